From an optimization exercise on the open Yosys and OpenROAD flow, aimed at small area; shortcuts taken in it are not production practice.
At most, simulation tests tie the RTL to the original design; equivalence was not proved.
Runs are listed by start time; runs that overlapped did not see each other's results, and the first one shown may already differ from the original design.
Some runs may be left out. An edit can pass the tests and still lose a function that they never use.
The RTL of runs 2, 3, 6, 9 and 10 was laid out without a check of its function.
Power figures rest on the tool's default switching activity, not on a simulated workload.

===== config.mk =====
export PLATFORM = sky130hd
export DESIGN_NAME = sparse_matrix_mul
export DESIGN_NICKNAME = sparse_matrix_mul
export VERILOG_FILES = /design/flow/design.v
export SDC_FILE = /design/flow/constraint.sdc
export NUM_CORES = 4
export LEC_CHECK = 0
export CAP_MARGIN = 20
export CORE_MARGIN = 2
export CORE_UTILIZATION = 40
export SLEW_MARGIN = 20

===== constraint.sdc =====
create_clock -name core_clock -period 5.0 [get_ports {clk}]
set_input_delay 1.0000 -clock core_clock [delete_from_list [all_inputs] [get_ports {clk}]]
set_output_delay 1.0000 -clock core_clock [all_outputs]
set_load 0.01 [all_outputs]

===== design.v =====
`timescale 1ns / 1ps
module computation_unit(clk,m1x,m2x,c1,co1,f);
input clk;
input [7:0] m1x, m2x;
input [8:0] c1;
input f;
output reg [8:0] co1;
reg [7:0] pm1am2;
reg [7:0] sout, fnew, en;
always @(posedge clk)
begin
    fnew = {f,f,f,f,f,f,f,f};
    en = (fnew & m2x);
    sout = m2x && 1'b1;
    sout = {sout[0],sout[0], sout[0], sout[0], sout[0], sout[0], sout[0], sout[0]};
    pm1am2 = m1x * en;
    co1 <= (sout & pm1am2) + c1;
end
endmodule
`timescale 1ns / 1ps
module sparse_matrix_mul(clk,m1i1,m1i2,m1i3,m1i4,m2c1,m2c2,m2c3,m2c4,m2c5, m2c6, m2c7, m2c8, m2c9, m2c10, m2c11, m2c12, m2c13, m2c14, m2c15, m2c16, f11, f12, f13, f14, f21, f22, f23, f24, f31, f32, f33, f34, f41, f42, f43, f44, o1,o2,o3,o4);
input clk;
input [7:0] m1i1,m1i2,m1i3,m1i4;
input [7:0] m2c1,m2c2,m2c3,m2c4;
input [7:0] m2c5,m2c6,m2c7,m2c8;
input [7:0] m2c9,m2c10,m2c11,m2c12;
input [7:0] m2c13,m2c14,m2c15,m2c16;
input f11, f12, f13, f14, f21, f22, f23, f24, f31, f32, f33, f34, f41, f42, f43, f44;
output [8:0] o1,o2,o3,o4;
wire [8:0] cu1oc1,cu2oc1,cu3oc1,cu4oc1;
wire [8:0] cu5oc1,cu6oc1,cu7oc1,cu8oc1;
wire [8:0] cu9oc1,cu10oc1,cu11oc1,cu12oc1;
wire [8:0] cu13oc1,cu14oc1,cu15oc1,cu16oc1;
computation_unit cu1c2(clk,m1i1,m2c1,0,cu1oc1,f11);
computation_unit cu2c2(clk,m1i1,m2c2,0,cu2oc1,f12);
computation_unit cu3c2(clk,m1i1,m2c3,0,cu3oc1,f13);
computation_unit cu4c2(clk,m1i1,m2c4,0,cu4oc1,f14);
computation_unit cu5c2(clk,m1i2,m2c5,cu1oc1,cu5oc1,f21);
computation_unit cu6c2(clk,m1i2,m2c6,cu2oc1,cu6oc1,f22);
computation_unit cu7c2(clk,m1i2,m2c7,cu3oc1,cu7oc1,f23);
computation_unit cu8c2(clk,m1i2,m2c8,cu4oc1,cu8oc1,f24);
computation_unit cu09c2(clk,m1i3,m2c9,cu5oc1,cu9oc1,f31);
computation_unit cu10c2(clk,m1i3,m2c10,cu6oc1,cu10oc1,f32);
computation_unit cu11c2(clk,m1i3,m2c11,cu7oc1,cu11oc1,f33);
computation_unit cu12c2(clk,m1i3,m2c12,cu8oc1,cu12oc1,f34);
computation_unit cu15c2(clk,m1i4,m2c13,cu9oc1,cu13oc1,f41);
computation_unit cu16c2(clk,m1i4,m2c14,cu10oc1,cu14oc1,f42);
computation_unit cu17c2(clk,m1i4,m2c15,cu11oc1,cu15oc1,f43);
computation_unit cu18c2(clk,m1i4,m2c16,cu12oc1,cu16oc1,f44);
assign {o1,o2,o3,o4} = {cu13oc1,cu14oc1,cu15oc1,cu16oc1};
endmodule

===== run.sh =====
#!/bin/bash
# synth_recipe.tcl (not shown) runs the flow's synth.tcl, then flattens the netlist and writes it again
# the make line also repeats each setting of config.mk as NAME=value (left out here)
make -C /OpenROAD-flow-scripts/flow DESIGN_CONFIG=/design/flow/config.mk WORK_HOME=/design/flow/orfs CLKGATE_MAP_FILE= SYNTH_SCRIPT=/design/flow/synth_recipe.tcl finish

==> results of run 1 <==
worst min path at each step:
stage,to,slack [ns],cells past startpoint
floorplan,cu09c2.co1[8]$_DFF_P_,0.41,1
global placement,cu17c2.co1[8]$_DFF_P_,0.42,1
detailed placement,cu17c2.co1[8]$_DFF_P_,0.42,1
CTS,cu17c2.co1[8]$_DFF_P_,0.44,1
global route,cu17c2.co1[8]$_DFF_P_,0.45,1
finish,cu17c2.co1[8]$_DFF_P_,0.43,1
critical path: stages:
cell	delay (ns)
dlygate4sd2_1	0.28
buf_12	0.16
and3_1	0.16
fa_1	0.41
inv_1	0.07
fa_1	0.43
fa_1	0.48
fa_2	0.37
xnor2_2	0.14
xnor2_1	0.13
xnor2_1	0.25
xnor3_1	0.40
xor2_2	0.18
nor2_2	0.06
ha_1	0.32
a21oi_2	0.15
a21oi_1	0.06
xor2_1	0.15
sequential cells by signal, indices dropped and copies added, names as in the netlist:
name	flops
cu15c2.co1	9
cu12c2.co1	9
cu11c2.co1	9
cu18c2.co1	9
cu5c2.co1	9
cu10c2.co1	9
cu09c2.co1	9
cu4c2.co1	8
cu1c2.co1	8
cu16c2.co1	9
cu17c2.co1	9
cu3c2.co1	8
cu2c2.co1	8
cu6c2.co1	9
cu8c2.co1	9
cu7c2.co1	9
where the power goes:
group	internal, W	switching [W]
logic	0.00321	0.00273
clock network	0.000809	0.000497
registers	0.00164	0.000217
final cells by class:
| cell class | count | area share [%] |
|---|---|---|
| Antenna cell | 4 | 0.0345 |
| Sequential cell | 140 | 9.65 |
| Tap cell | 704 | 3.03 |
| Multi-Input combinational cell | 1915 | 61.8 |
| Inverter | 404 | 5.22 |
| Timing Repair Buffer | 588 | 18.1 |
| Clock inverter | 10 | 0.483 |
| Clock buffer | 22 | 1.60 |
cells in the mapped netlist, drive strengths merged:
cell type	number
a21boi	16
a21o	49
a21oi	97
and2	58
and3	372
buf	11
clkbuf	89
dfxtp	140
fa	204
ha	352
inv	404
nand2	171
nand2b	12
nand3	97
nor2	55
nor2b	24
nor3	12
nor4	32
o211ai	8
o21a	4
o21ai	24
o41ai	4
or2	8
or3	16
xnor2	212
xnor3	27
xor2	61
stage by stage:
| step | utilization, % | cell area [um2] |
|---|---|---|
| after floorplan | - | 22400 |
| after global placement | 50.3 | 27600 |
| after detailed placement | 50.3 | 27600 |
| after CTS | 52.0 | 28500 |
| after global routing | 52.9 | 29000 |
| final | 52.9 | 29000 |
routing by layer:
| layer | wire length, um | share of wire [%] |
|---|---|---|
| met1 | 27600 | 45 |
| met2 | 28100 | 46 |
| met5 | 118 | 0.19 |
| met4 | 1300 | 2.1 |
| met3 | 3970 | 6.5 |
timing repair:
item,4_1_cts,5_1_grt
setup endpoints to repair,15,25
resized for setup,50,145
hold buffers,0,0
setup buffers,12,6
pin swaps,25,75
gates cloned,5,5
endpoints found under the hold margin,0,0
kinds of logic after synthesis:
group | count (synthesis) | share of synthesized area [%]
buf+inv | 504 | 8.67
compound gates | 202 | 5.52
fa+ha+maj | 556 | 38.4
simple gates | 857 | 21.1
xor+xnor | 300 | 13.6
flops | 140 | 12.7
==> metrics.cfg, run 1 <==
[timing]
layout_min_cycle_time_ns=4.89
fin_ws_ns=0.107
slew_headroom_pct=47.9
fin_skew_ns=0.00572
fmax_mhz=204
min_period_over_period_pct=97.9
finalHoldViolCount=0
tightest_slew_ns=0.774
slew_violations=0
setup_viol=0
tns_ns=0
rsz0062_at_grt=true
whs_ns=0.427

[yosys]
synth_top_area_share_pct=19.9
synth_cell_types=30
yosysSeqAreaShare_pct=12.7
netlist_area_um2=22100
yosys.area.top_type=ha_1
synth.area.top_cells=ha_1 20%, fa_1 18%, dfxtp_1 13%
post_synth.cell_area_avg_um2=8.63
ys_warn_count=5
syn_inst=2559
syn_nets=3292
synth-seq-cells=140

[drt]
wl_per_cell_um=16.1
drt_iter0_drc=1001
drc=0
vias_per_cell=5.06
dr.pass1.iters=5
routed_wl_um=61100
vias=19100
ant_nets=0

[worst_setup_path]
timing.rr.end=cu09c2.co1[6]$_DFF_P_
start_kind=input pin
crit_type=in -> reg
regToRegStartpoint=cu5c2.co1[0]$_DFF_P_
crit_end=cu18c2.co1[8]$_DFF_P_
endpoint_kind=flip-flop
ff2ff_path_depth=9
crit_fanout=12
crit_required_ns=5.34
r2r_slack_ns=2.85
cp.arrival_ns=5.23
startpoint=m1i4[1]

[clock_tree]
htree_levels=4
clk_pin_slew_ns=0.06
cts_root_buf=clkbuf_16
cts.sinks=140
cts_tree=yes
clock_latency_ns=0.46
numCtsBuffers=17
cts_max_path_buffers=2

[placed_design]
gp_congestion=0.925
post-dp-hpwl_um=49700
placed_cells=3724
dp_slack_ns=-0.737
portBuffers=212

[floorplan]
die-area_um2=57100
initial_utilization_pct=40.2
io-pin-count=213
rows=86
die_h_um=239
die-width_um=239
core_um2=54900

[power_and_ir_drop]
power_density_nw_per_um2=313
p_leak_nw=15.8
p_total_w=0.00910
ir_drop_v=0.000250

[final_layout]
nFillCells=5042
layout.nets=3799
seq_area_um2=2800
areaGrowthSynthToFinish_pct=31.4
final_common_cell=inv_1
multi_input_area_um2=17900
layout-drive-gt1-share_pct=17.5
mostFrequentLayoutCells=392 x inv_1, 363 x and3_1, 337 x buf_4
fin_cells=3787

[global_routing]
antenna_found_initial=14
gr-usage-met1_pct=29.1
use_met3_pct=4.18
grt_pass1_vias=20000
grt.overflow.total=0
track_usage_pct=21.8
grt_start_max_net_pins=31
busiest_layer=met2
grt_pass1_wl_um=100000
use_met2_pct=35.8

[run]
maxCapViolCount=0

[outcome]
status=no timing/DRC/antenna violations

[hold_path]
hp-start=cu11c2.co1[8]$_DFF_P_
hold_class=reg -> reg

## Run 2: large edit since run 1, in outline
design.v: 51 -> 3007 lines; modules unchanged: 0
  fa_cell: new, 6 lines
  ha_cell: new, 6 lines
  sparse_matrix_mul: edited, 31 -> 2995 lines, shown in part
  removed: computation_unit
  code outside the modules changed too, not shown
==> module fa_cell as of run 2 <==
module fa_cell(a, b, c, s, co);
  input a, b, c;
  output s, co;
  assign s = a ^ b ^ c;
  assign co = (a & b) | (a & c) | (b & c);
endmodule
==> module ha_cell as of run 2 <==
module ha_cell(a, b, s, co);
  input a, b;
  output s, co;
  assign s = a ^ b;
  assign co = a & b;
endmodule
==> module sparse_matrix_mul as of run 2, first 107 of 2995 lines <==
module sparse_matrix_mul(clk,m1i1,m1i2,m1i3,m1i4,m2c1,m2c2,m2c3,m2c4,m2c5, m2c6, m2c7, m2c8, m2c9, m2c10, m2c11, m2c12, m2c13, m2c14, m2c15, m2c16, f11, f12, f13, f14, f21, f22, f23, f24, f31, f32, f33, f34, f41, f42, f43, f44, o1,o2,o3,o4);
input clk;
input [7:0] m1i1,m1i2,m1i3,m1i4;
input [7:0] m2c1,m2c2,m2c3,m2c4,m2c5,m2c6,m2c7,m2c8,m2c9,m2c10,m2c11,m2c12,m2c13,m2c14,m2c15,m2c16;
input f11, f12, f13, f14, f21, f22, f23, f24, f31, f32, f33, f34, f41, f42, f43, f44;
output [8:0] o1,o2,o3,o4;
wire p11_1;
wire p11_2;
wire p11_3;
wire p11_4;
wire p11_5;
wire p11_6;
wire p11_7;
wire p11_8;
wire p11_9;
wire p11_10;
wire p11_11;
wire p11_12;
wire p11_13;
wire p11_14;
wire p11_15;
wire p11_16;
wire p11_17;
wire p11_18;
wire p11_19;
wire p11_20;
wire p11_21;
wire p11_22;
wire p11_23;
wire p11_24;
wire p11_25;
wire p11_26;
wire p11_27;
wire p11_28;
wire p11_29;
wire p11_30;
wire p11_31;
wire p11_32;
wire p11_33;
wire p11_34;
wire p11_35;
wire p11_36;
wire p11_37;
wire p11_38;
wire p11_39;
wire p11_40;
wire p11_41;
wire p11_42;
wire p11_43;
wire p11_44;
wire p11_45;
wire p11_46;
wire p11_47;
wire p11_48;
wire p11_49;
wire p11_50;
wire p11_51;
wire p11_52;
wire p11_53;
wire p11_54;
wire p11_55;
wire p11_56;
wire p11_57;
wire p11_58;
wire p11_59;
wire p11_60;
wire p11_61;
wire p11_62;
wire p11_63;
wire p11_64;
wire p11_65;
wire p11_66;
wire p11_67;
wire p11_68;
wire p11_69;
wire p11_70;
wire p11_71;
wire p11_72;
wire p11_73;
wire p11_74;
wire p11_75;
wire p11_76;
wire p11_77;
wire p11_78;
wire p11_79;
wire p11_80;
wire p11_81;
wire p11_82;
wire p11_83;
wire p11_84;
wire p11_85;
wire p11_86;
wire p11_87;
wire p11_88;
wire p11_89;
wire p11_90;
wire p11_91;
wire p11_92;
wire p11_93;
wire p12_1;
wire p12_2;
wire p12_3;
wire p12_4;
wire p12_5;
wire p12_6;
wire p12_7;
wire p12_8;
--- a/config.mk
+++ b/config.mk
@@ -9,3 +9,4 @@
 export CORE_MARGIN = 2
 export CORE_UTILIZATION = 40
 export SLEW_MARGIN = 20
+export SYNTH_HIERARCHICAL = 1
==> run 2 against run 1 <==
Net effect:
- still clean on timing, DRC and antenna
- critical path depth decreased by 6
- setup slack worse by 0.037 ns
- wire length decreased by 27%
- combinational power decreased by 52%
- clock power is 9.9% lower
- largest cell class unchanged
- highest routed layer unchanged
==> metrics.cfg, run 2 <==
[final_layout]
final_common_cell=and3_1
multi_input_area_um2=13600  ; -24%
layout.nets=2397  ; -37%
design_area_um2=21700  ; -25%
seq_area_um2=2800  ; unchanged
areaGrowthSynthToFinish_pct=31.7
mostFrequentLayoutCells=433 x and3_1, 270 x fa_1, 178 x clkdlybuf4s50_1
nFillCells=3576  ; -29%
layout-drive-gt1-share_pct=18.7  ; +1.2 points

[clock_tree]
cts.sinks=140  ; unchanged
cts_root_buf=clkbuf_16
clock_latency_ns=0.43  ; -0.03 ns
cts_setup_buffers=0  ; -12
numCtsBuffers=17  ; unchanged
clk_pin_slew_ns=0.06  ; about the same
cts_tree=yes
holdBufCountCts=0  ; unchanged
htree_levels=4  ; unchanged
cts_max_path_buffers=2  ; unchanged

[yosys]
synth-xor-area-share_pct=12.4  ; -1.1 points
synthMuxAreaShare_pct=0  ; unchanged
syn_nets=2053  ; -38%
synth.most_common_cell=and3_1
synth_edf_count=0  ; unchanged
yosys.area.top_type=fa_1
synth.area.top_cells=fa_1 39%, dfxtp_1 17%, and3_1 17%
netlist_area_um2=16500  ; -25%
post_synth.cell_area_avg_um2=11.4  ; +32%
synth-seq-cells=140  ; unchanged
ys_top_cells_by_count=438 x and3_1, 324 x fa_1, 140 x dfxtp_1, 116 x nand2_1, 112 x xnor2_1
yosysSeqAreaShare_pct=17.0  ; +4.3 points
synth_top_family_by_area=adder cells
syn_inst=1444  ; -44%
ys_warn_count=7  ; +2
synth_cell_types=13  ; -57%
synth_compound_area_share_pct=0  ; -5.5 points
async_flop_share_pct=0  ; unchanged
synth_top_area_share_pct=39.3  ; +19 points
synth_ff_type=dfxtp_1
synthSimpleGateAreaFrac_pct=20.7  ; -0.45 points
synth_adder_area_share_pct=47.5  ; +9.1 points

[timing]
finalHoldViolCount=0  ; unchanged
fmax_mhz=203  ; -0.76%
tightest_slew_ns=0.539  ; -0.235 ns
fin_skew_ns=0.0110  ; +0.00528 ns
slew_headroom_pct=63.9  ; +16 points
rsz0062_at_grt=true
setup_viol=0  ; unchanged
fin_ws_ns=0.0696  ; -0.0374 ns
layout_min_cycle_time_ns=4.93  ; +0.0374 ns
min_period_over_period_pct=98.6  ; +0.75 points
slew_violations=0  ; unchanged

[global_routing]
track_usage_pct=20.9  ; -0.86 points
grt_pass1_vias=13000  ; -35%
grt_pass1_wl_um=70700  ; -29%
grt.overflow.total=0  ; unchanged
antenna_found_initial=7  ; -7
grt_start_max_net_pins=25  ; -19%

[drt]
dr.pass1.iters=7  ; +2
wl_per_cell_um=19.0  ; +18%
drt_iter0_drc=779  ; -22%
drc=0  ; unchanged
vias_per_cell=5.16  ; +2.1%
ant_nets=0  ; unchanged
routed_wl_um=44400  ; -27%
vias=12100  ; -37%

[placed_design]
dp_slack_ns=-0.624  ; +0.113 ns
portBuffers=212  ; unchanged
dpl_cell_area_um2=20800  ; -25%
gp_congestion=0.870  ; -6.0%
post-dp-hpwl_um=35500  ; -28%

[worst_setup_path]
cp_slowest_stage_delay_ns=0.52  ; +0.04 ns
r2r_slack_ns=1.46  ; -1.39 ns
worst-path-buf-inv=2  ; -1
critPathTopFamily=adder cells
timing.rr.end=s34[8]$_DFF_P_
endpoint_kind=flip-flop
crit_path_frequent_cell=fa_1
ff2ff_path_depth=9  ; unchanged
crit_slowest_cell=fa_1
crit_fanout=12  ; unchanged
regToRegStartpoint=s24[0]$_DFF_P_
start_kind=input pin
crit_required_ns=5.31  ; -0.03 ns
crit_type=in -> reg
crit_chain=clkdlybuf4s50_1 -> buf_4 -> and3_1 -> ha_1 -> fa_1 -> fa_1 -> fa_2 -> fa_1 -> fa_1 -> fa_1 -> fa_2 -> xor2_1
cp.arrival_ns=5.24  ; about the same

[power_and_ir_drop]
seqPwrFrac_pct=32.3  ; +12 points
netSwitchingFraction_pct=34.8  ; -3.1 points
power_density_nw_per_um2=275  ; -12%
p_switching_w=0.00208  ; -40%
p_leak_nw=11.7  ; -26%
clock_power_share_pct=19.8  ; +5.4 points
power_frac_comb_pct=47.9  ; -17 points
ir_drop_v=0.000208  ; -17%
p_int_w=0.00390  ; -31%

[floorplan]
io-pin-count=213  ; unchanged
initial_utilization_pct=40.5  ; +0.23 points
core_um2=40700  ; -26%
die-width_um=207  ; -13%
die-area_um2=42900  ; -25%
die_h_um=207  ; -13%
rows=74  ; -14%

[hold_path]
hold_class=reg -> reg
hp-start=s31[8]$_DFF_P_
min_delay_worst_endpoint=s41[8]$_DFF_P_
min_path_cells=1  ; unchanged

[outcome]
status=no timing/DRC/antenna violations

[run]
maxCapViolCount=0  ; unchanged

==> run 2: logic make-up after synthesis <==
logic type | count (synthesis)
buffers and inverters | 96
flip-flops | 140
AND/OR/NAND/NOR | 592
XOR/XNOR | 184
adder cells (fa/ha/maj) | 432
==> run 2: worst max path at each step <==
stage / from / to / slack [ns] / depth (start not counted)
2_1_floorplan: f42 / s42[8]$_DFF_P_ / -0.01 / 15
3_3_place_gp: f44 / s44[7]$_DFF_P_ / -0.51 / 13
3_5_place_dp: f42 / s42[8]$_DFF_P_ / -0.62 / 15
4_1_cts: f41 / s41[7]$_DFF_P_ / 0.01 / 14
5_1_grt: m1i3[2] / s34[7]$_DFF_P_ / -0.02 / 14
6_report: f32 / s32[8]$_DFF_P_ / 0.07 / 12
==> run 2: per-stage QoR <==
stage          TNS, ns  hold slack (ns)  power [W]  cells  utilization [%]
2_1_floorplan  -0.0133            0.406    0.00357   1444                -
3_3_place_gp    -10.78            0.412    0.00473   2291             51.1
3_5_place_dp    -12.79            0.412    0.00482   2291             51.1
4_1_cts              0            0.420    0.00607   2328             52.9
5_1_grt        -0.0211            0.434    0.00650   2333             53.3
6_report             0            0.420    0.00597   2335             53.3
==> run 2: area by class of cell <==
class	instances	area share, %
Antenna cell	3	0.0346
Timing Repair Buffer	421	19.1
Sequential cell	140	12.9
Tap cell	532	3.06
Clock buffer	21	2.07
Multi-Input combinational cell	1208	62.4
Clock inverter	10	0.432
==> run 2: power by group through the flow <==
| stage | sequential [W] | combinational [W] | clock (W) |
|---|---|---|---|
| 2_1_floorplan | 0.00192 | 0.00165 | 0 |
| 3_3_place_gp | 0.00196 | 0.00278 | 0 |
| 3_5_place_dp | 0.00196 | 0.00286 | 0 |
| 4_1_cts | 0.00194 | 0.00291 | 0.00122 |
| 5_1_grt | 0.00198 | 0.00327 | 0.00126 |
| 6_report | 0.00193 | 0.00286 | 0.00118 |
==> run 2: what timing repair did <==
item,CTS,global route
setup endpoints to repair,21,23
cloned,6,4
pin swaps,30,65
gates resized for setup,19,51
==> run 2: worst reg2reg max path, delay by kind of cell (launching register included) <==
kind | cells | cell delay (ns)
adders and majority gates | 8 | 2.93
DFF | 1 | 0.34
xor gates and xnor gates | 1 | 0.17
==> run 2: per-module statistics from Yosys (local to each module, per instance) <==
module | area (um2) | cells | times used
sparse_matrix_mul | 8650 | 1012 | 1
ha_cell | 12.5 | 1 | 108
fa_cell | 20.0 | 1 | 324
==> run 2: metal layers <==
metal  up-vias  part of all wire (%)  track usage (%)  wire (um)
li1       5554                     -                -          -
met1      6035                    45             29.1      19900
met2       391                    47             33.3      20800
met3        60                   6.1             4.20       2690
met4        10                   2.0             5.86        895
met5         -                  0.17                0         75
--- run 3: outline of the changes from run 2 ---
design.v: 3007 -> 2068 lines; modules unchanged: 2
  dsel_cell: new, 7 lines
  nand3_cell: new, 5 lines
  or2_cell: new, 5 lines
  sel2_cell: new, 5 lines
  sel3_cell: new, 5 lines
  xnor2_cell: new, 5 lines
  xor2_cell: new, 5 lines
  sparse_matrix_mul: edited, 2995 -> 2019 lines, shown in part
==> module dsel_cell as of run 3 <==
module dsel_cell(lo, hi, f, s1, s2, s3);
  input lo, hi, f;
  output s1, s2, s3;
  assign s1 = f & lo & ~hi;
  assign s2 = f & ~lo & hi;
  assign s3 = f & lo & hi;
endmodule
==> module nand3_cell as of run 3 <==
module nand3_cell(a, b, c, y);
  input a, b, c;
  output y;
  assign y = ~(a & b & c);
endmodule
==> module or2_cell as of run 3 <==
module or2_cell(a, b, y);
  input a, b;
  output y;
  assign y = a | b;
endmodule
==> module sel2_cell as of run 3 <==
module sel2_cell(s1, s2, x, y);
  input s1, s2, x;
  output y;
  assign y = ~((s1 | s2) & x);
endmodule
==> module sel3_cell as of run 3 <==
module sel3_cell(s1, x1, s2, x2, s3, x3, y);
  input s1, x1, s2, x2, s3, x3;
  output y;
  assign y = ~((s1 & x1) | (s2 & x2) | (s3 & x3));
endmodule
==> module xnor2_cell as of run 3 <==
module xnor2_cell(a, b, y);
  input a, b;
  output y;
  assign y = ~(a ^ b);
endmodule
==> module xor2_cell as of run 3 <==
module xor2_cell(a, b, y);
  input a, b;
  output y;
  assign y = a ^ b;
endmodule
==> module sparse_matrix_mul, changes in run 3, first 122 of 2941 lines <==
@@ -4,6 +4,62 @@
 input [7:0] m2c1,m2c2,m2c3,m2c4,m2c5,m2c6,m2c7,m2c8,m2c9,m2c10,m2c11,m2c12,m2c13,m2c14,m2c15,m2c16;
 input f11, f12, f13, f14, f21, f22, f23, f24, f31, f32, f33, f34, f41, f42, f43, f44;
 output [8:0] o1,o2,o3,o4;
+wire t1_1;
+wire t1_2;
+wire t1_3;
+wire t1_4;
+wire t1_5;
+wire t1_6;
+wire t1_7;
+wire t1_8;
+wire t1_9;
+wire t1_10;
+wire t1_11;
+wire t1_12;
+wire t1_13;
+wire t1_14;
+wire t2_1;
+wire t2_2;
+wire t2_3;
+wire t2_4;
+wire t2_5;
+wire t2_6;
+wire t2_7;
+wire t2_8;
+wire t2_9;
+wire t2_10;
+wire t2_11;
+wire t2_12;
+wire t2_13;
+wire t2_14;
+wire t3_1;
+wire t3_2;
+wire t3_3;
+wire t3_4;
+wire t3_5;
+wire t3_6;
+wire t3_7;
+wire t3_8;
+wire t3_9;
+wire t3_10;
+wire t3_11;
+wire t3_12;
+wire t3_13;
+wire t3_14;
+wire t4_1;
+wire t4_2;
+wire t4_3;
+wire t4_4;
+wire t4_5;
+wire t4_6;
+wire t4_7;
+wire t4_8;
+wire t4_9;
+wire t4_10;
+wire t4_11;
+wire t4_12;
+wire t4_13;
+wire t4_14;
 wire p11_1;
 wire p11_2;
 wire p11_3;
@@ -59,44 +115,6 @@
 wire p11_53;
 wire p11_54;
 wire p11_55;
-wire p11_56;
-wire p11_57;
-wire p11_58;
-wire p11_59;
-wire p11_60;
-wire p11_61;
-wire p11_62;
-wire p11_63;
-wire p11_64;
-wire p11_65;
-wire p11_66;
-wire p11_67;
-wire p11_68;
-wire p11_69;
-wire p11_70;
-wire p11_71;
-wire p11_72;
-wire p11_73;
-wire p11_74;
-wire p11_75;
-wire p11_76;
-wire p11_77;
-wire p11_78;
-wire p11_79;
-wire p11_80;
-wire p11_81;
-wire p11_82;
-wire p11_83;
-wire p11_84;
-wire p11_85;
-wire p11_86;
-wire p11_87;
-wire p11_88;
-wire p11_89;
-wire p11_90;
-wire p11_91;
-wire p11_92;
-wire p11_93;
 wire p12_1;
 wire p12_2;
 wire p12_3;
@@ -152,44 +170,6 @@
 wire p12_53;
 wire p12_54;
 wire p12_55;
-wire p12_56;
-wire p12_57;
-wire p12_58;
-wire p12_59;
-wire p12_60;
-wire p12_61;
-wire p12_62;
-wire p12_63;
-wire p12_64;
-wire p12_65;
==> run 3 against run 2 <==
Net effect:
- now fails the layout checks on setup timing
- largest power group unchanged
- synthesized area down 21%
- non-clock buffer count is 22 higher
- register-to-register slack about the same
- clock power grew 12%
- worst hold slack got worse by 0.0055 ns
- first-iteration DRC count is 140% higher
- highest routed layer unchanged
- die area is 20% lower
- sequential power decreased by 2%
==> metrics.cfg, run 3 <==
[worst_setup_path]
crit_required_ns=5.30  ; about the same
crit_slowest_cell=fa_2
crit_fanout=5  ; -7
crit_path_frequent_cell=fa_2
endpoint_kind=flip-flop
cp_slowest_stage_delay_ns=0.51  ; about the same
start_kind=input pin
crit_chain=buf_8 -> ha_4 -> fa_2 -> fa_2 -> fa_2 -> fa_2 -> buf_6 -> a222oi_1 -> fa_1 -> fa_1 -> fa_2 -> fa_2 -> fa_2 -> xnor2_1
cp.arrival_ns=5.48  ; +0.24 ns
crit_type=in -> reg

[timing]
slew_violations=0  ; unchanged
layout_min_cycle_time_ns=5.18  ; +0.245 ns
fin_ws_ns=-0.175  ; -0.245 ns
finalHoldViolCount=0  ; unchanged
min_period_over_period_pct=104  ; +4.9 points
slew_headroom_pct=45.6  ; -18 points
whs_ns=0.414  ; -0.00550 ns
fmax_mhz=193  ; -4.7%
setup_viol=20  ; +20
rsz0062_at_grt=true
tns_ns=-2.04  ; -2.04 ns
tightest_slew_ns=0.815  ; +0.276 ns
fin_skew_ns=0.0117  ; +0.000682 ns

[drt]
wl_met1_um=16700  ; -16%
wl_met3_um=3260  ; +21%
vias_per_cell=5.98  ; +16%
vias=12100  ; +0.46%
wl_per_cell_um=19.9  ; +4.9%
dr.pass1.iters=13  ; +6
wl_met2_um=19000  ; -8.7%
routed_wl_um=40400  ; -9.0%
top_layer=met5
ant_nets=0  ; unchanged
drt_iter0_drc=1899  ; +140%
drc=0  ; unchanged

[yosys]
syn_nets=1489  ; -27%
synth.most_common_cell=a222oi_1
ys_warn_count=7  ; unchanged
yosys.area.top_type=fa_1
async_flop_share_pct=0  ; unchanged
netlist_area_um2=13100  ; -21%
ys_top_cells_by_count=240 x a222oi_1, 200 x fa_1, 140 x dfxtp_1, 104 x xor2_1, 96 x and3b_1
yosysSeqAreaShare_pct=21.4  ; +4.4 points
synth_top_area_share_pct=30.6  ; -8.8 points
synth-seq-cells=140  ; unchanged
synth.area.top_cells=fa_1 31%, dfxtp_1 21%, a222oi_1 18%
syn_inst=1108  ; -23%
synth_edf_count=0  ; unchanged
synth_cell_types=12  ; -1
synth_ff_type=dfxtp_1
post_synth.cell_area_avg_um2=11.8  ; +3.5%

[final_layout]
areaGrowthSynthToFinish_pct=39.9
layout.nets=1951  ; -19%
design_area_um2=18300  ; -16%
final_common_cell=a222oi_1
mostFrequentLayoutCells=240 x a222oi_1, 225 x buf_4, 203 x clkdlybuf4s50_1
layout-drive-gt1-share_pct=23.5  ; +4.8 points

[run]
maxCapViolCount=0  ; unchanged

[clock_tree]
clk_pin_slew_ns=0.06  ; about the same
cts.sinks=140  ; unchanged
holdBufCountCts=0  ; unchanged
htree_levels=4  ; unchanged
cts_tree=yes
cts_root_buf=clkbuf_16
cts_max_path_buffers=2  ; unchanged
clock_latency_ns=0.42  ; about the same
numCtsBuffers=17  ; unchanged

[power_and_ir_drop]
seqPwrFrac_pct=30.5  ; -1.8 points
clock_power_share_pct=21.4  ; +1.6 points
p_switching_w=0.00218  ; +5.0%
p_int_w=0.00401  ; +3.0%
power_density_nw_per_um2=338  ; +23%
power_frac_comb_pct=48.2  ; +0.3 points
netSwitchingFraction_pct=35.2  ; +0.43 points
ir_drop_v=0.000185  ; -11%
p_leak_nw=6.64  ; -43%

[placed_design]
portBuffers=212  ; unchanged
dpl_cell_area_um2=17600  ; -15%
post-dp-hpwl_um=32100  ; -9.8%
dp_slack_ns=-1.04  ; -0.417 ns
gp_congestion=0.949  ; +9.1%

[global_routing]
grt_pass1_vias=11900  ; -8.9%
antenna_found_initial=5  ; -2
grt_start_max_net_pins=33  ; +32%
grt.overflow.total=0  ; unchanged
grt_pass1_wl_um=62500  ; -12%
track_usage_pct=23.4  ; +2.4 points

[floorplan]
die_h_um=185  ; -11%
die-width_um=185  ; -11%
rows=66  ; -11%
die-area_um2=34200  ; -20%
core_um2=32400  ; -21%
initial_utilization_pct=40.5  ; about the same
io-pin-count=213  ; unchanged

[outcome]
failed_checks=setup timing
status=complete, but fails checks

[hold_path]
hold_class=reg -> reg

## run 3: routing by layer
metal / global-route usage [%] / vias to the layer above
met2: 38.7 / 675
met4: 9.46 / 6
met5: 0 / -
met3: 3.76 / 76
met1: 30.6 / 5894
li1: - / 5455
## run 3: cell type report
type                       count  area [um2]
multi-input combinational    932       10300
antenna                        2        5.00
timing repair buffer         443        3890
sequential                   140        2800
clock inverter                13         190
fill                        2824       14000
tap                          442         553
clock buffer                  17         425
inverter                      36         135
## run 3: worst paths after layout
check / to / start / slack [ns] / cells past startpoint
max: s44[8]$_DFF_P_ / m1i4[1] / -0.18 / 14
max reg2reg: s22[7]$_DFF_P_ / s12[0]$_DFF_P_ / 1.45 / 8
min reg2reg: s32[8]$_DFF_P_ / s22[8]$_DFF_P_ / 0.41 / 1
min: s32[8]$_DFF_P_ / s22[8]$_DFF_P_ / 0.41 / 1
## run 3: modules after synthesis, one instance, submodules excluded
module / area, um2 / flip-flops and latches / cells
dsel_cell: 25.0 / 0 / 3
fa_cell: 20.0 / 0 / 1
ha_cell: 12.5 / 0 / 1
nand3_cell: 5.00 / 0 / 1
or2_cell: 6.26 / 0 / 1
sel2_cell: 5.00 / 0 / 1
sel3_cell: 10.0 / 0 / 1
sparse_matrix_mul: 2940 / 140 / 176
xnor2_cell: 8.76 / 0 / 1
xor2_cell: 8.76 / 0 / 1
## run 3: cells by family (layout without fill, tap and decap cells)
| family | Yosys count | count (layout) | share of synthesized area (%) |
|---|---|---|---|
| AOI/OAI and AO/OA | 288 | 288 | 20.2 |
| buffers and inverters | 36 | 509 | 1.03 |
| adders and majority gates | 204 | 204 | 31.0 |
| and+or+nand+nor | 252 | 252 | 13.9 |
| DFF | 140 | 140 | 21.4 |
| other | 0 | 2 | 0 |
| xor gates and xnor gates | 188 | 188 | 12.6 |
## run 3: power groups by stage
stage / clock network, W / registers (W) / logic [W]
3_3_place_gp: 0 / 0.00193 / 0.00285
5_1_grt: 0.00140 / 0.00194 / 0.00330
3_5_place_dp: 0 / 0.00192 / 0.00295
4_1_cts: 0.00135 / 0.00190 / 0.00299
2_1_floorplan: 0 / 0.00183 / 0.00160
6_report: 0.00132 / 0.00189 / 0.00298
## run 3: per-stage QoR
stage / std cells / total power (W) / util (%)
after floorplan: 1108 / 0.00343 / -
final: 2025 / 0.00619 / 56.6
after global routing: 2024 / 0.00663 / 56.6
after global placement: 1985 / 0.00478 / 54.4
after detailed placement: 1985 / 0.00488 / 54.4
after CTS: 2019 / 0.00625 / 56.4
## run 3: critical path: cells and delay by family
family / cells / cell delay [ns]
buffers and inverters: 2 / 0.26
XOR/XNOR: 1 / 0.13
adder cells (fa/ha/maj): 10 / 3.70
AO/OA/AOI/OAI: 1 / 0.36
## run 3: what timing repair did
| item | CTS | global route |
|---|---|---|
| pin swaps | 31 | 25 |
| resized for setup | 55 | 5 |
| buffers inserted | 4 | 4 |
| endpoints found under the setup margin | 36 | 27 |
==> inputs of run 4 (changes only) <==
--- a/design.v
+++ b/design.v
@@ -11,12 +11,6 @@
   assign s = a ^ b ^ c;
   assign co = (a & b) | (a & c) | (b & c);
 endmodule
-module ha_cell(a, b, s, co);
-  input a, b;
-  output s, co;
-  assign s = a ^ b;
-  assign co = a & b;
-endmodule
 module nand3_cell(a, b, c, y);
   input a, b, c;
   output y;
@@ -37,6 +31,11 @@
   output y;
   assign y = ~((s1 & x1) | (s2 & x2) | (s3 & x3));
 endmodule
+module threea_cell(a, t);
+  input [7:0] a;
+  output [7:0] t;
+  assign t = a + {a[6:0], 1'b0};
+endmodule
 module xnor2_cell(a, b, y);
   input a, b;
   output y;
@@ -53,62 +52,6 @@
 input [7:0] m2c1,m2c2,m2c3,m2c4,m2c5,m2c6,m2c7,m2c8,m2c9,m2c10,m2c11,m2c12,m2c13,m2c14,m2c15,m2c16;
 input f11, f12, f13, f14, f21, f22, f23, f24, f31, f32, f33, f34, f41, f42, f43, f44;
 output [8:0] o1,o2,o3,o4;
-wire t1_1;
-wire t1_2;
-wire t1_3;
-wire t1_4;
-wire t1_5;
-wire t1_6;
-wire t1_7;
-wire t1_8;
-wire t1_9;
-wire t1_10;
-wire t1_11;
-wire t1_12;
-wire t1_13;
-wire t1_14;
-wire t2_1;
-wire t2_2;
-wire t2_3;
-wire t2_4;
-wire t2_5;
-wire t2_6;
-wire t2_7;
-wire t2_8;
-wire t2_9;
-wire t2_10;
-wire t2_11;
-wire t2_12;
-wire t2_13;
-wire t2_14;
-wire t3_1;
-wire t3_2;
-wire t3_3;
-wire t3_4;
-wire t3_5;
-wire t3_6;
-wire t3_7;
-wire t3_8;
-wire t3_9;
-wire t3_10;
-wire t3_11;
-wire t3_12;
-wire t3_13;
-wire t3_14;
-wire t4_1;
-wire t4_2;
-wire t4_3;
-wire t4_4;
-wire t4_5;
-wire t4_6;
-wire t4_7;
-wire t4_8;
-wire t4_9;
-wire t4_10;
-wire t4_11;
-wire t4_12;
-wire t4_13;
-wire t4_14;
 wire p11_1;
 wire p11_2;
 wire p11_3;
@@ -1189,42 +1132,14 @@
 wire p44_70;
 wire p44_71;
 wire p44_72;
-wire [7:0] t1 = {t1_14, t1_11, t1_9, t1_7, t1_5, t1_3, t1_1, m1i1[0]};   
-wire [7:0] t2 = {t2_14, t2_11, t2_9, t2_7, t2_5, t2_3, t2_1, m1i2[0]};   
-wire [7:0] t3 = {t3_14, t3_11, t3_9, t3_7, t3_5, t3_3, t3_1, m1i3[0]};   
-wire [7:0] t4 = {t4_14, t4_11, t4_9, t4_7, t4_5, t4_3, t4_1, m1i4[0]};   
-  ha_cell u_t1_1(m1i1[1], m1i1[0], t1_1, t1_2);
-  fa_cell u_t1_3(m1i1[2], m1i1[1], t1_2, t1_3, t1_4);
-  fa_cell u_t1_5(m1i1[3], m1i1[2], t1_4, t1_5, t1_6);
-  fa_cell u_t1_7(m1i1[4], m1i1[3], t1_6, t1_7, t1_8);
-  fa_cell u_t1_9(m1i1[5], m1i1[4], t1_8, t1_9, t1_10);
-  fa_cell u_t1_11(m1i1[6], m1i1[5], t1_10, t1_11, t1_12);
-  xor2_cell u_t1_13(m1i1[7], m1i1[6], t1_13);
-  xor2_cell u_t1_14(t1_13, t1_12, t1_14);
-  ha_cell u_t2_1(m1i2[1], m1i2[0], t2_1, t2_2);
-  fa_cell u_t2_3(m1i2[2], m1i2[1], t2_2, t2_3, t2_4);
-  fa_cell u_t2_5(m1i2[3], m1i2[2], t2_4, t2_5, t2_6);
-  fa_cell u_t2_7(m1i2[4], m1i2[3], t2_6, t2_7, t2_8);
-  fa_cell u_t2_9(m1i2[5], m1i2[4], t2_8, t2_9, t2_10);
-  fa_cell u_t2_11(m1i2[6], m1i2[5], t2_10, t2_11, t2_12);
-  xor2_cell u_t2_13(m1i2[7], m1i2[6], t2_13);
-  xor2_cell u_t2_14(t2_13, t2_12, t2_14);
-  ha_cell u_t3_1(m1i3[1], m1i3[0], t3_1, t3_2);
-  fa_cell u_t3_3(m1i3[2], m1i3[1], t3_2, t3_3, t3_4);
-  fa_cell u_t3_5(m1i3[3], m1i3[2], t3_4, t3_5, t3_6);
-  fa_cell u_t3_7(m1i3[4], m1i3[3], t3_6, t3_7, t3_8);
-  fa_cell u_t3_9(m1i3[5], m1i3[4], t3_8, t3_9, t3_10);
-  fa_cell u_t3_11(m1i3[6], m1i3[5], t3_10, t3_11, t3_12);
-  xor2_cell u_t3_13(m1i3[7], m1i3[6], t3_13);
-  xor2_cell u_t3_14(t3_13, t3_12, t3_14);
-  ha_cell u_t4_1(m1i4[1], m1i4[0], t4_1, t4_2);
-  fa_cell u_t4_3(m1i4[2], m1i4[1], t4_2, t4_3, t4_4);
-  fa_cell u_t4_5(m1i4[3], m1i4[2], t4_4, t4_5, t4_6);
-  fa_cell u_t4_7(m1i4[4], m1i4[3], t4_6, t4_7, t4_8);
-  fa_cell u_t4_9(m1i4[5], m1i4[4], t4_8, t4_9, t4_10);
-  fa_cell u_t4_11(m1i4[6], m1i4[5], t4_10, t4_11, t4_12);
-  xor2_cell u_t4_13(m1i4[7], m1i4[6], t4_13);
-  xor2_cell u_t4_14(t4_13, t4_12, t4_14);
+wire [7:0] t1;
+threea_cell u_t1(m1i1, t1);   
+wire [7:0] t2;
+threea_cell u_t2(m1i2, t2);   
+wire [7:0] t3;
+threea_cell u_t3(m1i3, t3);   
+wire [7:0] t4;
+threea_cell u_t4(m1i4, t4);   
   dsel_cell u_p11_1(m2c1[0], m2c1[1], f11, p11_1, p11_2, p11_3);
   sel2_cell u_p11_4(p11_1, p11_3, m1i1[0], p11_4);
   sel3_cell u_p11_5(p11_1, m1i1[1], p11_2, m1i1[0], p11_3, t1[1], p11_5);
@@ -1251,21 +1166,21 @@
   nand3_cell u_p11_30(m1i1[0], m2c1[7], f11, p11_30);
   xnor2_cell u_p11_31(p11_15, p11_6, p11_31);
   or2_cell u_p11_32(p11_15, p11_6, p11_32);
-  fa_cell u_p11_33(p11_16, p11_32, p11_7, p11_33, p11_34);
+  fa_cell u_p11_33(p11_16, p11_7, p11_32, p11_33, p11_34);
   fa_cell u_p11_35(p11_24, p11_17, p11_8, p11_35, p11_36);
   xnor2_cell u_p11_37(p11_34, p11_35, p11_37);
   or2_cell u_p11_38(p11_34, p11_35, p11_38);
   fa_cell u_p11_39(p11_25, p11_18, p11_9, p11_39, p11_40);
-  fa_cell u_p11_41(p11_36, p11_38, p11_39, p11_41, p11_42);
+  fa_cell u_p11_41(p11_36, p11_39, p11_38, p11_41, p11_42);
   fa_cell u_p11_43(p11_28, p11_26, p11_19, p11_43, p11_44);
-  fa_cell u_p11_45(p11_43, p11_10, p11_40, p11_45, p11_46);
-  xnor2_cell u_p11_47(p11_42, p11_45, p11_47);
-  or2_cell u_p11_48(p11_42, p11_45, p11_48);
+  fa_cell u_p11_45(p11_10, p11_43, p11_40, p11_45, p11_46);
+  xnor2_cell u_p11_47(p11_45, p11_42, p11_47);
+  or2_cell u_p11_48(p11_45, p11_42, p11_48);
   xor2_cell u_p11_49(p11_29, p11_30, p11_49);
   xor2_cell u_p11_50(p11_49, p11_27, p11_50);
   xor2_cell u_p11_51(p11_50, p11_20, p11_51);
-  xor2_cell u_p11_52(p11_44, p11_51, p11_52);
-  xor2_cell u_p11_53(p11_52, p11_11, p11_53);
+  xor2_cell u_p11_52(p11_51, p11_11, p11_52);
+  xor2_cell u_p11_53(p11_44, p11_52, p11_53);
   xor2_cell u_p11_54(p11_53, p11_46, p11_54);
   xnor2_cell u_p11_55(p11_54, p11_48, p11_55);
   dsel_cell u_p12_1(m2c2[0], m2c2[1], f12, p12_1, p12_2, p12_3);
@@ -1294,21 +1209,21 @@
   nand3_cell u_p12_30(m1i1[0], m2c2[7], f12, p12_30);
   xnor2_cell u_p12_31(p12_15, p12_6, p12_31);
   or2_cell u_p12_32(p12_15, p12_6, p12_32);
-  fa_cell u_p12_33(p12_16, p12_32, p12_7, p12_33, p12_34);
+  fa_cell u_p12_33(p12_16, p12_7, p12_32, p12_33, p12_34);
   fa_cell u_p12_35(p12_24, p12_17, p12_8, p12_35, p12_36);
   xnor2_cell u_p12_37(p12_34, p12_35, p12_37);
   or2_cell u_p12_38(p12_34, p12_35, p12_38);
   fa_cell u_p12_39(p12_25, p12_18, p12_9, p12_39, p12_40);
-  fa_cell u_p12_41(p12_36, p12_38, p12_39, p12_41, p12_42);
+  fa_cell u_p12_41(p12_36, p12_39, p12_38, p12_41, p12_42);
   fa_cell u_p12_43(p12_28, p12_26, p12_19, p12_43, p12_44);
-  fa_cell u_p12_45(p12_43, p12_10, p12_40, p12_45, p12_46);
-  xnor2_cell u_p12_47(p12_42, p12_45, p12_47);
-  or2_cell u_p12_48(p12_42, p12_45, p12_48);
+  fa_cell u_p12_45(p12_10, p12_43, p12_40, p12_45, p12_46);
+  xnor2_cell u_p12_47(p12_45, p12_42, p12_47);
+  or2_cell u_p12_48(p12_45, p12_42, p12_48);
   xor2_cell u_p12_49(p12_29, p12_30, p12_49);
   xor2_cell u_p12_50(p12_49, p12_27, p12_50);
   xor2_cell u_p12_51(p12_50, p12_20, p12_51);
-  xor2_cell u_p12_52(p12_44, p12_51, p12_52);
-  xor2_cell u_p12_53(p12_52, p12_11, p12_53);
+  xor2_cell u_p12_52(p12_51, p12_11, p12_52);
+  xor2_cell u_p12_53(p12_44, p12_52, p12_53);
   xor2_cell u_p12_54(p12_53, p12_46, p12_54);
   xnor2_cell u_p12_55(p12_54, p12_48, p12_55);
   dsel_cell u_p13_1(m2c3[0], m2c3[1], f13, p13_1, p13_2, p13_3);
@@ -1337,21 +1252,21 @@
   nand3_cell u_p13_30(m1i1[0], m2c3[7], f13, p13_30);
   xnor2_cell u_p13_31(p13_15, p13_6, p13_31);
   or2_cell u_p13_32(p13_15, p13_6, p13_32);
-  fa_cell u_p13_33(p13_16, p13_32, p13_7, p13_33, p13_34);
+  fa_cell u_p13_33(p13_16, p13_7, p13_32, p13_33, p13_34);
   fa_cell u_p13_35(p13_24, p13_17, p13_8, p13_35, p13_36);
   xnor2_cell u_p13_37(p13_34, p13_35, p13_37);
   or2_cell u_p13_38(p13_34, p13_35, p13_38);
   fa_cell u_p13_39(p13_25, p13_18, p13_9, p13_39, p13_40);
-  fa_cell u_p13_41(p13_36, p13_38, p13_39, p13_41, p13_42);
+  fa_cell u_p13_41(p13_36, p13_39, p13_38, p13_41, p13_42);
   fa_cell u_p13_43(p13_28, p13_26, p13_19, p13_43, p13_44);
-  fa_cell u_p13_45(p13_43, p13_10, p13_40, p13_45, p13_46);
-  xnor2_cell u_p13_47(p13_42, p13_45, p13_47);
-  or2_cell u_p13_48(p13_42, p13_45, p13_48);
+  fa_cell u_p13_45(p13_10, p13_43, p13_40, p13_45, p13_46);
+  xnor2_cell u_p13_47(p13_45, p13_42, p13_47);
+  or2_cell u_p13_48(p13_45, p13_42, p13_48);
   xor2_cell u_p13_49(p13_29, p13_30, p13_49);
   xor2_cell u_p13_50(p13_49, p13_27, p13_50);
   xor2_cell u_p13_51(p13_50, p13_20, p13_51);
-  xor2_cell u_p13_52(p13_44, p13_51, p13_52);
-  xor2_cell u_p13_53(p13_52, p13_11, p13_53);
+  xor2_cell u_p13_52(p13_51, p13_11, p13_52);
+  xor2_cell u_p13_53(p13_44, p13_52, p13_53);
   xor2_cell u_p13_54(p13_53, p13_46, p13_54);
   xnor2_cell u_p13_55(p13_54, p13_48, p13_55);
   dsel_cell u_p14_1(m2c4[0], m2c4[1], f14, p14_1, p14_2, p14_3);
@@ -1380,21 +1295,21 @@
   nand3_cell u_p14_30(m1i1[0], m2c4[7], f14, p14_30);
   xnor2_cell u_p14_31(p14_15, p14_6, p14_31);
   or2_cell u_p14_32(p14_15, p14_6, p14_32);
-  fa_cell u_p14_33(p14_16, p14_32, p14_7, p14_33, p14_34);
+  fa_cell u_p14_33(p14_16, p14_7, p14_32, p14_33, p14_34);
   fa_cell u_p14_35(p14_24, p14_17, p14_8, p14_35, p14_36);
   xnor2_cell u_p14_37(p14_34, p14_35, p14_37);
   or2_cell u_p14_38(p14_34, p14_35, p14_38);
   fa_cell u_p14_39(p14_25, p14_18, p14_9, p14_39, p14_40);
-  fa_cell u_p14_41(p14_36, p14_38, p14_39, p14_41, p14_42);
+  fa_cell u_p14_41(p14_36, p14_39, p14_38, p14_41, p14_42);
   fa_cell u_p14_43(p14_28, p14_26, p14_19, p14_43, p14_44);
-  fa_cell u_p14_45(p14_43, p14_10, p14_40, p14_45, p14_46);
-  xnor2_cell u_p14_47(p14_42, p14_45, p14_47);
-  or2_cell u_p14_48(p14_42, p14_45, p14_48);
+  fa_cell u_p14_45(p14_10, p14_43, p14_40, p14_45, p14_46);
+  xnor2_cell u_p14_47(p14_45, p14_42, p14_47);
+  or2_cell u_p14_48(p14_45, p14_42, p14_48);
   xor2_cell u_p14_49(p14_29, p14_30, p14_49);
   xor2_cell u_p14_50(p14_49, p14_27, p14_50);
   xor2_cell u_p14_51(p14_50, p14_20, p14_51);
-  xor2_cell u_p14_52(p14_44, p14_51, p14_52);
-  xor2_cell u_p14_53(p14_52, p14_11, p14_53);
+  xor2_cell u_p14_52(p14_51, p14_11, p14_52);
+  xor2_cell u_p14_53(p14_44, p14_52, p14_53);
   xor2_cell u_p14_54(p14_53, p14_46, p14_54);
   xnor2_cell u_p14_55(p14_54, p14_48, p14_55);
   dsel_cell u_p21_1(m2c5[0], m2c5[1], f21, p21_1, p21_2, p21_3);
@@ -1423,30 +1338,30 @@
   nand3_cell u_p21_30(m1i2[0], m2c5[7], f21, p21_30);
   xnor2_cell u_p21_31(p21_15, p21_6, p21_31);
   or2_cell u_p21_32(p21_15, p21_6, p21_32);
-  fa_cell u_p21_33(p21_16, p21_32, p21_7, p21_33, p21_34);
+  fa_cell u_p21_33(p21_16, p21_7, p21_32, p21_33, p21_34);
   fa_cell u_p21_35(p21_24, p21_17, p21_8, p21_35, p21_36);
   xnor2_cell u_p21_37(p21_34, p21_35, p21_37);
   or2_cell u_p21_38(p21_34, p21_35, p21_38);
   fa_cell u_p21_39(p21_25, p21_18, p21_9, p21_39, p21_40);
-  fa_cell u_p21_41(p21_36, p21_38, p21_39, p21_41, p21_42);
+  fa_cell u_p21_41(p21_36, p21_39, p21_38, p21_41, p21_42);
   fa_cell u_p21_43(p21_28, p21_26, p21_19, p21_43, p21_44);
-  fa_cell u_p21_45(p21_43, p21_10, p21_40, p21_45, p21_46);
-  xnor2_cell u_p21_47(p21_42, p21_45, p21_47);
-  or2_cell u_p21_48(p21_42, p21_45, p21_48);
+  fa_cell u_p21_45(p21_10, p21_43, p21_40, p21_45, p21_46);
+  xnor2_cell u_p21_47(p21_45, p21_42, p21_47);
+  or2_cell u_p21_48(p21_45, p21_42, p21_48);
   xor2_cell u_p21_49(p21_29, p21_30, p21_49);
   xor2_cell u_p21_50(p21_49, p21_27, p21_50);
   xor2_cell u_p21_51(p21_50, p21_20, p21_51);
-  xor2_cell u_p21_52(p21_44, p21_51, p21_52);
-  xor2_cell u_p21_53(p21_52, p21_11, p21_53);
+  xor2_cell u_p21_52(p21_51, p21_11, p21_52);
+  xor2_cell u_p21_53(p21_44, p21_52, p21_53);
   xor2_cell u_p21_54(p21_53, p21_46, p21_54);
   xnor2_cell u_p21_55(p21_54, p21_48, p21_55);
   xnor2_cell u_p21_56(s11[0], p21_4, p21_56);
   or2_cell u_p21_57(s11[0], p21_4, p21_57);
-  fa_cell u_p21_58(s11[1], p21_5, p21_57, p21_58, p21_59);
+  fa_cell u_p21_58(s11[1], p21_57, p21_5, p21_58, p21_59);
   fa_cell u_p21_60(s11[2], p21_59, p21_31, p21_60, p21_61);
   fa_cell u_p21_62(s11[3], p21_61, p21_33, p21_62, p21_63);
-  fa_cell u_p21_64(s11[4], p21_63, p21_37, p21_64, p21_65);
-  fa_cell u_p21_66(s11[5], p21_65, p21_41, p21_66, p21_67);
+  fa_cell u_p21_64(s11[4], p21_37, p21_63, p21_64, p21_65);
+  fa_cell u_p21_66(s11[5], p21_41, p21_65, p21_66, p21_67);
   fa_cell u_p21_68(s11[6], p21_47, p21_67, p21_68, p21_69);
   fa_cell u_p21_70(s11[7], p21_55, p21_69, p21_70, p21_71);
   dsel_cell u_p22_1(m2c6[0], m2c6[1], f22, p22_1, p22_2, p22_3);
@@ -1475,30 +1390,30 @@
   nand3_cell u_p22_30(m1i2[0], m2c6[7], f22, p22_30);
   xnor2_cell u_p22_31(p22_15, p22_6, p22_31);
   or2_cell u_p22_32(p22_15, p22_6, p22_32);
-  fa_cell u_p22_33(p22_16, p22_32, p22_7, p22_33, p22_34);
+  fa_cell u_p22_33(p22_16, p22_7, p22_32, p22_33, p22_34);
   fa_cell u_p22_35(p22_24, p22_17, p22_8, p22_35, p22_36);
   xnor2_cell u_p22_37(p22_34, p22_35, p22_37);
   or2_cell u_p22_38(p22_34, p22_35, p22_38);
   fa_cell u_p22_39(p22_25, p22_18, p22_9, p22_39, p22_40);
-  fa_cell u_p22_41(p22_36, p22_38, p22_39, p22_41, p22_42);
+  fa_cell u_p22_41(p22_36, p22_39, p22_38, p22_41, p22_42);
   fa_cell u_p22_43(p22_28, p22_26, p22_19, p22_43, p22_44);
-  fa_cell u_p22_45(p22_43, p22_10, p22_40, p22_45, p22_46);
-  xnor2_cell u_p22_47(p22_42, p22_45, p22_47);
-  or2_cell u_p22_48(p22_42, p22_45, p22_48);
+  fa_cell u_p22_45(p22_10, p22_43, p22_40, p22_45, p22_46);
+  xnor2_cell u_p22_47(p22_45, p22_42, p22_47);
+  or2_cell u_p22_48(p22_45, p22_42, p22_48);
   xor2_cell u_p22_49(p22_29, p22_30, p22_49);
   xor2_cell u_p22_50(p22_49, p22_27, p22_50);
   xor2_cell u_p22_51(p22_50, p22_20, p22_51);
-  xor2_cell u_p22_52(p22_44, p22_51, p22_52);
-  xor2_cell u_p22_53(p22_52, p22_11, p22_53);
+  xor2_cell u_p22_52(p22_51, p22_11, p22_52);
+  xor2_cell u_p22_53(p22_44, p22_52, p22_53);
   xor2_cell u_p22_54(p22_53, p22_46, p22_54);
   xnor2_cell u_p22_55(p22_54, p22_48, p22_55);
   xnor2_cell u_p22_56(s12[0], p22_4, p22_56);
   or2_cell u_p22_57(s12[0], p22_4, p22_57);
-  fa_cell u_p22_58(s12[1], p22_5, p22_57, p22_58, p22_59);
+  fa_cell u_p22_58(s12[1], p22_57, p22_5, p22_58, p22_59);
   fa_cell u_p22_60(s12[2], p22_59, p22_31, p22_60, p22_61);
   fa_cell u_p22_62(s12[3], p22_61, p22_33, p22_62, p22_63);
-  fa_cell u_p22_64(s12[4], p22_63, p22_37, p22_64, p22_65);
-  fa_cell u_p22_66(s12[5], p22_65, p22_41, p22_66, p22_67);
+  fa_cell u_p22_64(s12[4], p22_37, p22_63, p22_64, p22_65);
+  fa_cell u_p22_66(s12[5], p22_41, p22_65, p22_66, p22_67);
   fa_cell u_p22_68(s12[6], p22_47, p22_67, p22_68, p22_69);
   fa_cell u_p22_70(s12[7], p22_55, p22_69, p22_70, p22_71);
   dsel_cell u_p23_1(m2c7[0], m2c7[1], f23, p23_1, p23_2, p23_3);
@@ -1527,30 +1442,30 @@
   nand3_cell u_p23_30(m1i2[0], m2c7[7], f23, p23_30);
   xnor2_cell u_p23_31(p23_15, p23_6, p23_31);
   or2_cell u_p23_32(p23_15, p23_6, p23_32);
-  fa_cell u_p23_33(p23_16, p23_32, p23_7, p23_33, p23_34);
+  fa_cell u_p23_33(p23_16, p23_7, p23_32, p23_33, p23_34);
   fa_cell u_p23_35(p23_24, p23_17, p23_8, p23_35, p23_36);
   xnor2_cell u_p23_37(p23_34, p23_35, p23_37);
   or2_cell u_p23_38(p23_34, p23_35, p23_38);
   fa_cell u_p23_39(p23_25, p23_18, p23_9, p23_39, p23_40);
-  fa_cell u_p23_41(p23_36, p23_38, p23_39, p23_41, p23_42);
+  fa_cell u_p23_41(p23_36, p23_39, p23_38, p23_41, p23_42);
   fa_cell u_p23_43(p23_28, p23_26, p23_19, p23_43, p23_44);
-  fa_cell u_p23_45(p23_43, p23_10, p23_40, p23_45, p23_46);
-  xnor2_cell u_p23_47(p23_42, p23_45, p23_47);
-  or2_cell u_p23_48(p23_42, p23_45, p23_48);
+  fa_cell u_p23_45(p23_10, p23_43, p23_40, p23_45, p23_46);
+  xnor2_cell u_p23_47(p23_45, p23_42, p23_47);
+  or2_cell u_p23_48(p23_45, p23_42, p23_48);
   xor2_cell u_p23_49(p23_29, p23_30, p23_49);
   xor2_cell u_p23_50(p23_49, p23_27, p23_50);
   xor2_cell u_p23_51(p23_50, p23_20, p23_51);
-  xor2_cell u_p23_52(p23_44, p23_51, p23_52);
-  xor2_cell u_p23_53(p23_52, p23_11, p23_53);
+  xor2_cell u_p23_52(p23_51, p23_11, p23_52);
+  xor2_cell u_p23_53(p23_44, p23_52, p23_53);
   xor2_cell u_p23_54(p23_53, p23_46, p23_54);
   xnor2_cell u_p23_55(p23_54, p23_48, p23_55);
   xnor2_cell u_p23_56(s13[0], p23_4, p23_56);
   or2_cell u_p23_57(s13[0], p23_4, p23_57);
-  fa_cell u_p23_58(s13[1], p23_5, p23_57, p23_58, p23_59);
+  fa_cell u_p23_58(s13[1], p23_57, p23_5, p23_58, p23_59);
   fa_cell u_p23_60(s13[2], p23_59, p23_31, p23_60, p23_61);
   fa_cell u_p23_62(s13[3], p23_61, p23_33, p23_62, p23_63);
-  fa_cell u_p23_64(s13[4], p23_63, p23_37, p23_64, p23_65);
-  fa_cell u_p23_66(s13[5], p23_65, p23_41, p23_66, p23_67);
+  fa_cell u_p23_64(s13[4], p23_37, p23_63, p23_64, p23_65);
+  fa_cell u_p23_66(s13[5], p23_41, p23_65, p23_66, p23_67);
   fa_cell u_p23_68(s13[6], p23_47, p23_67, p23_68, p23_69);
   fa_cell u_p23_70(s13[7], p23_55, p23_69, p23_70, p23_71);
   dsel_cell u_p24_1(m2c8[0], m2c8[1], f24, p24_1, p24_2, p24_3);
@@ -1579,30 +1494,30 @@
   nand3_cell u_p24_30(m1i2[0], m2c8[7], f24, p24_30);
   xnor2_cell u_p24_31(p24_15, p24_6, p24_31);
   or2_cell u_p24_32(p24_15, p24_6, p24_32);
-  fa_cell u_p24_33(p24_16, p24_32, p24_7, p24_33, p24_34);
+  fa_cell u_p24_33(p24_16, p24_7, p24_32, p24_33, p24_34);
   fa_cell u_p24_35(p24_24, p24_17, p24_8, p24_35, p24_36);
   xnor2_cell u_p24_37(p24_34, p24_35, p24_37);
   or2_cell u_p24_38(p24_34, p24_35, p24_38);
   fa_cell u_p24_39(p24_25, p24_18, p24_9, p24_39, p24_40);
-  fa_cell u_p24_41(p24_36, p24_38, p24_39, p24_41, p24_42);
+  fa_cell u_p24_41(p24_36, p24_39, p24_38, p24_41, p24_42);
   fa_cell u_p24_43(p24_28, p24_26, p24_19, p24_43, p24_44);
-  fa_cell u_p24_45(p24_43, p24_10, p24_40, p24_45, p24_46);
-  xnor2_cell u_p24_47(p24_42, p24_45, p24_47);
-  or2_cell u_p24_48(p24_42, p24_45, p24_48);
+  fa_cell u_p24_45(p24_10, p24_43, p24_40, p24_45, p24_46);
+  xnor2_cell u_p24_47(p24_45, p24_42, p24_47);
+  or2_cell u_p24_48(p24_45, p24_42, p24_48);
   xor2_cell u_p24_49(p24_29, p24_30, p24_49);
   xor2_cell u_p24_50(p24_49, p24_27, p24_50);
   xor2_cell u_p24_51(p24_50, p24_20, p24_51);
-  xor2_cell u_p24_52(p24_44, p24_51, p24_52);
-  xor2_cell u_p24_53(p24_52, p24_11, p24_53);
+  xor2_cell u_p24_52(p24_51, p24_11, p24_52);
+  xor2_cell u_p24_53(p24_44, p24_52, p24_53);
   xor2_cell u_p24_54(p24_53, p24_46, p24_54);
   xnor2_cell u_p24_55(p24_54, p24_48, p24_55);
   xnor2_cell u_p24_56(s14[0], p24_4, p24_56);
   or2_cell u_p24_57(s14[0], p24_4, p24_57);
-  fa_cell u_p24_58(s14[1], p24_5, p24_57, p24_58, p24_59);
+  fa_cell u_p24_58(s14[1], p24_57, p24_5, p24_58, p24_59);
   fa_cell u_p24_60(s14[2], p24_59, p24_31, p24_60, p24_61);
   fa_cell u_p24_62(s14[3], p24_61, p24_33, p24_62, p24_63);
-  fa_cell u_p24_64(s14[4], p24_63, p24_37, p24_64, p24_65);
-  fa_cell u_p24_66(s14[5], p24_65, p24_41, p24_66, p24_67);
+  fa_cell u_p24_64(s14[4], p24_37, p24_63, p24_64, p24_65);
+  fa_cell u_p24_66(s14[5], p24_41, p24_65, p24_66, p24_67);
   fa_cell u_p24_68(s14[6], p24_47, p24_67, p24_68, p24_69);
   fa_cell u_p24_70(s14[7], p24_55, p24_69, p24_70, p24_71);
   dsel_cell u_p31_1(m2c9[0], m2c9[1], f31, p31_1, p31_2, p31_3);
@@ -1631,30 +1546,30 @@
   nand3_cell u_p31_30(m1i3[0], m2c9[7], f31, p31_30);
   xnor2_cell u_p31_31(p31_15, p31_6, p31_31);
   or2_cell u_p31_32(p31_15, p31_6, p31_32);
-  fa_cell u_p31_33(p31_16, p31_32, p31_7, p31_33, p31_34);
+  fa_cell u_p31_33(p31_16, p31_7, p31_32, p31_33, p31_34);
   fa_cell u_p31_35(p31_24, p31_17, p31_8, p31_35, p31_36);
   xnor2_cell u_p31_37(p31_34, p31_35, p31_37);
   or2_cell u_p31_38(p31_34, p31_35, p31_38);
   fa_cell u_p31_39(p31_25, p31_18, p31_9, p31_39, p31_40);
-  fa_cell u_p31_41(p31_36, p31_38, p31_39, p31_41, p31_42);
+  fa_cell u_p31_41(p31_36, p31_39, p31_38, p31_41, p31_42);
   fa_cell u_p31_43(p31_28, p31_26, p31_19, p31_43, p31_44);
-  fa_cell u_p31_45(p31_43, p31_10, p31_40, p31_45, p31_46);
-  xnor2_cell u_p31_47(p31_42, p31_45, p31_47);
-  or2_cell u_p31_48(p31_42, p31_45, p31_48);
+  fa_cell u_p31_45(p31_10, p31_43, p31_40, p31_45, p31_46);
+  xnor2_cell u_p31_47(p31_45, p31_42, p31_47);
+  or2_cell u_p31_48(p31_45, p31_42, p31_48);
   xor2_cell u_p31_49(p31_29, p31_30, p31_49);
   xor2_cell u_p31_50(p31_49, p31_27, p31_50);
   xor2_cell u_p31_51(p31_50, p31_20, p31_51);
-  xor2_cell u_p31_52(p31_44, p31_51, p31_52);
-  xor2_cell u_p31_53(p31_52, p31_11, p31_53);
+  xor2_cell u_p31_52(p31_51, p31_11, p31_52);
+  xor2_cell u_p31_53(p31_44, p31_52, p31_53);
   xor2_cell u_p31_54(p31_53, p31_46, p31_54);
   xnor2_cell u_p31_55(p31_54, p31_48, p31_55);
   xnor2_cell u_p31_56(s21[0], p31_4, p31_56);
   or2_cell u_p31_57(s21[0], p31_4, p31_57);
-  fa_cell u_p31_58(s21[1], p31_5, p31_57, p31_58, p31_59);
+  fa_cell u_p31_58(s21[1], p31_57, p31_5, p31_58, p31_59);
   fa_cell u_p31_60(s21[2], p31_59, p31_31, p31_60, p31_61);
   fa_cell u_p31_62(s21[3], p31_61, p31_33, p31_62, p31_63);
-  fa_cell u_p31_64(s21[4], p31_63, p31_37, p31_64, p31_65);
-  fa_cell u_p31_66(s21[5], p31_65, p31_41, p31_66, p31_67);
+  fa_cell u_p31_64(s21[4], p31_37, p31_63, p31_64, p31_65);
+  fa_cell u_p31_66(s21[5], p31_41, p31_65, p31_66, p31_67);
   fa_cell u_p31_68(s21[6], p31_47, p31_67, p31_68, p31_69);
   fa_cell u_p31_70(s21[7], p31_55, p31_69, p31_70, p31_71);
   xnor2_cell u_p31_72(s21[8], p31_71, p31_72);
@@ -1684,30 +1599,30 @@
   nand3_cell u_p32_30(m1i3[0], m2c10[7], f32, p32_30);
   xnor2_cell u_p32_31(p32_15, p32_6, p32_31);
   or2_cell u_p32_32(p32_15, p32_6, p32_32);
-  fa_cell u_p32_33(p32_16, p32_32, p32_7, p32_33, p32_34);
+  fa_cell u_p32_33(p32_16, p32_7, p32_32, p32_33, p32_34);
   fa_cell u_p32_35(p32_24, p32_17, p32_8, p32_35, p32_36);
   xnor2_cell u_p32_37(p32_34, p32_35, p32_37);
   or2_cell u_p32_38(p32_34, p32_35, p32_38);
   fa_cell u_p32_39(p32_25, p32_18, p32_9, p32_39, p32_40);
-  fa_cell u_p32_41(p32_36, p32_38, p32_39, p32_41, p32_42);
+  fa_cell u_p32_41(p32_36, p32_39, p32_38, p32_41, p32_42);
   fa_cell u_p32_43(p32_28, p32_26, p32_19, p32_43, p32_44);
-  fa_cell u_p32_45(p32_43, p32_10, p32_40, p32_45, p32_46);
-  xnor2_cell u_p32_47(p32_42, p32_45, p32_47);
-  or2_cell u_p32_48(p32_42, p32_45, p32_48);
+  fa_cell u_p32_45(p32_10, p32_43, p32_40, p32_45, p32_46);
+  xnor2_cell u_p32_47(p32_45, p32_42, p32_47);
+  or2_cell u_p32_48(p32_45, p32_42, p32_48);
   xor2_cell u_p32_49(p32_29, p32_30, p32_49);
   xor2_cell u_p32_50(p32_49, p32_27, p32_50);
   xor2_cell u_p32_51(p32_50, p32_20, p32_51);
-  xor2_cell u_p32_52(p32_44, p32_51, p32_52);
-  xor2_cell u_p32_53(p32_52, p32_11, p32_53);
+  xor2_cell u_p32_52(p32_51, p32_11, p32_52);
+  xor2_cell u_p32_53(p32_44, p32_52, p32_53);
   xor2_cell u_p32_54(p32_53, p32_46, p32_54);
   xnor2_cell u_p32_55(p32_54, p32_48, p32_55);
   xnor2_cell u_p32_56(s22[0], p32_4, p32_56);
   or2_cell u_p32_57(s22[0], p32_4, p32_57);
-  fa_cell u_p32_58(s22[1], p32_5, p32_57, p32_58, p32_59);
+  fa_cell u_p32_58(s22[1], p32_57, p32_5, p32_58, p32_59);
   fa_cell u_p32_60(s22[2], p32_59, p32_31, p32_60, p32_61);
   fa_cell u_p32_62(s22[3], p32_61, p32_33, p32_62, p32_63);
-  fa_cell u_p32_64(s22[4], p32_63, p32_37, p32_64, p32_65);
-  fa_cell u_p32_66(s22[5], p32_65, p32_41, p32_66, p32_67);
+  fa_cell u_p32_64(s22[4], p32_37, p32_63, p32_64, p32_65);
+  fa_cell u_p32_66(s22[5], p32_41, p32_65, p32_66, p32_67);
   fa_cell u_p32_68(s22[6], p32_47, p32_67, p32_68, p32_69);
   fa_cell u_p32_70(s22[7], p32_55, p32_69, p32_70, p32_71);
   xnor2_cell u_p32_72(s22[8], p32_71, p32_72);
@@ -1737,30 +1652,30 @@
   nand3_cell u_p33_30(m1i3[0], m2c11[7], f33, p33_30);
   xnor2_cell u_p33_31(p33_15, p33_6, p33_31);
   or2_cell u_p33_32(p33_15, p33_6, p33_32);
-  fa_cell u_p33_33(p33_16, p33_32, p33_7, p33_33, p33_34);
+  fa_cell u_p33_33(p33_16, p33_7, p33_32, p33_33, p33_34);
   fa_cell u_p33_35(p33_24, p33_17, p33_8, p33_35, p33_36);
   xnor2_cell u_p33_37(p33_34, p33_35, p33_37);
   or2_cell u_p33_38(p33_34, p33_35, p33_38);
   fa_cell u_p33_39(p33_25, p33_18, p33_9, p33_39, p33_40);
-  fa_cell u_p33_41(p33_36, p33_38, p33_39, p33_41, p33_42);
+  fa_cell u_p33_41(p33_36, p33_39, p33_38, p33_41, p33_42);
   fa_cell u_p33_43(p33_28, p33_26, p33_19, p33_43, p33_44);
-  fa_cell u_p33_45(p33_43, p33_10, p33_40, p33_45, p33_46);
-  xnor2_cell u_p33_47(p33_42, p33_45, p33_47);
-  or2_cell u_p33_48(p33_42, p33_45, p33_48);
+  fa_cell u_p33_45(p33_10, p33_43, p33_40, p33_45, p33_46);
+  xnor2_cell u_p33_47(p33_45, p33_42, p33_47);
+  or2_cell u_p33_48(p33_45, p33_42, p33_48);
   xor2_cell u_p33_49(p33_29, p33_30, p33_49);
   xor2_cell u_p33_50(p33_49, p33_27, p33_50);
   xor2_cell u_p33_51(p33_50, p33_20, p33_51);
-  xor2_cell u_p33_52(p33_44, p33_51, p33_52);
-  xor2_cell u_p33_53(p33_52, p33_11, p33_53);
+  xor2_cell u_p33_52(p33_51, p33_11, p33_52);
+  xor2_cell u_p33_53(p33_44, p33_52, p33_53);
   xor2_cell u_p33_54(p33_53, p33_46, p33_54);
   xnor2_cell u_p33_55(p33_54, p33_48, p33_55);
   xnor2_cell u_p33_56(s23[0], p33_4, p33_56);
   or2_cell u_p33_57(s23[0], p33_4, p33_57);
-  fa_cell u_p33_58(s23[1], p33_5, p33_57, p33_58, p33_59);
+  fa_cell u_p33_58(s23[1], p33_57, p33_5, p33_58, p33_59);
   fa_cell u_p33_60(s23[2], p33_59, p33_31, p33_60, p33_61);
   fa_cell u_p33_62(s23[3], p33_61, p33_33, p33_62, p33_63);
-  fa_cell u_p33_64(s23[4], p33_63, p33_37, p33_64, p33_65);
-  fa_cell u_p33_66(s23[5], p33_65, p33_41, p33_66, p33_67);
+  fa_cell u_p33_64(s23[4], p33_37, p33_63, p33_64, p33_65);
+  fa_cell u_p33_66(s23[5], p33_41, p33_65, p33_66, p33_67);
   fa_cell u_p33_68(s23[6], p33_47, p33_67, p33_68, p33_69);
   fa_cell u_p33_70(s23[7], p33_55, p33_69, p33_70, p33_71);
   xnor2_cell u_p33_72(s23[8], p33_71, p33_72);
@@ -1790,30 +1705,30 @@
   nand3_cell u_p34_30(m1i3[0], m2c12[7], f34, p34_30);
   xnor2_cell u_p34_31(p34_15, p34_6, p34_31);
   or2_cell u_p34_32(p34_15, p34_6, p34_32);
-  fa_cell u_p34_33(p34_16, p34_32, p34_7, p34_33, p34_34);
+  fa_cell u_p34_33(p34_16, p34_7, p34_32, p34_33, p34_34);
   fa_cell u_p34_35(p34_24, p34_17, p34_8, p34_35, p34_36);
   xnor2_cell u_p34_37(p34_34, p34_35, p34_37);
   or2_cell u_p34_38(p34_34, p34_35, p34_38);
   fa_cell u_p34_39(p34_25, p34_18, p34_9, p34_39, p34_40);
-  fa_cell u_p34_41(p34_36, p34_38, p34_39, p34_41, p34_42);
+  fa_cell u_p34_41(p34_36, p34_39, p34_38, p34_41, p34_42);
   fa_cell u_p34_43(p34_28, p34_26, p34_19, p34_43, p34_44);
-  fa_cell u_p34_45(p34_43, p34_10, p34_40, p34_45, p34_46);
-  xnor2_cell u_p34_47(p34_42, p34_45, p34_47);
-  or2_cell u_p34_48(p34_42, p34_45, p34_48);
+  fa_cell u_p34_45(p34_10, p34_43, p34_40, p34_45, p34_46);
+  xnor2_cell u_p34_47(p34_45, p34_42, p34_47);
+  or2_cell u_p34_48(p34_45, p34_42, p34_48);
   xor2_cell u_p34_49(p34_29, p34_30, p34_49);
   xor2_cell u_p34_50(p34_49, p34_27, p34_50);
   xor2_cell u_p34_51(p34_50, p34_20, p34_51);
-  xor2_cell u_p34_52(p34_44, p34_51, p34_52);
-  xor2_cell u_p34_53(p34_52, p34_11, p34_53);
+  xor2_cell u_p34_52(p34_51, p34_11, p34_52);
+  xor2_cell u_p34_53(p34_44, p34_52, p34_53);
   xor2_cell u_p34_54(p34_53, p34_46, p34_54);
   xnor2_cell u_p34_55(p34_54, p34_48, p34_55);
   xnor2_cell u_p34_56(s24[0], p34_4, p34_56);
   or2_cell u_p34_57(s24[0], p34_4, p34_57);
-  fa_cell u_p34_58(s24[1], p34_5, p34_57, p34_58, p34_59);
+  fa_cell u_p34_58(s24[1], p34_57, p34_5, p34_58, p34_59);
   fa_cell u_p34_60(s24[2], p34_59, p34_31, p34_60, p34_61);
   fa_cell u_p34_62(s24[3], p34_61, p34_33, p34_62, p34_63);
-  fa_cell u_p34_64(s24[4], p34_63, p34_37, p34_64, p34_65);
-  fa_cell u_p34_66(s24[5], p34_65, p34_41, p34_66, p34_67);
+  fa_cell u_p34_64(s24[4], p34_37, p34_63, p34_64, p34_65);
+  fa_cell u_p34_66(s24[5], p34_41, p34_65, p34_66, p34_67);
   fa_cell u_p34_68(s24[6], p34_47, p34_67, p34_68, p34_69);
   fa_cell u_p34_70(s24[7], p34_55, p34_69, p34_70, p34_71);
   xnor2_cell u_p34_72(s24[8], p34_71, p34_72);
@@ -1843,30 +1758,30 @@
   nand3_cell u_p41_30(m1i4[0], m2c13[7], f41, p41_30);
   xnor2_cell u_p41_31(p41_15, p41_6, p41_31);
   or2_cell u_p41_32(p41_15, p41_6, p41_32);
-  fa_cell u_p41_33(p41_16, p41_32, p41_7, p41_33, p41_34);
+  fa_cell u_p41_33(p41_16, p41_7, p41_32, p41_33, p41_34);
   fa_cell u_p41_35(p41_24, p41_17, p41_8, p41_35, p41_36);
   xnor2_cell u_p41_37(p41_34, p41_35, p41_37);
   or2_cell u_p41_38(p41_34, p41_35, p41_38);
   fa_cell u_p41_39(p41_25, p41_18, p41_9, p41_39, p41_40);
-  fa_cell u_p41_41(p41_36, p41_38, p41_39, p41_41, p41_42);
+  fa_cell u_p41_41(p41_36, p41_39, p41_38, p41_41, p41_42);
   fa_cell u_p41_43(p41_28, p41_26, p41_19, p41_43, p41_44);
-  fa_cell u_p41_45(p41_43, p41_10, p41_40, p41_45, p41_46);
-  xnor2_cell u_p41_47(p41_42, p41_45, p41_47);
-  or2_cell u_p41_48(p41_42, p41_45, p41_48);
+  fa_cell u_p41_45(p41_10, p41_43, p41_40, p41_45, p41_46);
+  xnor2_cell u_p41_47(p41_45, p41_42, p41_47);
+  or2_cell u_p41_48(p41_45, p41_42, p41_48);
   xor2_cell u_p41_49(p41_29, p41_30, p41_49);
   xor2_cell u_p41_50(p41_49, p41_27, p41_50);
   xor2_cell u_p41_51(p41_50, p41_20, p41_51);
-  xor2_cell u_p41_52(p41_44, p41_51, p41_52);
-  xor2_cell u_p41_53(p41_52, p41_11, p41_53);
+  xor2_cell u_p41_52(p41_51, p41_11, p41_52);
+  xor2_cell u_p41_53(p41_44, p41_52, p41_53);
   xor2_cell u_p41_54(p41_53, p41_46, p41_54);
   xnor2_cell u_p41_55(p41_54, p41_48, p41_55);
   xnor2_cell u_p41_56(s31[0], p41_4, p41_56);
   or2_cell u_p41_57(s31[0], p41_4, p41_57);
-  fa_cell u_p41_58(s31[1], p41_5, p41_57, p41_58, p41_59);
+  fa_cell u_p41_58(s31[1], p41_57, p41_5, p41_58, p41_59);
   fa_cell u_p41_60(s31[2], p41_59, p41_31, p41_60, p41_61);
   fa_cell u_p41_62(s31[3], p41_61, p41_33, p41_62, p41_63);
-  fa_cell u_p41_64(s31[4], p41_63, p41_37, p41_64, p41_65);
-  fa_cell u_p41_66(s31[5], p41_65, p41_41, p41_66, p41_67);
+  fa_cell u_p41_64(s31[4], p41_37, p41_63, p41_64, p41_65);
+  fa_cell u_p41_66(s31[5], p41_41, p41_65, p41_66, p41_67);
   fa_cell u_p41_68(s31[6], p41_47, p41_67, p41_68, p41_69);
   fa_cell u_p41_70(s31[7], p41_55, p41_69, p41_70, p41_71);
   xnor2_cell u_p41_72(s31[8], p41_71, p41_72);
@@ -1896,30 +1811,30 @@
   nand3_cell u_p42_30(m1i4[0], m2c14[7], f42, p42_30);
   xnor2_cell u_p42_31(p42_15, p42_6, p42_31);
   or2_cell u_p42_32(p42_15, p42_6, p42_32);
-  fa_cell u_p42_33(p42_16, p42_32, p42_7, p42_33, p42_34);
+  fa_cell u_p42_33(p42_16, p42_7, p42_32, p42_33, p42_34);
   fa_cell u_p42_35(p42_24, p42_17, p42_8, p42_35, p42_36);
   xnor2_cell u_p42_37(p42_34, p42_35, p42_37);
   or2_cell u_p42_38(p42_34, p42_35, p42_38);
   fa_cell u_p42_39(p42_25, p42_18, p42_9, p42_39, p42_40);
-  fa_cell u_p42_41(p42_36, p42_38, p42_39, p42_41, p42_42);
+  fa_cell u_p42_41(p42_36, p42_39, p42_38, p42_41, p42_42);
   fa_cell u_p42_43(p42_28, p42_26, p42_19, p42_43, p42_44);
-  fa_cell u_p42_45(p42_43, p42_10, p42_40, p42_45, p42_46);
-  xnor2_cell u_p42_47(p42_42, p42_45, p42_47);
-  or2_cell u_p42_48(p42_42, p42_45, p42_48);
+  fa_cell u_p42_45(p42_10, p42_43, p42_40, p42_45, p42_46);
+  xnor2_cell u_p42_47(p42_45, p42_42, p42_47);
+  or2_cell u_p42_48(p42_45, p42_42, p42_48);
   xor2_cell u_p42_49(p42_29, p42_30, p42_49);
   xor2_cell u_p42_50(p42_49, p42_27, p42_50);
   xor2_cell u_p42_51(p42_50, p42_20, p42_51);
-  xor2_cell u_p42_52(p42_44, p42_51, p42_52);
-  xor2_cell u_p42_53(p42_52, p42_11, p42_53);
+  xor2_cell u_p42_52(p42_51, p42_11, p42_52);
+  xor2_cell u_p42_53(p42_44, p42_52, p42_53);
   xor2_cell u_p42_54(p42_53, p42_46, p42_54);
   xnor2_cell u_p42_55(p42_54, p42_48, p42_55);
   xnor2_cell u_p42_56(s32[0], p42_4, p42_56);
   or2_cell u_p42_57(s32[0], p42_4, p42_57);
-  fa_cell u_p42_58(s32[1], p42_5, p42_57, p42_58, p42_59);
+  fa_cell u_p42_58(s32[1], p42_57, p42_5, p42_58, p42_59);
   fa_cell u_p42_60(s32[2], p42_59, p42_31, p42_60, p42_61);
   fa_cell u_p42_62(s32[3], p42_61, p42_33, p42_62, p42_63);
-  fa_cell u_p42_64(s32[4], p42_63, p42_37, p42_64, p42_65);
-  fa_cell u_p42_66(s32[5], p42_65, p42_41, p42_66, p42_67);
+  fa_cell u_p42_64(s32[4], p42_37, p42_63, p42_64, p42_65);
+  fa_cell u_p42_66(s32[5], p42_41, p42_65, p42_66, p42_67);
   fa_cell u_p42_68(s32[6], p42_47, p42_67, p42_68, p42_69);
   fa_cell u_p42_70(s32[7], p42_55, p42_69, p42_70, p42_71);
   xnor2_cell u_p42_72(s32[8], p42_71, p42_72);
@@ -1949,30 +1864,30 @@
   nand3_cell u_p43_30(m1i4[0], m2c15[7], f43, p43_30);
   xnor2_cell u_p43_31(p43_15, p43_6, p43_31);
   or2_cell u_p43_32(p43_15, p43_6, p43_32);
-  fa_cell u_p43_33(p43_16, p43_32, p43_7, p43_33, p43_34);
+  fa_cell u_p43_33(p43_16, p43_7, p43_32, p43_33, p43_34);
   fa_cell u_p43_35(p43_24, p43_17, p43_8, p43_35, p43_36);
   xnor2_cell u_p43_37(p43_34, p43_35, p43_37);
   or2_cell u_p43_38(p43_34, p43_35, p43_38);
   fa_cell u_p43_39(p43_25, p43_18, p43_9, p43_39, p43_40);
-  fa_cell u_p43_41(p43_36, p43_38, p43_39, p43_41, p43_42);
+  fa_cell u_p43_41(p43_36, p43_39, p43_38, p43_41, p43_42);
   fa_cell u_p43_43(p43_28, p43_26, p43_19, p43_43, p43_44);
-  fa_cell u_p43_45(p43_43, p43_10, p43_40, p43_45, p43_46);
-  xnor2_cell u_p43_47(p43_42, p43_45, p43_47);
-  or2_cell u_p43_48(p43_42, p43_45, p43_48);
+  fa_cell u_p43_45(p43_10, p43_43, p43_40, p43_45, p43_46);
+  xnor2_cell u_p43_47(p43_45, p43_42, p43_47);
+  or2_cell u_p43_48(p43_45, p43_42, p43_48);
   xor2_cell u_p43_49(p43_29, p43_30, p43_49);
   xor2_cell u_p43_50(p43_49, p43_27, p43_50);
   xor2_cell u_p43_51(p43_50, p43_20, p43_51);
-  xor2_cell u_p43_52(p43_44, p43_51, p43_52);
-  xor2_cell u_p43_53(p43_52, p43_11, p43_53);
+  xor2_cell u_p43_52(p43_51, p43_11, p43_52);
+  xor2_cell u_p43_53(p43_44, p43_52, p43_53);
   xor2_cell u_p43_54(p43_53, p43_46, p43_54);
   xnor2_cell u_p43_55(p43_54, p43_48, p43_55);
   xnor2_cell u_p43_56(s33[0], p43_4, p43_56);
   or2_cell u_p43_57(s33[0], p43_4, p43_57);
-  fa_cell u_p43_58(s33[1], p43_5, p43_57, p43_58, p43_59);
+  fa_cell u_p43_58(s33[1], p43_57, p43_5, p43_58, p43_59);
   fa_cell u_p43_60(s33[2], p43_59, p43_31, p43_60, p43_61);
   fa_cell u_p43_62(s33[3], p43_61, p43_33, p43_62, p43_63);
-  fa_cell u_p43_64(s33[4], p43_63, p43_37, p43_64, p43_65);
-  fa_cell u_p43_66(s33[5], p43_65, p43_41, p43_66, p43_67);
+  fa_cell u_p43_64(s33[4], p43_37, p43_63, p43_64, p43_65);
+  fa_cell u_p43_66(s33[5], p43_41, p43_65, p43_66, p43_67);
   fa_cell u_p43_68(s33[6], p43_47, p43_67, p43_68, p43_69);
   fa_cell u_p43_70(s33[7], p43_55, p43_69, p43_70, p43_71);
   xnor2_cell u_p43_72(s33[8], p43_71, p43_72);
@@ -2002,30 +1917,30 @@
   nand3_cell u_p44_30(m1i4[0], m2c16[7], f44, p44_30);
   xnor2_cell u_p44_31(p44_15, p44_6, p44_31);
   or2_cell u_p44_32(p44_15, p44_6, p44_32);
-  fa_cell u_p44_33(p44_16, p44_32, p44_7, p44_33, p44_34);
+  fa_cell u_p44_33(p44_16, p44_7, p44_32, p44_33, p44_34);
   fa_cell u_p44_35(p44_24, p44_17, p44_8, p44_35, p44_36);
   xnor2_cell u_p44_37(p44_34, p44_35, p44_37);
   or2_cell u_p44_38(p44_34, p44_35, p44_38);
   fa_cell u_p44_39(p44_25, p44_18, p44_9, p44_39, p44_40);
-  fa_cell u_p44_41(p44_36, p44_38, p44_39, p44_41, p44_42);
+  fa_cell u_p44_41(p44_36, p44_39, p44_38, p44_41, p44_42);
   fa_cell u_p44_43(p44_28, p44_26, p44_19, p44_43, p44_44);
-  fa_cell u_p44_45(p44_43, p44_10, p44_40, p44_45, p44_46);
-  xnor2_cell u_p44_47(p44_42, p44_45, p44_47);
-  or2_cell u_p44_48(p44_42, p44_45, p44_48);
+  fa_cell u_p44_45(p44_10, p44_43, p44_40, p44_45, p44_46);
+  xnor2_cell u_p44_47(p44_45, p44_42, p44_47);
+  or2_cell u_p44_48(p44_45, p44_42, p44_48);
   xor2_cell u_p44_49(p44_29, p44_30, p44_49);
   xor2_cell u_p44_50(p44_49, p44_27, p44_50);
   xor2_cell u_p44_51(p44_50, p44_20, p44_51);
-  xor2_cell u_p44_52(p44_44, p44_51, p44_52);
-  xor2_cell u_p44_53(p44_52, p44_11, p44_53);
+  xor2_cell u_p44_52(p44_51, p44_11, p44_52);
+  xor2_cell u_p44_53(p44_44, p44_52, p44_53);
   xor2_cell u_p44_54(p44_53, p44_46, p44_54);
   xnor2_cell u_p44_55(p44_54, p44_48, p44_55);
   xnor2_cell u_p44_56(s34[0], p44_4, p44_56);
   or2_cell u_p44_57(s34[0], p44_4, p44_57);
-  fa_cell u_p44_58(s34[1], p44_5, p44_57, p44_58, p44_59);
+  fa_cell u_p44_58(s34[1], p44_57, p44_5, p44_58, p44_59);
   fa_cell u_p44_60(s34[2], p44_59, p44_31, p44_60, p44_61);
   fa_cell u_p44_62(s34[3], p44_61, p44_33, p44_62, p44_63);
-  fa_cell u_p44_64(s34[4], p44_63, p44_37, p44_64, p44_65);
-  fa_cell u_p44_66(s34[5], p44_65, p44_41, p44_66, p44_67);
+  fa_cell u_p44_64(s34[4], p44_37, p44_63, p44_64, p44_65);
+  fa_cell u_p44_66(s34[5], p44_41, p44_65, p44_66, p44_67);
   fa_cell u_p44_68(s34[6], p44_47, p44_67, p44_68, p44_69);
   fa_cell u_p44_70(s34[7], p44_55, p44_69, p44_70, p44_71);
   xnor2_cell u_p44_72(s34[8], p44_71, p44_72);
==> run 4 against run 3 <==
Net effect:
- critical path depth is 1 lower
- first-iteration DRC count is 21% higher
- worst hold slack improved by 0.0047 ns
- setup slack better by 0.31 ns
- count of clock-buffer cells in the layout increased by 3
- critical endpoint is now s33[8]$_DFF_P_
- clock power down 11%
- synthesized cell count grew 9.0%
- core utilization rose by 0.099 points
- the run now finishes clean
- synthesized area up 4.3%
- largest power group unchanged
==> metrics.cfg, run 4 <==
[outcome]
status=no timing/DRC/antenna violations

[yosys]
ys_warn_count=7  ; unchanged
post_synth.cell_area_avg_um2=11.3  ; -4.4%
netlist_area_um2=13700  ; +4.3%
syn_nets=1593  ; +7.0%
syn_inst=1208  ; +9.0%

[timing]
tightest_slew_ns=0.902  ; +0.0866 ns
fin_ws_ns=0.134  ; +0.309 ns
min_period_over_period_pct=97.3  ; -6.2 points
layout_min_cycle_time_ns=4.87  ; -0.309 ns
setup_viol=0  ; -100%
slew_violations=0  ; unchanged
fmax_mhz=205  ; +6.3%
tns_ns=0  ; +2.04 ns
rsz0062_at_grt=false
finalHoldViolCount=0  ; unchanged
fin_skew_ns=0.00730  ; -0.00439 ns
slew_headroom_pct=39.5  ; -6.2 points

[drt]
vias_per_cell=6.02  ; +0.62%
dr.pass1.iters=13  ; unchanged
vias=13000  ; +7.1%
drt_iter0_drc=2300  ; +21%
routed_wl_um=45200  ; +12%
drc=0  ; unchanged
wl_per_cell_um=21.0  ; +5.1%
ant_nets=0  ; unchanged

[clock_tree]
cts.sinks=140  ; unchanged
htree_levels=4  ; unchanged
numCtsBuffers=17  ; unchanged
clock_latency_ns=0.43  ; about the same
holdBufCountCts=0  ; unchanged
cts_tree=yes
clk_pin_slew_ns=0.06  ; about the same
cts_max_path_buffers=2  ; unchanged
cts_root_buf=clkbuf_16

[placed_design]
post-dp-hpwl_um=34900  ; +8.7%
portBuffers=212  ; unchanged
gp_congestion=0.918  ; -3.2%
dp_slack_ns=-0.914  ; +0.127 ns

[final_layout]
layout-drive-gt1-share_pct=24.3  ; +0.75 points
areaGrowthSynthToFinish_pct=39.6
mostFrequentLayoutCells=249 x buf_4, 240 x a222oi_1, 199 x clkdlybuf4s50_1
layout.nets=2077  ; +6.5%
seq_area_um2=2800  ; unchanged
final_common_cell=buf_4
nFillCells=2938  ; +4.0%
multi_input_area_um2=10900  ; +5.7%

[power_and_ir_drop]
power_density_nw_per_um2=324  ; -4.0%
p_leak_nw=7.05  ; +6.2%
p_total_w=0.00618  ; -0.18%
ir_drop_v=0.000175  ; -5.4%

[floorplan]
core_um2=33600  ; +3.8%
rows=67  ; +1.5%
die_h_um=189  ; +2.1%
io-pin-count=213  ; unchanged
die-area_um2=35600  ; +4.2%
initial_utilization_pct=40.6  ; +0.17 points
die-width_um=189  ; +2.1%

[global_routing]
antenna_found_initial=4  ; -1
grt_start_max_net_pins=33  ; unchanged
grt_pass1_wl_um=71200  ; +14%
grt.overflow.total=0  ; unchanged
track_usage_pct=25.4  ; +2.0 points
grt_pass1_vias=13000  ; +9.6%

[worst_setup_path]
crit_fanout=8  ; +3
crit_required_ns=5.32  ; +0.02 ns
start_kind=input pin
endpoint_kind=flip-flop
cp.arrival_ns=5.19  ; -0.29 ns
crit_type=in -> reg

[run]
maxCapViolCount=0  ; unchanged

[hold_path]
hold_class=reg -> reg

## run 4: through the flow
step | utilization (%) | instances | hold WS [ns] | area [um2]
finish | 56.7 | 2156 | 0.419 | 19100
global route | 56.7 | 2153 | 0.429 | 19100
CTS | 56.3 | 2147 | 0.423 | 18900
detailed placement | 53.8 | 2100 | 0.414 | 18100
global placement | 53.8 | 2100 | 0.415 | 18100
floorplan | - | 1208 | 0.404 | 13700
## run 4: layout make-up
| type | count | area share [%] |
|---|---|---|
| Multi-Input combinational cell | 1016 | 57.3 |
| Timing Repair inverter | 1 | 0.0394 |
| Timing Repair Buffer | 464 | 21.1 |
| Antenna cell | 3 | 0.0394 |
| Sequential cell | 140 | 14.7 |
| Inverter | 52 | 1.08 |
| Clock buffer | 20 | 2.34 |
| Tap cell | 448 | 2.94 |
| Clock inverter | 12 | 0.518 |
## run 4: final timing paths
check | start | end | slack (ns) | depth (start not counted)
max | m1i3[4] | s33[8]$_DFF_P_ | 0.13 | 13
min | s21[8]$_DFF_P_ | s31[8]$_DFF_P_ | 0.42 | 1
max reg2reg | s14[0]$_DFF_P_ | s24[7]$_DFF_P_ | 1.40 | 8
min reg2reg | s21[8]$_DFF_P_ | s31[8]$_DFF_P_ | 0.42 | 1
## run 4: where the power goes
group          switching, W  total (W)  internal, W
registers          0.000266    0.00189      0.00162
clock network      0.000489    0.00118     0.000690
logic               0.00151    0.00312      0.00160
total               0.00227    0.00618      0.00391
## run 4: timing repair
action,4_1_cts,5_1_grt
setup endpoints to repair,30,24
buffers inserted,14,6
pin swaps,51,64
cloned,1,0
gates resized for setup,64,47
## run 4: critical path, stage by stage
cell and delay, ns:
clkdlybuf4s50_1 0.47, buf_4 0.17, ha_1 0.31, buf_4 0.15, nor2_1 0.18, a21oi_4 0.15, a222oi_1 0.43, fa_1 0.54
fa_1 0.51, fa_2 0.37, fa_2 0.40, fa_2 0.39, xnor2_1 0.13
## run 4: per-layer routing
layer | GRT usage, % | part of all wire, % | wire length [um] | vias to the layer above
met5 | 0 | 0.020 | 9 | -
met4 | 9.16 | 2.6 | 1200 | 2
met3 | 4.30 | 8.3 | 3740 | 65
met2 | 40.2 | 46 | 20800 | 730
met1 | 35.1 | 43 | 19400 | 6289
li1 | - | - | - | 5883
==> inputs of run 5 (changes only) <==
--- a/design.v
+++ b/design.v
@@ -1,3 +1,13 @@
+module a21o_cell(a1, a2, b1, y);
+  input a1, a2, b1;
+  output y;
+  assign y = (a1 & a2) | b1;
+endmodule
+module and2_cell(a, b, y);
+  input a, b;
+  output y;
+  assign y = a & b;
+endmodule
 module dsel_cell(lo, hi, f, s1, s2, s3);
   input lo, hi, f;
   output s1, s2, s3;
@@ -31,11 +41,6 @@
   output y;
   assign y = ~((s1 & x1) | (s2 & x2) | (s3 & x3));
 endmodule
-module threea_cell(a, t);
-  input [7:0] a;
-  output [7:0] t;
-  assign t = a + {a[6:0], 1'b0};
-endmodule
 module xnor2_cell(a, b, y);
   input a, b;
   output y;
@@ -51,7 +56,103 @@
 input [7:0] m1i1,m1i2,m1i3,m1i4;
 input [7:0] m2c1,m2c2,m2c3,m2c4,m2c5,m2c6,m2c7,m2c8,m2c9,m2c10,m2c11,m2c12,m2c13,m2c14,m2c15,m2c16;
 input f11, f12, f13, f14, f21, f22, f23, f24, f31, f32, f33, f34, f41, f42, f43, f44;
-output [8:0] o1,o2,o3,o4;
+output reg [8:0] o1,o2,o3,o4;
+wire t1_1;
+wire t1_2;
+wire t1_3;
+wire t1_4;
+wire t1_5;
+wire t1_6;
+wire t1_7;
+wire t1_8;
+wire t1_9;
+wire t1_10;
+wire t1_11;
+wire t1_12;
+wire t1_13;
+wire t1_14;
+wire t1_15;
+wire t1_16;
+wire t1_17;
+wire t1_18;
+wire t1_19;
+wire t1_20;
+wire t1_21;
+wire t1_22;
+wire t1_23;
+wire t1_24;
+wire t2_1;
+wire t2_2;
+wire t2_3;
+wire t2_4;
+wire t2_5;
+wire t2_6;
+wire t2_7;
+wire t2_8;
+wire t2_9;
+wire t2_10;
+wire t2_11;
+wire t2_12;
+wire t2_13;
+wire t2_14;
+wire t2_15;
+wire t2_16;
+wire t2_17;
+wire t2_18;
+wire t2_19;
+wire t2_20;
+wire t2_21;
+wire t2_22;
+wire t2_23;
+wire t2_24;
+wire t3_1;
+wire t3_2;
+wire t3_3;
+wire t3_4;
+wire t3_5;
+wire t3_6;
+wire t3_7;
+wire t3_8;
+wire t3_9;
+wire t3_10;
+wire t3_11;
+wire t3_12;
+wire t3_13;
+wire t3_14;
+wire t3_15;
+wire t3_16;
+wire t3_17;
+wire t3_18;
+wire t3_19;
+wire t3_20;
+wire t3_21;
+wire t3_22;
+wire t3_23;
+wire t3_24;
+wire t4_1;
+wire t4_2;
+wire t4_3;
+wire t4_4;
+wire t4_5;
+wire t4_6;
+wire t4_7;
+wire t4_8;
+wire t4_9;
+wire t4_10;
+wire t4_11;
+wire t4_12;
+wire t4_13;
+wire t4_14;
+wire t4_15;
+wire t4_16;
+wire t4_17;
+wire t4_18;
+wire t4_19;
+wire t4_20;
+wire t4_21;
+wire t4_22;
+wire t4_23;
+wire t4_24;
 wire p11_1;
 wire p11_2;
 wire p11_3;
@@ -1132,14 +1233,106 @@
 wire p44_70;
 wire p44_71;
 wire p44_72;
-wire [7:0] t1;
-threea_cell u_t1(m1i1, t1);   
-wire [7:0] t2;
-threea_cell u_t2(m1i2, t2);   
-wire [7:0] t3;
-threea_cell u_t3(m1i3, t3);   
-wire [7:0] t4;
-threea_cell u_t4(m1i4, t4);   
+wire [7:0] t1 = {t1_24, t1_20, t1_16, t1_12, t1_8, t1_4, t1_1, m1i1[0]};   
+wire [7:0] t2 = {t2_24, t2_20, t2_16, t2_12, t2_8, t2_4, t2_1, m1i2[0]};   
+wire [7:0] t3 = {t3_24, t3_20, t3_16, t3_12, t3_8, t3_4, t3_1, m1i3[0]};   
+wire [7:0] t4 = {t4_24, t4_20, t4_16, t4_12, t4_8, t4_4, t4_1, m1i4[0]};   
+  xor2_cell u_t1_1(m1i1[1], m1i1[0], t1_1);
+  and2_cell u_t1_2(m1i1[1], m1i1[0], t1_2);
+  xor2_cell u_t1_3(m1i1[2], m1i1[1], t1_3);
+  xor2_cell u_t1_4(t1_3, t1_2, t1_4);
+  and2_cell u_t1_5(m1i1[2], m1i1[1], t1_5);
+  a21o_cell u_t1_6(t1_3, t1_2, t1_5, t1_6);
+  xor2_cell u_t1_7(m1i1[3], m1i1[2], t1_7);
+  xor2_cell u_t1_8(t1_7, t1_6, t1_8);
+  and2_cell u_t1_9(m1i1[3], m1i1[2], t1_9);
+  a21o_cell u_t1_10(t1_7, t1_6, t1_9, t1_10);
+  xor2_cell u_t1_11(m1i1[4], m1i1[3], t1_11);
+  xor2_cell u_t1_12(t1_11, t1_10, t1_12);
+  and2_cell u_t1_13(m1i1[4], m1i1[3], t1_13);
+  a21o_cell u_t1_14(t1_11, t1_10, t1_13, t1_14);
+  xor2_cell u_t1_15(m1i1[5], m1i1[4], t1_15);
+  xor2_cell u_t1_16(t1_15, t1_14, t1_16);
+  and2_cell u_t1_17(m1i1[5], m1i1[4], t1_17);
+  a21o_cell u_t1_18(t1_15, t1_14, t1_17, t1_18);
+  xor2_cell u_t1_19(m1i1[6], m1i1[5], t1_19);
+  xor2_cell u_t1_20(t1_19, t1_18, t1_20);
+  and2_cell u_t1_21(m1i1[6], m1i1[5], t1_21);
+  a21o_cell u_t1_22(t1_19, t1_18, t1_21, t1_22);
+  xor2_cell u_t1_23(m1i1[7], m1i1[6], t1_23);
+  xor2_cell u_t1_24(t1_23, t1_22, t1_24);
+  xor2_cell u_t2_1(m1i2[1], m1i2[0], t2_1);
+  and2_cell u_t2_2(m1i2[1], m1i2[0], t2_2);
+  xor2_cell u_t2_3(m1i2[2], m1i2[1], t2_3);
+  xor2_cell u_t2_4(t2_3, t2_2, t2_4);
+  and2_cell u_t2_5(m1i2[2], m1i2[1], t2_5);
+  a21o_cell u_t2_6(t2_3, t2_2, t2_5, t2_6);
+  xor2_cell u_t2_7(m1i2[3], m1i2[2], t2_7);
+  xor2_cell u_t2_8(t2_7, t2_6, t2_8);
+  and2_cell u_t2_9(m1i2[3], m1i2[2], t2_9);
+  a21o_cell u_t2_10(t2_7, t2_6, t2_9, t2_10);
+  xor2_cell u_t2_11(m1i2[4], m1i2[3], t2_11);
+  xor2_cell u_t2_12(t2_11, t2_10, t2_12);
+  and2_cell u_t2_13(m1i2[4], m1i2[3], t2_13);
+  a21o_cell u_t2_14(t2_11, t2_10, t2_13, t2_14);
+  xor2_cell u_t2_15(m1i2[5], m1i2[4], t2_15);
+  xor2_cell u_t2_16(t2_15, t2_14, t2_16);
+  and2_cell u_t2_17(m1i2[5], m1i2[4], t2_17);
+  a21o_cell u_t2_18(t2_15, t2_14, t2_17, t2_18);
+  xor2_cell u_t2_19(m1i2[6], m1i2[5], t2_19);
+  xor2_cell u_t2_20(t2_19, t2_18, t2_20);
+  and2_cell u_t2_21(m1i2[6], m1i2[5], t2_21);
+  a21o_cell u_t2_22(t2_19, t2_18, t2_21, t2_22);
+  xor2_cell u_t2_23(m1i2[7], m1i2[6], t2_23);
+  xor2_cell u_t2_24(t2_23, t2_22, t2_24);
+  xor2_cell u_t3_1(m1i3[1], m1i3[0], t3_1);
+  and2_cell u_t3_2(m1i3[1], m1i3[0], t3_2);
+  xor2_cell u_t3_3(m1i3[2], m1i3[1], t3_3);
+  xor2_cell u_t3_4(t3_3, t3_2, t3_4);
+  and2_cell u_t3_5(m1i3[2], m1i3[1], t3_5);
+  a21o_cell u_t3_6(t3_3, t3_2, t3_5, t3_6);
+  xor2_cell u_t3_7(m1i3[3], m1i3[2], t3_7);
+  xor2_cell u_t3_8(t3_7, t3_6, t3_8);
+  and2_cell u_t3_9(m1i3[3], m1i3[2], t3_9);
+  a21o_cell u_t3_10(t3_7, t3_6, t3_9, t3_10);
+  xor2_cell u_t3_11(m1i3[4], m1i3[3], t3_11);
+  xor2_cell u_t3_12(t3_11, t3_10, t3_12);
+  and2_cell u_t3_13(m1i3[4], m1i3[3], t3_13);
+  a21o_cell u_t3_14(t3_11, t3_10, t3_13, t3_14);
+  xor2_cell u_t3_15(m1i3[5], m1i3[4], t3_15);
+  xor2_cell u_t3_16(t3_15, t3_14, t3_16);
+  and2_cell u_t3_17(m1i3[5], m1i3[4], t3_17);
+  a21o_cell u_t3_18(t3_15, t3_14, t3_17, t3_18);
+  xor2_cell u_t3_19(m1i3[6], m1i3[5], t3_19);
+  xor2_cell u_t3_20(t3_19, t3_18, t3_20);
+  and2_cell u_t3_21(m1i3[6], m1i3[5], t3_21);
+  a21o_cell u_t3_22(t3_19, t3_18, t3_21, t3_22);
+  xor2_cell u_t3_23(m1i3[7], m1i3[6], t3_23);
+  xor2_cell u_t3_24(t3_23, t3_22, t3_24);
+  xor2_cell u_t4_1(m1i4[1], m1i4[0], t4_1);
+  and2_cell u_t4_2(m1i4[1], m1i4[0], t4_2);
+  xor2_cell u_t4_3(m1i4[2], m1i4[1], t4_3);
+  xor2_cell u_t4_4(t4_3, t4_2, t4_4);
+  and2_cell u_t4_5(m1i4[2], m1i4[1], t4_5);
+  a21o_cell u_t4_6(t4_3, t4_2, t4_5, t4_6);
+  xor2_cell u_t4_7(m1i4[3], m1i4[2], t4_7);
+  xor2_cell u_t4_8(t4_7, t4_6, t4_8);
+  and2_cell u_t4_9(m1i4[3], m1i4[2], t4_9);
+  a21o_cell u_t4_10(t4_7, t4_6, t4_9, t4_10);
+  xor2_cell u_t4_11(m1i4[4], m1i4[3], t4_11);
+  xor2_cell u_t4_12(t4_11, t4_10, t4_12);
+  and2_cell u_t4_13(m1i4[4], m1i4[3], t4_13);
+  a21o_cell u_t4_14(t4_11, t4_10, t4_13, t4_14);
+  xor2_cell u_t4_15(m1i4[5], m1i4[4], t4_15);
+  xor2_cell u_t4_16(t4_15, t4_14, t4_16);
+  and2_cell u_t4_17(m1i4[5], m1i4[4], t4_17);
+  a21o_cell u_t4_18(t4_15, t4_14, t4_17, t4_18);
+  xor2_cell u_t4_19(m1i4[6], m1i4[5], t4_19);
+  xor2_cell u_t4_20(t4_19, t4_18, t4_20);
+  and2_cell u_t4_21(m1i4[6], m1i4[5], t4_21);
+  a21o_cell u_t4_22(t4_19, t4_18, t4_21, t4_22);
+  xor2_cell u_t4_23(m1i4[7], m1i4[6], t4_23);
+  xor2_cell u_t4_24(t4_23, t4_22, t4_24);
   dsel_cell u_p11_1(m2c1[0], m2c1[1], f11, p11_1, p11_2, p11_3);
   sel2_cell u_p11_4(p11_1, p11_3, m1i1[0], p11_4);
   sel3_cell u_p11_5(p11_1, m1i1[1], p11_2, m1i1[0], p11_3, t1[1], p11_5);
@@ -1179,8 +1372,8 @@
   xor2_cell u_p11_49(p11_29, p11_30, p11_49);
   xor2_cell u_p11_50(p11_49, p11_27, p11_50);
   xor2_cell u_p11_51(p11_50, p11_20, p11_51);
-  xor2_cell u_p11_52(p11_51, p11_11, p11_52);
-  xor2_cell u_p11_53(p11_44, p11_52, p11_53);
+  xor2_cell u_p11_52(p11_44, p11_51, p11_52);
+  xor2_cell u_p11_53(p11_11, p11_52, p11_53);
   xor2_cell u_p11_54(p11_53, p11_46, p11_54);
   xnor2_cell u_p11_55(p11_54, p11_48, p11_55);
   dsel_cell u_p12_1(m2c2[0], m2c2[1], f12, p12_1, p12_2, p12_3);
@@ -1222,8 +1415,8 @@
   xor2_cell u_p12_49(p12_29, p12_30, p12_49);
   xor2_cell u_p12_50(p12_49, p12_27, p12_50);
   xor2_cell u_p12_51(p12_50, p12_20, p12_51);
-  xor2_cell u_p12_52(p12_51, p12_11, p12_52);
-  xor2_cell u_p12_53(p12_44, p12_52, p12_53);
+  xor2_cell u_p12_52(p12_44, p12_51, p12_52);
+  xor2_cell u_p12_53(p12_11, p12_52, p12_53);
   xor2_cell u_p12_54(p12_53, p12_46, p12_54);
   xnor2_cell u_p12_55(p12_54, p12_48, p12_55);
   dsel_cell u_p13_1(m2c3[0], m2c3[1], f13, p13_1, p13_2, p13_3);
@@ -1265,8 +1458,8 @@
   xor2_cell u_p13_49(p13_29, p13_30, p13_49);
   xor2_cell u_p13_50(p13_49, p13_27, p13_50);
   xor2_cell u_p13_51(p13_50, p13_20, p13_51);
-  xor2_cell u_p13_52(p13_51, p13_11, p13_52);
-  xor2_cell u_p13_53(p13_44, p13_52, p13_53);
+  xor2_cell u_p13_52(p13_44, p13_51, p13_52);
+  xor2_cell u_p13_53(p13_11, p13_52, p13_53);
   xor2_cell u_p13_54(p13_53, p13_46, p13_54);
   xnor2_cell u_p13_55(p13_54, p13_48, p13_55);
   dsel_cell u_p14_1(m2c4[0], m2c4[1], f14, p14_1, p14_2, p14_3);
@@ -1308,8 +1501,8 @@
   xor2_cell u_p14_49(p14_29, p14_30, p14_49);
   xor2_cell u_p14_50(p14_49, p14_27, p14_50);
   xor2_cell u_p14_51(p14_50, p14_20, p14_51);
-  xor2_cell u_p14_52(p14_51, p14_11, p14_52);
-  xor2_cell u_p14_53(p14_44, p14_52, p14_53);
+  xor2_cell u_p14_52(p14_44, p14_51, p14_52);
+  xor2_cell u_p14_53(p14_11, p14_52, p14_53);
   xor2_cell u_p14_54(p14_53, p14_46, p14_54);
   xnor2_cell u_p14_55(p14_54, p14_48, p14_55);
   dsel_cell u_p21_1(m2c5[0], m2c5[1], f21, p21_1, p21_2, p21_3);
@@ -1351,15 +1544,15 @@
   xor2_cell u_p21_49(p21_29, p21_30, p21_49);
   xor2_cell u_p21_50(p21_49, p21_27, p21_50);
   xor2_cell u_p21_51(p21_50, p21_20, p21_51);
-  xor2_cell u_p21_52(p21_51, p21_11, p21_52);
-  xor2_cell u_p21_53(p21_44, p21_52, p21_53);
+  xor2_cell u_p21_52(p21_44, p21_51, p21_52);
+  xor2_cell u_p21_53(p21_11, p21_52, p21_53);
   xor2_cell u_p21_54(p21_53, p21_46, p21_54);
   xnor2_cell u_p21_55(p21_54, p21_48, p21_55);
   xnor2_cell u_p21_56(s11[0], p21_4, p21_56);
   or2_cell u_p21_57(s11[0], p21_4, p21_57);
-  fa_cell u_p21_58(s11[1], p21_57, p21_5, p21_58, p21_59);
-  fa_cell u_p21_60(s11[2], p21_59, p21_31, p21_60, p21_61);
-  fa_cell u_p21_62(s11[3], p21_61, p21_33, p21_62, p21_63);
+  fa_cell u_p21_58(s11[1], p21_5, p21_57, p21_58, p21_59);
+  fa_cell u_p21_60(s11[2], p21_31, p21_59, p21_60, p21_61);
+  fa_cell u_p21_62(s11[3], p21_33, p21_61, p21_62, p21_63);
   fa_cell u_p21_64(s11[4], p21_37, p21_63, p21_64, p21_65);
   fa_cell u_p21_66(s11[5], p21_41, p21_65, p21_66, p21_67);
   fa_cell u_p21_68(s11[6], p21_47, p21_67, p21_68, p21_69);
@@ -1403,15 +1596,15 @@
   xor2_cell u_p22_49(p22_29, p22_30, p22_49);
   xor2_cell u_p22_50(p22_49, p22_27, p22_50);
   xor2_cell u_p22_51(p22_50, p22_20, p22_51);
-  xor2_cell u_p22_52(p22_51, p22_11, p22_52);
-  xor2_cell u_p22_53(p22_44, p22_52, p22_53);
+  xor2_cell u_p22_52(p22_44, p22_51, p22_52);
+  xor2_cell u_p22_53(p22_11, p22_52, p22_53);
   xor2_cell u_p22_54(p22_53, p22_46, p22_54);
   xnor2_cell u_p22_55(p22_54, p22_48, p22_55);
   xnor2_cell u_p22_56(s12[0], p22_4, p22_56);
   or2_cell u_p22_57(s12[0], p22_4, p22_57);
-  fa_cell u_p22_58(s12[1], p22_57, p22_5, p22_58, p22_59);
-  fa_cell u_p22_60(s12[2], p22_59, p22_31, p22_60, p22_61);
-  fa_cell u_p22_62(s12[3], p22_61, p22_33, p22_62, p22_63);
+  fa_cell u_p22_58(s12[1], p22_5, p22_57, p22_58, p22_59);
+  fa_cell u_p22_60(s12[2], p22_31, p22_59, p22_60, p22_61);
+  fa_cell u_p22_62(s12[3], p22_33, p22_61, p22_62, p22_63);
   fa_cell u_p22_64(s12[4], p22_37, p22_63, p22_64, p22_65);
   fa_cell u_p22_66(s12[5], p22_41, p22_65, p22_66, p22_67);
   fa_cell u_p22_68(s12[6], p22_47, p22_67, p22_68, p22_69);
@@ -1455,15 +1648,15 @@
   xor2_cell u_p23_49(p23_29, p23_30, p23_49);
   xor2_cell u_p23_50(p23_49, p23_27, p23_50);
   xor2_cell u_p23_51(p23_50, p23_20, p23_51);
-  xor2_cell u_p23_52(p23_51, p23_11, p23_52);
-  xor2_cell u_p23_53(p23_44, p23_52, p23_53);
+  xor2_cell u_p23_52(p23_44, p23_51, p23_52);
+  xor2_cell u_p23_53(p23_11, p23_52, p23_53);
   xor2_cell u_p23_54(p23_53, p23_46, p23_54);
   xnor2_cell u_p23_55(p23_54, p23_48, p23_55);
   xnor2_cell u_p23_56(s13[0], p23_4, p23_56);
   or2_cell u_p23_57(s13[0], p23_4, p23_57);
-  fa_cell u_p23_58(s13[1], p23_57, p23_5, p23_58, p23_59);
-  fa_cell u_p23_60(s13[2], p23_59, p23_31, p23_60, p23_61);
-  fa_cell u_p23_62(s13[3], p23_61, p23_33, p23_62, p23_63);
+  fa_cell u_p23_58(s13[1], p23_5, p23_57, p23_58, p23_59);
+  fa_cell u_p23_60(s13[2], p23_31, p23_59, p23_60, p23_61);
+  fa_cell u_p23_62(s13[3], p23_33, p23_61, p23_62, p23_63);
   fa_cell u_p23_64(s13[4], p23_37, p23_63, p23_64, p23_65);
   fa_cell u_p23_66(s13[5], p23_41, p23_65, p23_66, p23_67);
   fa_cell u_p23_68(s13[6], p23_47, p23_67, p23_68, p23_69);
@@ -1507,15 +1700,15 @@
   xor2_cell u_p24_49(p24_29, p24_30, p24_49);
   xor2_cell u_p24_50(p24_49, p24_27, p24_50);
   xor2_cell u_p24_51(p24_50, p24_20, p24_51);
-  xor2_cell u_p24_52(p24_51, p24_11, p24_52);
-  xor2_cell u_p24_53(p24_44, p24_52, p24_53);
+  xor2_cell u_p24_52(p24_44, p24_51, p24_52);
+  xor2_cell u_p24_53(p24_11, p24_52, p24_53);
   xor2_cell u_p24_54(p24_53, p24_46, p24_54);
   xnor2_cell u_p24_55(p24_54, p24_48, p24_55);
   xnor2_cell u_p24_56(s14[0], p24_4, p24_56);
   or2_cell u_p24_57(s14[0], p24_4, p24_57);
-  fa_cell u_p24_58(s14[1], p24_57, p24_5, p24_58, p24_59);
-  fa_cell u_p24_60(s14[2], p24_59, p24_31, p24_60, p24_61);
-  fa_cell u_p24_62(s14[3], p24_61, p24_33, p24_62, p24_63);
+  fa_cell u_p24_58(s14[1], p24_5, p24_57, p24_58, p24_59);
+  fa_cell u_p24_60(s14[2], p24_31, p24_59, p24_60, p24_61);
+  fa_cell u_p24_62(s14[3], p24_33, p24_61, p24_62, p24_63);
   fa_cell u_p24_64(s14[4], p24_37, p24_63, p24_64, p24_65);
   fa_cell u_p24_66(s14[5], p24_41, p24_65, p24_66, p24_67);
   fa_cell u_p24_68(s14[6], p24_47, p24_67, p24_68, p24_69);
@@ -1559,15 +1752,15 @@
   xor2_cell u_p31_49(p31_29, p31_30, p31_49);
   xor2_cell u_p31_50(p31_49, p31_27, p31_50);
   xor2_cell u_p31_51(p31_50, p31_20, p31_51);
-  xor2_cell u_p31_52(p31_51, p31_11, p31_52);
-  xor2_cell u_p31_53(p31_44, p31_52, p31_53);
+  xor2_cell u_p31_52(p31_44, p31_51, p31_52);
+  xor2_cell u_p31_53(p31_11, p31_52, p31_53);
   xor2_cell u_p31_54(p31_53, p31_46, p31_54);
   xnor2_cell u_p31_55(p31_54, p31_48, p31_55);
   xnor2_cell u_p31_56(s21[0], p31_4, p31_56);
   or2_cell u_p31_57(s21[0], p31_4, p31_57);
-  fa_cell u_p31_58(s21[1], p31_57, p31_5, p31_58, p31_59);
-  fa_cell u_p31_60(s21[2], p31_59, p31_31, p31_60, p31_61);
-  fa_cell u_p31_62(s21[3], p31_61, p31_33, p31_62, p31_63);
+  fa_cell u_p31_58(s21[1], p31_5, p31_57, p31_58, p31_59);
+  fa_cell u_p31_60(s21[2], p31_31, p31_59, p31_60, p31_61);
+  fa_cell u_p31_62(s21[3], p31_33, p31_61, p31_62, p31_63);
   fa_cell u_p31_64(s21[4], p31_37, p31_63, p31_64, p31_65);
   fa_cell u_p31_66(s21[5], p31_41, p31_65, p31_66, p31_67);
   fa_cell u_p31_68(s21[6], p31_47, p31_67, p31_68, p31_69);
@@ -1612,15 +1805,15 @@
   xor2_cell u_p32_49(p32_29, p32_30, p32_49);
   xor2_cell u_p32_50(p32_49, p32_27, p32_50);
   xor2_cell u_p32_51(p32_50, p32_20, p32_51);
-  xor2_cell u_p32_52(p32_51, p32_11, p32_52);
-  xor2_cell u_p32_53(p32_44, p32_52, p32_53);
+  xor2_cell u_p32_52(p32_44, p32_51, p32_52);
+  xor2_cell u_p32_53(p32_11, p32_52, p32_53);
   xor2_cell u_p32_54(p32_53, p32_46, p32_54);
   xnor2_cell u_p32_55(p32_54, p32_48, p32_55);
   xnor2_cell u_p32_56(s22[0], p32_4, p32_56);
   or2_cell u_p32_57(s22[0], p32_4, p32_57);
-  fa_cell u_p32_58(s22[1], p32_57, p32_5, p32_58, p32_59);
-  fa_cell u_p32_60(s22[2], p32_59, p32_31, p32_60, p32_61);
-  fa_cell u_p32_62(s22[3], p32_61, p32_33, p32_62, p32_63);
+  fa_cell u_p32_58(s22[1], p32_5, p32_57, p32_58, p32_59);
+  fa_cell u_p32_60(s22[2], p32_31, p32_59, p32_60, p32_61);
+  fa_cell u_p32_62(s22[3], p32_33, p32_61, p32_62, p32_63);
   fa_cell u_p32_64(s22[4], p32_37, p32_63, p32_64, p32_65);
   fa_cell u_p32_66(s22[5], p32_41, p32_65, p32_66, p32_67);
   fa_cell u_p32_68(s22[6], p32_47, p32_67, p32_68, p32_69);
@@ -1665,15 +1858,15 @@
   xor2_cell u_p33_49(p33_29, p33_30, p33_49);
   xor2_cell u_p33_50(p33_49, p33_27, p33_50);
   xor2_cell u_p33_51(p33_50, p33_20, p33_51);
-  xor2_cell u_p33_52(p33_51, p33_11, p33_52);
-  xor2_cell u_p33_53(p33_44, p33_52, p33_53);
+  xor2_cell u_p33_52(p33_44, p33_51, p33_52);
+  xor2_cell u_p33_53(p33_11, p33_52, p33_53);
   xor2_cell u_p33_54(p33_53, p33_46, p33_54);
   xnor2_cell u_p33_55(p33_54, p33_48, p33_55);
   xnor2_cell u_p33_56(s23[0], p33_4, p33_56);
   or2_cell u_p33_57(s23[0], p33_4, p33_57);
-  fa_cell u_p33_58(s23[1], p33_57, p33_5, p33_58, p33_59);
-  fa_cell u_p33_60(s23[2], p33_59, p33_31, p33_60, p33_61);
-  fa_cell u_p33_62(s23[3], p33_61, p33_33, p33_62, p33_63);
+  fa_cell u_p33_58(s23[1], p33_5, p33_57, p33_58, p33_59);
+  fa_cell u_p33_60(s23[2], p33_31, p33_59, p33_60, p33_61);
+  fa_cell u_p33_62(s23[3], p33_33, p33_61, p33_62, p33_63);
   fa_cell u_p33_64(s23[4], p33_37, p33_63, p33_64, p33_65);
   fa_cell u_p33_66(s23[5], p33_41, p33_65, p33_66, p33_67);
   fa_cell u_p33_68(s23[6], p33_47, p33_67, p33_68, p33_69);
@@ -1718,15 +1911,15 @@
   xor2_cell u_p34_49(p34_29, p34_30, p34_49);
   xor2_cell u_p34_50(p34_49, p34_27, p34_50);
   xor2_cell u_p34_51(p34_50, p34_20, p34_51);
-  xor2_cell u_p34_52(p34_51, p34_11, p34_52);
-  xor2_cell u_p34_53(p34_44, p34_52, p34_53);
+  xor2_cell u_p34_52(p34_44, p34_51, p34_52);
+  xor2_cell u_p34_53(p34_11, p34_52, p34_53);
   xor2_cell u_p34_54(p34_53, p34_46, p34_54);
   xnor2_cell u_p34_55(p34_54, p34_48, p34_55);
   xnor2_cell u_p34_56(s24[0], p34_4, p34_56);
   or2_cell u_p34_57(s24[0], p34_4, p34_57);
-  fa_cell u_p34_58(s24[1], p34_57, p34_5, p34_58, p34_59);
-  fa_cell u_p34_60(s24[2], p34_59, p34_31, p34_60, p34_61);
-  fa_cell u_p34_62(s24[3], p34_61, p34_33, p34_62, p34_63);
+  fa_cell u_p34_58(s24[1], p34_5, p34_57, p34_58, p34_59);
+  fa_cell u_p34_60(s24[2], p34_31, p34_59, p34_60, p34_61);
+  fa_cell u_p34_62(s24[3], p34_33, p34_61, p34_62, p34_63);
   fa_cell u_p34_64(s24[4], p34_37, p34_63, p34_64, p34_65);
   fa_cell u_p34_66(s24[5], p34_41, p34_65, p34_66, p34_67);
   fa_cell u_p34_68(s24[6], p34_47, p34_67, p34_68, p34_69);
@@ -1771,20 +1964,20 @@
   xor2_cell u_p41_49(p41_29, p41_30, p41_49);
   xor2_cell u_p41_50(p41_49, p41_27, p41_50);
   xor2_cell u_p41_51(p41_50, p41_20, p41_51);
-  xor2_cell u_p41_52(p41_51, p41_11, p41_52);
-  xor2_cell u_p41_53(p41_44, p41_52, p41_53);
+  xor2_cell u_p41_52(p41_44, p41_51, p41_52);
+  xor2_cell u_p41_53(p41_11, p41_52, p41_53);
   xor2_cell u_p41_54(p41_53, p41_46, p41_54);
   xnor2_cell u_p41_55(p41_54, p41_48, p41_55);
-  xnor2_cell u_p41_56(s31[0], p41_4, p41_56);
+  xor2_cell u_p41_56(s31[0], p41_4, p41_56);
   or2_cell u_p41_57(s31[0], p41_4, p41_57);
-  fa_cell u_p41_58(s31[1], p41_57, p41_5, p41_58, p41_59);
-  fa_cell u_p41_60(s31[2], p41_59, p41_31, p41_60, p41_61);
-  fa_cell u_p41_62(s31[3], p41_61, p41_33, p41_62, p41_63);
+  fa_cell u_p41_58(s31[1], p41_5, p41_57, p41_58, p41_59);
+  fa_cell u_p41_60(s31[2], p41_31, p41_59, p41_60, p41_61);
+  fa_cell u_p41_62(s31[3], p41_33, p41_61, p41_62, p41_63);
   fa_cell u_p41_64(s31[4], p41_37, p41_63, p41_64, p41_65);
   fa_cell u_p41_66(s31[5], p41_41, p41_65, p41_66, p41_67);
   fa_cell u_p41_68(s31[6], p41_47, p41_67, p41_68, p41_69);
   fa_cell u_p41_70(s31[7], p41_55, p41_69, p41_70, p41_71);
-  xnor2_cell u_p41_72(s31[8], p41_71, p41_72);
+  xor2_cell u_p41_72(s31[8], p41_71, p41_72);
   dsel_cell u_p42_1(m2c14[0], m2c14[1], f42, p42_1, p42_2, p42_3);
   sel2_cell u_p42_4(p42_1, p42_3, m1i4[0], p42_4);
   sel3_cell u_p42_5(p42_1, m1i4[1], p42_2, m1i4[0], p42_3, t4[1], p42_5);
@@ -1824,20 +2017,20 @@
   xor2_cell u_p42_49(p42_29, p42_30, p42_49);
   xor2_cell u_p42_50(p42_49, p42_27, p42_50);
   xor2_cell u_p42_51(p42_50, p42_20, p42_51);
-  xor2_cell u_p42_52(p42_51, p42_11, p42_52);
-  xor2_cell u_p42_53(p42_44, p42_52, p42_53);
+  xor2_cell u_p42_52(p42_44, p42_51, p42_52);
+  xor2_cell u_p42_53(p42_11, p42_52, p42_53);
   xor2_cell u_p42_54(p42_53, p42_46, p42_54);
   xnor2_cell u_p42_55(p42_54, p42_48, p42_55);
-  xnor2_cell u_p42_56(s32[0], p42_4, p42_56);
+  xor2_cell u_p42_56(s32[0], p42_4, p42_56);
   or2_cell u_p42_57(s32[0], p42_4, p42_57);
-  fa_cell u_p42_58(s32[1], p42_57, p42_5, p42_58, p42_59);
-  fa_cell u_p42_60(s32[2], p42_59, p42_31, p42_60, p42_61);
-  fa_cell u_p42_62(s32[3], p42_61, p42_33, p42_62, p42_63);
+  fa_cell u_p42_58(s32[1], p42_5, p42_57, p42_58, p42_59);
+  fa_cell u_p42_60(s32[2], p42_31, p42_59, p42_60, p42_61);
+  fa_cell u_p42_62(s32[3], p42_33, p42_61, p42_62, p42_63);
   fa_cell u_p42_64(s32[4], p42_37, p42_63, p42_64, p42_65);
   fa_cell u_p42_66(s32[5], p42_41, p42_65, p42_66, p42_67);
   fa_cell u_p42_68(s32[6], p42_47, p42_67, p42_68, p42_69);
   fa_cell u_p42_70(s32[7], p42_55, p42_69, p42_70, p42_71);
-  xnor2_cell u_p42_72(s32[8], p42_71, p42_72);
+  xor2_cell u_p42_72(s32[8], p42_71, p42_72);
   dsel_cell u_p43_1(m2c15[0], m2c15[1], f43, p43_1, p43_2, p43_3);
   sel2_cell u_p43_4(p43_1, p43_3, m1i4[0], p43_4);
   sel3_cell u_p43_5(p43_1, m1i4[1], p43_2, m1i4[0], p43_3, t4[1], p43_5);
@@ -1877,20 +2070,20 @@
   xor2_cell u_p43_49(p43_29, p43_30, p43_49);
   xor2_cell u_p43_50(p43_49, p43_27, p43_50);
   xor2_cell u_p43_51(p43_50, p43_20, p43_51);
-  xor2_cell u_p43_52(p43_51, p43_11, p43_52);
-  xor2_cell u_p43_53(p43_44, p43_52, p43_53);
+  xor2_cell u_p43_52(p43_44, p43_51, p43_52);
+  xor2_cell u_p43_53(p43_11, p43_52, p43_53);
   xor2_cell u_p43_54(p43_53, p43_46, p43_54);
   xnor2_cell u_p43_55(p43_54, p43_48, p43_55);
-  xnor2_cell u_p43_56(s33[0], p43_4, p43_56);
+  xor2_cell u_p43_56(s33[0], p43_4, p43_56);
   or2_cell u_p43_57(s33[0], p43_4, p43_57);
-  fa_cell u_p43_58(s33[1], p43_57, p43_5, p43_58, p43_59);
-  fa_cell u_p43_60(s33[2], p43_59, p43_31, p43_60, p43_61);
-  fa_cell u_p43_62(s33[3], p43_61, p43_33, p43_62, p43_63);
+  fa_cell u_p43_58(s33[1], p43_5, p43_57, p43_58, p43_59);
+  fa_cell u_p43_60(s33[2], p43_31, p43_59, p43_60, p43_61);
+  fa_cell u_p43_62(s33[3], p43_33, p43_61, p43_62, p43_63);
   fa_cell u_p43_64(s33[4], p43_37, p43_63, p43_64, p43_65);
   fa_cell u_p43_66(s33[5], p43_41, p43_65, p43_66, p43_67);
   fa_cell u_p43_68(s33[6], p43_47, p43_67, p43_68, p43_69);
   fa_cell u_p43_70(s33[7], p43_55, p43_69, p43_70, p43_71);
-  xnor2_cell u_p43_72(s33[8], p43_71, p43_72);
+  xor2_cell u_p43_72(s33[8], p43_71, p43_72);
   dsel_cell u_p44_1(m2c16[0], m2c16[1], f44, p44_1, p44_2, p44_3);
   sel2_cell u_p44_4(p44_1, p44_3, m1i4[0], p44_4);
   sel3_cell u_p44_5(p44_1, m1i4[1], p44_2, m1i4[0], p44_3, t4[1], p44_5);
@@ -1930,20 +2123,20 @@
   xor2_cell u_p44_49(p44_29, p44_30, p44_49);
   xor2_cell u_p44_50(p44_49, p44_27, p44_50);
   xor2_cell u_p44_51(p44_50, p44_20, p44_51);
-  xor2_cell u_p44_52(p44_51, p44_11, p44_52);
-  xor2_cell u_p44_53(p44_44, p44_52, p44_53);
+  xor2_cell u_p44_52(p44_44, p44_51, p44_52);
+  xor2_cell u_p44_53(p44_11, p44_52, p44_53);
   xor2_cell u_p44_54(p44_53, p44_46, p44_54);
   xnor2_cell u_p44_55(p44_54, p44_48, p44_55);
-  xnor2_cell u_p44_56(s34[0], p44_4, p44_56);
+  xor2_cell u_p44_56(s34[0], p44_4, p44_56);
   or2_cell u_p44_57(s34[0], p44_4, p44_57);
-  fa_cell u_p44_58(s34[1], p44_57, p44_5, p44_58, p44_59);
-  fa_cell u_p44_60(s34[2], p44_59, p44_31, p44_60, p44_61);
-  fa_cell u_p44_62(s34[3], p44_61, p44_33, p44_62, p44_63);
+  fa_cell u_p44_58(s34[1], p44_5, p44_57, p44_58, p44_59);
+  fa_cell u_p44_60(s34[2], p44_31, p44_59, p44_60, p44_61);
+  fa_cell u_p44_62(s34[3], p44_33, p44_61, p44_62, p44_63);
   fa_cell u_p44_64(s34[4], p44_37, p44_63, p44_64, p44_65);
   fa_cell u_p44_66(s34[5], p44_41, p44_65, p44_66, p44_67);
   fa_cell u_p44_68(s34[6], p44_47, p44_67, p44_68, p44_69);
   fa_cell u_p44_70(s34[7], p44_55, p44_69, p44_70, p44_71);
-  xnor2_cell u_p44_72(s34[8], p44_71, p44_72);
+  xor2_cell u_p44_72(s34[8], p44_71, p44_72);
 reg [7:0] s11;
 always @(posedge clk) s11 <= {p11_55, p11_47, p11_41, p11_37, p11_33, p11_31, p11_5, p11_4};
 reg [7:0] s12;
@@ -1968,16 +2161,8 @@
 always @(posedge clk) s33 <= {p33_72, p33_70, p33_68, p33_66, p33_64, p33_62, p33_60, p33_58, p33_56};
 reg [8:0] s34;
 always @(posedge clk) s34 <= {p34_72, p34_70, p34_68, p34_66, p34_64, p34_62, p34_60, p34_58, p34_56};
-reg [8:0] s41;
-always @(posedge clk) s41 <= {p41_72, p41_70, p41_68, p41_66, p41_64, p41_62, p41_60, p41_58, p41_56};
-reg [8:0] s42;
-always @(posedge clk) s42 <= {p42_72, p42_70, p42_68, p42_66, p42_64, p42_62, p42_60, p42_58, p42_56};
-reg [8:0] s43;
-always @(posedge clk) s43 <= {p43_72, p43_70, p43_68, p43_66, p43_64, p43_62, p43_60, p43_58, p43_56};
-reg [8:0] s44;
-always @(posedge clk) s44 <= {p44_72, p44_70, p44_68, p44_66, p44_64, p44_62, p44_60, p44_58, p44_56};
-assign o1 = s41 ^ 9'd511;
-assign o2 = s42 ^ 9'd511;
-assign o3 = s43 ^ 9'd511;
-assign o4 = s44 ^ 9'd511;
+always @(posedge clk) o1 <= {p41_72, ~p41_70, ~p41_68, ~p41_66, ~p41_64, ~p41_62, ~p41_60, ~p41_58, p41_56};
+always @(posedge clk) o2 <= {p42_72, ~p42_70, ~p42_68, ~p42_66, ~p42_64, ~p42_62, ~p42_60, ~p42_58, p42_56};
+always @(posedge clk) o3 <= {p43_72, ~p43_70, ~p43_68, ~p43_66, ~p43_64, ~p43_62, ~p43_60, ~p43_58, p43_56};
+always @(posedge clk) o4 <= {p44_72, ~p44_70, ~p44_68, ~p44_66, ~p44_64, ~p44_62, ~p44_60, ~p44_58, p44_56};
 endmodule
==> flow/run.sh (new file) <==
#!/bin/bash
# Standard ORFS layout (standard.sh, unchanged) with two placement/CTS options:
#  - port buffers use the smallest buffer (buf_1) instead of buffer_ports' default pick
#  - CTS with clkbuf_8 and without dummy loads
set -euo pipefail
export BUFFER_PORTS_ARGS="-buffer_cell sky130_fd_sc_hd__buf_1"
export CTS_ARGS="-sink_clustering_enable -repair_clock_nets -buf_list sky130_fd_sc_hd__clkbuf_8 -dont_use_dummy_load"
bash standard.sh > standard.log 2>&1
==> standard.sh (new file) <==
#!/bin/bash
# synth_recipe.tcl (not shown) runs the flow's synth.tcl, then flattens the netlist and writes it again
# the make line also repeats each setting of config.mk as NAME=value (left out here)
make -C /OpenROAD-flow-scripts/flow DESIGN_CONFIG=/design/flow/config.mk WORK_HOME=/design/flow/orfs CLKGATE_MAP_FILE= SYNTH_SCRIPT=/design/flow/synth_recipe.tcl "${@:-finish}"
--- a/config.mk
+++ b/config.mk
@@ -8,5 +8,6 @@
 export CAP_MARGIN = 20
 export CORE_MARGIN = 2
 export CORE_UTILIZATION = 40
+export GPL_TIMING_DRIVEN = 0
 export SLEW_MARGIN = 20
 export SYNTH_HIERARCHICAL = 1
removed: run.sh
==> run 5 against run 4 <==
Net effect:
- count of clock-buffer cells in the layout down 3
- combinational power is 21% lower
- synthesized cell count down 3.6%
- worst hold slack worse by 0.0019 ns
- still clean on timing, DRC and antenna
- synthesized area decreased by 2.6%
- largest power group unchanged
==> metrics.cfg, run 5 <==
[power_and_ir_drop]
power_frac_comb_pct=49.5  ; -0.9 points
power_density_nw_per_um2=326  ; +0.45%
p_int_w=0.00298  ; -24%
clock_power_share_pct=13.3  ; -5.8 points
netSwitchingFraction_pct=40.6  ; +3.9 points
p_leak_nw=5.10  ; -28%
p_switching_w=0.00203  ; -10%
ir_drop_v=0.000154  ; -12%
seqPwrFrac_pct=37.2  ; +6.7 points

[worst_setup_path]
crit_required_ns=5.33  ; about the same
crit_type=in -> reg
critPathTopFamily=adder cells
endpoint_kind=flip-flop
cp_slowest_stage_delay_ns=0.49  ; -0.05 ns
crit_path_frequent_cell=fa_1
crit_slowest_cell=fa_1
crit_chain=buf_8 -> xor2_4 -> a21o_4 -> a21o_1 -> a21o_1 -> xor2_4 -> a222oi_1 -> fa_1 -> fa_1 -> fa_1 -> fa_1 -> fa_1 -> xnor2_1
worst-path-buf-inv=1  ; -2
start_kind=input pin
cp.arrival_ns=5.24  ; +0.05 ns
crit_fanout=32  ; +24

[drt]
vias=11500  ; -11%
dr.pass1.iters=15  ; +2
routed_wl_um=37900  ; -16%
vias_per_cell=6.26  ; +4.1%
drc=0  ; unchanged
drt_iter0_drc=2561  ; +11%
ant_nets=0  ; unchanged
wl_per_cell_um=20.7  ; -1.3%

[yosys]
synth.area.top_cells=fa_1 27%, dfxtp_1 21%, a222oi_1 18%
synth-seq-cells=140
synth_top_area_share_pct=27.1
syn_nets=1521  ; -4.5%
async_flop_share_pct=0
ys_warn_count=7  ; unchanged
netlist_area_um2=13300  ; -2.6%
synth_cell_types=13
syn_inst=1164  ; -3.6%
yosysSeqAreaShare_pct=21.1
yosys.area.top_type=fa_1
post_synth.cell_area_avg_um2=11.4  ; +1.1%
synth_ff_type=dfxtp_1
ys_top_cells_by_count=240 x a222oi_1, 180 x fa_1, 156 x xor2_1, 140 x dfxtp_1, 96 x and3b_1
synth.most_common_cell=a222oi_1
synth_edf_count=0

[placed_design]
post-dp-hpwl_um=28700  ; -18%
dp_slack_ns=-1.07  ; -0.155 ns
portBuffers=212  ; unchanged
placed_cells=1818  ; -13%
gp_congestion=0.856  ; -6.8%

[floorplan]
initial_utilization_pct=40.8  ; +0.15 points
die_h_um=186  ; -1.3%
die-area_um2=34700  ; -2.5%
die-width_um=186  ; -1.3%
io-pin-count=213  ; unchanged
core_um2=32600  ; -3.0%
rows=66  ; -1.5%

[global_routing]
grt.overflow.total=0  ; unchanged
grt_pass1_vias=11200  ; -14%
grt_start_max_net_pins=35  ; +6.1%
track_usage_pct=21.6  ; -3.8 points
antenna_found_initial=2  ; -2
grt_pass1_wl_um=60900  ; -14%

[timing]
slew_violations=0  ; unchanged
fin_skew_ns=0.0357  ; +0.0284 ns
layout_min_cycle_time_ns=4.91  ; +0.0413 ns
tightest_slew_ns=0.992  ; +0.0897 ns
setup_viol=0  ; unchanged
fmax_mhz=204  ; -0.84%
fin_ws_ns=0.0922  ; -0.0413 ns
slew_headroom_pct=33.9  ; -5.6 points
finalHoldViolCount=0  ; unchanged
min_period_over_period_pct=98.2  ; +0.83 points

[final_layout]
layout-drive-gt1-share_pct=8.33  ; -16 points
final_core_utilization_pct=47.2  ; -9.6 points
areaGrowthSynthToFinish_pct=15.6
fin_cells=1836  ; -15%
layout.nets=1752  ; -16%
mostFrequentLayoutCells=240 x a222oi_1, 193 x buf_1, 180 x fa_1
final_common_cell=a222oi_1

[clock_tree]
cts_tree=yes
htree_levels=4  ; unchanged
numCtsBuffers=17  ; unchanged
cts_max_path_buffers=2  ; unchanged
clk_pin_slew_ns=0.06  ; about the same
cts_root_buf=clkbuf_8
cts.sinks=140  ; unchanged
clock_latency_ns=0.45  ; +0.02 ns
holdBufCountCts=0  ; unchanged

[run]
maxCapViolCount=0  ; unchanged

[hold_path]
hold_class=reg -> reg

[outcome]
status=no timing/DRC/antenna violations

## run 5: power by group through the flow
stage	Combinational, W	Clock, W	Sequential, W
final	0.00248	0.000666	0.00186
after global routing	0.00282	0.000733	0.00192
after CTS	0.00249	0.000697	0.00188
after detailed placement	0.00245	0	0.00191
after global placement	0.00240	0	0.00189
after floorplan	0.00153	0	0.00191
## run 5: modules after synthesis, one instance, submodules excluded, excerpt
module / cells / times used / cell area, um2
fa_cell: 1 / 180 / 20.0
dsel_cell: 3 / 48 / 25.0
sparse_matrix_mul: 168 / 1 / 2910
xor2_cell: 1 / 156 / 8.76
or2_cell: 1 / 60 / 6.26
xnor2_cell: 1 / 76 / 8.76
a21o_cell: 1 / 20 / 7.51
## run 5: path summary, 6_finish.rpt
path,depth (start not counted),slack [ns],end,startpoint
setup reg to reg,9,1.40,s32[8]$_DFF_P_,s22[0]$_DFF_P_
setup / recovery,13,0.09,s32[8]$_DFF_P_,m1i3[1]
hold / removal,1,0.42,s34[8]$_DFF_P_,s24[8]$_DFF_P_
hold reg to reg,1,0.42,s34[8]$_DFF_P_,s24[8]$_DFF_P_
## run 5: cell families (layout without fill, tap and decap cells)
family	count (synthesis)	in the layout	synth area share, %
other	0	1	0
buffers and inverters	28	257	0.790
AO/OA/AOI/OAI	308	308	21.0
XOR/XNOR	232	232	15.3
adder cells (fa/ha/maj)	180	180	27.1
AND/OR/NAND/NOR	276	276	14.8
flip-flops	140	140	21.1
## run 5: through the flow
stage	power, W	hold slack [ns]	setup TNS, ns	instance area, um2
finish	0.00501	0.417	0	15400
detailed placement	0.00435	0.411	-33.66	14700
global route	0.00548	0.437	-0.000647	15400
global placement	0.00430	0.412	-71.88	14700
CTS	0.00507	0.413	0	15200
floorplan	0.00343	0.404	0	13300
## run 5: layout make-up
class,count,area (um2)
well taps,442,553
multi-input cells,996,10800
flip-flops and latches,140,2800
inverters,28,105
fillers,3073,17200
repair buffers,212,895
clock buffers,17,234
diodes,1,2.50
## run 5: timing repair
action / 4_1_cts / 5_1_grt
resized for setup: 52 / 30
buffers inserted: 0 / 0
setup endpoints to repair: 36 / 24
pin swaps: 0 / 6
hold endpoints to repair: 0 / 0
## run 5: routing by layer
layer	GRT usage (%)	up-vias	routed length, um
li1	-	5152	-
met1	30.3	5575	15900
met2	34.1	727	17400
met3	3.40	45	3870
met4	7.20	2	809
met5	0	-	14
==> inputs of run 6 (changes only) <==
--- a/design.v
+++ b/design.v
@@ -81,6 +81,13 @@
 wire t1_22;
 wire t1_23;
 wire t1_24;
+wire t1_25;
+wire t1_26;
+wire t1_27;
+wire t1_28;
+wire t1_29;
+wire t1_30;
+wire t1_31;
 wire t2_1;
 wire t2_2;
 wire t2_3;
@@ -105,6 +112,13 @@
 wire t2_22;
 wire t2_23;
 wire t2_24;
+wire t2_25;
+wire t2_26;
+wire t2_27;
+wire t2_28;
+wire t2_29;
+wire t2_30;
+wire t2_31;
 wire t3_1;
 wire t3_2;
 wire t3_3;
@@ -129,6 +143,13 @@
 wire t3_22;
 wire t3_23;
 wire t3_24;
+wire t3_25;
+wire t3_26;
+wire t3_27;
+wire t3_28;
+wire t3_29;
+wire t3_30;
+wire t3_31;
 wire t4_1;
 wire t4_2;
 wire t4_3;
@@ -153,6 +174,13 @@
 wire t4_22;
 wire t4_23;
 wire t4_24;
+wire t4_25;
+wire t4_26;
+wire t4_27;
+wire t4_28;
+wire t4_29;
+wire t4_30;
+wire t4_31;
 wire p11_1;
 wire p11_2;
 wire p11_3;
@@ -1233,106 +1261,138 @@
 wire p44_70;
 wire p44_71;
 wire p44_72;
-wire [7:0] t1 = {t1_24, t1_20, t1_16, t1_12, t1_8, t1_4, t1_1, m1i1[0]};   
-wire [7:0] t2 = {t2_24, t2_20, t2_16, t2_12, t2_8, t2_4, t2_1, m1i2[0]};   
-wire [7:0] t3 = {t3_24, t3_20, t3_16, t3_12, t3_8, t3_4, t3_1, m1i3[0]};   
-wire [7:0] t4 = {t4_24, t4_20, t4_16, t4_12, t4_8, t4_4, t4_1, m1i4[0]};   
+wire [7:0] t1 = {t1_30, t1_25, t1_20, t1_15, t1_10, t1_5, t1_1, m1i1[0]};   
+wire [7:0] t2 = {t2_30, t2_25, t2_20, t2_15, t2_10, t2_5, t2_1, m1i2[0]};   
+wire [7:0] t3 = {t3_30, t3_25, t3_20, t3_15, t3_10, t3_5, t3_1, m1i3[0]};   
+wire [7:0] t4 = {t4_30, t4_25, t4_20, t4_15, t4_10, t4_5, t4_1, m1i4[0]};   
+wire [7:0] t1b = {t1_31, t1_26, t1_21, t1_16, t1_11, t1_6, t1_2, m1i1[0]};   
+wire [7:0] t2b = {t2_31, t2_26, t2_21, t2_16, t2_11, t2_6, t2_2, m1i2[0]};   
+wire [7:0] t3b = {t3_31, t3_26, t3_21, t3_16, t3_11, t3_6, t3_2, m1i3[0]};   
+wire [7:0] t4b = {t4_31, t4_26, t4_21, t4_16, t4_11, t4_6, t4_2, m1i4[0]};   
   xor2_cell u_t1_1(m1i1[1], m1i1[0], t1_1);
-  and2_cell u_t1_2(m1i1[1], m1i1[0], t1_2);
-  xor2_cell u_t1_3(m1i1[2], m1i1[1], t1_3);
-  xor2_cell u_t1_4(t1_3, t1_2, t1_4);
-  and2_cell u_t1_5(m1i1[2], m1i1[1], t1_5);
-  a21o_cell u_t1_6(t1_3, t1_2, t1_5, t1_6);
-  xor2_cell u_t1_7(m1i1[3], m1i1[2], t1_7);
-  xor2_cell u_t1_8(t1_7, t1_6, t1_8);
-  and2_cell u_t1_9(m1i1[3], m1i1[2], t1_9);
-  a21o_cell u_t1_10(t1_7, t1_6, t1_9, t1_10);
-  xor2_cell u_t1_11(m1i1[4], m1i1[3], t1_11);
-  xor2_cell u_t1_12(t1_11, t1_10, t1_12);
-  and2_cell u_t1_13(m1i1[4], m1i1[3], t1_13);
-  a21o_cell u_t1_14(t1_11, t1_10, t1_13, t1_14);
-  xor2_cell u_t1_15(m1i1[5], m1i1[4], t1_15);
-  xor2_cell u_t1_16(t1_15, t1_14, t1_16);
-  and2_cell u_t1_17(m1i1[5], m1i1[4], t1_17);
-  a21o_cell u_t1_18(t1_15, t1_14, t1_17, t1_18);
-  xor2_cell u_t1_19(m1i1[6], m1i1[5], t1_19);
+  xor2_cell u_t1_2(m1i1[1], m1i1[0], t1_2);
+  and2_cell u_t1_3(m1i1[1], m1i1[0], t1_3);
+  xor2_cell u_t1_4(m1i1[2], m1i1[1], t1_4);
+  xor2_cell u_t1_5(t1_4, t1_3, t1_5);
+  xor2_cell u_t1_6(t1_4, t1_3, t1_6);
+  and2_cell u_t1_7(m1i1[2], m1i1[1], t1_7);
+  a21o_cell u_t1_8(t1_4, t1_3, t1_7, t1_8);
+  xor2_cell u_t1_9(m1i1[3], m1i1[2], t1_9);
+  xor2_cell u_t1_10(t1_9, t1_8, t1_10);
+  xor2_cell u_t1_11(t1_9, t1_8, t1_11);
+  and2_cell u_t1_12(m1i1[3], m1i1[2], t1_12);
+  a21o_cell u_t1_13(t1_9, t1_8, t1_12, t1_13);
+  xor2_cell u_t1_14(m1i1[4], m1i1[3], t1_14);
+  xor2_cell u_t1_15(t1_14, t1_13, t1_15);
+  xor2_cell u_t1_16(t1_14, t1_13, t1_16);
+  and2_cell u_t1_17(m1i1[4], m1i1[3], t1_17);
+  a21o_cell u_t1_18(t1_14, t1_13, t1_17, t1_18);
+  xor2_cell u_t1_19(m1i1[5], m1i1[4], t1_19);
   xor2_cell u_t1_20(t1_19, t1_18, t1_20);
-  and2_cell u_t1_21(m1i1[6], m1i1[5], t1_21);
-  a21o_cell u_t1_22(t1_19, t1_18, t1_21, t1_22);
-  xor2_cell u_t1_23(m1i1[7], m1i1[6], t1_23);
-  xor2_cell u_t1_24(t1_23, t1_22, t1_24);
+  xor2_cell u_t1_21(t1_19, t1_18, t1_21);
+  and2_cell u_t1_22(m1i1[5], m1i1[4], t1_22);
+  a21o_cell u_t1_23(t1_19, t1_18, t1_22, t1_23);
+  xor2_cell u_t1_24(m1i1[6], m1i1[5], t1_24);
+  xor2_cell u_t1_25(t1_24, t1_23, t1_25);
+  xor2_cell u_t1_26(t1_24, t1_23, t1_26);
+  and2_cell u_t1_27(m1i1[6], m1i1[5], t1_27);
+  a21o_cell u_t1_28(t1_24, t1_23, t1_27, t1_28);
+  xor2_cell u_t1_29(m1i1[7], m1i1[6], t1_29);
+  xor2_cell u_t1_30(t1_29, t1_28, t1_30);
+  xor2_cell u_t1_31(t1_29, t1_28, t1_31);
   xor2_cell u_t2_1(m1i2[1], m1i2[0], t2_1);
-  and2_cell u_t2_2(m1i2[1], m1i2[0], t2_2);
-  xor2_cell u_t2_3(m1i2[2], m1i2[1], t2_3);
-  xor2_cell u_t2_4(t2_3, t2_2, t2_4);
-  and2_cell u_t2_5(m1i2[2], m1i2[1], t2_5);
-  a21o_cell u_t2_6(t2_3, t2_2, t2_5, t2_6);
-  xor2_cell u_t2_7(m1i2[3], m1i2[2], t2_7);
-  xor2_cell u_t2_8(t2_7, t2_6, t2_8);
-  and2_cell u_t2_9(m1i2[3], m1i2[2], t2_9);
-  a21o_cell u_t2_10(t2_7, t2_6, t2_9, t2_10);
-  xor2_cell u_t2_11(m1i2[4], m1i2[3], t2_11);
-  xor2_cell u_t2_12(t2_11, t2_10, t2_12);
-  and2_cell u_t2_13(m1i2[4], m1i2[3], t2_13);
-  a21o_cell u_t2_14(t2_11, t2_10, t2_13, t2_14);
-  xor2_cell u_t2_15(m1i2[5], m1i2[4], t2_15);
-  xor2_cell u_t2_16(t2_15, t2_14, t2_16);
-  and2_cell u_t2_17(m1i2[5], m1i2[4], t2_17);
-  a21o_cell u_t2_18(t2_15, t2_14, t2_17, t2_18);
-  xor2_cell u_t2_19(m1i2[6], m1i2[5], t2_19);
+  xor2_cell u_t2_2(m1i2[1], m1i2[0], t2_2);
+  and2_cell u_t2_3(m1i2[1], m1i2[0], t2_3);
+  xor2_cell u_t2_4(m1i2[2], m1i2[1], t2_4);
+  xor2_cell u_t2_5(t2_4, t2_3, t2_5);
+  xor2_cell u_t2_6(t2_4, t2_3, t2_6);
+  and2_cell u_t2_7(m1i2[2], m1i2[1], t2_7);
+  a21o_cell u_t2_8(t2_4, t2_3, t2_7, t2_8);
+  xor2_cell u_t2_9(m1i2[3], m1i2[2], t2_9);
+  xor2_cell u_t2_10(t2_9, t2_8, t2_10);
+  xor2_cell u_t2_11(t2_9, t2_8, t2_11);
+  and2_cell u_t2_12(m1i2[3], m1i2[2], t2_12);
+  a21o_cell u_t2_13(t2_9, t2_8, t2_12, t2_13);
+  xor2_cell u_t2_14(m1i2[4], m1i2[3], t2_14);
+  xor2_cell u_t2_15(t2_14, t2_13, t2_15);
+  xor2_cell u_t2_16(t2_14, t2_13, t2_16);
+  and2_cell u_t2_17(m1i2[4], m1i2[3], t2_17);
+  a21o_cell u_t2_18(t2_14, t2_13, t2_17, t2_18);
+  xor2_cell u_t2_19(m1i2[5], m1i2[4], t2_19);
   xor2_cell u_t2_20(t2_19, t2_18, t2_20);
-  and2_cell u_t2_21(m1i2[6], m1i2[5], t2_21);
-  a21o_cell u_t2_22(t2_19, t2_18, t2_21, t2_22);
-  xor2_cell u_t2_23(m1i2[7], m1i2[6], t2_23);
-  xor2_cell u_t2_24(t2_23, t2_22, t2_24);
+  xor2_cell u_t2_21(t2_19, t2_18, t2_21);
+  and2_cell u_t2_22(m1i2[5], m1i2[4], t2_22);
+  a21o_cell u_t2_23(t2_19, t2_18, t2_22, t2_23);
+  xor2_cell u_t2_24(m1i2[6], m1i2[5], t2_24);
+  xor2_cell u_t2_25(t2_24, t2_23, t2_25);
+  xor2_cell u_t2_26(t2_24, t2_23, t2_26);
+  and2_cell u_t2_27(m1i2[6], m1i2[5], t2_27);
+  a21o_cell u_t2_28(t2_24, t2_23, t2_27, t2_28);
+  xor2_cell u_t2_29(m1i2[7], m1i2[6], t2_29);
+  xor2_cell u_t2_30(t2_29, t2_28, t2_30);
+  xor2_cell u_t2_31(t2_29, t2_28, t2_31);
   xor2_cell u_t3_1(m1i3[1], m1i3[0], t3_1);
-  and2_cell u_t3_2(m1i3[1], m1i3[0], t3_2);
-  xor2_cell u_t3_3(m1i3[2], m1i3[1], t3_3);
-  xor2_cell u_t3_4(t3_3, t3_2, t3_4);
-  and2_cell u_t3_5(m1i3[2], m1i3[1], t3_5);
-  a21o_cell u_t3_6(t3_3, t3_2, t3_5, t3_6);
-  xor2_cell u_t3_7(m1i3[3], m1i3[2], t3_7);
-  xor2_cell u_t3_8(t3_7, t3_6, t3_8);
-  and2_cell u_t3_9(m1i3[3], m1i3[2], t3_9);
-  a21o_cell u_t3_10(t3_7, t3_6, t3_9, t3_10);
-  xor2_cell u_t3_11(m1i3[4], m1i3[3], t3_11);
-  xor2_cell u_t3_12(t3_11, t3_10, t3_12);
-  and2_cell u_t3_13(m1i3[4], m1i3[3], t3_13);
-  a21o_cell u_t3_14(t3_11, t3_10, t3_13, t3_14);
-  xor2_cell u_t3_15(m1i3[5], m1i3[4], t3_15);
-  xor2_cell u_t3_16(t3_15, t3_14, t3_16);
-  and2_cell u_t3_17(m1i3[5], m1i3[4], t3_17);
-  a21o_cell u_t3_18(t3_15, t3_14, t3_17, t3_18);
-  xor2_cell u_t3_19(m1i3[6], m1i3[5], t3_19);
+  xor2_cell u_t3_2(m1i3[1], m1i3[0], t3_2);
+  and2_cell u_t3_3(m1i3[1], m1i3[0], t3_3);
+  xor2_cell u_t3_4(m1i3[2], m1i3[1], t3_4);
+  xor2_cell u_t3_5(t3_4, t3_3, t3_5);
+  xor2_cell u_t3_6(t3_4, t3_3, t3_6);
+  and2_cell u_t3_7(m1i3[2], m1i3[1], t3_7);
+  a21o_cell u_t3_8(t3_4, t3_3, t3_7, t3_8);
+  xor2_cell u_t3_9(m1i3[3], m1i3[2], t3_9);
+  xor2_cell u_t3_10(t3_9, t3_8, t3_10);
+  xor2_cell u_t3_11(t3_9, t3_8, t3_11);
+  and2_cell u_t3_12(m1i3[3], m1i3[2], t3_12);
+  a21o_cell u_t3_13(t3_9, t3_8, t3_12, t3_13);
+  xor2_cell u_t3_14(m1i3[4], m1i3[3], t3_14);
+  xor2_cell u_t3_15(t3_14, t3_13, t3_15);
+  xor2_cell u_t3_16(t3_14, t3_13, t3_16);
+  and2_cell u_t3_17(m1i3[4], m1i3[3], t3_17);
+  a21o_cell u_t3_18(t3_14, t3_13, t3_17, t3_18);
+  xor2_cell u_t3_19(m1i3[5], m1i3[4], t3_19);
   xor2_cell u_t3_20(t3_19, t3_18, t3_20);
-  and2_cell u_t3_21(m1i3[6], m1i3[5], t3_21);
-  a21o_cell u_t3_22(t3_19, t3_18, t3_21, t3_22);
-  xor2_cell u_t3_23(m1i3[7], m1i3[6], t3_23);
-  xor2_cell u_t3_24(t3_23, t3_22, t3_24);
+  xor2_cell u_t3_21(t3_19, t3_18, t3_21);
+  and2_cell u_t3_22(m1i3[5], m1i3[4], t3_22);
+  a21o_cell u_t3_23(t3_19, t3_18, t3_22, t3_23);
+  xor2_cell u_t3_24(m1i3[6], m1i3[5], t3_24);
+  xor2_cell u_t3_25(t3_24, t3_23, t3_25);
+  xor2_cell u_t3_26(t3_24, t3_23, t3_26);
+  and2_cell u_t3_27(m1i3[6], m1i3[5], t3_27);
+  a21o_cell u_t3_28(t3_24, t3_23, t3_27, t3_28);
+  xor2_cell u_t3_29(m1i3[7], m1i3[6], t3_29);
+  xor2_cell u_t3_30(t3_29, t3_28, t3_30);
+  xor2_cell u_t3_31(t3_29, t3_28, t3_31);
   xor2_cell u_t4_1(m1i4[1], m1i4[0], t4_1);
-  and2_cell u_t4_2(m1i4[1], m1i4[0], t4_2);
-  xor2_cell u_t4_3(m1i4[2], m1i4[1], t4_3);
-  xor2_cell u_t4_4(t4_3, t4_2, t4_4);
-  and2_cell u_t4_5(m1i4[2], m1i4[1], t4_5);
-  a21o_cell u_t4_6(t4_3, t4_2, t4_5, t4_6);
-  xor2_cell u_t4_7(m1i4[3], m1i4[2], t4_7);
-  xor2_cell u_t4_8(t4_7, t4_6, t4_8);
-  and2_cell u_t4_9(m1i4[3], m1i4[2], t4_9);
-  a21o_cell u_t4_10(t4_7, t4_6, t4_9, t4_10);
-  xor2_cell u_t4_11(m1i4[4], m1i4[3], t4_11);
-  xor2_cell u_t4_12(t4_11, t4_10, t4_12);
-  and2_cell u_t4_13(m1i4[4], m1i4[3], t4_13);
-  a21o_cell u_t4_14(t4_11, t4_10, t4_13, t4_14);
-  xor2_cell u_t4_15(m1i4[5], m1i4[4], t4_15);
-  xor2_cell u_t4_16(t4_15, t4_14, t4_16);
-  and2_cell u_t4_17(m1i4[5], m1i4[4], t4_17);
-  a21o_cell u_t4_18(t4_15, t4_14, t4_17, t4_18);
-  xor2_cell u_t4_19(m1i4[6], m1i4[5], t4_19);
+  xor2_cell u_t4_2(m1i4[1], m1i4[0], t4_2);
+  and2_cell u_t4_3(m1i4[1], m1i4[0], t4_3);
+  xor2_cell u_t4_4(m1i4[2], m1i4[1], t4_4);
+  xor2_cell u_t4_5(t4_4, t4_3, t4_5);
+  xor2_cell u_t4_6(t4_4, t4_3, t4_6);
+  and2_cell u_t4_7(m1i4[2], m1i4[1], t4_7);
+  a21o_cell u_t4_8(t4_4, t4_3, t4_7, t4_8);
+  xor2_cell u_t4_9(m1i4[3], m1i4[2], t4_9);
+  xor2_cell u_t4_10(t4_9, t4_8, t4_10);
+  xor2_cell u_t4_11(t4_9, t4_8, t4_11);
+  and2_cell u_t4_12(m1i4[3], m1i4[2], t4_12);
+  a21o_cell u_t4_13(t4_9, t4_8, t4_12, t4_13);
+  xor2_cell u_t4_14(m1i4[4], m1i4[3], t4_14);
+  xor2_cell u_t4_15(t4_14, t4_13, t4_15);
+  xor2_cell u_t4_16(t4_14, t4_13, t4_16);
+  and2_cell u_t4_17(m1i4[4], m1i4[3], t4_17);
+  a21o_cell u_t4_18(t4_14, t4_13, t4_17, t4_18);
+  xor2_cell u_t4_19(m1i4[5], m1i4[4], t4_19);
   xor2_cell u_t4_20(t4_19, t4_18, t4_20);
-  and2_cell u_t4_21(m1i4[6], m1i4[5], t4_21);
-  a21o_cell u_t4_22(t4_19, t4_18, t4_21, t4_22);
-  xor2_cell u_t4_23(m1i4[7], m1i4[6], t4_23);
-  xor2_cell u_t4_24(t4_23, t4_22, t4_24);
+  xor2_cell u_t4_21(t4_19, t4_18, t4_21);
+  and2_cell u_t4_22(m1i4[5], m1i4[4], t4_22);
+  a21o_cell u_t4_23(t4_19, t4_18, t4_22, t4_23);
+  xor2_cell u_t4_24(m1i4[6], m1i4[5], t4_24);
+  xor2_cell u_t4_25(t4_24, t4_23, t4_25);
+  xor2_cell u_t4_26(t4_24, t4_23, t4_26);
+  and2_cell u_t4_27(m1i4[6], m1i4[5], t4_27);
+  a21o_cell u_t4_28(t4_24, t4_23, t4_27, t4_28);
+  xor2_cell u_t4_29(m1i4[7], m1i4[6], t4_29);
+  xor2_cell u_t4_30(t4_29, t4_28, t4_30);
+  xor2_cell u_t4_31(t4_29, t4_28, t4_31);
   dsel_cell u_p11_1(m2c1[0], m2c1[1], f11, p11_1, p11_2, p11_3);
   sel2_cell u_p11_4(p11_1, p11_3, m1i1[0], p11_4);
   sel3_cell u_p11_5(p11_1, m1i1[1], p11_2, m1i1[0], p11_3, t1[1], p11_5);
@@ -1421,25 +1481,25 @@
   xnor2_cell u_p12_55(p12_54, p12_48, p12_55);
   dsel_cell u_p13_1(m2c3[0], m2c3[1], f13, p13_1, p13_2, p13_3);
   sel2_cell u_p13_4(p13_1, p13_3, m1i1[0], p13_4);
-  sel3_cell u_p13_5(p13_1, m1i1[1], p13_2, m1i1[0], p13_3, t1[1], p13_5);
-  sel3_cell u_p13_6(p13_1, m1i1[2], p13_2, m1i1[1], p13_3, t1[2], p13_6);
-  sel3_cell u_p13_7(p13_1, m1i1[3], p13_2, m1i1[2], p13_3, t1[3], p13_7);
-  sel3_cell u_p13_8(p13_1, m1i1[4], p13_2, m1i1[3], p13_3, t1[4], p13_8);
-  sel3_cell u_p13_9(p13_1, m1i1[5], p13_2, m1i1[4], p13_3, t1[5], p13_9);
-  sel3_cell u_p13_10(p13_1, m1i1[6], p13_2, m1i1[5], p13_3, t1[6], p13_10);
-  sel3_cell u_p13_11(p13_1, m1i1[7], p13_2, m1i1[6], p13_3, t1[7], p13_11);
+  sel3_cell u_p13_5(p13_1, m1i1[1], p13_2, m1i1[0], p13_3, t1b[1], p13_5);
+  sel3_cell u_p13_6(p13_1, m1i1[2], p13_2, m1i1[1], p13_3, t1b[2], p13_6);
+  sel3_cell u_p13_7(p13_1, m1i1[3], p13_2, m1i1[2], p13_3, t1b[3], p13_7);
+  sel3_cell u_p13_8(p13_1, m1i1[4], p13_2, m1i1[3], p13_3, t1b[4], p13_8);
+  sel3_cell u_p13_9(p13_1, m1i1[5], p13_2, m1i1[4], p13_3, t1b[5], p13_9);
+  sel3_cell u_p13_10(p13_1, m1i1[6], p13_2, m1i1[5], p13_3, t1b[6], p13_10);
+  sel3_cell u_p13_11(p13_1, m1i1[7], p13_2, m1i1[6], p13_3, t1b[7], p13_11);
   dsel_cell u_p13_12(m2c3[2], m2c3[3], f13, p13_12, p13_13, p13_14);
   sel2_cell u_p13_15(p13_12, p13_14, m1i1[0], p13_15);
-  sel3_cell u_p13_16(p13_12, m1i1[1], p13_13, m1i1[0], p13_14, t1[1], p13_16);
-  sel3_cell u_p13_17(p13_12, m1i1[2], p13_13, m1i1[1], p13_14, t1[2], p13_17);
-  sel3_cell u_p13_18(p13_12, m1i1[3], p13_13, m1i1[2], p13_14, t1[3], p13_18);
-  sel3_cell u_p13_19(p13_12, m1i1[4], p13_13, m1i1[3], p13_14, t1[4], p13_19);
-  sel3_cell u_p13_20(p13_12, m1i1[5], p13_13, m1i1[4], p13_14, t1[5], p13_20);
+  sel3_cell u_p13_16(p13_12, m1i1[1], p13_13, m1i1[0], p13_14, t1b[1], p13_16);
+  sel3_cell u_p13_17(p13_12, m1i1[2], p13_13, m1i1[1], p13_14, t1b[2], p13_17);
+  sel3_cell u_p13_18(p13_12, m1i1[3], p13_13, m1i1[2], p13_14, t1b[3], p13_18);
+  sel3_cell u_p13_19(p13_12, m1i1[4], p13_13, m1i1[3], p13_14, t1b[4], p13_19);
+  sel3_cell u_p13_20(p13_12, m1i1[5], p13_13, m1i1[4], p13_14, t1b[5], p13_20);
   dsel_cell u_p13_21(m2c3[4], m2c3[5], f13, p13_21, p13_22, p13_23);
   sel2_cell u_p13_24(p13_21, p13_23, m1i1[0], p13_24);
-  sel3_cell u_p13_25(p13_21, m1i1[1], p13_22, m1i1[0], p13_23, t1[1], p13_25);
-  sel3_cell u_p13_26(p13_21, m1i1[2], p13_22, m1i1[1], p13_23, t1[2], p13_26);
-  sel3_cell u_p13_27(p13_21, m1i1[3], p13_22, m1i1[2], p13_23, t1[3], p13_27);
+  sel3_cell u_p13_25(p13_21, m1i1[1], p13_22, m1i1[0], p13_23, t1b[1], p13_25);
+  sel3_cell u_p13_26(p13_21, m1i1[2], p13_22, m1i1[1], p13_23, t1b[2], p13_26);
+  sel3_cell u_p13_27(p13_21, m1i1[3], p13_22, m1i1[2], p13_23, t1b[3], p13_27);
   nand3_cell u_p13_28(m1i1[0], m2c3[6], f13, p13_28);
   nand3_cell u_p13_29(m1i1[1], m2c3[6], f13, p13_29);
   nand3_cell u_p13_30(m1i1[0], m2c3[7], f13, p13_30);
@@ -1464,25 +1524,25 @@
   xnor2_cell u_p13_55(p13_54, p13_48, p13_55);
   dsel_cell u_p14_1(m2c4[0], m2c4[1], f14, p14_1, p14_2, p14_3);
   sel2_cell u_p14_4(p14_1, p14_3, m1i1[0], p14_4);
-  sel3_cell u_p14_5(p14_1, m1i1[1], p14_2, m1i1[0], p14_3, t1[1], p14_5);
-  sel3_cell u_p14_6(p14_1, m1i1[2], p14_2, m1i1[1], p14_3, t1[2], p14_6);
-  sel3_cell u_p14_7(p14_1, m1i1[3], p14_2, m1i1[2], p14_3, t1[3], p14_7);
-  sel3_cell u_p14_8(p14_1, m1i1[4], p14_2, m1i1[3], p14_3, t1[4], p14_8);
-  sel3_cell u_p14_9(p14_1, m1i1[5], p14_2, m1i1[4], p14_3, t1[5], p14_9);
-  sel3_cell u_p14_10(p14_1, m1i1[6], p14_2, m1i1[5], p14_3, t1[6], p14_10);
-  sel3_cell u_p14_11(p14_1, m1i1[7], p14_2, m1i1[6], p14_3, t1[7], p14_11);
+  sel3_cell u_p14_5(p14_1, m1i1[1], p14_2, m1i1[0], p14_3, t1b[1], p14_5);
+  sel3_cell u_p14_6(p14_1, m1i1[2], p14_2, m1i1[1], p14_3, t1b[2], p14_6);
+  sel3_cell u_p14_7(p14_1, m1i1[3], p14_2, m1i1[2], p14_3, t1b[3], p14_7);
+  sel3_cell u_p14_8(p14_1, m1i1[4], p14_2, m1i1[3], p14_3, t1b[4], p14_8);
+  sel3_cell u_p14_9(p14_1, m1i1[5], p14_2, m1i1[4], p14_3, t1b[5], p14_9);
+  sel3_cell u_p14_10(p14_1, m1i1[6], p14_2, m1i1[5], p14_3, t1b[6], p14_10);
+  sel3_cell u_p14_11(p14_1, m1i1[7], p14_2, m1i1[6], p14_3, t1b[7], p14_11);
   dsel_cell u_p14_12(m2c4[2], m2c4[3], f14, p14_12, p14_13, p14_14);
   sel2_cell u_p14_15(p14_12, p14_14, m1i1[0], p14_15);
-  sel3_cell u_p14_16(p14_12, m1i1[1], p14_13, m1i1[0], p14_14, t1[1], p14_16);
-  sel3_cell u_p14_17(p14_12, m1i1[2], p14_13, m1i1[1], p14_14, t1[2], p14_17);
-  sel3_cell u_p14_18(p14_12, m1i1[3], p14_13, m1i1[2], p14_14, t1[3], p14_18);
-  sel3_cell u_p14_19(p14_12, m1i1[4], p14_13, m1i1[3], p14_14, t1[4], p14_19);
-  sel3_cell u_p14_20(p14_12, m1i1[5], p14_13, m1i1[4], p14_14, t1[5], p14_20);
+  sel3_cell u_p14_16(p14_12, m1i1[1], p14_13, m1i1[0], p14_14, t1b[1], p14_16);
+  sel3_cell u_p14_17(p14_12, m1i1[2], p14_13, m1i1[1], p14_14, t1b[2], p14_17);
+  sel3_cell u_p14_18(p14_12, m1i1[3], p14_13, m1i1[2], p14_14, t1b[3], p14_18);
+  sel3_cell u_p14_19(p14_12, m1i1[4], p14_13, m1i1[3], p14_14, t1b[4], p14_19);
+  sel3_cell u_p14_20(p14_12, m1i1[5], p14_13, m1i1[4], p14_14, t1b[5], p14_20);
   dsel_cell u_p14_21(m2c4[4], m2c4[5], f14, p14_21, p14_22, p14_23);
   sel2_cell u_p14_24(p14_21, p14_23, m1i1[0], p14_24);
-  sel3_cell u_p14_25(p14_21, m1i1[1], p14_22, m1i1[0], p14_23, t1[1], p14_25);
-  sel3_cell u_p14_26(p14_21, m1i1[2], p14_22, m1i1[1], p14_23, t1[2], p14_26);
-  sel3_cell u_p14_27(p14_21, m1i1[3], p14_22, m1i1[2], p14_23, t1[3], p14_27);
+  sel3_cell u_p14_25(p14_21, m1i1[1], p14_22, m1i1[0], p14_23, t1b[1], p14_25);
+  sel3_cell u_p14_26(p14_21, m1i1[2], p14_22, m1i1[1], p14_23, t1b[2], p14_26);
+  sel3_cell u_p14_27(p14_21, m1i1[3], p14_22, m1i1[2], p14_23, t1b[3], p14_27);
   nand3_cell u_p14_28(m1i1[0], m2c4[6], f14, p14_28);
   nand3_cell u_p14_29(m1i1[1], m2c4[6], f14, p14_29);
   nand3_cell u_p14_30(m1i1[0], m2c4[7], f14, p14_30);
@@ -1611,25 +1671,25 @@
   fa_cell u_p22_70(s12[7], p22_55, p22_69, p22_70, p22_71);
   dsel_cell u_p23_1(m2c7[0], m2c7[1], f23, p23_1, p23_2, p23_3);
   sel2_cell u_p23_4(p23_1, p23_3, m1i2[0], p23_4);
-  sel3_cell u_p23_5(p23_1, m1i2[1], p23_2, m1i2[0], p23_3, t2[1], p23_5);
-  sel3_cell u_p23_6(p23_1, m1i2[2], p23_2, m1i2[1], p23_3, t2[2], p23_6);
-  sel3_cell u_p23_7(p23_1, m1i2[3], p23_2, m1i2[2], p23_3, t2[3], p23_7);
-  sel3_cell u_p23_8(p23_1, m1i2[4], p23_2, m1i2[3], p23_3, t2[4], p23_8);
-  sel3_cell u_p23_9(p23_1, m1i2[5], p23_2, m1i2[4], p23_3, t2[5], p23_9);
-  sel3_cell u_p23_10(p23_1, m1i2[6], p23_2, m1i2[5], p23_3, t2[6], p23_10);
-  sel3_cell u_p23_11(p23_1, m1i2[7], p23_2, m1i2[6], p23_3, t2[7], p23_11);
+  sel3_cell u_p23_5(p23_1, m1i2[1], p23_2, m1i2[0], p23_3, t2b[1], p23_5);
+  sel3_cell u_p23_6(p23_1, m1i2[2], p23_2, m1i2[1], p23_3, t2b[2], p23_6);
+  sel3_cell u_p23_7(p23_1, m1i2[3], p23_2, m1i2[2], p23_3, t2b[3], p23_7);
+  sel3_cell u_p23_8(p23_1, m1i2[4], p23_2, m1i2[3], p23_3, t2b[4], p23_8);
+  sel3_cell u_p23_9(p23_1, m1i2[5], p23_2, m1i2[4], p23_3, t2b[5], p23_9);
+  sel3_cell u_p23_10(p23_1, m1i2[6], p23_2, m1i2[5], p23_3, t2b[6], p23_10);
+  sel3_cell u_p23_11(p23_1, m1i2[7], p23_2, m1i2[6], p23_3, t2b[7], p23_11);
   dsel_cell u_p23_12(m2c7[2], m2c7[3], f23, p23_12, p23_13, p23_14);
   sel2_cell u_p23_15(p23_12, p23_14, m1i2[0], p23_15);
-  sel3_cell u_p23_16(p23_12, m1i2[1], p23_13, m1i2[0], p23_14, t2[1], p23_16);
-  sel3_cell u_p23_17(p23_12, m1i2[2], p23_13, m1i2[1], p23_14, t2[2], p23_17);
-  sel3_cell u_p23_18(p23_12, m1i2[3], p23_13, m1i2[2], p23_14, t2[3], p23_18);
-  sel3_cell u_p23_19(p23_12, m1i2[4], p23_13, m1i2[3], p23_14, t2[4], p23_19);
-  sel3_cell u_p23_20(p23_12, m1i2[5], p23_13, m1i2[4], p23_14, t2[5], p23_20);
+  sel3_cell u_p23_16(p23_12, m1i2[1], p23_13, m1i2[0], p23_14, t2b[1], p23_16);
+  sel3_cell u_p23_17(p23_12, m1i2[2], p23_13, m1i2[1], p23_14, t2b[2], p23_17);
+  sel3_cell u_p23_18(p23_12, m1i2[3], p23_13, m1i2[2], p23_14, t2b[3], p23_18);
+  sel3_cell u_p23_19(p23_12, m1i2[4], p23_13, m1i2[3], p23_14, t2b[4], p23_19);
+  sel3_cell u_p23_20(p23_12, m1i2[5], p23_13, m1i2[4], p23_14, t2b[5], p23_20);
   dsel_cell u_p23_21(m2c7[4], m2c7[5], f23, p23_21, p23_22, p23_23);
   sel2_cell u_p23_24(p23_21, p23_23, m1i2[0], p23_24);
-  sel3_cell u_p23_25(p23_21, m1i2[1], p23_22, m1i2[0], p23_23, t2[1], p23_25);
-  sel3_cell u_p23_26(p23_21, m1i2[2], p23_22, m1i2[1], p23_23, t2[2], p23_26);
-  sel3_cell u_p23_27(p23_21, m1i2[3], p23_22, m1i2[2], p23_23, t2[3], p23_27);
+  sel3_cell u_p23_25(p23_21, m1i2[1], p23_22, m1i2[0], p23_23, t2b[1], p23_25);
+  sel3_cell u_p23_26(p23_21, m1i2[2], p23_22, m1i2[1], p23_23, t2b[2], p23_26);
+  sel3_cell u_p23_27(p23_21, m1i2[3], p23_22, m1i2[2], p23_23, t2b[3], p23_27);
   nand3_cell u_p23_28(m1i2[0], m2c7[6], f23, p23_28);
   nand3_cell u_p23_29(m1i2[1], m2c7[6], f23, p23_29);
   nand3_cell u_p23_30(m1i2[0], m2c7[7], f23, p23_30);
@@ -1663,25 +1723,25 @@
   fa_cell u_p23_70(s13[7], p23_55, p23_69, p23_70, p23_71);
   dsel_cell u_p24_1(m2c8[0], m2c8[1], f24, p24_1, p24_2, p24_3);
   sel2_cell u_p24_4(p24_1, p24_3, m1i2[0], p24_4);
-  sel3_cell u_p24_5(p24_1, m1i2[1], p24_2, m1i2[0], p24_3, t2[1], p24_5);
-  sel3_cell u_p24_6(p24_1, m1i2[2], p24_2, m1i2[1], p24_3, t2[2], p24_6);
-  sel3_cell u_p24_7(p24_1, m1i2[3], p24_2, m1i2[2], p24_3, t2[3], p24_7);
-  sel3_cell u_p24_8(p24_1, m1i2[4], p24_2, m1i2[3], p24_3, t2[4], p24_8);
-  sel3_cell u_p24_9(p24_1, m1i2[5], p24_2, m1i2[4], p24_3, t2[5], p24_9);
-  sel3_cell u_p24_10(p24_1, m1i2[6], p24_2, m1i2[5], p24_3, t2[6], p24_10);
-  sel3_cell u_p24_11(p24_1, m1i2[7], p24_2, m1i2[6], p24_3, t2[7], p24_11);
+  sel3_cell u_p24_5(p24_1, m1i2[1], p24_2, m1i2[0], p24_3, t2b[1], p24_5);
+  sel3_cell u_p24_6(p24_1, m1i2[2], p24_2, m1i2[1], p24_3, t2b[2], p24_6);
+  sel3_cell u_p24_7(p24_1, m1i2[3], p24_2, m1i2[2], p24_3, t2b[3], p24_7);
+  sel3_cell u_p24_8(p24_1, m1i2[4], p24_2, m1i2[3], p24_3, t2b[4], p24_8);
+  sel3_cell u_p24_9(p24_1, m1i2[5], p24_2, m1i2[4], p24_3, t2b[5], p24_9);
+  sel3_cell u_p24_10(p24_1, m1i2[6], p24_2, m1i2[5], p24_3, t2b[6], p24_10);
+  sel3_cell u_p24_11(p24_1, m1i2[7], p24_2, m1i2[6], p24_3, t2b[7], p24_11);
   dsel_cell u_p24_12(m2c8[2], m2c8[3], f24, p24_12, p24_13, p24_14);
   sel2_cell u_p24_15(p24_12, p24_14, m1i2[0], p24_15);
-  sel3_cell u_p24_16(p24_12, m1i2[1], p24_13, m1i2[0], p24_14, t2[1], p24_16);
-  sel3_cell u_p24_17(p24_12, m1i2[2], p24_13, m1i2[1], p24_14, t2[2], p24_17);
-  sel3_cell u_p24_18(p24_12, m1i2[3], p24_13, m1i2[2], p24_14, t2[3], p24_18);
-  sel3_cell u_p24_19(p24_12, m1i2[4], p24_13, m1i2[3], p24_14, t2[4], p24_19);
-  sel3_cell u_p24_20(p24_12, m1i2[5], p24_13, m1i2[4], p24_14, t2[5], p24_20);
+  sel3_cell u_p24_16(p24_12, m1i2[1], p24_13, m1i2[0], p24_14, t2b[1], p24_16);
+  sel3_cell u_p24_17(p24_12, m1i2[2], p24_13, m1i2[1], p24_14, t2b[2], p24_17);
+  sel3_cell u_p24_18(p24_12, m1i2[3], p24_13, m1i2[2], p24_14, t2b[3], p24_18);
+  sel3_cell u_p24_19(p24_12, m1i2[4], p24_13, m1i2[3], p24_14, t2b[4], p24_19);
+  sel3_cell u_p24_20(p24_12, m1i2[5], p24_13, m1i2[4], p24_14, t2b[5], p24_20);
   dsel_cell u_p24_21(m2c8[4], m2c8[5], f24, p24_21, p24_22, p24_23);
   sel2_cell u_p24_24(p24_21, p24_23, m1i2[0], p24_24);
-  sel3_cell u_p24_25(p24_21, m1i2[1], p24_22, m1i2[0], p24_23, t2[1], p24_25);
-  sel3_cell u_p24_26(p24_21, m1i2[2], p24_22, m1i2[1], p24_23, t2[2], p24_26);
-  sel3_cell u_p24_27(p24_21, m1i2[3], p24_22, m1i2[2], p24_23, t2[3], p24_27);
+  sel3_cell u_p24_25(p24_21, m1i2[1], p24_22, m1i2[0], p24_23, t2b[1], p24_25);
+  sel3_cell u_p24_26(p24_21, m1i2[2], p24_22, m1i2[1], p24_23, t2b[2], p24_26);
+  sel3_cell u_p24_27(p24_21, m1i2[3], p24_22, m1i2[2], p24_23, t2b[3], p24_27);
   nand3_cell u_p24_28(m1i2[0], m2c8[6], f24, p24_28);
   nand3_cell u_p24_29(m1i2[1], m2c8[6], f24, p24_29);
   nand3_cell u_p24_30(m1i2[0], m2c8[7], f24, p24_30);
@@ -1821,25 +1881,25 @@
   xnor2_cell u_p32_72(s22[8], p32_71, p32_72);
   dsel_cell u_p33_1(m2c11[0], m2c11[1], f33, p33_1, p33_2, p33_3);
   sel2_cell u_p33_4(p33_1, p33_3, m1i3[0], p33_4);
-  sel3_cell u_p33_5(p33_1, m1i3[1], p33_2, m1i3[0], p33_3, t3[1], p33_5);
-  sel3_cell u_p33_6(p33_1, m1i3[2], p33_2, m1i3[1], p33_3, t3[2], p33_6);
-  sel3_cell u_p33_7(p33_1, m1i3[3], p33_2, m1i3[2], p33_3, t3[3], p33_7);
-  sel3_cell u_p33_8(p33_1, m1i3[4], p33_2, m1i3[3], p33_3, t3[4], p33_8);
-  sel3_cell u_p33_9(p33_1, m1i3[5], p33_2, m1i3[4], p33_3, t3[5], p33_9);
-  sel3_cell u_p33_10(p33_1, m1i3[6], p33_2, m1i3[5], p33_3, t3[6], p33_10);
-  sel3_cell u_p33_11(p33_1, m1i3[7], p33_2, m1i3[6], p33_3, t3[7], p33_11);
+  sel3_cell u_p33_5(p33_1, m1i3[1], p33_2, m1i3[0], p33_3, t3b[1], p33_5);
+  sel3_cell u_p33_6(p33_1, m1i3[2], p33_2, m1i3[1], p33_3, t3b[2], p33_6);
+  sel3_cell u_p33_7(p33_1, m1i3[3], p33_2, m1i3[2], p33_3, t3b[3], p33_7);
+  sel3_cell u_p33_8(p33_1, m1i3[4], p33_2, m1i3[3], p33_3, t3b[4], p33_8);
+  sel3_cell u_p33_9(p33_1, m1i3[5], p33_2, m1i3[4], p33_3, t3b[5], p33_9);
+  sel3_cell u_p33_10(p33_1, m1i3[6], p33_2, m1i3[5], p33_3, t3b[6], p33_10);
+  sel3_cell u_p33_11(p33_1, m1i3[7], p33_2, m1i3[6], p33_3, t3b[7], p33_11);
   dsel_cell u_p33_12(m2c11[2], m2c11[3], f33, p33_12, p33_13, p33_14);
   sel2_cell u_p33_15(p33_12, p33_14, m1i3[0], p33_15);
-  sel3_cell u_p33_16(p33_12, m1i3[1], p33_13, m1i3[0], p33_14, t3[1], p33_16);
-  sel3_cell u_p33_17(p33_12, m1i3[2], p33_13, m1i3[1], p33_14, t3[2], p33_17);
-  sel3_cell u_p33_18(p33_12, m1i3[3], p33_13, m1i3[2], p33_14, t3[3], p33_18);
-  sel3_cell u_p33_19(p33_12, m1i3[4], p33_13, m1i3[3], p33_14, t3[4], p33_19);
-  sel3_cell u_p33_20(p33_12, m1i3[5], p33_13, m1i3[4], p33_14, t3[5], p33_20);
+  sel3_cell u_p33_16(p33_12, m1i3[1], p33_13, m1i3[0], p33_14, t3b[1], p33_16);
+  sel3_cell u_p33_17(p33_12, m1i3[2], p33_13, m1i3[1], p33_14, t3b[2], p33_17);
+  sel3_cell u_p33_18(p33_12, m1i3[3], p33_13, m1i3[2], p33_14, t3b[3], p33_18);
+  sel3_cell u_p33_19(p33_12, m1i3[4], p33_13, m1i3[3], p33_14, t3b[4], p33_19);
+  sel3_cell u_p33_20(p33_12, m1i3[5], p33_13, m1i3[4], p33_14, t3b[5], p33_20);
   dsel_cell u_p33_21(m2c11[4], m2c11[5], f33, p33_21, p33_22, p33_23);
   sel2_cell u_p33_24(p33_21, p33_23, m1i3[0], p33_24);
-  sel3_cell u_p33_25(p33_21, m1i3[1], p33_22, m1i3[0], p33_23, t3[1], p33_25);
-  sel3_cell u_p33_26(p33_21, m1i3[2], p33_22, m1i3[1], p33_23, t3[2], p33_26);
-  sel3_cell u_p33_27(p33_21, m1i3[3], p33_22, m1i3[2], p33_23, t3[3], p33_27);
+  sel3_cell u_p33_25(p33_21, m1i3[1], p33_22, m1i3[0], p33_23, t3b[1], p33_25);
+  sel3_cell u_p33_26(p33_21, m1i3[2], p33_22, m1i3[1], p33_23, t3b[2], p33_26);
+  sel3_cell u_p33_27(p33_21, m1i3[3], p33_22, m1i3[2], p33_23, t3b[3], p33_27);
   nand3_cell u_p33_28(m1i3[0], m2c11[6], f33, p33_28);
   nand3_cell u_p33_29(m1i3[1], m2c11[6], f33, p33_29);
   nand3_cell u_p33_30(m1i3[0], m2c11[7], f33, p33_30);
@@ -1874,25 +1934,25 @@
   xnor2_cell u_p33_72(s23[8], p33_71, p33_72);
   dsel_cell u_p34_1(m2c12[0], m2c12[1], f34, p34_1, p34_2, p34_3);
   sel2_cell u_p34_4(p34_1, p34_3, m1i3[0], p34_4);
-  sel3_cell u_p34_5(p34_1, m1i3[1], p34_2, m1i3[0], p34_3, t3[1], p34_5);
-  sel3_cell u_p34_6(p34_1, m1i3[2], p34_2, m1i3[1], p34_3, t3[2], p34_6);
-  sel3_cell u_p34_7(p34_1, m1i3[3], p34_2, m1i3[2], p34_3, t3[3], p34_7);
-  sel3_cell u_p34_8(p34_1, m1i3[4], p34_2, m1i3[3], p34_3, t3[4], p34_8);
-  sel3_cell u_p34_9(p34_1, m1i3[5], p34_2, m1i3[4], p34_3, t3[5], p34_9);
-  sel3_cell u_p34_10(p34_1, m1i3[6], p34_2, m1i3[5], p34_3, t3[6], p34_10);
-  sel3_cell u_p34_11(p34_1, m1i3[7], p34_2, m1i3[6], p34_3, t3[7], p34_11);
+  sel3_cell u_p34_5(p34_1, m1i3[1], p34_2, m1i3[0], p34_3, t3b[1], p34_5);
+  sel3_cell u_p34_6(p34_1, m1i3[2], p34_2, m1i3[1], p34_3, t3b[2], p34_6);
+  sel3_cell u_p34_7(p34_1, m1i3[3], p34_2, m1i3[2], p34_3, t3b[3], p34_7);
+  sel3_cell u_p34_8(p34_1, m1i3[4], p34_2, m1i3[3], p34_3, t3b[4], p34_8);
+  sel3_cell u_p34_9(p34_1, m1i3[5], p34_2, m1i3[4], p34_3, t3b[5], p34_9);
+  sel3_cell u_p34_10(p34_1, m1i3[6], p34_2, m1i3[5], p34_3, t3b[6], p34_10);
+  sel3_cell u_p34_11(p34_1, m1i3[7], p34_2, m1i3[6], p34_3, t3b[7], p34_11);
   dsel_cell u_p34_12(m2c12[2], m2c12[3], f34, p34_12, p34_13, p34_14);
   sel2_cell u_p34_15(p34_12, p34_14, m1i3[0], p34_15);
-  sel3_cell u_p34_16(p34_12, m1i3[1], p34_13, m1i3[0], p34_14, t3[1], p34_16);
-  sel3_cell u_p34_17(p34_12, m1i3[2], p34_13, m1i3[1], p34_14, t3[2], p34_17);
-  sel3_cell u_p34_18(p34_12, m1i3[3], p34_13, m1i3[2], p34_14, t3[3], p34_18);
-  sel3_cell u_p34_19(p34_12, m1i3[4], p34_13, m1i3[3], p34_14, t3[4], p34_19);
-  sel3_cell u_p34_20(p34_12, m1i3[5], p34_13, m1i3[4], p34_14, t3[5], p34_20);
+  sel3_cell u_p34_16(p34_12, m1i3[1], p34_13, m1i3[0], p34_14, t3b[1], p34_16);
+  sel3_cell u_p34_17(p34_12, m1i3[2], p34_13, m1i3[1], p34_14, t3b[2], p34_17);
+  sel3_cell u_p34_18(p34_12, m1i3[3], p34_13, m1i3[2], p34_14, t3b[3], p34_18);
+  sel3_cell u_p34_19(p34_12, m1i3[4], p34_13, m1i3[3], p34_14, t3b[4], p34_19);
+  sel3_cell u_p34_20(p34_12, m1i3[5], p34_13, m1i3[4], p34_14, t3b[5], p34_20);
   dsel_cell u_p34_21(m2c12[4], m2c12[5], f34, p34_21, p34_22, p34_23);
   sel2_cell u_p34_24(p34_21, p34_23, m1i3[0], p34_24);
-  sel3_cell u_p34_25(p34_21, m1i3[1], p34_22, m1i3[0], p34_23, t3[1], p34_25);
-  sel3_cell u_p34_26(p34_21, m1i3[2], p34_22, m1i3[1], p34_23, t3[2], p34_26);
-  sel3_cell u_p34_27(p34_21, m1i3[3], p34_22, m1i3[2], p34_23, t3[3], p34_27);
+  sel3_cell u_p34_25(p34_21, m1i3[1], p34_22, m1i3[0], p34_23, t3b[1], p34_25);
+  sel3_cell u_p34_26(p34_21, m1i3[2], p34_22, m1i3[1], p34_23, t3b[2], p34_26);
+  sel3_cell u_p34_27(p34_21, m1i3[3], p34_22, m1i3[2], p34_23, t3b[3], p34_27);
   nand3_cell u_p34_28(m1i3[0], m2c12[6], f34, p34_28);
   nand3_cell u_p34_29(m1i3[1], m2c12[6], f34, p34_29);
   nand3_cell u_p34_30(m1i3[0], m2c12[7], f34, p34_30);
@@ -2033,25 +2093,25 @@
   xor2_cell u_p42_72(s32[8], p42_71, p42_72);
   dsel_cell u_p43_1(m2c15[0], m2c15[1], f43, p43_1, p43_2, p43_3);
   sel2_cell u_p43_4(p43_1, p43_3, m1i4[0], p43_4);
-  sel3_cell u_p43_5(p43_1, m1i4[1], p43_2, m1i4[0], p43_3, t4[1], p43_5);
-  sel3_cell u_p43_6(p43_1, m1i4[2], p43_2, m1i4[1], p43_3, t4[2], p43_6);
-  sel3_cell u_p43_7(p43_1, m1i4[3], p43_2, m1i4[2], p43_3, t4[3], p43_7);
-  sel3_cell u_p43_8(p43_1, m1i4[4], p43_2, m1i4[3], p43_3, t4[4], p43_8);
-  sel3_cell u_p43_9(p43_1, m1i4[5], p43_2, m1i4[4], p43_3, t4[5], p43_9);
-  sel3_cell u_p43_10(p43_1, m1i4[6], p43_2, m1i4[5], p43_3, t4[6], p43_10);
-  sel3_cell u_p43_11(p43_1, m1i4[7], p43_2, m1i4[6], p43_3, t4[7], p43_11);
+  sel3_cell u_p43_5(p43_1, m1i4[1], p43_2, m1i4[0], p43_3, t4b[1], p43_5);
+  sel3_cell u_p43_6(p43_1, m1i4[2], p43_2, m1i4[1], p43_3, t4b[2], p43_6);
+  sel3_cell u_p43_7(p43_1, m1i4[3], p43_2, m1i4[2], p43_3, t4b[3], p43_7);
+  sel3_cell u_p43_8(p43_1, m1i4[4], p43_2, m1i4[3], p43_3, t4b[4], p43_8);
+  sel3_cell u_p43_9(p43_1, m1i4[5], p43_2, m1i4[4], p43_3, t4b[5], p43_9);
+  sel3_cell u_p43_10(p43_1, m1i4[6], p43_2, m1i4[5], p43_3, t4b[6], p43_10);
+  sel3_cell u_p43_11(p43_1, m1i4[7], p43_2, m1i4[6], p43_3, t4b[7], p43_11);
   dsel_cell u_p43_12(m2c15[2], m2c15[3], f43, p43_12, p43_13, p43_14);
   sel2_cell u_p43_15(p43_12, p43_14, m1i4[0], p43_15);
-  sel3_cell u_p43_16(p43_12, m1i4[1], p43_13, m1i4[0], p43_14, t4[1], p43_16);
-  sel3_cell u_p43_17(p43_12, m1i4[2], p43_13, m1i4[1], p43_14, t4[2], p43_17);
-  sel3_cell u_p43_18(p43_12, m1i4[3], p43_13, m1i4[2], p43_14, t4[3], p43_18);
-  sel3_cell u_p43_19(p43_12, m1i4[4], p43_13, m1i4[3], p43_14, t4[4], p43_19);
-  sel3_cell u_p43_20(p43_12, m1i4[5], p43_13, m1i4[4], p43_14, t4[5], p43_20);
+  sel3_cell u_p43_16(p43_12, m1i4[1], p43_13, m1i4[0], p43_14, t4b[1], p43_16);
+  sel3_cell u_p43_17(p43_12, m1i4[2], p43_13, m1i4[1], p43_14, t4b[2], p43_17);
+  sel3_cell u_p43_18(p43_12, m1i4[3], p43_13, m1i4[2], p43_14, t4b[3], p43_18);
+  sel3_cell u_p43_19(p43_12, m1i4[4], p43_13, m1i4[3], p43_14, t4b[4], p43_19);
+  sel3_cell u_p43_20(p43_12, m1i4[5], p43_13, m1i4[4], p43_14, t4b[5], p43_20);
   dsel_cell u_p43_21(m2c15[4], m2c15[5], f43, p43_21, p43_22, p43_23);
   sel2_cell u_p43_24(p43_21, p43_23, m1i4[0], p43_24);
-  sel3_cell u_p43_25(p43_21, m1i4[1], p43_22, m1i4[0], p43_23, t4[1], p43_25);
-  sel3_cell u_p43_26(p43_21, m1i4[2], p43_22, m1i4[1], p43_23, t4[2], p43_26);
-  sel3_cell u_p43_27(p43_21, m1i4[3], p43_22, m1i4[2], p43_23, t4[3], p43_27);
+  sel3_cell u_p43_25(p43_21, m1i4[1], p43_22, m1i4[0], p43_23, t4b[1], p43_25);
+  sel3_cell u_p43_26(p43_21, m1i4[2], p43_22, m1i4[1], p43_23, t4b[2], p43_26);
+  sel3_cell u_p43_27(p43_21, m1i4[3], p43_22, m1i4[2], p43_23, t4b[3], p43_27);
   nand3_cell u_p43_28(m1i4[0], m2c15[6], f43, p43_28);
   nand3_cell u_p43_29(m1i4[1], m2c15[6], f43, p43_29);
   nand3_cell u_p43_30(m1i4[0], m2c15[7], f43, p43_30);
@@ -2086,25 +2146,25 @@
   xor2_cell u_p43_72(s33[8], p43_71, p43_72);
   dsel_cell u_p44_1(m2c16[0], m2c16[1], f44, p44_1, p44_2, p44_3);
   sel2_cell u_p44_4(p44_1, p44_3, m1i4[0], p44_4);
-  sel3_cell u_p44_5(p44_1, m1i4[1], p44_2, m1i4[0], p44_3, t4[1], p44_5);
-  sel3_cell u_p44_6(p44_1, m1i4[2], p44_2, m1i4[1], p44_3, t4[2], p44_6);
-  sel3_cell u_p44_7(p44_1, m1i4[3], p44_2, m1i4[2], p44_3, t4[3], p44_7);
-  sel3_cell u_p44_8(p44_1, m1i4[4], p44_2, m1i4[3], p44_3, t4[4], p44_8);
-  sel3_cell u_p44_9(p44_1, m1i4[5], p44_2, m1i4[4], p44_3, t4[5], p44_9);
-  sel3_cell u_p44_10(p44_1, m1i4[6], p44_2, m1i4[5], p44_3, t4[6], p44_10);
-  sel3_cell u_p44_11(p44_1, m1i4[7], p44_2, m1i4[6], p44_3, t4[7], p44_11);
+  sel3_cell u_p44_5(p44_1, m1i4[1], p44_2, m1i4[0], p44_3, t4b[1], p44_5);
+  sel3_cell u_p44_6(p44_1, m1i4[2], p44_2, m1i4[1], p44_3, t4b[2], p44_6);
+  sel3_cell u_p44_7(p44_1, m1i4[3], p44_2, m1i4[2], p44_3, t4b[3], p44_7);
+  sel3_cell u_p44_8(p44_1, m1i4[4], p44_2, m1i4[3], p44_3, t4b[4], p44_8);
+  sel3_cell u_p44_9(p44_1, m1i4[5], p44_2, m1i4[4], p44_3, t4b[5], p44_9);
+  sel3_cell u_p44_10(p44_1, m1i4[6], p44_2, m1i4[5], p44_3, t4b[6], p44_10);
+  sel3_cell u_p44_11(p44_1, m1i4[7], p44_2, m1i4[6], p44_3, t4b[7], p44_11);
   dsel_cell u_p44_12(m2c16[2], m2c16[3], f44, p44_12, p44_13, p44_14);
   sel2_cell u_p44_15(p44_12, p44_14, m1i4[0], p44_15);
-  sel3_cell u_p44_16(p44_12, m1i4[1], p44_13, m1i4[0], p44_14, t4[1], p44_16);
-  sel3_cell u_p44_17(p44_12, m1i4[2], p44_13, m1i4[1], p44_14, t4[2], p44_17);
-  sel3_cell u_p44_18(p44_12, m1i4[3], p44_13, m1i4[2], p44_14, t4[3], p44_18);
-  sel3_cell u_p44_19(p44_12, m1i4[4], p44_13, m1i4[3], p44_14, t4[4], p44_19);
-  sel3_cell u_p44_20(p44_12, m1i4[5], p44_13, m1i4[4], p44_14, t4[5], p44_20);
+  sel3_cell u_p44_16(p44_12, m1i4[1], p44_13, m1i4[0], p44_14, t4b[1], p44_16);
+  sel3_cell u_p44_17(p44_12, m1i4[2], p44_13, m1i4[1], p44_14, t4b[2], p44_17);
+  sel3_cell u_p44_18(p44_12, m1i4[3], p44_13, m1i4[2], p44_14, t4b[3], p44_18);
+  sel3_cell u_p44_19(p44_12, m1i4[4], p44_13, m1i4[3], p44_14, t4b[4], p44_19);
+  sel3_cell u_p44_20(p44_12, m1i4[5], p44_13, m1i4[4], p44_14, t4b[5], p44_20);
   dsel_cell u_p44_21(m2c16[4], m2c16[5], f44, p44_21, p44_22, p44_23);
   sel2_cell u_p44_24(p44_21, p44_23, m1i4[0], p44_24);
-  sel3_cell u_p44_25(p44_21, m1i4[1], p44_22, m1i4[0], p44_23, t4[1], p44_25);
-  sel3_cell u_p44_26(p44_21, m1i4[2], p44_22, m1i4[1], p44_23, t4[2], p44_26);
-  sel3_cell u_p44_27(p44_21, m1i4[3], p44_22, m1i4[2], p44_23, t4[3], p44_27);
+  sel3_cell u_p44_25(p44_21, m1i4[1], p44_22, m1i4[0], p44_23, t4b[1], p44_25);
+  sel3_cell u_p44_26(p44_21, m1i4[2], p44_22, m1i4[1], p44_23, t4b[2], p44_26);
+  sel3_cell u_p44_27(p44_21, m1i4[3], p44_22, m1i4[2], p44_23, t4b[3], p44_27);
   nand3_cell u_p44_28(m1i4[0], m2c16[6], f44, p44_28);
   nand3_cell u_p44_29(m1i4[1], m2c16[6], f44, p44_29);
   nand3_cell u_p44_30(m1i4[0], m2c16[7], f44, p44_30);
==> run 6 against run 5 <==
Net effect:
- register-to-register slack barely moved
- flip-flop and latch count unchanged
- critical path type unchanged
- synthesized cell count increased by 2.4%
- largest power group unchanged
- first-iteration DRC count is 5.9% lower
- wire length rose by 0.35%
- critical path depth unchanged
- via count is 1.9% higher
- still clean
==> metrics.cfg, run 6 <==
[yosys]
synthMuxAreaShare_pct=0  ; unchanged
synth_top_area_share_pct=26.6  ; -0.49 points
synth.area.top_cells=fa_1 27%, dfxtp_1 21%, a222oi_1 18%
synth_adder_area_share_pct=26.6  ; -0.49 points
netlist_area_um2=13500  ; +1.8%
post_synth.cell_area_avg_um2=11.4  ; -0.55%
synth.most_common_cell=a222oi_1
syn_inst=1192  ; +2.4%
syn_nets=1549  ; +1.8%
ys_warn_count=7  ; unchanged
synth_ff_type=dfxtp_1
synth-xor-area-share_pct=16.8  ; +1.5 points
async_flop_share_pct=0  ; unchanged
yosys.area.top_type=fa_1
synth_top_family_by_area=adder cells
synthSimpleGateAreaFrac_pct=14.5  ; -0.27 points
synth_edf_count=0  ; unchanged
ys_top_cells_by_count=240 x a222oi_1, 184 x xor2_1, 180 x fa_1, 140 x dfxtp_1, 96 x and3b_1
synth_cell_types=13  ; unchanged
synth_compound_area_share_pct=20.6  ; -0.38 points
synth-seq-cells=140  ; unchanged
yosysSeqAreaShare_pct=20.7  ; -0.38 points

[power_and_ir_drop]
p_leak_nw=5.21  ; +2.2%
power_density_nw_per_um2=326  ; about the same
ir_drop_v=0.000133  ; -14%
p_total_w=0.00504  ; +0.53%

[placed_design]
post-dp-hpwl_um=29200  ; +2.1%
dp_slack_ns=-0.815  ; +0.254 ns
portBuffers=212  ; unchanged
gp_congestion=0.873  ; +1.9%

[final_layout]
mostFrequentLayoutCells=240 x a222oi_1, 194 x buf_1, 180 x fa_1
seq_area_um2=2800  ; unchanged
areaGrowthSynthToFinish_pct=14.1
nFillCells=3191  ; +3.8%
final_common_cell=a222oi_1
layout.nets=1781  ; +1.7%
layout-drive-gt1-share_pct=7.74  ; -0.59 points
multi_input_area_um2=10900  ; +0.58%

[timing]
fin_ws_ns=0.117  ; +0.0247 ns
rsz0062_at_grt=false
min_period_over_period_pct=97.7  ; -0.49 points
slew_headroom_pct=32.6  ; -1.3 points
whs_ns=0.418  ; +0.000996 ns
fmax_mhz=205  ; +0.50%
layout_min_cycle_time_ns=4.88  ; -0.0247 ns
slew_violations=0  ; unchanged
fin_skew_ns=0.0277  ; -0.00802 ns
finalHoldViolCount=0  ; unchanged
setup_viol=0  ; unchanged
tightest_slew_ns=1.01  ; +0.0193 ns

[clock_tree]
cts_tree=yes
cts_setup_buffers=0  ; unchanged
numCtsBuffers=17  ; unchanged
htree_levels=4  ; unchanged
clk_pin_slew_ns=0.07  ; about the same
cts_root_buf=clkbuf_8
cts.sinks=140  ; unchanged
cts_max_path_buffers=2  ; unchanged
clock_latency_ns=0.45  ; about the same

[worst_setup_path]
crit_fanout=33  ; +3.1%
cp_slowest_stage_delay_ns=0.53  ; +0.04 ns
cp.arrival_ns=5.20  ; -0.04 ns
critPathTopFamily=adder cells
start_kind=input pin
crit_type=in -> reg
crit_path_frequent_cell=fa_1
crit_required_ns=5.32  ; about the same
crit_chain=buf_8 -> and2_2 -> a21o_4 -> a21o_1 -> a21o_1 -> xor2_2 -> a222oi_1 -> fa_1 -> fa_1 -> fa_1 -> fa_1 -> fa_1 -> xor2_1
endpoint_kind=flip-flop
crit_slowest_cell=fa_1
worst-path-buf-inv=1  ; unchanged

[outcome]
status=no timing/DRC/antenna violations

[run]
maxCapViolCount=0  ; unchanged

[floorplan]
die-area_um2=35400  ; +1.8%
core_um2=33400  ; +2.5%
initial_utilization_pct=40.5  ; -0.28 points
io-pin-count=213  ; unchanged
die_h_um=188  ; +0.90%
die-width_um=188  ; +0.90%
rows=67  ; +1.5%

[drt]
routed_wl_um=38100  ; +0.35%
drt_iter0_drc=2411  ; -5.9%
vias=11700  ; +1.9%
wl_per_cell_um=20.3  ; -1.6%
ant_nets=0  ; unchanged
drc=0  ; unchanged
vias_per_cell=6.26  ; about the same
dr.pass1.iters=14  ; -1

[global_routing]
antenna_found_initial=6  ; +4
track_usage_pct=21.0  ; -0.57 points
grt_pass1_vias=11000  ; -1.7%
grt_pass1_wl_um=59500  ; -2.3%
grt_start_max_net_pins=36  ; +2.9%
grt.overflow.total=0  ; unchanged

[hold_path]
hold_class=reg -> reg

run 6: cells by family (layout without fill, tap and decap cells):
logic type | Yosys count | in the layout
compound gates | 308 | 308
xor+xnor | 260 | 260
fa+ha+maj | 180 | 180
buf+inv | 28 | 258
flops | 140 | 140
other cells | 0 | 2
simple gates | 276 | 276
run 6: power breakdown:
group          total [W]  internal (W)  switching, W
Clock           0.000672      0.000299      0.000373
Sequential       0.00185       0.00162      0.000231
Combinational    0.00251       0.00108       0.00144
run 6: path summary, 6_finish.rpt:
kind	start	to	slack [ns]	depth (start not counted)
setup / recovery	m1i4[1]	o3[8]$_DFF_P_	0.12	13
hold / removal	s31[8]$_DFF_P_	o1[8]$_DFF_P_	0.42	1
setup reg to reg	s33[0]$_DFF_P_	o3[8]$_DFF_P_	1.39	9
hold reg to reg	s31[8]$_DFF_P_	o1[8]$_DFF_P_	0.42	1
run 6: worst register-to-register path, cell delays in order, from the launching register on:
cell and delay [ns]:
dfxtp_1 0.31, or2_1 0.22, fa_1 0.39, fa_1 0.39, fa_1 0.40, fa_1 0.39, fa_1 0.39, fa_1 0.39
fa_1 0.43, xor2_1 0.20
run 6: per-module statistics from Yosys (local to each module, per instance), a selection:
module / cell area, um2 / cells
xor2_cell: 8.76 / 1
sparse_matrix_mul: 2910 / 168
sel2_cell: 5.00 / 1
a21o_cell: 7.51 / 1
and2_cell: 6.26 / 1
nand3_cell: 5.00 / 1
dsel_cell: 25.0 / 3
sel3_cell: 10.0 / 1
run 6: what timing repair did:
| item | CTS | global route |
|---|---|---|
| gates resized for setup | 31 | 40 |
| endpoints found under the setup margin | 24 | 24 |
| pin swaps | 0 | 4 |
| hold buffers | 0 | 0 |
run 6: stage by stage:
| step | setup TNS [ns] | util [%] | cell area (um2) | instances |
|---|---|---|---|---|
| 6_report | 0 | 46.2 | 15500 | 1872 |
| 5_1_grt | 0 | 46.2 | 15500 | 1870 |
| 4_1_cts | 0 | 45.8 | 15300 | 1870 |
| 3_5_place_dp | -20.16 | 44.6 | 14900 | 1853 |
| 3_3_place_gp | -47.77 | 44.6 | 14900 | 1852 |
| 2_1_floorplan | 0 | - | 13500 | 1192 |
run 6: final cells by class:
| class | instances | share of cell area, % |
|---|---|---|
| multi-input combinational | 1024 | 70.2 |
| clock buffer | 17 | 1.51 |
| tap | 448 | 3.63 |
| inverter | 28 | 0.680 |
| antenna | 2 | 0.0324 |
| sequential | 140 | 18.1 |
| timing repair buffer | 213 | 5.85 |
run 6: routing by layer:
| layer | GRT usage (%) | vias up | part of all wire (%) |
|---|---|---|---|
| li1 | - | 5248 | - |
| met1 | 29.7 | 5695 | 42 |
| met2 | 32.8 | 730 | 45 |
| met3 | 4.60 | 42 | 11 |
| met4 | 5.00 | 6 | 1.2 |
| met5 | 0 | - | 0.095 |
==> inputs of run 7 (changes only) <==
==> design.v: back to that of run 5 <==
--- a/config.mk
+++ b/config.mk
@@ -7,7 +7,7 @@
 export LEC_CHECK = 0
 export CAP_MARGIN = 20
 export CORE_MARGIN = 2
-export CORE_UTILIZATION = 40
+export CORE_UTILIZATION = 60
 export GPL_TIMING_DRIVEN = 0
 export SLEW_MARGIN = 20
 export SYNTH_HIERARCHICAL = 1
==> run 7 against run 6 <==
Net effect:
- still clean on timing, DRC and antenna
- setup slack lost 0.025 ns
- sequential power hardly changed
- first-iteration DRC count increased by 15%
- largest power group unchanged
==> metrics.cfg, run 7 <==
[floorplan]
io-pin-count=213  ; unchanged
die-area_um2=23400  ; -34%
rows=54  ; -19%
die_h_um=153  ; -19%
core_um2=21800  ; -35%
initial_utilization_pct=61.0  ; +20 points
die-width_um=153  ; -19%

[worst_setup_path]
cp_slowest_stage_delay_ns=0.49  ; -0.04 ns
endpoint_kind=flip-flop
crit_chain=buf_8 -> and2_2 -> a21o_4 -> a21o_1 -> a21o_1 -> xor2_4 -> a222oi_1 -> fa_1 -> fa_1 -> fa_1 -> fa_1 -> fa_1 -> xnor2_2
crit_type=in -> reg
cp.arrival_ns=5.25  ; +0.05 ns
crit_fanout=32  ; -3.0%
crit_required_ns=5.35  ; +0.03 ns
crit_slowest_cell=fa_1
start_kind=input pin
regToRegStartpoint=s23[0]$_DFF_P_
timing.rr.end=s33[8]$_DFF_P_
ff2ff_path_depth=9  ; unchanged
r2r_slack_ns=1.40  ; about the same
crit_path_frequent_cell=fa_1

[yosys]
syn_nets=1521  ; -1.8%
yosys.area.top_type=fa_1
netlist_area_um2=13300  ; -1.8%
synth_top_area_share_pct=27.1  ; +0.49 points
synth_ff_type=dfxtp_1
ys_top_cells_by_count=240 x a222oi_1, 180 x fa_1, 156 x xor2_1, 140 x dfxtp_1, 96 x and3b_1
synth-seq-cells=140  ; unchanged
synth.area.top_cells=fa_1 27%, dfxtp_1 21%, a222oi_1 18%
yosysSeqAreaShare_pct=21.1  ; +0.38 points
syn_inst=1164  ; -2.3%
synth_edf_count=0  ; unchanged
synth.most_common_cell=a222oi_1
ys_warn_count=7  ; unchanged
async_flop_share_pct=0  ; unchanged
synth_cell_types=13  ; unchanged
post_synth.cell_area_avg_um2=11.4  ; +0.55%

[clock_tree]
cts_max_path_buffers=2  ; unchanged
cts.sinks=140  ; unchanged
cts_root_buf=clkbuf_8
clk_pin_slew_ns=0.08  ; about the same
numCtsBuffers=17  ; unchanged
clock_latency_ns=0.45  ; about the same
htree_levels=4  ; unchanged
cts_tree=yes

[timing]
fin_skew_ns=0.0256  ; -0.00206 ns
fin_ws_ns=0.0923  ; -0.0246 ns
slew_violations=0  ; unchanged
layout_min_cycle_time_ns=4.91  ; +0.0246 ns
tightest_slew_ns=1.16  ; +0.146 ns
fmax_mhz=204  ; -0.50%
finalHoldViolCount=0  ; unchanged
min_period_over_period_pct=98.2  ; +0.49 points
tns_ns=0  ; unchanged
slew_headroom_pct=22.6  ; -10 points
setup_viol=0  ; unchanged

[drt]
drc=0  ; unchanged
wl_met3_um=3590  ; -12%
routed_wl_um=36100  ; -5.1%
vias=11600  ; -1.2%
top_layer=met4
wl_met1_um=14300  ; -11%
wl_per_cell_um=21.6  ; +6.0%
drt_iter0_drc=2768  ; +15%
ant_nets=0  ; unchanged
vias_per_cell=6.91  ; +10%
dr.pass1.iters=17  ; +3
wl_met2_um=17400  ; +0.51%

[final_layout]
areaGrowthSynthToFinish_pct=13.9
nFillCells=1759  ; -45%
final_common_cell=a222oi_1
layout-drive-gt1-share_pct=8.24  ; +0.51 points
final_core_utilization_pct=69.4  ; +23 points
layout.nets=1754  ; -1.5%
mostFrequentLayoutCells=240 x a222oi_1, 194 x buf_1, 178 x fa_1

[hold_path]
min_path_cells=1  ; unchanged
hold_class=reg -> reg
hp-start=s22[8]$_DFF_P_
min_delay_worst_endpoint=s32[8]$_DFF_P_

[power_and_ir_drop]
p_leak_nw=5.10  ; -2.1%
ir_drop_v=0.000177  ; +33%
power_frac_comb_pct=49.6  ; -0.3 points
power_density_nw_per_um2=329  ; +0.92%
clock_power_share_pct=13.2  ; -0.2 points
seqPwrFrac_pct=37.2  ; +0.5 points
p_switching_w=0.00200  ; -1.8%
p_int_w=0.00297  ; -0.71%
netSwitchingFraction_pct=40.3  ; -0.26 points

[global_routing]
grt_start_max_net_pins=35  ; -2.8%
grt_pass1_wl_um=56900  ; -4.4%
grt.overflow.total=0  ; unchanged
grt_pass1_vias=10700  ; -2.8%
antenna_found_initial=2  ; -4
track_usage_pct=30.4  ; +9.4 points

[placed_design]
portBuffers=212  ; unchanged
gp_congestion=0.902  ; +3.4%
dp_slack_ns=-1.13  ; -0.313 ns
post-dp-hpwl_um=26700  ; -8.7%

[outcome]
status=no timing/DRC/antenna violations

[run]
maxCapViolCount=0  ; unchanged

==> run 7: cell types whose count changed after synthesis, sizes merged <==
| cell | delta |
|---|---|
| xor2 | -28 |
==> run 7: metal layers <==
metal	global-route usage, %	up-vias
li1	-	5167
met5	0	-
met2	49.6	770
met4	8.73	0
met3	4.79	60
met1	42.5	5589
==> run 7: worst max path at each step <==
| stage | start | to | depth (start not counted) |
|---|---|---|---|
| 2_1_floorplan | m1i4[1] | o1[8]$_DFF_P_ | 11 |
| 3_3_place_gp | m1i4[0] | o4[8]$_DFF_P_ | 12 |
| 3_5_place_dp | m1i4[3] | o3[8]$_DFF_P_ | 11 |
| 4_1_cts | m1i3[4] | s33[8]$_DFF_P_ | 11 |
| 5_1_grt | m1i2[3] | s21[7]$_DFF_P_ | 11 |
| 6_report | m1i3[1] | s33[8]$_DFF_P_ | 13 |
==> run 7: power groups by stage <==
| stage | combinational (W) | sequential, W | clock, W |
|---|---|---|---|
| CTS | 0.00246 | 0.00186 | 0.000683 |
| finish | 0.00247 | 0.00185 | 0.000656 |
| floorplan | 0.00153 | 0.00191 | 0 |
| global route | 0.00278 | 0.00190 | 0.000723 |
| detailed placement | 0.00241 | 0.00189 | 0 |
| global placement | 0.00235 | 0.00188 | 0 |
==> run 7: worst max-delay path, delay by kind of cell <==
kind	cells	cell delay, ns
XOR/XNOR	2	0.41
AO/OA/AOI/OAI	4	1.18
buffers and inverters	1	0.16
AND/OR/NAND/NOR	1	0.26
adder cells (fa/ha/maj)	5	2.23
==> run 7: cell families after synthesis <==
group / count (synthesis) / synth area share, %
compound gates: 308 / 21.0
xor+xnor: 232 / 15.3
fa+ha+maj: 180 / 27.1
buf+inv: 28 / 0.790
flops: 140 / 21.1
simple gates: 276 / 14.8
==> run 7: cell type report <==
| type | instances | area [um2] | share of cell area (%) |
|---|---|---|---|
| antenna | 2 | 5.00 | 0.0330 |
| clock buffer | 17 | 234 | 1.54 |
| inverter | 28 | 105 | 0.694 |
| multi-input combinational | 996 | 10700 | 70.9 |
| sequential | 140 | 2800 | 18.5 |
| tap | 280 | 350 | 2.31 |
| timing repair buffer | 214 | 906 | 5.98 |
==> run 7: per-module statistics from Yosys (local to each module, per instance) <==
module             copies in the design  area [um2]  cells inside
xor2_cell                           156        8.76             1
a21o_cell                            20        7.51             1
sel3_cell                           240        10.0             1
fa_cell                             180        20.0             1
xnor2_cell                           76        8.76             1
and2_cell                            24        6.26             1
dsel_cell                            48        25.0             3
sparse_matrix_mul                     1        2910           168
nand3_cell                           48        5.00             1
sel2_cell                            48        5.00             1
or2_cell                             60        6.26             1
==> run 7: per-stage QoR <==
step | area [um2] | total power, W | instances | hold slack, ns
after global routing | 15100 | 0.00540 | 1675 | 0.414
after global placement | 14400 | 0.00423 | 1656 | 0.411
after floorplan | 13300 | 0.00343 | 1164 | 0.404
after CTS | 15000 | 0.00500 | 1674 | 0.407
final | 15100 | 0.00498 | 1677 | 0.407
after detailed placement | 14500 | 0.00430 | 1657 | 0.414
==> run 7: timing repair <==
item / CTS / global route
gates resized for setup: 43 / 38
endpoints found under the setup margin: 36 / 24
pin swaps: 0 / 11
hold buffers: 0 / 0
setup buffers: 0 / 1
==> inputs of run 8 (changes only) <==
==> flow/run.sh (replaced) <==
#!/bin/bash
# Standard ORFS layout (standard.sh, unchanged) with two placement/CTS options:
#  - port buffers use the smallest buffer (buf_1) instead of buffer_ports' default pick
#  - CTS with clkbuf_8, clusters of up to 25 flops, without dummy loads
set -euo pipefail
export BUFFER_PORTS_ARGS="-buffer_cell sky130_fd_sc_hd__buf_1"
export CTS_ARGS="-sink_clustering_enable -repair_clock_nets -buf_list sky130_fd_sc_hd__clkbuf_8 -sink_clustering_size 25 -sink_clustering_max_diameter 120 -dont_use_dummy_load"
bash standard.sh > standard.log 2>&1
--- a/config.mk
+++ b/config.mk
@@ -7,7 +7,7 @@
 export LEC_CHECK = 0
 export CAP_MARGIN = 20
 export CORE_MARGIN = 2
-export CORE_UTILIZATION = 60
+export CORE_UTILIZATION = 40
 export GPL_TIMING_DRIVEN = 0
 export SLEW_MARGIN = 20
 export SYNTH_HIERARCHICAL = 1
==> run 8 against run 7 <==
Net effect:
- still clean on timing, DRC and antenna
- cell count up 9.5%
- sequential share of layout area down 0.28 points
- synthesized cell count unchanged
- setup slack about the same
- clock skew up 0.010 ns
- count of clock-buffer cells in the layout unchanged
- first-iteration DRC count down 7.5%
- critical endpoint is now s32[8]$_DFF_P_
==> metrics.cfg, run 8 <==
[placed_design]
gp_congestion=0.856  ; -5.1%
placed_cells=1818  ; +9.7%
dpl_cell_area_um2=14700  ; +1.6%
dp_slack_ns=-1.07  ; +0.0592 ns
post-dp-hpwl_um=28700  ; +7.3%
portBuffers=212  ; unchanged

[final_layout]
fin_cells=1836  ; +9.5%
areaGrowthSynthToFinish_pct=15.6
layout-drive-gt1-share_pct=8.33  ; +0.084 points
mostFrequentLayoutCells=240 x a222oi_1, 193 x buf_1, 180 x fa_1
layout.nets=1752  ; -0.11%
design_area_um2=15400  ; +1.5%
final_common_cell=a222oi_1

[floorplan]
die_h_um=186  ; +22%
die-width_um=186  ; +22%
die-area_um2=34700  ; +49%
io-pin-count=213  ; unchanged
core_um2=32600  ; +49%
initial_utilization_pct=40.8  ; -20 points
rows=66  ; +22%

[yosys]
netlist_area_um2=13300  ; unchanged
synth_cell_types=13  ; unchanged
synth_compound_area_share_pct=21.0  ; unchanged
yosys.area.top_type=fa_1
synth_top_family_by_area=adder cells
syn_inst=1164  ; unchanged
synth_ff_type=dfxtp_1
synth-seq-cells=140  ; unchanged
ys_warn_count=7  ; unchanged
ys_top_cells_by_count=240 x a222oi_1, 180 x fa_1, 156 x xor2_1, 140 x dfxtp_1, 96 x and3b_1
async_flop_share_pct=0  ; unchanged
yosysSeqAreaShare_pct=21.1  ; unchanged
synth-xor-area-share_pct=15.3  ; unchanged
synth.area.top_cells=fa_1 27%, dfxtp_1 21%, a222oi_1 18%
synth_edf_count=0  ; unchanged
post_synth.cell_area_avg_um2=11.4  ; unchanged
synthMuxAreaShare_pct=0  ; unchanged
syn_nets=1521  ; unchanged
synth_top_area_share_pct=27.1  ; unchanged
synth.most_common_cell=a222oi_1
synth_adder_area_share_pct=27.1  ; unchanged
synthSimpleGateAreaFrac_pct=14.8  ; unchanged

[drt]
drc=0  ; unchanged
ant_nets=0  ; unchanged
routed_wl_um=37900  ; +5.0%
vias=11500  ; -0.73%
wl_per_cell_um=20.7  ; -4.1%
drt_iter0_drc=2561  ; -7.5%
dr.pass1.iters=15  ; -2
vias_per_cell=6.26  ; -9.3%

[timing]
fin_ws_ns=0.0922  ; -0.0000582 ns
layout_min_cycle_time_ns=4.91  ; +0.0000582 ns
slew_violations=0  ; unchanged
fin_skew_ns=0.0357  ; +0.0101 ns
slew_headroom_pct=33.9  ; +11 points
setup_viol=0  ; unchanged
finalHoldViolCount=0  ; unchanged
fmax_mhz=204  ; about the same
whs_ns=0.417  ; +0.0103 ns
tightest_slew_ns=0.992  ; -0.165 ns
min_period_over_period_pct=98.2  ; about the same

[clock_tree]
cts_setup_buffers=0  ; unchanged
cts_max_path_buffers=2  ; unchanged
numCtsBuffers=17  ; unchanged
clock_latency_ns=0.45  ; about the same
htree_levels=4  ; unchanged
clk_pin_slew_ns=0.06  ; -0.02 ns
cts_root_buf=clkbuf_8
cts.sinks=140  ; unchanged
cts_tree=yes

[global_routing]
grt.overflow.total=0  ; unchanged
track_usage_pct=21.6  ; -8.8 points
grt_start_max_net_pins=35  ; unchanged
grt_pass1_vias=11200  ; +4.6%
grt_pass1_wl_um=60900  ; +7.0%
antenna_found_initial=2  ; unchanged

[power_and_ir_drop]
power_density_nw_per_um2=326  ; -0.90%
p_leak_nw=5.10  ; about the same
ir_drop_v=0.000154  ; -13%

[worst_setup_path]
crit_path_frequent_cell=fa_1
cp.arrival_ns=5.24  ; about the same
start_kind=input pin
endpoint_kind=flip-flop
crit_slowest_cell=fa_1
crit_required_ns=5.33  ; -0.02 ns
crit_chain=buf_8 -> xor2_4 -> a21o_4 -> a21o_1 -> a21o_1 -> xor2_4 -> a222oi_1 -> fa_1 -> fa_1 -> fa_1 -> fa_1 -> fa_1 -> xnor2_1
crit_type=in -> reg
crit_fanout=32  ; unchanged
cp_slowest_stage_delay_ns=0.49  ; about the same

[outcome]
status=no timing/DRC/antenna violations

[run]
maxCapViolCount=0  ; unchanged

[hold_path]
hold_class=reg -> reg

run 8: cell counts after synthesis:
No cell type changed its count.
run 8: cell families after synthesis:
logic type                 Yosys count
adders and majority gates          180
buffers and inverters               28
DFF                                140
AOI/OAI and AO/OA                  308
and+or+nand+nor                    276
xor gates and xnor gates           232
run 8: cell type report:
cell class | instances | area [um2]
timing repair buffer | 212 | 895
antenna | 1 | 2.50
tap | 442 | 553
clock buffer | 17 | 234
multi-input combinational | 996 | 10800
fill | 3073 | 17200
sequential | 140 | 2800
inverter | 28 | 105
run 8: critical path: cells and delay by family:
kind | cells | cell delay [ns]
adders and majority gates | 5 | 2.20
AOI/OAI and AO/OA | 4 | 1.18
xor gates and xnor gates | 3 | 0.69
buffers and inverters | 1 | 0.16
run 8: modules after synthesis, one instance, submodules excluded:
module             flops+latches  times used
dsel_cell                      0          48
xor2_cell                      0         156
sel2_cell                      0          48
xnor2_cell                     0          76
a21o_cell                      0          20
fa_cell                        0         180
sparse_matrix_mul            140           1
or2_cell                       0          60
and2_cell                      0          24
sel3_cell                      0         240
nand3_cell                     0          48
run 8: final timing paths:
check	cells past startpoint	to	slack (ns)	startpoint
setup / recovery	13	s32[8]$_DFF_P_	0.09	m1i3[1]
hold / removal	1	s34[8]$_DFF_P_	0.42	s24[8]$_DFF_P_
setup reg to reg	9	s32[8]$_DFF_P_	1.40	s22[0]$_DFF_P_
hold reg to reg	1	s34[8]$_DFF_P_	0.42	s24[8]$_DFF_P_
run 8: repair_timing:
| action | CTS | global route |
|---|---|---|
| pin swaps | 0 | 6 |
| hold buffers | 0 | 0 |
| resized for setup | 52 | 30 |
| endpoints found under the setup margin | 36 | 24 |
run 8: through the flow:
step	util, %	power [W]	TNS, ns
2_1_floorplan	-	0.00343	0
3_3_place_gp	44.9	0.00430	-71.88
3_5_place_dp	45.1	0.00435	-33.66
4_1_cts	46.7	0.00507	0
5_1_grt	47.1	0.00548	-0.000647
6_report	47.2	0.00501	0
run 8: power by group:
| part | internal (W) | switching [W] | total (W) |
|---|---|---|---|
| registers | 0.00162 | 0.000245 | 0.00186 |
| logic | 0.00106 | 0.00142 | 0.00248 |
| clock network | 0.000300 | 0.000367 | 0.000666 |
run 8: metal layers:
layer,vias up,track usage (%),wire [um]
met5,-,0,14
met4,2,7.20,809
met3,45,3.40,3870
met2,727,34.1,17400
met1,5575,30.3,15900
li1,5152,-,-
## Run 9: large edit since run 8, in outline
design.v: 2168 -> 2200 lines; modules unchanged: 10
  sparse_matrix_mul: edited, 2115 -> 2147 lines, shown in part
==> module sparse_matrix_mul, changes in run 9, first 67 of 811 lines <==
@@ -28,6 +28,10 @@
 wire t1_22;
 wire t1_23;
 wire t1_24;
+wire t1_25;
+wire t1_26;
+wire t1_27;
+wire t1_28;
 wire t2_1;
 wire t2_2;
 wire t2_3;
@@ -52,6 +56,10 @@
 wire t2_22;
 wire t2_23;
 wire t2_24;
+wire t2_25;
+wire t2_26;
+wire t2_27;
+wire t2_28;
 wire t3_1;
 wire t3_2;
 wire t3_3;
@@ -76,6 +84,10 @@
 wire t3_22;
 wire t3_23;
 wire t3_24;
+wire t3_25;
+wire t3_26;
+wire t3_27;
+wire t3_28;
 wire t4_1;
 wire t4_2;
 wire t4_3;
@@ -100,6 +112,10 @@
 wire t4_22;
 wire t4_23;
 wire t4_24;
+wire t4_25;
+wire t4_26;
+wire t4_27;
+wire t4_28;
 wire p11_1;
 wire p11_2;
 wire p11_3;
@@ -1180,106 +1196,122 @@
 wire p44_70;
 wire p44_71;
 wire p44_72;
-wire [7:0] t1 = {t1_24, t1_20, t1_16, t1_12, t1_8, t1_4, t1_1, m1i1[0]};   
-wire [7:0] t2 = {t2_24, t2_20, t2_16, t2_12, t2_8, t2_4, t2_1, m1i2[0]};   
-wire [7:0] t3 = {t3_24, t3_20, t3_16, t3_12, t3_8, t3_4, t3_1, m1i3[0]};   
-wire [7:0] t4 = {t4_24, t4_20, t4_16, t4_12, t4_8, t4_4, t4_1, m1i4[0]};   
+wire [7:0] t1 = {t1_28, t1_27, t1_26, t1_25, t1_24, t1_23, t1_1, m1i1[0]};   
+wire [7:0] t2 = {t2_28, t2_27, t2_26, t2_25, t2_24, t2_23, t2_1, m1i2[0]};   
+wire [7:0] t3 = {t3_28, t3_27, t3_26, t3_25, t3_24, t3_23, t3_1, m1i3[0]};   
+wire [7:0] t4 = {t4_28, t4_27, t4_26, t4_25, t4_24, t4_23, t4_1, m1i4[0]};   
   xor2_cell u_t1_1(m1i1[1], m1i1[0], t1_1);
-  and2_cell u_t1_2(m1i1[1], m1i1[0], t1_2);
-  xor2_cell u_t1_3(m1i1[2], m1i1[1], t1_3);
-  xor2_cell u_t1_4(t1_3, t1_2, t1_4);
-  and2_cell u_t1_5(m1i1[2], m1i1[1], t1_5);
-  a21o_cell u_t1_6(t1_3, t1_2, t1_5, t1_6);
-  xor2_cell u_t1_7(m1i1[3], m1i1[2], t1_7);
-  xor2_cell u_t1_8(t1_7, t1_6, t1_8);
-  and2_cell u_t1_9(m1i1[3], m1i1[2], t1_9);
-  a21o_cell u_t1_10(t1_7, t1_6, t1_9, t1_10);
-  xor2_cell u_t1_11(m1i1[4], m1i1[3], t1_11);
==> flow/run.sh (replaced) <==
#!/bin/bash
# Standard ORFS layout (standard.sh, unchanged) with two placement/CTS options:
#  - port buffers use the smallest buffer (buf_1) instead of buffer_ports' default pick
#  - CTS with clkbuf_8 and without dummy loads
set -euo pipefail
export BUFFER_PORTS_ARGS="-buffer_cell sky130_fd_sc_hd__buf_1"
export CTS_ARGS="-sink_clustering_enable -repair_clock_nets -buf_list sky130_fd_sc_hd__clkbuf_8 -dont_use_dummy_load"
bash standard.sh > standard.log 2>&1
==> run 9 against run 8 <==
Net effect:
- clock skew rose by 0.0050 ns
- cell area up 1.3%
- wire length rose by 4.4%
- fmax is 0.16% higher
==> metrics.cfg, run 9 <==
[outcome]
status=no timing/DRC/antenna violations

[timing]
finalHoldViolCount=0  ; unchanged
whs_ns=0.413  ; -0.00401 ns
slew_violations=0  ; unchanged
tightest_slew_ns=1.16  ; +0.173 ns
layout_min_cycle_time_ns=4.90  ; -0.00780 ns
min_period_over_period_pct=98.0  ; -0.16 points
fin_skew_ns=0.0407  ; +0.00503 ns
setup_viol=0  ; unchanged
slew_headroom_pct=22.1  ; -12 points
fmax_mhz=204  ; +0.16%

[worst_setup_path]
crit_path_frequent_cell=fa_1
regToRegStartpoint=s31[0]$_DFF_P_
timing.rr.end=o1[8]$_DFF_P_
crit_type=in -> reg
crit_chain=buf_2 -> buf_8 -> xor2_4 -> xor2_4 -> a222oi_1 -> fa_1 -> fa_1 -> fa_1 -> fa_1 -> fa_1 -> fa_1 -> xor2_1
cp.depth=12  ; -1
cp_slowest_stage_delay_ns=0.50  ; about the same
cp.arrival_ns=5.24  ; about the same
crit_fanout=16  ; -50%
startpoint=m1i4[3]
critPathTopFamily=adder cells
start_kind=input pin
worst-path-buf-inv=2  ; +1
crit_slowest_cell=fa_1
crit_end=o1[8]$_DFF_P_
crit_required_ns=5.34  ; about the same
endpoint_kind=flip-flop
ff2ff_path_depth=9  ; unchanged
r2r_slack_ns=1.24  ; -0.16 ns

[yosys]
ys_top_cells_by_count=240 x a222oi_1, 180 x fa_1, 156 x xor2_1, 140 x dfxtp_1, 96 x and3b_1
synthMuxAreaShare_pct=0  ; unchanged
syn_nets=1537  ; +1.1%
synth_edf_count=0  ; unchanged
synth_top_area_share_pct=26.9  ; -0.22 points
yosys.area.top_type=fa_1
syn_inst=1180  ; +1.4%
synth.area.top_cells=fa_1 27%, dfxtp_1 21%, a222oi_1 18%
synth_ff_type=dfxtp_1
yosysSeqAreaShare_pct=20.9  ; -0.17 points
synth_top_family_by_area=adder cells
post_synth.cell_area_avg_um2=11.4  ; -0.54%
synth_compound_area_share_pct=21.3  ; +0.28 points
async_flop_share_pct=0  ; unchanged
synth-seq-cells=140  ; unchanged
synth_adder_area_share_pct=26.9  ; -0.22 points
synth.most_common_cell=a222oi_1
ys_warn_count=7  ; unchanged
netlist_area_um2=13400  ; +0.83%
synthSimpleGateAreaFrac_pct=15.0  ; +0.25 points
synth-xor-area-share_pct=15.1  ; -0.13 points
synth_cell_types=13  ; unchanged

[floorplan]
core_um2=33300  ; +2.0%
die-width_um=187  ; +0.40%
die-area_um2=35000  ; +0.81%
initial_utilization_pct=40.3  ; -0.48 points
rows=67  ; +1.5%
die_h_um=187  ; +0.40%
io-pin-count=213  ; unchanged

[power_and_ir_drop]
power_frac_comb_pct=49.6  ; about the same
clock_power_share_pct=13.3  ; about the same
p_switching_w=0.00207  ; +1.7%
seqPwrFrac_pct=37.1  ; about the same
p_leak_nw=5.23  ; +2.5%
power_density_nw_per_um2=324  ; -0.38%
netSwitchingFraction_pct=40.9  ; +0.30 points
ir_drop_v=0.000132  ; -14%
p_int_w=0.00299  ; +0.40%

[final_layout]
layout.nets=1778  ; +1.5%
final_common_cell=a222oi_1
nFillCells=3222  ; +4.8%
layout-drive-gt1-share_pct=8.88  ; +0.55 points
design_area_um2=15600  ; +1.3%
mostFrequentLayoutCells=240 x a222oi_1, 193 x buf_1, 179 x fa_1
areaGrowthSynthToFinish_pct=16.2

[clock_tree]
cts.sinks=140  ; unchanged
cts_max_path_buffers=2  ; unchanged
cts_root_buf=clkbuf_8
holdBufCountCts=0  ; unchanged
clk_pin_slew_ns=0.07  ; about the same
clock_latency_ns=0.45  ; about the same
numCtsBuffers=17  ; unchanged
cts_tree=yes
htree_levels=4  ; unchanged

[global_routing]
grt_pass1_vias=11500  ; +2.4%
antenna_found_initial=6  ; +4
track_usage_pct=22.3  ; +0.74 points
grt_pass1_wl_um=62600  ; +2.8%
grt.overflow.total=0  ; unchanged
grt_start_max_net_pins=35  ; unchanged

[drt]
drt_iter0_drc=2816  ; +10%
ant_nets=0  ; unchanged
wl_per_cell_um=21.2  ; +2.5%
routed_wl_um=39600  ; +4.4%
vias_per_cell=6.33  ; +1.0%
dr.pass1.iters=14  ; -1
drc=0  ; unchanged
vias=11800  ; +2.9%

[hold_path]
hold_class=reg -> reg

[placed_design]
post-dp-hpwl_um=29500  ; +3.1%
dpl_cell_area_um2=14800  ; +0.93%
gp_congestion=0.846  ; -1.2%
portBuffers=212  ; unchanged

[run]
maxCapViolCount=0  ; unchanged

==> run 9: cell types whose count changed in the layout (fill, tap and decap cells not counted), sizes merged <==
cell	before	now
a21o	20	28
and2	24	32
buf	206	219
clkbuf	23	18
clkdlybuf4s15	0	2
diode	1	2
==> run 9: routing by layer <==
layer  part of all wire (%)  global-route usage (%)  up-vias
li1                       -                       -     5238
met1                     42                    30.7     5765
met2                     46                    35.6      757
met3                    9.9                    4.07       61
met4                    2.2                    7.63        8
met5                   0.12                       0        -
==> run 9: power by group through the flow <==
stage | clock [W] | combinational, W | sequential [W]
2_1_floorplan | 0 | 0.00154 | 0.00191
3_3_place_gp | 0 | 0.00241 | 0.00191
3_5_place_dp | 0 | 0.00247 | 0.00192
4_1_cts | 0.000703 | 0.00252 | 0.00189
5_1_grt | 0.000739 | 0.00287 | 0.00193
6_report | 0.000672 | 0.00251 | 0.00188
==> run 9: kinds of logic after synthesis <==
kind of cell | after synthesis
simple gates | 284
flops | 140
fa+ha+maj | 180
compound gates | 316
buf+inv | 28
xor+xnor | 232
==> run 9: repair_timing <==
| item | in CTS | in global routing |
|---|---|---|
| endpoints found under the hold margin | 0 | 0 |
| setup buffers | 4 | 4 |
| gates resized for setup | 46 | 29 |
| gates cloned | 0 | 0 |
| pin swaps | 3 | 9 |
| endpoints found under the setup margin | 35 | 24 |
==> run 9: worst min-delay path by stage <==
stage	from	depth (start not counted)	slack, ns	endpoint
final	s24[8]$_DFF_P_	1	0.41	s34[8]$_DFF_P_
after global routing	s34[8]$_DFF_P_	1	0.44	o4[8]$_DFF_P_
after CTS	s22[8]$_DFF_P_	1	0.42	s32[8]$_DFF_P_
after detailed placement	s22[8]$_DFF_P_	1	0.41	s32[8]$_DFF_P_
after global placement	s22[8]$_DFF_P_	1	0.41	s32[8]$_DFF_P_
after floorplan	s21[8]$_DFF_P_	1	0.40	s31[8]$_DFF_P_
==> run 9: per-module statistics from Yosys (local to each module, per instance) <==
module,flip-flops and latches,copies in the design,cells inside,area (um2)
xnor2_cell,0,76,1,8.76
and2_cell,0,32,1,6.26
xor2_cell,0,156,1,8.76
nand3_cell,0,48,1,5.00
or2_cell,0,60,1,6.26
sparse_matrix_mul,140,1,168,2910
dsel_cell,0,48,3,25.0
sel3_cell,0,240,1,10.0
fa_cell,0,180,1,20.0
sel2_cell,0,48,1,5.00
a21o_cell,0,28,1,7.51
==> run 9: layout make-up <==
type	instances	area (um2)	area share, %
diodes	2	5.00	0.0321
inverters	28	105	0.675
multi-input cells	1012	10900	69.9
well taps	448	561	3.60
flip-flops and latches	140	2800	18.0
clock buffers	17	234	1.50
repair buffers	222	986	6.33
==> run 9: metrics by stage <==
stage | util [%] | setup slack [ns] | total power [W] | setup TNS, ns | cells
3_5_place_dp | 44.6 | -1.24 | 0.00439 | -36.27 | 1842
6_report | 46.8 | 0.100 | 0.00505 | 0 | 1869
4_1_cts | 46.3 | -0.00603 | 0.00512 | -0.00603 | 1863
3_3_place_gp | 44.4 | -1.81 | 0.00432 | -76.21 | 1840
2_1_floorplan | - | 0.0653 | 0.00345 | 0 | 1180
5_1_grt | 46.8 | -0.00845 | 0.00554 | -0.0127 | 1867
==> inputs of run 10 (changes only) <==
--- a/design.v
+++ b/design.v
@@ -1,13 +1,3 @@
-module a21o_cell(a1, a2, b1, y);
-  input a1, a2, b1;
-  output y;
-  assign y = (a1 & a2) | b1;
-endmodule
-module and2_cell(a, b, y);
-  input a, b;
-  output y;
-  assign y = a & b;
-endmodule
 module dsel_cell(lo, hi, f, s1, s2, s3);
   input lo, hi, f;
   output s1, s2, s3;
@@ -21,6 +11,12 @@
   assign s = a ^ b ^ c;
   assign co = (a & b) | (a & c) | (b & c);
 endmodule
+module ha_cell(a, b, s, co);
+  input a, b;
+  output s, co;
+  assign s = a ^ b;
+  assign co = a & b;
+endmodule
 module nand3_cell(a, b, c, y);
   input a, b, c;
   output y;
@@ -71,20 +67,6 @@
 wire t1_12;
 wire t1_13;
 wire t1_14;
-wire t1_15;
-wire t1_16;
-wire t1_17;
-wire t1_18;
-wire t1_19;
-wire t1_20;
-wire t1_21;
-wire t1_22;
-wire t1_23;
-wire t1_24;
-wire t1_25;
-wire t1_26;
-wire t1_27;
-wire t1_28;
 wire t2_1;
 wire t2_2;
 wire t2_3;
@@ -99,20 +81,6 @@
 wire t2_12;
 wire t2_13;
 wire t2_14;
-wire t2_15;
-wire t2_16;
-wire t2_17;
-wire t2_18;
-wire t2_19;
-wire t2_20;
-wire t2_21;
-wire t2_22;
-wire t2_23;
-wire t2_24;
-wire t2_25;
-wire t2_26;
-wire t2_27;
-wire t2_28;
 wire t3_1;
 wire t3_2;
 wire t3_3;
@@ -127,20 +95,6 @@
 wire t3_12;
 wire t3_13;
 wire t3_14;
-wire t3_15;
-wire t3_16;
-wire t3_17;
-wire t3_18;
-wire t3_19;
-wire t3_20;
-wire t3_21;
-wire t3_22;
-wire t3_23;
-wire t3_24;
-wire t3_25;
-wire t3_26;
-wire t3_27;
-wire t3_28;
 wire t4_1;
 wire t4_2;
 wire t4_3;
@@ -155,20 +109,6 @@
 wire t4_12;
 wire t4_13;
 wire t4_14;
-wire t4_15;
-wire t4_16;
-wire t4_17;
-wire t4_18;
-wire t4_19;
-wire t4_20;
-wire t4_21;
-wire t4_22;
-wire t4_23;
-wire t4_24;
-wire t4_25;
-wire t4_26;
-wire t4_27;
-wire t4_28;
 wire p11_1;
 wire p11_2;
 wire p11_3;
@@ -1249,122 +1189,42 @@
 wire p44_70;
 wire p44_71;
 wire p44_72;
-wire [7:0] t1 = {t1_28, t1_27, t1_26, t1_25, t1_24, t1_23, t1_1, m1i1[0]};   
-wire [7:0] t2 = {t2_28, t2_27, t2_26, t2_25, t2_24, t2_23, t2_1, m1i2[0]};   
-wire [7:0] t3 = {t3_28, t3_27, t3_26, t3_25, t3_24, t3_23, t3_1, m1i3[0]};   
-wire [7:0] t4 = {t4_28, t4_27, t4_26, t4_25, t4_24, t4_23, t4_1, m1i4[0]};   
-  xor2_cell u_t1_1(m1i1[1], m1i1[0], t1_1);
-  xor2_cell u_t1_2(m1i1[2], m1i1[1], t1_2);
-  xor2_cell u_t1_3(m1i1[3], m1i1[2], t1_3);
-  xor2_cell u_t1_4(m1i1[4], m1i1[3], t1_4);
-  xor2_cell u_t1_5(m1i1[5], m1i1[4], t1_5);
-  xor2_cell u_t1_6(m1i1[6], m1i1[5], t1_6);
-  xor2_cell u_t1_7(m1i1[7], m1i1[6], t1_7);
-  and2_cell u_t1_8(m1i1[1], m1i1[0], t1_8);
-  and2_cell u_t1_9(m1i1[2], m1i1[1], t1_9);
-  and2_cell u_t1_10(m1i1[3], m1i1[2], t1_10);
-  and2_cell u_t1_11(m1i1[4], m1i1[3], t1_11);
-  and2_cell u_t1_12(m1i1[5], m1i1[4], t1_12);
-  and2_cell u_t1_13(m1i1[6], m1i1[5], t1_13);
-  a21o_cell u_t1_14(t1_2, t1_8, t1_9, t1_14);
-  a21o_cell u_t1_15(t1_4, t1_10, t1_11, t1_15);
-  and2_cell u_t1_16(t1_4, t1_3, t1_16);
-  a21o_cell u_t1_17(t1_6, t1_12, t1_13, t1_17);
-  and2_cell u_t1_18(t1_6, t1_5, t1_18);
-  a21o_cell u_t1_19(t1_3, t1_14, t1_10, t1_19);
-  a21o_cell u_t1_20(t1_16, t1_14, t1_15, t1_20);
-  a21o_cell u_t1_21(t1_5, t1_20, t1_12, t1_21);
-  a21o_cell u_t1_22(t1_18, t1_20, t1_17, t1_22);
-  xor2_cell u_t1_23(t1_2, t1_8, t1_23);
-  xor2_cell u_t1_24(t1_3, t1_14, t1_24);
-  xor2_cell u_t1_25(t1_4, t1_19, t1_25);
-  xor2_cell u_t1_26(t1_5, t1_20, t1_26);
-  xor2_cell u_t1_27(t1_6, t1_21, t1_27);
-  xor2_cell u_t1_28(t1_7, t1_22, t1_28);
-  xor2_cell u_t2_1(m1i2[1], m1i2[0], t2_1);
-  xor2_cell u_t2_2(m1i2[2], m1i2[1], t2_2);
-  xor2_cell u_t2_3(m1i2[3], m1i2[2], t2_3);
-  xor2_cell u_t2_4(m1i2[4], m1i2[3], t2_4);
-  xor2_cell u_t2_5(m1i2[5], m1i2[4], t2_5);
-  xor2_cell u_t2_6(m1i2[6], m1i2[5], t2_6);
-  xor2_cell u_t2_7(m1i2[7], m1i2[6], t2_7);
-  and2_cell u_t2_8(m1i2[1], m1i2[0], t2_8);
-  and2_cell u_t2_9(m1i2[2], m1i2[1], t2_9);
-  and2_cell u_t2_10(m1i2[3], m1i2[2], t2_10);
-  and2_cell u_t2_11(m1i2[4], m1i2[3], t2_11);
-  and2_cell u_t2_12(m1i2[5], m1i2[4], t2_12);
-  and2_cell u_t2_13(m1i2[6], m1i2[5], t2_13);
-  a21o_cell u_t2_14(t2_2, t2_8, t2_9, t2_14);
-  a21o_cell u_t2_15(t2_4, t2_10, t2_11, t2_15);
-  and2_cell u_t2_16(t2_4, t2_3, t2_16);
-  a21o_cell u_t2_17(t2_6, t2_12, t2_13, t2_17);
-  and2_cell u_t2_18(t2_6, t2_5, t2_18);
-  a21o_cell u_t2_19(t2_3, t2_14, t2_10, t2_19);
-  a21o_cell u_t2_20(t2_16, t2_14, t2_15, t2_20);
-  a21o_cell u_t2_21(t2_5, t2_20, t2_12, t2_21);
-  a21o_cell u_t2_22(t2_18, t2_20, t2_17, t2_22);
-  xor2_cell u_t2_23(t2_2, t2_8, t2_23);
-  xor2_cell u_t2_24(t2_3, t2_14, t2_24);
-  xor2_cell u_t2_25(t2_4, t2_19, t2_25);
-  xor2_cell u_t2_26(t2_5, t2_20, t2_26);
-  xor2_cell u_t2_27(t2_6, t2_21, t2_27);
-  xor2_cell u_t2_28(t2_7, t2_22, t2_28);
-  xor2_cell u_t3_1(m1i3[1], m1i3[0], t3_1);
-  xor2_cell u_t3_2(m1i3[2], m1i3[1], t3_2);
-  xor2_cell u_t3_3(m1i3[3], m1i3[2], t3_3);
-  xor2_cell u_t3_4(m1i3[4], m1i3[3], t3_4);
-  xor2_cell u_t3_5(m1i3[5], m1i3[4], t3_5);
-  xor2_cell u_t3_6(m1i3[6], m1i3[5], t3_6);
-  xor2_cell u_t3_7(m1i3[7], m1i3[6], t3_7);
-  and2_cell u_t3_8(m1i3[1], m1i3[0], t3_8);
-  and2_cell u_t3_9(m1i3[2], m1i3[1], t3_9);
-  and2_cell u_t3_10(m1i3[3], m1i3[2], t3_10);
-  and2_cell u_t3_11(m1i3[4], m1i3[3], t3_11);
-  and2_cell u_t3_12(m1i3[5], m1i3[4], t3_12);
-  and2_cell u_t3_13(m1i3[6], m1i3[5], t3_13);
-  a21o_cell u_t3_14(t3_2, t3_8, t3_9, t3_14);
-  a21o_cell u_t3_15(t3_4, t3_10, t3_11, t3_15);
-  and2_cell u_t3_16(t3_4, t3_3, t3_16);
-  a21o_cell u_t3_17(t3_6, t3_12, t3_13, t3_17);
-  and2_cell u_t3_18(t3_6, t3_5, t3_18);
-  a21o_cell u_t3_19(t3_3, t3_14, t3_10, t3_19);
-  a21o_cell u_t3_20(t3_16, t3_14, t3_15, t3_20);
-  a21o_cell u_t3_21(t3_5, t3_20, t3_12, t3_21);
-  a21o_cell u_t3_22(t3_18, t3_20, t3_17, t3_22);
-  xor2_cell u_t3_23(t3_2, t3_8, t3_23);
-  xor2_cell u_t3_24(t3_3, t3_14, t3_24);
-  xor2_cell u_t3_25(t3_4, t3_19, t3_25);
-  xor2_cell u_t3_26(t3_5, t3_20, t3_26);
-  xor2_cell u_t3_27(t3_6, t3_21, t3_27);
-  xor2_cell u_t3_28(t3_7, t3_22, t3_28);
-  xor2_cell u_t4_1(m1i4[1], m1i4[0], t4_1);
-  xor2_cell u_t4_2(m1i4[2], m1i4[1], t4_2);
-  xor2_cell u_t4_3(m1i4[3], m1i4[2], t4_3);
-  xor2_cell u_t4_4(m1i4[4], m1i4[3], t4_4);
-  xor2_cell u_t4_5(m1i4[5], m1i4[4], t4_5);
-  xor2_cell u_t4_6(m1i4[6], m1i4[5], t4_6);
-  xor2_cell u_t4_7(m1i4[7], m1i4[6], t4_7);
-  and2_cell u_t4_8(m1i4[1], m1i4[0], t4_8);
-  and2_cell u_t4_9(m1i4[2], m1i4[1], t4_9);
-  and2_cell u_t4_10(m1i4[3], m1i4[2], t4_10);
-  and2_cell u_t4_11(m1i4[4], m1i4[3], t4_11);
-  and2_cell u_t4_12(m1i4[5], m1i4[4], t4_12);
-  and2_cell u_t4_13(m1i4[6], m1i4[5], t4_13);
-  a21o_cell u_t4_14(t4_2, t4_8, t4_9, t4_14);
-  a21o_cell u_t4_15(t4_4, t4_10, t4_11, t4_15);
-  and2_cell u_t4_16(t4_4, t4_3, t4_16);
-  a21o_cell u_t4_17(t4_6, t4_12, t4_13, t4_17);
-  and2_cell u_t4_18(t4_6, t4_5, t4_18);
-  a21o_cell u_t4_19(t4_3, t4_14, t4_10, t4_19);
-  a21o_cell u_t4_20(t4_16, t4_14, t4_15, t4_20);
-  a21o_cell u_t4_21(t4_5, t4_20, t4_12, t4_21);
-  a21o_cell u_t4_22(t4_18, t4_20, t4_17, t4_22);
-  xor2_cell u_t4_23(t4_2, t4_8, t4_23);
-  xor2_cell u_t4_24(t4_3, t4_14, t4_24);
-  xor2_cell u_t4_25(t4_4, t4_19, t4_25);
-  xor2_cell u_t4_26(t4_5, t4_20, t4_26);
-  xor2_cell u_t4_27(t4_6, t4_21, t4_27);
-  xor2_cell u_t4_28(t4_7, t4_22, t4_28);
+wire [7:0] t1 = {t1_14, t1_11, t1_9, t1_7, t1_5, t1_3, t1_1, m1i1[0]};   
+wire [7:0] t2 = {t2_14, t2_11, t2_9, t2_7, t2_5, t2_3, t2_1, m1i2[0]};   
+wire [7:0] t3 = {t3_14, t3_11, t3_9, t3_7, t3_5, t3_3, t3_1, m1i3[0]};   
+wire [7:0] t4 = {t4_14, t4_11, t4_9, t4_7, t4_5, t4_3, t4_1, m1i4[0]};   
+  ha_cell u_t1_1(m1i1[1], m1i1[0], t1_1, t1_2);
+  fa_cell u_t1_3(m1i1[2], m1i1[1], t1_2, t1_3, t1_4);
+  fa_cell u_t1_5(m1i1[3], m1i1[2], t1_4, t1_5, t1_6);
+  fa_cell u_t1_7(m1i1[4], m1i1[3], t1_6, t1_7, t1_8);
+  fa_cell u_t1_9(m1i1[5], m1i1[4], t1_8, t1_9, t1_10);
+  fa_cell u_t1_11(m1i1[6], m1i1[5], t1_10, t1_11, t1_12);
+  xor2_cell u_t1_13(m1i1[7], m1i1[6], t1_13);
+  xor2_cell u_t1_14(t1_13, t1_12, t1_14);
+  ha_cell u_t2_1(m1i2[1], m1i2[0], t2_1, t2_2);
+  fa_cell u_t2_3(m1i2[2], m1i2[1], t2_2, t2_3, t2_4);
+  fa_cell u_t2_5(m1i2[3], m1i2[2], t2_4, t2_5, t2_6);
+  fa_cell u_t2_7(m1i2[4], m1i2[3], t2_6, t2_7, t2_8);
+  fa_cell u_t2_9(m1i2[5], m1i2[4], t2_8, t2_9, t2_10);
+  fa_cell u_t2_11(m1i2[6], m1i2[5], t2_10, t2_11, t2_12);
+  xor2_cell u_t2_13(m1i2[7], m1i2[6], t2_13);
+  xor2_cell u_t2_14(t2_13, t2_12, t2_14);
+  ha_cell u_t3_1(m1i3[1], m1i3[0], t3_1, t3_2);
+  fa_cell u_t3_3(m1i3[2], m1i3[1], t3_2, t3_3, t3_4);
+  fa_cell u_t3_5(m1i3[3], m1i3[2], t3_4, t3_5, t3_6);
+  fa_cell u_t3_7(m1i3[4], m1i3[3], t3_6, t3_7, t3_8);
+  fa_cell u_t3_9(m1i3[5], m1i3[4], t3_8, t3_9, t3_10);
+  fa_cell u_t3_11(m1i3[6], m1i3[5], t3_10, t3_11, t3_12);
+  xor2_cell u_t3_13(m1i3[7], m1i3[6], t3_13);
+  xor2_cell u_t3_14(t3_13, t3_12, t3_14);
+  ha_cell u_t4_1(m1i4[1], m1i4[0], t4_1, t4_2);
+  fa_cell u_t4_3(m1i4[2], m1i4[1], t4_2, t4_3, t4_4);
+  fa_cell u_t4_5(m1i4[3], m1i4[2], t4_4, t4_5, t4_6);
+  fa_cell u_t4_7(m1i4[4], m1i4[3], t4_6, t4_7, t4_8);
+  fa_cell u_t4_9(m1i4[5], m1i4[4], t4_8, t4_9, t4_10);
+  fa_cell u_t4_11(m1i4[6], m1i4[5], t4_10, t4_11, t4_12);
+  xor2_cell u_t4_13(m1i4[7], m1i4[6], t4_13);
+  xor2_cell u_t4_14(t4_13, t4_12, t4_14);
   dsel_cell u_p11_1(m2c1[0], m2c1[1], f11, p11_1, p11_2, p11_3);
   sel2_cell u_p11_4(p11_1, p11_3, m1i1[0], p11_4);
   sel3_cell u_p11_5(p11_1, m1i1[1], p11_2, m1i1[0], p11_3, t1[1], p11_5);
@@ -1396,16 +1256,16 @@
   xnor2_cell u_p11_37(p11_34, p11_35, p11_37);
   or2_cell u_p11_38(p11_34, p11_35, p11_38);
   fa_cell u_p11_39(p11_25, p11_18, p11_9, p11_39, p11_40);
-  fa_cell u_p11_41(p11_36, p11_39, p11_38, p11_41, p11_42);
+  fa_cell u_p11_41(p11_36, p11_38, p11_39, p11_41, p11_42);
   fa_cell u_p11_43(p11_28, p11_26, p11_19, p11_43, p11_44);
-  fa_cell u_p11_45(p11_10, p11_40, p11_43, p11_45, p11_46);
-  xnor2_cell u_p11_47(p11_45, p11_42, p11_47);
-  or2_cell u_p11_48(p11_45, p11_42, p11_48);
+  fa_cell u_p11_45(p11_43, p11_10, p11_40, p11_45, p11_46);
+  xnor2_cell u_p11_47(p11_42, p11_45, p11_47);
+  or2_cell u_p11_48(p11_42, p11_45, p11_48);
   xor2_cell u_p11_49(p11_29, p11_30, p11_49);
   xor2_cell u_p11_50(p11_49, p11_27, p11_50);
   xor2_cell u_p11_51(p11_50, p11_20, p11_51);
-  xor2_cell u_p11_52(p11_51, p11_11, p11_52);
-  xor2_cell u_p11_53(p11_44, p11_52, p11_53);
+  xor2_cell u_p11_52(p11_44, p11_51, p11_52);
+  xor2_cell u_p11_53(p11_52, p11_11, p11_53);
   xor2_cell u_p11_54(p11_53, p11_46, p11_54);
   xnor2_cell u_p11_55(p11_54, p11_48, p11_55);
   dsel_cell u_p12_1(m2c2[0], m2c2[1], f12, p12_1, p12_2, p12_3);
@@ -1439,16 +1299,16 @@
   xnor2_cell u_p12_37(p12_34, p12_35, p12_37);
   or2_cell u_p12_38(p12_34, p12_35, p12_38);
   fa_cell u_p12_39(p12_25, p12_18, p12_9, p12_39, p12_40);
-  fa_cell u_p12_41(p12_36, p12_39, p12_38, p12_41, p12_42);
+  fa_cell u_p12_41(p12_36, p12_38, p12_39, p12_41, p12_42);
   fa_cell u_p12_43(p12_28, p12_26, p12_19, p12_43, p12_44);
-  fa_cell u_p12_45(p12_10, p12_40, p12_43, p12_45, p12_46);
-  xnor2_cell u_p12_47(p12_45, p12_42, p12_47);
-  or2_cell u_p12_48(p12_45, p12_42, p12_48);
+  fa_cell u_p12_45(p12_43, p12_10, p12_40, p12_45, p12_46);
+  xnor2_cell u_p12_47(p12_42, p12_45, p12_47);
+  or2_cell u_p12_48(p12_42, p12_45, p12_48);
   xor2_cell u_p12_49(p12_29, p12_30, p12_49);
   xor2_cell u_p12_50(p12_49, p12_27, p12_50);
   xor2_cell u_p12_51(p12_50, p12_20, p12_51);
-  xor2_cell u_p12_52(p12_51, p12_11, p12_52);
-  xor2_cell u_p12_53(p12_44, p12_52, p12_53);
+  xor2_cell u_p12_52(p12_44, p12_51, p12_52);
+  xor2_cell u_p12_53(p12_52, p12_11, p12_53);
   xor2_cell u_p12_54(p12_53, p12_46, p12_54);
   xnor2_cell u_p12_55(p12_54, p12_48, p12_55);
   dsel_cell u_p13_1(m2c3[0], m2c3[1], f13, p13_1, p13_2, p13_3);
@@ -1482,16 +1342,16 @@
   xnor2_cell u_p13_37(p13_34, p13_35, p13_37);
   or2_cell u_p13_38(p13_34, p13_35, p13_38);
   fa_cell u_p13_39(p13_25, p13_18, p13_9, p13_39, p13_40);
-  fa_cell u_p13_41(p13_36, p13_39, p13_38, p13_41, p13_42);
+  fa_cell u_p13_41(p13_36, p13_38, p13_39, p13_41, p13_42);
   fa_cell u_p13_43(p13_28, p13_26, p13_19, p13_43, p13_44);
-  fa_cell u_p13_45(p13_10, p13_40, p13_43, p13_45, p13_46);
-  xnor2_cell u_p13_47(p13_45, p13_42, p13_47);
-  or2_cell u_p13_48(p13_45, p13_42, p13_48);
+  fa_cell u_p13_45(p13_43, p13_10, p13_40, p13_45, p13_46);
+  xnor2_cell u_p13_47(p13_42, p13_45, p13_47);
+  or2_cell u_p13_48(p13_42, p13_45, p13_48);
   xor2_cell u_p13_49(p13_29, p13_30, p13_49);
   xor2_cell u_p13_50(p13_49, p13_27, p13_50);
   xor2_cell u_p13_51(p13_50, p13_20, p13_51);
-  xor2_cell u_p13_52(p13_51, p13_11, p13_52);
-  xor2_cell u_p13_53(p13_44, p13_52, p13_53);
+  xor2_cell u_p13_52(p13_44, p13_51, p13_52);
+  xor2_cell u_p13_53(p13_52, p13_11, p13_53);
   xor2_cell u_p13_54(p13_53, p13_46, p13_54);
   xnor2_cell u_p13_55(p13_54, p13_48, p13_55);
   dsel_cell u_p14_1(m2c4[0], m2c4[1], f14, p14_1, p14_2, p14_3);
@@ -1525,16 +1385,16 @@
   xnor2_cell u_p14_37(p14_34, p14_35, p14_37);
   or2_cell u_p14_38(p14_34, p14_35, p14_38);
   fa_cell u_p14_39(p14_25, p14_18, p14_9, p14_39, p14_40);
-  fa_cell u_p14_41(p14_36, p14_39, p14_38, p14_41, p14_42);
+  fa_cell u_p14_41(p14_36, p14_38, p14_39, p14_41, p14_42);
   fa_cell u_p14_43(p14_28, p14_26, p14_19, p14_43, p14_44);
-  fa_cell u_p14_45(p14_10, p14_40, p14_43, p14_45, p14_46);
-  xnor2_cell u_p14_47(p14_45, p14_42, p14_47);
-  or2_cell u_p14_48(p14_45, p14_42, p14_48);
+  fa_cell u_p14_45(p14_43, p14_10, p14_40, p14_45, p14_46);
+  xnor2_cell u_p14_47(p14_42, p14_45, p14_47);
+  or2_cell u_p14_48(p14_42, p14_45, p14_48);
   xor2_cell u_p14_49(p14_29, p14_30, p14_49);
   xor2_cell u_p14_50(p14_49, p14_27, p14_50);
   xor2_cell u_p14_51(p14_50, p14_20, p14_51);
-  xor2_cell u_p14_52(p14_51, p14_11, p14_52);
-  xor2_cell u_p14_53(p14_44, p14_52, p14_53);
+  xor2_cell u_p14_52(p14_44, p14_51, p14_52);
+  xor2_cell u_p14_53(p14_52, p14_11, p14_53);
   xor2_cell u_p14_54(p14_53, p14_46, p14_54);
   xnor2_cell u_p14_55(p14_54, p14_48, p14_55);
   dsel_cell u_p21_1(m2c5[0], m2c5[1], f21, p21_1, p21_2, p21_3);
@@ -1568,23 +1428,23 @@
   xnor2_cell u_p21_37(p21_34, p21_35, p21_37);
   or2_cell u_p21_38(p21_34, p21_35, p21_38);
   fa_cell u_p21_39(p21_25, p21_18, p21_9, p21_39, p21_40);
-  fa_cell u_p21_41(p21_36, p21_39, p21_38, p21_41, p21_42);
+  fa_cell u_p21_41(p21_36, p21_38, p21_39, p21_41, p21_42);
   fa_cell u_p21_43(p21_28, p21_26, p21_19, p21_43, p21_44);
-  fa_cell u_p21_45(p21_10, p21_40, p21_43, p21_45, p21_46);
-  xnor2_cell u_p21_47(p21_45, p21_42, p21_47);
-  or2_cell u_p21_48(p21_45, p21_42, p21_48);
+  fa_cell u_p21_45(p21_43, p21_10, p21_40, p21_45, p21_46);
+  xnor2_cell u_p21_47(p21_42, p21_45, p21_47);
+  or2_cell u_p21_48(p21_42, p21_45, p21_48);
   xor2_cell u_p21_49(p21_29, p21_30, p21_49);
   xor2_cell u_p21_50(p21_49, p21_27, p21_50);
   xor2_cell u_p21_51(p21_50, p21_20, p21_51);
-  xor2_cell u_p21_52(p21_51, p21_11, p21_52);
-  xor2_cell u_p21_53(p21_44, p21_52, p21_53);
+  xor2_cell u_p21_52(p21_44, p21_51, p21_52);
+  xor2_cell u_p21_53(p21_52, p21_11, p21_53);
   xor2_cell u_p21_54(p21_53, p21_46, p21_54);
   xnor2_cell u_p21_55(p21_54, p21_48, p21_55);
   xnor2_cell u_p21_56(s11[0], p21_4, p21_56);
   or2_cell u_p21_57(s11[0], p21_4, p21_57);
   fa_cell u_p21_58(s11[1], p21_5, p21_57, p21_58, p21_59);
-  fa_cell u_p21_60(s11[2], p21_31, p21_59, p21_60, p21_61);
-  fa_cell u_p21_62(s11[3], p21_33, p21_61, p21_62, p21_63);
+  fa_cell u_p21_60(s11[2], p21_59, p21_31, p21_60, p21_61);
+  fa_cell u_p21_62(s11[3], p21_61, p21_33, p21_62, p21_63);
   fa_cell u_p21_64(s11[4], p21_63, p21_37, p21_64, p21_65);
   fa_cell u_p21_66(s11[5], p21_65, p21_41, p21_66, p21_67);
   fa_cell u_p21_68(s11[6], p21_47, p21_67, p21_68, p21_69);
@@ -1620,23 +1480,23 @@
   xnor2_cell u_p22_37(p22_34, p22_35, p22_37);
   or2_cell u_p22_38(p22_34, p22_35, p22_38);
   fa_cell u_p22_39(p22_25, p22_18, p22_9, p22_39, p22_40);
-  fa_cell u_p22_41(p22_36, p22_39, p22_38, p22_41, p22_42);
+  fa_cell u_p22_41(p22_36, p22_38, p22_39, p22_41, p22_42);
   fa_cell u_p22_43(p22_28, p22_26, p22_19, p22_43, p22_44);
-  fa_cell u_p22_45(p22_10, p22_40, p22_43, p22_45, p22_46);
-  xnor2_cell u_p22_47(p22_45, p22_42, p22_47);
-  or2_cell u_p22_48(p22_45, p22_42, p22_48);
+  fa_cell u_p22_45(p22_43, p22_10, p22_40, p22_45, p22_46);
+  xnor2_cell u_p22_47(p22_42, p22_45, p22_47);
+  or2_cell u_p22_48(p22_42, p22_45, p22_48);
   xor2_cell u_p22_49(p22_29, p22_30, p22_49);
   xor2_cell u_p22_50(p22_49, p22_27, p22_50);
   xor2_cell u_p22_51(p22_50, p22_20, p22_51);
-  xor2_cell u_p22_52(p22_51, p22_11, p22_52);
-  xor2_cell u_p22_53(p22_44, p22_52, p22_53);
+  xor2_cell u_p22_52(p22_44, p22_51, p22_52);
+  xor2_cell u_p22_53(p22_52, p22_11, p22_53);
   xor2_cell u_p22_54(p22_53, p22_46, p22_54);
   xnor2_cell u_p22_55(p22_54, p22_48, p22_55);
   xnor2_cell u_p22_56(s12[0], p22_4, p22_56);
   or2_cell u_p22_57(s12[0], p22_4, p22_57);
   fa_cell u_p22_58(s12[1], p22_5, p22_57, p22_58, p22_59);
-  fa_cell u_p22_60(s12[2], p22_31, p22_59, p22_60, p22_61);
-  fa_cell u_p22_62(s12[3], p22_33, p22_61, p22_62, p22_63);
+  fa_cell u_p22_60(s12[2], p22_59, p22_31, p22_60, p22_61);
+  fa_cell u_p22_62(s12[3], p22_61, p22_33, p22_62, p22_63);
   fa_cell u_p22_64(s12[4], p22_63, p22_37, p22_64, p22_65);
   fa_cell u_p22_66(s12[5], p22_65, p22_41, p22_66, p22_67);
   fa_cell u_p22_68(s12[6], p22_47, p22_67, p22_68, p22_69);
@@ -1672,23 +1532,23 @@
   xnor2_cell u_p23_37(p23_34, p23_35, p23_37);
   or2_cell u_p23_38(p23_34, p23_35, p23_38);
   fa_cell u_p23_39(p23_25, p23_18, p23_9, p23_39, p23_40);
-  fa_cell u_p23_41(p23_36, p23_39, p23_38, p23_41, p23_42);
+  fa_cell u_p23_41(p23_36, p23_38, p23_39, p23_41, p23_42);
   fa_cell u_p23_43(p23_28, p23_26, p23_19, p23_43, p23_44);
-  fa_cell u_p23_45(p23_10, p23_40, p23_43, p23_45, p23_46);
-  xnor2_cell u_p23_47(p23_45, p23_42, p23_47);
-  or2_cell u_p23_48(p23_45, p23_42, p23_48);
+  fa_cell u_p23_45(p23_43, p23_10, p23_40, p23_45, p23_46);
+  xnor2_cell u_p23_47(p23_42, p23_45, p23_47);
+  or2_cell u_p23_48(p23_42, p23_45, p23_48);
   xor2_cell u_p23_49(p23_29, p23_30, p23_49);
   xor2_cell u_p23_50(p23_49, p23_27, p23_50);
   xor2_cell u_p23_51(p23_50, p23_20, p23_51);
-  xor2_cell u_p23_52(p23_51, p23_11, p23_52);
-  xor2_cell u_p23_53(p23_44, p23_52, p23_53);
+  xor2_cell u_p23_52(p23_44, p23_51, p23_52);
+  xor2_cell u_p23_53(p23_52, p23_11, p23_53);
   xor2_cell u_p23_54(p23_53, p23_46, p23_54);
   xnor2_cell u_p23_55(p23_54, p23_48, p23_55);
   xnor2_cell u_p23_56(s13[0], p23_4, p23_56);
   or2_cell u_p23_57(s13[0], p23_4, p23_57);
   fa_cell u_p23_58(s13[1], p23_5, p23_57, p23_58, p23_59);
-  fa_cell u_p23_60(s13[2], p23_31, p23_59, p23_60, p23_61);
-  fa_cell u_p23_62(s13[3], p23_33, p23_61, p23_62, p23_63);
+  fa_cell u_p23_60(s13[2], p23_59, p23_31, p23_60, p23_61);
+  fa_cell u_p23_62(s13[3], p23_61, p23_33, p23_62, p23_63);
   fa_cell u_p23_64(s13[4], p23_63, p23_37, p23_64, p23_65);
   fa_cell u_p23_66(s13[5], p23_65, p23_41, p23_66, p23_67);
   fa_cell u_p23_68(s13[6], p23_47, p23_67, p23_68, p23_69);
@@ -1724,23 +1584,23 @@
   xnor2_cell u_p24_37(p24_34, p24_35, p24_37);
   or2_cell u_p24_38(p24_34, p24_35, p24_38);
   fa_cell u_p24_39(p24_25, p24_18, p24_9, p24_39, p24_40);
-  fa_cell u_p24_41(p24_36, p24_39, p24_38, p24_41, p24_42);
+  fa_cell u_p24_41(p24_36, p24_38, p24_39, p24_41, p24_42);
   fa_cell u_p24_43(p24_28, p24_26, p24_19, p24_43, p24_44);
-  fa_cell u_p24_45(p24_10, p24_40, p24_43, p24_45, p24_46);
-  xnor2_cell u_p24_47(p24_45, p24_42, p24_47);
-  or2_cell u_p24_48(p24_45, p24_42, p24_48);
+  fa_cell u_p24_45(p24_43, p24_10, p24_40, p24_45, p24_46);
+  xnor2_cell u_p24_47(p24_42, p24_45, p24_47);
+  or2_cell u_p24_48(p24_42, p24_45, p24_48);
   xor2_cell u_p24_49(p24_29, p24_30, p24_49);
   xor2_cell u_p24_50(p24_49, p24_27, p24_50);
   xor2_cell u_p24_51(p24_50, p24_20, p24_51);
-  xor2_cell u_p24_52(p24_51, p24_11, p24_52);
-  xor2_cell u_p24_53(p24_44, p24_52, p24_53);
+  xor2_cell u_p24_52(p24_44, p24_51, p24_52);
+  xor2_cell u_p24_53(p24_52, p24_11, p24_53);
   xor2_cell u_p24_54(p24_53, p24_46, p24_54);
   xnor2_cell u_p24_55(p24_54, p24_48, p24_55);
   xnor2_cell u_p24_56(s14[0], p24_4, p24_56);
   or2_cell u_p24_57(s14[0], p24_4, p24_57);
   fa_cell u_p24_58(s14[1], p24_5, p24_57, p24_58, p24_59);
-  fa_cell u_p24_60(s14[2], p24_31, p24_59, p24_60, p24_61);
-  fa_cell u_p24_62(s14[3], p24_33, p24_61, p24_62, p24_63);
+  fa_cell u_p24_60(s14[2], p24_59, p24_31, p24_60, p24_61);
+  fa_cell u_p24_62(s14[3], p24_61, p24_33, p24_62, p24_63);
   fa_cell u_p24_64(s14[4], p24_63, p24_37, p24_64, p24_65);
   fa_cell u_p24_66(s14[5], p24_65, p24_41, p24_66, p24_67);
   fa_cell u_p24_68(s14[6], p24_47, p24_67, p24_68, p24_69);
@@ -1776,23 +1636,23 @@
   xnor2_cell u_p31_37(p31_34, p31_35, p31_37);
   or2_cell u_p31_38(p31_34, p31_35, p31_38);
   fa_cell u_p31_39(p31_25, p31_18, p31_9, p31_39, p31_40);
-  fa_cell u_p31_41(p31_36, p31_39, p31_38, p31_41, p31_42);
+  fa_cell u_p31_41(p31_36, p31_38, p31_39, p31_41, p31_42);
   fa_cell u_p31_43(p31_28, p31_26, p31_19, p31_43, p31_44);
-  fa_cell u_p31_45(p31_10, p31_40, p31_43, p31_45, p31_46);
-  xnor2_cell u_p31_47(p31_45, p31_42, p31_47);
-  or2_cell u_p31_48(p31_45, p31_42, p31_48);
+  fa_cell u_p31_45(p31_43, p31_10, p31_40, p31_45, p31_46);
+  xnor2_cell u_p31_47(p31_42, p31_45, p31_47);
+  or2_cell u_p31_48(p31_42, p31_45, p31_48);
   xor2_cell u_p31_49(p31_29, p31_30, p31_49);
   xor2_cell u_p31_50(p31_49, p31_27, p31_50);
   xor2_cell u_p31_51(p31_50, p31_20, p31_51);
-  xor2_cell u_p31_52(p31_51, p31_11, p31_52);
-  xor2_cell u_p31_53(p31_44, p31_52, p31_53);
+  xor2_cell u_p31_52(p31_44, p31_51, p31_52);
+  xor2_cell u_p31_53(p31_52, p31_11, p31_53);
   xor2_cell u_p31_54(p31_53, p31_46, p31_54);
   xnor2_cell u_p31_55(p31_54, p31_48, p31_55);
   xnor2_cell u_p31_56(s21[0], p31_4, p31_56);
   or2_cell u_p31_57(s21[0], p31_4, p31_57);
   fa_cell u_p31_58(s21[1], p31_5, p31_57, p31_58, p31_59);
-  fa_cell u_p31_60(s21[2], p31_31, p31_59, p31_60, p31_61);
-  fa_cell u_p31_62(s21[3], p31_33, p31_61, p31_62, p31_63);
+  fa_cell u_p31_60(s21[2], p31_59, p31_31, p31_60, p31_61);
+  fa_cell u_p31_62(s21[3], p31_61, p31_33, p31_62, p31_63);
   fa_cell u_p31_64(s21[4], p31_63, p31_37, p31_64, p31_65);
   fa_cell u_p31_66(s21[5], p31_65, p31_41, p31_66, p31_67);
   fa_cell u_p31_68(s21[6], p31_47, p31_67, p31_68, p31_69);
@@ -1829,23 +1689,23 @@
   xnor2_cell u_p32_37(p32_34, p32_35, p32_37);
   or2_cell u_p32_38(p32_34, p32_35, p32_38);
   fa_cell u_p32_39(p32_25, p32_18, p32_9, p32_39, p32_40);
-  fa_cell u_p32_41(p32_36, p32_39, p32_38, p32_41, p32_42);
+  fa_cell u_p32_41(p32_36, p32_38, p32_39, p32_41, p32_42);
   fa_cell u_p32_43(p32_28, p32_26, p32_19, p32_43, p32_44);
-  fa_cell u_p32_45(p32_10, p32_40, p32_43, p32_45, p32_46);
-  xnor2_cell u_p32_47(p32_45, p32_42, p32_47);
-  or2_cell u_p32_48(p32_45, p32_42, p32_48);
+  fa_cell u_p32_45(p32_43, p32_10, p32_40, p32_45, p32_46);
+  xnor2_cell u_p32_47(p32_42, p32_45, p32_47);
+  or2_cell u_p32_48(p32_42, p32_45, p32_48);
   xor2_cell u_p32_49(p32_29, p32_30, p32_49);
   xor2_cell u_p32_50(p32_49, p32_27, p32_50);
   xor2_cell u_p32_51(p32_50, p32_20, p32_51);
-  xor2_cell u_p32_52(p32_51, p32_11, p32_52);
-  xor2_cell u_p32_53(p32_44, p32_52, p32_53);
+  xor2_cell u_p32_52(p32_44, p32_51, p32_52);
+  xor2_cell u_p32_53(p32_52, p32_11, p32_53);
   xor2_cell u_p32_54(p32_53, p32_46, p32_54);
   xnor2_cell u_p32_55(p32_54, p32_48, p32_55);
   xnor2_cell u_p32_56(s22[0], p32_4, p32_56);
   or2_cell u_p32_57(s22[0], p32_4, p32_57);
   fa_cell u_p32_58(s22[1], p32_5, p32_57, p32_58, p32_59);
-  fa_cell u_p32_60(s22[2], p32_31, p32_59, p32_60, p32_61);
-  fa_cell u_p32_62(s22[3], p32_33, p32_61, p32_62, p32_63);
+  fa_cell u_p32_60(s22[2], p32_59, p32_31, p32_60, p32_61);
+  fa_cell u_p32_62(s22[3], p32_61, p32_33, p32_62, p32_63);
   fa_cell u_p32_64(s22[4], p32_63, p32_37, p32_64, p32_65);
   fa_cell u_p32_66(s22[5], p32_65, p32_41, p32_66, p32_67);
   fa_cell u_p32_68(s22[6], p32_47, p32_67, p32_68, p32_69);
@@ -1882,23 +1742,23 @@
   xnor2_cell u_p33_37(p33_34, p33_35, p33_37);
   or2_cell u_p33_38(p33_34, p33_35, p33_38);
   fa_cell u_p33_39(p33_25, p33_18, p33_9, p33_39, p33_40);
-  fa_cell u_p33_41(p33_36, p33_39, p33_38, p33_41, p33_42);
+  fa_cell u_p33_41(p33_36, p33_38, p33_39, p33_41, p33_42);
   fa_cell u_p33_43(p33_28, p33_26, p33_19, p33_43, p33_44);
-  fa_cell u_p33_45(p33_10, p33_40, p33_43, p33_45, p33_46);
-  xnor2_cell u_p33_47(p33_45, p33_42, p33_47);
-  or2_cell u_p33_48(p33_45, p33_42, p33_48);
+  fa_cell u_p33_45(p33_43, p33_10, p33_40, p33_45, p33_46);
+  xnor2_cell u_p33_47(p33_42, p33_45, p33_47);
+  or2_cell u_p33_48(p33_42, p33_45, p33_48);
   xor2_cell u_p33_49(p33_29, p33_30, p33_49);
   xor2_cell u_p33_50(p33_49, p33_27, p33_50);
   xor2_cell u_p33_51(p33_50, p33_20, p33_51);
-  xor2_cell u_p33_52(p33_51, p33_11, p33_52);
-  xor2_cell u_p33_53(p33_44, p33_52, p33_53);
+  xor2_cell u_p33_52(p33_44, p33_51, p33_52);
+  xor2_cell u_p33_53(p33_52, p33_11, p33_53);
   xor2_cell u_p33_54(p33_53, p33_46, p33_54);
   xnor2_cell u_p33_55(p33_54, p33_48, p33_55);
   xnor2_cell u_p33_56(s23[0], p33_4, p33_56);
   or2_cell u_p33_57(s23[0], p33_4, p33_57);
   fa_cell u_p33_58(s23[1], p33_5, p33_57, p33_58, p33_59);
-  fa_cell u_p33_60(s23[2], p33_31, p33_59, p33_60, p33_61);
-  fa_cell u_p33_62(s23[3], p33_33, p33_61, p33_62, p33_63);
+  fa_cell u_p33_60(s23[2], p33_59, p33_31, p33_60, p33_61);
+  fa_cell u_p33_62(s23[3], p33_61, p33_33, p33_62, p33_63);
   fa_cell u_p33_64(s23[4], p33_63, p33_37, p33_64, p33_65);
   fa_cell u_p33_66(s23[5], p33_65, p33_41, p33_66, p33_67);
   fa_cell u_p33_68(s23[6], p33_47, p33_67, p33_68, p33_69);
@@ -1935,23 +1795,23 @@
   xnor2_cell u_p34_37(p34_34, p34_35, p34_37);
   or2_cell u_p34_38(p34_34, p34_35, p34_38);
   fa_cell u_p34_39(p34_25, p34_18, p34_9, p34_39, p34_40);
-  fa_cell u_p34_41(p34_36, p34_39, p34_38, p34_41, p34_42);
+  fa_cell u_p34_41(p34_36, p34_38, p34_39, p34_41, p34_42);
   fa_cell u_p34_43(p34_28, p34_26, p34_19, p34_43, p34_44);
-  fa_cell u_p34_45(p34_10, p34_40, p34_43, p34_45, p34_46);
-  xnor2_cell u_p34_47(p34_45, p34_42, p34_47);
-  or2_cell u_p34_48(p34_45, p34_42, p34_48);
+  fa_cell u_p34_45(p34_43, p34_10, p34_40, p34_45, p34_46);
+  xnor2_cell u_p34_47(p34_42, p34_45, p34_47);
+  or2_cell u_p34_48(p34_42, p34_45, p34_48);
   xor2_cell u_p34_49(p34_29, p34_30, p34_49);
   xor2_cell u_p34_50(p34_49, p34_27, p34_50);
   xor2_cell u_p34_51(p34_50, p34_20, p34_51);
-  xor2_cell u_p34_52(p34_51, p34_11, p34_52);
-  xor2_cell u_p34_53(p34_44, p34_52, p34_53);
+  xor2_cell u_p34_52(p34_44, p34_51, p34_52);
+  xor2_cell u_p34_53(p34_52, p34_11, p34_53);
   xor2_cell u_p34_54(p34_53, p34_46, p34_54);
   xnor2_cell u_p34_55(p34_54, p34_48, p34_55);
   xnor2_cell u_p34_56(s24[0], p34_4, p34_56);
   or2_cell u_p34_57(s24[0], p34_4, p34_57);
   fa_cell u_p34_58(s24[1], p34_5, p34_57, p34_58, p34_59);
-  fa_cell u_p34_60(s24[2], p34_31, p34_59, p34_60, p34_61);
-  fa_cell u_p34_62(s24[3], p34_33, p34_61, p34_62, p34_63);
+  fa_cell u_p34_60(s24[2], p34_59, p34_31, p34_60, p34_61);
+  fa_cell u_p34_62(s24[3], p34_61, p34_33, p34_62, p34_63);
   fa_cell u_p34_64(s24[4], p34_63, p34_37, p34_64, p34_65);
   fa_cell u_p34_66(s24[5], p34_65, p34_41, p34_66, p34_67);
   fa_cell u_p34_68(s24[6], p34_47, p34_67, p34_68, p34_69);
@@ -1988,23 +1848,23 @@
   xnor2_cell u_p41_37(p41_34, p41_35, p41_37);
   or2_cell u_p41_38(p41_34, p41_35, p41_38);
   fa_cell u_p41_39(p41_25, p41_18, p41_9, p41_39, p41_40);
-  fa_cell u_p41_41(p41_36, p41_39, p41_38, p41_41, p41_42);
+  fa_cell u_p41_41(p41_36, p41_38, p41_39, p41_41, p41_42);
   fa_cell u_p41_43(p41_28, p41_26, p41_19, p41_43, p41_44);
-  fa_cell u_p41_45(p41_10, p41_40, p41_43, p41_45, p41_46);
-  xnor2_cell u_p41_47(p41_45, p41_42, p41_47);
-  or2_cell u_p41_48(p41_45, p41_42, p41_48);
+  fa_cell u_p41_45(p41_43, p41_10, p41_40, p41_45, p41_46);
+  xnor2_cell u_p41_47(p41_42, p41_45, p41_47);
+  or2_cell u_p41_48(p41_42, p41_45, p41_48);
   xor2_cell u_p41_49(p41_29, p41_30, p41_49);
   xor2_cell u_p41_50(p41_49, p41_27, p41_50);
   xor2_cell u_p41_51(p41_50, p41_20, p41_51);
-  xor2_cell u_p41_52(p41_51, p41_11, p41_52);
-  xor2_cell u_p41_53(p41_44, p41_52, p41_53);
+  xor2_cell u_p41_52(p41_44, p41_51, p41_52);
+  xor2_cell u_p41_53(p41_52, p41_11, p41_53);
   xor2_cell u_p41_54(p41_53, p41_46, p41_54);
   xnor2_cell u_p41_55(p41_54, p41_48, p41_55);
   xor2_cell u_p41_56(s31[0], p41_4, p41_56);
   or2_cell u_p41_57(s31[0], p41_4, p41_57);
   fa_cell u_p41_58(s31[1], p41_5, p41_57, p41_58, p41_59);
-  fa_cell u_p41_60(s31[2], p41_31, p41_59, p41_60, p41_61);
-  fa_cell u_p41_62(s31[3], p41_33, p41_61, p41_62, p41_63);
+  fa_cell u_p41_60(s31[2], p41_59, p41_31, p41_60, p41_61);
+  fa_cell u_p41_62(s31[3], p41_61, p41_33, p41_62, p41_63);
   fa_cell u_p41_64(s31[4], p41_63, p41_37, p41_64, p41_65);
   fa_cell u_p41_66(s31[5], p41_65, p41_41, p41_66, p41_67);
   fa_cell u_p41_68(s31[6], p41_47, p41_67, p41_68, p41_69);
@@ -2041,23 +1901,23 @@
   xnor2_cell u_p42_37(p42_34, p42_35, p42_37);
   or2_cell u_p42_38(p42_34, p42_35, p42_38);
   fa_cell u_p42_39(p42_25, p42_18, p42_9, p42_39, p42_40);
-  fa_cell u_p42_41(p42_36, p42_39, p42_38, p42_41, p42_42);
+  fa_cell u_p42_41(p42_36, p42_38, p42_39, p42_41, p42_42);
   fa_cell u_p42_43(p42_28, p42_26, p42_19, p42_43, p42_44);
-  fa_cell u_p42_45(p42_10, p42_40, p42_43, p42_45, p42_46);
-  xnor2_cell u_p42_47(p42_45, p42_42, p42_47);
-  or2_cell u_p42_48(p42_45, p42_42, p42_48);
+  fa_cell u_p42_45(p42_43, p42_10, p42_40, p42_45, p42_46);
+  xnor2_cell u_p42_47(p42_42, p42_45, p42_47);
+  or2_cell u_p42_48(p42_42, p42_45, p42_48);
   xor2_cell u_p42_49(p42_29, p42_30, p42_49);
   xor2_cell u_p42_50(p42_49, p42_27, p42_50);
   xor2_cell u_p42_51(p42_50, p42_20, p42_51);
-  xor2_cell u_p42_52(p42_51, p42_11, p42_52);
-  xor2_cell u_p42_53(p42_44, p42_52, p42_53);
+  xor2_cell u_p42_52(p42_44, p42_51, p42_52);
+  xor2_cell u_p42_53(p42_52, p42_11, p42_53);
   xor2_cell u_p42_54(p42_53, p42_46, p42_54);
   xnor2_cell u_p42_55(p42_54, p42_48, p42_55);
   xor2_cell u_p42_56(s32[0], p42_4, p42_56);
   or2_cell u_p42_57(s32[0], p42_4, p42_57);
   fa_cell u_p42_58(s32[1], p42_5, p42_57, p42_58, p42_59);
-  fa_cell u_p42_60(s32[2], p42_31, p42_59, p42_60, p42_61);
-  fa_cell u_p42_62(s32[3], p42_33, p42_61, p42_62, p42_63);
+  fa_cell u_p42_60(s32[2], p42_59, p42_31, p42_60, p42_61);
+  fa_cell u_p42_62(s32[3], p42_61, p42_33, p42_62, p42_63);
   fa_cell u_p42_64(s32[4], p42_63, p42_37, p42_64, p42_65);
   fa_cell u_p42_66(s32[5], p42_65, p42_41, p42_66, p42_67);
   fa_cell u_p42_68(s32[6], p42_47, p42_67, p42_68, p42_69);
@@ -2094,23 +1954,23 @@
   xnor2_cell u_p43_37(p43_34, p43_35, p43_37);
   or2_cell u_p43_38(p43_34, p43_35, p43_38);
   fa_cell u_p43_39(p43_25, p43_18, p43_9, p43_39, p43_40);
-  fa_cell u_p43_41(p43_36, p43_39, p43_38, p43_41, p43_42);
+  fa_cell u_p43_41(p43_36, p43_38, p43_39, p43_41, p43_42);
   fa_cell u_p43_43(p43_28, p43_26, p43_19, p43_43, p43_44);
-  fa_cell u_p43_45(p43_10, p43_40, p43_43, p43_45, p43_46);
-  xnor2_cell u_p43_47(p43_45, p43_42, p43_47);
-  or2_cell u_p43_48(p43_45, p43_42, p43_48);
+  fa_cell u_p43_45(p43_43, p43_10, p43_40, p43_45, p43_46);
+  xnor2_cell u_p43_47(p43_42, p43_45, p43_47);
+  or2_cell u_p43_48(p43_42, p43_45, p43_48);
   xor2_cell u_p43_49(p43_29, p43_30, p43_49);
   xor2_cell u_p43_50(p43_49, p43_27, p43_50);
   xor2_cell u_p43_51(p43_50, p43_20, p43_51);
-  xor2_cell u_p43_52(p43_51, p43_11, p43_52);
-  xor2_cell u_p43_53(p43_44, p43_52, p43_53);
+  xor2_cell u_p43_52(p43_44, p43_51, p43_52);
+  xor2_cell u_p43_53(p43_52, p43_11, p43_53);
   xor2_cell u_p43_54(p43_53, p43_46, p43_54);
   xnor2_cell u_p43_55(p43_54, p43_48, p43_55);
   xor2_cell u_p43_56(s33[0], p43_4, p43_56);
   or2_cell u_p43_57(s33[0], p43_4, p43_57);
   fa_cell u_p43_58(s33[1], p43_5, p43_57, p43_58, p43_59);
-  fa_cell u_p43_60(s33[2], p43_31, p43_59, p43_60, p43_61);
-  fa_cell u_p43_62(s33[3], p43_33, p43_61, p43_62, p43_63);
+  fa_cell u_p43_60(s33[2], p43_59, p43_31, p43_60, p43_61);
+  fa_cell u_p43_62(s33[3], p43_61, p43_33, p43_62, p43_63);
   fa_cell u_p43_64(s33[4], p43_63, p43_37, p43_64, p43_65);
   fa_cell u_p43_66(s33[5], p43_65, p43_41, p43_66, p43_67);
   fa_cell u_p43_68(s33[6], p43_47, p43_67, p43_68, p43_69);
@@ -2147,23 +2007,23 @@
   xnor2_cell u_p44_37(p44_34, p44_35, p44_37);
   or2_cell u_p44_38(p44_34, p44_35, p44_38);
   fa_cell u_p44_39(p44_25, p44_18, p44_9, p44_39, p44_40);
-  fa_cell u_p44_41(p44_36, p44_39, p44_38, p44_41, p44_42);
+  fa_cell u_p44_41(p44_36, p44_38, p44_39, p44_41, p44_42);
   fa_cell u_p44_43(p44_28, p44_26, p44_19, p44_43, p44_44);
-  fa_cell u_p44_45(p44_10, p44_40, p44_43, p44_45, p44_46);
-  xnor2_cell u_p44_47(p44_45, p44_42, p44_47);
-  or2_cell u_p44_48(p44_45, p44_42, p44_48);
+  fa_cell u_p44_45(p44_43, p44_10, p44_40, p44_45, p44_46);
+  xnor2_cell u_p44_47(p44_42, p44_45, p44_47);
+  or2_cell u_p44_48(p44_42, p44_45, p44_48);
   xor2_cell u_p44_49(p44_29, p44_30, p44_49);
   xor2_cell u_p44_50(p44_49, p44_27, p44_50);
   xor2_cell u_p44_51(p44_50, p44_20, p44_51);
-  xor2_cell u_p44_52(p44_51, p44_11, p44_52);
-  xor2_cell u_p44_53(p44_44, p44_52, p44_53);
+  xor2_cell u_p44_52(p44_44, p44_51, p44_52);
+  xor2_cell u_p44_53(p44_52, p44_11, p44_53);
   xor2_cell u_p44_54(p44_53, p44_46, p44_54);
   xnor2_cell u_p44_55(p44_54, p44_48, p44_55);
   xor2_cell u_p44_56(s34[0], p44_4, p44_56);
   or2_cell u_p44_57(s34[0], p44_4, p44_57);
   fa_cell u_p44_58(s34[1], p44_5, p44_57, p44_58, p44_59);
-  fa_cell u_p44_60(s34[2], p44_31, p44_59, p44_60, p44_61);
-  fa_cell u_p44_62(s34[3], p44_33, p44_61, p44_62, p44_63);
+  fa_cell u_p44_60(s34[2], p44_59, p44_31, p44_60, p44_61);
+  fa_cell u_p44_62(s34[3], p44_61, p44_33, p44_62, p44_63);
   fa_cell u_p44_64(s34[4], p44_63, p44_37, p44_64, p44_65);
   fa_cell u_p44_66(s34[5], p44_65, p44_41, p44_66, p44_67);
   fa_cell u_p44_68(s34[6], p44_47, p44_67, p44_68, p44_69);
==> run 10 against run 9 <==
Net effect:
- now fails the layout checks on setup timing
- highest routed layer unchanged
- flip-flop and latch count did not move
- core utilization rose by 0.70 points
- combinational power barely moved
- largest power group unchanged
- fmax fell by 7.7%
- sequential power barely moved
==> metrics.cfg, run 10 <==
[outcome]
status=complete, but fails checks
failed_checks=setup timing

[worst_setup_path]
crit_chain=buf_16 -> ha_4 -> fa_2 -> fa_2 -> fa_2 -> fa_2 -> buf_6 -> a222oi_1 -> fa_1 -> fa_1 -> fa_2 -> fa_2 -> fa_2 -> inv_1
crit_type=in -> reg
cp.arrival_ns=5.63  ; +0.39 ns
worst-path-buf-inv=3  ; +1
critPathTopFamily=adder cells
r2r_slack_ns=1.38  ; +0.14 ns
crit_slowest_cell=fa_1
crit_path_frequent_cell=fa_2
start_kind=input pin
crit_required_ns=5.32  ; -0.02 ns
crit_fanout=4  ; -12
endpoint_kind=flip-flop
cp_slowest_stage_delay_ns=0.52  ; +0.02 ns

[global_routing]
use_met3_pct=5.35  ; +1.3 points
busiest_layer=met2
antenna_found_initial=5  ; -1
use_met2_pct=36.5  ; +0.98 points
gr-usage-met1_pct=29.0  ; -1.7 points
track_usage_pct=22.3  ; about the same
grt.overflow.total=0  ; unchanged
grt_pass1_wl_um=59200  ; -5.4%
grt_pass1_vias=11000  ; -4.4%
grt_start_max_net_pins=34  ; -2.9%

[yosys]
synth_cell_types=12  ; -1
yosys.area.top_type=fa_1
synth.area.top_cells=fa_1 31%, dfxtp_1 21%, a222oi_1 18%
synth.most_common_cell=a222oi_1
yosysSeqAreaShare_pct=21.4  ; +0.55 points
synth_ff_type=dfxtp_1
ys_top_cells_by_count=240 x a222oi_1, 200 x fa_1, 140 x dfxtp_1, 112 x xor2_1, 96 x and3b_1
ys_warn_count=7  ; unchanged
post_synth.cell_area_avg_um2=11.9  ; +4.5%
syn_nets=1481  ; -3.6%
synth-seq-cells=140  ; unchanged
synth_top_area_share_pct=30.6  ; +3.8 points
netlist_area_um2=13100  ; -2.6%
synth_edf_count=0  ; unchanged
async_flop_share_pct=0  ; unchanged
syn_inst=1100  ; -6.8%

[drt]
drt_iter0_drc=2293  ; -19%
drc=0  ; unchanged
vias=11400  ; -3.8%
wl_per_cell_um=21.2  ; about the same
dr.pass1.iters=12  ; -2
ant_nets=0  ; unchanged
vias_per_cell=6.32  ; about the same
routed_wl_um=38200  ; -3.6%

[timing]
fin_skew_ns=0.0206  ; -0.0201 ns
layout_min_cycle_time_ns=5.31  ; +0.409 ns
finalHoldViolCount=0  ; unchanged
fin_ws_ns=-0.309  ; -0.409 ns
fmax_mhz=188  ; -7.7%
whs_ns=0.422  ; +0.00942 ns
tns_ns=-3.90  ; -3.90 ns
tightest_slew_ns=0.970  ; -0.194 ns
slew_violations=0  ; unchanged
rsz0062_at_grt=true
setup_viol=23  ; +23
slew_headroom_pct=35.3  ; +13 points
min_period_over_period_pct=106  ; +8.2 points

[power_and_ir_drop]
p_int_w=0.00307  ; +2.6%
ir_drop_v=0.000132  ; about the same
power_density_nw_per_um2=329  ; +1.4%
seqPwrFrac_pct=37.1  ; about the same
netSwitchingFraction_pct=39.4  ; -1.5 points
p_total_w=0.00506  ; +0.12%
p_switching_w=0.00199  ; -3.5%
p_leak_nw=5.03  ; -3.8%
power_frac_comb_pct=49.9  ; +0.3 points
clock_power_share_pct=13.1  ; -0.2 points

[placed_design]
post-dp-hpwl_um=27700  ; -6.4%
portBuffers=212  ; unchanged
gp_congestion=0.911  ; +7.7%
dpl_cell_area_um2=14600  ; -1.7%

[hold_path]
hold_class=reg -> reg

[floorplan]
rows=66  ; -1.5%
initial_utilization_pct=40.4  ; +0.066 points
core_um2=32400  ; -2.7%
die-width_um=185  ; -1.3%
die_h_um=185  ; -1.3%
io-pin-count=213  ; unchanged
die-area_um2=34100  ; -2.5%

[clock_tree]
htree_levels=4  ; unchanged
numCtsBuffers=17  ; unchanged
cts_max_path_buffers=2  ; unchanged
clock_latency_ns=0.44  ; about the same
cts_root_buf=clkbuf_8
cts_tree=yes
clk_pin_slew_ns=0.07  ; about the same
cts.sinks=140  ; unchanged

[final_layout]
nFillCells=3106  ; -3.6%
final_common_cell=a222oi_1
layout-drive-gt1-share_pct=11.9  ; +3.0 points
design_area_um2=15400  ; -1.3%
mostFrequentLayoutCells=240 x a222oi_1, 197 x buf_1, 151 x fa_1
areaGrowthSynthToFinish_pct=17.7
layout.nets=1740  ; -2.1%

[run]
maxCapViolCount=0  ; unchanged

## run 10: cell types whose count changed in the layout (fill, tap and decap cells not counted), sizes merged
cell | previous run | this run
ha | 0 | 4
diode | 2 | 1
clkdlybuf4s15 | 2 | 0
a21o | 28 | 0
fa | 180 | 200
and2 | 32 | 0
xor2 | 156 | 112
clkbuf | 18 | 20
bufbuf | 0 | 6
buf | 219 | 231
## run 10: power groups by stage
| stage | sequential [W] | clock (W) | combinational (W) |
|---|---|---|---|
| floorplan | 0.00192 | 0 | 0.00156 |
| global placement | 0.00191 | 0 | 0.00239 |
| detailed placement | 0.00191 | 0 | 0.00243 |
| CTS | 0.00188 | 0.000689 | 0.00252 |
| global route | 0.00193 | 0.000733 | 0.00287 |
| finish | 0.00188 | 0.000662 | 0.00252 |
## run 10: cell type report
cell class	count	area (um2)	share of cell area, %
antenna	1	2.50	0.0163
clock buffer	17	234	1.52
inverter	28	105	0.683
multi-input combinational	932	10300	67.1
sequential	140	2800	18.2
tap	442	553	3.60
timing repair buffer	240	1360	8.82
## run 10: kinds of logic (layout without fill, tap and decap cells)
group                      Yosys count  count (layout)  synth area share, %
AOI/OAI and AO/OA                  288             288                 20.2
xor gates and xnor gates           188             188                 12.6
adders and majority gates          204             204                 31.0
buffers and inverters               28             285                0.804
DFF                                140             140                 21.4
other                                0               1                    0
and+or+nand+nor                    252             252                 13.9
## run 10: Yosys stat by module (local to each module, per instance), excerpt
| module | area, um2 | cells inside | flip-flops and latches | times used |
|---|---|---|---|---|
| ha_cell | 12.5 | 1 | 0 | 4 |
| xnor2_cell | 8.76 | 1 | 0 | 76 |
| fa_cell | 20.0 | 1 | 0 | 200 |
| sel3_cell | 10.0 | 1 | 0 | 240 |
| xor2_cell | 8.76 | 1 | 0 | 112 |
| sparse_matrix_mul | 2910 | 168 | 140 | 1 |
| or2_cell | 6.26 | 1 | 0 | 60 |
## run 10: path summary, 6_finish.rpt
path | start | endpoint | depth (start not counted)
worst max-delay path | m1i4[1] | o2[7]$_DFF_P_ | 14
worst min-delay path | s24[8]$_DFF_P_ | s34[8]$_DFF_P_ | 1
worst min register to register | s24[8]$_DFF_P_ | s34[8]$_DFF_P_ | 1
worst max register to register | s22[0]$_DFF_P_ | s32[7]$_DFF_P_ | 8
## run 10: routing by layer
layer	vias to the layer above	routed length [um]	part of all wire, %
li1	5034	-	-
met1	5439	15200	40
met2	824	17600	46
met3	76	4370	11
met4	8	909	2.4
met5	-	50	0.13
## run 10: what timing repair did
action	CTS	global route
cloned	6	0
pin swaps	36	13
hold buffers	0	0
resized for setup	44	9
endpoints found under the setup margin	36	27
setup buffers	12	9
## run 10: through the flow
stage | utilization, % | std cells | setup slack [ns]
6_report | 47.5 | 1800 | -0.309
3_5_place_dp | 45.1 | 1755 | -1.00
3_3_place_gp | 45.0 | 1754 | -1.46
4_1_cts | 47.2 | 1790 | -0.317
5_1_grt | 47.5 | 1799 | -0.371
2_1_floorplan | - | 1100 | -0.325
## Run 11: large edit since run 10, in outline
design.v: 2060 -> 2267 lines; modules unchanged: 7
  a21o_cell: new, 5 lines
  and2_cell: new, 5 lines
  and3_cell: new, 5 lines
  and3b_cell: new, 5 lines
  sparse_matrix_mul: edited, 2011 -> 2211 lines, shown in part
  removed: dsel_cell, ha_cell
==> module a21o_cell as of run 11 <==
module a21o_cell(a1, a2, b1, y);
  input a1, a2, b1;
  output y;
  assign y = (a1 & a2) | b1;
endmodule
==> module and2_cell as of run 11 <==
module and2_cell(a, b, y);
  input a, b;
  output y;
  assign y = a & b;
endmodule
==> module and3_cell as of run 11 <==
module and3_cell(a, b, c, y);
  input a, b, c;
  output y;
  assign y = a & b & c;
endmodule
==> module and3b_cell as of run 11 <==
module and3b_cell(an, b, c, y);
  input an, b, c;
  output y;
  assign y = ~an & b & c;
endmodule
==> module sparse_matrix_mul, changes in run 11, first 86 of 1252 lines <==
@@ -18,6 +18,16 @@
 wire t1_12;
 wire t1_13;
 wire t1_14;
+wire t1_15;
+wire t1_16;
+wire t1_17;
+wire t1_18;
+wire t1_19;
+wire t1_20;
+wire t1_21;
+wire t1_22;
+wire t1_23;
+wire t1_24;
 wire t2_1;
 wire t2_2;
 wire t2_3;
@@ -32,6 +42,16 @@
 wire t2_12;
 wire t2_13;
 wire t2_14;
+wire t2_15;
+wire t2_16;
+wire t2_17;
+wire t2_18;
+wire t2_19;
+wire t2_20;
+wire t2_21;
+wire t2_22;
+wire t2_23;
+wire t2_24;
 wire t3_1;
 wire t3_2;
 wire t3_3;
@@ -46,6 +66,16 @@
 wire t3_12;
 wire t3_13;
 wire t3_14;
+wire t3_15;
+wire t3_16;
+wire t3_17;
+wire t3_18;
+wire t3_19;
+wire t3_20;
+wire t3_21;
+wire t3_22;
+wire t3_23;
+wire t3_24;
 wire t4_1;
 wire t4_2;
 wire t4_3;
@@ -60,6 +90,16 @@
 wire t4_12;
 wire t4_13;
 wire t4_14;
+wire t4_15;
+wire t4_16;
+wire t4_17;
+wire t4_18;
+wire t4_19;
+wire t4_20;
+wire t4_21;
+wire t4_22;
+wire t4_23;
+wire t4_24;
 wire p11_1;
 wire p11_2;
 wire p11_3;
@@ -1140,43 +1180,109 @@
 wire p44_70;
 wire p44_71;
 wire p44_72;
-wire [7:0] t1 = {t1_14, t1_11, t1_9, t1_7, t1_5, t1_3, t1_1, m1i1[0]};   
-wire [7:0] t2 = {t2_14, t2_11, t2_9, t2_7, t2_5, t2_3, t2_1, m1i2[0]};   
-wire [7:0] t3 = {t3_14, t3_11, t3_9, t3_7, t3_5, t3_3, t3_1, m1i3[0]};   
-wire [7:0] t4 = {t4_14, t4_11, t4_9, t4_7, t4_5, t4_3, t4_1, m1i4[0]};   
-  ha_cell u_t1_1(m1i1[1], m1i1[0], t1_1, t1_2);
-  fa_cell u_t1_3(m1i1[2], m1i1[1], t1_2, t1_3, t1_4);
-  fa_cell u_t1_5(m1i1[3], m1i1[2], t1_4, t1_5, t1_6);
-  fa_cell u_t1_7(m1i1[4], m1i1[3], t1_6, t1_7, t1_8);
-  fa_cell u_t1_9(m1i1[5], m1i1[4], t1_8, t1_9, t1_10);
-  fa_cell u_t1_11(m1i1[6], m1i1[5], t1_10, t1_11, t1_12);
-  xor2_cell u_t1_13(m1i1[7], m1i1[6], t1_13);
-  xor2_cell u_t1_14(t1_13, t1_12, t1_14);
-  ha_cell u_t2_1(m1i2[1], m1i2[0], t2_1, t2_2);
-  fa_cell u_t2_3(m1i2[2], m1i2[1], t2_2, t2_3, t2_4);
--- a/config.mk
+++ b/config.mk
@@ -7,7 +7,8 @@
 export LEC_CHECK = 0
 export CAP_MARGIN = 20
 export CORE_MARGIN = 2
-export CORE_UTILIZATION = 40
+export CORE_UTILIZATION = 60
 export GPL_TIMING_DRIVEN = 0
+export PLACE_DENSITY = 0.7
 export SLEW_MARGIN = 20
 export SYNTH_HIERARCHICAL = 1
==> run 11 against run 10 <==
Net effect:
- now clean on timing, DRC and antenna
- clock power barely moved
- critical path depth fell by 1
- highest routed layer unchanged
- synthesized area rose by 1.3%
- critical endpoint is now o3[8]$_DFF_P_
- die area fell by 32%
==> metrics.cfg, run 11 <==
[drt]
vias_per_cell=7.00  ; +11%
ant_nets=0  ; unchanged
dr.pass1.iters=17  ; +5
vias=11700  ; +2.9%
wl_per_cell_um=21.9  ; +3.2%
drc=0  ; unchanged
drt_iter0_drc=2720  ; +19%
routed_wl_um=36600  ; -4.1%

[global_routing]
grt_pass1_wl_um=57800  ; -2.3%
track_usage_pct=30.6  ; +8.2 points
antenna_found_initial=2  ; -3
grt_pass1_vias=11000  ; +0.19%
grt_start_max_net_pins=35  ; +2.9%
grt.overflow.total=0  ; unchanged

[yosys]
ys_warn_count=7  ; unchanged
yosys.area.top_type=fa_1
syn_nets=1521  ; +2.7%
netlist_area_um2=13200  ; +1.3%
synth_top_area_share_pct=27.2  ; -3.4 points
yosysSeqAreaShare_pct=21.2  ; -0.28 points
synth-seq-cells=140  ; unchanged
async_flop_share_pct=0  ; unchanged
post_synth.cell_area_avg_um2=11.4  ; -4.2%
syn_inst=1164  ; +5.8%
synth.most_common_cell=a222oi_1
synth_ff_type=dfxtp_1
synth_edf_count=0  ; unchanged
synth.area.top_cells=fa_1 27%, dfxtp_1 21%, a222oi_1 18%
synth_cell_types=13  ; +1
ys_top_cells_by_count=240 x a222oi_1, 180 x fa_1, 156 x xor2_1, 140 x dfxtp_1, 96 x and3b_1

[clock_tree]
cts_tree=yes
cts.sinks=140  ; unchanged
numCtsBuffers=17  ; unchanged
cts_setup_buffers=0  ; -12
cts_root_buf=clkbuf_8
cts_max_path_buffers=2  ; unchanged
htree_levels=4  ; unchanged
clock_latency_ns=0.45  ; about the same
clk_pin_slew_ns=0.09  ; +0.02 ns
holdBufCountCts=0  ; unchanged

[timing]
finalHoldViolCount=0  ; unchanged
fin_skew_ns=0.0280  ; +0.00740 ns
slew_headroom_pct=18.7  ; -17 points
tightest_slew_ns=1.22  ; +0.245 ns
whs_ns=0.405  ; -0.0169 ns
rsz0062_at_grt=false
fmax_mhz=205  ; +8.8%
slew_violations=0  ; unchanged
setup_viol=0  ; -100%
tns_ns=0  ; +3.90 ns
layout_min_cycle_time_ns=4.88  ; -0.428 ns
min_period_over_period_pct=97.6  ; -8.6 points

[floorplan]
rows=54  ; -18%
die-width_um=153  ; -17%
core_um2=21800  ; -33%
io-pin-count=213  ; unchanged
initial_utilization_pct=60.9  ; +21 points
die-area_um2=23300  ; -32%
die_h_um=153  ; -17%

[placed_design]
post-dp-hpwl_um=26300  ; -4.8%
dpl_cell_area_um2=14400  ; -1.1%
gp_congestion=0.893  ; -2.0%
placed_cells=1656  ; -5.6%
portBuffers=212  ; unchanged

[power_and_ir_drop]
power_density_nw_per_um2=330  ; +0.16%
clock_power_share_pct=13.2  ; about the same
power_frac_comb_pct=49.4  ; -0.5 points
p_int_w=0.00297  ; -3.2%
seqPwrFrac_pct=37.4  ; +0.3 points
p_switching_w=0.00202  ; +1.2%
p_leak_nw=5.12  ; +1.8%
ir_drop_v=0.000180  ; +36%
netSwitchingFraction_pct=40.5  ; +1.1 points

[worst_setup_path]
crit_type=in -> reg
ff2ff_path_depth=9  ; +1
crit_required_ns=5.32  ; about the same
timing.rr.end=o2[8]$_DFF_P_
r2r_slack_ns=1.41  ; +0.03 ns
startpoint=m1i4[1]
cp.arrival_ns=5.20  ; -0.43 ns
endpoint_kind=flip-flop
start_kind=input pin
regToRegStartpoint=s32[0]$_DFF_P_
crit_fanout=32  ; +28

[final_layout]
layout-drive-gt1-share_pct=5.17  ; -6.7 points
final_common_cell=a222oi_1
design_area_um2=15100  ; -1.6%
fin_cells=1673  ; -7.1%
areaGrowthSynthToFinish_pct=14.3
antennaDiodeCount=0  ; -1
mostFrequentLayoutCells=240 x a222oi_1, 193 x buf_1, 179 x fa_1
final_core_utilization_pct=69.6  ; +22 points
nFillCells=1753  ; -44%
layout.nets=1752  ; +0.69%

[hold_path]
hp-start=s34[8]$_DFF_P_
min_path_cells=1  ; unchanged
min_delay_worst_endpoint=o4[8]$_DFF_P_
hold_class=reg -> reg

[outcome]
status=no timing/DRC/antenna violations

[run]
maxCapViolCount=0  ; unchanged

run 11: per-module statistics from Yosys, one instance, submodules excluded:
module | flip-flops and latches | cell area (um2) | times used
a21o_cell | 0 | 7.51 | 20
or2_cell | 0 | 6.26 | 60
xor2_cell | 0 | 8.76 | 156
xnor2_cell | 0 | 8.76 | 76
and3b_cell | 0 | 8.76 | 96
and2_cell | 0 | 6.26 | 24
sparse_matrix_mul | 140 | 2910 | 1
nand3_cell | 0 | 5.00 | 48
sel3_cell | 0 | 10.0 | 240
and3_cell | 0 | 6.26 | 48
sel2_cell | 0 | 5.00 | 48
fa_cell | 0 | 20.0 | 180
run 11: power groups by stage:
stage / Sequential (W) / Combinational, W / Clock (W)
CTS: 0.00187 / 0.00243 / 0.000683
global placement: 0.00189 / 0.00231 / 0
finish: 0.00187 / 0.00246 / 0.000659
floorplan: 0.00191 / 0.00152 / 0
global route: 0.00191 / 0.00279 / 0.000721
detailed placement: 0.00190 / 0.00237 / 0
run 11: worst max-delay path by stage:
| stage | slack [ns] | endpoint |
|---|---|---|
| 3_3_place_gp | -1.69 | o3[8]$_DFF_P_ |
| 5_1_grt | 0.007 | o1[8]$_DFF_P_ |
| 4_1_cts | -0.01 | s31[8]$_DFF_P_ |
| 6_report | 0.12 | o3[8]$_DFF_P_ |
| 3_5_place_dp | -1.09 | s24[7]$_DFF_P_ |
| 2_1_floorplan | 0.17 | o1[8]$_DFF_P_ |
run 11: kinds of logic (layout without fill, tap and decap cells):
kind of cell / Yosys count / count (layout) / synth area share, %
xor+xnor: 232 / 232 / 15.3
buf+inv: 28 / 257 / 0.794
simple gates: 276 / 276 / 14.4
compound gates: 308 / 308 / 21.1
flops: 140 / 140 / 21.2
fa+ha+maj: 180 / 180 / 27.2
run 11: critical path, cell delays in order:
cell and delay [ns]:
buf_8 0.16, xor2_4 0.22, a21o_4 0.27, a21o_4 0.24, a21o_4 0.23, xor2_4 0.22, a222oi_1 0.40, fa_1 0.54
fa_1 0.53, fa_1 0.43, fa_1 0.39, fa_1 0.38, xor2_1 0.18
run 11: timing repair:
| item | 4_1_cts | 5_1_grt |
|---|---|---|
| setup endpoints to repair | 36 | 24 |
| resized for setup | 49 | 40 |
| pin swaps | 0 | 8 |
run 11: through the flow:
stage,power [W],worst slack [ns]
detailed placement,0.00427,-1.09
finish,0.00499,0.119
global route,0.00542,0.00701
global placement,0.00419,-1.69
floorplan,0.00343,0.175
CTS,0.00498,-0.0102
run 11: layout make-up:
class,count,area [um2],area share (%)
multi-input combinational,996,10700,71.0
sequential,140,2800,18.5
timing repair buffer,212,898,5.94
tap,280,350,2.32
clock buffer,17,234,1.55
inverter,28,105,0.695
run 11: routing by layer:
metal | GRT usage (%) | up-vias | share of wire, %
li1 | - | 5152 | -
met1 | 41.8 | 5584 | 38
met2 | 49.6 | 883 | 48
met3 | 5.26 | 84 | 11
met4 | 10.7 | 4 | 2.7
met5 | 0 | - | 0.063
==> inputs of run 12 (changes only) <==
--- a/config.mk
+++ b/config.mk
@@ -7,8 +7,7 @@
 export LEC_CHECK = 0
 export CAP_MARGIN = 20
 export CORE_MARGIN = 2
-export CORE_UTILIZATION = 60
+export CORE_UTILIZATION = 40
 export GPL_TIMING_DRIVEN = 0
-export PLACE_DENSITY = 0.7
 export SLEW_MARGIN = 20
 export SYNTH_HIERARCHICAL = 1
==> run 12 against run 11 <==
Net effect:
- flip-flop and latch count stayed put
- cell count is 9.7% higher
- clock skew is 0.0010 ns higher
- non-clock buffer count is 1 higher
- synthesized area did not move
- wire length up 5.1%
- global-route usage is 8.3 points lower
- combinational power grew 3%
- highest routed layer unchanged
==> metrics.cfg, run 12 <==
[outcome]
status=no timing/DRC/antenna violations

[yosys]
synth_cell_types=13  ; unchanged
syn_nets=1521  ; unchanged
yosysSeqAreaShare_pct=21.2  ; unchanged
synth.most_common_cell=a222oi_1
netlist_area_um2=13200  ; unchanged
ys_warn_count=7  ; unchanged
synth-seq-cells=140  ; unchanged
post_synth.cell_area_avg_um2=11.4  ; unchanged
ys_top_cells_by_count=240 x a222oi_1, 180 x fa_1, 156 x xor2_1, 140 x dfxtp_1, 96 x and3b_1
yosys.area.top_type=fa_1
synth.area.top_cells=fa_1 27%, dfxtp_1 21%, a222oi_1 18%
syn_inst=1164  ; unchanged
synth_ff_type=dfxtp_1
synth_top_area_share_pct=27.2  ; unchanged
synth_edf_count=0  ; unchanged
async_flop_share_pct=0  ; unchanged

[power_and_ir_drop]
p_total_w=0.00505  ; +1.2%
ir_drop_v=0.000156  ; -14%
power_density_nw_per_um2=329  ; -0.14%
p_leak_nw=5.12  ; about the same

[clock_tree]
cts.sinks=140  ; unchanged
numCtsBuffers=17  ; unchanged
cts_setup_buffers=0  ; unchanged
cts_root_buf=clkbuf_8
cts_tree=yes
clock_latency_ns=0.45  ; about the same
clk_pin_slew_ns=0.07  ; -0.02 ns
htree_levels=4  ; unchanged
cts_max_path_buffers=2  ; unchanged
holdBufCountCts=0  ; unchanged

[drt]
drc=0  ; unchanged
dr.pass1.iters=13  ; -4
drt_iter0_drc=2306  ; -15%
vias_per_cell=6.36  ; -9.1%
vias=11700  ; -0.26%
wl_per_cell_um=21.0  ; -4.3%
ant_nets=0  ; unchanged
routed_wl_um=38500  ; +5.1%

[run]
maxCapViolCount=0  ; unchanged

[final_layout]
final_common_cell=a222oi_1
antennaDiodeCount=0  ; unchanged
nFillCells=3143  ; +79%
multi_input_area_um2=10700  ; unchanged
layout.nets=1753  ; +0.057%
areaGrowthSynthToFinish_pct=15.8
layout-drive-gt1-share_pct=5.09  ; -0.075 points
mostFrequentLayoutCells=240 x a222oi_1, 193 x buf_1, 180 x fa_1
seq_area_um2=2800  ; unchanged

[worst_setup_path]
cp.arrival_ns=5.20  ; about the same
crit_required_ns=5.32  ; about the same
cp_slowest_stage_delay_ns=0.51  ; -0.03 ns
crit_type=in -> reg
crit_path_frequent_cell=fa_1
worst-path-buf-inv=1  ; unchanged
crit_chain=buf_8 -> xor2_4 -> a21o_4 -> a21o_4 -> a21o_1 -> xor2_4 -> a222oi_1 -> fa_1 -> fa_1 -> fa_1 -> fa_1 -> fa_1 -> xor2_1
start_kind=input pin
crit_slowest_cell=fa_1
endpoint_kind=flip-flop
critPathTopFamily=adder cells
crit_fanout=32  ; unchanged

[timing]
finalHoldViolCount=0  ; unchanged
fin_ws_ns=0.127  ; +0.00863 ns
tightest_slew_ns=1.02  ; -0.197 ns
tns_ns=0  ; unchanged
fin_skew_ns=0.0290  ; +0.00102 ns
setup_viol=0  ; unchanged
slew_violations=0  ; unchanged
layout_min_cycle_time_ns=4.87  ; -0.00863 ns
min_period_over_period_pct=97.5  ; -0.17 points
fmax_mhz=205  ; +0.18%
slew_headroom_pct=32.1  ; +13 points

[floorplan]
rows=66  ; +22%
die-width_um=186  ; +22%
io-pin-count=213  ; unchanged
die_h_um=186  ; +22%
core_um2=32500  ; +50%
initial_utilization_pct=40.7  ; -20 points
die-area_um2=34600  ; +49%

[placed_design]
gp_congestion=0.860  ; -3.6%
post-dp-hpwl_um=28700  ; +8.8%
portBuffers=212  ; unchanged
dp_slack_ns=-1.07  ; +0.0193 ns

[global_routing]
antenna_found_initial=3  ; +1
grt_start_max_net_pins=35  ; unchanged
grt_pass1_vias=11200  ; +1.8%
grt.overflow.total=0  ; unchanged
track_usage_pct=22.3  ; -8.3 points
grt_pass1_wl_um=60200  ; +4.2%

[hold_path]
hold_class=reg -> reg

run 12: cell counts after synthesis:
Identical to the previous run, type by type.
run 12: where the power goes:
| part | switching, W | leakage [nW] | internal [W] | total (W) |
|---|---|---|---|---|
| logic | 0.00145 | 3.82 | 0.00108 | 0.00253 |
| clock network | 0.000363 | 0.122 | 0.000299 | 0.000662 |
| registers | 0.000237 | 1.18 | 0.00162 | 0.00186 |
| total | 0.00205 | 5.12 | 0.00300 | 0.00505 |
run 12: final cells by class:
type / count / area share, %
Clock buffer: 17 / 1.53
Inverter: 28 / 0.685
Multi-Input combinational cell: 996 / 70.0
Sequential cell: 140 / 18.3
Tap cell: 442 / 3.61
Timing Repair Buffer: 213 / 5.88
run 12: kinds of logic (layout without fill, tap and decap cells):
group | count (synthesis) | after routing | share of synthesized area (%)
compound gates | 308 | 308 | 21.1
simple gates | 276 | 276 | 14.4
xor+xnor | 232 | 232 | 15.3
fa+ha+maj | 180 | 180 | 27.2
flops | 140 | 140 | 21.2
buf+inv | 28 | 258 | 0.794
run 12: worst paths after layout:
path | slack, ns | startpoint | cells past startpoint | to
max | 0.13 | m1i4[1] | 13 | o4[8]$_DFF_P_
max reg2reg | 1.43 | s32[0]$_DFF_P_ | 9 | o2[8]$_DFF_P_
min | 0.42 | s22[8]$_DFF_P_ | 1 | s32[8]$_DFF_P_
min reg2reg | 0.42 | s22[8]$_DFF_P_ | 1 | s32[8]$_DFF_P_
run 12: modules after synthesis (local to each module, per instance), a selection:
module	area (um2)	flip-flops and latches	cells	times used
fa_cell	20.0	0	1	180
sel3_cell	10.0	0	1	240
and3b_cell	8.76	0	1	96
xnor2_cell	8.76	0	1	76
xor2_cell	8.76	0	1	156
a21o_cell	7.51	0	1	20
and3_cell	6.26	0	1	48
and2_cell	6.26	0	1	24
or2_cell	6.26	0	1	60
sel2_cell	5.00	0	1	48
nand3_cell	5.00	0	1	48
run 12: per-layer routing:
layer  part of all wire (%)  track usage, %  routed length, um
met1                     42            31.2              16300
met2                     46            35.6              17800
met3                     10            4.19               3890
met4                    1.2            5.57                452
met5                  0.088               0                 34
run 12: worst reg2reg max path, stage by stage, from the launching register on:
cell	delay (ns)
dfxtp_1	0.33
or2_1	0.22
fa_1	0.37
fa_1	0.39
fa_1	0.39
fa_1	0.40
fa_1	0.39
fa_1	0.38
fa_1	0.38
xor2_1	0.18
run 12: repair_timing:
item / in CTS / in global routing
pin swaps: 0 / 6
gates resized for setup: 52 / 30
gates cloned: 0 / 0
setup endpoints to repair: 36 / 24
run 12: per-stage QoR:
stage / area (um2) / hold WS, ns / std cells / util, %
2_1_floorplan: 13200 / 0.404 / 1164 / -
3_3_place_gp: 14600 / 0.415 / 1818 / 44.8
3_5_place_dp: 14700 / 0.410 / 1819 / 45.1
4_1_cts: 15200 / 0.415 / 1836 / 46.8
5_1_grt: 15300 / 0.445 / 1836 / 47.1
6_report: 15300 / 0.416 / 1836 / 47.1
==> inputs of run 13 (changes only) <==
--- a/design.v
+++ b/design.v
@@ -29,6 +29,11 @@
   output y;
   assign y = ~(a & b & c);
 endmodule
+module nor2_cell(a, b, y);
+  input a, b;
+  output y;
+  assign y = ~(a | b);
+endmodule
 module or2_cell(a, b, y);
   input a, b;
   output y;
@@ -1377,14 +1382,14 @@
   fa_cell u_p11_43(p11_28, p11_26, p11_19, p11_43, p11_44);
   fa_cell u_p11_45(p11_10, p11_43, p11_40, p11_45, p11_46);
   xnor2_cell u_p11_47(p11_45, p11_42, p11_47);
-  or2_cell u_p11_48(p11_45, p11_42, p11_48);
+  nor2_cell u_p11_48(p11_45, p11_42, p11_48);
   xor2_cell u_p11_49(p11_29, p11_30, p11_49);
   xor2_cell u_p11_50(p11_49, p11_27, p11_50);
   xor2_cell u_p11_51(p11_50, p11_20, p11_51);
   xor2_cell u_p11_52(p11_44, p11_51, p11_52);
   xor2_cell u_p11_53(p11_11, p11_52, p11_53);
   xor2_cell u_p11_54(p11_53, p11_46, p11_54);
-  xnor2_cell u_p11_55(p11_54, p11_48, p11_55);
+  xor2_cell u_p11_55(p11_54, p11_48, p11_55);
   and3b_cell u_p12_1(m2c2[1], m2c2[0], f12, p12_1);
   and3b_cell u_p12_2(m2c2[0], m2c2[1], f12, p12_2);
   and3_cell u_p12_3(m2c2[0], m2c2[1], f12, p12_3);
@@ -1426,14 +1431,14 @@
   fa_cell u_p12_43(p12_28, p12_26, p12_19, p12_43, p12_44);
   fa_cell u_p12_45(p12_10, p12_43, p12_40, p12_45, p12_46);
   xnor2_cell u_p12_47(p12_45, p12_42, p12_47);
-  or2_cell u_p12_48(p12_45, p12_42, p12_48);
+  nor2_cell u_p12_48(p12_45, p12_42, p12_48);
   xor2_cell u_p12_49(p12_29, p12_30, p12_49);
   xor2_cell u_p12_50(p12_49, p12_27, p12_50);
   xor2_cell u_p12_51(p12_50, p12_20, p12_51);
   xor2_cell u_p12_52(p12_44, p12_51, p12_52);
   xor2_cell u_p12_53(p12_11, p12_52, p12_53);
   xor2_cell u_p12_54(p12_53, p12_46, p12_54);
-  xnor2_cell u_p12_55(p12_54, p12_48, p12_55);
+  xor2_cell u_p12_55(p12_54, p12_48, p12_55);
   and3b_cell u_p13_1(m2c3[1], m2c3[0], f13, p13_1);
   and3b_cell u_p13_2(m2c3[0], m2c3[1], f13, p13_2);
   and3_cell u_p13_3(m2c3[0], m2c3[1], f13, p13_3);
@@ -1475,14 +1480,14 @@
   fa_cell u_p13_43(p13_28, p13_26, p13_19, p13_43, p13_44);
   fa_cell u_p13_45(p13_10, p13_43, p13_40, p13_45, p13_46);
   xnor2_cell u_p13_47(p13_45, p13_42, p13_47);
-  or2_cell u_p13_48(p13_45, p13_42, p13_48);
+  nor2_cell u_p13_48(p13_45, p13_42, p13_48);
   xor2_cell u_p13_49(p13_29, p13_30, p13_49);
   xor2_cell u_p13_50(p13_49, p13_27, p13_50);
   xor2_cell u_p13_51(p13_50, p13_20, p13_51);
   xor2_cell u_p13_52(p13_44, p13_51, p13_52);
   xor2_cell u_p13_53(p13_11, p13_52, p13_53);
   xor2_cell u_p13_54(p13_53, p13_46, p13_54);
-  xnor2_cell u_p13_55(p13_54, p13_48, p13_55);
+  xor2_cell u_p13_55(p13_54, p13_48, p13_55);
   and3b_cell u_p14_1(m2c4[1], m2c4[0], f14, p14_1);
   and3b_cell u_p14_2(m2c4[0], m2c4[1], f14, p14_2);
   and3_cell u_p14_3(m2c4[0], m2c4[1], f14, p14_3);
@@ -1524,14 +1529,14 @@
   fa_cell u_p14_43(p14_28, p14_26, p14_19, p14_43, p14_44);
   fa_cell u_p14_45(p14_10, p14_43, p14_40, p14_45, p14_46);
   xnor2_cell u_p14_47(p14_45, p14_42, p14_47);
-  or2_cell u_p14_48(p14_45, p14_42, p14_48);
+  nor2_cell u_p14_48(p14_45, p14_42, p14_48);
   xor2_cell u_p14_49(p14_29, p14_30, p14_49);
   xor2_cell u_p14_50(p14_49, p14_27, p14_50);
   xor2_cell u_p14_51(p14_50, p14_20, p14_51);
   xor2_cell u_p14_52(p14_44, p14_51, p14_52);
   xor2_cell u_p14_53(p14_11, p14_52, p14_53);
   xor2_cell u_p14_54(p14_53, p14_46, p14_54);
-  xnor2_cell u_p14_55(p14_54, p14_48, p14_55);
+  xor2_cell u_p14_55(p14_54, p14_48, p14_55);
   and3b_cell u_p21_1(m2c5[1], m2c5[0], f21, p21_1);
   and3b_cell u_p21_2(m2c5[0], m2c5[1], f21, p21_2);
   and3_cell u_p21_3(m2c5[0], m2c5[1], f21, p21_3);
@@ -1573,14 +1578,14 @@
   fa_cell u_p21_43(p21_28, p21_26, p21_19, p21_43, p21_44);
   fa_cell u_p21_45(p21_10, p21_43, p21_40, p21_45, p21_46);
   xnor2_cell u_p21_47(p21_45, p21_42, p21_47);
-  or2_cell u_p21_48(p21_45, p21_42, p21_48);
+  nor2_cell u_p21_48(p21_45, p21_42, p21_48);
   xor2_cell u_p21_49(p21_29, p21_30, p21_49);
   xor2_cell u_p21_50(p21_49, p21_27, p21_50);
   xor2_cell u_p21_51(p21_50, p21_20, p21_51);
   xor2_cell u_p21_52(p21_44, p21_51, p21_52);
   xor2_cell u_p21_53(p21_11, p21_52, p21_53);
   xor2_cell u_p21_54(p21_53, p21_46, p21_54);
-  xnor2_cell u_p21_55(p21_54, p21_48, p21_55);
+  xor2_cell u_p21_55(p21_54, p21_48, p21_55);
   xnor2_cell u_p21_56(s11[0], p21_4, p21_56);
   or2_cell u_p21_57(s11[0], p21_4, p21_57);
   fa_cell u_p21_58(s11[1], p21_5, p21_57, p21_58, p21_59);
@@ -1631,14 +1636,14 @@
   fa_cell u_p22_43(p22_28, p22_26, p22_19, p22_43, p22_44);
   fa_cell u_p22_45(p22_10, p22_43, p22_40, p22_45, p22_46);
   xnor2_cell u_p22_47(p22_45, p22_42, p22_47);
-  or2_cell u_p22_48(p22_45, p22_42, p22_48);
+  nor2_cell u_p22_48(p22_45, p22_42, p22_48);
   xor2_cell u_p22_49(p22_29, p22_30, p22_49);
   xor2_cell u_p22_50(p22_49, p22_27, p22_50);
   xor2_cell u_p22_51(p22_50, p22_20, p22_51);
   xor2_cell u_p22_52(p22_44, p22_51, p22_52);
   xor2_cell u_p22_53(p22_11, p22_52, p22_53);
   xor2_cell u_p22_54(p22_53, p22_46, p22_54);
-  xnor2_cell u_p22_55(p22_54, p22_48, p22_55);
+  xor2_cell u_p22_55(p22_54, p22_48, p22_55);
   xnor2_cell u_p22_56(s12[0], p22_4, p22_56);
   or2_cell u_p22_57(s12[0], p22_4, p22_57);
   fa_cell u_p22_58(s12[1], p22_5, p22_57, p22_58, p22_59);
@@ -1689,14 +1694,14 @@
   fa_cell u_p23_43(p23_28, p23_26, p23_19, p23_43, p23_44);
   fa_cell u_p23_45(p23_10, p23_43, p23_40, p23_45, p23_46);
   xnor2_cell u_p23_47(p23_45, p23_42, p23_47);
-  or2_cell u_p23_48(p23_45, p23_42, p23_48);
+  nor2_cell u_p23_48(p23_45, p23_42, p23_48);
   xor2_cell u_p23_49(p23_29, p23_30, p23_49);
   xor2_cell u_p23_50(p23_49, p23_27, p23_50);
   xor2_cell u_p23_51(p23_50, p23_20, p23_51);
   xor2_cell u_p23_52(p23_44, p23_51, p23_52);
   xor2_cell u_p23_53(p23_11, p23_52, p23_53);
   xor2_cell u_p23_54(p23_53, p23_46, p23_54);
-  xnor2_cell u_p23_55(p23_54, p23_48, p23_55);
+  xor2_cell u_p23_55(p23_54, p23_48, p23_55);
   xnor2_cell u_p23_56(s13[0], p23_4, p23_56);
   or2_cell u_p23_57(s13[0], p23_4, p23_57);
   fa_cell u_p23_58(s13[1], p23_5, p23_57, p23_58, p23_59);
@@ -1747,14 +1752,14 @@
   fa_cell u_p24_43(p24_28, p24_26, p24_19, p24_43, p24_44);
   fa_cell u_p24_45(p24_10, p24_43, p24_40, p24_45, p24_46);
   xnor2_cell u_p24_47(p24_45, p24_42, p24_47);
-  or2_cell u_p24_48(p24_45, p24_42, p24_48);
+  nor2_cell u_p24_48(p24_45, p24_42, p24_48);
   xor2_cell u_p24_49(p24_29, p24_30, p24_49);
   xor2_cell u_p24_50(p24_49, p24_27, p24_50);
   xor2_cell u_p24_51(p24_50, p24_20, p24_51);
   xor2_cell u_p24_52(p24_44, p24_51, p24_52);
   xor2_cell u_p24_53(p24_11, p24_52, p24_53);
   xor2_cell u_p24_54(p24_53, p24_46, p24_54);
-  xnor2_cell u_p24_55(p24_54, p24_48, p24_55);
+  xor2_cell u_p24_55(p24_54, p24_48, p24_55);
   xnor2_cell u_p24_56(s14[0], p24_4, p24_56);
   or2_cell u_p24_57(s14[0], p24_4, p24_57);
   fa_cell u_p24_58(s14[1], p24_5, p24_57, p24_58, p24_59);
@@ -1805,14 +1810,14 @@
   fa_cell u_p31_43(p31_28, p31_26, p31_19, p31_43, p31_44);
   fa_cell u_p31_45(p31_10, p31_43, p31_40, p31_45, p31_46);
   xnor2_cell u_p31_47(p31_45, p31_42, p31_47);
-  or2_cell u_p31_48(p31_45, p31_42, p31_48);
+  nor2_cell u_p31_48(p31_45, p31_42, p31_48);
   xor2_cell u_p31_49(p31_29, p31_30, p31_49);
   xor2_cell u_p31_50(p31_49, p31_27, p31_50);
   xor2_cell u_p31_51(p31_50, p31_20, p31_51);
   xor2_cell u_p31_52(p31_44, p31_51, p31_52);
   xor2_cell u_p31_53(p31_11, p31_52, p31_53);
   xor2_cell u_p31_54(p31_53, p31_46, p31_54);
-  xnor2_cell u_p31_55(p31_54, p31_48, p31_55);
+  xor2_cell u_p31_55(p31_54, p31_48, p31_55);
   xnor2_cell u_p31_56(s21[0], p31_4, p31_56);
   or2_cell u_p31_57(s21[0], p31_4, p31_57);
   fa_cell u_p31_58(s21[1], p31_5, p31_57, p31_58, p31_59);
@@ -1864,14 +1869,14 @@
   fa_cell u_p32_43(p32_28, p32_26, p32_19, p32_43, p32_44);
   fa_cell u_p32_45(p32_10, p32_43, p32_40, p32_45, p32_46);
   xnor2_cell u_p32_47(p32_45, p32_42, p32_47);
-  or2_cell u_p32_48(p32_45, p32_42, p32_48);
+  nor2_cell u_p32_48(p32_45, p32_42, p32_48);
   xor2_cell u_p32_49(p32_29, p32_30, p32_49);
   xor2_cell u_p32_50(p32_49, p32_27, p32_50);
   xor2_cell u_p32_51(p32_50, p32_20, p32_51);
   xor2_cell u_p32_52(p32_44, p32_51, p32_52);
   xor2_cell u_p32_53(p32_11, p32_52, p32_53);
   xor2_cell u_p32_54(p32_53, p32_46, p32_54);
-  xnor2_cell u_p32_55(p32_54, p32_48, p32_55);
+  xor2_cell u_p32_55(p32_54, p32_48, p32_55);
   xnor2_cell u_p32_56(s22[0], p32_4, p32_56);
   or2_cell u_p32_57(s22[0], p32_4, p32_57);
   fa_cell u_p32_58(s22[1], p32_5, p32_57, p32_58, p32_59);
@@ -1923,14 +1928,14 @@
   fa_cell u_p33_43(p33_28, p33_26, p33_19, p33_43, p33_44);
   fa_cell u_p33_45(p33_10, p33_43, p33_40, p33_45, p33_46);
   xnor2_cell u_p33_47(p33_45, p33_42, p33_47);
-  or2_cell u_p33_48(p33_45, p33_42, p33_48);
+  nor2_cell u_p33_48(p33_45, p33_42, p33_48);
   xor2_cell u_p33_49(p33_29, p33_30, p33_49);
   xor2_cell u_p33_50(p33_49, p33_27, p33_50);
   xor2_cell u_p33_51(p33_50, p33_20, p33_51);
   xor2_cell u_p33_52(p33_44, p33_51, p33_52);
   xor2_cell u_p33_53(p33_11, p33_52, p33_53);
   xor2_cell u_p33_54(p33_53, p33_46, p33_54);
-  xnor2_cell u_p33_55(p33_54, p33_48, p33_55);
+  xor2_cell u_p33_55(p33_54, p33_48, p33_55);
   xnor2_cell u_p33_56(s23[0], p33_4, p33_56);
   or2_cell u_p33_57(s23[0], p33_4, p33_57);
   fa_cell u_p33_58(s23[1], p33_5, p33_57, p33_58, p33_59);
@@ -1982,14 +1987,14 @@
   fa_cell u_p34_43(p34_28, p34_26, p34_19, p34_43, p34_44);
   fa_cell u_p34_45(p34_10, p34_43, p34_40, p34_45, p34_46);
   xnor2_cell u_p34_47(p34_45, p34_42, p34_47);
-  or2_cell u_p34_48(p34_45, p34_42, p34_48);
+  nor2_cell u_p34_48(p34_45, p34_42, p34_48);
   xor2_cell u_p34_49(p34_29, p34_30, p34_49);
   xor2_cell u_p34_50(p34_49, p34_27, p34_50);
   xor2_cell u_p34_51(p34_50, p34_20, p34_51);
   xor2_cell u_p34_52(p34_44, p34_51, p34_52);
   xor2_cell u_p34_53(p34_11, p34_52, p34_53);
   xor2_cell u_p34_54(p34_53, p34_46, p34_54);
-  xnor2_cell u_p34_55(p34_54, p34_48, p34_55);
+  xor2_cell u_p34_55(p34_54, p34_48, p34_55);
   xnor2_cell u_p34_56(s24[0], p34_4, p34_56);
   or2_cell u_p34_57(s24[0], p34_4, p34_57);
   fa_cell u_p34_58(s24[1], p34_5, p34_57, p34_58, p34_59);
@@ -2041,14 +2046,14 @@
   fa_cell u_p41_43(p41_28, p41_26, p41_19, p41_43, p41_44);
   fa_cell u_p41_45(p41_10, p41_43, p41_40, p41_45, p41_46);
   xnor2_cell u_p41_47(p41_45, p41_42, p41_47);
-  or2_cell u_p41_48(p41_45, p41_42, p41_48);
+  nor2_cell u_p41_48(p41_45, p41_42, p41_48);
   xor2_cell u_p41_49(p41_29, p41_30, p41_49);
   xor2_cell u_p41_50(p41_49, p41_27, p41_50);
   xor2_cell u_p41_51(p41_50, p41_20, p41_51);
   xor2_cell u_p41_52(p41_44, p41_51, p41_52);
   xor2_cell u_p41_53(p41_11, p41_52, p41_53);
   xor2_cell u_p41_54(p41_53, p41_46, p41_54);
-  xnor2_cell u_p41_55(p41_54, p41_48, p41_55);
+  xor2_cell u_p41_55(p41_54, p41_48, p41_55);
   xor2_cell u_p41_56(s31[0], p41_4, p41_56);
   or2_cell u_p41_57(s31[0], p41_4, p41_57);
   fa_cell u_p41_58(s31[1], p41_5, p41_57, p41_58, p41_59);
@@ -2100,14 +2105,14 @@
   fa_cell u_p42_43(p42_28, p42_26, p42_19, p42_43, p42_44);
   fa_cell u_p42_45(p42_10, p42_43, p42_40, p42_45, p42_46);
   xnor2_cell u_p42_47(p42_45, p42_42, p42_47);
-  or2_cell u_p42_48(p42_45, p42_42, p42_48);
+  nor2_cell u_p42_48(p42_45, p42_42, p42_48);
   xor2_cell u_p42_49(p42_29, p42_30, p42_49);
   xor2_cell u_p42_50(p42_49, p42_27, p42_50);
   xor2_cell u_p42_51(p42_50, p42_20, p42_51);
   xor2_cell u_p42_52(p42_44, p42_51, p42_52);
   xor2_cell u_p42_53(p42_11, p42_52, p42_53);
   xor2_cell u_p42_54(p42_53, p42_46, p42_54);
-  xnor2_cell u_p42_55(p42_54, p42_48, p42_55);
+  xor2_cell u_p42_55(p42_54, p42_48, p42_55);
   xor2_cell u_p42_56(s32[0], p42_4, p42_56);
   or2_cell u_p42_57(s32[0], p42_4, p42_57);
   fa_cell u_p42_58(s32[1], p42_5, p42_57, p42_58, p42_59);
@@ -2159,14 +2164,14 @@
   fa_cell u_p43_43(p43_28, p43_26, p43_19, p43_43, p43_44);
   fa_cell u_p43_45(p43_10, p43_43, p43_40, p43_45, p43_46);
   xnor2_cell u_p43_47(p43_45, p43_42, p43_47);
-  or2_cell u_p43_48(p43_45, p43_42, p43_48);
+  nor2_cell u_p43_48(p43_45, p43_42, p43_48);
   xor2_cell u_p43_49(p43_29, p43_30, p43_49);
   xor2_cell u_p43_50(p43_49, p43_27, p43_50);
   xor2_cell u_p43_51(p43_50, p43_20, p43_51);
   xor2_cell u_p43_52(p43_44, p43_51, p43_52);
   xor2_cell u_p43_53(p43_11, p43_52, p43_53);
   xor2_cell u_p43_54(p43_53, p43_46, p43_54);
-  xnor2_cell u_p43_55(p43_54, p43_48, p43_55);
+  xor2_cell u_p43_55(p43_54, p43_48, p43_55);
   xor2_cell u_p43_56(s33[0], p43_4, p43_56);
   or2_cell u_p43_57(s33[0], p43_4, p43_57);
   fa_cell u_p43_58(s33[1], p43_5, p43_57, p43_58, p43_59);
@@ -2218,14 +2223,14 @@
   fa_cell u_p44_43(p44_28, p44_26, p44_19, p44_43, p44_44);
   fa_cell u_p44_45(p44_10, p44_43, p44_40, p44_45, p44_46);
   xnor2_cell u_p44_47(p44_45, p44_42, p44_47);
-  or2_cell u_p44_48(p44_45, p44_42, p44_48);
+  nor2_cell u_p44_48(p44_45, p44_42, p44_48);
   xor2_cell u_p44_49(p44_29, p44_30, p44_49);
   xor2_cell u_p44_50(p44_49, p44_27, p44_50);
   xor2_cell u_p44_51(p44_50, p44_20, p44_51);
   xor2_cell u_p44_52(p44_44, p44_51, p44_52);
   xor2_cell u_p44_53(p44_11, p44_52, p44_53);
   xor2_cell u_p44_54(p44_53, p44_46, p44_54);
-  xnor2_cell u_p44_55(p44_54, p44_48, p44_55);
+  xor2_cell u_p44_55(p44_54, p44_48, p44_55);
   xor2_cell u_p44_56(s34[0], p44_4, p44_56);
   or2_cell u_p44_57(s34[0], p44_4, p44_57);
   fa_cell u_p44_58(s34[1], p44_5, p44_57, p44_58, p44_59);
==> run 13 against run 12 <==
Net effect:
- still clean on timing, DRC and antenna
- setup slack lost 0.053 ns
- flip-flop and latch count is the same
- first-iteration DRC count increased by 10%
- clock skew grew 0.015 ns
- combinational power is essentially flat
- non-clock buffer count did not move
- fmax down 1.1%
- register-to-register slack got worse by 0.05 ns
- largest cell class unchanged
==> metrics.cfg, run 13 <==
[yosys]
syn_inst=1164  ; unchanged
synth_top_area_share_pct=27.3  ; +0.083 points
yosysSeqAreaShare_pct=21.2  ; +0.064 points
synth_edf_count=0  ; unchanged
synth_ff_type=dfxtp_1
ys_warn_count=7  ; unchanged
ys_top_cells_by_count=240 x a222oi_1, 180 x fa_1, 172 x xor2_1, 140 x dfxtp_1, 96 x and3b_1
netlist_area_um2=13200  ; -0.30%
synth.area.top_cells=fa_1 27%, dfxtp_1 21%, a222oi_1 18%
yosys.area.top_type=fa_1
synth-seq-cells=140  ; unchanged
async_flop_share_pct=0  ; unchanged
synth.most_common_cell=a222oi_1
post_synth.cell_area_avg_um2=11.3  ; -0.30%
synth_cell_types=14  ; +1
syn_nets=1521  ; unchanged

[clock_tree]
cts.sinks=140  ; unchanged
cts_root_buf=clkbuf_8
cts_tree=yes
clk_pin_slew_ns=0.06  ; about the same
numCtsBuffers=17  ; unchanged
clock_latency_ns=0.46  ; about the same
htree_levels=4  ; unchanged
cts_max_path_buffers=2  ; unchanged

[outcome]
status=no timing/DRC/antenna violations

[final_layout]
final_common_cell=a222oi_1
areaGrowthSynthToFinish_pct=16.1
mostFrequentLayoutCells=240 x a222oi_1, 193 x buf_1, 176 x fa_1
layout-drive-gt1-share_pct=5.45  ; +0.36 points
nFillCells=3116  ; -0.86%
layout.nets=1753  ; unchanged

[timing]
slew_headroom_pct=32.4  ; +0.38 points
fmax_mhz=203  ; -1.1%
fin_skew_ns=0.0440  ; +0.0150 ns
whs_ns=0.428  ; +0.0123 ns
rsz0062_at_grt=false
tightest_slew_ns=1.01  ; -0.00914 ns
layout_min_cycle_time_ns=4.93  ; +0.0525 ns
tns_ns=0  ; unchanged
min_period_over_period_pct=98.5  ; +1.1 points
finalHoldViolCount=0  ; unchanged
setup_viol=0  ; unchanged
slew_violations=0  ; unchanged

[worst_setup_path]
cp.arrival_ns=5.22  ; +0.02 ns
ff2ff_path_depth=9  ; unchanged
crit_end=s23[7]$_DFF_P_
crit_required_ns=5.30  ; -0.02 ns
timing.rr.end=o1[8]$_DFF_P_
endpoint_kind=flip-flop
regToRegStartpoint=s31[0]$_DFF_P_
startpoint=m1i2[3]
crit_fanout=24  ; -25%
crit_type=in -> reg
start_kind=input pin
r2r_slack_ns=1.38  ; -0.05 ns

[floorplan]
die_h_um=186  ; -0.15%
core_um2=32500  ; unchanged
die-width_um=186  ; -0.15%
die-area_um2=34500  ; -0.30%
initial_utilization_pct=40.6  ; -0.12 points
rows=66  ; unchanged
io-pin-count=213  ; unchanged

[drt]
dr.pass1.iters=12  ; -1
vias=11600  ; -0.64%
drc=0  ; unchanged
ant_nets=0  ; unchanged
drt_iter0_drc=2541  ; +10%
wl_per_cell_um=21.5  ; +2.4%
routed_wl_um=39400  ; +2.5%
vias_per_cell=6.32  ; -0.70%

[global_routing]
grt.overflow.total=0  ; unchanged
grt_pass1_wl_um=61400  ; +1.9%
grt_pass1_vias=11100  ; -0.66%
grt_start_max_net_pins=35  ; unchanged
track_usage_pct=22.9  ; +0.56 points
antenna_found_initial=4  ; +1

[power_and_ir_drop]
ir_drop_v=0.000138  ; -11%
power_density_nw_per_um2=330  ; +0.33%
p_leak_nw=5.19  ; +1.5%

[placed_design]
gp_congestion=0.892  ; +3.7%
portBuffers=212  ; unchanged
post-dp-hpwl_um=29300  ; +2.3%

[hold_path]
hold_class=reg -> reg

[run]
maxCapViolCount=0  ; unchanged

run 13: changes by cell type in the layout (fill, tap and decap cells not counted), sizes merged, moves of 2 or more:
cell    change
nor2       +16
or2        -16
xnor2      -16
xor2       +16
clkbuf      -2
run 13: report_power, final:
group	internal (W)	total (W)	leakage [nW]	switching, W
logic	0.00108	0.00254	3.89	0.00146
registers	0.00162	0.00186	1.18	0.000240
clock network	0.000299	0.000664	0.122	0.000365
run 13: cell families (layout without fill, tap and decap cells):
logic type / count (synthesis) / in the layout / share of synthesized area (%)
flip-flops: 140 / 140 / 21.2
buffers and inverters: 28 / 258 / 0.796
AO/OA/AOI/OAI: 308 / 308 / 21.2
AND/OR/NAND/NOR: 276 / 276 / 14.1
other: 0 / 1 / 0
adder cells (fa/ha/maj): 180 / 180 / 27.3
XOR/XNOR: 232 / 232 / 15.4
run 13: worst min-delay path by stage:
| stage | from | end | cells past startpoint |
|---|---|---|---|
| 2_1_floorplan | s21[8]$_DFF_P_ | s31[8]$_DFF_P_ | 1 |
| 6_report | s23[8]$_DFF_P_ | s33[8]$_DFF_P_ | 1 |
| 3_3_place_gp | s31[8]$_DFF_P_ | o1[8]$_DFF_P_ | 1 |
| 4_1_cts | s23[8]$_DFF_P_ | s33[8]$_DFF_P_ | 1 |
| 5_1_grt | s31[8]$_DFF_P_ | o1[8]$_DFF_P_ | 1 |
| 3_5_place_dp | s33[8]$_DFF_P_ | o3[8]$_DFF_P_ | 1 |
run 13: routing by layer:
| layer | track usage (%) | vias to the layer above | share of wire (%) |
|---|---|---|---|
| met3 | 3.82 | 31 | 11 |
| met2 | 37.2 | 757 | 47 |
| met4 | 5.51 | 6 | 1.1 |
| met1 | 31.8 | 5650 | 41 |
| met5 | 0 | - | 0.091 |
| li1 | - | 5158 | - |
run 13: per-module statistics from Yosys, one instance, submodules excluded, excerpt:
module	flip-flops and latches	times used	cells inside	area (um2)
nor2_cell	0	16	1	3.75
or2_cell	0	44	1	6.26
sparse_matrix_mul	140	1	168	2910
nand3_cell	0	48	1	5.00
xnor2_cell	0	60	1	8.76
and3b_cell	0	96	1	8.76
run 13: what timing repair did:
| action | 4_1_cts | 5_1_grt |
|---|---|---|
| hold buffers | 0 | 0 |
| endpoints found under the setup margin | 36 | 23 |
| pin swaps | 1 | 13 |
| gates resized for setup | 62 | 28 |
| setup buffers | 0 | 1 |
run 13: per-stage QoR:
stage / worst slack [ns] / cells / total power (W) / instance area (um2) / utilization (%)
2_1_floorplan: 0.175 / 1164 / 0.00342 / 13200 / -
3_3_place_gp: -1.78 / 1818 / 0.00429 / 14600 / 44.7
3_5_place_dp: -1.13 / 1818 / 0.00436 / 14600 / 45.0
4_1_cts: 0.00468 / 1835 / 0.00508 / 15200 / 46.7
5_1_grt: 0.0149 / 1836 / 0.00554 / 15300 / 47.1
6_report: 0.0749 / 1837 / 0.00506 / 15300 / 47.1
run 13: layout make-up:
cell class / count / area, um2 / share of cell area (%)
flip-flops and latches: 140 / 2800 / 18.3
well taps: 442 / 553 / 3.61
multi-input cells: 996 / 10700 / 69.9
repair buffers: 213 / 912 / 5.95
inverters: 28 / 105 / 0.686
diodes: 1 / 2.50 / 0.0163
clock buffers: 17 / 234 / 1.53
run 13: critical path, cell delays in order:
cell      delay (ns)
clkbuf_4        0.32
xor2_1          0.42
a21o_1          0.32
xor2_4          0.17
a222oi_1        0.37
fa_1            0.52
or2_1           0.26
fa_1            0.52
fa_1            0.44
fa_1            0.39
fa_1            0.48
==> inputs of run 14 (changes only) <==
--- a/config.mk
+++ b/config.mk
@@ -7,7 +7,8 @@
 export LEC_CHECK = 0
 export CAP_MARGIN = 20
 export CORE_MARGIN = 2
-export CORE_UTILIZATION = 40
+export CORE_UTILIZATION = 55
 export GPL_TIMING_DRIVEN = 0
+export PLACE_DENSITY = 0.75
 export SLEW_MARGIN = 20
 export SYNTH_HIERARCHICAL = 1
==> run 14 against run 13 <==
Net effect:
- clock power fell by 2%
- clock skew fell by 0.013 ns
- cell area decreased by 1.3%
==> metrics.cfg, run 14 <==
[worst_setup_path]
crit_path_frequent_cell=fa_1
cp.depth=13  ; +2
worst-path-buf-inv=1  ; unchanged
crit_required_ns=5.33  ; +0.03 ns
crit_type=in -> reg
endpoint_kind=flip-flop
crit_chain=buf_8 -> and2_2 -> a21o_4 -> a21o_1 -> a21o_1 -> xor2_4 -> a222oi_1 -> fa_1 -> fa_1 -> fa_1 -> fa_1 -> fa_1 -> xor2_2
cp.arrival_ns=5.26  ; +0.04 ns
start_kind=input pin
ff2ff_path_depth=9  ; unchanged
crit_fanout=32  ; +33%
crit_slowest_cell=fa_1
critPathTopFamily=adder cells
cp_slowest_stage_delay_ns=0.51  ; about the same

[timing]
min_period_over_period_pct=98.5  ; about the same
layout_min_cycle_time_ns=4.93  ; +0.00124 ns
setup_viol=0  ; unchanged
slew_violations=0  ; unchanged
fin_skew_ns=0.0313  ; -0.0126 ns
finalHoldViolCount=0  ; unchanged
tightest_slew_ns=1.08  ; +0.0726 ns
fmax_mhz=203  ; about the same
slew_headroom_pct=27.6  ; -4.9 points

[yosys]
ys_warn_count=7  ; unchanged
synth_ff_type=dfxtp_1
synth-seq-cells=140  ; unchanged
synth_cell_types=14  ; unchanged
yosys.area.top_type=fa_1
synth.most_common_cell=a222oi_1
synth_top_area_share_pct=27.3  ; unchanged
synth.area.top_cells=fa_1 27%, dfxtp_1 21%, a222oi_1 18%
netlist_area_um2=13200  ; unchanged
syn_nets=1521  ; unchanged
syn_inst=1164  ; unchanged
ys_top_cells_by_count=240 x a222oi_1, 180 x fa_1, 172 x xor2_1, 140 x dfxtp_1, 96 x and3b_1
yosysSeqAreaShare_pct=21.2  ; unchanged
async_flop_share_pct=0  ; unchanged
post_synth.cell_area_avg_um2=11.3  ; unchanged
synth_edf_count=0  ; unchanged

[clock_tree]
cts_tree=yes
cts_max_path_buffers=2  ; unchanged
clk_pin_slew_ns=0.07  ; about the same
clock_latency_ns=0.46  ; about the same
cts_root_buf=clkbuf_8
numCtsBuffers=17  ; unchanged
htree_levels=4  ; unchanged
holdBufCountCts=0  ; unchanged
cts.sinks=140  ; unchanged

[drt]
ant_nets=0  ; unchanged
vias=11700  ; +0.97%
drt_iter0_drc=2779  ; +9.4%
routed_wl_um=36600  ; -7.3%
vias_per_cell=6.83  ; +8.2%
wl_per_cell_um=21.3  ; -0.68%
drc=0  ; unchanged
dr.pass1.iters=22  ; +10

[placed_design]
gp_congestion=0.892  ; about the same
post-dp-hpwl_um=26800  ; -8.5%
portBuffers=212  ; unchanged

[floorplan]
rows=56  ; -15%
die-width_um=159  ; -14%
core_um2=23500  ; -28%
die-area_um2=25300  ; -27%
die_h_um=159  ; -14%
initial_utilization_pct=56.1  ; +16 points
io-pin-count=213  ; unchanged

[final_layout]
final_common_cell=a222oi_1
layout.nets=1752  ; -0.057%
areaGrowthSynthToFinish_pct=14.7
layout-drive-gt1-share_pct=4.95  ; -0.50 points
mostFrequentLayoutCells=240 x a222oi_1, 193 x buf_1, 180 x fa_1
final_core_utilization_pct=64.3  ; +17 points

[global_routing]
antenna_found_initial=3  ; -1
track_usage_pct=28.4  ; +5.5 points
grt_pass1_wl_um=57800  ; -5.7%
grt_pass1_vias=11000  ; -1.5%
grt_start_max_net_pins=35  ; unchanged
grt.overflow.total=0  ; unchanged

[power_and_ir_drop]
clock_power_share_pct=13.1  ; about the same
netSwitchingFraction_pct=40.6  ; -0.24 points
power_density_nw_per_um2=329  ; -0.34%
p_leak_nw=5.19  ; about the same
p_int_w=0.00296  ; -1.2%
seqPwrFrac_pct=37.3  ; +0.6 points
p_total_w=0.00498  ; -1.6%
power_frac_comb_pct=49.6  ; -0.5 points
p_switching_w=0.00202  ; -2.2%
ir_drop_v=0.000164  ; +19%

[hold_path]
min_path_cells=1  ; unchanged
hold_class=reg -> reg

[run]
maxCapViolCount=0  ; unchanged

[outcome]
status=no timing/DRC/antenna violations

-- run 14: layout make-up --
class                      count  area [um2]
timing repair buffer         212         898
inverter                      28         105
tap                          319         399
clock buffer                  17         234
sequential                   140        2800
antenna                        2        5.00
multi-input combinational    996       10700
fill                        1967        8410
-- run 14: power groups by stage --
stage               logic, W  clock network (W)  registers [W]
finish               0.00247           0.000652        0.00186
floorplan            0.00151                  0        0.00191
global placement     0.00234                  0        0.00188
detailed placement   0.00240                  0        0.00189
CTS                  0.00246           0.000674        0.00187
global route         0.00278           0.000721        0.00191
-- run 14: final timing paths --
path	startpoint	end	slack (ns)
setup / recovery	m1i4[1]	o1[8]$_DFF_P_	0.07
hold / removal	s32[8]$_DFF_P_	o2[8]$_DFF_P_	0.41
setup reg to reg	s24[0]$_DFF_P_	s34[8]$_DFF_P_	1.42
hold reg to reg	s32[8]$_DFF_P_	o2[8]$_DFF_P_	0.41
-- run 14: kinds of logic after synthesis --
| family | after synthesis | synth area share [%] |
|---|---|---|
| simple gates | 276 | 14.1 |
| compound gates | 308 | 21.2 |
| buf+inv | 28 | 0.796 |
| flops | 140 | 21.2 |
| fa+ha+maj | 180 | 27.3 |
| xor+xnor | 232 | 15.4 |
-- run 14: modules after synthesis (local to each module, per instance) --
module / area (um2) / times used
nand3_cell: 5.00 / 48
xor2_cell: 8.76 / 172
fa_cell: 20.0 / 180
and3_cell: 6.26 / 48
nor2_cell: 3.75 / 16
sel2_cell: 5.00 / 48
a21o_cell: 7.51 / 20
sparse_matrix_mul: 2910 / 1
and2_cell: 6.26 / 24
and3b_cell: 8.76 / 96
xnor2_cell: 8.76 / 60
or2_cell: 6.26 / 44
sel3_cell: 10.0 / 240
-- run 14: repair_timing --
action / in CTS / in global routing
gates resized for setup: 53 / 36
pin swaps: 0 / 13
hold endpoints to repair: 0 / 0
setup buffers: 0 / 0
endpoints found under the setup margin: 36 / 24
-- run 14: through the flow --
| stage | setup slack, ns | hold slack [ns] | TNS (ns) | cell area, um2 | cells |
|---|---|---|---|---|---|
| 6_report | 0.0737 | 0.408 | 0 | 15100 | 1714 |
| 5_1_grt | -0.00711 | 0.436 | -0.0106 | 15100 | 1714 |
| 3_3_place_gp | -1.60 | 0.413 | -62.52 | 14400 | 1695 |
| 2_1_floorplan | 0.175 | 0.404 | 0 | 13200 | 1164 |
| 3_5_place_dp | -1.15 | 0.413 | -35.78 | 14400 | 1695 |
| 4_1_cts | 0.00294 | 0.410 | 0 | 15000 | 1712 |
-- run 14: per-layer routing --
layer	global-route usage, %	up-vias	wire [um]
li1	-	5155	-
met3	4.48	75	3910
met2	45.9	879	17400
met4	10.7	2	1120
met5	0	-	13
met1	39.0	5603	14100

[port drivers added, routing unchanged]
In the flow no input, the clock included, has a driving cell. The finished layouts below were timed again as built, in two steps. Step 1 sets driving cells, clkbuf_16 on the clock port and buf_2 on the other inputs (assumed; they add their load-dependent delay and slew). Step 2 adds t to the input delays and takes it off the output delays; t is the mean of the earliest and latest rising clock arrival at the registers after step 1. Input paths then give back, and output paths get back, about the clock's delay inside the block. Slacks: ideal ports / drivers / drivers and shift; pairs: ideal ports / drivers.
run	shift t [ns]	setup WS [ns]	worst setup path after step 2	worst slew at a driven data input, ns
run 1	0.508	0.107 / 0.143 / -0.366	input to register	0.12
run 2	0.476	0.070 / 0.094 / -0.382	input to register	0.09
run 3	0.464	-0.175 / -0.171 / -0.635	input to register	0.09
run 4	0.485	0.134 / 0.160 / -0.326	input to register	0.12
run 5	0.468	0.092 / 0.095 / -0.373	input to register	0.11
run 6	0.478	0.117 / 0.123 / -0.355	input to register	0.10
run 7	0.485	0.092 / 0.099 / -0.386	input to register	0.09
run 8	0.468	0.092 / 0.095 / -0.373	input to register	0.11
run 9	0.485	0.100 / 0.128 / -0.357	input to register	0.11
run 10	0.471	-0.309 / -0.349 / -0.820	input to register	0.16
run 11	0.464	0.119 / 0.114 / -0.350	input to register	0.09
run 12	0.482	0.127 / 0.135 / -0.347	input to register	0.09
run 13	0.480	0.075 / 0.095 / -0.385	input to register	0.10
run 14	0.484	0.074 / 0.075 / -0.409	input to register	0.08
With both steps, setup timing fails in 12 of these runs, where it was met with ideal ports. For run 10, which loses most, drivers alone change the setup slack by -0.040 ns; drivers and shift together by -0.511 ns.
